What follows belongs to an exercise in optimizing a design on an open flow for small area and a short achievable clock period; a production flow would make more cautious choices. At most, simulation tests tie the RTL to the original design; equivalence was not proved. The runs stand in the order in which they began. Some may have run side by side, so a run need not build on the results above it, and the first need not be the original design. Not every run is shown, and edits may drop behaviour that the tests do not exercise. Function not checked in runs 2, 4 to 10, 17 to 20, 31, 37, 39, 40, 42, 44 to 49 and 51: the RTL went through the layout flow alone. No activity file was given, so power comes from the tool's default toggle rates.

**flow/config.mk**
```make
export PLATFORM = sky130hd
export DESIGN_NAME = pipecpu
export DESIGN_NICKNAME = pipecpu
export VERILOG_FILES = /design/flow/design.v
export SDC_FILE = /design/flow/constraint.sdc
export NUM_CORES = 8
export LEC_CHECK = 0
export CAP_MARGIN = 20
export CORE_MARGIN = 2
export CORE_UTILIZATION = 40
export SLEW_MARGIN = 20
```
**flow/constraint.sdc**
```tcl
create_clock -name core_clock -period 12.5 [get_ports {clk}]
set_input_delay 2.5000 -clock core_clock [delete_from_list [all_inputs] [get_ports {clk}]]
set_output_delay 2.5000 -clock core_clock [all_outputs]
set_load 0.01 [all_outputs]
```
**flow/design.v**
```verilog
module alu(A, B, ALUOp, C, Zero);
   input  signed [31:0] A, B;
   input         [3:0]  ALUOp;
   output signed [31:0] C;
   output Zero;
   reg signed [31:0] C;
   integer    i;
   always @( * ) begin
      case ( ALUOp )
          4'b0000:  C = A;                           
          4'b0001:  C = A + B;                       
          4'b0010:  C = A - B;                       
          4'b0011:  C = A & B;                       
          4'b0100:   C = A | B;                       
          4'b0101:  C = (A < B) ? 32'd1 : 32'd0;     
          4'b0110: C = ({1'b0, A} < {1'b0, B}) ? 32'd1 : 32'd0;
	      4'b0111:  C = ~(A | B);
	      4'b1000:  C = B << A[4:0];                      
	      4'b1001:  C = B >> A[4:0];                      
	      4'b1010:  C = B >>> A[4:0];                     
	      4'b1011: C = B << A[4:0];                      
	      4'b1100: C = B >> A[4:0];                      
	      4'b1101: C = B << 16;                    
          4'b1110:  C = A ^ B;                       
          default:   C = A;                           
      endcase
   end  
   assign Zero = (C == 32'b0);
endmodule
module dffe32(d, clk, clrn, e, q);
	input [31:0] d;
	input        clk, clrn, e;
	output [31:0] q;
	reg [31:0] q;
	always @(posedge clk or posedge clrn) begin
		if (clrn) begin
				q <= 0;
		end
		else begin
		if(e) 
			q <= d;
		end
	end
endmodule
module mux2x32(a0, a1, s, y);
	input [31:0] a0, a1;
	input        s;
	output [31:0] y;
	assign y = s ? a1:a0;
endmodule
module mux2x5(a0, a1, s, y);
	input [4:0] a0, a1;
	input       s;
	output [4:0] y;
	assign y = s ? a1:a0;
endmodule
module mux4x32(a0, a1, a2, a3, s, y);
	input [31:0] a0, a1, a2, a3;
	input [1:0]  s;
	output [31:0] y;
	function [31:0] select;
		input [31:0] a0,a1,a2,a3;
		input [1:0]  s;
		case(s)
			2'b00:select=a0;
			2'b01:select=a1;
			2'b10:select=a2;
			2'b11:select=a3;
		endcase
	endfunction
	assign y = select(a0, a1, a2, a3, s);
endmodule
module regfile(rna, rnb, d, wn, we, clk, clrn, qa, qb);
	input [4:0] rna, rnb, wn;
	input [31:0] d;
	input        we, clk, clrn;
	output [31:0] qa, qb;
	reg [31:0] register [1:31];
	assign qa = (rna == 0) ? 0:register[rna];
	assign qb = (rnb == 0) ? 0:register[rnb];
	integer i;
	always @(negedge clk or posedge clrn) begin
		if(clrn) begin
			for(i = 1; i <32; i = i + 1)
				register[i] <= 0;
		end else if((wn != 0) && we)
			register[wn] <= d;
	end
endmodule
module pipepc(npc, wpc, clk, clrn, pc);
	input [31:0] npc;
	input        wpc, clrn, clk;
	output [31:0] pc;
	dffe32 program_counter(npc, clk, clrn, wpc, pc);
endmodule
module pipeif(pcsource, ins, pc, bpc, rpc, jpc, npc, pc4, inst);
	input [31:0] pc, bpc, rpc, jpc;   
	input [1:0] pcsource;             
	input [31:0] ins;                 
	output [31:0] npc, pc4, inst;     
	assign pc4 = pc + 4;
	assign inst = ins;               
	mux4x32 next_pc(pc4, bpc, rpc, jpc, pcsource, npc);
endmodule
module pipeir(pc4, inst, wir, clk, clrn, dpc4, dinst);
	input [31:0] pc4,  inst;    
	input        wir, clk, clrn;
	output [31:0] dpc4, dinst;   
	dffe32 pc_plus4(pc4, clk, clrn, wir, dpc4);
	dffe32 instruction (inst, clk, clrn, wir, dinst);
endmodule
module pipeidcu (mwreg, mrn, ern, ewreg, em2reg, mm2reg, rsrtequ, func, op, rs, rt, wreg, m2reg, 
	wmem, aluc, regrt, aluimm, fwda, fwdb, nostall, sext, pcsource, shift, jal);
	input mwreg, ewreg, em2reg, mm2reg, rsrtequ;
	input [4:0] mrn, ern, rs, rt;
	input [5:0] func, op;
	output     wreg, m2reg, wmem, regrt, aluimm, sext, shift, jal;
	output [3:0] aluc;
	output [1:0] pcsource;
	output [1:0] fwda, fwdb;
	output nostall;
	reg [1:0] fwda, fwdb;
   wire r_type  = ~|op;
   wire i_add  = r_type& func[5]&~func[4]&~func[3]&~func[2]&~func[1]&~func[0];  
   wire i_sub  = r_type& func[5]&~func[4]&~func[3]&~func[2]& func[1]&~func[0];  
   wire i_and  = r_type& func[5]&~func[4]&~func[3]& func[2]&~func[1]&~func[0];  
   wire i_or   = r_type& func[5]&~func[4]&~func[3]& func[2]&~func[1]& func[0];  
   wire i_xor  = r_type& func[5]&~func[4]&~func[3]& func[2]& func[1]&~func[0];
   wire i_slt  = r_type& func[5]&~func[4]& func[3]&~func[2]& func[1]&~func[0];  
   wire i_jr   = r_type&~func[5]&~func[4]& func[3]&~func[2]&~func[1]&~func[0];  
   wire i_nor  = r_type& func[5]&~func[4]&~func[3]& func[2]& func[1]& func[0];  
   wire i_sll  = r_type&~func[5]&~func[4]&~func[3]&~func[2]&~func[1]&~func[0];  
   wire i_srl  = r_type&~func[5]&~func[4]&~func[3]&~func[2]& func[1]&~func[0];  
   wire i_sra  = r_type&~func[5]&~func[4]&~func[3]&~func[2]& func[1]& func[0];  
   wire i_sllv = r_type&~func[5]&~func[4]&~func[3]& func[2]&~func[1]&~func[0];  
   wire i_srlv = r_type&~func[5]&~func[4]&~func[3]& func[2]& func[1]&~func[0];  
   wire i_addi = ~op[5]&~op[4]& op[3]&~op[2]&~op[1]&~op[0];  
   wire i_ori  = ~op[5]&~op[4]& op[3]& op[2]&~op[1]& op[0];  
   wire i_xori = ~op[5]&~op[4]& op[3]& op[2]& op[1]&~op[0]; 
   wire i_lw   =  op[5]&~op[4]&~op[3]&~op[2]& op[1]& op[0];  
   wire i_sw   =  op[5]&~op[4]& op[3]&~op[2]& op[1]& op[0];  
   wire i_beq  = ~op[5]&~op[4]&~op[3]& op[2]&~op[1]&~op[0];  
   wire i_bne  = ~op[5]&~op[4]&~op[3]& op[2]&~op[1]& op[0];  
   wire i_lui  = ~op[5]&~op[4]& op[3]& op[2]& op[1]& op[0];  
   wire i_andi = ~op[5]&~op[4]& op[3]& op[2]&~op[1]&~op[0];  
   wire i_j    = ~op[5]&~op[4]&~op[3]&~op[2]& op[1]&~op[0];   
   wire i_jal  = ~op[5]&~op[4]&~op[3]&~op[2]& op[1]& op[0];   
	wire i_rs = i_add | i_sub | i_and | i_or | i_xor | i_jr | i_addi | i_andi | i_ori | i_xori | i_lw | i_sw | i_beq | i_bne | i_nor | i_slt | i_sllv | i_srlv;
	wire i_rt = i_add | i_sub | i_and | i_or | i_xor | i_sll | i_sllv | i_srl | i_srlv | i_sra | i_sw | i_beq | i_bne | i_nor | i_slt;
	assign nostall = ~(ewreg & em2reg & (ern != 0) & (i_rs & (ern == rs) | i_rt & (ern == rt)));
	always @(ewreg or mwreg or ern or mrn or em2reg or mm2reg or mm2reg or rs or rt)
	begin
		fwda = 2'b00;
		if(ewreg & (ern != 0) & (ern == rs) & ~em2reg)
		begin
			fwda = 2'b01;
		end else begin
			if(mwreg & (mrn != 0) & (mrn == rs) & ~mm2reg)
			begin
				fwda = 2'b10;
			end else begin
				if(mwreg & (mrn != 0) & (mrn == rs) & mm2reg) begin
					fwda = 2'b11;
				end
			end
		end
	fwdb = 2'b00;
	if(ewreg & (ern != 0) & (ern == rt) & ~em2reg)begin
		fwdb = 2'b01;
	end else begin
		if(mwreg & (mrn != 0) & (mrn == rt) & ~mm2reg)begin
			fwdb = 2'b10;
		end else begin
			if(mwreg & (mrn != 0) & (mrn == rt) & mm2reg)begin
				fwdb = 2'b11;
			end
		end
	end
end
	assign wreg = (i_add | i_sub | i_and | i_or | i_xor | i_sll | i_sllv | i_srlv | i_nor | i_slt| i_srl | i_sra | i_addi | i_andi | i_ori | i_xori | i_lw | i_lw | i_lui | i_jal) & nostall;
	assign regrt = i_addi | i_andi | i_ori | i_xori | i_lw | i_lui;
	assign jal = i_jal;	
	assign m2reg = i_lw;
	assign shift = i_sll | i_srl | i_sra ;
	assign aluimm = i_addi | i_lw | i_sw | i_beq | i_bne | i_lui | i_ori | i_andi | i_xori;
	assign sext = i_addi | i_lw | i_sw | i_beq | i_bne;
    assign aluc[0] = i_add | i_lw | i_sw | i_addi | i_and   | i_srl  |i_lui | i_andi | i_sllv | i_nor | i_slt;
    assign aluc[1] = i_sub | i_beq | i_and | i_bne | i_sra  | i_andi | i_sllv | i_nor | i_xor | i_xori;
    assign aluc[2] = i_or | i_ori   | i_lui | i_srlv | i_nor | i_slt | i_xor | i_xori;
    assign aluc[3] = i_sll | i_sra | i_srl | i_lui | i_sllv | i_srlv | i_xor | i_xori;
	assign wmem = i_sw & nostall;
	assign pcsource[1] = i_jr | i_j | i_jal;
	assign pcsource[0] = i_beq & rsrtequ | i_bne & ~rsrtequ | i_j | i_jal;
endmodule
module pipeid(mwreg, mrn, ern, ewreg, em2reg, mm2reg, dpc4, dinst, wrn, wdi, ealu, malu, mmo, wwreg, clk, 
clrn, bpc, jpc, pcsource, nostall, wreg, m2reg, wmem, aluc, aluimm, a,b,imm, rn, shift, jal);
	input [31:0] dpc4, dinst, wdi, ealu, malu, mmo;   
	input [4:0]  ern, mrn, wrn;
	input        mwreg, ewreg, em2reg, mm2reg, wwreg;
	input        clk, clrn;
	output [31:0] bpc, jpc, a, b, imm;
	output [4:0]  rn;
	output [3:0]  aluc;
	output [1:0]  pcsource;
	output nostall, wreg, m2reg, wmem, aluimm, shift, jal;
	wire [5:0] op, func;
	wire [4:0] rs, rt, rd;
	wire [31:0] qa, qb, br_offset;
	wire [15:0] ext16;
	wire [1:0]  fwda, fwdb;
	wire        regrt, sext, rsrtequ,e;
	assign func = dinst[5:0];
	assign op = dinst[31:26];
	assign rs = dinst[25:21];
	assign rt = dinst[20:16];
	assign rd = dinst[15:11];
	assign jpc = {dpc4[31:28], dinst[25:0], 2'b00};
	pipeidcu cu(mwreg, mrn, ern, ewreg, em2reg, mm2reg, rsrtequ, func, op, rs, rt, wreg, m2reg, wmem, aluc,
		regrt, aluimm, fwda, fwdb, nostall, sext, pcsource, shift, jal);
	regfile rf(rs,rt, wdi, wrn, wwreg, clk, clrn, qa, qb);
	mux2x5 des_reg_no(rd, rt, regrt, rn);
	mux4x32 alu_a(qa, ealu, malu, mmo, fwda, a);
	mux4x32 alu_b(qb, ealu, malu, mmo, fwdb, b);
	assign rsrtequ = ~|(a^b);                     
	assign e = sext & dinst[15];
	assign ext16 = {16{e}};
	assign imm = {ext16, dinst[15:0]};
	assign br_offset = {imm[29:0], 2'b00};
	assign bpc = dpc4 + br_offset;
endmodule
module pipedereg(dwreg, dm2reg, dwmem, daluc, daluimm, da, db, dimm, drn, dshift, djal, dpc4, clk, clrn, 
                 ewreg,em2reg ,ewmem, ealuc, ealuimm, ea, eb, eimm, ern, eshift, ejal, epc4);
	input [31:0] da, db, dimm, dpc4;
	input [4:0] drn;
	input [3:0]  daluc;
	input        dwreg, dm2reg, dwmem, daluimm, dshift, djal;
	input        clk, clrn;
	output [31:0] ea, eb, eimm, epc4;
	output [4:0]  ern;
	output [3:0]  ealuc;
	output        ewreg, em2reg, ewmem, ealuimm, eshift, ejal;
	reg [31:0]    ea, eb, eimm, epc4;
	reg [4:0]     ern;
	reg [3:0]     ealuc;
	reg	          ewreg, em2reg, ewmem, ealuimm, eshift, ejal;
	always @ (posedge clrn or posedge clk)begin
	if(clrn)
	begin
		ewreg <= 0;
		em2reg <= 0;
		ewmem <= 0;
		ealuc <= 0;
		ealuimm <= 0;
		ea <= 0;
		eb <= 0;
		eimm <= 0;
		ern <= 0;
		eshift <= 0;
		ejal <= 0;
		epc4 <= 0;
	end else begin
		ewreg <= dwreg;
		em2reg <= dm2reg;
		ewmem <= dwmem;
		ealuc <= daluc;
		ealuimm <= daluimm;
		ea <= da;
		eb <= db;
		eimm <= dimm;
		ern <= drn;
		eshift <= dshift;
		ejal <= djal;
		epc4 <= dpc4;
	end
	end
endmodule
module pipeexe(ealuc, ealuimm, ea, eb, eimm, eshift, ern0, epc4, ejal, ern, ealu);
	input [31:0] ea, eb, eimm, epc4;
	input [4:0]  ern0;
	input [3:0]  ealuc;
	input        ealuimm, eshift, ejal;
	output [31:0] ealu;
	output [4:0]  ern;
	wire [31:0] alua, alub, sa, ealu0, epc8;
	wire z;
	assign sa = {eimm[5:0], eimm[10:6]};            
	assign epc8 = epc4 + 4;
	mux2x32 alu_ina(ea, sa, eshift, alua);          
	mux2x32 alu_inb(eb, eimm, ealuimm, alub);       
	mux2x32 save_pc8(ealu0, epc8, ejal, ealu);
	assign ern = ern0 | {5{ejal}};
	alu al_unit(alua, alub, ealuc, ealu0, z);
endmodule
module pipeemreg(ewreg, em2reg, ewmem, ealu, eb, ern, clk, clrn, mwreg, 
	             mm2reg, mwmem, malu, mb, mrn);
	input [31:0] ealu, eb;
	input [4:0]  ern;
	input        ewreg, em2reg, ewmem;
	input        clk, clrn;
	output [31:0] malu, mb;
	output [4:0]  mrn;
	output        mwreg, mm2reg, mwmem;
	reg [31:0]    malu, mb;
	reg [4:0]     mrn;
	reg           mwreg, mm2reg, mwmem;
	always @(posedge clrn or posedge clk) begin
		if (clrn)begin
			mwreg <= 0;
			mm2reg <= 0;
			mwmem <= 0;
			malu <= 0;
			mb <= 0;
			mrn <= 0;
		end
		else  begin
			mwreg <= ewreg;
			mm2reg <= em2reg;
			mwmem <= ewmem;
			malu <= ealu;
			mb <= eb;
			mrn <= ern;
		end
	end
endmodule
module pipemwreg(mwreg, mm2reg, mmo, malu, mrn, clk, clrn,
				  wwreg, wm2reg, wmo, walu, wrn);
	input [31:0] mmo, malu;
	input [4:0] mrn;
	input       mwreg, mm2reg;
	input       clk, clrn;
	output [31:0] wmo, walu;
	output [4:0]  wrn;
	output        wwreg, wm2reg;
	reg [31:0] wmo, walu;
	reg [4:0]  wrn;
	reg        wwreg, wm2reg;
	always @(posedge clrn or posedge clk) begin
		if (clrn) begin
			wwreg <= 0;
			wm2reg <= 0;
			wmo <= 0;
			walu <= 0;
			wrn <= 0;
		end
		else   begin
			wwreg <= mwreg;
			wm2reg <= mm2reg;
			wmo <= mmo;
			walu <= malu;
			wrn <= mrn;
		end
	end
endmodule
module pipecpu(clk, rst, instr, readdata, PC, MemWrite, aluout, writedata);
   input      clk;           
   input      rst;           
   input [31:0]  instr;      
   input [31:0]  readdata;   
   output [31:0] PC;         
   output        MemWrite;   
   output [31:0] aluout;     
   output [31:0] writedata;  
   wire [31:0] dpc4, dinstr, da, db, dimm, ea, eb, eimm;
   wire [31:0] epc4,  wmo, wdi;
   wire       wpcir;         
   wire [1:0] pcsource;      
   wire [31:0] bpc;
   wire [31:0] jpc;
   wire [31:0] npc;
   wire [31:0] pc4;
   wire [31:0] dinst;
   wire [31:0]  walu;
   wire [31:0] ealu;
   wire dwreg, dm2reg, dwmem, daluimm, dshift, djal;
   wire ewreg, em2reg, ewmem, ealuimm, eshift, ejal;
   wire mwreg, mm2reg, mwmem;
   wire wwreg, wm2reg;
   wire [3:0] daluc, ealuc;
   wire [4:0] drn, ern0, ern, mrn, wrn;
   pipepc prog_cnt(  
   				.npc(npc),                
   				.wpc(wpcir),              
   				.clk(clk),              
   				.clrn(rst), 
   				.pc(PC)                  
   				);
   pipeif if_stage(
   		.pcsource(pcsource),          
   		.ins(instr),                  
   		.pc(PC),                      
   		.bpc(bpc),                    
   		.rpc(da),                    
   		.jpc(jpc),                    
   		.npc(npc),                    
   		.pc4(pc4),                    
   		.inst(dinst)                  
   		);
   pipeir inst_reg(
   		.pc4(pc4),                   
   		.inst(dinst),                
   		.wir(wpcir),                 
   		.clk(clk),
   		.clrn(rst),
   		.dpc4(dpc4),                 
   		.dinst(dinstr)                
   	);
   pipeid id_stage(
         .mwreg(mwreg),                 
         .mrn(mrn),                     
         .ern(ern),                    
         .ewreg(ewreg),                 
         .em2reg(em2reg),               
         .mm2reg(mm2reg),               
         .dpc4(dpc4),                   
         .dinst(dinstr),                
         .wrn(wrn),                     
         .wdi(wdi),                     
         .ealu(ealu),                  
         .malu(aluout),                 
         .mmo(readdata),                
         .wwreg(wwreg),
         .clk(clk),
         .clrn(rst),
         .bpc(bpc),
         .jpc(jpc),
         .pcsource(pcsource),
         .nostall(wpcir),
         .wreg(dwreg),
         .m2reg(dm2reg),
         .wmem(dwmem),
         .aluc(daluc),
         .aluimm(daluimm),
         .a(da),
         .b(db),
         .imm(dimm),
         .rn(drn),
         .shift(dshift),
         .jal(djal)
      );
      pipedereg de_reg(
            .dwreg(dwreg),
            .dm2reg(dm2reg),
            .dwmem(dwmem),
            .daluc(daluc),
            .daluimm(daluimm),
            .da(da),
            .db(db),
            .dimm(dimm),
            .drn(drn),
            .dshift(dshift),
            .djal(djal),
            .dpc4(dpc4),
            .clk(clk),
            .clrn(rst),
            .ewreg(ewreg),
            .em2reg(em2reg),
            .ewmem(ewmem),
            .ealuc(ealuc),
            .ealuimm(ealuimm),
            .ea(ea),
            .eb(eb),
            .eimm(eimm),
            .ern(ern0),
            .eshift(eshift),
            .ejal(ejal),
            .epc4(epc4)
         );
      pipeexe exe_stage(
            .ealuc(ealuc),
            .ealuimm(ealuimm),
            .ea(ea),
            .eb(eb),
            .eimm(eimm),
            .eshift(eshift),
            .ern0(ern0),
            .epc4(epc4),
            .ejal(ejal),
            .ern(ern),
            .ealu(ealu)
         );
      pipeemreg em_reg(
            .ewreg(ewreg),
            .em2reg(em2reg),
            .ewmem(ewmem),
            .ealu(ealu),
            .eb(eb),                    
            .ern(ern),
            .clk(clk),
            .clrn(rst),
            .mwreg(mwreg),
            .mm2reg(mm2reg),
            .mwmem(MemWrite),
            .malu(aluout),                 
            .mb(writedata),                
            .mrn(mrn)
         );
      pipemwreg mw_reg(
            .mwreg(mwreg),              
            .mm2reg(mm2reg),            
            .mmo(readdata),             
            .malu(aluout),       
            .mrn(mrn),                
            .clk(clk),
            .clrn(rst),
            .wwreg(wwreg),        
            .wm2reg(wm2reg),     
            .wmo(wmo),            
            .walu(walu),          
            .wrn(wrn)             
         );
      mux2x32 wb_stage(
            .a0(walu),
            .a1(wmo),
            .s(wm2reg),           
            .y(wdi)
         ); 
endmodule
```
**flow/run.sh**
```bash
#!/bin/bash
# synth_recipe.tcl (not shown) runs the flow's synth.tcl, then flattens the netlist and writes it again
# the make line also repeats each setting of config.mk as NAME=value (left out here)
make -C /OpenROAD-flow-scripts/flow DESIGN_CONFIG=/design/flow/config.mk WORK_HOME=/design/flow/orfs CLKGATE_MAP_FILE= SYNTH_SCRIPT=/design/flow/synth_recipe.tcl finish
```
==> impl_metrics.toml, run 1 <==
[run_status]
outcome = "finished clean"

[die]
coreArea_um2 = 188200
fp.dieH_um = 439.7
io-pin-count = 163
rows = 159
initial_core_util = 0.4034
dieWidth_um = 439.7
dieArea_um2 = 193300

[critical_path]
r2r_cells = 19
start_kind = "flip-flop"
critPathBufInv = 4
crit_slowest_cell = "nor4_1"
cp.required_ns = 13.23
slowest_delay_ns = 0.59
crit_fanout = 53
crit_chain = "a22oi_1, nand2_1, or4_1, nor4_1, buf_4, nor2_1, nor3_1, o211ai_1, o21a_1, a2111oi_0, nand4_1, nor4_2, buf_4, and4b_1, or3_2, buf_4, buf_4, nor3_1, nor4_1"
crit_path_end_kind = "flip-flop"
crit_cells = 19
critical_path_class = "flip-flop to flip-flop"
cp_top_family = "simple AND/OR/NAND/NOR gates"
path_common_cell = "buf_4"
arrival_ns = 12.90

[clock_tree]
holdBufCountCts = 0
cts_resized = 0
tritoncts = "yes"
insertion_delay_ns = 0.86
cts.sinks = 1359
cts_setup_buffers = 0
clk_pin_slew_ns = 0.06
h-tree-depth = 4
clockBufferDepth = 3
root_buffer = "clkbuf_16"
cts-buffers-inserted = 152

[routing]
remaining_drc_errors = 0
avgViaCountPerCell = 7.112
ant_nets = 0
wl_per_cell_um = 38.96
drt_iter0_drc = 14470
wirelength_um = 435700
dr.pass1.iters = 10
num_vias = 79520

[run]
drv_cap = 0

[global_route]
antenna_found_initial = 48
grt_pass1_vias = 73540
grt_pass1_wl_um = 595300
grt.total_usage = 0.4385
grt_overflow = 0
grt_max_degree = 159

[yosys]
synth-seq-area-share = 0.4479
synthesis.nets = 8863
synth_edf_count = 0
yosysWarnings = 9
synth.avg_cell_area_um2 = 8.767
async_flop_share = 1.000
ys_ff_latch = 1359
synth_cell_types = 98
syn_inst = 8660
ys.flop_type = "dfrtn_1"
synth_area_um2 = 75920

[power_and_ir_drop]
vdd_drop_max_uv = 160.0
power_frac_seq = 0.401
powerDensity_nw_per_um2 = 165.2
internal_power_mw = 9.046
p_clk_frac = 0.338
pwr-share-comb = 0.261
p_leak_nw = 36.74
p_sw_mw = 5.258
switching_share = 0.3676

[sta]
fin_skew_ns = 0.1312
rsz0062_at_grt = "no"
maxSlewHeadroom = 0.1591
finalHoldViolations = 0
setup_viol = 0
drv_slew = 0
worst_pin_slew_ns = 1.261
timing.setup.tns_ns = 0

[placed_design]
routabilityCongestion = 1.033
place_area_um2 = 81060
port_buffers = 162
dp.cells = 10870
dp_hpwl_um = 287200

[finish]
final_cell_count_no_fill = 11180
nets = 8733
drive_above_1_share = 0.09861
final_area_um2 = 86570
areaGrowthSynthToFinish_pct = 14.02

[min_path]
hold_depth = 0
hold_path_class = "flip-flop to flip-flop"
power by group through the flow:
stage	Combinational [mW]	Sequential, mW	Clock, mW
finish	3.73	5.74	4.83
global route	3.90	5.78	5.02
CTS	3.56	5.71	4.84
detailed placement	3.55	5.77	0
global placement	3.53	5.76	0
floorplan	2.12	5.54	0
Yosys cell counts, types with 19 or more instances:
| cell type | instances | share of area |
|---|---|---|
| nor2_1 | 993 | 0.049 |
| dfrtn_1 | 992 | 0.33 |
| nand2_1 | 968 | 0.048 |
| a21oi_1 | 833 | 0.055 |
| a22oi_1 | 717 | 0.071 |
| o21ai_0 | 704 | 0.046 |
| clkbuf_1 | 610 | 0.030 |
| dfrtp_1 | 367 | 0.12 |
| mux2i_1 | 204 | 0.027 |
| nand3_1 | 142 | 0.0094 |
| nand4_1 | 135 | 0.011 |
| ha_1 | 134 | 0.022 |
| nor3_1 | 123 | 0.0081 |
| inv_1 | 116 | 0.0057 |
| a221oi_1 | 109 | 0.013 |
| a22o_1 | 90 | 0.010 |
| buf_1 | 78 | 0.0039 |
| nand2b_1 | 76 | 0.0063 |
| a211oi_1 | 72 | 0.0071 |
| nor4_1 | 65 | 0.0054 |
| xnor2_1 | 62 | 0.0072 |
| and3_1 | 60 | 0.0049 |
| o211ai_1 | 57 | 0.0056 |
| a222oi_1 | 53 | 0.0070 |
| a31oi_1 | 53 | 0.0044 |
| xor2_1 | 48 | 0.0055 |
| nor2b_1 | 47 | 0.0039 |
| o22ai_1 | 47 | 0.0039 |
| buf_2 | 43 | 0.0028 |
| or3_1 | 42 | 0.0035 |
| mux2_2 | 34 | 0.0050 |
| a21o_1 | 30 | 0.0030 |
| o221ai_1 | 29 | 0.0033 |
| o21a_1 | 27 | 0.0027 |
| o21bai_1 | 24 | 0.0024 |
| o31ai_1 | 21 | 0.0021 |
| or2_2 | 21 | 0.0017 |
| o22a_1 | 20 | 0.0023 |
| a32oi_1 | 19 | 0.0022 |
cells by family (layout without fill, tap and decap cells):
group                    after synthesis  count (layout)  share of synthesized area
AO/OA/AOI/OAI                       3111            3111                     0.2657
AND/OR/NAND/NOR                     2777            2777                     0.1622
flip-flops                          1359            1359                     0.4479
buffers and inverters                887             887                    0.04603
multiplexers                         279             279                    0.04249
adder cells (fa/ha/maj)              137             137                    0.02287
XOR/XNOR                             110             110                    0.01269
other                                  0              27                          0
cell usage in the layout (no fill, tap or decap), types with 34 or more instances in the layout:
| cell | count |
|---|---|
| nand4_1 | 135 |
| clkdlybuf4s50_1 | 162 |
| mux2i_1 | 171 |
| o22ai_1 | 47 |
| nor3_1 | 116 |
| a31oi_1 | 53 |
| a21oi_1 | 833 |
| mux2i_2 | 38 |
| o211ai_1 | 57 |
| nand2_1 | 957 |
| xor2_1 | 48 |
| a221oi_1 | 109 |
| nor2b_1 | 45 |
| nand2b_1 | 73 |
| a222oi_1 | 53 |
| a22oi_1 | 717 |
| nor2_4 | 70 |
| nand3_1 | 142 |
| a211oi_1 | 71 |
| a22o_1 | 90 |
| inv_1 | 115 |
| nor2_1 | 919 |
| clkbuf_16 | 157 |
| mux2_2 | 34 |
| xnor2_1 | 62 |
| o21ai_0 | 702 |
| ha_1 | 134 |
| dfrtn_1 | 992 |
| nor4_1 | 60 |
| clkbuf_8 | 40 |
| or3_1 | 40 |
| dfrtp_1 | 361 |
| and3_1 | 60 |
| buf_4 | 285 |
state kept, by name (all words and copies together), names as in the netlist, 5 cells and up:
name                        count
de_reg.ea                      32
prog_cnt.program_counter.q     32
em_reg.malu                    32
mw_reg.wmo                     32
id_stage.rf.register          992
inst_reg.pc_plus4.q            32
de_reg.epc4                    32
mw_reg.wrn                      5
de_reg.eb                      32
em_reg.mb                      32
mw_reg.walu                    32
em_reg.mrn                      5
de_reg.eimm                    17
de_reg.ern                      5
inst_reg.instruction.q         32
routing by layer:
layer	vias up	share of wire	GRT usage
met1	38990	0.38	0.5797
met5	-	0.0011	0.001737
li1	31530	-	-
met2	7068	0.38	0.5762
met3	1892	0.16	0.1875
met4	46	0.084	0.2888
final cells by class:
cell class,count,area (um2)
antenna,27,67.56
multi-input combinational,6414,39360
clock buffer,223,4556
tap,2495,3122
sequential,1359,34020
timing repair buffer,466,4129
fill,18220,101600
clock inverter,61,795.8
inverter,137,520.5
final timing paths:
path	from	to	slack [ns]
max	id_stage.rf.register[25][9]	prog_cnt.program_counter.q[30]	0.33
min	de_reg.ewmem	em_reg.mwmem	0.39
max reg2reg	id_stage.rf.register[25][9]	prog_cnt.program_counter.q[30]	0.33
min reg2reg	de_reg.ewmem	em_reg.mwmem	0.39
max in group asynchronous	rst	id_stage.rf.register[1][9]	2.79
min in group asynchronous	rst	mw_reg.walu[18]	2.56
through the flow:
step	setup WS (ns)	power (mW)	hold WS (ns)	util
floorplan	-14.56	7.654	0.3312	-
global placement	0.5084	9.291	0.3731	0.4304
detailed placement	0.4474	9.326	0.3582	0.4307
CTS	0.4932	14.11	0.3790	0.4591
global route	0.2422	14.70	0.3812	0.4596
finish	0.3291	14.30	0.3869	0.4600
## Run 2: large edit since run 1, in outline
flow/design.v: 517 -> 302 lines; modules unchanged: 0
  pipecpu: edited, 164 -> 231 lines, shown in part
  rf_read: new, 11 lines, not shown
  alu_add: new, 9 lines, not shown
  alu_ls: new, 27 lines, not shown
  br_eq: new, 24 lines, not shown
  removed: alu, dffe32, mux2x32, mux2x5, mux4x32, regfile, pipepc, pipeif, pipeir and 6 more
==> module pipecpu, changes in run 2, first 4 of 393 lines <==
@@ -1,164 +1,231 @@
 module pipecpu(clk, rst, instr, readdata, PC, MemWrite, aluout, writedata);
-   input      clk;           
-   input      rst;           
removed: flow/run.sh
==> flow/flow/run.sh (new file) <==
#!/bin/bash
# The standard layout, with timing repair aiming well below the clock
# period (the SDC is unchanged).
set -euo pipefail
bash standard.sh SETUP_SLACK_MARGIN=8.5 finish > standard_flow.log 2>&1
==> flow/standard.sh (new file) <==
#!/bin/bash
# synth_recipe.tcl (not shown) runs the flow's synth.tcl, then flattens the netlist and writes it again
# the make line also repeats each setting of config.mk as NAME=value (left out here)
make -C /OpenROAD-flow-scripts/flow DESIGN_CONFIG=/design/flow/config.mk WORK_HOME=/design/flow/orfs CLKGATE_MAP_FILE= SYNTH_SCRIPT=/design/flow/synth_recipe.tcl "${@:-finish}"
--- a/flow/config.mk
+++ b/flow/config.mk
@@ -9,3 +9,4 @@
 export CORE_MARGIN = 2
-export CORE_UTILIZATION = 40
+export CORE_UTILIZATION = 50
 export SLEW_MARGIN = 20
+export SYNTH_HIERARCHICAL = 1
==> run 2 against run 1 <==
  * Critical path depth decreased by 14
  * Die area decreased by 26%
  * Cell count fell by 28%
  * Sequential power is essentially flat
  * Sequential share of layout area is 8.6 points higher
  * Critical endpoint is now PC[0]
==> impl_metrics.toml, run 2 <==
[finish]
mostFrequentLayoutCell = "edfxtp_1"
fillCellCount = 11340
largest_register_ffs = 992
multi_input_area_um2 = 30100
drive_above_1_share = 0.1987
areaGrowthSynthToFinish_pct = 17.56
seqCellArea_um2 = 39610
largest_register = "rf"
most-common-layout-cells = "edfxtp_1, a22oi_1, nand2_1, buf_4, inv_1"
nets = 6342

[yosys]
yosysTopAreaCell = "edfxtp_1"
synth_area_um2 = 70310
async_flop_share = 0.1495
synthTopCellsByCount = "edfxtp_1, a22oi_1, clkbuf_1"
ys.flop_type = "edfxtp_1"
synthTopCellsByArea = "edfxtp_1, a22oi_1, dfrtp_1, dfxtp_1, ha_1"
ys_ff_latch = 1411
synth_edf_count = 1024
synthesis.nets = 6091
synth_top_area_frac = 0.4374
synth_cell_types = 112
synth.avg_cell_area_um2 = 12.12
syn_inst = 5799
yosysMostFrequentCell = "edfxtp_1"
yosysWarnings = 9
synth-seq-area-share = 0.5626

[power_and_ir_drop]
power_mw = 13.02
powerDensity_nw_per_um2 = 157.6
vdd_drop_max_uv = 140.9
p_leak_nw = 30.53

[routing]
wl_per_cell_um = 35.85
num_vias = 56470
ant_nets = 0
avgViaCountPerCell = 7.011
drt_iter0_drc = 8339
dr.pass1.iters = 9
remaining_drc_errors = 0
wirelength_um = 288700

[global_route]
grt_pass1_vias = 52500
grt_max_degree = 123
grt_overflow = 0
antenna_found_initial = 19
grt_pass1_wl_um = 401200
grt.total_usage = 0.3940

[sta]
fin_crit_sh = 0.3706
timing.setup.tns_ns = 0
fin_ws_ns = 7.868
setup_viol = 0
fin_skew_ns = 0.05706
finalHoldViolations = 0
maxSlewHeadroom = 0.08162
worst_pin_slew_ns = 1.378
fmax_mhz = 215.9
fin_crit_ns = 4.632
rsz0062_at_grt = "yes"
hold_ws_ns = 0.3651
drv_slew = 0

[min_path]
hold_path_class = "flip-flop to flip-flop"

[die]
fp.dieH_um = 379.0
initial_core_util = 0.5039
coreArea_um2 = 139500
dieWidth_um = 379.0
dieArea_um2 = 143600
io-pin-count = 163
rows = 137

[placed_design]
pre_cts_ws_ns = 6.772
port_buffers = 162
dp_hpwl_um = 189200
routabilityCongestion = 1.013

[critical_path]
arrival_ns = 2.13
crit_path_end_kind = "primary output"
rrSetupSlack_ns = 8.13
crit_slowest_cell = "dfrtp_2"
cp_top_family = "buffers and inverters"
slowest_delay_ns = 0.41
crit_fanout = 5
crit_chain = "buf_12, buf_8, buf_16, mux2_4, buf_6"
start_kind = "flip-flop"
critPathBufInv = 4
cp.required_ns = 10.00
critical_path_class = "flip-flop to primary output"

[clock_tree]
clk_pin_slew_ns = 0.07
holdBufCountCts = 0
root_buffer = "clkbuf_16"
insertion_delay_ns = 0.82
tritoncts = "yes"
cts.sinks = 1411
cts-buffers-inserted = 154
clockBufferDepth = 3
h-tree-depth = 4

[run]
drv_cap = 0

[run_status]
outcome = "finished clean"
run 2: area by class of cell:
cell class,count,share of cell area
Sequential cell,1411,0.4792
Multi-Input combinational cell,3724,0.3642
Timing Repair Buffer,477,0.05332
Clock buffer,196,0.05064
Tap cell,1876,0.02840
Inverter,282,0.01305
Clock inverter,84,0.01107
Antenna cell,4,0.0001211
run 2: what timing repair did:
item                                    CTS  global route
resized for setup                       647           135
pin swaps                                79            45
buffers inserted                        113            36
gates cloned                             11             2
endpoints found under the setup margin  240           153
run 2: layer usage:
| layer | share of wire | track usage | vias to the layer above |
|---|---|---|---|
| li1 | - | - | 23480 |
| met1 | 0.39 | 0.5391 | 28440 |
| met2 | 0.43 | 0.5820 | 3898 |
| met3 | 0.12 | 0.09460 | 631 |
| met4 | 0.059 | 0.2057 | 18 |
| met5 | 0.00044 | 0 | - |
run 2: worst paths after layout:
path,from,endpoint,cells past startpoint
worst min register to register,ewmem,mwmem,0
max in group asynchronous,rst,dinst[29],3
worst min-delay path,ewmem,mwmem,0
worst max register to register,selb[2],taken,15
min in group asynchronous,rst,sela[19],2
worst max-delay path,taken,PC[0],5
run 2: per-module statistics from Yosys (local to each module, per instance):
module	cell area, um2	cells inside	times used	flip-flops and latches
br_eq	3218	429	1	0
pipecpu	49600	2963	1	1411
alu_add	1837	270	1	0
rf_read	5328	733	2	0
alu_ls	4999	671	1	0
run 2: cell families after synthesis:
family	after synthesis	synth area share
fa+ha+maj	226	0.04054
xor+xnor	240	0.03033
flops	1411	0.5626
compound gates	1830	0.1989
simple gates	1229	0.09532
buf+inv	666	0.04022
mux	197	0.03214
run 2: where the power goes:
part,internal (mW),switching (mW),total [mW]
combinational,1.08,1.63,2.71
sequential,5.45,0.265,5.71
clock,2.60,2.00,4.60
run 2: stage by stage:
step	std cells	instance area [um2]	util
global placement	7607	74020	0.5305
detailed placement	7607	74030	0.5305
finish	8054	82650	0.5924
CTS	8011	81660	0.5852
floorplan	5799	70400	-
global route	8050	82640	0.5923
--- run 3: outline of the changes from run 2 ---
flow/design.v: 302 -> 246 lines; modules unchanged: 0
  pipecpu: edited, 231 -> 246 lines, shown in part
  removed: rf_read, alu_add, alu_ls, br_eq
==> module pipecpu, changes in run 3, first 30 of 75 lines <==
@@ -90,11 +90,12 @@
    end
-   wire [31*32-1:0] rfq;
-   generate
-      for (gi = 1; gi < 32; gi = gi + 1) begin : g_rfq
-         assign rfq[(gi-1)*32 +: 32] = rf[gi];
-      end
-   endgenerate
-   wire [31:0] qa, qb;
-   rf_read rda (.d(rfq), .sel(sela), .q(qa));
-   rf_read rdb (.d(rfq), .sel(selb), .q(qb));
+   reg [31:0] qa, qb;
+   integer k;
+   always @(*) begin
+      qa = 32'd0;
+      qb = 32'd0;
+      for (k = 1; k < 32; k = k + 1) begin
+         qa = qa | (rf[k] & {32{sela[k]}});
+         qb = qb | (rf[k] & {32{selb[k]}});
+      end
+   end
    wire [31:0] ealu;
@@ -141,12 +142,17 @@
    end
-   wire [31:0] sum;
-   wire        slt;
-   alu_add add (.a(ea), .b(eb), .cin(ecin), .sum(sum), .slt(slt));
+   wire [32:0] sum1 = {ea, 1'b1} + {eb, ecin};
+   wire [31:0] sum = sum1[32:1];
+   wire        slt = (ea[31] ^ ~eb[31]) ? ea[31] : sum[31];
--- a/flow/config.mk
+++ b/flow/config.mk
@@ -11,2 +11 @@
 export SLEW_MARGIN = 20
-export SYNTH_HIERARCHICAL = 1
==> run 3 against run 2 <==
  * Highest routed layer unchanged
  * Via count is 12% higher
  * Combinational power is 7% higher
  * Sequential power is 2% higher
  * Fmax is 13% lower
  * Cell count is 2.5% lower
  * Cell area is 0.47% higher
  * Flip-flop and latch count stayed put
  * Still clean on timing, DRC and antenna
  * Clock skew is 0.013 ns higher
==> impl_metrics.toml, run 3 <==
[run_status]
outcome = "finished clean"

[sta]
fin_crit_ns = 5.318
fin_crit_sh = 0.4254
timing.setup.tns_ns = 0
hold_ws_ns = 0.3814
maxSlewHeadroom = 0.1590
worst_pin_slew_ns = 1.262
setup_viol = 0
rsz0062_at_grt = "yes"
fin_ws_ns = 7.182
finalHoldViolations = 0
fmax_mhz = 188.1
drv_slew = 0
fin_skew_ns = 0.06984

[finish]
nets = 6145
most-common-layout-cells = "edfxtp_1, a22oi_1, buf_4, nand2_1, a22o_1"
fillCellCount = 10740
largest_register_ffs = 992
final_util = 0.6055
mostFrequentLayoutCell = "edfxtp_1"
final_cell_count_no_fill = 7855
final_area_um2 = 83040
drive_above_1_share = 0.2464
largest_register = "rf"
areaGrowthSynthToFinish_pct = 20.60

[global_route]
grt_pass1_vias = 58440
grt_max_degree = 78
grt_pass1_wl_um = 496100
grt_overflow = 0
antenna_found_initial = 19
grt.total_usage = 0.5174

[yosys]
synth_edf_count = 1024
ys_ff_latch = 1411
yosysMostFrequentCell = "edfxtp_1"
synth-seq-area-share = 0.5744
async_flop_share = 0.1495
synthesis.nets = 5778
yosysTopAreaCell = "edfxtp_1"
synth_cell_types = 89
synth.avg_cell_area_um2 = 12.40
synth_top_area_frac = 0.4466
synthTopCellsByArea = "edfxtp_1, dfrtp_1, dfxtp_1, a22oi_1, a221oi_1"
syn_inst = 5552
synth_area_um2 = 68860
ys.flop_type = "edfxtp_1"
yosysWarnings = 2
synthTopCellsByCount = "edfxtp_1, a22oi_1, nand2_1"

[critical_path]
rrSetupSlack_ns = 7.23
arrival_ns = 6.00
critical_path_class = "input pin to flip-flop"
start_kind = "input pin"
crit_path_end_kind = "flip-flop"
cp.required_ns = 13.18
crit_end = "taken"
reg2reg_from = "selb[17]"
r2r_cells = 19
crit_fanout = 3
cp-startpoint = "readdata[7]"
r2r-end = "taken"

[die]
io-pin-count = 163
fp.dieH_um = 375.1
coreArea_um2 = 137200
rows = 136
initial_core_util = 0.5021
dieArea_um2 = 140700
dieWidth_um = 375.1

[min_path]
holdPathEnd = "bpcr[0]"
hold_depth = 0
hp-start = "dpc4[0]"
hold_path_class = "flip-flop to flip-flop"

[placed_design]
dp.cells = 7288
routabilityCongestion = 1.066
dp_hpwl_um = 224600
port_buffers = 162
pre_cts_ws_ns = 5.176
place_area_um2 = 73120

[clock_tree]
insertion_delay_ns = 0.85
cts_resized = 814
h-tree-depth = 4
clk_pin_slew_ns = 0.06
cts_setup_buffers = 195
cts.sinks = 1411
tritoncts = "yes"
clockBufferDepth = 3
holdBufCountCts = 0
root_buffer = "clkbuf_16"
cts-buffers-inserted = 151

[routing]
remaining_drc_errors = 0
drt_iter0_drc = 13850
dr.pass1.iters = 12
avgViaCountPerCell = 8.060
wirelength_um = 374400
wl_per_cell_um = 47.67
num_vias = 63310
ant_nets = 0

[power_and_ir_drop]
p_leak_nw = 30.19
powerDensity_nw_per_um2 = 161.4
power_mw = 13.40
vdd_drop_max_uv = 195.0

[run]
drv_cap = 0
==> run 3: changes by cell type in the layout (fill, tap and decap cells not counted), moves of 46 or more <==
cell / before / now
ha_1: 184 / 83
o21ai_0: 158 / 112
dfrtp_2: 31 / 107
buf_4: 263 / 356
nor3_1: 48 / 114
dfrtp_1: 180 / 102
a221o_1: 68 / 8
a22oi_1: 805 / 422
mux4_2: 11 / 76
a22o_1: 68 / 291
a221oi_1: 27 / 270
inv_1: 246 / 134
==> run 3: cell type report <==
| cell class | instances | area [um2] | area share |
|---|---|---|---|
| timing repair buffer | 610 | 5672 | 0.06830 |
| antenna | 13 | 32.53 | 0.0003917 |
| multi-input combinational | 3559 | 29400 | 0.3540 |
| clock buffer | 192 | 4096 | 0.04933 |
| sequential | 1411 | 39800 | 0.4793 |
| clock inverter | 90 | 1052 | 0.01267 |
| timing repair inverter | 3 | 25.02 | 0.0003013 |
| tap | 1794 | 2245 | 0.02703 |
| inverter | 183 | 725.7 | 0.008739 |
==> run 3: layer usage <==
layer	global-route usage	share of wire	up-vias
met4	0.3896	0.10	14
met2	0.7055	0.39	7154
li1	-	-	23140
met5	0	0.00041	-
met3	0.2352	0.17	2257
met1	0.6394	0.33	30750
==> run 3: worst max-delay path: stages <==
cell and delay [ns]:
clkdlybuf4s15_2 0.22, a222oi_1 0.37, nand4_1 0.20, nor3_4 0.27
ha_4 0.22, fa_1 0.41, xor2_1 0.15, nand4_1 0.17
nor4_2 0.29, nand4_1 0.14, o31ai_2 0.24, maj3_2 0.24
nor2_4 0.05, nand3_2 0.07, a31oi_1 0.04, or3_1 0.40
==> run 3: cells by family (layout without fill, tap and decap cells) <==
logic type | after synthesis | count (layout) | synth area share
AO/OA/AOI/OAI | 1714 | 1714 | 0.1933
flip-flops | 1411 | 1411 | 0.5744
AND/OR/NAND/NOR | 1251 | 1251 | 0.09158
buffers and inverters | 582 | 1078 | 0.03252
multiplexers | 249 | 249 | 0.05188
XOR/XNOR | 184 | 184 | 0.02340
adder cells (fa/ha/maj) | 161 | 161 | 0.03292
other | 0 | 13 | 0
==> run 3: power breakdown <==
part           leakage, nW  internal [mW]  switching, mW  total [mW]
combinational         14.2           1.21           1.69        2.90
sequential            13.5           5.45          0.345        5.80
clock                 2.49           2.65           2.06        4.71
--- run 4: outline of the changes from run 3 ---
flow/design.v: 246 -> 300 lines; modules unchanged: 0
  pipecpu: edited, 246 -> 229 lines, shown in part
  rf_read: new, 11 lines, not shown
  alu_add: new, 9 lines
  alu_ls: new, 27 lines, not shown
  br_eq: new, 24 lines, not shown
==> module pipecpu, changes in run 4, first 19 of 92 lines <==
@@ -11,3 +11,3 @@
               OP_SLT = 5, OP_SLL = 6, OP_SRL = 7, OP_SRA = 8;
-   reg  [31:0] dpc4, dinst;
+   reg  [31:0] dinst;
    reg  [31:1] sela, selb;       
@@ -90,12 +90,11 @@
    end
-   reg [31:0] qa, qb;
-   integer k;
-   always @(*) begin
-      qa = 32'd0;
-      qb = 32'd0;
-      for (k = 1; k < 32; k = k + 1) begin
-         qa = qa | (rf[k] & {32{sela[k]}});
-         qb = qb | (rf[k] & {32{selb[k]}});
-      end
-   end
+   wire [31*32-1:0] rfq;
+   generate
==> module alu_add as of run 4 <==
module alu_add(a, b, cin, sum, slt);
   input  [31:0] a, b;
   input         cin;
   output [31:0] sum;
   output        slt;
   wire [32:0] sum1 = {a, 1'b1} + {b, cin};
   assign sum = sum1[32:1];
   assign slt = (a[31] ^ ~b[31]) ? a[31] : sum[31];
endmodule
--- a/flow/config.mk
+++ b/flow/config.mk
@@ -11 +11,2 @@
 export SLEW_MARGIN = 20
+export SYNTH_HIERARCHICAL = 1
==> run 4 against run 3 <==
  * Still clean
  * First-iteration DRC count shrank 36%
  * Fmax up 13%
  * Total power fell by 6.8%
  * Critical path type is now flip-flop to primary output
  * Largest cell class unchanged
==> impl_metrics.toml, run 4 <==
[sta]
fin_skew_ns = 0.06419
maxSlewHeadroom = 0.2175
drv_slew = 0
fin_crit_sh = 0.3771
worst_pin_slew_ns = 1.174
timing.setup.tns_ns = 0
fmax_mhz = 212.1
setup_viol = 0
fin_crit_ns = 4.714
fin_ws_ns = 7.786
rsz0062_at_grt = "yes"
finalHoldViolations = 0

[die]
fp.dieH_um = 375.1
io-pin-count = 163
dieWidth_um = 375.1
initial_core_util = 0.5020
dieArea_um2 = 140700
coreArea_um2 = 137200
rows = 136

[power_and_ir_drop]
power_frac_seq = 0.438
p_leak_nw = 29.79
switching_share = 0.2966
p_sw_mw = 3.706
pwr-share-comb = 0.215
p_clk_frac = 0.347
power_mw = 12.50
powerDensity_nw_per_um2 = 153.6
internal_power_mw = 8.789
vdd_drop_max_uv = 126.8

[yosys]
syn_inst = 5709
async_flop_share = 0.1530
synthTopCellsByArea = "edfxtp_1, a22oi_1, dfrtp_1, dfxtp_1, ha_1"
synth_cell_types = 108
synthTopCellsByCount = "edfxtp_1, a22oi_1, nand2_1"
yosysMostFrequentCell = "edfxtp_1"
yosysTopAreaCell = "edfxtp_1"
synth_area_um2 = 68850
synth.avg_cell_area_um2 = 12.06
yosysWarnings = 9
synth_edf_count = 992
synth-seq-area-share = 0.5605
synth_top_area_frac = 0.4327
ys.flop_type = "edfxtp_1"
ys_ff_latch = 1379
synthesis.nets = 6001

[global_route]
antenna_found_initial = 32
grt.total_usage = 0.3930
grt_max_degree = 155
grt_pass1_vias = 51810
grt_pass1_wl_um = 395300
grt_overflow = 0

[clock_tree]
cts-buffers-inserted = 151
h-tree-depth = 4
root_buffer = "clkbuf_16"
clockBufferDepth = 3
holdBufCountCts = 0
insertion_delay_ns = 0.80
cts.sinks = 1379
clk_pin_slew_ns = 0.06
tritoncts = "yes"

[routing]
remaining_drc_errors = 0
dr.pass1.iters = 10
num_vias = 55700
wirelength_um = 283800
wl_per_cell_um = 35.81
avgViaCountPerCell = 7.027
ant_nets = 0
drt_iter0_drc = 8931

[critical_path]
cp.required_ns = 10.00
start_kind = "flip-flop"
r2r_cells = 13
arrival_ns = 2.21
crit_path_end_kind = "primary output"
crit_fanout = 7
critical_path_class = "flip-flop to primary output"

[run_status]
outcome = "finished clean"

[placed_design]
port_buffers = 162
place_area_um2 = 72420
dp_hpwl_um = 189500
pre_cts_ws_ns = 6.781
routabilityCongestion = 1.045
dp.cells = 7432

[finish]
most-common-layout-cells = "edfxtp_1, a22oi_1, buf_4, nand2_1, inv_1"
final_area_um2 = 81350
areaGrowthSynthToFinish_pct = 18.16
largest_register_ffs = 992
mostFrequentLayoutCell = "edfxtp_1"
drive_above_1_share = 0.2173
final_cell_count_no_fill = 7926
nets = 6294
largest_register = "rf"

[min_path]
hold_depth = 0
hold_path_class = "flip-flop to flip-flop"

[run]
drv_cap = 0
run 4: logic make-up (layout without fill, tap and decap cells):
kind of cell               count (synthesis)  count (layout)  synth area share
AOI/OAI and AO/OA                       1808            1808            0.2007
xor gates and xnor gates                 229             229           0.02924
adders and majority gates                226             226           0.04140
buffers and inverters                    658            1064           0.04071
DFF                                     1379            1379            0.5605
muxes                                    178             178           0.03082
other                                      0              17                 0
and+or+nand+nor                         1231            1231           0.09657
run 4: area by class of cell:
| cell class | instances | area (um2) |
|---|---|---|
| fill | 11100 | 55800 |
| sequential | 1379 | 38720 |
| multi-input combinational | 3672 | 29860 |
| timing repair buffer | 512 | 4663 |
| clock buffer | 200 | 4086 |
| tap | 1794 | 2245 |
| inverter | 286 | 1104 |
| clock inverter | 66 | 628.1 |
| antenna | 17 | 42.54 |
run 4: critical path, cell delays in order (launching register included):
cell	delay, ns
dfrtp_2	0.50
buf_6	0.17
buf_16	0.14
buf_12	0.14
mux2_4	0.34
buf_6	0.13
run 4: final timing paths:
| check | slack [ns] | startpoint | to |
|---|---|---|---|
| max | 7.79 | taken | PC[25] |
| min | 0.36 | ewmem | mwmem |
| max reg2reg | 8.18 | selb[18] | taken |
| min reg2reg | 0.36 | ewmem | mwmem |
| max in group asynchronous | 8.95 | rst | malu[13] |
| min in group asynchronous | 2.25 | rst | dinst[15] |
run 4: power groups by stage:
stage          Combinational, mW  Sequential (mW)  Clock (mW)
4_1_cts                     2.45             5.46        4.37
2_1_floorplan               1.25             5.42           0
3_5_place_dp                2.09             5.51           0
5_1_grt                     2.81             5.48        4.55
6_report                    2.68             5.47        4.34
3_3_place_gp                2.09             5.51           0
run 4: what timing repair did:
item                                    in CTS  in global routing
buffers inserted                           153                 52
gates cloned                                 6                  0
pin swaps                                   96                 68
endpoints found under the setup margin     256                152
resized for setup                          709                154
run 4: routing by layer:
| metal | wire, um | GRT usage |
|---|---|---|
| met5 | 128 | 0 |
| met1 | 111400 | 0.5415 |
| met4 | 15900 | 0.1830 |
| met2 | 125900 | 0.5964 |
| met3 | 30450 | 0.08223 |
run 4: through the flow:
| stage | hold slack (ns) | util |
|---|---|---|
| finish | 0.3550 | 0.5931 |
| global route | 0.3580 | 0.5930 |
| CTS | 0.3563 | 0.5851 |
| detailed placement | 0.3435 | 0.5280 |
| global placement | 0.3421 | 0.5280 |
| floorplan | 0.3290 | - |
==> run 5: changes to the inputs <==
--- a/flow/design.v
+++ b/flow/design.v
@@ -17,3 +17,2 @@
    reg  [31:0] pcn, bpcr;        
-   reg         taken;
    reg  [31:0] ea, eb, es;       
@@ -27,3 +26,2 @@
    reg         mwreg, mm2reg, mwmem;
-   assign PC = taken ? bpcr : pcn;
    assign MemWrite = mwmem;
@@ -152,4 +150,4 @@
    wire [31:0] imm = {{16{sext & dinst[15]}}, dinst[15:0]};
-   wire [31:0] bpc = PC + {imm[29:0], 2'b00};
-   wire [31:0] jpc = {PC[31:28], dinst[25:0], 2'b00};
+   wire [31:0] bpc = pcn + {{14{dinst[15]}}, dinst[15:0], 2'b00};
+   wire [31:0] jpc = {pcn[31:28], dinst[25:0], 2'b00};
    wire [31:0] pc4 = PC + 32'd4;
@@ -157,10 +155,11 @@
    always @(posedge clk or posedge rst) begin
-      if (rst) begin
-         pcn <= 32'd0;
-         taken <= 1'b0;
-      end else begin
-         pcn <= npc;
-         taken <= ntaken;
-      end
+      if (rst) pcn <= 32'd0;
+      else pcn <= npc;
    end
+   generate
+      for (gi = 0; gi < 4; gi = gi + 1) begin : g_pc
+         pc_sel psel (.clk(clk), .rst(rst), .ntaken(ntaken), .bpc(bpcr[gi*8 +: 8]),
+                      .pcn(pcn[gi*8 +: 8]), .pc(PC[gi*8 +: 8]));
+      end
+   endgenerate
    always @(posedge clk) bpcr <= bpc;
@@ -182,3 +181,3 @@
    assign dop[OP_SRA] = i_sra;
-   wire [31:0] da = i_jal ? PC : i_lui ? 32'd0 :
+   wire [31:0] da = i_jal ? pcn : i_lui ? 32'd0 :
                     shift ? {a[31:5], dinst[10:6]} : a;
@@ -300 +299,12 @@
 endmodule
+module pc_sel(clk, rst, ntaken, bpc, pcn, pc);
+   input        clk, rst, ntaken;
+   input  [7:0] bpc, pcn;
+   output [7:0] pc;
+   reg taken;
+   always @(posedge clk or posedge rst) begin
+      if (rst) taken <= 1'b0;
+      else taken <= ntaken;
+   end
+   assign pc = taken ? bpc : pcn;
+endmodule
==> run 5 against run 4 <==
  * First-iteration DRC count shrank 6.6%
  * Global-route usage up 0.28 points
  * Critical path type is now flip-flop to flip-flop
  * Flip-flop and latch count rose by 3
  * Via count barely moved
  * Highest routed layer unchanged
  * Clock power increased by 6.2%
  * Largest power group unchanged
==> impl_metrics.toml, run 5 <==
[routing]
avgViaCountPerCell = 7.112
num_vias = 55700
drt_iter0_drc = 8338
dr.pass1.iters = 7
wirelength_um = 285200
wl_per_cell_um = 36.41
ant_nets = 0
remaining_drc_errors = 0

[yosys]
synthTopCellsByArea = "edfxtp_1, a22oi_1, dfrtp_1, dfxtp_1, ha_1"
synth_cell_types = 106
synth.avg_cell_area_um2 = 12.06
synth_top_area_frac = 0.4330
yosysMostFrequentCell = "edfxtp_1"
synth_edf_count = 992
yosysWarnings = 10
async_flop_share = 0.1548
ys_ff_latch = 1382
yosysTopAreaCell = "edfxtp_1"
syn_inst = 5704
synth-seq-area-share = 0.5620
synthTopCellsByCount = "edfxtp_1, a22oi_1, clkbuf_1"
synthesis.nets = 5996
ys.flop_type = "edfxtp_1"
synth_area_um2 = 68800

[critical_path]
crit_fanout = 16
path_common_cell = "xnor2_1"
cp.required_ns = 13.19
arrival_ns = 5.11
start_kind = "flip-flop"
crit_path_end_kind = "flip-flop"
crit_slowest_cell = "or4_4"
crit_chain = "buf_12, buf_16, a22o_1, a221oi_1, nand3_1, or4_4, a221o_1, inv_1, ha_4, xnor2_1, xnor2_1, nand4_1, nor3_2, a41oi_4, mux2_4"
slowest_delay_ns = 0.65
critical_path_class = "flip-flop to flip-flop"

[global_route]
met1_usage = 0.5292
grtUsageMet2 = 0.5863
grt_pass1_wl_um = 396200
use_met3 = 0.1048
top_usage_layer = "met2"
grt_pass1_vias = 52230
grt_overflow = 0
grt_max_degree = 67
grt.total_usage = 0.3957
antenna_found_initial = 19

[die]
rows = 136
io-pin-count = 163
fp.dieH_um = 375.0
initial_core_util = 0.5023
dieWidth_um = 375.0
coreArea_um2 = 137000
dieArea_um2 = 140600

[clock_tree]
cts-buffers-inserted = 153
holdBufCountCts = 0
clk_pin_slew_ns = 0.06
h-tree-depth = 4
cts.sinks = 1382
tritoncts = "yes"
insertion_delay_ns = 0.83
clockBufferDepth = 3
root_buffer = "clkbuf_16"

[run_status]
outcome = "finished clean"

[power_and_ir_drop]
powerDensity_nw_per_um2 = 157.9
p_leak_nw = 29.53
switching_share = 0.2962
power_frac_seq = 0.432
vdd_drop_max_uv = 129.1
pwr-share-comb = 0.203
p_clk_frac = 0.365
power_mw = 12.64
pg_comb_mw = 2.57
powerClk_mw = 4.61
power_leader = "sequential cells"
internal_power_mw = 8.899
p_seq_mw = 5.46
p_sw_mw = 3.746

[finish]
mostFrequentLayoutCell = "edfxtp_1"
most-common-layout-cells = "edfxtp_1, a22oi_1, nand2_1, buf_4, inv_1"
areaGrowthSynthToFinish_pct = 16.41
final_util = 0.5847
fillCellCount = 11190
final_cell_count_no_fill = 7832
nets = 6202
largest_register_ffs = 992
drive_above_1_share = 0.1905
final_area_um2 = 80090
largest_register = "rf"

[placed_design]
place_area_um2 = 72360
dp_hpwl_um = 188200
dp.cells = 7424
port_buffers = 162
pre_cts_ws_ns = 6.558
routabilityCongestion = 1.024

[sta]
drv_slew = 0
fmax_mhz = 226.6
setup_viol = 0
fin_skew_ns = 0.04274
fin_crit_sh = 0.3530
worst_pin_slew_ns = 1.266
fin_crit_ns = 4.413
finalHoldViolations = 0
hold_ws_ns = 0.3463
fin_ws_ns = 8.087
maxSlewHeadroom = 0.1559
timing.setup.tns_ns = 0
rsz0062_at_grt = "yes"

[run]
drv_cap = 0

[min_path]
hold_path_class = "flip-flop to flip-flop"
## run 5: cell count changes after synthesis, sizes merged, moves of 26 or more
cell	delta
mux2	+32
o22ai	-26
o21ai	+40
nor2	+28
nor2b	-39
mux2i	-30
## run 5: final timing paths
path,start,endpoint,slack (ns),cells after the start
setup / recovery,sela[2],g_pc[3].psel.taken,8.09,15
hold / removal,ewmem,mwmem,0.35,0
setup reg to reg,sela[2],g_pc[3].psel.taken,8.09,15
hold reg to reg,ewmem,mwmem,0.35,0
max in group asynchronous,rst,malu[2],8.89,3
min in group asynchronous,rst,g_pc[2].psel.taken,2.09,2
## run 5: Yosys stat by module, one instance, submodules excluded
module	copies in the design	cells	area (um2)
pipecpu	1	2824	47450
rf_read	2	733	5328
alu_ls	1	671	4999
br_eq	1	429	3218
alu_add	1	270	1837
pc_sel	4	11	160.2
## run 5: logic make-up (layout without fill, tap and decap cells)
group                      count (synthesis)  count (layout)  share of synthesized area
buffers and inverters                    637             966                    0.03934
AOI/OAI and AO/OA                       1845            1845                     0.2047
and+or+nand+nor                         1213            1216                    0.09198
xor gates and xnor gates                 221             221                    0.02813
DFF                                     1382            1382                     0.5620
other                                      0               2                          0
adders and majority gates                226             226                    0.04143
muxes                                    180             180                    0.03242
## run 5: layer usage
| metal | vias up | wire length (um) |
|---|---|---|
| met1 | 27970 | 109200 |
| met3 | 766 | 33680 |
| met4 | 8 | 18200 |
| met5 | - | 49 |
| li1 | 23090 | - |
| met2 | 3867 | 124100 |
## run 5: area by class of cell
class | instances | area, um2 | area share
Sequential cell | 1382 | 38740 | 0.4837
Clock buffer | 211 | 4249 | 0.05305
Multi-Input combinational cell | 3688 | 29280 | 0.3656
Inverter | 261 | 997.2 | 0.01245
Timing Repair Buffer | 423 | 3667 | 0.04579
Tap cell | 1794 | 2245 | 0.02803
Clock inverter | 70 | 897.1 | 0.01120
Timing Repair inverter | 1 | 7.507 | 0.00009373
Antenna cell | 2 | 5.005 | 0.00006249
## run 5: worst max-delay path: cells and delay by family, from the launching register on
kind            cells  cell delay [ns]
buf+inv             3             0.41
flops               1             0.45
mux                 1             0.38
fa+ha+maj           1             0.19
compound gates      4             0.97
xor+xnor            2             0.44
simple gates        4             1.41
## run 5: timing repair
action	4_1_cts	5_1_grt
pin swaps	104	41
gates resized for setup	641	114
gates cloned	4	1
setup endpoints to repair	271	235
buffers inserted	108	12
==> run 6: changes to the inputs <==
--- a/flow/config.mk
+++ b/flow/config.mk
@@ -10,2 +10,3 @@
 export CORE_UTILIZATION = 50
+export CTS_BUF_LIST = sky130_fd_sc_hd__clkbuf_8
 export SLEW_MARGIN = 20
==> run 6 against run 5 <==
  * Area after synthesis stayed put
  * Non-clock buffer count fell by 16
  * Cell count increased by 1.6%
  * Via count grew 0.50%
  * Fmax shrank 3.4%
  * Cell area decreased by 1.1%
  * Total power decreased by 6.0%
  * Synthesized cell count unchanged
  * Clock skew increased by 0.022 ns
  * Critical path type is now flip-flop to primary output
  * Critical endpoint is now PC[0]
==> impl_metrics.toml, run 6 <==
[run_status]
outcome = "finished clean"

[critical_path]
arrival_ns = 2.07
cp_top_family = "flip-flops"
slowest_delay_ns = 0.41
critical_path_class = "flip-flop to primary output"
start_kind = "flip-flop"
crit_chain = "buf_12, mux2_4, buf_6"
crit_slowest_cell = "dfrtp_2"
critPathBufInv = 2
cp.required_ns = 10.00
crit_path_end_kind = "primary output"
crit_fanout = 8

[sta]
setup_viol = 0
hold_ws_ns = 0.3468
fin_crit_sh = 0.3655
rsz0062_at_grt = "yes"
fin_skew_ns = 0.06464
timing.setup.tns_ns = 0
fin_crit_ns = 4.569
finalHoldViolations = 0
worst_pin_slew_ns = 1.268
fmax_mhz = 218.9
drv_slew = 0
maxSlewHeadroom = 0.1545

[power_and_ir_drop]
internal_power_mw = 8.202
p_leak_nw = 29.52
switching_share = 0.3101
pwr-share-comb = 0.214
powerDensity_nw_per_um2 = 150.2
p_sw_mw = 3.688
p_clk_frac = 0.326
power_frac_seq = 0.460
vdd_drop_max_uv = 108.6

[die]
rows = 136
initial_core_util = 0.5023
dieArea_um2 = 140600
dieWidth_um = 375.0
io-pin-count = 163
fp.dieH_um = 375.0
coreArea_um2 = 137000

[yosys]
synthTopCellsByArea = "edfxtp_1, a22oi_1, dfrtp_1, dfxtp_1, ha_1"
yosysWarnings = 10
synth.avg_cell_area_um2 = 12.06
synth-seq-area-share = 0.5620
yosysTopAreaCell = "edfxtp_1"
yosysMostFrequentCell = "edfxtp_1"
ys_ff_latch = 1382
synth_top_area_frac = 0.4330
synth_area_um2 = 68800
synthesis.nets = 5996
ys.flop_type = "edfxtp_1"
async_flop_share = 0.1548
synth_edf_count = 992
synth_cell_types = 106
synthTopCellsByCount = "edfxtp_1, a22oi_1, clkbuf_1"
syn_inst = 5704

[routing]
remaining_drc_errors = 0
wl_per_cell_um = 35.95
ant_nets = 0
num_vias = 55980
avgViaCountPerCell = 7.038
met2_wirelength_um = 124100
drt_iter0_drc = 8132
wl_met1_um = 109900
wirelength_um = 286000
top_layer = "met5"
met3_length_um = 33850
dr.pass1.iters = 6

[clock_tree]
cts.sinks = 1382
h-tree-depth = 4
holdBufCountCts = 0
root_buffer = "clkbuf_8"
cts-buffers-inserted = 226
tritoncts = "yes"
insertion_delay_ns = 1.02
clk_pin_slew_ns = 0.06
clockBufferDepth = 3

[finish]
most-common-layout-cells = "edfxtp_1, a22oi_1, inv_1, nand2_1, clkbuf_8"
areaGrowthSynthToFinish_pct = 15.08
fillCellCount = 11370
largest_register = "rf"
final_area_um2 = 79180
drive_above_1_share = 0.1995
nets = 6259
mostFrequentLayoutCell = "edfxtp_1"
largest_register_ffs = 992

[global_route]
grt_max_degree = 67
grt_overflow = 0
grt_pass1_vias = 52830
top_usage_layer = "met2"
grt_pass1_wl_um = 396700
grtUsageMet2 = 0.5841
antenna_found_initial = 21
grt.total_usage = 0.3959
use_met3 = 0.09731
met1_usage = 0.5346

[placed_design]
dp_hpwl_um = 188200
place_area_um2 = 72360
routabilityCongestion = 1.024
port_buffers = 162

[run]
drv_cap = 0

[min_path]
hold_path_class = "flip-flop to flip-flop"
==> run 6: kinds of logic after synthesis <==
group	after synthesis	share of synthesized area
adders and majority gates	226	0.04143
and+or+nand+nor	1213	0.09198
AOI/OAI and AO/OA	1845	0.2047
buffers and inverters	637	0.03934
muxes	180	0.03242
xor gates and xnor gates	221	0.02813
DFF	1382	0.5620
==> run 6: worst paths after layout <==
path                                          from            endpoint  slack (ns)  cells after the start
worst min register to register               ewmem               mwmem        0.35                      0
worst max register to register             sela[2]  g_pc[1].psel.taken        8.19                     14
worst min-delay path                         ewmem               mwmem        0.35                      0
worst max-delay path            g_pc[0].psel.taken               PC[0]        7.93                      3
max in group asynchronous                      rst            malu[10]        8.78                      3
min in group asynchronous                      rst  g_pc[2].psel.taken        1.86                      2
==> run 6: modules after synthesis (local to each module, per instance) <==
module	cell area (um2)	cells inside	copies in the design	flip-flops and latches
alu_add	1837	270	1	0
alu_ls	4999	671	1	0
br_eq	3218	429	1	0
pc_sel	160.2	11	4	1
pipecpu	47450	2824	1	1378
rf_read	5328	733	2	0
==> run 6: final cells by class <==
class | instances | area [um2] | area share
Timing Repair Buffer | 407 | 3513 | 0.04437
Multi-Input combinational cell | 3688 | 29270 | 0.3697
Tap cell | 1794 | 2245 | 0.02835
Clock inverter | 166 | 952.2 | 0.01203
Clock buffer | 250 | 3441 | 0.04346
Inverter | 261 | 989.7 | 0.01250
Timing Repair inverter | 1 | 7.507 | 0.00009481
Antenna cell | 5 | 12.51 | 0.0001580
Sequential cell | 1382 | 38750 | 0.4893
==> run 6: through the flow <==
stage                     setup slack, ns  cells    util  power [mW]
after global routing                7.899   7951  0.5780       12.25
after global placement              6.608   7424  0.5282       7.751
after floorplan                     7.272   5704       -       6.790
final                               7.931   7954  0.5780       11.89
after CTS                           7.876   7927  0.5738       11.81
after detailed placement            6.558   7424  0.5282       7.765
==> run 6: what timing repair did <==
action | in CTS | in global routing
pin swaps | 86 | 45
setup buffers | 85 | 20
gates resized for setup | 776 | 85
setup endpoints to repair | 269 | 167
gates cloned | 2 | 2
==> run 6: power groups by stage <==
stage | logic, mW | clock network, mW | registers [mW]
final | 2.55 | 3.88 | 5.47
after global routing | 2.67 | 4.09 | 5.48
after CTS | 2.44 | 3.90 | 5.46
after detailed placement | 2.21 | 0 | 5.55
after global placement | 2.20 | 0 | 5.55
after floorplan | 1.33 | 0 | 5.46
==> run 7: changes to the inputs <==
--- a/flow/design.v
+++ b/flow/design.v
@@ -29,2 +29,28 @@
    assign writedata = mb;
+   function uses_rs;
+      input [31:0] w;
+      reg r;
+      begin
+         r = (w[31:26] == 6'b000000);
+         uses_rs = r & (w[5:0] == 6'b100000 || w[5:0] == 6'b100010 || w[5:0] == 6'b100100 ||
+                        w[5:0] == 6'b100101 || w[5:0] == 6'b100110 || w[5:0] == 6'b100111 ||
+                        w[5:0] == 6'b101010 || w[5:0] == 6'b000100 || w[5:0] == 6'b000110 ||
+                        w[5:0] == 6'b001000) |
+                   (w[31:26] == 6'b001000) | (w[31:26] == 6'b001100) | (w[31:26] == 6'b001101) |
+                   (w[31:26] == 6'b001110) | (w[31:26] == 6'b100011) | (w[31:26] == 6'b101011) |
+                   (w[31:26] == 6'b000100) | (w[31:26] == 6'b000101);
+      end
+   endfunction
+   function uses_rt;
+      input [31:0] w;
+      reg r;
+      begin
+         r = (w[31:26] == 6'b000000);
+         uses_rt = r & (w[5:0] == 6'b100000 || w[5:0] == 6'b100010 || w[5:0] == 6'b100100 ||
+                        w[5:0] == 6'b100101 || w[5:0] == 6'b100110 || w[5:0] == 6'b100111 ||
+                        w[5:0] == 6'b101010 || w[5:0] == 6'b000000 || w[5:0] == 6'b000010 ||
+                        w[5:0] == 6'b000011 || w[5:0] == 6'b000100 || w[5:0] == 6'b000110) |
+                   (w[31:26] == 6'b101011) | (w[31:26] == 6'b000100) | (w[31:26] == 6'b000101);
+      end
+   endfunction
    wire [5:0] op = dinst[31:26];
@@ -59,6 +85,2 @@
    wire i_jal  = (op == 6'b000011);
-   wire i_rs = i_add | i_sub | i_and | i_or | i_xor | i_jr | i_addi | i_andi | i_ori | i_xori |
-               i_lw | i_sw | i_beq | i_bne | i_nor | i_slt | i_sllv | i_srlv;
-   wire i_rt = i_add | i_sub | i_and | i_or | i_xor | i_sll | i_sllv | i_srl | i_srlv | i_sra |
-               i_sw | i_beq | i_bne | i_nor | i_slt;
    wire wreg = i_add | i_sub | i_and | i_or | i_xor | i_sll | i_sllv | i_srlv | i_nor | i_slt |
@@ -71,3 +93,3 @@
    wire dwreg = wreg & (rn != 5'd0);    
-   wire stall = ewreg & em2reg & (i_rs & (ern == rs) | i_rt & (ern == rt));
+   reg stall;
    reg  [31:0] rf [1:31];
@@ -107,2 +129,4 @@
    wire efwd = ~stall & dwreg & ~i_lw;
+   wire nstall = ~stall & dwreg & i_lw &
+                 (uses_rs(instr) & (rn == instr[25:21]) | uses_rt(instr) & (rn == instr[20:16]));
    wire nfea = efwd & (rn == nrs);
@@ -120,2 +144,3 @@
       if (rst) begin
+         stall <= 1'b0;
          sela <= 31'd0;
@@ -129,2 +154,3 @@
       end else begin
+         stall <= nstall;
          sela <= nsela;
--- a/flow/config.mk
+++ b/flow/config.mk
@@ -10,3 +10,2 @@
 export CORE_UTILIZATION = 50
-export CTS_BUF_LIST = sky130_fd_sc_hd__clkbuf_8
 export SLEW_MARGIN = 20
==> run 7 against run 6 <==
  * Largest cell class unchanged
  * Cell count down 1.4%
  * Clock skew is 0.027 ns lower
  * Critical endpoint is now g_pc[0].psel.taken
  * Critical path depth is 8 higher
  * Area after synthesis up 0.27%
  * Count of clock-buffer cells in the layout shrank 55
  * Via count decreased by 1.8%
  * Highest routed layer unchanged
  * Sequential share of layout area is 0.86 points lower
  * Non-clock buffer count increased by 64
  * Worst setup slack improved by 0.19 ns
  * Utilization grew 1.0 points
==> impl_metrics.toml, run 7 <==
[run_status]
outcome = "finished clean"

[yosys]
syn_inst = 5649
synth_area_um2 = 68990
yosysMostFrequentCell = "edfxtp_1"
synth.avg_cell_area_um2 = 12.21
ys.flop_type = "edfxtp_1"
synthesis.nets = 5941
synthTopCellsByArea = "edfxtp_1, a22oi_1, dfrtp_1, dfxtp_1, ha_1"
async_flop_share = 0.1555
yosysTopAreaCell = "edfxtp_1"
ys_ff_latch = 1383
synth-seq-area-share = 0.5609
synth_edf_count = 992
synthTopCellsByCount = "edfxtp_1, a22oi_1, inv_1"
synth_cell_types = 117
yosysWarnings = 10
synth_top_area_frac = 0.4318

[global_route]
grt_pass1_wl_um = 398300
grt_overflow = 0
use_met3 = 0.08610
grt.total_usage = 0.3986
met1_usage = 0.5461
grt_pass1_vias = 51070
top_usage_layer = "met2"
grtUsageMet2 = 0.5898
antenna_found_initial = 32
grt_max_degree = 78

[critical_path]
critPathBufInv = 3
cp.required_ns = 13.17
crit_slowest_cell = "nor4_2"
cp_top_family = "simple AND/OR/NAND/NOR gates"
start_kind = "input pin"
crit_path_end_kind = "flip-flop"
critical_path_class = "input pin to flip-flop"
slowest_delay_ns = 0.39
crit_fanout = 4
arrival_ns = 5.05
crit_chain = "dlygate4sd2_1, a221o_1, inv_2, ha_4, buf_4, xnor2_1, xnor2_2, nor4_2, and3_1, a41oi_4, mux2_4"

[placed_design]
place_area_um2 = 72640
dp_hpwl_um = 197400
routabilityCongestion = 0.9943
pre_cts_ws_ns = 6.756
dp.cells = 7391
port_buffers = 162

[sta]
fin_crit_sh = 0.3502
rsz0062_at_grt = "yes"
fmax_mhz = 228.4
timing.setup.tns_ns = 0
setup_viol = 0
maxSlewHeadroom = 0.2297
worst_pin_slew_ns = 1.155
drv_slew = 0
fin_ws_ns = 8.122
fin_skew_ns = 0.03723
finalHoldViolations = 0
fin_crit_ns = 4.378
hold_ws_ns = 0.3603

[clock_tree]
tritoncts = "yes"
clk_pin_slew_ns = 0.06
root_buffer = "clkbuf_16"
cts.sinks = 1383
cts-buffers-inserted = 147
insertion_delay_ns = 0.81
h-tree-depth = 4
clockBufferDepth = 3
holdBufCountCts = 0

[routing]
dr.pass1.iters = 9
wirelength_um = 287100
top_layer = "met5"
avgViaCountPerCell = 7.014
drt_iter0_drc = 8140
ant_nets = 0
met2_wirelength_um = 125500
wl_met1_um = 112500
num_vias = 55000
wl_per_cell_um = 36.61
met3_length_um = 30310
remaining_drc_errors = 0

[finish]
nets = 6200
final_util = 0.5882
largest_register_ffs = 992
final_area_um2 = 80670
multi_input_area_um2 = 29520
drive_above_1_share = 0.2104
most-common-layout-cells = "edfxtp_1, a22oi_1, buf_4, nand2_1, inv_1"
seqCellArea_um2 = 38780
largest_register = "rf"
areaGrowthSynthToFinish_pct = 16.93
mostFrequentLayoutCell = "edfxtp_1"
fillCellCount = 11190
final_cell_count_no_fill = 7841

[die]
dieArea_um2 = 141000
io-pin-count = 163
initial_core_util = 0.5030
rows = 136
fp.dieH_um = 375.5
coreArea_um2 = 137200
dieWidth_um = 375.5

[power_and_ir_drop]
power_mw = 12.69
vdd_drop_max_uv = 143.7
powerDensity_nw_per_um2 = 157.3
p_leak_nw = 29.42

[run]
drv_cap = 0

[min_path]
hold_path_class = "flip-flop to flip-flop"
==> run 7: changes by cell type after synthesis, moves of 20 or more <==
cell / previous run / this run
nor3_1: 67 / 36
nand3_1: 210 / 179
mux2_2: 71 / 96
nand2_1: 270 / 248
and4_1: 3 / 28
nor2_1: 210 / 182
and2_1: 32 / 12
==> run 7: cell type report <==
cell class                      count  share of cell area
Tap cell                         1794             0.02783
Clock inverter                     73             0.01018
Multi-Input combinational cell   3628              0.3660
Clock buffer                      195             0.05004
Sequential cell                  1383              0.4808
Timing Repair Buffer              471             0.05156
Antenna cell                       20           0.0006204
Inverter                          276             0.01300
Timing Repair inverter              1          0.00006204
==> run 7: worst register-to-register path, stage by stage, from the launching register on <==
cell,delay (ns)
dfrtp_1,0.36
buf_4,0.25
buf_4,0.29
a22oi_1,0.23
nand4_1,0.32
or4_4,0.62
a221o_1,0.32
inv_2,0.08
ha_4,0.23
o21ai_2,0.12
xnor2_2,0.30
nand4_1,0.21
nor4_4,0.33
a41oi_4,0.22
mux2_4,0.36
==> run 7: worst paths after layout <==
path,startpoint,to,slack [ns],cells past startpoint
worst max register to register,sela[15],g_pc[0].psel.taken,8.15,14
max in group asynchronous,rst,selb[8],8.79,4
worst min-delay path,ewmem,mwmem,0.36,0
worst min register to register,ewmem,mwmem,0.36,0
worst max-delay path,readdata[4],g_pc[0].psel.taken,8.12,11
min in group asynchronous,rst,g_pc[1].psel.taken,2.08,2
==> run 7: cell families (layout without fill, tap and decap cells) <==
family / count (synthesis) / in the layout / share of synthesized area
compound gates: 1795 / 1795 / 0.1987
flops: 1383 / 1383 / 0.5609
simple gates: 1156 / 1156 / 0.09188
buf+inv: 638 / 1016 / 0.03941
xor+xnor: 238 / 238 / 0.03032
fa+ha+maj: 226 / 226 / 0.04132
mux: 213 / 213 / 0.03756
other cells: 0 / 20 / 0
==> run 7: power by group <==
part           switching (mW)  total, mW  leakage [nW]  internal [mW]
Sequential              0.230       5.49          13.3           5.26
Combinational            1.66       2.78          13.8           1.13
Clock                    1.93       4.42          2.35           2.49
Total                    3.82       12.7          29.4           8.87
==> run 7: repair_timing <==
item / 4_1_cts / 5_1_grt
cloned: 2 / 3
endpoints found under the hold margin: 0 / 0
resized for setup: 644 / 150
buffers inserted: 118 / 39
setup endpoints to repair: 296 / 202
pin swaps: 128 / 70
==> run 8: changes to the inputs <==
==> flow/flow/run.sh (replaced) <==
#!/bin/bash
# The standard layout, with timing repair aiming well below the clock
# period (the SDC is unchanged).
set -euo pipefail
bash standard.sh SETUP_SLACK_MARGIN=8.0 finish > standard_flow.log 2>&1
==> run 8 against run 7 <==
  * Global-route usage decreased by 0.35 points
  * Area after synthesis unchanged
  * Synthesized cell count unchanged
  * Utilization decreased by 1.5 points
  * Worst setup slack got worse by 0.24 ns
  * Fmax decreased by 5.1%
  * Critical path depth unchanged
  * Total power decreased by 2.2%
  * Critical path type is now flip-flop to flip-flop
==> impl_metrics.toml, run 8 <==
[yosys]
async_flop_share = 0.1555
ys_ff_latch = 1383
synth_top_area_frac = 0.4318
synthTopCellsByArea = "edfxtp_1, a22oi_1, dfrtp_1, dfxtp_1, ha_1"
synth_cell_types = 117
yosys.area_share.simple = 0.09188
synth_top_family_by_area = "compound AO/OA/AOI/OAI gates"
syn_inst = 5649
synth_area_um2 = 68990
ys.flop_type = "edfxtp_1"
synth-adder-area-share = 0.04132
synth-compound-area-share = 0.1987
synthesis.nets = 5941
yosysTopAreaCell = "edfxtp_1"
yosysWarnings = 10
synth_edf_count = 992
synth-seq-area-share = 0.5609
synth_xor_area_frac = 0.03032
yosysMostFrequentCell = "edfxtp_1"
synth.avg_cell_area_um2 = 12.21
synthTopCellsByCount = "edfxtp_1, a22oi_1, inv_1"
synthMuxAreaShare = 0.03756

[die]
io-pin-count = 163
coreArea_um2 = 137200
initial_core_util = 0.5030
rows = 136
dieArea_um2 = 141000
dieWidth_um = 375.5
fp.dieH_um = 375.5

[clock_tree]
clk_pin_slew_ns = 0.06
cts.sinks = 1383
cts-buffers-inserted = 150
clockBufferDepth = 3
root_buffer = "clkbuf_16"
cts_setup_buffers = 10
tritoncts = "yes"
holdBufCountCts = 0
h-tree-depth = 4
insertion_delay_ns = 0.81
cts_resized = 207

[power_and_ir_drop]
power_frac_seq = 0.443
p_clk_frac = 0.355
switching_share = 0.2997
internal_power_mw = 8.695
pwr-share-comb = 0.202
vdd_drop_max_uv = 136.5
powerDensity_nw_per_um2 = 157.9
p_leak_nw = 28.38
p_sw_mw = 3.722

[critical_path]
crit_slowest_cell = "a221oi_1"
cp_top_family = "compound AO/OA/AOI/OAI gates"
start_kind = "flip-flop"
crit_fanout = 29
crit_chain = "buf_4, nand2b_1, o22ai_1, a221oi_1, o221ai_1, o31ai_2, a21o_1, a21oi_1, nor2_1, a21oi_1, o21ai_0"
cp.required_ns = 13.08
arrival_ns = 5.19
crit_path_end_kind = "flip-flop"
critPathBufInv = 1
critical_path_class = "flip-flop to flip-flop"
path_common_cell = "a21oi_1"
slowest_delay_ns = 0.71

[placed_design]
dp_hpwl_um = 191500
place_area_um2 = 72520
routabilityCongestion = 1.039
port_buffers = 162

[routing]
drt_iter0_drc = 8570
remaining_drc_errors = 0
wl_per_cell_um = 37.05
dr.pass1.iters = 6
ant_nets = 0
wirelength_um = 285000
avgViaCountPerCell = 7.154
num_vias = 55050

[sta]
finalHoldViolations = 0
fmax_mhz = 216.7
timing.setup.tns_ns = 0
fin_crit_ns = 4.615
setup_viol = 0
rsz0062_at_grt = "yes"
fin_crit_sh = 0.3692
maxSlewHeadroom = 0.1363
fin_skew_ns = 0.04637
worst_pin_slew_ns = 1.296
drv_slew = 0
hold_ws_ns = 0.3503

[finish]
mostFrequentLayoutCell = "edfxtp_1"
seqCellArea_um2 = 38730
areaGrowthSynthToFinish_pct = 13.96
fillCellCount = 11230
final_area_um2 = 78620
drive_above_1_share = 0.1522
nets = 6055
largest_register = "rf"
most-common-layout-cells = "edfxtp_1, a22oi_1, inv_1, nand2_1, dfrtp_1"
largest_register_ffs = 992
multi_input_area_um2 = 28710

[global_route]
grt_pass1_vias = 50900
grt_pass1_wl_um = 394300
grtUsageMet2 = 0.5778
grt_overflow = 0
top_usage_layer = "met2"
met1_usage = 0.5267
use_met3 = 0.1162
antenna_found_initial = 46
grt.total_usage = 0.3951
grt_max_degree = 78

[run]
drv_cap = 0

[run_status]
outcome = "finished clean"

[min_path]
hold_path_class = "flip-flop to flip-flop"
## run 8: per-module statistics from Yosys, one instance, submodules excluded
module,cells inside,flops+latches,cell area [um2],copies in the design
alu_ls,671,0,4999,1
pipecpu,2769,1379,47640,1
rf_read,733,0,5328,2
alu_add,270,0,1837,1
pc_sel,11,1,160.2,4
br_eq,429,0,3218,1
## run 8: stage by stage
stage,worst slack [ns],utilization,std cells,power (mW)
after floorplan,7.258,-,5649,6.869
after global placement,6.388,0.5287,7379,7.884
after detailed placement,6.306,0.5288,7380,7.895
after CTS,8.000,0.5699,7659,12.33
after global routing,7.936,0.5730,7681,12.76
final,7.885,0.5732,7694,12.42
## run 8: metal layers
| layer | wire [um] | part of all wire | up-vias |
|---|---|---|---|
| met4 | 18400 | 0.065 | 24 |
| li1 | - | - | 22670 |
| met2 | 122800 | 0.43 | 3887 |
| met3 | 35180 | 0.12 | 765 |
| met5 | 153 | 0.00054 | - |
| met1 | 108500 | 0.38 | 27700 |
## run 8: worst paths after layout
check | to | start | slack [ns] | cells past startpoint
setup / recovery | ea[2] | esa[0] | 7.88 | 11
hold / removal | mb[4] | es[4] | 0.35 | 0
setup reg to reg | ea[2] | esa[0] | 7.88 | 11
hold reg to reg | mb[4] | es[4] | 0.35 | 0
max in group asynchronous | sela[3] | rst | 8.34 | 4
min in group asynchronous | g_pc[0].psel.taken | rst | 2.11 | 2
## run 8: final cells by class
class	count	share of cell area
flip-flops and latches	1383	0.4926
multi-input cells	3628	0.3651
clock buffers	195	0.05198
repair buffers	323	0.03789
well taps	1794	0.02855
inverters	276	0.01323
clock inverters	74	0.009883
diodes	20	0.0006366
repair inverters	1	0.00006366
## run 8: power groups by stage
| stage | Sequential [mW] | Combinational (mW) | Clock [mW] |
|---|---|---|---|
| global placement | 5.58 | 2.31 | 0 |
| CTS | 5.49 | 2.40 | 4.44 |
| global route | 5.50 | 2.64 | 4.62 |
| detailed placement | 5.58 | 2.31 | 0 |
| floorplan | 5.47 | 1.40 | 0 |
| finish | 5.50 | 2.51 | 4.41 |
## run 8: worst reg2reg max path, stage by stage (launching register included)
cell and delay (ns):
dfxtp_1 0.30, buf_4 0.36, nand2b_1 0.49, o22ai_1 0.18, a221oi_1 0.71, o221ai_1 0.28, o31ai_2 0.54, a21o_1 0.19
a21oi_1 0.38, nor2_1 0.24, a21oi_1 0.05, o21ai_0 0.71
==> run 9: changes to the inputs <==
==> flow/design.v: back to that of run 5 <==
==> flow/flow/run.sh (replaced) <==
#!/bin/bash
# The standard layout, with timing repair aiming well below the clock
# period (the SDC is unchanged).
set -euo pipefail
bash standard.sh SETUP_SLACK_MARGIN=8.5 finish > standard_flow.log 2>&1
--- a/flow/config.mk
+++ b/flow/config.mk
@@ -10,2 +10,3 @@
 export CORE_UTILIZATION = 50
+export PLACE_DENSITY = 0.75
 export SLEW_MARGIN = 20
==> run 9 against run 8 <==
  * Sequential share of layout area shrank 1.0 points
  * Clock power is essentially flat
  * Synthesized cell count grew 0.97%
  * Worst hold slack gained 0.019 ns
  * Clock skew grew 0.014 ns
  * Total power grew 0.74%
  * Die area shrank 0.27%
  * Sequential power is essentially flat
  * First-iteration DRC count grew 36%
  * Worst setup slack gained 0.25 ns
  * Fmax grew 5.6%
  * Area after synthesis shrank 0.27%
==> impl_metrics.toml, run 9 <==
[run_status]
outcome = "finished clean"

[yosys]
synth.avg_cell_area_um2 = 12.06
yosysTopAreaCell = "edfxtp_1"
ys.flop_type = "edfxtp_1"
synth_area_um2 = 68800
syn_inst = 5704
synth_edf_count = 992
async_flop_share = 0.1548
synthesis.nets = 5996
yosysWarnings = 10
synth_top_area_frac = 0.4330
synth-seq-area-share = 0.5620
synthTopCellsByCount = "edfxtp_1, a22oi_1, clkbuf_1"
ys_ff_latch = 1382
synth_cell_types = 106
synthTopCellsByArea = "edfxtp_1, a22oi_1, dfrtp_1, dfxtp_1, ha_1"
yosysMostFrequentCell = "edfxtp_1"

[finish]
largest_register = "rf"
areaGrowthSynthToFinish_pct = 16.76
drive_above_1_share = 0.2030
fillCellCount = 10620
final_cell_count_no_fill = 7873
nets = 6227
seqCellArea_um2 = 38750
mostFrequentLayoutCell = "edfxtp_1"
final_util = 0.5865
multi_input_area_um2 = 29440
final_area_um2 = 80330
most-common-layout-cells = "edfxtp_1, a22oi_1, nand2_1, buf_4, inv_1"
largest_register_ffs = 992

[placed_design]
port_buffers = 162
routabilityCongestion = 1.049
pre_cts_ws_ns = 6.930
place_area_um2 = 72440
dp.cells = 7432
dp_hpwl_um = 195900

[power_and_ir_drop]
powerDensity_nw_per_um2 = 155.7
p_leak_nw = 29.70
pwr-share-comb = 0.209
p_sw_mw = 3.750
power_frac_seq = 0.439
switching_share = 0.2998
p_clk_frac = 0.352
vdd_drop_max_uv = 101.0
power_mw = 12.51
internal_power_mw = 8.757

[routing]
dr.pass1.iters = 13
avgViaCountPerCell = 7.335
remaining_drc_errors = 0
wl_per_cell_um = 37.33
drt_iter0_drc = 11690
num_vias = 57750
wirelength_um = 293900
ant_nets = 0

[critical_path]
critPathBufInv = 2
start_kind = "flip-flop"
cp.required_ns = 10.00
arrival_ns = 1.87
r2r_cells = 15
crit_fanout = 8
crit_path_end_kind = "primary output"
crit_cells = 3
crit_slowest_cell = "dfrtp_2"
cp_top_family = "flip-flops"
critical_path_class = "flip-flop to primary output"
crit_chain = "buf_12, mux2_4, buf_6"
slowest_delay_ns = 0.41

[die]
coreArea_um2 = 137000
dieArea_um2 = 140600
io-pin-count = 163
dieWidth_um = 375.0
fp.dieH_um = 375.0
rows = 136
initial_core_util = 0.5023

[clock_tree]
root_buffer = "clkbuf_16"
clk_pin_slew_ns = 0.06
cts-buffers-inserted = 145
cts.sinks = 1382
insertion_delay_ns = 0.84
h-tree-depth = 4
tritoncts = "yes"
clockBufferDepth = 3

[sta]
fmax_mhz = 228.8
worst_pin_slew_ns = 1.319
rsz0062_at_grt = "yes"
fin_ws_ns = 8.130
timing.setup.tns_ns = 0
fin_crit_sh = 0.3496
hold_ws_ns = 0.3694
drv_slew = 0
setup_viol = 0
finalHoldViolations = 0
fin_crit_ns = 4.370
maxSlewHeadroom = 0.1206
fin_skew_ns = 0.06036

[global_route]
grt_overflow = 0
antenna_found_initial = 42
grt.total_usage = 0.4055
grt_max_degree = 73
grt_pass1_vias = 53680
grt_pass1_wl_um = 405800

[min_path]
hold_depth = 0
hold_path_class = "flip-flop to flip-flop"

[run]
drv_cap = 0
## run 9: cell types whose count changed after synthesis, moves of 16 or more
cell      change
o211ai_1     -17
mux2_2       -25
nand2b_1     -18
nand3_1      +31
nand2_1      +22
inv_1        -16
nor3_1       +31
nor2_1       +28
and2_1       +20
and4_1       -25
## run 9: kinds of logic (layout without fill, tap and decap cells)
group                    Yosys count  in the layout  synth area share
multiplexers                     180            180           0.03242
adder cells (fa/ha/maj)          226            226           0.04143
AND/OR/NAND/NOR                 1213           1218           0.09198
XOR/XNOR                         221            221           0.02813
other                              0             24                 0
AO/OA/AOI/OAI                   1845           1845            0.2047
flip-flops                      1382           1382            0.5620
buffers and inverters            637            983           0.03934
## run 9: final timing paths
path                                            to  slack [ns]               start
worst min-delay path                         mwmem        0.37               ewmem
worst min register to register               mwmem        0.37               ewmem
worst max register to register  g_pc[3].psel.taken        8.20             selb[2]
min in group asynchronous       g_pc[2].psel.taken        2.08                 rst
worst max-delay path                         PC[3]        8.13  g_pc[0].psel.taken
max in group asynchronous                 sela[20]        8.73                 rst
## run 9: routing by layer
layer / part of all wire / track usage
met5: 0.00036 / 0
met4: 0.076 / 0.2458
met3: 0.15 / 0.1413
met2: 0.43 / 0.6070
met1: 0.34 / 0.5053
## run 9: modules after synthesis, one instance, submodules excluded
| module | times used | area [um2] |
|---|---|---|
| pc_sel | 4 | 160.2 |
| alu_add | 1 | 1837 |
| br_eq | 1 | 3218 |
| rf_read | 2 | 5328 |
| alu_ls | 1 | 4999 |
| pipecpu | 1 | 47450 |
## run 9: layout make-up
class,instances,share of cell area
multi-input combinational,3690,0.3665
antenna,24,0.0007476
clock inverter,83,0.01123
timing repair buffer,454,0.05043
timing repair inverter,1,0.00009345
sequential,1382,0.4823
inverter,261,0.01238
tap,1794,0.02794
clock buffer,184,0.04838
## run 9: power groups by stage
stage                     logic, mW  registers (mW)  clock network (mW)
after floorplan                1.33            5.46                   0
after global placement         2.19            5.57                   0
after detailed placement       2.21            5.57                   0
after CTS                      2.46            5.47                4.41
after global routing           2.71            5.49                4.58
final                          2.61            5.49                4.41
## run 9: repair_timing
| action | CTS | global route |
|---|---|---|
| hold buffers | 0 | 0 |
| pin swaps | 130 | 38 |
| setup buffers | 122 | 15 |
| cloned | 10 | 2 |
| hold endpoints to repair | 0 | 0 |
| resized for setup | 696 | 110 |
| endpoints found under the setup margin | 344 | 213 |
==> run 10: changes to the inputs <==
==> flow/flow/run.sh (replaced) <==
#!/bin/bash
# The standard layout, with timing repair aiming well below the clock
# period (the SDC is unchanged).
set -euo pipefail
bash standard.sh SETUP_SLACK_MARGIN=9.0 finish > standard_flow.log 2>&1
--- a/flow/config.mk
+++ b/flow/config.mk
@@ -10,3 +10,2 @@
 export CORE_UTILIZATION = 50
-export PLACE_DENSITY = 0.75
 export SLEW_MARGIN = 20
==> run 10 against run 9 <==
  * Sequential share of layout area decreased by 2.0 points
  * Critical path depth is 12 higher
  * Combinational power grew 4%
  * Total power up 0.46%
  * Still clean
  * Register-to-register slack got worse by 0.04 ns
  * Clock skew is 0.0092 ns lower
  * Utilization up 2.8 points
  * Via count fell by 0.29%
  * Count of clock-buffer cells in the layout rose by 27
  * Routed wire length increased by 3.0%
  * Global-route usage increased by 1.3 points
  * Largest power group unchanged
==> impl_metrics.toml, run 10 <==
[run_status]
outcome = "finished clean"

[yosys]
synth-seq-area-share = 0.5620
async_flop_share = 0.1548
synth_top_area_frac = 0.4330
yosysMostFrequentCell = "edfxtp_1"
ys_ff_latch = 1382
synthTopCellsByCount = "edfxtp_1, a22oi_1, clkbuf_1"
synthTopCellsByArea = "edfxtp_1, a22oi_1, dfrtp_1, dfxtp_1, ha_1"
syn_inst = 5704
synthesis.nets = 5996
yosysTopAreaCell = "edfxtp_1"
synth_edf_count = 992
ys.flop_type = "edfxtp_1"
synth_area_um2 = 68800
synth.avg_cell_area_um2 = 12.06
yosysWarnings = 10
synth_cell_types = 106

[critical_path]
start_kind = "flip-flop"
crit_cells = 15
crit_chain = "buf_12, buf_4, a22oi_1, nand4_1, or4_1, a221o_1, inv_1, ha_4, buf_4, o21ai_0, xnor2_1, nand4_1, nor3_2, a41oi_4, mux2_4"
r2r_cells = 15
critical_path_class = "flip-flop to flip-flop"
cp.required_ns = 13.16
crit_slowest_cell = "or4_1"
cp_top_family = "simple AND/OR/NAND/NOR gates"
crit_fanout = 6
critPathBufInv = 4
arrival_ns = 5.00
slowest_delay_ns = 0.69
crit_path_end_kind = "flip-flop"

[routing]
num_vias = 57580
met3_length_um = 36560
met2_wirelength_um = 130600
wl_met1_um = 112500
dr.pass1.iters = 10
ant_nets = 0
avgViaCountPerCell = 7.166
drt_iter0_drc = 10230
wl_per_cell_um = 37.69
remaining_drc_errors = 0
wirelength_um = 302800
top_layer = "met5"

[global_route]
grt_max_degree = 82
grt.total_usage = 0.4185
grt_pass1_vias = 53470
antenna_found_initial = 21
grt_pass1_wl_um = 416300
grt_overflow = 0

[power_and_ir_drop]
power_frac_seq = 0.436
internal_power_mw = 8.808
vdd_drop_max_uv = 118.8
p_clk_frac = 0.348
power_mw = 12.56
p_leak_nw = 30.56
powerDensity_nw_per_um2 = 149.3
p_sw_mw = 3.757
pwr-share-comb = 0.216
switching_share = 0.2990

[clock_tree]
clockBufferDepth = 3
clk_pin_slew_ns = 0.06
insertion_delay_ns = 0.81
cts.sinks = 1382
cts_resized = 1144
h-tree-depth = 4
holdBufCountCts = 0
cts-buffers-inserted = 153
tritoncts = "yes"
cts_setup_buffers = 225
root_buffer = "clkbuf_16"

[finish]
largest_register = "rf"
areaGrowthSynthToFinish_pct = 22.30
fillCellCount = 10720
most-common-layout-cells = "edfxtp_1, a22oi_1, buf_4, nand2_1, inv_1"
final_util = 0.6143
final_cell_count_no_fill = 8035
mostFrequentLayoutCell = "edfxtp_1"
seqCellArea_um2 = 38870
largest_register_ffs = 992
drive_above_1_share = 0.2681
nets = 6397
multi_input_area_um2 = 30790

[sta]
fmax_mhz = 230.5
fin_crit_sh = 0.3471
maxSlewHeadroom = 0.2183
worst_pin_slew_ns = 1.173
rsz0062_at_grt = "yes"
finalHoldViolations = 0
drv_slew = 0
fin_crit_ns = 4.338
fin_skew_ns = 0.05117
timing.setup.tns_ns = 0
setup_viol = 0
hold_ws_ns = 0.3553

[min_path]
hold_depth = 0
hold_path_class = "flip-flop to flip-flop"

[die]
fp.dieH_um = 375.0
coreArea_um2 = 137000
initial_core_util = 0.5023
io-pin-count = 163
dieWidth_um = 375.0
dieArea_um2 = 140600
rows = 136

[run]
drv_cap = 0

[placed_design]
dp.cells = 7421
routabilityCongestion = 0.9892
dp_hpwl_um = 188200
port_buffers = 162
==> run 10: cell types whose count changed in the layout (fill, tap and decap cells not counted), moves of 39 or more <==
cell,delta
buf_4,+82
buf_6,+73
dfxtp_1,-48
nor3_1,-43
nor3_2,+43
nand3_1,+39
==> run 10: worst register-to-register path: cells and delay by family, from the launching register on <==
family,cells,cell delay [ns]
and+or+nand+nor,4,1.38
muxes,1,0.37
buffers and inverters,4,0.60
adders and majority gates,1,0.19
xor gates and xnor gates,1,0.33
AOI/OAI and AO/OA,4,0.91
DFF,1,0.45
==> run 10: metrics by stage <==
step	area, um2	setup WS (ns)
floorplan	69370	7.272
global placement	72790	6.526
detailed placement	72790	6.500
CTS	82660	8.152
global route	84130	8.152
finish	84140	8.162
==> run 10: cell families after synthesis <==
group           synth area share
compound gates            0.2047
flops                     0.5620
simple gates             0.09198
buf+inv                  0.03934
fa+ha+maj                0.04143
xor+xnor                 0.02813
mux                      0.03242
==> run 10: final timing paths <==
path / startpoint / endpoint / slack (ns)
setup / recovery: selb[1] / g_pc[0].psel.taken / 8.16
min in group asynchronous: rst / g_pc[2].psel.taken / 2.09
max in group asynchronous: rst / selb[30] / 9.09
setup reg to reg: selb[1] / g_pc[0].psel.taken / 8.16
hold / removal: ewmem / mwmem / 0.36
hold reg to reg: ewmem / mwmem / 0.36
==> run 10: final cells by class <==
class	instances	share of cell area
well taps	1794	0.02668
clock buffers	211	0.05016
diodes	9	0.0002677
flip-flops and latches	1382	0.4620
repair buffers	616	0.07542
multi-input cells	3690	0.3660
repair inverters	1	0.0001041
clock inverters	71	0.007316
inverters	261	0.01213
==> run 10: layer usage <==
layer  global-route usage  vias up
li1                     -    23510
met1               0.5548    28680
met2               0.6205     4475
met3               0.1019      909
met4               0.2575        8
met5                    0        -
==> run 10: power groups by stage <==
stage          clock network (mW)  registers [mW]  logic [mW]
2_1_floorplan                   0            5.46        1.34
3_3_place_gp                    0            5.56        2.19
3_5_place_dp                    0            5.56        2.19
4_1_cts                      4.39            5.47        2.54
5_1_grt                      4.57            5.49        2.84
6_report                     4.37            5.48        2.71
==> run 10: per-module statistics from Yosys, one instance, submodules excluded <==
module,times used,cells,flops+latches,area [um2]
pipecpu,1,2824,1378,47450
alu_add,1,270,0,1837
alu_ls,1,671,0,4999
rf_read,2,733,0,5328
br_eq,1,429,0,3218
pc_sel,4,11,1,160.2
==> run 11: changes to the inputs <==
--- a/flow/design.v
+++ b/flow/design.v
@@ -139,2 +139,4 @@
    end
+   wire [31:0] ep = ea ^ eb;
+   wire [31:0] eg = ea & eb;
    wire [31:0] sum;
@@ -143,7 +145,8 @@
    wire [31:0] ealu_ls;
+   wire [31:0] ealu_lss = ealu_ls | {31'd0, eop[OP_SLT] & slt};
    wire ntaken;
    wire fe1 = fea ^ feb;
-   br_eq beq_unit (.ao(ao), .bo(bo), .ea(ea), .eb(eb), .ecin(ecin), .slt(slt), .els(ealu_ls),
+   br_eq beq_unit (.ao(ao), .bo(bo), .p(ep), .g(eg), .ecin(ecin), .els(ealu_lss),
                    .m_same(fea & feb), .m_n(~fea & ~feb), .m_add(fe1 & eop[OP_ADD]),
-                   .m_slt(fe1 & eop[OP_SLT]), .m_ls(fe1 & ~eop[OP_ADD] & ~eop[OP_SLT]),
+                   .m_ls(fe1 & ~eop[OP_ADD]),
                    .beq(i_beq & ~stall), .bne(i_bne & ~stall), .taken(ntaken));
@@ -191,4 +194,4 @@
       ecin <= dsub;
-      esa <= (i_sll ? -dinst[10:6] : 5'd0) | ((i_srl | i_sra) ? dinst[10:6] : 5'd0) |
-             (i_sllv ? -a[4:0] : 5'd0) | (i_srlv ? a[4:0] : 5'd0);
+      esa <= (i_sll ? ~dinst[10:6] : 5'd0) | ((i_srl | i_sra) ? dinst[10:6] : 5'd0) |
+             (i_sllv ? ~a[4:0] : 5'd0) | (i_srlv ? a[4:0] : 5'd0);
       ern <= rn;
@@ -208,4 +211,4 @@
    end
-   alu_ls ls (.a(ea), .b(eb), .s(es), .sa(esa), .op(eop[8:1]), .y(ealu_ls));
-   assign ealu = ({32{eop[OP_ADD]}} & sum) | ({32{eop[OP_SLT]}} & {31'd0, slt}) | ealu_ls;
+   alu_ls ls (.p(ep), .g(eg), .s(es), .sa(esa), .op(eop[8:1]), .y(ealu_ls));
+   assign ealu = ({32{eop[OP_ADD]}} & sum) | ealu_lss;
    always @(posedge clk or posedge rst) begin
@@ -248,4 +251,4 @@
 endmodule
-module alu_ls(a, b, s, sa, op, y);
-   input  [31:0] a, b, s;
+module alu_ls(p, g, s, sa, op, y);
+   input  [31:0] p, g, s;       
    input  [4:0]  sa;
@@ -253,3 +256,5 @@
    output [31:0] y;
-   wire [31:0] r1 = sa[0] ? {s[0],     s[31:1]}  : s;
+   wire left = op[5];
+   wire [31:0] r0 = left  ? {s[0],     s[31:1]}  : s;
+   wire [31:0] r1 = sa[0] ? {r0[0],    r0[31:1]} : r0;
    wire [31:0] r2 = sa[1] ? {r1[1:0],  r1[31:2]} : r1;
@@ -267,17 +272,15 @@
    wire fill = op[7] & s[31];
-   wire [31:0] m = op[5] ? (~t & {32{|sa}}) : t;
+   wire [31:0] m = left ? ~{1'b1, t[31:1]} : t;
    wire [31:0] sh = (r5 & ~m) | ({32{fill}} & m);
-   assign y = ({32{op[0]}} & (a & b)) |
-              ({32{op[1]}} & (a | b)) |
-              ({32{op[2]}} & (a ^ b)) |
-              ({32{op[3]}} & ~(a | b)) |
+   assign y = ({32{op[0]}} & g) |
+              ({32{op[1]}} & (p | g)) |
+              ({32{op[2]}} & p) |
+              ({32{op[3]}} & ~(p | g)) |
               ({32{op[5] | op[6] | op[7]}} & sh);
 endmodule
-module br_eq(ao, bo, ea, eb, ecin, slt, els, m_same, m_n, m_add, m_slt, m_ls, beq, bne, taken);
-   input  [31:0] ao, bo, ea, eb, els;
-   input         ecin, slt, m_same, m_n, m_add, m_slt, m_ls, beq, bne;
+module br_eq(ao, bo, p, g, ecin, els, m_same, m_n, m_add, m_ls, beq, bne, taken);
+   input  [31:0] ao, bo, p, g, els;
+   input         ecin, m_same, m_n, m_add, m_ls, beq, bne;
    output        taken;
    wire [31:0] x = ao | bo;
-   wire [31:0] p = ea ^ eb;
-   wire [31:0] g = ea & eb;
    wire [31:0] c0 = {g[30:0] | p[30:0], ecin};
@@ -293,6 +296,5 @@
    wire eq_add = &(~(x ^ p ^ cin_i));
-   wire eq_slt = ~|x[31:1] & ~(x[0] ^ slt);
    wire eq_ls = &(~(els ^ x));
    wire eq_n = &(~(ao ^ bo));
-   wire eq = m_same | (m_n & eq_n) | (m_add & eq_add) | (m_slt & eq_slt) | (m_ls & eq_ls);
+   wire eq = m_same | (m_n & eq_n) | (m_add & eq_add) | (m_ls & eq_ls);
    assign taken = beq & eq | bne & ~eq;
==> flow/flow/run.sh (replaced) <==
#!/bin/bash
# The standard layout, with timing repair aiming well below the clock
# period (the SDC is unchanged).
set -euo pipefail
bash standard.sh SETUP_SLACK_MARGIN=8.5 finish > standard_flow.log 2>&1
==> run 11 against run 10 <==
  * Sequential power fell by 0.9%
  * Non-clock buffer count fell by 222
  * Total power fell by 3.3%
  * Sequential share of layout area rose by 3.4 points
  * Critical path depth did not move
  * Area after synthesis fell by 2.3%
  * Via count fell by 6.8%
  * Flip-flop and latch count did not move
  * Fmax fell by 2.9%
  * Clock skew rose by 0.0013 ns
  * Critical path type unchanged
  * Still clean on timing, DRC and antenna
==> impl_metrics.toml, run 11 <==
[run_status]
outcome = "finished clean"

[power_and_ir_drop]
internal_power_mw = 8.606
power_mw = 12.15
pwr-share-comb = 0.189
p_clk_frac = 0.364
p_leak_nw = 28.43
p_sw_mw = 3.540
powerDensity_nw_per_um2 = 155.6
switching_share = 0.2915
vdd_drop_max_uv = 132.2
power_frac_seq = 0.447

[min_path]
hold_path_class = "flip-flop to flip-flop"

[global_route]
grt_pass1_vias = 49740
grt_overflow = 0
grt_pass1_wl_um = 373600
grt_max_degree = 147
grt.total_usage = 0.3808
antenna_found_initial = 27

[sta]
drv_slew = 0
fin_skew_ns = 0.05249
fin_crit_sh = 0.3574
timing.setup.tns_ns = 0
fin_crit_ns = 4.467
finalHoldViolations = 0
worst_pin_slew_ns = 1.148
rsz0062_at_grt = "yes"
maxSlewHeadroom = 0.2323
fin_ws_ns = 8.033
fmax_mhz = 223.8
hold_ws_ns = 0.3519
setup_viol = 0

[placed_design]
place_area_um2 = 70710
dp_hpwl_um = 181500
dp.cells = 7128
port_buffers = 162
routabilityCongestion = 1.017
pre_cts_ws_ns = 6.827

[routing]
drt_iter0_drc = 8647
remaining_drc_errors = 0
wl_per_cell_um = 35.79
avgViaCountPerCell = 7.135
wirelength_um = 269300
num_vias = 53680
ant_nets = 0
dr.pass1.iters = 7

[critical_path]
critical_path_class = "flip-flop to flip-flop"
start_kind = "flip-flop"
crit_slowest_cell = "or4_1"
critPathBufInv = 2
cp.required_ns = 13.16
cp_top_family = "simple AND/OR/NAND/NOR gates"
crit_fanout = 32
crit_path_end_kind = "flip-flop"
slowest_delay_ns = 0.81
arrival_ns = 5.13
crit_chain = "buf_4, a22o_1, a221oi_2, nand3_1, or4_1, a221o_1, inv_1, ha_2, nor4_4, nand4_1, nor4_2, a21oi_1, o21ai_2, a31oi_4, mux2_4"

[finish]
final_area_um2 = 78050
most-common-layout-cells = "edfxtp_1, a22oi_1, a21oi_1, nand2_1, buf_4"
final_util = 0.5848
fillCellCount = 10940
areaGrowthSynthToFinish_pct = 16.08
largest_register_ffs = 992
seqCellArea_um2 = 38730
largest_register = "rf"
final_cell_count_no_fill = 7523
drive_above_1_share = 0.1948
multi_input_area_um2 = 27880
mostFrequentLayoutCell = "edfxtp_1"
nets = 5814

[die]
rows = 134
dieWidth_um = 370.7
dieArea_um2 = 137400
coreArea_um2 = 133500
initial_core_util = 0.5038
io-pin-count = 163
fp.dieH_um = 370.7

[yosys]
synth-seq-area-share = 0.5751
yosysTopAreaCell = "edfxtp_1"
synth_edf_count = 992
syn_inst = 5444
yosysWarnings = 10
synthTopCellsByCount = "edfxtp_1, a22oi_1, clkbuf_1"
ys.flop_type = "edfxtp_1"
yosysMostFrequentCell = "edfxtp_1"
synth_top_area_frac = 0.4430
synthesis.nets = 5640
synth.avg_cell_area_um2 = 12.35
async_flop_share = 0.1548
synthTopCellsByArea = "edfxtp_1, a22oi_1, dfrtp_1, dfxtp_1, ha_1"
synth_area_um2 = 67240
ys_ff_latch = 1382
synth_cell_types = 114

[clock_tree]
insertion_delay_ns = 0.80
root_buffer = "clkbuf_16"
clockBufferDepth = 3
cts-buffers-inserted = 151
cts.sinks = 1382
h-tree-depth = 4
holdBufCountCts = 0
cts_setup_buffers = 76
tritoncts = "yes"
clk_pin_slew_ns = 0.06
cts_resized = 531

[run]
drv_cap = 0
## run 11: changes by cell type in the layout (fill, tap and decap cells not counted), moves of 52 or more
| cell | previous run | this run |
|---|---|---|
| buf_4 | 339 | 204 |
| inv_1 | 224 | 140 |
| buf_6 | 112 | 33 |
| ha_1 | 172 | 99 |
| a21oi_1 | 151 | 211 |
| dfxtp_1 | 117 | 174 |
| nand3_1 | 205 | 150 |
| nor3_1 | 22 | 74 |
## run 11: kinds of logic (layout without fill, tap and decap cells)
| group | Yosys count | after routing | share of synthesized area |
|---|---|---|---|
| multiplexers | 190 | 190 | 0.04250 |
| XOR/XNOR | 177 | 177 | 0.02306 |
| adder cells (fa/ha/maj) | 130 | 130 | 0.02453 |
| AO/OA/AOI/OAI | 1877 | 1877 | 0.2096 |
| buffers and inverters | 545 | 843 | 0.03435 |
| AND/OR/NAND/NOR | 1143 | 1144 | 0.09095 |
| other | 0 | 12 | 0 |
| flip-flops | 1382 | 1382 | 0.5751 |
## run 11: final timing paths
| check | startpoint | to | slack (ns) | depth (start not counted) |
|---|---|---|---|---|
| min in group asynchronous | rst | g_pc[3].psel.taken | 2.12 | 2 |
| worst max-delay path | sela[5] | g_pc[2].psel.taken | 8.03 | 15 |
| worst max register to register | sela[5] | g_pc[2].psel.taken | 8.03 | 15 |
| max in group asynchronous | rst | sela[7] | 8.67 | 3 |
| worst min-delay path | ewmem | mwmem | 0.35 | 0 |
| worst min register to register | ewmem | mwmem | 0.35 | 0 |
## run 11: power groups by stage
stage / logic, mW / clock network (mW) / registers [mW]
2_1_floorplan: 1.23 / 0 / 5.42
3_3_place_gp: 1.98 / 0 / 5.52
3_5_place_dp: 1.99 / 0 / 5.52
4_1_cts: 2.18 / 4.45 / 5.42
5_1_grt: 2.42 / 4.63 / 5.44
6_report: 2.29 / 4.42 / 5.43
## run 11: final cells by class
type / instances / area share
clock buffer: 199 / 0.05218
inverter: 171 / 0.008432
timing repair buffer: 394 / 0.04670
tap: 1768 / 0.02834
antenna: 12 / 0.0003847
multi-input combinational: 3518 / 0.3571
sequential: 1382 / 0.4962
clock inverter: 79 / 0.01068
## run 11: per-layer routing
layer,GRT usage,vias to the layer above,wire (um)
li1,-,22440,-
met2,0.5746,3549,121000
met3,0.08795,547,30970
met5,0,-,85
met1,0.5143,27130,102200
met4,0.1974,12,15000
==> run 12: changes to the inputs <==
--- a/flow/config.mk
+++ b/flow/config.mk
@@ -10,2 +10,3 @@
 export CORE_UTILIZATION = 50
+export PLACE_DENSITY = 0.85
 export SLEW_MARGIN = 20
==> run 12 against run 11 <==
  * Critical path type unchanged
  * First-iteration DRC count up 47%
  * Die area unchanged
  * Critical endpoint is now g_pc[0].psel.taken
  * Sequential share of layout area increased by 0.31 points
  * Total power shrank 0.34%
  * Largest power group unchanged
  * Via count up 8.6%
  * Count of clock-buffer cells in the layout increased by 2
  * Highest routed layer unchanged
==> impl_metrics.toml, run 12 <==
[power_and_ir_drop]
power_mw = 12.10
pg_comb_mw = 2.37
switching_share = 0.2916
power_frac_seq = 0.450
p_sw_mw = 3.530
internal_power_mw = 8.574
power_leader = "sequential cells"
p_leak_nw = 28.11
p_clk_frac = 0.354
pwr-share-comb = 0.196
powerClk_mw = 4.28
powerDensity_nw_per_um2 = 155.8
vdd_drop_max_uv = 161.9
p_seq_mw = 5.45

[sta]
finalHoldViolations = 0
rsz0062_at_grt = "yes"
timing.setup.tns_ns = 0
worst_pin_slew_ns = 1.171
fin_crit_ns = 4.586
fin_skew_ns = 0.04450
fmax_mhz = 218.0
drv_slew = 0
setup_viol = 0
fin_ws_ns = 7.914
maxSlewHeadroom = 0.2171
fin_crit_sh = 0.3669
hold_ws_ns = 0.3585

[yosys]
yosysTopAreaCell = "edfxtp_1"
synthTopCellsByArea = "edfxtp_1, a22oi_1, dfrtp_1, dfxtp_1, ha_1"
synth_edf_count = 992
yosysWarnings = 10
async_flop_share = 0.1548
ys_ff_latch = 1382
yosysMostFrequentCell = "edfxtp_1"
synth_top_area_frac = 0.4430
synth_area_um2 = 67240
synthTopCellsByCount = "edfxtp_1, a22oi_1, clkbuf_1"
synth.avg_cell_area_um2 = 12.35
ys.flop_type = "edfxtp_1"
synthesis.nets = 5640
synth-seq-area-share = 0.5751
synth_cell_types = 114
syn_inst = 5444

[routing]
num_vias = 58270
avgViaCountPerCell = 7.752
dr.pass1.iters = 13
remaining_drc_errors = 0
drt_iter0_drc = 12680
wirelength_um = 275400
wl_per_cell_um = 36.63
ant_nets = 0

[finish]
final_cell_count_no_fill = 7517
most-common-layout-cells = "edfxtp_1, a22oi_1, nand2_1, a21oi_1, buf_4"
drive_above_1_share = 0.1949
final_area_um2 = 77700
largest_register_ffs = 992
largest_register = "rf"
mostFrequentLayoutCell = "edfxtp_1"
fillCellCount = 10020
final_util = 0.5822
areaGrowthSynthToFinish_pct = 15.55
nets = 5799

[min_path]
hold_path_class = "flip-flop to flip-flop"
hp-start = "ewmem"

[clock_tree]
cts-buffers-inserted = 136
clockBufferDepth = 3
root_buffer = "clkbuf_16"
cts.sinks = 1382
clk_pin_slew_ns = 0.06
tritoncts = "yes"
insertion_delay_ns = 0.81
h-tree-depth = 4

[placed_design]
pre_cts_ws_ns = 6.684
dp.cells = 7112
routabilityCongestion = 1.166
port_buffers = 162
dp_hpwl_um = 177000
place_area_um2 = 70600

[run]
drv_cap = 0

[die]
dieWidth_um = 370.7
fp.dieH_um = 370.7
rows = 134
dieArea_um2 = 137400
initial_core_util = 0.5038
io-pin-count = 163
coreArea_um2 = 133500

[run_status]
outcome = "finished clean"

[critical_path]
slowest_delay_ns = 0.61
crit_path_end_kind = "flip-flop"
arrival_ns = 5.26
critical_path_class = "flip-flop to flip-flop"
reg2reg_from = "esa[0]"
crit_chain = "buf_16, mux4_2, mux4_2, a222oi_1, o22a_1, o21ai_1, xnor2_1, nor4_2, nand3_1, o21ai_2, a31oi_4, mux2_4"
crit_fanout = 12
cp-startpoint = "esa[0]"
rrSetupSlack_ns = 7.91
path_common_cell = "mux4_2"
start_kind = "flip-flop"
cp.required_ns = 13.17
crit_slowest_cell = "mux4_2"

[global_route]
grt_pass1_vias = 53820
grt_max_degree = 69
grt_pass1_wl_um = 383600
grt_overflow = 0
grt.total_usage = 0.3839
antenna_found_initial = 42
[run 12: what timing repair did]
item / in CTS / in global routing
gates cloned: 1 / 5
hold buffers: 0 / 0
setup endpoints to repair: 352 / 270
pin swaps: 89 / 51
buffers inserted: 89 / 26
resized for setup: 566 / 142
[run 12: final cells by class]
| class | count | area, um2 | area share |
|---|---|---|---|
| antenna | 32 | 80.08 | 0.001031 |
| clock buffer | 201 | 4030 | 0.05187 |
| clock inverter | 51 | 601.8 | 0.007746 |
| inverter | 171 | 655.6 | 0.008438 |
| multi-input combinational | 3517 | 27790 | 0.3576 |
| sequential | 1382 | 38790 | 0.4992 |
| tap | 1768 | 2212 | 0.02847 |
| timing repair buffer | 394 | 3536 | 0.04551 |
| timing repair inverter | 1 | 5.005 | 0.00006442 |
[run 12: final timing paths]
kind                                      end  cells past startpoint
setup / recovery           g_pc[0].psel.taken                     12
hold / removal                          mwmem                      0
setup reg to reg           g_pc[0].psel.taken                     12
hold reg to reg                         mwmem                      0
max in group asynchronous            dinst[2]                      4
min in group asynchronous  g_pc[2].psel.taken                      2
[run 12: modules after synthesis (local to each module, per instance)]
module,cells inside,area [um2]
br_eq,283,1981
rf_read,733,5328
alu_add,273,1879
pc_sel,11,160.2
alu_ls,519,4325
pipecpu,2859,47760
[run 12: logic make-up (layout without fill, tap and decap cells)]
| group | Yosys count | after routing | share of synthesized area |
|---|---|---|---|
| AOI/OAI and AO/OA | 1877 | 1877 | 0.2096 |
| DFF | 1382 | 1382 | 0.5751 |
| and+or+nand+nor | 1143 | 1143 | 0.09095 |
| buffers and inverters | 545 | 818 | 0.03435 |
| muxes | 190 | 190 | 0.04250 |
| xor gates and xnor gates | 177 | 177 | 0.02306 |
| adders and majority gates | 130 | 130 | 0.02453 |
| other | 0 | 32 | 0 |
[run 12: layer usage]
metal | share of wire | GRT usage | wire, um
met3 | 0.18 | 0.1675 | 49470
met2 | 0.41 | 0.5581 | 113700
met4 | 0.095 | 0.2525 | 26290
met5 | 0.0013 | 0 | 356
met1 | 0.31 | 0.4631 | 85590
[run 12: critical path: cells and delay by family, from the launching register on]
kind,cells,cell delay (ns)
multiplexers,3,1.57
AO/OA/AOI/OAI,5,1.30
AND/OR/NAND/NOR,2,0.59
flip-flops,1,0.50
XOR/XNOR,1,0.26
buffers and inverters,1,0.22
==> run 13: changes to the inputs <==
==> flow/flow/run.sh (replaced) <==
#!/bin/bash
# The standard layout, with timing repair aiming well below the clock
# period (the SDC is unchanged), plain buffers on the ports, and without the
# slow two-stage OR / AND cells (the platform's don't-use cells stay
# don't-use).
set -euo pipefail
DONT_USE="sky130_fd_sc_hd__probe_p_8 sky130_fd_sc_hd__probec_p_8 sky130_fd_sc_hd__lpflow_bleeder_1 sky130_fd_sc_hd__lpflow_clkbufkapwr_1 sky130_fd_sc_hd__lpflow_clkbufkapwr_16 sky130_fd_sc_hd__lpflow_clkbufkapwr_2 sky130_fd_sc_hd__lpflow_clkbufkapwr_4 sky130_fd_sc_hd__lpflow_clkbufkapwr_8 sky130_fd_sc_hd__lpflow_clkinvkapwr_1 sky130_fd_sc_hd__lpflow_clkinvkapwr_16 sky130_fd_sc_hd__lpflow_clkinvkapwr_2 sky130_fd_sc_hd__lpflow_clkinvkapwr_4 sky130_fd_sc_hd__lpflow_clkinvkapwr_8 sky130_fd_sc_hd__lpflow_decapkapwr_12 sky130_fd_sc_hd__lpflow_decapkapwr_3 sky130_fd_sc_hd__lpflow_decapkapwr_4 sky130_fd_sc_hd__lpflow_decapkapwr_6 sky130_fd_sc_hd__lpflow_decapkapwr_8 sky130_fd_sc_hd__lpflow_inputiso0n_1 sky130_fd_sc_hd__lpflow_inputiso0p_1 sky130_fd_sc_hd__lpflow_inputiso1n_1 sky130_fd_sc_hd__lpflow_inputiso1p_1 sky130_fd_sc_hd__lpflow_inputisolatch_1 sky130_fd_sc_hd__lpflow_isobufsrc_1 sky130_fd_sc_hd__lpflow_isobufsrc_16 sky130_fd_sc_hd__lpflow_isobufsrc_2 sky130_fd_sc_hd__lpflow_isobufsrc_4 sky130_fd_sc_hd__lpflow_isobufsrc_8 sky130_fd_sc_hd__lpflow_isobufsrckapwr_16 sky130_fd_sc_hd__lpflow_lsbuf_lh_hl_isowell_tap_1 sky130_fd_sc_hd__lpflow_lsbuf_lh_hl_isowell_tap_2 sky130_fd_sc_hd__lpflow_lsbuf_lh_hl_isowell_tap_4 sky130_fd_sc_hd__lpflow_lsbuf_lh_isowell_4 sky130_fd_sc_hd__lpflow_lsbuf_lh_isowell_tap_1 sky130_fd_sc_hd__lpflow_lsbuf_lh_isowell_tap_2 sky130_fd_sc_hd__lpflow_lsbuf_lh_isowell_tap_4 sky130_fd_sc_hd__a2111o_1 sky130_fd_sc_hd__a2111o_2 sky130_fd_sc_hd__a2111o_4 sky130_fd_sc_hd__and4_1 sky130_fd_sc_hd__and4_2 sky130_fd_sc_hd__and4_4 sky130_fd_sc_hd__and4b_1 sky130_fd_sc_hd__and4b_2 sky130_fd_sc_hd__and4b_4 sky130_fd_sc_hd__and4bb_1 sky130_fd_sc_hd__and4bb_2 sky130_fd_sc_hd__and4bb_4 sky130_fd_sc_hd__o2111a_1 sky130_fd_sc_hd__o2111a_2 sky130_fd_sc_hd__o2111a_4 sky130_fd_sc_hd__or3_1 sky130_fd_sc_hd__or3_2 sky130_fd_sc_hd__or3_4 sky130_fd_sc_hd__or3b_1 sky130_fd_sc_hd__or3b_2 sky130_fd_sc_hd__or3b_4 sky130_fd_sc_hd__or4_1 sky130_fd_sc_hd__or4_2 sky130_fd_sc_hd__or4_4 sky130_fd_sc_hd__or4b_1 sky130_fd_sc_hd__or4b_2 sky130_fd_sc_hd__or4b_4 sky130_fd_sc_hd__or4bb_1 sky130_fd_sc_hd__or4bb_2 sky130_fd_sc_hd__or4bb_4 "
bash standard.sh SETUP_SLACK_MARGIN=8.5 "BUFFER_PORTS_ARGS=-buffer_cell sky130_fd_sc_hd__buf_4" "DONT_USE_CELLS=$DONT_USE" finish > standard_flow.log 2>&1
--- a/flow/config.mk
+++ b/flow/config.mk
@@ -10,3 +10,3 @@
 export CORE_UTILIZATION = 50
-export PLACE_DENSITY = 0.85
+export PLACE_DENSITY = 0.75
 export SLEW_MARGIN = 20
==> run 13 against run 12 <==
  * Worst hold slack worse by 0.0057 ns
  * Cell count about the same
  * Cell area is essentially flat
  * Fmax is 5.1% higher
  * Critical path type is now flip-flop to primary output
  * Largest power group unchanged
  * Total power shrank 0.30%
  * Non-clock buffer count down 21
  * Sequential power about the same
  * Routed wire length shrank 1.7%
  * Via count down 4.1%
  * Highest routed layer unchanged
  * Synthesized cell count is essentially flat
  * First-iteration DRC count fell by 13%
==> impl_metrics.toml, run 13 <==
[run_status]
outcome = "finished clean"

[routing]
avgViaCountPerCell = 7.440
remaining_drc_errors = 0
drt_iter0_drc = 10970
dr.pass1.iters = 12
wirelength_um = 270700
wl_per_cell_um = 36.03
num_vias = 55890
ant_nets = 0

[critical_path]
cp-startpoint = "g_pc[3].psel.taken"
critPathBufInv = 2
cp_top_family = "flip-flops"
crit_cells = 3
crit_fanout = 8
r2r_cells = 15
cp.required_ns = 10.00
arrival_ns = 1.87
reg2reg_from = "selb[22]"
crit_slowest_cell = "dfrtp_2"
crit_end = "PC[26]"
crit_chain = "buf_12, mux2_4, buf_6"
crit_path_end_kind = "primary output"
start_kind = "flip-flop"
slowest_delay_ns = 0.41
critical_path_class = "flip-flop to primary output"
r2r-end = "g_pc[1].psel.taken"
rrSetupSlack_ns = 8.14

[placed_design]
dp.cells = 7157
dp_hpwl_um = 172700
port_buffers = 162
routabilityCongestion = 1.126
pre_cts_ws_ns = 7.271
place_area_um2 = 70850

[sta]
maxSlewHeadroom = 0.2153
fmax_mhz = 229.1
drv_slew = 0
hold_ws_ns = 0.3528
fin_crit_ns = 4.365
fin_crit_sh = 0.3492
finalHoldViolations = 0
setup_viol = 0
fin_skew_ns = 0.05652
fin_ws_ns = 8.135
timing.setup.tns_ns = 0
worst_pin_slew_ns = 1.166
rsz0062_at_grt = "yes"

[clock_tree]
clk_pin_slew_ns = 0.06
cts.sinks = 1382
clockBufferDepth = 3
h-tree-depth = 4
root_buffer = "clkbuf_16"
tritoncts = "yes"
insertion_delay_ns = 0.81
cts-buffers-inserted = 145

[finish]
fillCellCount = 10500
areaGrowthSynthToFinish_pct = 15.35
final_util = 0.5818
final_area_um2 = 77750
most-common-layout-cells = "edfxtp_1, a22oi_1, buf_4, nand4_1, a21oi_1"
drive_above_1_share = 0.1968
nets = 5807
largest_register_ffs = 992
mostFrequentLayoutCell = "edfxtp_1"
final_cell_count_no_fill = 7513
largest_register = "rf"

[yosys]
ys_ff_latch = 1382
yosysTopAreaCell = "edfxtp_1"
ys.flop_type = "edfxtp_1"
yosysMostFrequentCell = "edfxtp_1"
synth-seq-area-share = 0.5737
synth_top_family_by_area = "compound AO/OA/AOI/OAI gates"
synth.avg_cell_area_um2 = 12.37
synth_xor_area_frac = 0.02311
synth_top_area_frac = 0.4420
async_flop_share = 0.1548
syn_inst = 5447
synthTopCellsByCount = "edfxtp_1, a22oi_1, clkbuf_1"
synthMuxAreaShare = 0.04218
synth-adder-area-share = 0.02447
synth_cell_types = 114
synthTopCellsByArea = "edfxtp_1, dfrtp_1, a22oi_1, dfxtp_1, ha_1"
yosysWarnings = 10
yosys.area_share.simple = 0.09046
synthesis.nets = 5643
synth_area_um2 = 67400
synth_edf_count = 992
synth-compound-area-share = 0.2128

[power_and_ir_drop]
internal_power_mw = 8.512
power_mw = 12.07
pwr-share-comb = 0.191
p_clk_frac = 0.357
powerDensity_nw_per_um2 = 155.2
power_frac_seq = 0.451
switching_share = 0.2946
p_sw_mw = 3.556
vdd_drop_max_uv = 125.0
p_leak_nw = 27.50

[global_route]
grt_pass1_wl_um = 371700
grt_overflow = 0
grt.total_usage = 0.3766
grt_max_degree = 153
antenna_found_initial = 34
grt_pass1_vias = 51490

[die]
coreArea_um2 = 133600
dieWidth_um = 371.1
io-pin-count = 163
rows = 134
initial_core_util = 0.5044
dieArea_um2 = 137700
fp.dieH_um = 371.1

[run]
drv_cap = 0

[min_path]
hold_path_class = "flip-flop to flip-flop"
==> run 13: repair_timing <==
| item | in CTS | in global routing |
|---|---|---|
| cloned | 3 | 9 |
| hold buffers | 0 | 0 |
| setup endpoints to repair | 225 | 137 |
| pin swaps | 54 | 64 |
| resized for setup | 179 | 182 |
| setup buffers | 40 | 23 |
==> run 13: cell type report <==
type	count	area (um2)	area share
repair buffers	373	3550	0.04566
well taps	1768	2212	0.02845
inverters	171	650.6	0.008369
flip-flops and latches	1382	38710	0.4980
clock inverters	71	823.3	0.01059
clock buffers	193	3879	0.04989
multi-input cells	3538	27870	0.3585
diodes	17	42.54	0.0005472
==> run 13: Yosys stat by module, one instance, submodules excluded <==
module / times used / flip-flops and latches
alu_ls: 1 / 0
pipecpu: 1 / 1378
pc_sel: 4 / 1
br_eq: 1 / 0
alu_add: 1 / 0
rf_read: 2 / 0
==> run 13: worst min-delay path by stage <==
stage               startpoint      to  cells past startpoint
finish                   ewmem   mwmem                      0
global route             ewmem   mwmem                      0
CTS                      ewmem   mwmem                      0
detailed placement       ewmem   mwmem                      0
global placement         ewmem   mwmem                      0
floorplan               ern[2]  mrn[2]                      0
==> run 13: worst reg2reg max path, delay by kind of cell (launching register included) <==
kind	cells	cell delay, ns
AO/OA/AOI/OAI	4	1.08
buffers and inverters	2	0.32
flip-flops	1	0.37
XOR/XNOR	1	0.15
AND/OR/NAND/NOR	6	1.76
multiplexers	1	0.38
adder cells (fa/ha/maj)	1	0.19
==> run 13: logic make-up after synthesis <==
logic type,count (synthesis)
adder cells (fa/ha/maj),130
AO/OA/AOI/OAI,1887
AND/OR/NAND/NOR,1162
multiplexers,180
buffers and inverters,529
flip-flops,1382
XOR/XNOR,177
==> run 13: per-layer routing <==
| layer | vias up | global-route usage | part of all wire |
|---|---|---|---|
| met5 | - | 0 | 0.00036 |
| met4 | 14 | 0.2305 | 0.077 |
| met3 | 1018 | 0.1202 | 0.15 |
| met2 | 5000 | 0.5591 | 0.43 |
| met1 | 27430 | 0.4807 | 0.34 |
| li1 | 22430 | - | - |
==> run 13: power by group through the flow <==
stage	logic, mW	registers [mW]	clock network [mW]
4_1_cts	2.16	5.43	4.31
5_1_grt	2.39	5.45	4.50
2_1_floorplan	1.25	5.43	0
3_5_place_dp	2.01	5.52	0
3_3_place_gp	1.99	5.52	0
6_report	2.31	5.45	4.31
==> run 14: changes to the inputs <==
==> flow/flow/run.sh (replaced) <==
#!/bin/bash
# The standard layout, with timing repair aiming well below the clock
# period (the SDC is unchanged) and plain buffers on the ports.
set -euo pipefail
bash standard.sh SETUP_SLACK_MARGIN=8.5 "BUFFER_PORTS_ARGS=-buffer_cell sky130_fd_sc_hd__buf_4" finish > standard_flow.log 2>&1
--- a/flow/config.mk
+++ b/flow/config.mk
@@ -10,2 +10,4 @@
 export CORE_UTILIZATION = 50
+export CTS_CLUSTER_DIAMETER = 100
+export CTS_CLUSTER_SIZE = 30
 export PLACE_DENSITY = 0.75
==> run 14 against run 13 <==
  * Still clean
  * First-iteration DRC count decreased by 1.8%
  * Clock power decreased by 42%
  * Synthesized cell count about the same
  * Count of clock-buffer cells in the layout decreased by 117
  * Non-clock buffer count decreased by 14
  * Combinational power about the same
  * Sequential power about the same
  * Worst hold slack improved by 0.045 ns
  * Area after synthesis decreased by 0.23%
  * Die area decreased by 0.23%
==> impl_metrics.toml, run 14 <==
[clock_tree]
cts.sinks = 1382
clockBufferDepth = 3
holdBufCountCts = 0
tritoncts = "yes"
root_buffer = "clkbuf_16"
h-tree-depth = 2
clk_pin_slew_ns = 0.11
insertion_delay_ns = 0.80
cts-buffers-inserted = 59

[global_route]
grtUsageMet2 = 0.5986
top_usage_layer = "met2"
grt_overflow = 0
grt.total_usage = 0.3906
grt_pass1_vias = 50730
grt_pass1_wl_um = 384200
grt_max_degree = 69
met1_usage = 0.5081
use_met3 = 0.1127
antenna_found_initial = 36

[yosys]
synthTopCellsByCount = "edfxtp_1, a22oi_1, clkbuf_1"
synth_cell_types = 114
synth_top_area_frac = 0.4430
synth_area_um2 = 67240
synth-seq-area-share = 0.5751
synth_edf_count = 992
synthesis.nets = 5640
yosysWarnings = 10
synthTopCellsByArea = "edfxtp_1, a22oi_1, dfrtp_1, dfxtp_1, ha_1"
yosysTopAreaCell = "edfxtp_1"
synth.avg_cell_area_um2 = 12.35
ys_ff_latch = 1382
async_flop_share = 0.1548
yosysMostFrequentCell = "edfxtp_1"
syn_inst = 5444
ys.flop_type = "edfxtp_1"

[placed_design]
routabilityCongestion = 1.078
dp_hpwl_um = 186700
dp.cells = 7129
port_buffers = 162

[routing]
wirelength_um = 276700
dr.pass1.iters = 10
avgViaCountPerCell = 7.498
remaining_drc_errors = 0
drt_iter0_drc = 10780
wl_met1_um = 97250
met2_wirelength_um = 123200
ant_nets = 0
wl_per_cell_um = 37.81
met3_length_um = 38540
top_layer = "met5"
num_vias = 54870

[sta]
maxSlewHeadroom = 0.1859
rsz0062_at_grt = "yes"
setup_viol = 0
fin_skew_ns = 0.07137
drv_slew = 0
fin_crit_ns = 4.588
fin_crit_sh = 0.3671
timing.setup.tns_ns = 0
worst_pin_slew_ns = 1.217
finalHoldViolations = 0
fmax_mhz = 218.0

[finish]
areaGrowthSynthToFinish_pct = 10.87
fillCellCount = 10890
mostFrequentLayoutCell = "edfxtp_1"
multi_input_area_um2 = 27870
nets = 5686
most-common-layout-cells = "edfxtp_1, a22oi_1, buf_4, nand2_1, a21oi_1"
seqCellArea_um2 = 38740
final_cell_count_no_fill = 7317
drive_above_1_share = 0.1902
largest_register = "rf"
largest_register_ffs = 992

[power_and_ir_drop]
p_sw_mw = 3.230
vdd_drop_max_uv = 125.3
p_clk_frac = 0.243
p_seq_mw = 5.46
pg_comb_mw = 2.32
switching_share = 0.3138
power_leader = "sequential cells"
power_frac_seq = 0.531
pwr-share-comb = 0.226
powerClk_mw = 2.50
powerDensity_nw_per_um2 = 138.0
p_leak_nw = 26.66
internal_power_mw = 7.061

[critical_path]
crit_chain = "buf_12, a22o_1, a221oi_2, nand3_1, or4_4, a221o_1, inv_1, ha_2, a21oi_1, xor2_1, o21ai_0, a32oi_1, nor4_2, a31oi_4, mux2_4"
crit_path_end_kind = "flip-flop"
crit_slowest_cell = "or4_4"
slowest_delay_ns = 0.64
start_kind = "flip-flop"
crit_fanout = 32
critical_path_class = "flip-flop to flip-flop"
arrival_ns = 5.22
cp.required_ns = 13.13

[die]
fp.dieH_um = 370.7
dieWidth_um = 370.7
initial_core_util = 0.5038
coreArea_um2 = 133500
rows = 134
io-pin-count = 163
dieArea_um2 = 137400

[run_status]
outcome = "finished clean"

[min_path]
hold_path_class = "flip-flop to flip-flop"

[run]
drv_cap = 0
[run 14: changes by cell type in the layout (fill, tap and decap cells not counted), moves of 33 or more]
cell,previous run,this run
nand4_1,239,189
nor2_1,195,138
or4_4,0,37
nand3_2,2,41
a22o_1,126,71
or4_1,0,33
a22oi_1,662,805
and3_1,86,27
nand3_1,87,150
clkbuf_16,151,61
a221oi_1,73,7
[run 14: kinds of logic after synthesis]
logic type                 synth area share
and+or+nand+nor                     0.09095
AOI/OAI and AO/OA                    0.2096
xor gates and xnor gates            0.02306
buffers and inverters               0.03435
adders and majority gates           0.02453
muxes                               0.04250
DFF                                  0.5751
[run 14: worst paths after layout]
check                        start            endpoint  slack, ns  cells after the start
min in group asynchronous      rst  g_pc[0].psel.taken       1.63                      2
setup reg to reg           sela[7]  g_pc[1].psel.taken       7.91                     15
max in group asynchronous      rst            malu[22]       8.83                      4
hold / removal               ewmem               mwmem       0.40                      0
hold reg to reg              ewmem               mwmem       0.40                      0
setup / recovery           sela[7]  g_pc[1].psel.taken       7.91                     15
[run 14: final cells by class]
| class | count | area share |
|---|---|---|
| repair buffers | 359 | 0.04161 |
| well taps | 1768 | 0.02967 |
| clock inverters | 21 | 0.005018 |
| clock buffers | 76 | 0.02066 |
| diodes | 23 | 0.0007720 |
| inverters | 171 | 0.008761 |
| multi-input cells | 3517 | 0.3738 |
| flip-flops and latches | 1382 | 0.5197 |
[run 14: stage by stage]
step                      instance area [um2]  setup slack [ns]    util  hold slack (ns)  power, mW
after detailed placement                70320             6.785  0.5269           0.3355      7.531
after floorplan                         67260             7.272       -           0.3290      6.646
after CTS                               73880             8.165  0.5536           0.4032      10.14
after global placement                  70320             6.782  0.5269           0.3364      7.505
final                                   74550             7.912  0.5586           0.3981      10.29
after global routing                    74520             7.901  0.5584           0.4057      10.53
[run 14: critical path: cells and delay by family (launching register included)]
kind / cells / cell delay, ns
buffers and inverters: 2 / 0.25
AOI/OAI and AO/OA: 7 / 1.54
and+or+nand+nor: 3 / 1.26
adders and majority gates: 1 / 0.31
muxes: 1 / 0.36
xor gates and xnor gates: 1 / 0.21
DFF: 1 / 0.45
[run 14: timing repair]
item | in CTS | in global routing
gates cloned | 1 | 2
resized for setup | 280 | 89
setup buffers | 48 | 17
endpoints found under the setup margin | 333 | 217
pin swaps | 29 | 31
==> run 15: changes to the inputs <==
--- a/flow/config.mk
+++ b/flow/config.mk
@@ -10,4 +10,2 @@
 export CORE_UTILIZATION = 50
-export CTS_CLUSTER_DIAMETER = 100
-export CTS_CLUSTER_SIZE = 30
 export PLACE_DENSITY = 0.75
==> run 15 against run 14 <==
  * Routed wire length rose by 1.4%
  * Register-to-register slack improved by 0.21 ns
  * Total power rose by 20%
  * Synthesized cell count did not move
  * Utilization rose by 2.5 points
  * Cell area rose by 4.5%
  * Critical path depth fell by 2
  * Cell count rose by 2.5%
  * Fmax rose by 4.8%
  * Count of clock-buffer cells in the layout rose by 105
  * Largest cell class unchanged
  * Largest power group unchanged
  * Highest routed layer unchanged
==> impl_metrics.toml, run 15 <==
[run_status]
outcome = "finished clean"

[power_and_ir_drop]
p_sw_mw = 3.601
p_clk_frac = 0.363
internal_power_mw = 8.699
power_frac_seq = 0.445
p_leak_nw = 28.23
vdd_drop_max_uv = 125.1
power_mw = 12.30
powerDensity_nw_per_um2 = 157.8
pwr-share-comb = 0.192
switching_share = 0.2927

[routing]
avgViaCountPerCell = 7.448
wl_per_cell_um = 37.41
wirelength_um = 280600
dr.pass1.iters = 15
drt_iter0_drc = 10660
remaining_drc_errors = 0
ant_nets = 0
num_vias = 55870

[finish]
largest_register = "rf"
final_util = 0.5840
nets = 5780
mostFrequentLayoutCell = "edfxtp_1"
most-common-layout-cells = "edfxtp_1, a22oi_1, buf_4, nand2_1, a21oi_1"
final_area_um2 = 77930
largest_register_ffs = 992
final_cell_count_no_fill = 7501
drive_above_1_share = 0.2188
fillCellCount = 10500
areaGrowthSynthToFinish_pct = 15.90

[clock_tree]
cts-buffers-inserted = 149
holdBufCountCts = 0
clk_pin_slew_ns = 0.06
clockBufferDepth = 3
cts_resized = 337
h-tree-depth = 4
cts_setup_buffers = 53
cts.sinks = 1382
root_buffer = "clkbuf_16"
tritoncts = "yes"
insertion_delay_ns = 0.81

[critical_path]
crit_chain = "a22oi_1, nand4_1, or4_4, a221o_1, inv_2, ha_4, xnor2_1, xnor2_1, nor4_2, nand4_1, nor4_4, a31oi_4, mux2_4"
start_kind = "flip-flop"
critical_path_class = "flip-flop to flip-flop"
crit_path_end_kind = "flip-flop"
crit_fanout = 32
crit_slowest_cell = "dfrtp_2"
critPathBufInv = 1
slowest_delay_ns = 0.78
arrival_ns = 5.07
cp.required_ns = 13.19
cp_top_family = "simple AND/OR/NAND/NOR gates"

[yosys]
synth-compound-area-share = 0.2096
synthMuxAreaShare = 0.04250
synth_top_area_frac = 0.4430
ys.flop_type = "edfxtp_1"
synth_area_um2 = 67240
yosysTopAreaCell = "edfxtp_1"
synth.avg_cell_area_um2 = 12.35
yosys.area_share.simple = 0.09095
synthTopCellsByCount = "edfxtp_1, a22oi_1, clkbuf_1"
yosysWarnings = 10
synth_cell_types = 114
yosysMostFrequentCell = "edfxtp_1"
async_flop_share = 0.1548
synth-seq-area-share = 0.5751
ys_ff_latch = 1382
syn_inst = 5444
synth_top_family_by_area = "compound AO/OA/AOI/OAI gates"
synth_xor_area_frac = 0.02306
synth_edf_count = 992
synthesis.nets = 5640
synthTopCellsByArea = "edfxtp_1, a22oi_1, dfrtp_1, dfxtp_1, ha_1"
synth-adder-area-share = 0.02453

[min_path]
hold_path_class = "flip-flop to flip-flop"

[global_route]
grt_pass1_wl_um = 391100
antenna_found_initial = 36
grt_overflow = 0
grt.total_usage = 0.3985
grt_pass1_vias = 51990
grt_max_degree = 69

[placed_design]
dp_hpwl_um = 186700
place_area_um2 = 70320
pre_cts_ws_ns = 6.785
port_buffers = 162
dp.cells = 7129
routabilityCongestion = 1.078

[die]
rows = 134
initial_core_util = 0.5038
dieArea_um2 = 137400
io-pin-count = 163
coreArea_um2 = 133500
dieWidth_um = 370.7
fp.dieH_um = 370.7

[sta]
setup_viol = 0
finalHoldViolations = 0
timing.setup.tns_ns = 0
fin_skew_ns = 0.03132
fin_ws_ns = 8.122
drv_slew = 0
fin_crit_ns = 4.378
fmax_mhz = 228.4
maxSlewHeadroom = 0.2167
rsz0062_at_grt = "yes"
worst_pin_slew_ns = 1.171
fin_crit_sh = 0.3502
hold_ws_ns = 0.3537

[run]
drv_cap = 0
-- run 15: cell types whose count changed in the layout (fill, tap and decap cells not counted), sizes merged, moves of 2 or more --
cell / before / now
clkbuf: 79 / 182
bufinv: 0 / 13
clkinvlp: 1 / 8
diode: 23 / 30
buf: 356 / 361
clkinv: 15 / 65
inv: 176 / 174
-- run 15: kinds of logic (layout without fill, tap and decap cells) --
logic type | after synthesis | count (layout)
other | 0 | 30
AO/OA/AOI/OAI | 1877 | 1877
buffers and inverters | 545 | 804
flip-flops | 1382 | 1382
AND/OR/NAND/NOR | 1143 | 1143
multiplexers | 190 | 190
XOR/XNOR | 177 | 177
adder cells (fa/ha/maj) | 130 | 130
-- run 15: per-module statistics from Yosys, one instance, submodules excluded --
module   area, um2  times used  flip-flops and latches
alu_add       1879           1                       0
alu_ls        4325           1                       0
br_eq         1981           1                       0
pc_sel       160.2           4                       1
pipecpu      47760           1                    1378
rf_read       5328           2                       0
-- run 15: path summary, 6_finish.rpt --
path / startpoint / end / slack (ns) / cells after the start
setup reg to reg: selb[1] / g_pc[1].psel.taken / 8.12 / 13
setup / recovery: selb[1] / g_pc[1].psel.taken / 8.12 / 13
hold reg to reg: ewmem / mwmem / 0.35 / 0
max in group asynchronous: rst / malu[21] / 8.88 / 4
min in group asynchronous: rst / g_pc[0].psel.taken / 1.58 / 2
hold / removal: ewmem / mwmem / 0.35 / 0
-- run 15: power groups by stage --
stage               sequential, mW  combinational [mW]  clock (mW)
floorplan                     5.42                1.23           0
global placement              5.54                1.96           0
detailed placement            5.55                1.98           0
CTS                           5.46                2.22        4.47
global route                  5.47                2.45        4.66
finish                        5.47                2.36        4.47
-- run 15: area by class of cell --
| cell class | count | area, um2 | share of cell area |
|---|---|---|---|
| clock buffer | 181 | 3963 | 0.05084 |
| inverter | 171 | 653.1 | 0.008380 |
| sequential | 1382 | 38750 | 0.4972 |
| clock inverter | 89 | 915.9 | 0.01175 |
| tap | 1768 | 2212 | 0.02838 |
| timing repair buffer | 363 | 3174 | 0.04073 |
| multi-input combinational | 3517 | 28190 | 0.3617 |
| antenna | 30 | 75.07 | 0.0009633 |
-- run 15: per-layer routing --
layer  global-route usage  part of all wire
met5             0.003846           0.00093
met4               0.2046             0.063
met3               0.1204              0.14
met2               0.6086              0.45
met1               0.5135              0.35
==> run 16: changes to the inputs <==
==> flow/flow/run.sh: back to that of run 13 <==
--- a/flow/config.mk
+++ b/flow/config.mk
@@ -10,2 +10,4 @@
 export CORE_UTILIZATION = 50
+export CTS_CLUSTER_DIAMETER = 70
+export CTS_CLUSTER_SIZE = 20
 export PLACE_DENSITY = 0.75
==> run 16 against run 15 <==
  * Still clean on timing, DRC and antenna
  * Cell area fell by 2.4%
  * Global-route usage is 2.6 points lower
  * Largest power group unchanged
  * Routed wire length shrank 3.9%
  * Count of clock-buffer cells in the layout decreased by 67
  * Critical path type unchanged
  * Largest cell class unchanged
  * Critical path depth up 3
  * Critical endpoint unchanged
  * Clock power shrank 29%
  * Sequential power about the same
  * Worst hold slack better by 0.0036 ns
  * Highest routed layer unchanged
  * Worst setup slack worse by 0.091 ns
  * Clock skew is 0.064 ns higher
  * Total power shrank 11%
  * Via count fell by 1.1%
==> impl_metrics.toml, run 16 <==
[run_status]
outcome = "finished clean"

[sta]
finalHoldViolations = 0
maxSlewHeadroom = 0.3071
fin_crit_sh = 0.3575
rsz0062_at_grt = "yes"
fmax_mhz = 223.8
timing.setup.tns_ns = 0
setup_viol = 0
fin_ws_ns = 8.032
worst_pin_slew_ns = 1.030
fin_skew_ns = 0.09540
fin_crit_ns = 4.468
drv_slew = 0
hold_ws_ns = 0.3573

[min_path]
hold_path_class = "flip-flop to flip-flop"

[power_and_ir_drop]
switching_share = 0.3054
powerDensity_nw_per_um2 = 143.7
power_mw = 10.93
internal_power_mw = 7.591
power_frac_seq = 0.498
vdd_drop_max_uv = 120.6
p_clk_frac = 0.292
p_sw_mw = 3.338
pwr-share-comb = 0.211
p_leak_nw = 26.75

[die]
dieWidth_um = 371.1
rows = 134
io-pin-count = 163
fp.dieH_um = 371.1
coreArea_um2 = 133600
dieArea_um2 = 137700
initial_core_util = 0.5044

[yosys]
synth-seq-area-share = 0.5737
ys_ff_latch = 1382
synth_top_area_frac = 0.4420
synthesis.nets = 5643
synth_area_um2 = 67400
ys.flop_type = "edfxtp_1"
yosysMostFrequentCell = "edfxtp_1"
synth.avg_cell_area_um2 = 12.37
synth_cell_types = 114
synthTopCellsByArea = "edfxtp_1, dfrtp_1, a22oi_1, dfxtp_1, ha_1"
yosysTopAreaCell = "edfxtp_1"
synthTopCellsByCount = "edfxtp_1, a22oi_1, clkbuf_1"
synth_edf_count = 992
async_flop_share = 0.1548
syn_inst = 5447
yosysWarnings = 10

[global_route]
grt_pass1_wl_um = 367700
grt_pass1_vias = 50830
grt_overflow = 0
grt_max_degree = 153
use_met3 = 0.1079
top_usage_layer = "met2"
grt.total_usage = 0.3722
grtUsageMet2 = 0.5553
met1_usage = 0.4777
antenna_found_initial = 32

[critical_path]
cp.required_ns = 13.13
start_kind = "flip-flop"
crit_path_end_kind = "flip-flop"
arrival_ns = 5.10
crit_fanout = 16
critical_path_class = "flip-flop to flip-flop"
rrSetupSlack_ns = 8.03

[clock_tree]
h-tree-depth = 3
cts.sinks = 1382
clk_pin_slew_ns = 0.09
cts-buffers-inserted = 93
clockBufferDepth = 3
tritoncts = "yes"
holdBufCountCts = 0
insertion_delay_ns = 0.78
root_buffer = "clkbuf_16"

[finish]
mostFrequentLayoutCell = "edfxtp_1"
largest_register_ffs = 992
nets = 5762
final_area_um2 = 76080
most-common-layout-cells = "edfxtp_1, a22oi_1, buf_4, nand4_1, a21oi_1"
fillCellCount = 10640
final_cell_count_no_fill = 7410
final_util = 0.5694
largest_register = "rf"
areaGrowthSynthToFinish_pct = 12.88
drive_above_1_share = 0.1874

[routing]
met2_wirelength_um = 117500
wl_per_cell_um = 36.37
remaining_drc_errors = 0
num_vias = 55270
top_layer = "met5"
wirelength_um = 269500
drt_iter0_drc = 10620
dr.pass1.iters = 10
met3_length_um = 39880
wl_met1_um = 91120
ant_nets = 0
avgViaCountPerCell = 7.459

[placed_design]
routabilityCongestion = 1.126
dp_hpwl_um = 172700
dp.cells = 7157
pre_cts_ws_ns = 7.271
port_buffers = 162
place_area_um2 = 70850

[run]
drv_cap = 0
-- run 16: cell count changes after synthesis, moves of 55 or more --
cell / change
a22oi_1: -125
nand3_1: -102
nor2_1: +93
or4_1: -69
a221oi_1: +68
and3_1: +60
a22o_1: +55
-- run 16: what timing repair did --
action / in CTS / in global routing
pin swaps: 50 / 60
resized for setup: 152 / 194
cloned: 0 / 12
endpoints found under the setup margin: 210 / 209
buffers inserted: 37 / 33
-- run 16: layout make-up --
class | count | area, um2 | area share
diodes | 13 | 32.53 | 0.0004276
clock buffers | 114 | 2426 | 0.03189
clock inverters | 44 | 573.1 | 0.007532
inverters | 171 | 650.6 | 0.008552
multi-input cells | 3538 | 27850 | 0.3660
flip-flops and latches | 1382 | 38710 | 0.5088
well taps | 1768 | 2212 | 0.02908
repair buffers | 380 | 3631 | 0.04772
-- run 16: worst paths after layout --
| check | from | end | cells after the start |
|---|---|---|---|
| worst max-delay path | sela[15] | g_pc[1].psel.taken | 16 |
| worst min-delay path | ewmem | mwmem | 0 |
| worst max register to register | sela[15] | g_pc[1].psel.taken | 16 |
| worst min register to register | ewmem | mwmem | 0 |
| max in group asynchronous | rst | sela[8] | 4 |
| min in group asynchronous | rst | g_pc[0].psel.taken | 2 |
-- run 16: power by group through the flow --
| stage | clock, mW | combinational, mW | sequential (mW) |
|---|---|---|---|
| 2_1_floorplan | 0 | 1.25 | 5.43 |
| 3_3_place_gp | 0 | 1.99 | 5.52 |
| 3_5_place_dp | 0 | 2.01 | 5.52 |
| 4_1_cts | 3.19 | 2.16 | 5.42 |
| 5_1_grt | 3.35 | 2.39 | 5.44 |
| 6_report | 3.19 | 2.31 | 5.44 |
-- run 16: worst max-delay path, stage by stage (launching register included) --
cell       delay, ns
dfrtp_2         0.43
buf_4           0.18
clkbuf_16       0.21
a22oi_1         0.18
nand4_1         0.14
nor2_2          0.33
nand4_1         0.54
a221o_1         0.48
inv_2           0.07
ha_4            0.15
xnor2_2         0.13
xnor2_1         0.13
nor4_2          0.29
nand2_1         0.14
nor4_4          0.29
a31oi_4         0.23
mux2_4          0.37
-- run 16: cell families (layout without fill, tap and decap cells) --
group           Yosys count  after routing  synth area share
mux                     180            180           0.04218
other cells               0             13                 0
simple gates           1162           1163           0.09046
compound gates         1887           1888            0.2128
fa+ha+maj               130            130           0.02447
flops                  1382           1382            0.5737
xor+xnor                177            177           0.02311
buf+inv                 529            709           0.03327
==> run 17: changes to the inputs <==
--- a/flow/design.v
+++ b/flow/design.v
@@ -95,7 +95,7 @@
    wire [31:0] qa, qb;
-   rf_read rda (.d(rfq), .sel(sela), .q(qa));
-   rf_read rdb (.d(rfq), .sel(selb), .q(qb));
+   rf_read rda (.d({malu, rfq}), .sel({fxa, sela}), .q(qa));
+   rf_read rdb (.d({malu, rfq}), .sel({fxb, selb}), .q(qb));
+   wire [31:0] ao = ({32{fla}} & readdata) | qa;
+   wire [31:0] bo = ({32{flb}} & readdata) | qb;
    wire [31:0] ealu;
-   wire [31:0] ao = ({32{fla}} & readdata) | ({32{fxa}} & malu) | qa;    
-   wire [31:0] bo = ({32{flb}} & readdata) | ({32{fxb}} & malu) | qb;    
    wire [31:0] a = ({32{fea}} & ealu) | ao;
@@ -232,4 +232,4 @@
 module rf_read(d, sel, q);
-   input  [31*32-1:0] d;
-   input  [31:1]      sel;
+   input  [32*32-1:0] d;
+   input  [32:1]      sel;
    output reg [31:0]  q;
@@ -238,3 +238,3 @@
       q = 32'd0;
-      for (k = 1; k < 32; k = k + 1)
+      for (k = 1; k < 33; k = k + 1)
          q = q | (d[(k-1)*32 +: 32] & {32{sel[k]}});
--- a/flow/config.mk
+++ b/flow/config.mk
@@ -10,4 +10,2 @@
 export CORE_UTILIZATION = 50
-export CTS_CLUSTER_DIAMETER = 70
-export CTS_CLUSTER_SIZE = 20
 export PLACE_DENSITY = 0.75
==> run 17 against run 16 <==
  * Still clean
  * Clock power up 33%
  * Non-clock buffer count up 40
  * Cell area rose by 3.6%
  * Count of clock-buffer cells in the layout increased by 89
  * Largest cell class unchanged
  * Largest power group unchanged
  * Highest routed layer unchanged
==> impl_metrics.toml, run 17 <==
[run_status]
outcome = "finished clean"

[yosys]
synthesis.nets = 5718
yosysMostFrequentCell = "edfxtp_1"
synthMuxAreaShare = 0.04150
synth_edf_count = 992
ys.flop_type = "edfxtp_1"
synth_cell_types = 107
synthTopCellsByArea = "edfxtp_1, dfrtp_1, a22o_1, a22oi_1, dfxtp_1"
synth_top_area_frac = 0.4364
synth-seq-area-share = 0.5665
ys_ff_latch = 1382
synth-compound-area-share = 0.2105
synth.avg_cell_area_um2 = 12.36
synthTopCellsByCount = "edfxtp_1, a22oi_1, a22o_1"
yosys.area_share.simple = 0.09998
synth-adder-area-share = 0.02416
yosysWarnings = 10
synth_top_family_by_area = "compound AO/OA/AOI/OAI gates"
synth_area_um2 = 68260
syn_inst = 5522
synth_xor_area_frac = 0.02359
yosysTopAreaCell = "edfxtp_1"
async_flop_share = 0.1548

[placed_design]
routabilityCongestion = 1.052
dp_hpwl_um = 197500
port_buffers = 162

[die]
coreArea_um2 = 135500
dieArea_um2 = 139500
dieWidth_um = 373.5
initial_core_util = 0.5039
rows = 135
fp.dieH_um = 373.5
io-pin-count = 163

[routing]
dr.pass1.iters = 9
num_vias = 57310
ant_nets = 0
avgViaCountPerCell = 7.512
remaining_drc_errors = 0
wirelength_um = 295500
drt_iter0_drc = 11010
wl_per_cell_um = 38.74

[global_route]
antenna_found_initial = 26
grt_pass1_vias = 54260
grt_pass1_wl_um = 406100
grt_overflow = 0
grt.total_usage = 0.4108
grt_max_degree = 85

[clock_tree]
insertion_delay_ns = 0.83
cts-buffers-inserted = 145
cts.sinks = 1382
root_buffer = "clkbuf_16"
tritoncts = "yes"
h-tree-depth = 4
clk_pin_slew_ns = 0.06
clockBufferDepth = 3

[power_and_ir_drop]
vdd_drop_max_uv = 122.3
p_clk_frac = 0.352
p_sw_mw = 3.548
powerDensity_nw_per_um2 = 152.8
internal_power_mw = 8.498
power_frac_seq = 0.453
p_leak_nw = 29.02
switching_share = 0.2945
pwr-share-comb = 0.195
power_mw = 12.05

[critical_path]
crit_slowest_cell = "dfrtp_4"
slowest_delay_ns = 0.58
crit_fanout = 8
cp.required_ns = 10.00
crit_chain = "mux2_4, buf_6"
arrival_ns = 1.93
critPathBufInv = 1
critical_path_class = "flip-flop to primary output"
crit_path_end_kind = "primary output"
start_kind = "flip-flop"
cp_top_family = "flip-flops"

[sta]
fmax_mhz = 225.7
worst_pin_slew_ns = 1.088
setup_viol = 0
rsz0062_at_grt = "yes"
fin_crit_ns = 4.431
fin_crit_sh = 0.3545
maxSlewHeadroom = 0.2750
finalHoldViolations = 0
timing.setup.tns_ns = 0
drv_slew = 0
fin_skew_ns = 0.03670
hold_ws_ns = 0.3514

[finish]
largest_register = "rf"
mostFrequentLayoutCell = "edfxtp_1"
drive_above_1_share = 0.1998
nets = 5917
largest_register_ffs = 992
most-common-layout-cells = "edfxtp_1, a22oi_1, a22o_1, buf_4, nand2_1"
areaGrowthSynthToFinish_pct = 15.53

[min_path]
hold_path_class = "flip-flop to flip-flop"

[run]
drv_cap = 0
==> run 17: cell count changes after synthesis, sizes merged, moves of 62 or more <==
cell,change
nand4,-84
nor2,-96
nand4bb,+62
a22o,+384
nand2,+76
a222oi,-65
a221o,-68
and3,-62
a221oi,-126
nor4,+167
a22oi,-131
==> run 17: routing by layer <==
layer,vias up,share of wire,track usage
met1,27860,0.35,0.5175
li1,22600,-,-
met3,1313,0.16,0.1605
met2,5519,0.42,0.5890
met4,18,0.076,0.2649
met5,-,0.00049,0
==> run 17: final timing paths <==
| kind | slack [ns] | start | depth (start not counted) | to |
|---|---|---|---|---|
| worst min-delay path | 0.35 | ewmem | 0 | mwmem |
| worst min register to register | 0.35 | ewmem | 0 | mwmem |
| worst max-delay path | 8.07 | g_pc[1].psel.taken | 2 | PC[11] |
| worst max register to register | 8.20 | selb[6] | 14 | g_pc[3].psel.taken |
| min in group asynchronous | 1.58 | rst | 2 | g_pc[0].psel.taken |
| max in group asynchronous | 8.84 | rst | 4 | malu[17] |
==> run 17: what timing repair did <==
action	4_1_cts	5_1_grt
pin swaps	23	55
buffers inserted	56	25
endpoints found under the setup margin	248	143
gates resized for setup	229	170
cloned	3	3
hold buffers	0	0
==> run 17: power groups by stage <==
stage                     clock [mW]  sequential (mW)  combinational, mW
after floorplan                    0             5.43               1.23
after detailed placement           0             5.54               1.99
after global placement             0             5.54               1.97
after CTS                       4.22             5.44               2.19
after global routing            4.41             5.46               2.45
final                           4.24             5.46               2.35
==> run 17: modules after synthesis, one instance, submodules excluded <==
module,cell area (um2),cells,flops+latches,copies in the design
br_eq,2016,283,0,1
alu_ls,4362,526,0,1
pipecpu,47520,2864,1378,1
rf_read,5937,768,0,2
alu_add,1844,269,0,1
pc_sel,160.2,11,1,4
==> run 17: metrics by stage <==
step | instances | worst slack [ns] | util | cell area (um2)
6_report | 7629 | 8.069 | 0.5821 | 78860
5_1_grt | 7621 | 8.035 | 0.5820 | 78840
4_1_cts | 7590 | 8.047 | 0.5731 | 77630
3_5_place_dp | 7268 | 7.324 | 0.5287 | 71630
3_3_place_gp | 7267 | 7.346 | 0.5287 | 71620
2_1_floorplan | 5522 | 7.272 | - | 68310
==> run 17: cell type report <==
class                      count  area, um2
fill                       10660      56610
timing repair buffer         420       3628
sequential                  1382      38740
tap                         1781       2228
multi-input combinational   3602      29060
clock inverter                60      551.8
antenna                       11      27.53
inverter                     170      646.9
clock buffer                 203       3970
==> run 18: changes to the inputs <==
--- a/flow/config.mk
+++ b/flow/config.mk
@@ -12,2 +12 @@
 export SLEW_MARGIN = 20
-export SYNTH_HIERARCHICAL = 1
==> run 18 against run 17 <==
  * Count of clock-buffer cells in the layout is 14 lower
  * Synthesized cell count is 5.6% higher
  * Critical endpoint is now g_pc[3].psel.taken
  * Global-route usage grew 8.8 points
  * Still clean on timing, DRC and antenna
  * Critical path depth grew 16
  * Routed wire length rose by 23%
  * Register-to-register slack worse by 1.2 ns
  * Critical path type is now input pin to flip-flop
  * Via count is 14% higher
  * Area after synthesis rose by 0.71%
  * Clock power grew 4%
  * Total power is 14% higher
  * Largest cell class unchanged
  * Non-clock buffer count rose by 164
==> impl_metrics.toml, run 18 <==
[yosys]
synthesis.nets = 6028
synth_cell_types = 91
synth.avg_cell_area_um2 = 11.79
synthTopCellsByCount = "edfxtp_1, a22oi_1, nand2_1"
synth_area_um2 = 68740
yosysWarnings = 4
synthTopCellsByArea = "edfxtp_1, dfrtp_1, dfxtp_1, a22oi_1, a221oi_1"
ys_ff_latch = 1379
yosysMostFrequentCell = "edfxtp_1"
ys.flop_type = "edfxtp_1"
syn_inst = 5831
synth_top_area_frac = 0.4333
yosysTopAreaCell = "edfxtp_1"
synth-seq-area-share = 0.5614
synth_edf_count = 992
async_flop_share = 0.1530

[sta]
timing.setup.tns_ns = 0
finalHoldViolations = 0
setup_viol = 0
fin_crit_ns = 5.595
rsz0062_at_grt = "yes"
fin_crit_sh = 0.4476
worst_pin_slew_ns = 1.247
drv_slew = 0
maxSlewHeadroom = 0.1683
fin_skew_ns = 0.06802
fmax_mhz = 178.7

[die]
coreArea_um2 = 137000
fp.dieH_um = 374.8
dieWidth_um = 374.8
rows = 136
dieArea_um2 = 140500
io-pin-count = 163
initial_core_util = 0.5018

[routing]
wirelength_um = 364200
remaining_drc_errors = 0
wl_per_cell_um = 45.11
dr.pass1.iters = 15
ant_nets = 0
avgViaCountPerCell = 8.103
drt_iter0_drc = 16090
num_vias = 65430

[finish]
most-common-layout-cells = "edfxtp_1, buf_4, a22oi_1, nand2_1"
areaGrowthSynthToFinish_pct = 19.56
multi_input_area_um2 = 30090
mostFrequentLayoutCell = "edfxtp_1"
seqCellArea_um2 = 38790
final_cell_count_no_fill = 8074
nets = 6318
largest_register = "rf"
drive_above_1_share = 0.2411
largest_register_ffs = 992
final_util = 0.6000
final_area_um2 = 82190
fillCellCount = 10530

[min_path]
holdPathEnd = "mwmem"
hp-start = "ewmem"
hold_depth = 0
hold_path_class = "flip-flop to flip-flop"

[global_route]
grt_pass1_wl_um = 485200
grt_max_degree = 114
antenna_found_initial = 30
grt.total_usage = 0.4984
grt_overflow = 0
grt_pass1_vias = 60610

[clock_tree]
root_buffer = "clkbuf_16"
tritoncts = "yes"
cts.sinks = 1379
cts-buffers-inserted = 147
h-tree-depth = 4
clk_pin_slew_ns = 0.06
holdBufCountCts = 0
insertion_delay_ns = 0.84
clockBufferDepth = 3

[power_and_ir_drop]
pwr-share-comb = 0.259
vdd_drop_max_uv = 149.6
internal_power_mw = 9.134
p_leak_nw = 29.72
switching_share = 0.3349
powerClk_mw = 4.43
power_mw = 13.73
powerDensity_nw_per_um2 = 167.1
p_clk_frac = 0.323
pg_comb_mw = 3.55
p_sw_mw = 4.599
power_frac_seq = 0.419
p_seq_mw = 5.75
power_leader = "sequential cells"

[critical_path]
cp.required_ns = 13.24
rrSetupSlack_ns = 7.01
crit_path_end_kind = "flip-flop"
crit_fanout = 7
r2r-end = "g_pc[3].psel.taken"
reg2reg_from = "sela[12]"
start_kind = "input pin"
r2r_cells = 19
critical_path_class = "input pin to flip-flop"
cp-startpoint = "readdata[3]"
arrival_ns = 6.33

[placed_design]
place_area_um2 = 72120
dp.cells = 7528
routabilityCongestion = 1.066
port_buffers = 162
dp_hpwl_um = 224800

[run_status]
outcome = "finished clean"

[run]
drv_cap = 0
run 18: per-layer routing:
layer,track usage,vias to the layer above,share of wire
li1,-,23870,-
met1,0.5643,30820,0.31
met2,0.6858,7911,0.39
met3,0.2550,2792,0.18
met4,0.4251,28,0.12
met5,0.07238,-,0.0031
run 18: how the worst max path moves through the flow:
stage | to | slack (ns) | cells after the start
6_report | g_pc[3].psel.taken | 6.90 | 18
5_1_grt | g_pc[3].psel.taken | 6.82 | 18
4_1_cts | g_pc[3].psel.taken | 7.01 | 23
3_5_place_dp | g_pc[3].psel.taken | 5.27 | 15
3_3_place_gp | g_pc[3].psel.taken | 5.30 | 15
2_1_floorplan | dinst[0] | 7.26 | 1
run 18: critical path, cell delays in order:
cell       delay, ns
buf_4           0.13
a22oi_1         0.19
nand3_1         0.10
nor3_1          0.32
nand2_2         0.24
inv_1           0.11
ha_1            0.16
buf_6           0.23
xor2_1          0.42
xnor2_2         0.24
nand4_1         0.32
nor2_1          0.18
o2111ai_1       0.17
nor4_2          0.41
a211oi_1        0.15
o41ai_4         0.14
xnor2_1         0.14
nor4_2          0.16
run 18: cells by family (layout without fill, tap and decap cells):
| kind of cell | count (synthesis) | count (layout) | share of synthesized area |
|---|---|---|---|
| compound gates | 1865 | 1865 | 0.2067 |
| xor+xnor | 187 | 187 | 0.02383 |
| fa+ha+maj | 131 | 131 | 0.02417 |
| buf+inv | 656 | 1063 | 0.03928 |
| flops | 1379 | 1379 | 0.5614 |
| mux | 270 | 270 | 0.04900 |
| other cells | 0 | 42 | 0 |
| simple gates | 1343 | 1343 | 0.09566 |
run 18: repair_timing:
| item | in CTS | in global routing |
|---|---|---|
| setup endpoints to repair | 344 | 178 |
| gates resized for setup | 525 | 199 |
| buffers inserted | 141 | 81 |
| cloned | 7 | 5 |
| pin swaps | 86 | 83 |
run 18: metrics by stage:
stage / hold WS, ns / setup slack, ns
CTS: 0.3639 / 7.014
global placement: 0.3337 / 5.302
global route: 0.3777 / 6.824
floorplan: 0.3290 / 7.258
finish: 0.3567 / 6.905
detailed placement: 0.3509 / 5.267
run 18: area by class of cell:
| type | instances | area share |
|---|---|---|
| diodes | 42 | 0.001279 |
| clock buffers | 189 | 0.04804 |
| clock inverters | 77 | 0.01011 |
| inverters | 213 | 0.009941 |
| multi-input cells | 3796 | 0.3661 |
| flip-flops and latches | 1379 | 0.4720 |
| well taps | 1794 | 0.02731 |
| repair buffers | 584 | 0.06526 |
--- run 19: outline of the changes from run 18 ---
flow/design.v: 312 -> 330 lines; modules unchanged: 3
  pipecpu: edited, 231 -> 241 lines, shown in part
  alu_ls: edited, 29 -> 30 lines, not shown
  br_eq: edited, 21 -> 28 lines, not shown
==> module pipecpu, changes in run 19, first 16 of 55 lines <==
@@ -20,2 +20,3 @@
    reg  [4:0]  esa;              
+   reg  [3:0]  esb, esc;         
    reg  [8:0]  eop;
@@ -97,5 +98,5 @@
    rf_read rdb (.d({malu, rfq}), .sel({fxb, selb}), .q(qb));
-   wire [31:0] ao = ({32{fla}} & readdata) | qa;
-   wire [31:0] bo = ({32{flb}} & readdata) | qb;
    wire [31:0] ealu;
+   wire [31:0] ao = ({32{fla}} & readdata) | qa;    
+   wire [31:0] bo = ({32{flb}} & readdata) | qb;    
    wire [31:0] a = ({32{fea}} & ealu) | ao;
@@ -148,5 +149,8 @@
    wire fe1 = fea ^ feb;
-   br_eq beq_unit (.ao(ao), .bo(bo), .p(ep), .g(eg), .ecin(ecin), .els(ealu_lss),
-                   .m_same(fea & feb), .m_n(~fea & ~feb), .m_add(fe1 & eop[OP_ADD]),
--- a/flow/config.mk
+++ b/flow/config.mk
@@ -10,3 +10,6 @@
 export CORE_UTILIZATION = 50
+export CTS_CLUSTER_DIAMETER = 70
+export CTS_CLUSTER_SIZE = 20
 export PLACE_DENSITY = 0.75
 export SLEW_MARGIN = 20
+export SYNTH_HIERARCHICAL = 1
==> run 19 against run 18 <==
  * Non-clock buffer count down 183
  * Total power decreased by 17%
  * Count of clock-buffer cells in the layout down 60
  * First-iteration DRC count down 30%
  * Combinational power down 32%
  * Via count fell by 11%
  * Die area rose by 2.3%
  * Critical path depth shrank 10
==> impl_metrics.toml, run 19 <==
[yosys]
synthTopCellsByArea = "edfxtp_1, dfrtp_1, a22o_1, a22oi_1, dfxtp_1"
synth-seq-area-share = 0.5533
synthesis.nets = 6021
async_flop_share = 0.1564
ys_ff_latch = 1394
synth_cell_types = 111
synth.avg_cell_area_um2 = 12.08
yosysWarnings = 10
syn_inst = 5823
ys.flop_type = "edfxtp_1"
synth_edf_count = 992
synth_top_area_frac = 0.4234
yosysTopAreaCell = "edfxtp_1"
yosysMostFrequentCell = "edfxtp_1"
synth_area_um2 = 70350
synthTopCellsByCount = "edfxtp_1, a22oi_1, a22o_1"

[placed_design]
port_buffers = 162
pre_cts_ws_ns = 6.867
dp_hpwl_um = 191600
dp.cells = 7611
place_area_um2 = 73500
routabilityCongestion = 1.121

[global_route]
antenna_found_initial = 17
grt_max_degree = 164
grt.total_usage = 0.3774
grt_pass1_vias = 53780
grt_overflow = 0
grt_pass1_wl_um = 390700

[power_and_ir_drop]
power_mw = 11.44
internal_power_mw = 7.920
p_sw_mw = 3.521
powerDensity_nw_per_um2 = 141.9
pwr-share-comb = 0.210
p_leak_nw = 28.79
vdd_drop_max_uv = 111.6
switching_share = 0.3077
power_frac_seq = 0.478
p_clk_frac = 0.312

[critical_path]
crit_path_end_kind = "flip-flop"
start_kind = "input pin"
cp.required_ns = 13.14
cp_top_family = "compound AO/OA/AOI/OAI gates"
crit_chain = "buf_4, xor2_4, o32ai_4, nor3_2, nand4_1, a2111oi_4, a311oi_4, mux2_4"
slowest_delay_ns = 0.44
critical_path_class = "input pin to flip-flop"
arrival_ns = 5.03
crit_fanout = 8
crit_slowest_cell = "xor2_4"
critPathBufInv = 1

[finish]
largest_register = "rf"
multi_input_area_um2 = 31510
areaGrowthSynthToFinish_pct = 14.57
nets = 6140
most-common-layout-cells = "edfxtp_1, a22oi_1, a22o_1, buf_4, nor2_1"
largest_register_ffs = 992
mostFrequentLayoutCell = "edfxtp_1"
final_util = 0.5777
fillCellCount = 11100
final_cell_count_no_fill = 7902
seqCellArea_um2 = 39030
drive_above_1_share = 0.1916
final_area_um2 = 80600

[die]
coreArea_um2 = 139500
io-pin-count = 163
dieWidth_um = 379.1
fp.dieH_um = 379.1
dieArea_um2 = 143700
rows = 137
initial_core_util = 0.5042

[sta]
hold_ws_ns = 0.3552
rsz0062_at_grt = "yes"
setup_viol = 0
fin_crit_sh = 0.3516
fin_skew_ns = 0.08574
worst_pin_slew_ns = 1.367
maxSlewHeadroom = 0.07899
fin_ws_ns = 8.105
timing.setup.tns_ns = 0
fmax_mhz = 227.5
finalHoldViolations = 0
drv_slew = 0
fin_crit_ns = 4.395

[routing]
remaining_drc_errors = 0
drt_iter0_drc = 11190
num_vias = 57940
wirelength_um = 280700
dr.pass1.iters = 12
ant_nets = 0
wl_per_cell_um = 35.53
avgViaCountPerCell = 7.332

[clock_tree]
insertion_delay_ns = 0.78
h-tree-depth = 3
clk_pin_slew_ns = 0.07
cts.sinks = 1394
tritoncts = "yes"
clockBufferDepth = 3
root_buffer = "clkbuf_16"
cts-buffers-inserted = 100

[run_status]
outcome = "finished clean"

[min_path]
hold_path_class = "flip-flop to flip-flop"

[run]
drv_cap = 0
run 19: timing repair:
action,4_1_cts,5_1_grt
setup endpoints to repair,246,147
hold buffers,0,0
pin swaps,21,55
gates resized for setup,225,214
gates cloned,1,1
setup buffers,39,64
run 19: path summary, 6_finish.rpt:
kind	cells after the start	slack, ns	from	end
setup / recovery	8	8.11	readdata[14]	g_pc[1].psel.taken
setup reg to reg	15	8.19	es[27]	g_pc[1].psel.taken
hold reg to reg	0	0.36	ewmem	mwmem
max in group asynchronous	3	9.54	rst	sela[13]
hold / removal	0	0.36	ewmem	mwmem
min in group asynchronous	2	1.63	rst	g_pc[2].isel.taken
run 19: logic make-up (layout without fill, tap and decap cells):
family          Yosys count  after routing  share of synthesized area
compound gates         2021           2022                     0.2174
fa+ha+maj               133            133                    0.02394
simple gates           1238           1239                     0.1034
xor+xnor                302            302                    0.03781
flops                  1394           1394                     0.5533
buf+inv                 577            775                    0.03537
mux                     158            158                    0.02878
other cells               0              3                          0
run 19: power by group through the flow:
| stage | clock network [mW] | registers (mW) | logic, mW |
|---|---|---|---|
| floorplan | 0 | 5.42 | 1.35 |
| global placement | 0 | 5.53 | 2.08 |
| detailed placement | 0 | 5.54 | 2.10 |
| CTS | 3.57 | 5.44 | 2.21 |
| global route | 3.74 | 5.47 | 2.51 |
| finish | 3.57 | 5.46 | 2.41 |
run 19: final cells by class:
type,instances,area share
Multi-Input combinational cell,3854,0.3909
Antenna cell,3,0.00009314
Inverter,191,0.009081
Timing Repair Buffer,401,0.04284
Sequential cell,1394,0.4843
Clock buffer,129,0.03502
Clock inverter,54,0.008647
Tap cell,1876,0.02912
run 19: per-module statistics from Yosys (local to each module, per instance):
module / cells inside / cell area, um2 / flip-flops and latches
alu_add: 268 / 1854 / 0
alu_ls: 650 / 4334 / 0
br_eq: 542 / 3795 / 0
pc_sel: 11 / 160.2 / 1
pipecpu: 2739 / 47210 / 1386
rf_read: 768 / 5937 / 0
run 19: per-layer routing:
layer / share of wire / track usage / vias to the layer above
met2: 0.45 / 0.5885 / 4661
met5: 0.00039 / 0 / -
met4: 0.066 / 0.1956 / 16
met1: 0.35 / 0.4807 / 28780
met3: 0.14 / 0.1039 / 912
li1: - / - / 23570
==> run 20: changes to the inputs <==
--- a/flow/design.v
+++ b/flow/design.v
@@ -12,6 +12,5 @@
    reg  [31:0] dinst;
-   reg  [31:1] sela, selb;       
+   reg  [31:0] qa, qb;           
    reg         fea, feb;
    reg         fla, flb;
-   reg         fxa, fxb;
    reg  [31:0] pcn, bpcr;        
@@ -25,2 +24,3 @@
    reg  [31:0] malu, mb;
+   wire [31:0] ealu;
    reg  [4:0]  mrn;
@@ -30,2 +30,28 @@
    assign writedata = mb;
+   function uses_rs;
+      input [31:0] w;
+      reg r;
+      begin
+         r = (w[31:26] == 6'b000000);
+         uses_rs = r & (w[5:0] == 6'b100000 || w[5:0] == 6'b100010 || w[5:0] == 6'b100100 ||
+                        w[5:0] == 6'b100101 || w[5:0] == 6'b100110 || w[5:0] == 6'b100111 ||
+                        w[5:0] == 6'b101010 || w[5:0] == 6'b000100 || w[5:0] == 6'b000110 ||
+                        w[5:0] == 6'b001000) |
+                   (w[31:26] == 6'b001000) | (w[31:26] == 6'b001100) | (w[31:26] == 6'b001101) |
+                   (w[31:26] == 6'b001110) | (w[31:26] == 6'b100011) | (w[31:26] == 6'b101011) |
+                   (w[31:26] == 6'b000100) | (w[31:26] == 6'b000101);
+      end
+   endfunction
+   function uses_rt;
+      input [31:0] w;
+      reg r;
+      begin
+         r = (w[31:26] == 6'b000000);
+         uses_rt = r & (w[5:0] == 6'b100000 || w[5:0] == 6'b100010 || w[5:0] == 6'b100100 ||
+                        w[5:0] == 6'b100101 || w[5:0] == 6'b100110 || w[5:0] == 6'b100111 ||
+                        w[5:0] == 6'b101010 || w[5:0] == 6'b000000 || w[5:0] == 6'b000010 ||
+                        w[5:0] == 6'b000011 || w[5:0] == 6'b000100 || w[5:0] == 6'b000110) |
+                   (w[31:26] == 6'b101011) | (w[31:26] == 6'b000100) | (w[31:26] == 6'b000101);
+      end
+   endfunction
    wire [5:0] op = dinst[31:26];
@@ -60,6 +86,2 @@
    wire i_jal  = (op == 6'b000011);
-   wire i_rs = i_add | i_sub | i_and | i_or | i_xor | i_jr | i_addi | i_andi | i_ori | i_xori |
-               i_lw | i_sw | i_beq | i_bne | i_nor | i_slt | i_sllv | i_srlv;
-   wire i_rt = i_add | i_sub | i_and | i_or | i_xor | i_sll | i_sllv | i_srl | i_srlv | i_sra |
-               i_sw | i_beq | i_bne | i_nor | i_slt;
    wire wreg = i_add | i_sub | i_and | i_or | i_xor | i_sll | i_sllv | i_srlv | i_nor | i_slt |
@@ -72,3 +94,3 @@
    wire dwreg = wreg & (rn != 5'd0);    
-   wire stall = ewreg & em2reg & (i_rs & (ern == rs) | i_rt & (ern == rt));
+   reg stall;
    reg  [31:0] rf [1:31];
@@ -95,6 +117,2 @@
    endgenerate
-   wire [31:0] qa, qb;
-   rf_read rda (.d({malu, rfq}), .sel({fxa, sela}), .q(qa));
-   rf_read rdb (.d({malu, rfq}), .sel({fxb, selb}), .q(qb));
-   wire [31:0] ealu;
    wire [31:0] ao = ({32{fla}} & readdata) | qa;    
@@ -106,3 +124,3 @@
    wire [4:0]  nrt = ninst[20:16];
-   wire [31:1] nvalid = rfv | wsel;
+   wire [31:1] rfok = rfv & ~wsel;     
    wire efwd = ~stall & dwreg & ~i_lw;
@@ -112,2 +130,4 @@
    wire nfmb = ewreg & (ern == nrt) & ~nfeb;
+   wire nfwa = mwreg & (mrn == nrs) & ~nfea & ~nfma;
+   wire nfwb = mwreg & (mrn == nrt) & ~nfeb & ~nfmb;
    wire [31:1] nsela, nselb;
@@ -115,10 +135,18 @@
       for (gi = 1; gi < 32; gi = gi + 1) begin : g_sel
-         assign nsela[gi] = (nrs == gi) & nvalid[gi] & ~nfea & ~nfma;
-         assign nselb[gi] = (nrt == gi) & nvalid[gi] & ~nfeb & ~nfmb;
+         assign nsela[gi] = (nrs == gi) & rfok[gi];
+         assign nselb[gi] = (nrt == gi) & rfok[gi];
       end
    endgenerate
+   wire [31:0] rqa, rqb;
+   rf_read rda (.d(rfq), .sel(nsela), .q(rqa));
+   rf_read rdb (.d(rfq), .sel(nselb), .q(rqb));
+   wire [31:0] nqa = ({32{~nfea & ~nfma}} & rqa) | ({32{nfma & ~em2reg}} & ealu) | ({32{nfwa}} & wdi);
+   wire [31:0] nqb = ({32{~nfeb & ~nfmb}} & rqb) | ({32{nfmb & ~em2reg}} & ealu) | ({32{nfwb}} & wdi);
+   wire nstall = ~stall & dwreg & i_lw &
+                 (uses_rs(instr) & (rn == instr[25:21]) | uses_rt(instr) & (rn == instr[20:16]));
    always @(posedge clk or posedge rst) begin
       if (rst) begin
-         sela <= 31'd0;
-         selb <= 31'd0;
+         stall <= 1'b0;
+         qa <= 32'd0;
+         qb <= 32'd0;
          fea <= 1'b0;
@@ -127,7 +155,6 @@
          flb <= 1'b0;
-         fxa <= 1'b0;
-         fxb <= 1'b0;
       end else begin
-         sela <= nsela;
-         selb <= nselb;
+         stall <= nstall;
+         qa <= nqa;
+         qb <= nqb;
          fea <= nfea;
@@ -136,4 +163,2 @@
          flb <= nfmb & em2reg;
-         fxa <= nfma & ~em2reg;
-         fxb <= nfmb & ~em2reg;
       end
@@ -242,4 +267,4 @@
 module rf_read(d, sel, q);
-   input  [32*32-1:0] d;
-   input  [32:1]      sel;
+   input  [31*32-1:0] d;
+   input  [31:1]      sel;
    output reg [31:0]  q;
@@ -248,3 +273,3 @@
       q = 32'd0;
-      for (k = 1; k < 33; k = k + 1)
+      for (k = 1; k < 32; k = k + 1)
          q = q | (d[(k-1)*32 +: 32] & {32{sel[k]}});
==> run 20 against run 19 <==
  * Cell count up 3.5%
  * Die area is 0.15% lower
  * Fmax shrank 0.20%
  * Combinational power rose by 17%
  * Total power rose by 2.4%
  * Sequential power increased by 2%
  * Still clean
  * Worst hold slack worse by 0.0026 ns
  * Worst setup slack worse by 0.0089 ns
  * Utilization increased by 3.1 points
  * Clock skew decreased by 0.0016 ns
==> impl_metrics.toml, run 20 <==
[run_status]
outcome = "finished clean"

[run]
drv_cap = 0

[die]
initial_core_util = 0.5034
io-pin-count = 163
dieWidth_um = 378.8
fp.dieH_um = 378.8
rows = 137
dieArea_um2 = 143500
coreArea_um2 = 139500

[sta]
fin_ws_ns = 8.096
finalHoldViolations = 0
fin_crit_ns = 4.404
worst_pin_slew_ns = 1.218
hold_ws_ns = 0.3525
maxSlewHeadroom = 0.1796
fin_crit_sh = 0.3523
drv_slew = 0
fin_skew_ns = 0.08418
timing.setup.tns_ns = 0
setup_viol = 0
rsz0062_at_grt = "yes"
fmax_mhz = 227.1

[placed_design]
place_area_um2 = 74300
routabilityCongestion = 1.158
pre_cts_ws_ns = 6.986
port_buffers = 162
dp_hpwl_um = 195300
dp.cells = 7754

[clock_tree]
h-tree-depth = 3
clk_pin_slew_ns = 0.09
clockBufferDepth = 3
insertion_delay_ns = 0.78
tritoncts = "yes"
holdBufCountCts = 0
cts.sinks = 1395
cts-buffers-inserted = 95
root_buffer = "clkbuf_16"

[power_and_ir_drop]
power_mw = 11.72
switching_share = 0.3265
vdd_drop_max_uv = 127.3
p_sw_mw = 3.826
pwr-share-comb = 0.241
p_clk_frac = 0.284
internal_power_mw = 7.892
power_frac_seq = 0.475
powerDensity_nw_per_um2 = 138.0
p_leak_nw = 29.46

[yosys]
synthesis.nets = 6154
synth_top_family_by_area = "compound AO/OA/AOI/OAI gates"
synthMuxAreaShare = 0.02925
synth.avg_cell_area_um2 = 11.79
ys_ff_latch = 1395
synth_xor_area_frac = 0.03913
synth_area_um2 = 70240
synthTopCellsByCount = "edfxtp_1, a22oi_1, a21oi_1"
yosys.area_share.simple = 0.09086
yosysWarnings = 10
syn_inst = 5956
async_flop_share = 0.1570
yosysMostFrequentCell = "edfxtp_1"
synth_edf_count = 992
synth_top_area_frac = 0.4241
synth-compound-area-share = 0.2262
synth_cell_types = 103
synth-adder-area-share = 0.02397
synth-seq-area-share = 0.5545
ys.flop_type = "edfxtp_1"
synthTopCellsByArea = "edfxtp_1, dfrtp_1, a22oi_1, dfxtp_1, a21oi_1"
yosysTopAreaCell = "edfxtp_1"

[critical_path]
crit_fanout = 32
slowest_delay_ns = 0.40
critPathBufInv = 4
critical_path_class = "input pin to flip-flop"
crit_path_end_kind = "flip-flop"
cp_top_family = "simple AND/OR/NAND/NOR gates"
start_kind = "input pin"
crit_chain = "buf_12, mux2i_4, clkinv_4, buf_12, nand3_4, nor3_2, buf_12, a22oi_2, nand4_1, nor2_2, nand4_1, a21oi_2, o22ai_1"
crit_slowest_cell = "nand4_1"
arrival_ns = 5.03
path_common_cell = "buf_12"
cp.required_ns = 13.13

[finish]
final_util = 0.6084
largest_register_ffs = 992
final_cell_count_no_fill = 8176
nets = 6438
mostFrequentLayoutCell = "edfxtp_1"
final_area_um2 = 84890
most-common-layout-cells = "edfxtp_1, a22oi_1, buf_4, a21oi_1, nand4_1"
largest_register = "rf"
areaGrowthSynthToFinish_pct = 20.85
drive_above_1_share = 0.2582
fillCellCount = 10670

[routing]
avgViaCountPerCell = 7.577
wirelength_um = 314000
ant_nets = 0
dr.pass1.iters = 17
wl_per_cell_um = 38.40
remaining_drc_errors = 0
num_vias = 61950
drt_iter0_drc = 11750

[global_route]
grt_overflow = 0
grt_pass1_wl_um = 432500
grt_max_degree = 89
antenna_found_initial = 15
grt_pass1_vias = 57840
grt.total_usage = 0.4229

[min_path]
hold_path_class = "flip-flop to flip-flop"
[run 20: changes by cell type after synthesis, moves of 48 or more]
cell and change:
a21oi_1 +126, a221oi_1 +66, a221oi_2 +60, a222oi_1 +63
a22o_1 -386, a22oi_1 +127, and3_1 +61, nand4_1 +61
nand4bb_1 -64, nor3_1 +66, nor4_1 -121, nor4_2 -60
o21ai_0 +48, o22ai_1 +69
[run 20: final cells by class]
| cell class | count | area [um2] | area share |
|---|---|---|---|
| Sequential cell | 1395 | 39010 | 0.4595 |
| Timing Repair Buffer | 576 | 6794 | 0.08003 |
| Clock buffer | 110 | 2486 | 0.02929 |
| Multi-Input combinational cell | 3968 | 32840 | 0.3868 |
| Clock inverter | 41 | 586.8 | 0.006913 |
| Tap cell | 1876 | 2347 | 0.02765 |
| Antenna cell | 6 | 15.01 | 0.0001769 |
| Inverter | 204 | 810.8 | 0.009551 |
[run 20: what timing repair did]
item | CTS | global route
hold endpoints to repair | 0 | 0
setup endpoints to repair | 301 | 237
gates resized for setup | 703 | 249
cloned | 35 | 6
buffers inserted | 172 | 52
pin swaps | 239 | 233
[run 20: path summary, 6_finish.rpt]
path / start / depth (start not counted) / slack, ns / end
max: instr[20] / 13 / 8.10 / qb[2]
min reg2reg: ewmem / 0 / 0.35 / mwmem
min: ewmem / 0 / 0.35 / mwmem
min in group asynchronous: rst / 2 / 1.63 / g_pc[3].isel.taken
max reg2reg: mrn[1] / 12 / 8.33 / qb[17]
max in group asynchronous: rst / 5 / 8.77 / malu[19]
[run 20: kinds of logic (layout without fill, tap and decap cells)]
logic type | after synthesis | after routing
XOR/XNOR | 313 | 313
buffers and inverters | 593 | 931
AO/OA/AOI/OAI | 2149 | 2149
other | 0 | 6
multiplexers | 164 | 164
flip-flops | 1395 | 1395
adder cells (fa/ha/maj) | 133 | 133
AND/OR/NAND/NOR | 1209 | 1209
[run 20: per-layer routing]
metal / up-vias / GRT usage / part of all wire
met5: - / 0 / 0.00022
li1: 24390 / - / -
met1: 30090 / 0.5084 / 0.33
met2: 5875 / 0.6343 / 0.43
met3: 1590 / 0.1274 / 0.14
met4: 10 / 0.3321 / 0.10
[run 20: power groups by stage]
stage,Clock [mW],Sequential [mW],Combinational [mW]
after floorplan,0,5.51,1.50
after global placement,0,5.63,2.37
after detailed placement,0,5.64,2.39
after CTS,3.30,5.55,2.61
after global routing,3.47,5.58,2.90
final,3.33,5.57,2.82
## Run 21: large edit since run 20, in outline
flow/design.v: 355 -> 315 lines; modules unchanged: 3
  pipecpu: edited, 266 -> 234 lines, shown in part
  alu_ls: edited, 30 -> 29 lines, not shown
  br_eq: edited, 28 -> 21 lines, not shown
==> module pipecpu as of run 21, first 29 of 234 lines <==
module pipecpu(clk, rst, instr, readdata, PC, MemWrite, aluout, writedata);
   input         clk;
   input         rst;
   input  [31:0] instr;
   input  [31:0] readdata;
   output [31:0] PC;
   output        MemWrite;
   output [31:0] aluout;
   output [31:0] writedata;
   localparam OP_ADD = 0, OP_AND = 1, OP_OR = 2, OP_XOR = 3, OP_NOR = 4,
              OP_SLT = 5, OP_SLL = 6, OP_SRL = 7, OP_SRA = 8;
   reg  [31:0] dinst;
   reg  [31:1] sela, selb;       
   reg         fea, feb;
   reg         fla, flb;
   reg         fxa, fxb;
   reg  [31:0] pcn, bpcr;        
   reg  [31:0] ea, eb, es;       
   reg         ecin;             
   reg  [4:0]  esa;              
   reg  [8:0]  eop;
   reg  [4:0]  ern;
   reg         ewreg, em2reg, ewmem;
   reg  [31:0] malu, mb;
   reg  [4:0]  mrn;
   reg         mwreg, mm2reg, mwmem;
   assign MemWrite = mwmem;
   assign aluout = malu;
   assign writedata = mb;
==> run 21 against run 20 <==
  * Critical path type is now flip-flop to flip-flop
  * Largest cell class unchanged
  * Routed wire length is 13% lower
  * Clock power is 4% lower
  * Synthesized cell count is 7.8% lower
  * First-iteration DRC count is 13% lower
  * Fmax is 0.15% lower
  * Non-clock buffer count is 234 lower
  * Flip-flop and latch count is 9 lower
  * Sequential power is 1% lower
  * Sequential share of layout area is 5.0 points higher
  * Combinational power is about 20% lower
  * Still clean
==> impl_metrics.toml, run 21 <==
[run_status]
outcome = "finished clean"

[clock_tree]
h-tree-depth = 3
cts.sinks = 1386
cts-buffers-inserted = 93
tritoncts = "yes"
holdBufCountCts = 0
insertion_delay_ns = 0.77
clk_pin_slew_ns = 0.09
clockBufferDepth = 3
root_buffer = "clkbuf_16"

[global_route]
grt_pass1_wl_um = 381500
grt.total_usage = 0.3795
grt_max_degree = 79
grt_pass1_vias = 51210
grt_overflow = 0
antenna_found_initial = 22

[power_and_ir_drop]
p_seq_mw = 5.49
pg_comb_mw = 2.27
power_mw = 10.97
p_leak_nw = 26.81
vdd_drop_max_uv = 149.9
powerClk_mw = 3.21
switching_share = 0.3055
internal_power_mw = 7.618
p_sw_mw = 3.351
pwr-share-comb = 0.207
powerDensity_nw_per_um2 = 144.1
power_frac_seq = 0.500
p_clk_frac = 0.293
power_leader = "sequential cells"

[placed_design]
routabilityCongestion = 1.082
dp_hpwl_um = 179900
port_buffers = 162

[sta]
rsz0062_at_grt = "yes"
timing.setup.tns_ns = 0
drv_slew = 0
setup_viol = 0
fin_skew_ns = 0.07398
fmax_mhz = 226.7
fin_crit_sh = 0.3528
finalHoldViolations = 0
worst_pin_slew_ns = 1.133
maxSlewHeadroom = 0.2422
fin_crit_ns = 4.410

[critical_path]
slowest_delay_ns = 0.47
critical_path_class = "flip-flop to flip-flop"
crit_chain = "buf_4, a22oi_1, nand4_1, nor2_2, nand4_1, a221o_1, inv_2, ha_4, xnor2_2, xnor2_2, nor4_2, nand2_1, nor4_4, a31oi_4, mux2_4"
reg2reg_from = "selb[21]"
crit_slowest_cell = "a221o_1"
cp.required_ns = 13.14
crit_end = "g_pc[1].psel.taken"
arrival_ns = 5.05
rrSetupSlack_ns = 8.09
cp-startpoint = "selb[21]"
start_kind = "flip-flop"
crit_fanout = 32
r2r_cells = 15
crit_path_end_kind = "flip-flop"
r2r-end = "g_pc[1].psel.taken"

[die]
initial_core_util = 0.5029
io-pin-count = 163
coreArea_um2 = 135300
dieWidth_um = 372.9
dieArea_um2 = 139000
rows = 135
fp.dieH_um = 372.9

[yosys]
yosysWarnings = 10
synth-compound-area-share = 0.2108
synth_area_um2 = 68040
synth_top_family_by_area = "compound AO/OA/AOI/OAI gates"
synth-seq-area-share = 0.5698
synth_top_area_frac = 0.4378
yosysMostFrequentCell = "edfxtp_1"
synthTopCellsByCount = "edfxtp_1, a22oi_1, clkbuf_1"
synthTopCellsByArea = "edfxtp_1, dfrtp_1, a22oi_1, dfxtp_1, ha_1"
ys.flop_type = "edfxtp_1"
yosysTopAreaCell = "edfxtp_1"
yosys.area_share.simple = 0.08961
synthMuxAreaShare = 0.04884
synth_xor_area_frac = 0.02289
synth.avg_cell_area_um2 = 12.39
synth_edf_count = 992
ys_ff_latch = 1386
synthesis.nets = 5687
syn_inst = 5491
synth-adder-area-share = 0.02424
synth_cell_types = 114
async_flop_share = 0.1573

[routing]
wl_met1_um = 95840
top_layer = "met5"
wirelength_um = 273600
drt_iter0_drc = 10270
dr.pass1.iters = 9
wl_per_cell_um = 36.85
remaining_drc_errors = 0
met2_wirelength_um = 121400
num_vias = 55230
met3_length_um = 36360
ant_nets = 0
avgViaCountPerCell = 7.439

[finish]
largest_register_ffs = 992
drive_above_1_share = 0.1867
nets = 5763
areaGrowthSynthToFinish_pct = 11.89
most-common-layout-cells = "edfxtp_1, a22oi_1, buf_4, nand4_1, nor2_1"
largest_register = "rf"
mostFrequentLayoutCell = "edfxtp_1"

[min_path]
hold_path_class = "flip-flop to flip-flop"

[run]
drv_cap = 0
[run 21: cell types whose count changed in the layout (fill, tap and decap cells not counted), sizes merged, moves of 33 or more]
| cell | before | now |
|---|---|---|
| a21oi | 355 | 244 |
| nor4 | 75 | 34 |
| xnor2 | 192 | 91 |
| o22ai | 199 | 36 |
| o21ai | 246 | 197 |
| a21o | 15 | 77 |
| xor2 | 121 | 86 |
| a221o | 10 | 69 |
| inv | 223 | 190 |
| buf | 567 | 339 |
| mux4 | 0 | 60 |
| a221oi | 191 | 136 |
[run 21: worst min path at each step]
stage,depth (start not counted),start,end
after global routing,0,ewmem,mwmem
after floorplan,0,ern[2],mrn[2]
after global placement,0,ewmem,mwmem
final,0,ewmem,mwmem
after CTS,0,ewmem,mwmem
after detailed placement,0,ewmem,mwmem
[run 21: metal layers]
| metal | up-vias | global-route usage |
|---|---|---|
| met5 | - | 0 |
| met4 | 14 | 0.2181 |
| met3 | 887 | 0.09253 |
| met2 | 4728 | 0.5831 |
| met1 | 27250 | 0.4916 |
| li1 | 22350 | - |
[run 21: stage by stage]
step                area, um2  setup WS (ns)    util  instances  hold WS, ns
detailed placement      71420          7.257  0.5279       7207       0.3425
floorplan               68340          7.272       -       5491       0.3258
global route            76100          8.066  0.5625       7413       0.3733
finish                  76130          8.090  0.5627       7424       0.3659
global placement        71420          7.262  0.5279       7207       0.3449
CTS                     75390          8.198  0.5572       7386       0.3686
[run 21: layout make-up]
cell class	instances	area, um2
antenna	18	45.04
clock buffer	114	2441
clock inverter	39	548.0
fill	10860	59170
inverter	175	666.9
multi-input combinational	3569	28390
sequential	1386	38820
tap	1781	2228
timing repair buffer	342	2990
[run 21: modules after synthesis, one instance, submodules excluded]
module	times used	cells	flops+latches	area (um2)
pc_sel	8	11	1	160.2
alu_add	1	269	0	1844
rf_read	2	733	0	5358
pipecpu	1	2859	1378	47820
alu_ls	1	526	0	4362
br_eq	1	283	0	2016
[run 21: critical path, delay by kind of cell (launching register included)]
kind / cells / cell delay, ns
fa+ha+maj: 1 / 0.18
flops: 1 / 0.36
simple gates: 6 / 1.77
buf+inv: 2 / 0.39
compound gates: 3 / 0.92
xor+xnor: 2 / 0.25
mux: 1 / 0.38
[run 21: repair_timing]
item,4_1_cts,5_1_grt
setup endpoints to repair,269,215
gates resized for setup,178,129
gates cloned,2,2
pin swaps,45,44
setup buffers,24,18
==> run 22: changes to the inputs <==
--- a/flow/config.mk
+++ b/flow/config.mk
@@ -15 +15,2 @@
 export SYNTH_HIERARCHICAL = 1
+export TNS_END_PERCENT = 20
==> run 22 against run 21 <==
  * Still clean
  * First-iteration DRC count rose by 9.9%
  * Register-to-register slack barely moved
  * Routed wire length rose by 2.9%
  * Combinational power barely moved
==> impl_metrics.toml, run 22 <==
[yosys]
synth_cell_types = 114
synthTopCellsByCount = "edfxtp_1, a22oi_1, clkbuf_1"
synth-seq-area-share = 0.5698
synthesis.nets = 5687
yosysWarnings = 10
yosysMostFrequentCell = "edfxtp_1"
synth.avg_cell_area_um2 = 12.39
yosysTopAreaCell = "edfxtp_1"
async_flop_share = 0.1573
ys.flop_type = "edfxtp_1"
ys_ff_latch = 1386
synth_area_um2 = 68040
synth_top_area_frac = 0.4378
synthTopCellsByArea = "edfxtp_1, dfrtp_1, a22oi_1, dfxtp_1, ha_1"
synth_edf_count = 992
syn_inst = 5491

[die]
io-pin-count = 163
coreArea_um2 = 135300
initial_core_util = 0.5029
rows = 135
fp.dieH_um = 372.9
dieWidth_um = 372.9
dieArea_um2 = 139000

[critical_path]
slowest_delay_ns = 0.69
path_common_cell = "mux4_2"
r2r_cells = 9
crit_fanout = 12
crit_chain = "buf_12, mux4_2, mux4_2, a222oi_1, mux2i_1, a31o_1, a21o_1, a21oi_1, o21ai_0"
rrSetupSlack_ns = 8.07
reg2reg_from = "esa[0]"
r2r-end = "ea[29]"
start_kind = "flip-flop"
cp.required_ns = 13.00
arrival_ns = 4.93
crit_path_end_kind = "flip-flop"
crit_slowest_cell = "a21oi_1"
critical_path_class = "flip-flop to flip-flop"

[global_route]
grt_max_degree = 165
antenna_found_initial = 22
met1_usage = 0.5001
grt.total_usage = 0.3835
grt_pass1_wl_um = 385000
grtUsageMet2 = 0.5701
grt_overflow = 0
grt_pass1_vias = 51950
top_usage_layer = "met2"
use_met3 = 0.1021

[routing]
ant_nets = 0
wl_per_cell_um = 37.70
wirelength_um = 281400
avgViaCountPerCell = 7.498
dr.pass1.iters = 10
drt_iter0_drc = 11290
remaining_drc_errors = 0
num_vias = 55970

[clock_tree]
clk_pin_slew_ns = 0.08
clockBufferDepth = 3
cts.sinks = 1386
cts-buffers-inserted = 96
root_buffer = "clkbuf_16"
tritoncts = "yes"
insertion_delay_ns = 0.77
h-tree-depth = 3

[sta]
worst_pin_slew_ns = 1.123
rsz0062_at_grt = "yes"
setup_viol = 0
finalHoldViolations = 0
fin_crit_ns = 4.425
maxSlewHeadroom = 0.2432
fin_crit_sh = 0.3540
fin_ws_ns = 8.075
drv_slew = 0
fmax_mhz = 226.0
timing.setup.tns_ns = 0
fin_skew_ns = 0.03966

[finish]
final_cell_count_no_fill = 7464
largest_register_ffs = 992
final_util = 0.5675
mostFrequentLayoutCell = "edfxtp_1"
nets = 5798
most-common-layout-cells = "edfxtp_1, a22oi_1, buf_4, nand4_1, a21oi_1"
areaGrowthSynthToFinish_pct = 12.84
drive_above_1_share = 0.1922
largest_register = "rf"

[min_path]
holdPathEnd = "mwmem"
hold_path_class = "flip-flop to flip-flop"
hp-start = "ewmem"
hold_depth = 0

[placed_design]
dp_hpwl_um = 179000
port_buffers = 162
routabilityCongestion = 1.088
pre_cts_ws_ns = 7.047
dp.cells = 7206

[run]
drv_cap = 0

[power_and_ir_drop]
power_mw = 11.04
powerDensity_nw_per_um2 = 143.8
vdd_drop_max_uv = 167.6
p_leak_nw = 27.04

[run_status]
outcome = "finished clean"
## run 22: cell families (layout without fill, tap and decap cells)
| kind of cell | after synthesis | in the layout | share of synthesized area |
|---|---|---|---|
| flip-flops | 1386 | 1386 | 0.5698 |
| XOR/XNOR | 177 | 177 | 0.02289 |
| adder cells (fa/ha/maj) | 130 | 130 | 0.02424 |
| buffers and inverters | 537 | 710 | 0.03384 |
| AO/OA/AOI/OAI | 1887 | 1888 | 0.2108 |
| other | 0 | 16 | 0 |
| multiplexers | 212 | 212 | 0.04884 |
| AND/OR/NAND/NOR | 1162 | 1164 | 0.08961 |
## run 22: worst max-delay path by stage
stage / from / cells after the start / end
global route: esa[0] / 13 / g_pc[0].psel.taken
detailed placement: readdata[12] / 11 / g_pc[1].isel.taken
finish: esa[0] / 9 / ea[29]
floorplan: rst / 1 / dinst[0]
CTS: g_pc[2].psel.taken / 3 / PC[21]
global placement: readdata[12] / 11 / g_pc[0].isel.taken
## run 22: layout make-up
class	count	area [um2]
fill	10860	58520
sequential	1386	38840
multi-input combinational	3571	28250
timing repair buffer	372	3691
clock buffer	121	2527
tap	1781	2228
inverter	175	663.1
clock inverter	42	538.0
antenna	16	40.04
## run 22: worst max-delay path, delay by kind of cell, from the launching register on
family                 cells  cell delay (ns)
flip-flops                 1             0.48
AO/OA/AOI/OAI              5             2.16
multiplexers               3             1.30
buffers and inverters      1             0.21
## run 22: through the flow
stage / hold slack, ns / area, um2
6_report: 0.3626 / 76780
2_1_floorplan: 0.3258 / 68040
3_3_place_gp: 0.3404 / 71170
4_1_cts: 0.3636 / 75440
3_5_place_dp: 0.3443 / 71170
5_1_grt: 0.3679 / 76760
## run 22: where the power goes
group	switching (mW)	total (mW)	leakage, nW	internal [mW]
combinational	1.39	2.28	12.2	0.890
sequential	0.254	5.49	13.4	5.24
clock	1.76	3.26	1.47	1.50
total	3.41	11.0	27.0	7.63
## run 22: metal layers
layer  vias up  share of wire
met5         -        0.00016
met3      1043           0.14
met2      5020           0.43
met1     27480           0.35
met4         8          0.080
li1      22420              -
## run 22: what timing repair did
item	in CTS	in global routing
hold buffers	0	0
cloned	6	11
endpoints found under the setup margin	217	152
setup buffers	24	38
pin swaps	51	66
resized for setup	210	212
endpoints found under the hold margin	0	0
## run 22: modules after synthesis, one instance, submodules excluded
module,flops+latches,times used
br_eq,0,1
alu_add,0,1
alu_ls,0,1
pipecpu,1378,1
rf_read,0,2
pc_sel,1,8
==> run 23: changes to the inputs <==
--- a/flow/design.v
+++ b/flow/design.v
@@ -12,3 +12,2 @@
    reg  [31:0] dinst;
-   reg  [31:1] sela, selb;       
    reg         fea, feb;
@@ -88,6 +87,7 @@
    end
-   wire [31*32-1:0] rfq;
+   wire [31*16-1:0] rfh [0:1];    
    generate
       for (gi = 1; gi < 32; gi = gi + 1) begin : g_rfq
-         assign rfq[(gi-1)*32 +: 32] = rf[gi];
+         assign rfh[0][(gi-1)*16 +: 16] = rf[gi][15:0];
+         assign rfh[1][(gi-1)*16 +: 16] = rf[gi][31:16];
       end
@@ -95,4 +95,9 @@
    wire [31:0] qa, qb;
-   rf_read rda (.d(rfq), .sel(sela), .q(qa));
-   rf_read rdb (.d(rfq), .sel(selb), .q(qb));
+   wire [31:1] nsela, nselb;    
+   generate
+      for (gi = 0; gi < 2; gi = gi + 1) begin : g_rd
+         rf_read rda (.clk(clk), .rst(rst), .nsel(nsela), .d(rfh[gi]), .q(qa[gi*16 +: 16]));
+         rf_read rdb (.clk(clk), .rst(rst), .nsel(nselb), .d(rfh[gi]), .q(qb[gi*16 +: 16]));
+      end
+   endgenerate
    wire [31:0] ealu;
@@ -111,3 +116,2 @@
    wire nfmb = ewreg & (ern == nrt) & ~nfeb;
-   wire [31:1] nsela, nselb;
    generate
@@ -120,4 +124,2 @@
       if (rst) begin
-         sela <= 31'd0;
-         selb <= 31'd0;
          fea <= 1'b0;
@@ -129,4 +131,2 @@
       end else begin
-         sela <= nsela;
-         selb <= nselb;
          fea <= nfea;
@@ -234,11 +234,17 @@
 endmodule
-module rf_read(d, sel, q);
-   input  [31*32-1:0] d;
-   input  [31:1]      sel;
-   output reg [31:0]  q;
+module rf_read(clk, rst, nsel, d, q);
+   input              clk, rst;
+   input  [31:1]      nsel;
+   input  [31*16-1:0] d;
+   output reg [15:0]  q;
+   reg [31:1] sel;
+   always @(posedge clk or posedge rst) begin
+      if (rst) sel <= 31'd0;
+      else sel <= nsel;
+   end
    integer k;
    always @(*) begin
-      q = 32'd0;
+      q = 16'd0;
       for (k = 1; k < 32; k = k + 1)
-         q = q | (d[(k-1)*32 +: 32] & {32{sel[k]}});
+         q = q | (d[(k-1)*16 +: 16] & {16{sel[k]}});
    end
--- a/flow/config.mk
+++ b/flow/config.mk
@@ -9,3 +9,3 @@
 export CORE_MARGIN = 2
-export CORE_UTILIZATION = 50
+export CORE_UTILIZATION = 65
 export CTS_CLUSTER_DIAMETER = 70
@@ -15,2 +15 @@
 export SYNTH_HIERARCHICAL = 1
-export TNS_END_PERCENT = 20
==> run 23 against run 22 <==
  * Utilization increased by 15 points
  * First-iteration DRC count grew 1.1%
  * Sequential share of layout area is 2.1 points higher
  * Worst hold slack got worse by 0.0013 ns
  * Count of clock-buffer cells in the layout up 25
  * Largest cell class unchanged
  * Cell area barely moved
  * Critical path depth up 5
  * Combinational power shrank 11%
  * Synthesized cell count rose by 2.7%
==> impl_metrics.toml, run 23 <==
[run_status]
outcome = "finished clean"

[sta]
fin_crit_sh = 0.3557
maxSlewHeadroom = 0.1958
fin_crit_ns = 4.446
drv_slew = 0
worst_pin_slew_ns = 1.198
timing.setup.tns_ns = 0
fmax_mhz = 224.9
finalHoldViolations = 0
rsz0062_at_grt = "yes"
setup_viol = 0
fin_skew_ns = 0.07726
fin_ws_ns = 8.054
hold_ws_ns = 0.3612

[die]
dieArea_um2 = 110300
rows = 120
coreArea_um2 = 106900
dieWidth_um = 332.1
fp.dieH_um = 332.1
initial_core_util = 0.6544
io-pin-count = 163

[clock_tree]
h-tree-depth = 3
root_buffer = "clkbuf_16"
tritoncts = "yes"
cts_resized = 261
clk_pin_slew_ns = 0.08
cts.sinks = 1448
cts_setup_buffers = 20
cts-buffers-inserted = 93
clockBufferDepth = 3
holdBufCountCts = 0
insertion_delay_ns = 0.76

[critical_path]
crit_fanout = 16
arrival_ns = 5.05
critical_path_class = "flip-flop to flip-flop"
crit_chain = "a22oi_1, nand4_1, nor2_1, nand4_1, a221o_1, inv_1, ha_2, a21oi_2, xnor2_1, nor4_2, nand2_1, nor4_4, a31oi_4, mux2_4"
slowest_delay_ns = 0.63
r2r-end = "g_pc[2].psel.taken"
crit_end = "g_pc[2].psel.taken"
r2r_cells = 14
start_kind = "flip-flop"
reg2reg_from = "g_rd[1].rda.sel[12]"
cp-startpoint = "g_rd[1].rda.sel[12]"
path_common_cell = "nand4_1"
crit_path_end_kind = "flip-flop"
crit_slowest_cell = "dfrtp_2"
rrSetupSlack_ns = 8.05
cp.required_ns = 13.11

[yosys]
synthTopCellsByArea = "edfxtp_1, dfrtp_1, a22oi_1, dfxtp_1, ha_1"
yosysMostFrequentCell = "edfxtp_1"
synthesis.nets = 5836
synth_area_um2 = 69950
ys.flop_type = "edfxtp_1"
syn_inst = 5640
async_flop_share = 0.1934
synth_cell_types = 106
synth_edf_count = 992
yosysWarnings = 11
synth-seq-area-share = 0.5764
ys_ff_latch = 1448
synth_top_area_frac = 0.4258
yosysTopAreaCell = "edfxtp_1"
synthTopCellsByCount = "edfxtp_1, a22oi_1, nand2_1"
synth.avg_cell_area_um2 = 12.40

[routing]
dr.pass1.iters = 10
drt_iter0_drc = 11410
top_layer = "met5"
avgViaCountPerCell = 7.870
met3_length_um = 38870
num_vias = 55920
wl_met1_um = 88570
remaining_drc_errors = 0
wirelength_um = 266700
met2_wirelength_um = 116200
wl_per_cell_um = 37.53
ant_nets = 0

[power_and_ir_drop]
pwr-share-comb = 0.187
p_sw_mw = 3.154
powerDensity_nw_per_um2 = 141.7
vdd_drop_max_uv = 135.5
internal_power_mw = 7.727
power_mw = 10.88
switching_share = 0.2899
p_leak_nw = 27.20
p_clk_frac = 0.297
power_frac_seq = 0.516

[finish]
final_util = 0.7184
most-common-layout-cells = "edfxtp_1, a22oi_1, nand2_1, buf_4, nand4_1"
largest_register = "rf"
areaGrowthSynthToFinish_pct = 9.782
mostFrequentLayoutCell = "edfxtp_1"
largest_register_ffs = 992
top_regs = "rf x992, g_rd.rda.sel x62, g_rd.rdb.sel x62"
nets = 5812
final_cell_count_no_fill = 7106
drive_above_1_share = 0.1889
final_area_um2 = 76800

[global_route]
grt_pass1_wl_um = 372900
grt.total_usage = 0.4712
grt_max_degree = 76
grt_overflow = 0
grt_pass1_vias = 52280
antenna_found_initial = 20

[min_path]
hold_depth = 0
hold_path_class = "flip-flop to flip-flop"

[placed_design]
pre_cts_ws_ns = 7.289
dp_hpwl_um = 177300
routabilityCongestion = 1.064
dp.cells = 6864
place_area_um2 = 71940
port_buffers = 162

[run]
drv_cap = 0
## run 23: area by class of cell
type | instances | area [um2]
Antenna cell | 6 | 15.01
Timing Repair Buffer | 299 | 2560
Sequential cell | 1448 | 40490
Multi-Input combinational cell | 3628 | 28410
Inverter | 145 | 553.0
Tap cell | 1403 | 1755
Clock inverter | 30 | 362.8
Fill cell | 7183 | 30110
Clock buffer | 146 | 2636
Timing Repair inverter | 1 | 7.507
## run 23: cells by family (layout without fill, tap and decap cells)
group                    count (synthesis)  count (layout)  share of synthesized area
flip-flops                            1448            1448                     0.5764
XOR/XNOR                               201             201                    0.02527
multiplexers                           218             218                    0.04860
other                                    0               6                          0
AND/OR/NAND/NOR                       1242            1242                    0.09081
buffers and inverters                  565             621                    0.03693
adder cells (fa/ha/maj)                130             130                    0.02357
AO/OA/AOI/OAI                         1836            1837                     0.1985
## run 23: worst min path at each step
| stage | from | to | slack [ns] |
|---|---|---|---|
| after floorplan | ern[1] | mrn[1] | 0.33 |
| after global placement | ewmem | mwmem | 0.34 |
| after detailed placement | ewmem | mwmem | 0.35 |
| after CTS | ewmem | mwmem | 0.36 |
| after global routing | ewmem | mwmem | 0.36 |
| final | ewmem | mwmem | 0.36 |
## run 23: critical path: cells and delay by family, from the launching register on
family	cells	cell delay, ns
flip-flops	1	0.63
AND/OR/NAND/NOR	6	1.85
adder cells (fa/ha/maj)	1	0.21
buffers and inverters	1	0.07
XOR/XNOR	1	0.16
multiplexers	1	0.38
AO/OA/AOI/OAI	4	0.98
## run 23: per-layer routing
layer,GRT usage,up-vias
met5,0.002171,-
met4,0.3094,18
met3,0.1331,1147
met2,0.7036,5322
met1,0.6063,27000
li1,-,22430
## run 23: modules after synthesis (local to each module, per instance)
module / flops+latches / times used
pc_sel: 1 / 8
pipecpu: 1316 / 1
rf_read: 31 / 4
alu_add: 0 / 1
alu_ls: 0 / 1
br_eq: 0 / 1
## run 23: power groups by stage
stage | clock, mW | sequential (mW) | combinational [mW]
2_1_floorplan | 0 | 5.60 | 1.21
3_3_place_gp | 0 | 5.70 | 1.80
3_5_place_dp | 0 | 5.71 | 1.83
4_1_cts | 3.21 | 5.60 | 1.93
5_1_grt | 3.39 | 5.62 | 2.13
6_report | 3.23 | 5.61 | 2.03
==> run 24: changes to the inputs <==
--- a/flow/flow/run.sh
+++ b/flow/flow/run.sh
@@ -7,2 +7,2 @@
 DONT_USE="sky130_fd_sc_hd__probe_p_8 sky130_fd_sc_hd__probec_p_8 sky130_fd_sc_hd__lpflow_bleeder_1 sky130_fd_sc_hd__lpflow_clkbufkapwr_1 sky130_fd_sc_hd__lpflow_clkbufkapwr_16 sky130_fd_sc_hd__lpflow_clkbufkapwr_2 sky130_fd_sc_hd__lpflow_clkbufkapwr_4 sky130_fd_sc_hd__lpflow_clkbufkapwr_8 sky130_fd_sc_hd__lpflow_clkinvkapwr_1 sky130_fd_sc_hd__lpflow_clkinvkapwr_16 sky130_fd_sc_hd__lpflow_clkinvkapwr_2 sky130_fd_sc_hd__lpflow_clkinvkapwr_4 sky130_fd_sc_hd__lpflow_clkinvkapwr_8 sky130_fd_sc_hd__lpflow_decapkapwr_12 sky130_fd_sc_hd__lpflow_decapkapwr_3 sky130_fd_sc_hd__lpflow_decapkapwr_4 sky130_fd_sc_hd__lpflow_decapkapwr_6 sky130_fd_sc_hd__lpflow_decapkapwr_8 sky130_fd_sc_hd__lpflow_inputiso0n_1 sky130_fd_sc_hd__lpflow_inputiso0p_1 sky130_fd_sc_hd__lpflow_inputiso1n_1 sky130_fd_sc_hd__lpflow_inputiso1p_1 sky130_fd_sc_hd__lpflow_inputisolatch_1 sky130_fd_sc_hd__lpflow_isobufsrc_1 sky130_fd_sc_hd__lpflow_isobufsrc_16 sky130_fd_sc_hd__lpflow_isobufsrc_2 sky130_fd_sc_hd__lpflow_isobufsrc_4 sky130_fd_sc_hd__lpflow_isobufsrc_8 sky130_fd_sc_hd__lpflow_isobufsrckapwr_16 sky130_fd_sc_hd__lpflow_lsbuf_lh_hl_isowell_tap_1 sky130_fd_sc_hd__lpflow_lsbuf_lh_hl_isowell_tap_2 sky130_fd_sc_hd__lpflow_lsbuf_lh_hl_isowell_tap_4 sky130_fd_sc_hd__lpflow_lsbuf_lh_isowell_4 sky130_fd_sc_hd__lpflow_lsbuf_lh_isowell_tap_1 sky130_fd_sc_hd__lpflow_lsbuf_lh_isowell_tap_2 sky130_fd_sc_hd__lpflow_lsbuf_lh_isowell_tap_4 sky130_fd_sc_hd__a2111o_1 sky130_fd_sc_hd__a2111o_2 sky130_fd_sc_hd__a2111o_4 sky130_fd_sc_hd__and4_1 sky130_fd_sc_hd__and4_2 sky130_fd_sc_hd__and4_4 sky130_fd_sc_hd__and4b_1 sky130_fd_sc_hd__and4b_2 sky130_fd_sc_hd__and4b_4 sky130_fd_sc_hd__and4bb_1 sky130_fd_sc_hd__and4bb_2 sky130_fd_sc_hd__and4bb_4 sky130_fd_sc_hd__o2111a_1 sky130_fd_sc_hd__o2111a_2 sky130_fd_sc_hd__o2111a_4 sky130_fd_sc_hd__or3_1 sky130_fd_sc_hd__or3_2 sky130_fd_sc_hd__or3_4 sky130_fd_sc_hd__or3b_1 sky130_fd_sc_hd__or3b_2 sky130_fd_sc_hd__or3b_4 sky130_fd_sc_hd__or4_1 sky130_fd_sc_hd__or4_2 sky130_fd_sc_hd__or4_4 sky130_fd_sc_hd__or4b_1 sky130_fd_sc_hd__or4b_2 sky130_fd_sc_hd__or4b_4 sky130_fd_sc_hd__or4bb_1 sky130_fd_sc_hd__or4bb_2 sky130_fd_sc_hd__or4bb_4 "
-bash standard.sh SETUP_SLACK_MARGIN=8.5 "BUFFER_PORTS_ARGS=-buffer_cell sky130_fd_sc_hd__buf_4" "DONT_USE_CELLS=$DONT_USE" finish > standard_flow.log 2>&1
+bash standard.sh SETUP_SLACK_MARGIN=8.8 "BUFFER_PORTS_ARGS=-buffer_cell sky130_fd_sc_hd__buf_4" "DONT_USE_CELLS=$DONT_USE" finish > standard_flow.log 2>&1
--- a/flow/config.mk
+++ b/flow/config.mk
@@ -9,3 +9,3 @@
 export CORE_MARGIN = 2
-export CORE_UTILIZATION = 65
+export CORE_UTILIZATION = 50
 export CTS_CLUSTER_DIAMETER = 70
==> run 24 against run 23 <==
  * Area after synthesis unchanged
  * Utilization fell by 14 points
  * Sequential power is essentially flat
  * Still clean
  * Fmax up 0.35%
  * Count of clock-buffer cells in the layout is 9 lower
==> impl_metrics.toml, run 24 <==
[sta]
fin_ws_ns = 8.069
finalHoldViolations = 0
timing.setup.tns_ns = 0
rsz0062_at_grt = "yes"
fmax_mhz = 225.7
fin_skew_ns = 0.04568
drv_slew = 0
setup_viol = 0
maxSlewHeadroom = 0.2430
fin_crit_ns = 4.431
fin_crit_sh = 0.3545
worst_pin_slew_ns = 1.136

[yosys]
yosysWarnings = 11
ys_ff_latch = 1448
async_flop_share = 0.1934
yosysMostFrequentCell = "edfxtp_1"
synthTopCellsByCount = "edfxtp_1, a22oi_1, nand2_1"
synth_area_um2 = 69950
synth.avg_cell_area_um2 = 12.40
synth_cell_types = 106
synth-seq-area-share = 0.5764
synthTopCellsByArea = "edfxtp_1, dfrtp_1, a22oi_1, dfxtp_1, ha_1"
synthesis.nets = 5836
synth_top_area_frac = 0.4258
ys.flop_type = "edfxtp_1"
yosysTopAreaCell = "edfxtp_1"
synth_edf_count = 992
syn_inst = 5640

[power_and_ir_drop]
pwr-share-comb = 0.194
p_leak_nw = 28.25
power_frac_seq = 0.505
p_sw_mw = 3.263
switching_share = 0.2932
internal_power_mw = 7.867
powerDensity_nw_per_um2 = 137.9
p_clk_frac = 0.301
vdd_drop_max_uv = 109.9

[critical_path]
crit_fanout = 16
critical_path_class = "flip-flop to flip-flop"
crit_path_end_kind = "flip-flop"
cp-startpoint = "g_rd[1].rdb.sel[19]"
start_kind = "flip-flop"
crit_slowest_cell = "dfrtp_2"
cp.required_ns = 13.13
slowest_delay_ns = 0.65
arrival_ns = 5.06
crit_chain = "a22oi_1, nand4_1, nor2_1, nand4_1, a221o_1, inv_1, ha_1, nor4_1, nand4_1, nor2_1, a21oi_1, o21ai_2, a31oi_4, mux2_4"
path_common_cell = "nand4_1"
reg2reg_from = "g_rd[1].rdb.sel[19]"

[global_route]
grt_pass1_vias = 53370
grt_pass1_wl_um = 384000
met1_usage = 0.4621
grt.total_usage = 0.3760
grtUsageMet2 = 0.5665
use_met3 = 0.1155
grt_overflow = 0
grt_max_degree = 64
antenna_found_initial = 12
top_usage_layer = "met2"

[routing]
wl_met1_um = 92880
drt_iter0_drc = 10190
remaining_drc_errors = 0
top_layer = "met5"
wirelength_um = 277800
ant_nets = 0
wl_per_cell_um = 35.96
dr.pass1.iters = 13
num_vias = 56670
met3_length_um = 38880
met2_wirelength_um = 122000
avgViaCountPerCell = 7.336

[clock_tree]
root_buffer = "clkbuf_16"
cts_resized = 423
cts.sinks = 1448
tritoncts = "yes"
insertion_delay_ns = 0.76
cts_setup_buffers = 86
h-tree-depth = 3
holdBufCountCts = 0
clk_pin_slew_ns = 0.09
cts-buffers-inserted = 96
clockBufferDepth = 3

[placed_design]
routabilityCongestion = 1.037
port_buffers = 162
dp_hpwl_um = 180800
pre_cts_ws_ns = 7.193

[die]
rows = 137
fp.dieH_um = 378.0
io-pin-count = 163
initial_core_util = 0.5026
dieWidth_um = 378.0
dieArea_um2 = 142900
coreArea_um2 = 139200

[min_path]
hold_path_class = "flip-flop to flip-flop"
hp-start = "ewmem"

[finish]
areaGrowthSynthToFinish_pct = 15.37
top_regs = "rf x992, g_rd.rda.sel x62, g_rd.rdb.sel x62"
mostFrequentLayoutCell = "edfxtp_1"
nets = 5960
largest_register_ffs = 992
drive_above_1_share = 0.2381
largest_register = "rf"
most-common-layout-cells = "edfxtp_1, a22oi_1, nand2_1, buf_4, nand4_1"

[run]
drv_cap = 0

[run_status]
outcome = "finished clean"
run 24: critical path, delay by kind of cell (launching register included):
family	cells	cell delay (ns)
DFF	1	0.65
and+or+nand+nor	6	1.95
AOI/OAI and AO/OA	5	1.05
buffers and inverters	1	0.07
adders and majority gates	1	0.22
muxes	1	0.38
run 24: path summary, 6_finish.rpt:
check | to | slack [ns] | cells after the start
min in group asynchronous | g_pc[2].psel.taken | 1.71 | 2
max in group asynchronous | malu[23] | 9.03 | 4
hold / removal | mwmem | 0.38 | 0
hold reg to reg | mwmem | 0.38 | 0
setup / recovery | g_pc[2].psel.taken | 8.07 | 14
setup reg to reg | g_pc[2].psel.taken | 8.07 | 14
run 24: stage by stage:
stage	cells	area, um2	hold slack, ns	total power [mW]	utilization
2_1_floorplan	5640	70960	0.3258	6.822	-
3_3_place_gp	7374	73550	0.3358	7.531	0.5284
3_5_place_dp	7375	73560	0.3404	7.565	0.5285
4_1_cts	7646	79220	0.3724	10.98	0.5692
5_1_grt	7717	80690	0.3786	11.42	0.5797
6_report	7725	80710	0.3800	11.13	0.5799
run 24: logic make-up after synthesis:
group / Yosys count / synth area share
AOI/OAI and AO/OA: 1836 / 0.1985
xor gates and xnor gates: 201 / 0.02527
adders and majority gates: 130 / 0.02357
buffers and inverters: 565 / 0.03693
DFF: 1448 / 0.5764
muxes: 218 / 0.04860
and+or+nand+nor: 1242 / 0.09081
run 24: per-module statistics from Yosys (local to each module, per instance):
| module | cells | flops+latches | times used |
|---|---|---|---|
| rf_read | 411 | 31 | 4 |
| pc_sel | 11 | 1 | 8 |
| br_eq | 283 | 0 | 1 |
| alu_ls | 526 | 0 | 1 |
| alu_add | 268 | 0 | 1 |
| pipecpu | 2831 | 1316 | 1 |
run 24: cell type report:
type	instances	area, um2
sequential	1448	40500
clock inverter	38	521.8
fill	10950	58480
timing repair inverter	1	7.507
inverter	145	561.8
tap	1876	2347
timing repair buffer	444	4364
antenna	8	20.02
clock buffer	137	2640
multi-input combinational	3628	29750
run 24: power groups by stage:
stage | clock network [mW] | logic [mW] | registers, mW
floorplan | 0 | 1.23 | 5.60
global placement | 0 | 1.83 | 5.70
detailed placement | 0 | 1.86 | 5.71
CTS | 3.35 | 2.03 | 5.60
global route | 3.52 | 2.26 | 5.63
finish | 3.35 | 2.16 | 5.62
==> run 25: changes to the inputs <==
==> flow/flow/run.sh: back to that of run 13 <==
==> run 25 against run 24 <==
  * Die area unchanged
  * Largest power group unchanged
  * Synthesized cell count unchanged
  * Via count decreased by 1.5%
  * Critical path depth fell by 2
  * Critical endpoint is now g_pc[0].psel.taken
  * Cell count down 1.9%
==> impl_metrics.toml, run 25 <==
[sta]
fin_crit_ns = 4.291
drv_slew = 0
fin_crit_sh = 0.3433
fin_skew_ns = 0.05203
maxSlewHeadroom = 0.1334
fmax_mhz = 233.1
finalHoldViolations = 0
hold_ws_ns = 0.3542
rsz0062_at_grt = "yes"
worst_pin_slew_ns = 1.291
setup_viol = 0
fin_ws_ns = 8.209
timing.setup.tns_ns = 0

[power_and_ir_drop]
power_frac_seq = 0.511
pwr-share-comb = 0.186
power_mw = 11.02
internal_power_mw = 7.824
vdd_drop_max_uv = 124.0
powerDensity_nw_per_um2 = 141.8
switching_share = 0.2899
p_sw_mw = 3.194
p_clk_frac = 0.303
p_leak_nw = 27.30

[critical_path]
rrSetupSlack_ns = 8.21
arrival_ns = 4.89
start_kind = "flip-flop"
cp-startpoint = "g_rd[0].rda.sel[22]"
cp.required_ns = 13.09
crit_path_end_kind = "flip-flop"
crit_fanout = 16
reg2reg_from = "g_rd[0].rda.sel[22]"
r2r_cells = 12
r2r-end = "g_pc[0].psel.taken"
crit_end = "g_pc[0].psel.taken"
critical_path_class = "flip-flop to flip-flop"

[global_route]
grt.total_usage = 0.3704
grtUsageMet2 = 0.5563
use_met3 = 0.1162
grt_overflow = 0
grt_max_degree = 133
met1_usage = 0.4559
top_usage_layer = "met2"
grt_pass1_vias = 52640
antenna_found_initial = 15
grt_pass1_wl_um = 379300

[clock_tree]
cts.sinks = 1448
cts-buffers-inserted = 96
h-tree-depth = 3
clockBufferDepth = 3
tritoncts = "yes"
clk_pin_slew_ns = 0.08
insertion_delay_ns = 0.77
holdBufCountCts = 0
root_buffer = "clkbuf_16"

[finish]
nets = 5814
mostFrequentLayoutCell = "edfxtp_1"
final_cell_count_no_fill = 7577
top_regs = "rf x992, g_rd.rda.sel x62, g_rd.rdb.sel x62"
largest_register_ffs = 992
final_area_um2 = 77730
largest_register = "rf"
drive_above_1_share = 0.1919
final_util = 0.5584
fillCellCount = 11170
areaGrowthSynthToFinish_pct = 11.11
most-common-layout-cells = "edfxtp_1, a22oi_1, nand2_1, buf_4, nand4_1"

[yosys]
ys.flop_type = "edfxtp_1"
synthTopCellsByCount = "edfxtp_1, a22oi_1, nand2_1"
yosysMostFrequentCell = "edfxtp_1"
synthesis.nets = 5836
synthTopCellsByArea = "edfxtp_1, dfrtp_1, a22oi_1, dfxtp_1, ha_1"
synth_cell_types = 106
yosysTopAreaCell = "edfxtp_1"
synth-seq-area-share = 0.5764
synth.avg_cell_area_um2 = 12.40
ys_ff_latch = 1448
synth_edf_count = 992
syn_inst = 5640
async_flop_share = 0.1934
synth_area_um2 = 69950
synth_top_area_frac = 0.4258
yosysWarnings = 11

[routing]
avgViaCountPerCell = 7.370
wirelength_um = 271800
dr.pass1.iters = 9
met3_length_um = 38590
drt_iter0_drc = 10600
met2_wirelength_um = 119100
wl_met1_um = 91220
remaining_drc_errors = 0
ant_nets = 0
wl_per_cell_um = 35.88
top_layer = "met5"
num_vias = 55850

[run]
drv_cap = 0

[min_path]
hold_path_class = "flip-flop to flip-flop"
hp-start = "ewmem"

[die]
dieArea_um2 = 142900
io-pin-count = 163
initial_core_util = 0.5026
dieWidth_um = 378.0
fp.dieH_um = 378.0
rows = 137
coreArea_um2 = 139200

[placed_design]
place_area_um2 = 72670
dp.cells = 7354
pre_cts_ws_ns = 7.301
routabilityCongestion = 1.035
port_buffers = 162
dp_hpwl_um = 179500

[run_status]
outcome = "finished clean"
-- run 25: cell type report --
| type | instances | area [um2] | share of cell area |
|---|---|---|---|
| flip-flops and latches | 1448 | 40470 | 0.5207 |
| diodes | 5 | 12.51 | 0.0001610 |
| clock buffers | 138 | 2675 | 0.03442 |
| clock inverters | 38 | 440.4 | 0.005666 |
| well taps | 1876 | 2347 | 0.03020 |
| inverters | 145 | 551.8 | 0.007099 |
| multi-input cells | 3628 | 28580 | 0.3678 |
| repair buffers | 299 | 2645 | 0.03403 |
-- run 25: kinds of logic after synthesis --
logic type      after synthesis  synth area share
compound gates             1836            0.1985
xor+xnor                    201           0.02527
fa+ha+maj                   130           0.02357
buf+inv                     565           0.03693
flops                      1448            0.5764
mux                         218           0.04860
simple gates               1242           0.09081
-- run 25: modules after synthesis (local to each module, per instance) --
| module | cells | flip-flops and latches | area, um2 |
|---|---|---|---|
| pipecpu | 2831 | 1316 | 46340 |
| pc_sel | 11 | 1 | 160.2 |
| br_eq | 283 | 0 | 2016 |
| rf_read | 411 | 31 | 3525 |
| alu_ls | 526 | 0 | 4362 |
| alu_add | 268 | 0 | 1854 |
-- run 25: power groups by stage --
| stage | registers (mW) | clock network [mW] | logic, mW |
|---|---|---|---|
| 2_1_floorplan | 5.60 | 0 | 1.21 |
| 3_3_place_gp | 5.72 | 0 | 1.82 |
| 3_5_place_dp | 5.72 | 0 | 1.84 |
| 4_1_cts | 5.62 | 3.34 | 1.95 |
| 5_1_grt | 5.64 | 3.51 | 2.16 |
| 6_report | 5.63 | 3.34 | 2.05 |
-- run 25: worst min-delay path by stage --
| stage | slack (ns) | to | cells past startpoint |
|---|---|---|---|
| final | 0.35 | mwmem | 0 |
| after global routing | 0.37 | mwmem | 0 |
| after CTS | 0.35 | mwmem | 0 |
| after detailed placement | 0.34 | mwmem | 0 |
| after global placement | 0.34 | mwmem | 0 |
| after floorplan | 0.33 | mrn[1] | 0 |
-- run 25: critical path, stage by stage (launching register included) --
cell and delay (ns):
dfrtp_2 0.61, a22oi_1 0.28, nand4_1 0.16, nor2_1 0.53, nand4_1 0.51, a221o_1 0.43, inv_1 0.06, ha_1 0.30
o21ai_0 0.20, a32oi_4 0.33, nor4_4 0.08, a31oi_4 0.25, mux2_4 0.37
-- run 25: repair_timing --
action,CTS,global route
cloned,5,0
pin swaps,30,33
endpoints found under the setup margin,242,194
buffers inserted,21,16
resized for setup,241,137
==> run 26: changes to the inputs <==
==> flow/flow/run.sh (replaced) <==
#!/bin/bash
# The standard layout, with timing repair aiming well below the clock
# period (the SDC is unchanged), plain buffers on the ports, and without the
# slow two-stage OR / AND / MUX cells (the platform's don't-use cells stay
# don't-use).
set -euo pipefail
DONT_USE="sky130_fd_sc_hd__probe_p_8 sky130_fd_sc_hd__probec_p_8 sky130_fd_sc_hd__lpflow_bleeder_1 sky130_fd_sc_hd__lpflow_clkbufkapwr_1 sky130_fd_sc_hd__lpflow_clkbufkapwr_16 sky130_fd_sc_hd__lpflow_clkbufkapwr_2 sky130_fd_sc_hd__lpflow_clkbufkapwr_4 sky130_fd_sc_hd__lpflow_clkbufkapwr_8 sky130_fd_sc_hd__lpflow_clkinvkapwr_1 sky130_fd_sc_hd__lpflow_clkinvkapwr_16 sky130_fd_sc_hd__lpflow_clkinvkapwr_2 sky130_fd_sc_hd__lpflow_clkinvkapwr_4 sky130_fd_sc_hd__lpflow_clkinvkapwr_8 sky130_fd_sc_hd__lpflow_decapkapwr_12 sky130_fd_sc_hd__lpflow_decapkapwr_3 sky130_fd_sc_hd__lpflow_decapkapwr_4 sky130_fd_sc_hd__lpflow_decapkapwr_6 sky130_fd_sc_hd__lpflow_decapkapwr_8 sky130_fd_sc_hd__lpflow_inputiso0n_1 sky130_fd_sc_hd__lpflow_inputiso0p_1 sky130_fd_sc_hd__lpflow_inputiso1n_1 sky130_fd_sc_hd__lpflow_inputiso1p_1 sky130_fd_sc_hd__lpflow_inputisolatch_1 sky130_fd_sc_hd__lpflow_isobufsrc_1 sky130_fd_sc_hd__lpflow_isobufsrc_16 sky130_fd_sc_hd__lpflow_isobufsrc_2 sky130_fd_sc_hd__lpflow_isobufsrc_4 sky130_fd_sc_hd__lpflow_isobufsrc_8 sky130_fd_sc_hd__lpflow_isobufsrckapwr_16 sky130_fd_sc_hd__lpflow_lsbuf_lh_hl_isowell_tap_1 sky130_fd_sc_hd__lpflow_lsbuf_lh_hl_isowell_tap_2 sky130_fd_sc_hd__lpflow_lsbuf_lh_hl_isowell_tap_4 sky130_fd_sc_hd__lpflow_lsbuf_lh_isowell_4 sky130_fd_sc_hd__lpflow_lsbuf_lh_isowell_tap_1 sky130_fd_sc_hd__lpflow_lsbuf_lh_isowell_tap_2 sky130_fd_sc_hd__lpflow_lsbuf_lh_isowell_tap_4 sky130_fd_sc_hd__a2111o_1 sky130_fd_sc_hd__a2111o_2 sky130_fd_sc_hd__a2111o_4 sky130_fd_sc_hd__and4_1 sky130_fd_sc_hd__and4_2 sky130_fd_sc_hd__and4_4 sky130_fd_sc_hd__and4b_1 sky130_fd_sc_hd__and4b_2 sky130_fd_sc_hd__and4b_4 sky130_fd_sc_hd__and4bb_1 sky130_fd_sc_hd__and4bb_2 sky130_fd_sc_hd__and4bb_4 sky130_fd_sc_hd__o2111a_1 sky130_fd_sc_hd__o2111a_2 sky130_fd_sc_hd__o2111a_4 sky130_fd_sc_hd__or3_1 sky130_fd_sc_hd__or3_2 sky130_fd_sc_hd__or3_4 sky130_fd_sc_hd__or3b_1 sky130_fd_sc_hd__or3b_2 sky130_fd_sc_hd__or3b_4 sky130_fd_sc_hd__or4_1 sky130_fd_sc_hd__or4_2 sky130_fd_sc_hd__or4_4 sky130_fd_sc_hd__or4b_1 sky130_fd_sc_hd__or4b_2 sky130_fd_sc_hd__or4b_4 sky130_fd_sc_hd__or4bb_1 sky130_fd_sc_hd__or4bb_2 sky130_fd_sc_hd__or4bb_4  sky130_fd_sc_hd__mux2_1 sky130_fd_sc_hd__mux2_2 sky130_fd_sc_hd__mux2_4 sky130_fd_sc_hd__mux2_8"
bash standard.sh SETUP_SLACK_MARGIN=8.5 "BUFFER_PORTS_ARGS=-buffer_cell sky130_fd_sc_hd__buf_4" "DONT_USE_CELLS=$DONT_USE" finish > standard_flow.log 2>&1
==> run 26 against run 25 <==
  * Highest routed layer unchanged
  * First-iteration DRC count grew 1.8%
  * Critical path depth grew 3
  * Worst setup slack lost 0.036 ns
  * Utilization grew 1.4 points
  * Largest cell class unchanged
  * Clock power is essentially flat
==> impl_metrics.toml, run 26 <==
[critical_path]
crit_fanout = 8
arrival_ns = 4.97
cp_top_family = "simple AND/OR/NAND/NOR gates"
crit_chain = "buf_4, a22oi_1, nand4_1, nor2_1, nand4_1, a221o_1, inv_1, ha_4, a21oi_1, xnor2_1, nor4_2, nand2_1, nor4_4, a31oi_4, mux2i_4"
crit_slowest_cell = "dfrtp_4"
path_common_cell = "nand4_1"
critical_path_class = "flip-flop to flip-flop"
start_kind = "flip-flop"
crit_path_end_kind = "flip-flop"
cp.required_ns = 13.15
critPathBufInv = 2
slowest_delay_ns = 0.57

[finish]
fillCellCount = 11100
largest_register = "rf"
areaGrowthSynthToFinish_pct = 14.13
multi_input_area_um2 = 28900
top_regs = "rf x992, g_rd.rda.sel x62, g_rd.rdb.sel x62"
final_cell_count_no_fill = 7905
drive_above_1_share = 0.2022
seqCellArea_um2 = 40520
most-common-layout-cells = "edfxtp_1, a22oi_1, nand2_1, buf_4, inv_1"
final_area_um2 = 79570
final_util = 0.5723
mostFrequentLayoutCell = "edfxtp_1"
nets = 6141
largest_register_ffs = 992

[die]
io-pin-count = 163
dieArea_um2 = 142400
coreArea_um2 = 139000
fp.dieH_um = 377.4
initial_core_util = 0.5015
dieWidth_um = 377.4
rows = 137

[yosys]
synthTopCellsByCount = "edfxtp_1, a22oi_1, nand2_1"
synth-seq-area-share = 0.5783
synthTopCellsByArea = "edfxtp_1, dfrtp_1, a22oi_1, dfxtp_1, ha_1"
async_flop_share = 0.1934
synthesis.nets = 6067
syn_inst = 5871
synth_cell_types = 105
synth_top_area_frac = 0.4273
ys.flop_type = "edfxtp_1"
yosysTopAreaCell = "edfxtp_1"
ys_ff_latch = 1448
synth_area_um2 = 69710
yosysWarnings = 11
yosysMostFrequentCell = "edfxtp_1"
synth_edf_count = 992
synth.avg_cell_area_um2 = 11.87

[routing]
dr.pass1.iters = 9
wl_per_cell_um = 36.14
remaining_drc_errors = 0
drt_iter0_drc = 10790
wirelength_um = 285700
ant_nets = 0
avgViaCountPerCell = 7.206
num_vias = 56960

[power_and_ir_drop]
vdd_drop_max_uv = 139.1
p_leak_nw = 28.11
power_mw = 11.63
powerDensity_nw_per_um2 = 146.2

[clock_tree]
tritoncts = "yes"
cts.sinks = 1448
cts-buffers-inserted = 97
clk_pin_slew_ns = 0.09
holdBufCountCts = 0
h-tree-depth = 3
clockBufferDepth = 3
insertion_delay_ns = 0.79
root_buffer = "clkbuf_16"

[sta]
rsz0062_at_grt = "yes"
drv_slew = 0
finalHoldViolations = 0
timing.setup.tns_ns = 0
setup_viol = 0
maxSlewHeadroom = 0.2619
fmax_mhz = 231.1
fin_skew_ns = 0.07120
worst_pin_slew_ns = 1.107
fin_crit_ns = 4.327
fin_crit_sh = 0.3462

[placed_design]
place_area_um2 = 73060
dp.cells = 7603
port_buffers = 162
dp_hpwl_um = 194200
routabilityCongestion = 1.050

[global_route]
grt.total_usage = 0.3870
antenna_found_initial = 30
grt_overflow = 0
grt_max_degree = 71
grt_pass1_wl_um = 391600
grt_pass1_vias = 52660

[min_path]
hold_path_class = "flip-flop to flip-flop"

[run]
drv_cap = 0

[run_status]
outcome = "finished clean"
==> run 26: logic make-up after synthesis <==
family                     count (synthesis)  synth area share
xor gates and xnor gates                 200           0.02523
and+or+nand+nor                         1315           0.09469
adders and majority gates                130           0.02365
muxes                                    116           0.02527
buffers and inverters                    700           0.04433
DFF                                     1448            0.5783
AOI/OAI and AO/OA                       1962            0.2085
==> run 26: layer usage <==
metal | track usage | share of wire | vias up
met5 | 0 | 0.00067 | -
met4 | 0.2524 | 0.079 | 30
met3 | 0.1289 | 0.15 | 1000
met2 | 0.5679 | 0.43 | 4831
met1 | 0.4895 | 0.35 | 27890
li1 | - | - | 23210
==> run 26: power by group <==
part | leakage [nW] | total [mW] | switching, mW | internal (mW)
Clock | 1.52 | 3.33 | 1.78 | 1.55
Combinational | 12.5 | 2.56 | 1.62 | 0.935
Sequential | 14.1 | 5.75 | 0.283 | 5.46
==> run 26: cell type report <==
cell class,count,area share
clock inverter,43,0.006526
tap,1876,0.02950
antenna,14,0.0004403
clock buffer,126,0.03280
sequential,1448,0.5093
timing repair buffer,401,0.04497
inverter,272,0.01313
timing repair inverter,1,0.00006290
multi-input combinational,3724,0.3633
==> run 26: worst paths after layout <==
check	startpoint	to	slack (ns)	cells after the start
max	g_rd[0].rdb.sel[23]	g_pc[3].psel.taken	8.17	15
min	ewmem	mwmem	0.36	0
min in group asynchronous	rst	g_pc[0].psel.taken	1.67	2
max in group asynchronous	rst	malu[30]	9.21	3
min reg2reg	ewmem	mwmem	0.36	0
max reg2reg	g_rd[0].rdb.sel[23]	g_pc[3].psel.taken	8.17	15
==> run 26: modules after synthesis (local to each module, per instance) <==
module	copies in the design	flip-flops and latches	cell area, um2
pipecpu	1	1316	46460
alu_ls	1	0	4160
rf_read	4	31	3525
br_eq	1	0	2024
alu_add	1	0	1852
pc_sel	8	1	140.1
==> run 26: stage by stage <==
step / setup slack, ns / hold slack (ns)
4_1_cts: 8.218 / 0.3582
3_5_place_dp: 7.089 / 0.3441
6_report: 8.173 / 0.3601
2_1_floorplan: 8.139 / 0.3258
3_3_place_gp: 7.133 / 0.3381
5_1_grt: 8.198 / 0.3631
==> run 26: repair_timing <==
item                       in CTS  in global routing
buffers inserted               35                 78
pin swaps                      52                 74
setup endpoints to repair     277                203
gates resized for setup       389                206
cloned                          3                  2
==> run 27: changes to the inputs <==
==> flow/flow/run.sh (replaced) <==
#!/bin/bash
# The standard layout, with timing repair aiming well below the clock
# period (the SDC is unchanged), plain buffers on the ports, and without the
# slow two-stage OR / AND cells (the platform's don't-use cells stay
# don't-use), and resizing free to change a cell's footprint.
set -euo pipefail
DONT_USE="sky130_fd_sc_hd__probe_p_8 sky130_fd_sc_hd__probec_p_8 sky130_fd_sc_hd__lpflow_bleeder_1 sky130_fd_sc_hd__lpflow_clkbufkapwr_1 sky130_fd_sc_hd__lpflow_clkbufkapwr_16 sky130_fd_sc_hd__lpflow_clkbufkapwr_2 sky130_fd_sc_hd__lpflow_clkbufkapwr_4 sky130_fd_sc_hd__lpflow_clkbufkapwr_8 sky130_fd_sc_hd__lpflow_clkinvkapwr_1 sky130_fd_sc_hd__lpflow_clkinvkapwr_16 sky130_fd_sc_hd__lpflow_clkinvkapwr_2 sky130_fd_sc_hd__lpflow_clkinvkapwr_4 sky130_fd_sc_hd__lpflow_clkinvkapwr_8 sky130_fd_sc_hd__lpflow_decapkapwr_12 sky130_fd_sc_hd__lpflow_decapkapwr_3 sky130_fd_sc_hd__lpflow_decapkapwr_4 sky130_fd_sc_hd__lpflow_decapkapwr_6 sky130_fd_sc_hd__lpflow_decapkapwr_8 sky130_fd_sc_hd__lpflow_inputiso0n_1 sky130_fd_sc_hd__lpflow_inputiso0p_1 sky130_fd_sc_hd__lpflow_inputiso1n_1 sky130_fd_sc_hd__lpflow_inputiso1p_1 sky130_fd_sc_hd__lpflow_inputisolatch_1 sky130_fd_sc_hd__lpflow_isobufsrc_1 sky130_fd_sc_hd__lpflow_isobufsrc_16 sky130_fd_sc_hd__lpflow_isobufsrc_2 sky130_fd_sc_hd__lpflow_isobufsrc_4 sky130_fd_sc_hd__lpflow_isobufsrc_8 sky130_fd_sc_hd__lpflow_isobufsrckapwr_16 sky130_fd_sc_hd__lpflow_lsbuf_lh_hl_isowell_tap_1 sky130_fd_sc_hd__lpflow_lsbuf_lh_hl_isowell_tap_2 sky130_fd_sc_hd__lpflow_lsbuf_lh_hl_isowell_tap_4 sky130_fd_sc_hd__lpflow_lsbuf_lh_isowell_4 sky130_fd_sc_hd__lpflow_lsbuf_lh_isowell_tap_1 sky130_fd_sc_hd__lpflow_lsbuf_lh_isowell_tap_2 sky130_fd_sc_hd__lpflow_lsbuf_lh_isowell_tap_4 sky130_fd_sc_hd__a2111o_1 sky130_fd_sc_hd__a2111o_2 sky130_fd_sc_hd__a2111o_4 sky130_fd_sc_hd__and4_1 sky130_fd_sc_hd__and4_2 sky130_fd_sc_hd__and4_4 sky130_fd_sc_hd__and4b_1 sky130_fd_sc_hd__and4b_2 sky130_fd_sc_hd__and4b_4 sky130_fd_sc_hd__and4bb_1 sky130_fd_sc_hd__and4bb_2 sky130_fd_sc_hd__and4bb_4 sky130_fd_sc_hd__o2111a_1 sky130_fd_sc_hd__o2111a_2 sky130_fd_sc_hd__o2111a_4 sky130_fd_sc_hd__or3_1 sky130_fd_sc_hd__or3_2 sky130_fd_sc_hd__or3_4 sky130_fd_sc_hd__or3b_1 sky130_fd_sc_hd__or3b_2 sky130_fd_sc_hd__or3b_4 sky130_fd_sc_hd__or4_1 sky130_fd_sc_hd__or4_2 sky130_fd_sc_hd__or4_4 sky130_fd_sc_hd__or4b_1 sky130_fd_sc_hd__or4b_2 sky130_fd_sc_hd__or4b_4 sky130_fd_sc_hd__or4bb_1 sky130_fd_sc_hd__or4bb_2 sky130_fd_sc_hd__or4bb_4 "
bash standard.sh SETUP_SLACK_MARGIN=8.5 "BUFFER_PORTS_ARGS=-buffer_cell sky130_fd_sc_hd__buf_4" "DONT_USE_CELLS=$DONT_USE" MATCH_CELL_FOOTPRINT=0 finish > standard_flow.log 2>&1
==> run 27 against run 26 <==
  * Register-to-register slack improved by 0.02 ns
  * Total power shrank 4.9%
  * Routed wire length decreased by 3.7%
  * Still clean
  * Cell area fell by 2.6%
  * Critical path type is now flip-flop to primary output
  * Global-route usage is 1.2 points lower
  * Largest cell class unchanged
  * Critical path depth down 12
  * Worst setup slack gained 0.0099 ns
  * Clock skew shrank 0.025 ns
==> impl_metrics.toml, run 27 <==
[critical_path]
crit_chain = "buf_12, mux2_4, buf_6"
slowest_delay_ns = 0.42
cp.required_ns = 10.00
crit_fanout = 8
crit_slowest_cell = "dfrtp_2"
crit_path_end_kind = "primary output"
start_kind = "flip-flop"
arrival_ns = 1.82
critical_path_class = "flip-flop to primary output"

[sta]
timing.setup.tns_ns = 0
fmax_mhz = 231.6
drv_slew = 0
rsz0062_at_grt = "yes"
maxSlewHeadroom = 0.1797
fin_skew_ns = 0.04640
finalHoldViolations = 0
fin_crit_sh = 0.3454
setup_viol = 0
fin_crit_ns = 4.317
worst_pin_slew_ns = 1.227

[yosys]
synthTopCellsByArea = "edfxtp_1, dfrtp_1, a22oi_1, dfxtp_1, ha_1"
synth_top_area_frac = 0.4258
synth.avg_cell_area_um2 = 12.40
yosysMostFrequentCell = "edfxtp_1"
synthMuxAreaShare = 0.04860
synth-seq-area-share = 0.5764
synth_edf_count = 992
synth-adder-area-share = 0.02357
synthesis.nets = 5836
synthTopCellsByCount = "edfxtp_1, a22oi_1, nand2_1"
synth_xor_area_frac = 0.02527
synth_cell_types = 106
async_flop_share = 0.1934
yosys.area_share.simple = 0.09081
synth_top_family_by_area = "compound AO/OA/AOI/OAI gates"
synth_area_um2 = 69950
yosysWarnings = 11
synth-compound-area-share = 0.1985
yosysTopAreaCell = "edfxtp_1"
ys_ff_latch = 1448
ys.flop_type = "edfxtp_1"
syn_inst = 5640

[finish]
largest_register = "rf"
areaGrowthSynthToFinish_pct = 10.84
most-common-layout-cells = "edfxtp_1, a22oi_1, nand2_1, buf_4, nand4_1"
top_regs = "rf x992, g_rd.rda.sel x62, g_rd.rdb.sel x62"
final_cell_count_no_fill = 7582
mostFrequentLayoutCell = "edfxtp_1"
drive_above_1_share = 0.1854
largest_register_ffs = 992
nets = 5820

[global_route]
grt_max_degree = 68
grt_overflow = 0
met1_usage = 0.4676
grt.total_usage = 0.3747
grt_pass1_vias = 52530
antenna_found_initial = 15
grtUsageMet2 = 0.5713
top_usage_layer = "met2"
use_met3 = 0.1012
grt_pass1_wl_um = 381200

[power_and_ir_drop]
vdd_drop_max_uv = 123.6
p_leak_nw = 27.33
powerDensity_nw_per_um2 = 142.6

[clock_tree]
cts.sinks = 1448
insertion_delay_ns = 0.76
tritoncts = "yes"
h-tree-depth = 3
clk_pin_slew_ns = 0.09
cts-buffers-inserted = 96
holdBufCountCts = 0
root_buffer = "clkbuf_16"
clockBufferDepth = 3

[routing]
remaining_drc_errors = 0
num_vias = 55320
avgViaCountPerCell = 7.296
wl_per_cell_um = 36.29
top_layer = "met5"
met3_length_um = 35530
wirelength_um = 275200
drt_iter0_drc = 10150
met2_wirelength_um = 122400
wl_met1_um = 94890
dr.pass1.iters = 9
ant_nets = 0

[placed_design]
port_buffers = 162
dp_hpwl_um = 183600
dp.cells = 7368
routabilityCongestion = 1.012

[die]
coreArea_um2 = 139200
dieArea_um2 = 142900
fp.dieH_um = 378.0
rows = 137
initial_core_util = 0.5026
io-pin-count = 163
dieWidth_um = 378.0

[run]
drv_cap = 0

[run_status]
outcome = "finished clean"

[min_path]
hold_path_class = "flip-flop to flip-flop"
==> run 27: changes by cell type in the layout (fill, tap and decap cells not counted), sizes merged, moves of 18 or more <==
cell and delta:
mux2 +123, inv -116, o21ai -111, buf -99, nand2 -94, mux2i -37, a21oi -27, a21o +21
clkinv -18
==> run 27: worst paths after layout <==
kind                       slack, ns                  to           startpoint  cells past startpoint
max                             8.18               PC[7]   g_pc[0].psel.taken                      3
min                             0.36               mwmem                ewmem                      0
max reg2reg                     8.19  g_pc[2].psel.taken  g_rd[1].rdb.sel[19]                     13
min reg2reg                     0.36               mwmem                ewmem                      0
max in group asynchronous       8.79                 feb                  rst                      4
min in group asynchronous       1.70  g_pc[3].psel.taken                  rst                      2
==> run 27: timing repair <==
| action | in CTS | in global routing |
|---|---|---|
| setup buffers | 15 | 15 |
| endpoints found under the setup margin | 324 | 257 |
| pin swaps | 32 | 39 |
| endpoints found under the hold margin | 0 | 0 |
| gates resized for setup | 229 | 103 |
| cloned | 4 | 0 |
==> run 27: stage by stage <==
step / utilization / setup slack [ns] / total power [mW] / area (um2) / hold WS [ns]
after floorplan: - / 8.111 / 6.809 / 70130 / 0.3258
after global placement: 0.5229 / 7.307 / 7.562 / 72780 / 0.3397
after detailed placement: 0.5229 / 7.228 / 7.591 / 72780 / 0.3385
after CTS: 0.5530 / 8.177 / 10.96 / 76970 / 0.3562
after global routing: 0.5570 / 8.159 / 11.35 / 77530 / 0.3683
final: 0.5571 / 8.183 / 11.06 / 77540 / 0.3571
==> run 27: layout make-up <==
class | instances | area [um2]
inverters | 145 | 554.3
fillers | 11280 | 61650
clock inverters | 35 | 505.5
diodes | 6 | 15.01
well taps | 1876 | 2347
repair inverters | 1 | 7.507
flip-flops and latches | 1448 | 40430
repair buffers | 305 | 2650
multi-input cells | 3627 | 28400
clock buffers | 139 | 2626
==> run 27: cell families (layout without fill, tap and decap cells) <==
family          Yosys count  count (layout)
compound gates         1836            1836
xor+xnor                201             201
fa+ha+maj               130             130
buf+inv                 565             625
flops                  1448            1448
mux                     218             218
other cells               0               6
simple gates           1242            1242
==> run 27: critical path: cells and delay by family (launching register included) <==
family,cells,cell delay [ns]
flip-flops,1,0.42
multiplexers,1,0.35
buffers and inverters,2,0.29
==> run 27: where the power goes <==
group	internal (mW)	switching [mW]
clock	1.60	1.77
sequential	5.38	0.243
combinational	0.847	1.22
total	7.82	3.23
==> run 28: changes to the inputs <==
==> flow/flow/run.sh: back to that of run 13 <==
--- a/flow/config.mk
+++ b/flow/config.mk
@@ -10,4 +10,4 @@
 export CORE_UTILIZATION = 50
-export CTS_CLUSTER_DIAMETER = 70
-export CTS_CLUSTER_SIZE = 20
+export CTS_CLUSTER_DIAMETER = 85
+export CTS_CLUSTER_SIZE = 25
 export PLACE_DENSITY = 0.75
==> run 28 against run 27 <==
  * Non-clock buffer count decreased by 11
  * Synthesized cell count did not move
  * Count of clock-buffer cells in the layout down 32
  * Critical path type unchanged
  * Total power is 4.8% lower
  * Critical path depth is the same
  * Combinational power shrank 2%
  * Worst setup slack better by 0.015 ns
  * Clock skew grew 0.0088 ns
  * First-iteration DRC count up 0.71%
  * Fmax increased by 0.35%
  * Utilization decreased by 0.59 points
  * Die area is the same
==> impl_metrics.toml, run 28 <==
[global_route]
grt_max_degree = 133
grt_pass1_vias = 52250
grt_overflow = 0
grt.total_usage = 0.3686
grt_pass1_wl_um = 377200
antenna_found_initial = 15

[yosys]
yosysTopAreaCell = "edfxtp_1"
synth_cell_types = 106
synthTopCellsByArea = "edfxtp_1, dfrtp_1, a22oi_1, dfxtp_1, ha_1"
synthTopCellsByCount = "edfxtp_1, a22oi_1, nand2_1"
async_flop_share = 0.1934
synth-seq-area-share = 0.5764
synth_top_area_frac = 0.4258
synth_edf_count = 992
synth_area_um2 = 69950
yosysMostFrequentCell = "edfxtp_1"
synthesis.nets = 5836
ys.flop_type = "edfxtp_1"
ys_ff_latch = 1448
yosysWarnings = 11
syn_inst = 5640
synth.avg_cell_area_um2 = 12.40

[die]
n_tap_cell = 1876
rows = 137
fp.dieH_um = 378.0
dieWidth_um = 378.0
io-pin-count = 163
coreArea_um2 = 139200
dieArea_um2 = 142900
initial_core_util = 0.5026

[clock_tree]
cts_resized = 228
root_buffer = "clkbuf_16"
tritoncts = "yes"
cts.sinks = 1448
cts-buffers-inserted = 74
cts_setup_buffers = 17
holdBufCountCts = 0
insertion_delay_ns = 0.75
h-tree-depth = 3
clockBufferDepth = 3
clk_pin_slew_ns = 0.10

[finish]
most-common-layout-cells = "edfxtp_1, a22oi_1, nand2_1, buf_4, nand4_1"
num-nonclk-buffers = 294
seq-cell-share = 0.5274
drive_above_1_share = 0.1815
areaGrowthSynthToFinish_pct = 9.669
multi_input_area_um2 = 28360
clock_area_frac = 0.03086
seq_cells = 1448
largest_register_ffs = 992
fillCellCount = 11310
largest_register = "rf"
seqCellArea_um2 = 40460
n_all_inverters = 145
largest_cell_class = "registers"
diodes = 9
clock_buffers = 107
multi_input_area_share = 0.3697
multi_input_cells = 3628
mostFrequentLayoutCell = "edfxtp_1"
top_regs = "rf x992, g_rd.rda.sel x62, g_rd.rdb.sel x62"
nets = 5787
buffer_area_frac = 0.03400

[critical_path]
arrival_ns = 1.80
start_kind = "flip-flop"
cp.required_ns = 10.00
crit_path_end_kind = "primary output"
critical_path_class = "flip-flop to primary output"
crit_fanout = 5

[power_and_ir_drop]
powerDensity_nw_per_um2 = 137.3
power_mw = 10.53
p_leak_nw = 26.86
vdd_drop_max_uv = 125.2

[routing]
wl_met1_um = 91090
met3_length_um = 38150
ant_nets = 0
avgViaCountPerCell = 7.384
drt_iter0_drc = 10220
wl_per_cell_um = 35.92
dr.pass1.iters = 9
met2_wirelength_um = 118300
num_vias = 55630
top_layer = "met5"
wirelength_um = 270600
remaining_drc_errors = 0

[sta]
rsz0062_at_grt = "yes"
fin_skew_ns = 0.05522
timing.setup.tns_ns = 0
drv_slew = 0
worst_pin_slew_ns = 1.270
maxSlewHeadroom = 0.1484
fmax_mhz = 232.4
finalHoldViolations = 0
setup_viol = 0
fin_crit_sh = 0.3442
fin_crit_ns = 4.302

[placed_design]
routabilityCongestion = 1.035
dp_hpwl_um = 179500
port_buffers = 162

[run_status]
outcome = "finished clean"

[min_path]
hold_path_class = "flip-flop to flip-flop"

[run]
drv_cap = 0
-- run 28: cell counts after synthesis --
Identical to the previous run, type by type.
-- run 28: where the power goes --
part / total [mW] / internal [mW] / leakage, nW / switching, mW
sequential: 5.63 / 5.38 / 14.2 / 0.250
combinational: 2.03 / 0.836 / 11.6 / 1.19
clock: 2.87 / 1.23 / 1.14 / 1.65
total: 10.5 / 7.44 / 26.9 / 3.09
-- run 28: path summary, 6_finish.rpt --
check | slack, ns | cells past startpoint | endpoint | startpoint
setup / recovery | 8.20 | 3 | PC[5] | g_pc[0].psel.taken
hold / removal | 0.36 | 0 | mwmem | ewmem
setup reg to reg | 8.20 | 15 | g_pc[2].psel.taken | g_rd[1].rda.sel[20]
hold reg to reg | 0.36 | 0 | mwmem | ewmem
max in group asynchronous | 9.22 | 3 | feb | rst
min in group asynchronous | 1.72 | 2 | g_pc[0].psel.taken | rst
-- run 28: logic make-up (layout without fill, tap and decap cells) --
group	Yosys count	after routing	share of synthesized area
other	0	9	0
flip-flops	1448	1448	0.5764
XOR/XNOR	201	201	0.02527
AND/OR/NAND/NOR	1242	1242	0.09081
buffers and inverters	565	572	0.03693
multiplexers	218	218	0.04860
adder cells (fa/ha/maj)	130	130	0.02357
AO/OA/AOI/OAI	1836	1837	0.1985
-- run 28: modules after synthesis, one instance, submodules excluded --
| module | flip-flops and latches | cells inside | copies in the design |
|---|---|---|---|
| pc_sel | 1 | 11 | 8 |
| br_eq | 0 | 283 | 1 |
| rf_read | 31 | 411 | 4 |
| alu_ls | 0 | 526 | 1 |
| alu_add | 0 | 268 | 1 |
| pipecpu | 1316 | 2831 | 1 |
-- run 28: metrics by stage --
step	std cells	instance area [um2]	worst slack (ns)	util	hold WS [ns]
after global routing	7524	76700	8.165	0.5510	0.3753
after floorplan	5640	70130	8.111	-	0.3258
final	7533	76720	8.198	0.5512	0.3562
after global placement	7354	72670	7.312	0.5221	0.3354
after CTS	7508	76150	8.184	0.5471	0.3572
after detailed placement	7354	72670	7.301	0.5221	0.3356
-- run 28: metal layers --
| metal | vias to the layer above | track usage |
|---|---|---|
| li1 | 22350 | - |
| met1 | 27250 | 0.4532 |
| met2 | 4955 | 0.5542 |
| met3 | 1061 | 0.1160 |
| met4 | 10 | 0.2550 |
| met5 | - | 0 |
-- run 28: critical path, cell delays in order, from the launching register on --
cell	delay [ns]
dfrtp_2	0.45
buf_12	0.15
mux2_4	0.32
buf_6	0.14
==> run 29: changes to the inputs <==
--- a/flow/config.mk
+++ b/flow/config.mk
@@ -12,3 +12,3 @@
 export CTS_CLUSTER_SIZE = 25
-export PLACE_DENSITY = 0.75
+export PLACE_DENSITY = 0.8
 export SLEW_MARGIN = 20
==> run 29 against run 28 <==
  * Largest cell class unchanged
  * Critical endpoint is now PC[28]
  * Still clean on timing, DRC and antenna
  * Register-to-register slack gained 0.02 ns
  * Utilization increased by 0.13 points
  * Worst setup slack got worse by 0.034 ns
==> impl_metrics.toml, run 29 <==
[critical_path]
critPathBufInv = 1
crit_slowest_cell = "dfrtp_4"
cp-startpoint = "g_pc[3].psel.taken"
crit_fanout = 8
start_kind = "flip-flop"
slowest_delay_ns = 0.59
critical_path_class = "flip-flop to primary output"
arrival_ns = 1.84
cp.required_ns = 10.00
crit_chain = "mux2_4, buf_6"
crit_path_end_kind = "primary output"
cp_top_family = "flip-flops"
reg2reg_from = "g_rd[0].rda.sel[3]"

[placed_design]
dp_hpwl_um = 180300
port_buffers = 162
routabilityCongestion = 1.036

[power_and_ir_drop]
p_clk_frac = 0.276
switching_share = 0.2964
p_sw_mw = 3.146
internal_power_mw = 7.469
powerDensity_nw_per_um2 = 138.0
p_leak_nw = 26.95
power_mw = 10.62
power_frac_seq = 0.529
pwr-share-comb = 0.195
vdd_drop_max_uv = 112.1

[routing]
drt_iter0_drc = 10630
num_vias = 55680
wl_per_cell_um = 35.78
remaining_drc_errors = 0
ant_nets = 0
wirelength_um = 269700
avgViaCountPerCell = 7.387
dr.pass1.iters = 11

[clock_tree]
clockBufferDepth = 3
tritoncts = "yes"
h-tree-depth = 3
holdBufCountCts = 0
root_buffer = "clkbuf_16"
insertion_delay_ns = 0.76
cts_resized = 191
cts-buffers-inserted = 76
cts_setup_buffers = 11
clk_pin_slew_ns = 0.11
cts.sinks = 1448

[sta]
fmax_mhz = 230.6
timing.setup.tns_ns = 0
drv_slew = 0
fin_crit_sh = 0.3469
setup_viol = 0
fin_skew_ns = 0.04472
worst_pin_slew_ns = 1.136
finalHoldViolations = 0
hold_ws_ns = 0.3603
fin_crit_ns = 4.336
rsz0062_at_grt = "yes"
maxSlewHeadroom = 0.2382

[yosys]
ys_ff_latch = 1448
synth_edf_count = 992
yosysMostFrequentCell = "edfxtp_1"
synthTopCellsByArea = "edfxtp_1, dfrtp_1, a22oi_1, dfxtp_1, ha_1"
synth.avg_cell_area_um2 = 12.40
ys.flop_type = "edfxtp_1"
synth_area_um2 = 69950
syn_inst = 5640
yosysWarnings = 11
synth_cell_types = 106
synth-seq-area-share = 0.5764
synthesis.nets = 5836
synthTopCellsByCount = "edfxtp_1, a22oi_1, nand2_1"
async_flop_share = 0.1934
synth_top_area_frac = 0.4258
yosysTopAreaCell = "edfxtp_1"

[min_path]
hp-start = "ewmem"
hold_path_class = "flip-flop to flip-flop"

[run_status]
outcome = "finished clean"

[finish]
fillCellCount = 11210
largest_register = "rf"
most-common-layout-cells = "edfxtp_1, a22oi_1, nand2_1, buf_4, nand4_1"
drive_above_1_share = 0.1812
mostFrequentLayoutCell = "edfxtp_1"
multi_input_area_um2 = 28420
top_regs = "rf x992, g_rd.rda.sel x62, g_rd.rdb.sel x62"
seqCellArea_um2 = 40470
largest_register_ffs = 992
areaGrowthSynthToFinish_pct = 9.925
nets = 5793
final_util = 0.5525

[die]
dieWidth_um = 378.0
io-pin-count = 163
rows = 137
fp.dieH_um = 378.0
initial_core_util = 0.5026
coreArea_um2 = 139200
dieArea_um2 = 142900

[global_route]
antenna_found_initial = 13
grt_max_degree = 65
grt_pass1_vias = 52100
grt.total_usage = 0.3663
grt_overflow = 0
grt_pass1_wl_um = 375500

[run]
drv_cap = 0
-- run 29: cell counts after synthesis --
No cell type changed its count.
-- run 29: logic make-up after synthesis --
logic type / Yosys count / share of synthesized area
and+or+nand+nor: 1242 / 0.09081
AOI/OAI and AO/OA: 1836 / 0.1985
buffers and inverters: 565 / 0.03693
xor gates and xnor gates: 201 / 0.02527
DFF: 1448 / 0.5764
muxes: 218 / 0.04860
adders and majority gates: 130 / 0.02357
-- run 29: Yosys stat by module (local to each module, per instance) --
| module | copies in the design | cells inside | flip-flops and latches | cell area (um2) |
|---|---|---|---|---|
| rf_read | 4 | 411 | 31 | 3525 |
| br_eq | 1 | 283 | 0 | 2016 |
| alu_add | 1 | 268 | 0 | 1854 |
| pc_sel | 8 | 11 | 1 | 160.2 |
| pipecpu | 1 | 2831 | 1316 | 46340 |
| alu_ls | 1 | 526 | 0 | 4362 |
-- run 29: worst paths after layout --
| kind | endpoint | slack, ns | cells after the start |
|---|---|---|---|
| worst min-delay path | mwmem | 0.36 | 0 |
| worst max register to register | g_pc[1].psel.taken | 8.22 | 13 |
| worst min register to register | mwmem | 0.36 | 0 |
| min in group asynchronous | g_pc[3].isel.taken | 1.70 | 2 |
| max in group asynchronous | feb | 9.09 | 3 |
| worst max-delay path | PC[28] | 8.16 | 2 |
-- run 29: power groups by stage --
stage          combinational, mW  sequential [mW]  clock, mW
3_5_place_dp                1.86             5.71          0
4_1_cts                     1.96             5.60       2.91
5_1_grt                     2.18             5.62       3.08
2_1_floorplan               1.21             5.60          0
6_report                    2.07             5.62       2.93
3_3_place_gp                1.83             5.70          0
-- run 29: layout make-up --
type | count | share of cell area
Antenna cell | 6 | 0.0001953
Tap cell | 1876 | 0.03052
Clock buffer | 109 | 0.02662
Multi-Input combinational cell | 3629 | 0.3696
Clock inverter | 28 | 0.005321
Timing Repair Buffer | 297 | 0.03427
Sequential cell | 1448 | 0.5263
Inverter | 145 | 0.007176
-- run 29: metrics by stage --
stage	setup slack [ns]	std cells	area, um2
global route	8.115	7533	76890
floorplan	8.111	5640	70130
finish	8.164	7538	76900
detailed placement	7.244	7353	72660
CTS	8.140	7505	75970
global placement	7.237	7353	72660
-- run 29: layer usage --
metal	wire, um	track usage	vias to the layer above	part of all wire
li1	-	-	22380	-
met1	89260	0.4541	27100	0.33
met2	118500	0.5534	5094	0.44
met3	39090	0.1112	1099	0.14
met4	22770	0.2449	12	0.084
met5	80	0	-	0.00030
==> run 30: changes to the inputs <==
--- a/flow/design.v
+++ b/flow/design.v
@@ -163,7 +163,9 @@
    generate
-      for (gi = 0; gi < 4; gi = gi + 1) begin : g_pc
-         pc_sel psel (.clk(clk), .rst(rst), .ntaken(ntaken), .bpc(bpcr[gi*8 +: 8]),
-                      .pcn(pcn[gi*8 +: 8]), .pc(PC[gi*8 +: 8]));
-         pc_sel isel (.clk(clk), .rst(rst), .ntaken(ntaken), .bpc(bpcr[gi*8 +: 8]),
-                      .pcn(pcn[gi*8 +: 8]), .pc(pci[gi*8 +: 8]));
+      for (gi = 0; gi < 8; gi = gi + 1) begin : g_pc
+         pc_sel psel (.clk(clk), .rst(rst), .ntaken(ntaken), .bpc(bpcr[gi*4 +: 4]),
+                      .pcn(pcn[gi*4 +: 4]), .pc(PC[gi*4 +: 4]));
+      end
+      for (gi = 0; gi < 2; gi = gi + 1) begin : g_pci
+         pci_sel isel (.clk(clk), .rst(rst), .ntaken(ntaken), .bpc(bpcr[gi*16 +: 16]),
+                       .pcn(pcn[gi*16 +: 16]), .pc(pci[gi*16 +: 16]));
       end
@@ -312,4 +314,15 @@
    input        clk, rst, ntaken;
-   input  [7:0] bpc, pcn;
-   output [7:0] pc;
+   input  [3:0] bpc, pcn;
+   output [3:0] pc;
+   reg taken;
+   always @(posedge clk or posedge rst) begin
+      if (rst) taken <= 1'b0;
+      else taken <= ntaken;
+   end
+   assign pc = taken ? bpc : pcn;
+endmodule
+module pci_sel(clk, rst, ntaken, bpc, pcn, pc);
+   input         clk, rst, ntaken;
+   input  [15:0] bpc, pcn;
+   output [15:0] pc;
    reg taken;
--- a/flow/config.mk
+++ b/flow/config.mk
@@ -12,3 +12,3 @@
 export CTS_CLUSTER_SIZE = 25
-export PLACE_DENSITY = 0.8
+export PLACE_DENSITY = 0.75
 export SLEW_MARGIN = 20
==> run 30 against run 29 <==
  * Sequential power about the same
  * Synthesized cell count about the same
  * Clock power about the same
  * Combinational power about the same
  * Count of clock-buffer cells in the layout decreased by 5
  * Still clean on timing, DRC and antenna
==> impl_metrics.toml, run 30 <==
[yosys]
ys.flop_type = "edfxtp_1"
synthTopCellsByCount = "edfxtp_1, a22oi_1, nand2_1"
synthesis.nets = 5837
synth_top_area_frac = 0.4267
async_flop_share = 0.1945
synth-seq-area-share = 0.5783
synth_edf_count = 992
ys_ff_latch = 1450
yosysMostFrequentCell = "edfxtp_1"
syn_inst = 5641
synth.avg_cell_area_um2 = 12.38
yosysTopAreaCell = "edfxtp_1"
synth_cell_types = 105
synthTopCellsByArea = "edfxtp_1, dfrtp_1, a22oi_1, dfxtp_1, ha_1"
yosysWarnings = 12
synth_area_um2 = 69810

[sta]
fmax_mhz = 234.5
finalHoldViolations = 0
drv_slew = 0
fin_crit_ns = 4.265
fin_crit_sh = 0.3412
fin_skew_ns = 0.04853
setup_viol = 0
timing.setup.tns_ns = 0
worst_pin_slew_ns = 1.193
rsz0062_at_grt = "yes"
maxSlewHeadroom = 0.2048

[min_path]
holdPathEnd = "mwmem"
hp-start = "ewmem"
hold_path_class = "flip-flop to flip-flop"
hold_depth = 0

[routing]
wirelength_um = 269400
ant_nets = 0
wl_per_cell_um = 35.70
avgViaCountPerCell = 7.321
drt_iter0_drc = 9557
remaining_drc_errors = 0
dr.pass1.iters = 10
num_vias = 55260

[die]
rows = 137
initial_core_util = 0.5022
dieWidth_um = 377.7
io-pin-count = 163
dieArea_um2 = 142600
coreArea_um2 = 139000
fp.dieH_um = 377.7

[critical_path]
arrival_ns = 4.88
r2r-end = "g_pc[2].psel.taken"
start_kind = "flip-flop"
cp.required_ns = 13.11
critical_path_class = "flip-flop to flip-flop"
crit_fanout = 16
rrSetupSlack_ns = 8.24
r2r_cells = 14
crit_path_end_kind = "flip-flop"
reg2reg_from = "g_rd[1].rda.sel[16]"

[clock_tree]
clk_pin_slew_ns = 0.10
cts-buffers-inserted = 75
h-tree-depth = 3
holdBufCountCts = 0
insertion_delay_ns = 0.74
cts_setup_buffers = 14
tritoncts = "yes"
root_buffer = "clkbuf_16"
cts.sinks = 1450
clockBufferDepth = 3
cts_resized = 248

[finish]
largest_register_ffs = 992
top_regs = "rf x992, g_rd.rda.sel x62, g_rd.rdb.sel x62"
nets = 5810
final_cell_count_no_fill = 7548
drive_above_1_share = 0.1849
largest_register = "rf"
areaGrowthSynthToFinish_pct = 10.08
most-common-layout-cells = "edfxtp_1, a22oi_1, nand2_1, buf_4, nand4_1"
mostFrequentLayoutCell = "edfxtp_1"
final_util = 0.5528

[placed_design]
port_buffers = 162
routabilityCongestion = 1.042
dp_hpwl_um = 181400
dp.cells = 7380

[global_route]
grt.total_usage = 0.3678
grt_pass1_vias = 51800
grt_overflow = 0
grt_pass1_wl_um = 375900
grt_max_degree = 147
antenna_found_initial = 16

[power_and_ir_drop]
p_leak_nw = 27.00
vdd_drop_max_uv = 110.3
powerDensity_nw_per_um2 = 137.7

[run]
drv_cap = 0

[run_status]
outcome = "finished clean"
## run 30: area by class of cell
cell class                 count  area, um2
fill                       11270      62170
sequential                  1450      40480
multi-input combinational   3632      28430
timing repair buffer         309       2621
tap                         1876       2347
clock buffer                 104       2092
inverter                     146      555.5
clock inverter                23      311.5
antenna                        8      20.02
## run 30: where the power goes
group	internal (mW)	switching, mW
sequential	5.39	0.231
combinational	0.841	1.23
clock	1.25	1.65
## run 30: stage by stage
step	instance area, um2	power (mW)	setup WS [ns]	hold WS [ns]
5_1_grt	76830	10.85	8.181	0.3691
2_1_floorplan	69990	6.771	8.102	0.3258
3_5_place_dp	72700	7.533	7.136	0.3402
3_3_place_gp	72700	7.504	7.073	0.3355
6_report	76850	10.59	8.235	0.3633
4_1_cts	76170	10.46	8.254	0.3626
## run 30: worst max-delay path, stage by stage, from the launching register on
cell and delay, ns:
dfrtp_1 0.70, a22oi_1 0.35, nand4_1 0.12, nor2_1 0.43
nand4_1 0.36, a221o_1 0.41, inv_2 0.09, ha_4 0.16
xor2_1 0.25, nand4_1 0.19, nor4_4 0.33, nand4_1 0.14
o21ai_2 0.18, a31oi_4 0.08, mux2_4 0.37
## run 30: modules after synthesis, one instance, submodules excluded
module,cell area (um2),flops+latches
pipecpu,46340,1316
alu_ls,4362,0
rf_read,3525,31
br_eq,2016,0
alu_add,1844,0
pci_sel,277.8,1
pc_sel,73.82,1
## run 30: layer usage
metal,up-vias,GRT usage,share of wire
met4,12,0.2412,0.079
li1,22410,-,-
met1,27150,0.4536,0.34
met2,4711,0.5681,0.45
met3,973,0.1013,0.13
met5,-,0,0.00030
## run 30: kinds of logic after synthesis
kind of cell	after synthesis	synth area share
flip-flops	1450	0.5783
AO/OA/AOI/OAI	1836	0.1986
AND/OR/NAND/NOR	1244	0.09107
buffers and inverters	562	0.03676
multiplexers	218	0.04633
adder cells (fa/ha/maj)	130	0.02362
XOR/XNOR	201	0.02533
## run 30: worst max path at each step
stage          depth (start not counted)                 end                 from
2_1_floorplan                         10  g_pc[0].psel.taken         readdata[25]
5_1_grt                               11  g_pc[4].psel.taken          readdata[4]
4_1_cts                                2               PC[1]   g_pc[0].psel.taken
3_5_place_dp                          11  g_pc[4].psel.taken          readdata[3]
6_report                              14  g_pc[2].psel.taken  g_rd[1].rda.sel[16]
3_3_place_gp                          11  g_pc[4].psel.taken          readdata[3]
==> run 31: changes to the inputs <==
--- a/flow/design.v
+++ b/flow/design.v
@@ -147,6 +147,6 @@
    wire ntaken;
-   wire fe1 = fea ^ feb;
    br_eq beq_unit (.ao(ao), .bo(bo), .p(ep), .g(eg), .ecin(ecin), .els(ealu_lss),
-                   .m_same(fea & feb), .m_n(~fea & ~feb), .m_add(fe1 & eop[OP_ADD]),
-                   .m_ls(fe1 & ~eop[OP_ADD]),
+                   .m_same(fea & feb), .m_n(~fea & ~feb),
+                   .m_adda(feb & ~fea & eop[OP_ADD]), .m_addb(fea & ~feb & eop[OP_ADD]),
+                   .m_lsa(feb & ~fea & ~eop[OP_ADD]), .m_lsb(fea & ~feb & ~eop[OP_ADD]),
                    .beq(i_beq & ~stall), .bne(i_bne & ~stall), .taken(ntaken));
@@ -164,8 +164,8 @@
       for (gi = 0; gi < 8; gi = gi + 1) begin : g_pc
-         pc_sel psel (.clk(clk), .rst(rst), .ntaken(ntaken), .bpc(bpcr[gi*4 +: 4]),
-                      .pcn(pcn[gi*4 +: 4]), .pc(PC[gi*4 +: 4]));
+         pc_sel #(4) psel (.clk(clk), .rst(rst), .ntaken(ntaken), .bpc(bpcr[gi*4 +: 4]),
+                           .pcn(pcn[gi*4 +: 4]), .pc(PC[gi*4 +: 4]));
       end
       for (gi = 0; gi < 2; gi = gi + 1) begin : g_pci
-         pci_sel isel (.clk(clk), .rst(rst), .ntaken(ntaken), .bpc(bpcr[gi*16 +: 16]),
-                       .pcn(pcn[gi*16 +: 16]), .pc(pci[gi*16 +: 16]));
+         pc_sel #(16) isel (.clk(clk), .rst(rst), .ntaken(ntaken), .bpc(bpcr[gi*16 +: 16]),
+                            .pcn(pcn[gi*16 +: 16]), .pc(pci[gi*16 +: 16]));
       end
@@ -291,11 +291,11 @@
 endmodule
-module br_eq(ao, bo, p, g, ecin, els, m_same, m_n, m_add, m_ls, beq, bne, taken);
+module br_eq(ao, bo, p, g, ecin, els, m_same, m_n, m_adda, m_addb, m_lsa, m_lsb, beq, bne, taken);
    input  [31:0] ao, bo, p, g, els;
-   input         ecin, m_same, m_n, m_add, m_ls, beq, bne;
+   input         ecin, m_same, m_n, m_adda, m_addb, m_lsa, m_lsb, beq, bne;
    output        taken;
-   wire [31:0] x = ao | bo;
    wire [31:0] c0 = {g[30:0] | p[30:0], ecin};
    wire [31:0] c1 = {g[30:0], ecin};
-   wire [31:0] xm1 = {x[30:0], 1'b0};
-   wire [31:0] cin_i;
+   wire [31:0] am1 = {ao[30:0], 1'b0};
+   wire [31:0] bm1 = {bo[30:0], 1'b0};
+   wire [31:0] cin_a, cin_b;
    genvar i;
@@ -303,9 +303,13 @@
       for (i = 0; i < 32; i = i + 1) begin : g_c
-         assign cin_i[i] = xm1[i] ? c1[i] : c0[i];
+         assign cin_a[i] = am1[i] ? c1[i] : c0[i];
+         assign cin_b[i] = bm1[i] ? c1[i] : c0[i];
       end
    endgenerate
-   wire eq_add = &(~(x ^ p ^ cin_i));
-   wire eq_ls = &(~(els ^ x));
+   wire eq_adda = &(~(ao ^ p ^ cin_a));
+   wire eq_addb = &(~(bo ^ p ^ cin_b));
+   wire eq_lsa = &(~(els ^ ao));
+   wire eq_lsb = &(~(els ^ bo));
    wire eq_n = &(~(ao ^ bo));
-   wire eq = m_same | (m_n & eq_n) | (m_add & eq_add) | (m_ls & eq_ls);
+   wire eq = m_same | (m_n & eq_n) | (m_adda & eq_adda) | (m_addb & eq_addb) |
+             (m_lsa & eq_lsa) | (m_lsb & eq_lsb);
    assign taken = beq & eq | bne & ~eq;
@@ -313,16 +317,6 @@
 module pc_sel(clk, rst, ntaken, bpc, pcn, pc);
-   input        clk, rst, ntaken;
-   input  [3:0] bpc, pcn;
-   output [3:0] pc;
-   reg taken;
-   always @(posedge clk or posedge rst) begin
-      if (rst) taken <= 1'b0;
-      else taken <= ntaken;
-   end
-   assign pc = taken ? bpc : pcn;
-endmodule
-module pci_sel(clk, rst, ntaken, bpc, pcn, pc);
-   input         clk, rst, ntaken;
-   input  [15:0] bpc, pcn;
-   output [15:0] pc;
+   parameter W = 8;
+   input          clk, rst, ntaken;
+   input  [W-1:0] bpc, pcn;
+   output [W-1:0] pc;
    reg taken;
==> run 31 against run 30 <==
  * Highest routed layer unchanged
  * Routed wire length grew 4.0%
  * Sequential power is 2% higher
  * First-iteration DRC count grew 16%
  * Clock power decreased by 3%
  * Synthesized cell count grew 3.6%
  * Register-to-register slack got worse by 0.38 ns
  * Combinational power grew 23%
  * Clock skew up 0.0011 ns
  * Critical endpoint is now g_pc[0].psel.taken
  * Critical path depth decreased by 2
==> impl_metrics.toml, run 31 <==
[sta]
hold_ws_ns = 0.3745
fmax_mhz = 215.1
fin_skew_ns = 0.04965
drv_slew = 0
maxSlewHeadroom = 0.1909
rsz0062_at_grt = "yes"
fin_crit_sh = 0.3719
fin_crit_ns = 4.648
fin_ws_ns = 7.852
setup_viol = 0
worst_pin_slew_ns = 1.208
timing.setup.tns_ns = 0
finalHoldViolations = 0

[yosys]
yosysMostFrequentCell = "edfxtp_1"
yosysTopAreaCell = "edfxtp_1"
synth_area_um2 = 70880
async_flop_share = 0.1945
synth_cell_types = 110
synth-seq-area-share = 0.5695
synth_top_area_frac = 0.4202
yosysWarnings = 12
synth_edf_count = 992
ys.flop_type = "edfxtp_1"
synthTopCellsByCount = "edfxtp_1, a22oi_1, nor2_1"
ys_ff_latch = 1450
syn_inst = 5842
synth.avg_cell_area_um2 = 12.13
synthTopCellsByArea = "edfxtp_1, dfrtp_1, a22oi_1, dfxtp_1, xnor2_1"
synthesis.nets = 6004

[global_route]
grt_max_degree = 67
grt.total_usage = 0.3737
met1_usage = 0.4724
grt_pass1_vias = 53340
top_usage_layer = "met2"
antenna_found_initial = 7
grt_overflow = 0
use_met3 = 0.09779
grt_pass1_wl_um = 391200
grtUsageMet2 = 0.5635

[critical_path]
crit_fanout = 16
crit_chain = "a22oi_1, nand4_1, nor2_1, nand4_1, a221o_1, xnor2_1, nand4_1, nor4_2, nor4_2, o311ai_4, buf_6, mux2_4"
crit_slowest_cell = "dfrtp_2"
crit_path_end_kind = "flip-flop"
slowest_delay_ns = 0.64
critPathBufInv = 1
cp.required_ns = 13.12
critical_path_class = "flip-flop to flip-flop"
cp_top_family = "simple AND/OR/NAND/NOR gates"
path_common_cell = "nand4_1"
start_kind = "flip-flop"
arrival_ns = 5.27

[clock_tree]
clk_pin_slew_ns = 0.10
tritoncts = "yes"
clockBufferDepth = 3
cts_resized = 263
holdBufCountCts = 0
insertion_delay_ns = 0.75
cts_setup_buffers = 32
h-tree-depth = 3
root_buffer = "clkbuf_16"
cts.sinks = 1450
cts-buffers-inserted = 73

[run]
drv_cap = 0

[routing]
wirelength_um = 280300
drt_iter0_drc = 11070
num_vias = 57380
ant_nets = 0
avgViaCountPerCell = 7.400
dr.pass1.iters = 9
wl_per_cell_um = 36.14
remaining_drc_errors = 0

[finish]
largest_register_ffs = 992
mostFrequentLayoutCell = "edfxtp_1"
most-common-layout-cells = "edfxtp_1, a22oi_1, nand2_1, buf_4, nand4_1"
nets = 5965
largest_register = "rf"
final_area_um2 = 77870
top_regs = "rf x992, g_rd.rda.sel x62, g_rd.rdb.sel x62"
final_util = 0.5520
drive_above_1_share = 0.1738
final_cell_count_no_fill = 7754
areaGrowthSynthToFinish_pct = 9.862

[power_and_ir_drop]
power_frac_seq = 0.517
pwr-share-comb = 0.230
pg_comb_mw = 2.55
switching_share = 0.3147
internal_power_mw = 7.616
powerClk_mw = 2.81
p_leak_nw = 27.05
power_mw = 11.11
p_clk_frac = 0.253
power_leader = "sequential cells"
powerDensity_nw_per_um2 = 142.7
vdd_drop_max_uv = 132.5
p_seq_mw = 5.75
p_sw_mw = 3.497

[placed_design]
pre_cts_ws_ns = 6.681
port_buffers = 162
place_area_um2 = 73460
routabilityCongestion = 1.112
dp_hpwl_um = 189500
dp.cells = 7563

[run_status]
outcome = "finished clean"

[die]
dieWidth_um = 380.5
fp.dieH_um = 380.5
rows = 138
dieArea_um2 = 144800
io-pin-count = 163
coreArea_um2 = 141100
initial_core_util = 0.5025

[min_path]
hold_path_class = "flip-flop to flip-flop"
[run 31: cell count changes after synthesis, sizes merged, moves of 27 or more]
cell | before | now
xor2 | 93 | 63
nor2 | 266 | 297
or2 | 43 | 11
xnor2 | 108 | 224
nor3 | 50 | 88
a21oi | 222 | 262
ha | 127 | 93
inv | 144 | 171
[run 31: final timing paths]
check | start | endpoint | slack [ns] | depth (start not counted)
min reg2reg | ewmem | mwmem | 0.37 | 0
min | ewmem | mwmem | 0.37 | 0
max in group asynchronous | rst | rfv[27] | 8.94 | 4
max | g_rd[0].rdb.sel[12] | g_pc[0].psel.taken | 7.85 | 12
min in group asynchronous | rst | g_pc[3].psel.taken | 1.75 | 2
max reg2reg | g_rd[0].rdb.sel[12] | g_pc[0].psel.taken | 7.85 | 12
[run 31: area by class of cell]
| type | count | area [um2] |
|---|---|---|
| Antenna cell | 1 | 2.502 |
| Fill cell | 11500 | 63190 |
| Inverter | 172 | 655.6 |
| Clock buffer | 118 | 2058 |
| Timing Repair inverter | 1 | 5.005 |
| Tap cell | 1890 | 2365 |
| Multi-Input combinational cell | 3801 | 29420 |
| Timing Repair Buffer | 304 | 2658 |
| Clock inverter | 17 | 241.5 |
| Sequential cell | 1450 | 40470 |
[run 31: logic make-up (layout without fill, tap and decap cells)]
family,Yosys count,count (layout),synth area share
AO/OA/AOI/OAI,1906,1906,0.2026
flip-flops,1450,1450,0.5695
AND/OR/NAND/NOR,1303,1305,0.09384
buffers and inverters,594,612,0.03746
XOR/XNOR,287,287,0.03557
multiplexers,206,207,0.04381
adder cells (fa/ha/maj),96,96,0.01726
other,0,1,0
[run 31: layer usage]
layer  routed length [um]  vias to the layer above  part of all wire
met2               122200                     5078              0.44
met4                24790                       10             0.088
met3                37770                     1095              0.13
met5                   61                        -           0.00022
li1                     -                    23140                 -
met1                95390                    28050              0.34
[run 31: Yosys stat by module (local to each module, per instance), a selection]
module,flip-flops and latches,times used
pipecpu,1316,1
alu_ls,0,1
rf_read,31,4
br_eq,0,1
alu_add,0,1
[run 31: worst register-to-register path, stage by stage, from the launching register on]
cell and delay, ns:
dfrtp_2 0.64, a22oi_1 0.27, nand4_1 0.17, nor2_1 0.41, nand4_1 0.48, a221o_1 0.61, xnor2_1 0.56, nand4_1 0.39
nor4_2 0.32, nor4_2 0.10, o311ai_4 0.07, buf_6 0.17, mux2_4 0.34
==> run 32: changes to the inputs <==
==> flow/design.v: back to that of run 23 <==
==> flow/flow/run.sh (replaced) <==
#!/bin/bash
# The standard layout, with:
# - synthesis: the standard flow's own synthesis script, with a delay-driven ABC script
#   (strash; dch; map -D; buffer; upsize; dnsize) for the final technology
#   mapping in place of ORFS's abc_speed.script; registers are untouched;
# - timing repair aiming well below the clock period (the SDC is unchanged);
# - plain buffers on the ports;
# - without the slow two-stage OR / AND cells (the platform's don't-use cells
#   stay don't-use).
set -euo pipefail
W=$(pwd)
cat > "$W/synth_abc.tcl" <<EOT
proc abc {args} {
   set rest {}
   set skip 0
   foreach a \$args {
      if {\$skip} { set skip 0; continue }
      if {\$a eq "-script"} { set skip 1; continue }
      lappend rest \$a
   }
   yosys abc -script "+strash;dch;map,-D,1100;buffer;upsize,-D,1100;dnsize,-D,1100" {*}\$rest
}
source $W/synth_recipe.tcl
EOT
DONT_USE="sky130_fd_sc_hd__probe_p_8 sky130_fd_sc_hd__probec_p_8 sky130_fd_sc_hd__lpflow_bleeder_1 sky130_fd_sc_hd__lpflow_clkbufkapwr_1 sky130_fd_sc_hd__lpflow_clkbufkapwr_16 sky130_fd_sc_hd__lpflow_clkbufkapwr_2 sky130_fd_sc_hd__lpflow_clkbufkapwr_4 sky130_fd_sc_hd__lpflow_clkbufkapwr_8 sky130_fd_sc_hd__lpflow_clkinvkapwr_1 sky130_fd_sc_hd__lpflow_clkinvkapwr_16 sky130_fd_sc_hd__lpflow_clkinvkapwr_2 sky130_fd_sc_hd__lpflow_clkinvkapwr_4 sky130_fd_sc_hd__lpflow_clkinvkapwr_8 sky130_fd_sc_hd__lpflow_decapkapwr_12 sky130_fd_sc_hd__lpflow_decapkapwr_3 sky130_fd_sc_hd__lpflow_decapkapwr_4 sky130_fd_sc_hd__lpflow_decapkapwr_6 sky130_fd_sc_hd__lpflow_decapkapwr_8 sky130_fd_sc_hd__lpflow_inputiso0n_1 sky130_fd_sc_hd__lpflow_inputiso0p_1 sky130_fd_sc_hd__lpflow_inputiso1n_1 sky130_fd_sc_hd__lpflow_inputiso1p_1 sky130_fd_sc_hd__lpflow_inputisolatch_1 sky130_fd_sc_hd__lpflow_isobufsrc_1 sky130_fd_sc_hd__lpflow_isobufsrc_16 sky130_fd_sc_hd__lpflow_isobufsrc_2 sky130_fd_sc_hd__lpflow_isobufsrc_4 sky130_fd_sc_hd__lpflow_isobufsrc_8 sky130_fd_sc_hd__lpflow_isobufsrckapwr_16 sky130_fd_sc_hd__lpflow_lsbuf_lh_hl_isowell_tap_1 sky130_fd_sc_hd__lpflow_lsbuf_lh_hl_isowell_tap_2 sky130_fd_sc_hd__lpflow_lsbuf_lh_hl_isowell_tap_4 sky130_fd_sc_hd__lpflow_lsbuf_lh_isowell_4 sky130_fd_sc_hd__lpflow_lsbuf_lh_isowell_tap_1 sky130_fd_sc_hd__lpflow_lsbuf_lh_isowell_tap_2 sky130_fd_sc_hd__lpflow_lsbuf_lh_isowell_tap_4 sky130_fd_sc_hd__a2111o_1 sky130_fd_sc_hd__a2111o_2 sky130_fd_sc_hd__a2111o_4 sky130_fd_sc_hd__and4_1 sky130_fd_sc_hd__and4_2 sky130_fd_sc_hd__and4_4 sky130_fd_sc_hd__and4b_1 sky130_fd_sc_hd__and4b_2 sky130_fd_sc_hd__and4b_4 sky130_fd_sc_hd__and4bb_1 sky130_fd_sc_hd__and4bb_2 sky130_fd_sc_hd__and4bb_4 sky130_fd_sc_hd__o2111a_1 sky130_fd_sc_hd__o2111a_2 sky130_fd_sc_hd__o2111a_4 sky130_fd_sc_hd__or3_1 sky130_fd_sc_hd__or3_2 sky130_fd_sc_hd__or3_4 sky130_fd_sc_hd__or3b_1 sky130_fd_sc_hd__or3b_2 sky130_fd_sc_hd__or3b_4 sky130_fd_sc_hd__or4_1 sky130_fd_sc_hd__or4_2 sky130_fd_sc_hd__or4_4 sky130_fd_sc_hd__or4b_1 sky130_fd_sc_hd__or4b_2 sky130_fd_sc_hd__or4b_4 sky130_fd_sc_hd__or4bb_1 sky130_fd_sc_hd__or4bb_2 sky130_fd_sc_hd__or4bb_4 "
bash standard.sh "SYNTH_SCRIPT=$W/synth_abc.tcl" SETUP_SLACK_MARGIN=8.5 "BUFFER_PORTS_ARGS=-buffer_cell sky130_fd_sc_hd__buf_4" "DONT_USE_CELLS=$DONT_USE" finish > standard_flow.log 2>&1
==> run 32 against run 31 <==
  * Still clean on timing, DRC and antenna
  * Die area is 1.3% lower
  * Cell count rose by 7.7%
  * Global-route usage up 0.95 points
  * Non-clock buffer count increased by 20
  * First-iteration DRC count decreased by 4.4%
  * Routed wire length increased by 0.58%
  * Clock skew grew 0.0061 ns
  * Sequential power up 1%
  * Critical path type is now flip-flop to primary output
  * Largest power group unchanged
  * Highest routed layer unchanged
==> impl_metrics.toml, run 32 <==
[run_status]
outcome = "finished clean"

[routing]
wl_per_cell_um = 33.75
ant_nets = 0
num_vias = 59490
avgViaCountPerCell = 7.123
wirelength_um = 281900
remaining_drc_errors = 0
drt_iter0_drc = 10580
dr.pass1.iters = 8

[power_and_ir_drop]
powerDensity_nw_per_um2 = 145.9
power_mw = 11.37
pwr-share-comb = 0.228
internal_power_mw = 7.705
vdd_drop_max_uv = 122.4
power_frac_seq = 0.512
switching_share = 0.3226
p_sw_mw = 3.669
p_clk_frac = 0.260
p_leak_nw = 28.84

[global_route]
grt_pass1_vias = 55440
grt.total_usage = 0.3832
grt_pass1_wl_um = 394600
antenna_found_initial = 12
grt_overflow = 0
grt_max_degree = 72

[sta]
timing.setup.tns_ns = 0
setup_viol = 0
maxSlewHeadroom = 0.1863
fin_crit_sh = 0.3423
rsz0062_at_grt = "yes"
fin_ws_ns = 8.222
fin_skew_ns = 0.05574
drv_slew = 0
finalHoldViolations = 0
fmax_mhz = 233.7
fin_crit_ns = 4.278
worst_pin_slew_ns = 1.221
hold_ws_ns = 0.3752

[yosys]
ys.flop_type = "edfxtp_1"
synth.avg_cell_area_um2 = 11.09
syn_inst = 6307
yosysTopAreaCell = "edfxtp_1"
synth_cell_types = 89
synth_edf_count = 992
synth_top_area_frac = 0.4259
yosysMostFrequentCell = "edfxtp_1"
ys_ff_latch = 1448
synthTopCellsByArea = "edfxtp_1, dfrtp_1, a22oi_1, dfxtp_1, nand2_1"
synthesis.nets = 6503
async_flop_share = 0.1934
synth_area_um2 = 69940
synth-seq-area-share = 0.5765
yosysWarnings = 11
synthTopCellsByCount = "edfxtp_1, a22oi_1, nand2_1"

[critical_path]
r2r-end = "g_pc[0].isel.taken"
crit_slowest_cell = "dfrtp_2"
reg2reg_from = "g_rd[1].rdb.sel[6]"
critPathBufInv = 2
start_kind = "flip-flop"
critical_path_class = "flip-flop to primary output"
crit_fanout = 8
crit_chain = "buf_12, mux2_2, buf_4"
rrSetupSlack_ns = 8.40
slowest_delay_ns = 0.39
cp_top_family = "flip-flops"
r2r_cells = 15
cp-startpoint = "g_pc[1].psel.taken"
cp.required_ns = 10.00
crit_path_end_kind = "primary output"
arrival_ns = 1.78

[min_path]
hp-start = "es[8]"
hold_path_class = "flip-flop to flip-flop"
hold_depth = 0
holdPathEnd = "mb[8]"

[finish]
areaGrowthSynthToFinish_pct = 11.44
drive_above_1_share = 0.1418
largest_register_ffs = 992
top_regs = "rf x992, g_rd.rda.sel x62, g_rd.rdb.sel x62"
largest_register = "rf"
nets = 6599
most-common-layout-cells = "edfxtp_1, a22oi_1, nand2_1, nand3_1, nor2_1"
mostFrequentLayoutCell = "edfxtp_1"
final_cell_count_no_fill = 8352

[die]
initial_core_util = 0.5025
rows = 137
io-pin-count = 163
fp.dieH_um = 378.0
dieArea_um2 = 142900
coreArea_um2 = 139200
dieWidth_um = 378.0

[clock_tree]
root_buffer = "clkbuf_16"
insertion_delay_ns = 0.76
cts.sinks = 1448
cts-buffers-inserted = 77
tritoncts = "yes"
clockBufferDepth = 3
h-tree-depth = 3
clk_pin_slew_ns = 0.10

[run]
drv_cap = 0

[placed_design]
pre_cts_ws_ns = 7.295
dp_hpwl_um = 193800
routabilityCongestion = 1.064
dp.cells = 8136
port_buffers = 162
==> run 32: per-stage QoR <==
step | instance area, um2 | utilization
after global routing | 77920 | 0.5598
after global placement | 73280 | 0.5265
after CTS | 77030 | 0.5534
final | 77940 | 0.5599
after detailed placement | 73280 | 0.5265
after floorplan | 70000 | -
==> run 32: timing repair <==
action,4_1_cts,5_1_grt
pin swaps,55,54
gates cloned,4,2
gates resized for setup,217,212
hold buffers,0,0
setup buffers,36,22
endpoints found under the setup margin,250,221
==> run 32: cells by family after synthesis <==
| family | Yosys count | share of synthesized area |
|---|---|---|
| adders and majority gates | 130 | 0.02358 |
| and+or+nand+nor | 1839 | 0.1212 |
| xor gates and xnor gates | 137 | 0.01716 |
| buffers and inverters | 652 | 0.03703 |
| muxes | 101 | 0.01617 |
| DFF | 1448 | 0.5765 |
| AOI/OAI and AO/OA | 2000 | 0.2083 |
==> run 32: worst max path at each step <==
stage	to	slack, ns	cells after the start
after global placement	g_pc[0].isel.taken	7.33	11
after global routing	PC[13]	8.19	3
after CTS	PC[31]	8.22	3
after floorplan	dinst[0]	8.14	1
after detailed placement	g_pc[0].isel.taken	7.30	11
final	PC[12]	8.22	3
==> run 32: layout make-up <==
cell class / instances / area, um2
sequential: 1448 / 40450
timing repair buffer: 324 / 2791
clock inverter: 25 / 390.4
fill: 11630 / 61250
multi-input combinational: 4211 / 28500
inverter: 341 / 1299
clock buffer: 119 / 2137
tap: 1876 / 2347
antenna: 8 / 20.02
==> run 32: layer usage <==
metal | GRT usage | wire length (um) | vias up
met4 | 0.2240 | 21200 | 10
met5 | 0 | 61 | -
met1 | 0.4872 | 98860 | 28920
li1 | - | - | 24590
met3 | 0.1147 | 38850 | 1002
met2 | 0.5809 | 122900 | 4977
==> run 32: modules after synthesis, one instance, submodules excluded <==
| module | cell area, um2 | flops+latches |
|---|---|---|
| pc_sel | 122.6 | 1 |
| br_eq | 1982 | 0 |
| alu_ls | 4190 | 0 |
| rf_read | 3378 | 31 |
| pipecpu | 47510 | 1316 |
| alu_add | 1759 | 0 |
==> run 32: power by group through the flow <==
stage	logic, mW	clock network (mW)	registers [mW]
2_1_floorplan	1.42	0	5.76
3_3_place_gp	2.24	0	5.90
3_5_place_dp	2.27	0	5.90
4_1_cts	2.41	2.96	5.80
5_1_grt	2.74	3.12	5.83
6_report	2.59	2.96	5.82
==> run 33: changes to the inputs <==
--- a/flow/flow/run.sh
+++ b/flow/flow/run.sh
@@ -20,3 +20,3 @@
    }
-   yosys abc -script "+strash;dch;map,-D,1100;buffer;upsize,-D,1100;dnsize,-D,1100" {*}\$rest
+   yosys abc -script "+strash;dch;map,-D,700;buffer;upsize,-D,700;dnsize,-D,700" {*}\$rest
 }
==> run 33 against run 32 <==
  * Still clean on timing, DRC and antenna
  * Non-clock buffer count is 13 lower
  * Synthesized cell count is 6.5% higher
  * Clock power is 6% higher
  * Count of clock-buffer cells in the layout is 1 higher
  * Via count is 5.3% higher
  * Cell count is 4.8% higher
  * Cell area is 2.2% higher
  * Total power is 1.6% higher
  * Critical endpoint is now PC[30]
  * Largest cell class unchanged
  * Highest routed layer unchanged
==> impl_metrics.toml, run 33 <==
[run_status]
outcome = "finished clean"

[yosys]
syn_inst = 6718
synth-seq-area-share = 0.5573
synthesis.nets = 6914
synth_cell_types = 93
synth_edf_count = 992
yosysTopAreaCell = "edfxtp_1"
yosysMostFrequentCell = "edfxtp_1"
ys_ff_latch = 1448
ys.flop_type = "edfxtp_1"
synthTopCellsByArea = "edfxtp_1, dfrtp_1, a22oi_1, dfxtp_1, nand3_1"
yosysWarnings = 11
synth.avg_cell_area_um2 = 10.77
synthTopCellsByCount = "edfxtp_1, a22oi_1, nand2_1"
synth_area_um2 = 72340
synth_top_area_frac = 0.4118
async_flop_share = 0.1934

[sta]
finalHoldViolations = 0
worst_pin_slew_ns = 1.238
hold_ws_ns = 0.3794
setup_viol = 0
fin_ws_ns = 8.188
fin_skew_ns = 0.04786
fin_crit_ns = 4.312
timing.setup.tns_ns = 0
fmax_mhz = 231.9
rsz0062_at_grt = "yes"
fin_crit_sh = 0.3450
drv_slew = 0
maxSlewHeadroom = 0.1746

[global_route]
grt_pass1_wl_um = 409800
grt.total_usage = 0.3828
grt_pass1_vias = 57580
antenna_found_initial = 18
grt_max_degree = 95
grt_overflow = 0

[clock_tree]
clk_pin_slew_ns = 0.10
root_buffer = "clkbuf_16"
cts.sinks = 1448
clockBufferDepth = 3
insertion_delay_ns = 0.77
tritoncts = "yes"
h-tree-depth = 3
holdBufCountCts = 0
cts-buffers-inserted = 80

[routing]
wirelength_um = 290900
met3_length_um = 42240
top_layer = "met5"
met2_wirelength_um = 121400
ant_nets = 0
dr.pass1.iters = 27
wl_per_cell_um = 33.24
num_vias = 62640
remaining_drc_errors = 0
wl_met1_um = 106800
avgViaCountPerCell = 7.158
drt_iter0_drc = 11350

[power_and_ir_drop]
powerDensity_nw_per_um2 = 145.0
vdd_drop_max_uv = 137.3
p_leak_nw = 29.74
power_mw = 11.55

[finish]
most-common-layout-cells = "edfxtp_1, a22oi_1, nand2_1, nand3_1, inv_1"
final_area_um2 = 79680
top_regs = "rf x992, g_rd.rda.sel x62, g_rd.rdb.sel x62"
largest_register = "rf"
mostFrequentLayoutCell = "edfxtp_1"
final_cell_count_no_fill = 8752
nets = 6970
drive_above_1_share = 0.1285
areaGrowthSynthToFinish_pct = 10.14
largest_register_ffs = 992
final_util = 0.5546

[die]
dieArea_um2 = 147700
initial_core_util = 0.5036
coreArea_um2 = 143700
fp.dieH_um = 384.4
rows = 139
io-pin-count = 163
dieWidth_um = 384.4

[critical_path]
crit_path_end_kind = "primary output"
critical_path_class = "flip-flop to primary output"
critPathBufInv = 2
rrSetupSlack_ns = 8.39
slowest_delay_ns = 0.43
cp_top_family = "flip-flops"
crit_slowest_cell = "dfrtp_2"
arrival_ns = 1.81
crit_chain = "buf_12, mux2_4, buf_6"
crit_fanout = 8
cp.required_ns = 10.00
start_kind = "flip-flop"

[placed_design]
dp_hpwl_um = 200000
port_buffers = 162
routabilityCongestion = 1.053
place_area_um2 = 75250
pre_cts_ws_ns = 7.256
dp.cells = 8536

[min_path]
hold_path_class = "flip-flop to flip-flop"

[run]
drv_cap = 0
## run 33: kinds of logic after synthesis
group	Yosys count	share of synthesized area
AOI/OAI and AO/OA	1988	0.2032
xor gates and xnor gates	78	0.009824
adders and majority gates	130	0.02280
buffers and inverters	748	0.04590
DFF	1448	0.5573
muxes	96	0.01494
and+or+nand+nor	2230	0.1460
## run 33: area by class of cell
cell class / instances / area (um2)
Sequential cell: 1448 / 40360
Tap cell: 1903 / 2381
Clock inverter: 30 / 584.3
Inverter: 408 / 1551
Clock buffer: 120 / 2226
Antenna cell: 7 / 17.52
Timing Repair Buffer: 311 / 2678
Multi-Input combinational cell: 4525 / 29880
Fill cell: 12140 / 63980
## run 33: worst reg2reg max path, cell delays in order, from the launching register on
cell      delay (ns)
dfrtp_1         0.76
a22oi_1         0.38
nand4_1         0.15
nor2_1          0.45
nand2_1         0.20
a221o_1         0.39
inv_1           0.10
ha_2            0.27
nor2_2          0.12
nand4_1         0.20
nor2_2          0.26
nand4_1         0.11
nand2_1         0.11
o21bai_4        0.14
a41oi_2         0.07
o21ai_4         0.30
## run 33: where the power goes
part | switching, mW | internal [mW] | leakage [nW]
combinational | 1.69 | 0.898 | 14.2
clock | 1.79 | 1.36 | 1.33
sequential | 0.288 | 5.52 | 14.2
total | 3.77 | 7.78 | 29.7
## run 33: metal layers
| layer | vias to the layer above | global-route usage |
|---|---|---|
| li1 | 26040 | - |
| met5 | - | 0 |
| met3 | 959 | 0.1127 |
| met1 | 30250 | 0.5198 |
| met2 | 5372 | 0.5494 |
| met4 | 20 | 0.2114 |
## run 33: final timing paths
kind                                          from                 end  cells past startpoint
worst min register to register               ewmem               mwmem                      0
worst max register to register  g_rd[1].rdb.sel[9]  g_pc[0].psel.taken                     15
worst min-delay path                         ewmem               mwmem                      0
worst max-delay path            g_pc[3].psel.taken              PC[30]                      3
max in group asynchronous                      rst              mm2reg                      4
min in group asynchronous                      rst  g_pc[0].isel.taken                      2
## run 33: repair_timing
action,in CTS,in global routing
cloned,3,1
setup buffers,38,15
setup endpoints to repair,282,211
pin swaps,39,20
resized for setup,159,122
## run 33: per-module statistics from Yosys, one instance, submodules excluded
module	cell area [um2]	cells inside
br_eq	2387	425
alu_add	2253	385
pipecpu	47510	3084
alu_ls	5225	1012
pc_sel	123.9	11
rf_read	3493	431
==> run 34: changes to the inputs <==
--- a/flow/design.v
+++ b/flow/design.v
@@ -163,7 +163,9 @@
    generate
-      for (gi = 0; gi < 4; gi = gi + 1) begin : g_pc
-         pc_sel psel (.clk(clk), .rst(rst), .ntaken(ntaken), .bpc(bpcr[gi*8 +: 8]),
-                      .pcn(pcn[gi*8 +: 8]), .pc(PC[gi*8 +: 8]));
-         pc_sel isel (.clk(clk), .rst(rst), .ntaken(ntaken), .bpc(bpcr[gi*8 +: 8]),
-                      .pcn(pcn[gi*8 +: 8]), .pc(pci[gi*8 +: 8]));
+      for (gi = 0; gi < 8; gi = gi + 1) begin : g_pc
+         pc_sel psel (.clk(clk), .rst(rst), .ntaken(ntaken), .bpc(bpcr[gi*4 +: 4]),
+                      .pcn(pcn[gi*4 +: 4]), .pc(PC[gi*4 +: 4]));
+      end
+      for (gi = 0; gi < 2; gi = gi + 1) begin : g_pci
+         pci_sel isel (.clk(clk), .rst(rst), .ntaken(ntaken), .bpc(bpcr[gi*16 +: 16]),
+                       .pcn(pcn[gi*16 +: 16]), .pc(pci[gi*16 +: 16]));
       end
@@ -312,4 +314,15 @@
    input        clk, rst, ntaken;
-   input  [7:0] bpc, pcn;
-   output [7:0] pc;
+   input  [3:0] bpc, pcn;
+   output [3:0] pc;
+   reg taken;
+   always @(posedge clk or posedge rst) begin
+      if (rst) taken <= 1'b0;
+      else taken <= ntaken;
+   end
+   assign pc = taken ? bpc : pcn;
+endmodule
+module pci_sel(clk, rst, ntaken, bpc, pcn, pc);
+   input         clk, rst, ntaken;
+   input  [15:0] bpc, pcn;
+   output [15:0] pc;
    reg taken;
--- a/flow/flow/run.sh
+++ b/flow/flow/run.sh
@@ -20,3 +20,3 @@
    }
-   yosys abc -script "+strash;dch;map,-D,700;buffer;upsize,-D,700;dnsize,-D,700" {*}\$rest
+   yosys abc -script "+strash;dch;map,-D,1100;buffer;upsize,-D,1100;dnsize,-D,1100" {*}\$rest
 }
==> run 34 against run 33 <==
  * Combinational power about the same
  * Largest power group unchanged
  * Via count decreased by 5.0%
  * First-iteration DRC count decreased by 6.8%
  * Die area decreased by 3.2%
  * Global-route usage decreased by 0.15 points
  * Cell count decreased by 4.6%
==> impl_metrics.toml, run 34 <==
[routing]
wl_per_cell_um = 33.56
num_vias = 59490
wirelength_um = 280200
dr.pass1.iters = 22
drt_iter0_drc = 10580
ant_nets = 0
remaining_drc_errors = 0
avgViaCountPerCell = 7.123

[power_and_ir_drop]
vdd_drop_max_uv = 126.7
p_leak_nw = 28.85
powerDensity_nw_per_um2 = 146.1

[die]
fp.dieH_um = 378.1
dieWidth_um = 378.1
coreArea_um2 = 139200
dieArea_um2 = 143000
io-pin-count = 163
rows = 137
initial_core_util = 0.5028

[yosys]
yosysTopAreaCell = "edfxtp_1"
synth_edf_count = 992
synth.avg_cell_area_um2 = 11.10
yosysMostFrequentCell = "edfxtp_1"
synth_cell_types = 89
syn_inst = 6307
synthesis.nets = 6503
synthTopCellsByArea = "edfxtp_1, dfrtp_1, a22oi_1, dfxtp_1, nand2_1"
synthTopCellsByCount = "edfxtp_1, a22oi_1, nand2_1"
synth_area_um2 = 69980
ys.flop_type = "edfxtp_1"
async_flop_share = 0.1945
synth-seq-area-share = 0.5768
synth_top_area_frac = 0.4257
yosysWarnings = 12
ys_ff_latch = 1450

[clock_tree]
tritoncts = "yes"
clk_pin_slew_ns = 0.10
clockBufferDepth = 3
cts.sinks = 1450
root_buffer = "clkbuf_16"
cts-buffers-inserted = 78
insertion_delay_ns = 0.77
h-tree-depth = 3
holdBufCountCts = 0

[sta]
fin_ws_ns = 8.277
fin_skew_ns = 0.05537
drv_slew = 0
hold_ws_ns = 0.3704
fmax_mhz = 236.8
fin_crit_sh = 0.3378
maxSlewHeadroom = 0.1855
setup_viol = 0
rsz0062_at_grt = "yes"
finalHoldViolations = 0
timing.setup.tns_ns = 0
worst_pin_slew_ns = 1.222
fin_crit_ns = 4.223

[finish]
drive_above_1_share = 0.1388
nets = 6594
largest_register_ffs = 992
mostFrequentLayoutCell = "edfxtp_1"
top_regs = "rf x992, g_rd.rda.sel x62, g_rd.rdb.sel x62"
final_util = 0.5595
areaGrowthSynthToFinish_pct = 11.28
most-common-layout-cells = "edfxtp_1, a22oi_1, nand2_1, nand3_1, nor2_1"
final_area_um2 = 77880
fillCellCount = 11600
largest_register = "rf"

[run]
drv_cap = 0

[critical_path]
start_kind = "flip-flop"
crit_path_end_kind = "primary output"
crit_fanout = 4
crit_slowest_cell = "dfrtp_2"
crit_chain = "mux2_4, buf_6"
cp.required_ns = 10.00
rrSetupSlack_ns = 8.37
arrival_ns = 1.72
slowest_delay_ns = 0.52
critical_path_class = "flip-flop to primary output"

[global_route]
grt_overflow = 0
antenna_found_initial = 9
grt_pass1_vias = 55800
grt_max_degree = 72
grt_pass1_wl_um = 392800
grt.total_usage = 0.3813

[placed_design]
dp_hpwl_um = 192500
port_buffers = 162
routabilityCongestion = 1.050
pre_cts_ws_ns = 7.239
place_area_um2 = 73320

[run_status]
outcome = "finished clean"

[min_path]
hold_path_class = "flip-flop to flip-flop"
run 34: final timing paths:
check | start | to | cells past startpoint
setup / recovery | g_pc[0].psel.taken | PC[1] | 2
hold / removal | ewmem | mwmem | 0
setup reg to reg | g_rd[1].rdb.sel[27] | g_pc[7].psel.taken | 15
hold reg to reg | ewmem | mwmem | 0
max in group asynchronous | rst | mm2reg | 4
min in group asynchronous | rst | g_pc[1].psel.taken | 2
run 34: cells by family after synthesis:
logic type,count (synthesis),synth area share
simple gates,1839,0.1212
buf+inv,650,0.03694
compound gates,2000,0.2082
mux,101,0.01616
xor+xnor,137,0.01715
flops,1450,0.5768
fa+ha+maj,130,0.02356
run 34: layout make-up:
type | count | area, um2 | area share
antenna | 12 | 30.03 | 0.0003856
clock buffer | 119 | 2137 | 0.02744
clock inverter | 26 | 404.1 | 0.005190
inverter | 343 | 1320 | 0.01695
multi-input combinational | 4211 | 28530 | 0.3663
sequential | 1450 | 40500 | 0.5200
tap | 1876 | 2347 | 0.03014
timing repair buffer | 314 | 2613 | 0.03355
run 34: metrics by stage:
step | instances | power [mW]
finish | 8351 | 11.38
global route | 8340 | 11.69
CTS | 8314 | 11.22
global placement | 8137 | 8.119
floorplan | 6307 | 7.182
detailed placement | 8137 | 8.152
run 34: modules after synthesis (local to each module, per instance):
module	area, um2	cells inside
pipecpu	47510	3084
alu_ls	4190	835
rf_read	3378	431
br_eq	1982	296
alu_add	1759	280
pci_sel	217.7	20
pc_sel	73.82	6
run 34: where the power goes:
part / leakage, nW / internal (mW) / switching [mW]
Combinational: 13.5 / 0.921 / 1.65
Clock: 1.22 / 1.28 / 1.71
Sequential: 14.2 / 5.53 / 0.289
run 34: critical path, delay by kind of cell, from the launching register on:
kind / cells / cell delay, ns
multiplexers: 1 / 0.33
flip-flops: 1 / 0.52
buffers and inverters: 1 / 0.12
run 34: per-layer routing:
metal / vias up / GRT usage / part of all wire
met1: 28830 / 0.4753 / 0.35
met5: - / 0.002401 / 0.00023
met2: 5008 / 0.5799 / 0.44
li1: 24610 / - / -
met3: 1035 / 0.1256 / 0.14
met4: 6 / 0.2225 / 0.072
run 34: repair_timing:
| item | in CTS | in global routing |
|---|---|---|
| pin swaps | 67 | 34 |
| setup buffers | 28 | 23 |
| gates cloned | 4 | 1 |
| endpoints found under the setup margin | 264 | 215 |
| gates resized for setup | 269 | 147 |
==> run 35: changes to the inputs <==
--- a/flow/config.mk
+++ b/flow/config.mk
@@ -14,2 +14 @@
 export SLEW_MARGIN = 20
-export SYNTH_HIERARCHICAL = 1
==> run 35 against run 34 <==
  * Die area grew 0.55%
  * Cell count grew 14%
  * First-iteration DRC count grew 27%
  * Sequential power shrank 5.0%
  * Count of clock-buffer cells in the layout shrank 37
  * Synthesized cell count grew 14%
  * Area after synthesis grew 0.55%
  * Sequential share of layout area shrank 5.5 points
  * Non-clock buffer count grew 382
  * Critical path type is now input pin to flip-flop
  * Flip-flop and latch count shrank 71
  * Routed wire length grew 32%
  * Fmax shrank 16%
==> impl_metrics.toml, run 35 <==
[critical_path]
arrival_ns = 5.69
r2r-end = "g_pci[1].isel.taken"
crit_end = "g_pci[1].isel.taken"
cp.required_ns = 13.15
rrSetupSlack_ns = 7.50
r2r_cells = 19
crit_path_end_kind = "flip-flop"
cp-startpoint = "readdata[20]"
critical_path_class = "input pin to flip-flop"
crit_fanout = 4
start_kind = "input pin"
reg2reg_from = "g_rd[1].rdb.sel[21]"

[yosys]
synth_edf_count = 992
synth_cell_types = 80
synth-compound-area-share = 0.1993
ys.flop_type = "edfxtp_1"
synthTopCellsByArea = "edfxtp_1, dfrtp_1, nand2_1, dfxtp_1, inv_1"
async_flop_share = 0.1530
ys_ff_latch = 1379
synth_top_area_frac = 0.4233
synth_top_family_by_area = "compound AO/OA/AOI/OAI gates"
synthMuxAreaShare = 0.001600
yosys.area_share.simple = 0.1450
yosysTopAreaCell = "edfxtp_1"
synth_xor_area_frac = 0.01469
synth_area_um2 = 70370
synthTopCellsByCount = "nand2_1, edfxtp_1, inv_1"
syn_inst = 7199
yosysWarnings = 6
yosysMostFrequentCell = "nand2_1"
synth-seq-area-share = 0.5484
synth.avg_cell_area_um2 = 9.775
synth-adder-area-share = 0.02361
synthesis.nets = 7396

[die]
rows = 137
io-pin-count = 163
initial_core_util = 0.5043
coreArea_um2 = 139500
dieWidth_um = 379.2
dieArea_um2 = 143800
fp.dieH_um = 379.2

[sta]
hold_ws_ns = 0.3997
fin_crit_ns = 5.041
fin_crit_sh = 0.4033
fin_ws_ns = 7.459
worst_pin_slew_ns = 1.400
fmax_mhz = 198.4
setup_viol = 0
rsz0062_at_grt = "yes"
timing.setup.tns_ns = 0
drv_slew = 0
fin_skew_ns = 0.06566
finalHoldViolations = 0
maxSlewHeadroom = 0.05811

[global_route]
grt_overflow = 0
grt_pass1_vias = 62130
grt_max_degree = 73
antenna_found_initial = 25
grt.total_usage = 0.4938
grt_pass1_wl_um = 488300

[min_path]
hold_path_class = "flip-flop to flip-flop"
hold_depth = 0

[finish]
final_util = 0.5961
most-common-layout-cells = "nand2_1, edfxtp_1, inv_1, buf_4, nand3_1"
drive_above_1_share = 0.1807
largest_register = "rf"
mostFrequentLayoutCell = "nand2_1"
fillCellCount = 11390
largest_register_ffs = 992
areaGrowthSynthToFinish_pct = 18.20
final_area_um2 = 83180
final_cell_count_no_fill = 9518
nets = 7771

[routing]
wl_per_cell_um = 38.96
num_vias = 68850
drt_iter0_drc = 13470
avgViaCountPerCell = 7.233
wirelength_um = 370800
dr.pass1.iters = 15
remaining_drc_errors = 0
ant_nets = 0

[placed_design]
pre_cts_ws_ns = 5.390
dp_hpwl_um = 243300
routabilityCongestion = 1.147
place_area_um2 = 74420
dp.cells = 9051
port_buffers = 162

[clock_tree]
tritoncts = "yes"
cts-buffers-inserted = 73
clk_pin_slew_ns = 0.11
insertion_delay_ns = 0.77
clockBufferDepth = 3
h-tree-depth = 3
root_buffer = "clkbuf_16"
cts.sinks = 1379

[power_and_ir_drop]
powerDensity_nw_per_um2 = 141.6
vdd_drop_max_uv = 169.3
power_mw = 11.78
p_leak_nw = 32.89

[run_status]
outcome = "finished clean"

[run]
drv_cap = 0
## run 35: cell types whose count changed in the layout (fill, tap and decap cells not counted), moves of 91 or more
cell | previous run | this run
nand2_1 | 712 | 1011
a221oi_1 | 146 | 242
o211ai_1 | 75 | 191
nand3_1 | 335 | 449
inv_1 | 305 | 785
buf_4 | 263 | 486
a22o_1 | 128 | 37
buf_6 | 41 | 158
o22ai_1 | 15 | 193
a22oi_1 | 748 | 290
## run 35: what timing repair did
action / CTS / global route
resized for setup: 539 / 364
hold endpoints to repair: 0 / 0
buffers inserted: 196 / 112
setup endpoints to repair: 280 / 191
cloned: 7 / 3
pin swaps: 89 / 131
hold buffers: 0 / 0
## run 35: layout make-up
| class | count | area [um2] | area share |
|---|---|---|---|
| clock buffers | 82 | 1892 | 0.02274 |
| diodes | 34 | 85.08 | 0.001023 |
| flip-flops and latches | 1379 | 38650 | 0.4647 |
| multi-input cells | 4579 | 30100 | 0.3619 |
| clock inverters | 27 | 417.9 | 0.005024 |
| repair buffers | 696 | 6460 | 0.07767 |
| inverters | 845 | 3222 | 0.03874 |
| well taps | 1876 | 2347 | 0.02822 |
## run 35: critical path, cell delays in order
cell	delay, ns
buf_4	0.14
a22o_1	0.24
a211oi_1	0.34
nand4_1	0.34
nor4_2	0.26
buf_4	0.24
ha_2	0.29
nor2_1	0.06
a21oi_1	0.25
o22ai_1	0.18
nor4_4	0.37
nand4_1	0.17
nand2_2	0.14
inv_1	0.05
nand4_1	0.06
o21ai_1	0.06
## run 35: report_power, final
group          internal, mW  switching [mW]
logic                  1.28            2.14
registers              5.25           0.278
clock network          1.17            1.67
total                  7.70            4.08
## run 35: cell families (layout without fill, tap and decap cells)
logic type | Yosys count | count (layout)
fa+ha+maj | 131 | 131
xor+xnor | 118 | 118
compound gates | 2009 | 2010
flops | 1379 | 1379
mux | 10 | 10
simple gates | 2309 | 2310
buf+inv | 1243 | 1650
other cells | 0 | 34
## run 35: how the worst min path moves through the flow
stage	start	endpoint
2_1_floorplan	ewmem	mwmem
3_3_place_gp	ewmem	mwmem
3_5_place_dp	ewmem	mwmem
4_1_cts	ewmem	mwmem
5_1_grt	ewmem	mwmem
6_report	ewmem	mwmem
## run 35: layer usage
layer  global-route usage  share of wire  vias up
li1                     -              -    27150
met1               0.5809           0.32    32660
met2               0.6994           0.40     7008
met3               0.2047           0.16     2019
met4               0.4155           0.11       18
met5            0.0003431         0.0011        -
==> run 36: changes to the inputs <==
--- a/flow/flow/run.sh
+++ b/flow/flow/run.sh
@@ -20,3 +20,3 @@
    }
-   yosys abc -script "+strash;dch;map,-D,1100;buffer;upsize,-D,1100;dnsize,-D,1100" {*}\$rest
+   yosys abc -script "+strash;dch;map,-D,1300;buffer;upsize,-D,1300;dnsize,-D,1300" {*}\$rest
 }
--- a/flow/config.mk
+++ b/flow/config.mk
@@ -14 +14,2 @@
 export SLEW_MARGIN = 20
+export SYNTH_HIERARCHICAL = 1
==> run 36 against run 35 <==
  * First-iteration DRC count decreased by 22%
  * Non-clock buffer count shrank 335
  * Clock skew shrank 0.025 ns
  * Worst hold slack got worse by 0.031 ns
==> impl_metrics.toml, run 36 <==
[clock_tree]
cts-buffers-inserted = 77
cts.sinks = 1450
root_buffer = "clkbuf_16"
tritoncts = "yes"
h-tree-depth = 3
insertion_delay_ns = 0.74
clockBufferDepth = 3
clk_pin_slew_ns = 0.10

[die]
dieWidth_um = 377.9
io-pin-count = 163
rows = 137
coreArea_um2 = 139200
fp.dieH_um = 377.9
initial_core_util = 0.5023
dieArea_um2 = 142800

[critical_path]
r2r_cells = 22
critical_path_class = "flip-flop to flip-flop"
crit_slowest_cell = "dfrtp_4"
crit_path_end_kind = "flip-flop"
path_common_cell = "nand2_1"
cp.required_ns = 13.17
arrival_ns = 4.93
reg2reg_from = "eop[6]"
start_kind = "flip-flop"
crit_fanout = 13
crit_chain = "buf_8, clkbuf_16, o21a_1, o21ai_2, nand2_1, o21a_1, nand2_1, o21ai_1, nand2_1, o21ai_2, nand2_1, nand3_1, o211ai_1, o311ai_2, xor2_1, nand3b_1, nor4_1, a221o_1, a41oi_4, nand2_1, o21ai_2, buf_6"
r2r-end = "g_pc[7].psel.taken"
slowest_delay_ns = 0.52
rrSetupSlack_ns = 8.24

[yosys]
syn_inst = 6325
synthTopCellsByCount = "edfxtp_1, a22oi_1, nand2_1"
synth_cell_types = 85
yosysMostFrequentCell = "edfxtp_1"
synth.avg_cell_area_um2 = 11.05
ys.flop_type = "edfxtp_1"
async_flop_share = 0.1945
synth_edf_count = 992
synthTopCellsByArea = "edfxtp_1, dfrtp_1, a22oi_1, dfxtp_1, nand2_1"
synth_top_area_frac = 0.4261
ys_ff_latch = 1450
synth-seq-area-share = 0.5774
yosysTopAreaCell = "edfxtp_1"
synthesis.nets = 6521
synth_area_um2 = 69910
yosysWarnings = 12

[global_route]
grt_overflow = 0
grt_pass1_wl_um = 396000
use_met3 = 0.09474
grt.total_usage = 0.3862
grt_max_degree = 64
top_usage_layer = "met2"
grtUsageMet2 = 0.5975
grt_pass1_vias = 54440
antenna_found_initial = 23
met1_usage = 0.5010

[finish]
most-common-layout-cells = "edfxtp_1, a22oi_1, nand2_1, inv_1, nor2_1"
drive_above_1_share = 0.1641
largest_register_ffs = 992
fillCellCount = 11560
final_area_um2 = 79380
top_regs = "rf x992, g_rd.rda.sel x62, g_rd.rdb.sel x62"
final_cell_count_no_fill = 8419
final_util = 0.5703
areaGrowthSynthToFinish_pct = 13.54
mostFrequentLayoutCell = "edfxtp_1"
largest_register = "rf"
nets = 6663

[min_path]
hp-start = "es[8]"
holdPathEnd = "mb[8]"
hold_path_class = "flip-flop to flip-flop"
hold_depth = 0

[sta]
fin_crit_sh = 0.3411
maxSlewHeadroom = 0.2367
drv_slew = 0
setup_viol = 0
timing.setup.tns_ns = 0
fin_ws_ns = 8.236
hold_ws_ns = 0.3687
worst_pin_slew_ns = 1.140
fin_skew_ns = 0.04074
finalHoldViolations = 0
fin_crit_ns = 4.264
fmax_mhz = 234.5
rsz0062_at_grt = "yes"

[placed_design]
dp_hpwl_um = 197400
place_area_um2 = 73300
dp.cells = 8170
pre_cts_ws_ns = 6.788
routabilityCongestion = 1.054
port_buffers = 162

[power_and_ir_drop]
powerDensity_nw_per_um2 = 144.4
p_leak_nw = 29.47
vdd_drop_max_uv = 146.3
power_mw = 11.46

[routing]
num_vias = 59130
ant_nets = 0
avgViaCountPerCell = 7.023
wl_per_cell_um = 33.80
dr.pass1.iters = 7
remaining_drc_errors = 0
wirelength_um = 284600
drt_iter0_drc = 10470

[run_status]
outcome = "finished clean"

[run]
drv_cap = 0
-- run 36: layout make-up --
type / count / area, um2 / share of cell area
inverters: 394 / 1540 / 0.01940
multi-input cells: 4183 / 29210 / 0.3680
flip-flops and latches: 1450 / 40500 / 0.5102
repair buffers: 361 / 3191 / 0.04020
well taps: 1876 / 2347 / 0.02957
clock buffers: 117 / 2150 / 0.02708
diodes: 12 / 30.03 / 0.0003783
clock inverters: 26 / 406.6 / 0.005123
-- run 36: where the power goes --
part           total [mW]  switching [mW]  internal, mW
combinational        2.65            1.70         0.955
clock                2.97            1.70          1.27
sequential           5.84           0.302          5.54
total                11.5            3.70          7.76
-- run 36: what timing repair did --
action                                 in CTS  in global routing
endpoints found under the hold margin       0                  0
gates cloned                                4                  9
setup buffers                              40                 41
pin swaps                                  50                 82
hold buffers                                0                  0
resized for setup                         332                349
setup endpoints to repair                 299                231
-- run 36: modules after synthesis, one instance, submodules excluded --
module | flops+latches | cells
pipecpu | 1316 | 3084
alu_ls | 0 | 836
rf_read | 31 | 431
br_eq | 0 | 297
alu_add | 0 | 296
pci_sel | 1 | 20
pc_sel | 1 | 6
-- run 36: worst max-delay path, delay by kind of cell (launching register included) --
kind                   cells  cell delay, ns
buffers and inverters      3            0.46
flip-flops                 1            0.52
AO/OA/AOI/OAI             10            2.20
AND/OR/NAND/NOR            8            0.80
XOR/XNOR                   1            0.22
-- run 36: layer usage --
metal	wire length [um]	share of wire	up-vias
li1	-	-	24670
met3	35690	0.13	867
met1	101700	0.36	28930
met5	156	0.00055	-
met2	126900	0.45	4633
met4	20110	0.071	20
-- run 36: worst max path at each step --
stage / start / endpoint / cells after the start
after floorplan: readdata[13] / g_pc[0].psel.taken / 11
after global placement: readdata[1] / g_pc[6].psel.taken / 11
after detailed placement: readdata[1] / g_pc[6].psel.taken / 11
after CTS: g_pc[1].psel.taken / PC[6] / 2
after global routing: eop[6] / g_pc[7].psel.taken / 23
final: eop[6] / g_pc[7].psel.taken / 22
-- run 36: cell families (layout without fill, tap and decap cells) --
kind of cell / after synthesis / in the layout / synth area share
XOR/XNOR: 141 / 141 / 0.01766
AND/OR/NAND/NOR: 1791 / 1793 / 0.1163
flip-flops: 1450 / 1450 / 0.5774
adder cells (fa/ha/maj): 130 / 130 / 0.02359
AO/OA/AOI/OAI: 2016 / 2016 / 0.2091
buffers and inverters: 694 / 898 / 0.03950
multiplexers: 103 / 103 / 0.01647
other: 0 / 12 / 0
==> run 37: changes to the inputs <==
--- a/flow/design.v
+++ b/flow/design.v
@@ -19,2 +19,3 @@
    reg  [4:0]  esa;              
+   reg  [4:0]  esan;             
    reg  [8:0]  eop;
@@ -194,2 +195,4 @@
    wire [31:0] db = dsub ? ~db0 : db0;
+   wire [4:0] dsa = (i_sll ? ~dinst[10:6] : 5'd0) | ((i_srl | i_sra) ? dinst[10:6] : 5'd0) |
+             (i_sllv ? ~a[4:0] : 5'd0) | (i_srlv ? a[4:0] : 5'd0);
    always @(posedge clk) begin
@@ -199,4 +202,4 @@
       ecin <= dsub;
-      esa <= (i_sll ? ~dinst[10:6] : 5'd0) | ((i_srl | i_sra) ? dinst[10:6] : 5'd0) |
-             (i_sllv ? ~a[4:0] : 5'd0) | (i_srlv ? a[4:0] : 5'd0);
+      esa <= dsa;
+      esan <= ~dsa;
       ern <= rn;
@@ -216,3 +219,3 @@
    end
-   alu_ls ls (.p(ep), .g(eg), .s(es), .sa(esa), .op(eop[8:1]), .y(ealu_ls));
+   alu_ls ls (.p(ep), .g(eg), .s(es), .sa(esa), .sm(~esan), .op(eop[8:1]), .y(ealu_ls));
    assign ealu = ({32{eop[OP_ADD]}} & sum) | ealu_lss;
@@ -262,5 +265,5 @@
 endmodule
-module alu_ls(p, g, s, sa, op, y);
+module alu_ls(p, g, s, sa, sm, op, y);
    input  [31:0] p, g, s;       
-   input  [4:0]  sa;
+   input  [4:0]  sa, sm;        
    input  [7:0]  op;
@@ -279,3 +282,3 @@
          if (i == 0) assign t[i] = 1'b0;
-         else assign t[i] = (sa >= 32 - i);
+         else assign t[i] = (sm >= 32 - i);
       end
--- a/flow/flow/run.sh
+++ b/flow/flow/run.sh
@@ -20,3 +20,3 @@
    }
-   yosys abc -script "+strash;dch;map,-D,1300;buffer;upsize,-D,1300;dnsize,-D,1300" {*}\$rest
+   yosys abc -script "+strash;dch;map,-D,1100;buffer;upsize,-D,1100;dnsize,-D,1100" {*}\$rest
 }
==> run 37 against run 36 <==
  * Combinational power about the same
  * Total power grew 0.23%
  * Critical path depth is 10 lower
  * Die area about the same
  * Fmax up 1.0%
  * Register-to-register slack gained 0.04 ns
  * Non-clock buffer count is 61 lower
  * Synthesized cell count shrank 0.19%
  * Worst hold slack got worse by 0.011 ns
  * Largest power group unchanged
==> impl_metrics.toml, run 37 <==
[finish]
mostFrequentLayoutCell = "edfxtp_1"
fillCellCount = 11830
final_area_um2 = 77770
largest_register_ffs = 992
largest_register = "rf"
areaGrowthSynthToFinish_pct = 11.21
drive_above_1_share = 0.1316
top_regs = "rf x992, g_rd.rda.sel x62, g_rd.rdb.sel x62"
final_cell_count_no_fill = 8343
final_util = 0.5588
nets = 6593
most-common-layout-cells = "edfxtp_1, a22oi_1, nand2_1, nor2_1, inv_1"

[routing]
wirelength_um = 285400
num_vias = 59000
remaining_drc_errors = 0
avgViaCountPerCell = 7.072
drt_iter0_drc = 10130
wl_per_cell_um = 34.20
dr.pass1.iters = 6
ant_nets = 0

[run_status]
outcome = "finished clean"

[power_and_ir_drop]
vdd_drop_max_uv = 167.6
power_leader = "sequential cells"
switching_share = 0.3244
p_sw_mw = 3.726
power_mw = 11.49
pg_comb_mw = 2.67
internal_power_mw = 7.760
power_frac_seq = 0.507
p_seq_mw = 5.83
p_clk_frac = 0.260
powerDensity_nw_per_um2 = 147.7
powerClk_mw = 2.98
p_leak_nw = 28.80
pwr-share-comb = 0.233

[sta]
maxSlewHeadroom = 0.1601
setup_viol = 0
fin_skew_ns = 0.05665
rsz0062_at_grt = "yes"
fmax_mhz = 236.9
fin_crit_ns = 4.221
worst_pin_slew_ns = 1.260
drv_slew = 0
hold_ws_ns = 0.3580
fin_crit_sh = 0.3377
fin_ws_ns = 8.279
finalHoldViolations = 0
timing.setup.tns_ns = 0

[die]
dieArea_um2 = 142900
dieWidth_um = 378.0
coreArea_um2 = 139200
io-pin-count = 163
initial_core_util = 0.5025
rows = 137
fp.dieH_um = 378.0

[critical_path]
crit_chain = "buf_4, a221o_1, inv_1, ha_4, buf_4, xnor2_2, xor2_1, o211ai_1, nor4_4, a41oi_4, nand2_4, o21ai_4"
crit_slowest_cell = "a221o_1"
crit_fanout = 5
critPathBufInv = 3
crit_path_end_kind = "flip-flop"
arrival_ns = 4.80
cp.required_ns = 13.08
start_kind = "input pin"
slowest_delay_ns = 0.37
critical_path_class = "input pin to flip-flop"
path_common_cell = "buf_4"
cp_top_family = "compound AO/OA/AOI/OAI gates"

[clock_tree]
tritoncts = "yes"
h-tree-depth = 3
cts-buffers-inserted = 78
cts.sinks = 1455
holdBufCountCts = 0
clockBufferDepth = 3
insertion_delay_ns = 0.76
root_buffer = "clkbuf_16"
clk_pin_slew_ns = 0.10

[placed_design]
pre_cts_ws_ns = 6.956
port_buffers = 162
dp_hpwl_um = 197900
dp.cells = 8136
routabilityCongestion = 1.033
place_area_um2 = 73190

[min_path]
hold_path_class = "flip-flop to flip-flop"

[yosys]
synth.avg_cell_area_um2 = 11.08
synthTopCellsByArea = "edfxtp_1, dfrtp_1, a22oi_1, dfxtp_1, nand2_1"
synthesis.nets = 6509
ys_ff_latch = 1455
ys.flop_type = "edfxtp_1"
async_flop_share = 0.1938
synthTopCellsByCount = "edfxtp_1, a22oi_1, nand2_1"
synth_cell_types = 86
yosysWarnings = 12
yosysTopAreaCell = "edfxtp_1"
synth_top_area_frac = 0.4259
yosysMostFrequentCell = "edfxtp_1"
synth_area_um2 = 69940
synth_edf_count = 992
synth-seq-area-share = 0.5787
syn_inst = 6313

[global_route]
grt_max_degree = 149
grt_pass1_wl_um = 398400
antenna_found_initial = 21
grt_overflow = 0
grt.total_usage = 0.3897
grt_pass1_vias = 54530

[run]
drv_cap = 0
-- run 37: cell types whose count changed after synthesis, moves of 20 or more --
| cell | delta |
|---|---|
| o21ai_0 | -51 |
| a21oi_1 | +42 |
| o311a_1 | +40 |
| o211a_1 | -33 |
| nor3_1 | +32 |
| o21ai_1 | +31 |
| inv_1 | -28 |
| nor4_1 | -28 |
| o21a_1 | -25 |
| o211ai_1 | +24 |
| nand4_1 | -20 |
| o21bai_1 | -20 |
-- run 37: what timing repair did --
item                                    4_1_cts  5_1_grt
pin swaps                                    56       32
gates cloned                                  6        0
gates resized for setup                     239      129
endpoints found under the setup margin      309      230
setup buffers                                28       23
-- run 37: cell type report --
class / count / area, um2 / share of cell area
flip-flops and latches: 1455 / 40530 / 0.5211
multi-input cells: 4194 / 28360 / 0.3647
repair buffers: 300 / 2545 / 0.03272
well taps: 1876 / 2347 / 0.03018
clock buffers: 108 / 2107 / 0.02709
inverters: 367 / 1405 / 0.01807
clock inverters: 34 / 451.7 / 0.005808
diodes: 8 / 20.02 / 0.0002574
repair inverters: 1 / 7.507 / 0.00009653
-- run 37: worst paths after layout --
kind                                     start            endpoint  cells past startpoint  slack, ns
setup reg to reg           g_rd[1].rdb.sel[31]  g_pc[4].psel.taken                     16       8.28
hold reg to reg                          ewmem               mwmem                      0       0.36
max in group asynchronous                  rst              eop[6]                      3       9.44
setup / recovery                  readdata[20]  g_pc[4].psel.taken                     12       8.28
min in group asynchronous                  rst  g_pc[2].psel.taken                      2       1.75
hold / removal                           ewmem               mwmem                      0       0.36
-- run 37: modules after synthesis (local to each module, per instance) --
module	times used	cell area [um2]
br_eq	1	1982
rf_read	4	3378
pci_sel	2	217.7
pc_sel	8	73.82
alu_add	1	1759
alu_ls	1	4214
pipecpu	1	47440
-- run 37: routing by layer --
layer / track usage / part of all wire / up-vias
li1: - / - / 24480
met1: 0.5153 / 0.37 / 28860
met2: 0.5854 / 0.43 / 4742
met3: 0.09460 / 0.12 / 903
met4: 0.2263 / 0.073 / 14
met5: 0 / 0.00029 / -
-- run 37: logic make-up (layout without fill, tap and decap cells) --
kind of cell,count (synthesis),in the layout,synth area share
mux,99,99,0.01589
fa+ha+maj,130,130,0.02358
simple gates,1787,1790,0.1158
flops,1455,1455,0.5787
other cells,0,8,0
xor+xnor,157,157,0.01966
buf+inv,668,810,0.03811
compound gates,2017,2018,0.2083
==> run 38: changes to the inputs <==
--- a/flow/design.v
+++ b/flow/design.v
@@ -19,3 +19,2 @@
    reg  [4:0]  esa;              
-   reg  [4:0]  esan;             
    reg  [8:0]  eop;
@@ -195,4 +194,2 @@
    wire [31:0] db = dsub ? ~db0 : db0;
-   wire [4:0] dsa = (i_sll ? ~dinst[10:6] : 5'd0) | ((i_srl | i_sra) ? dinst[10:6] : 5'd0) |
-             (i_sllv ? ~a[4:0] : 5'd0) | (i_srlv ? a[4:0] : 5'd0);
    always @(posedge clk) begin
@@ -202,4 +199,4 @@
       ecin <= dsub;
-      esa <= dsa;
-      esan <= ~dsa;
+      esa <= (i_sll ? ~dinst[10:6] : 5'd0) | ((i_srl | i_sra) ? dinst[10:6] : 5'd0) |
+             (i_sllv ? ~a[4:0] : 5'd0) | (i_srlv ? a[4:0] : 5'd0);
       ern <= rn;
@@ -219,3 +216,3 @@
    end
-   alu_ls ls (.p(ep), .g(eg), .s(es), .sa(esa), .sm(~esan), .op(eop[8:1]), .y(ealu_ls));
+   alu_ls ls (.p(ep), .g(eg), .s(es), .sa(esa), .op(eop[8:1]), .y(ealu_ls));
    assign ealu = ({32{eop[OP_ADD]}} & sum) | ealu_lss;
@@ -265,5 +262,5 @@
 endmodule
-module alu_ls(p, g, s, sa, sm, op, y);
+module alu_ls(p, g, s, sa, op, y);
    input  [31:0] p, g, s;       
-   input  [4:0]  sa, sm;        
+   input  [4:0]  sa;
    input  [7:0]  op;
@@ -282,3 +279,3 @@
          if (i == 0) assign t[i] = 1'b0;
-         else assign t[i] = (sm >= 32 - i);
+         else assign t[i] = (sa >= 32 - i);
       end
--- a/flow/flow/run.sh
+++ b/flow/flow/run.sh
@@ -25,2 +25,2 @@
 DONT_USE="sky130_fd_sc_hd__probe_p_8 sky130_fd_sc_hd__probec_p_8 sky130_fd_sc_hd__lpflow_bleeder_1 sky130_fd_sc_hd__lpflow_clkbufkapwr_1 sky130_fd_sc_hd__lpflow_clkbufkapwr_16 sky130_fd_sc_hd__lpflow_clkbufkapwr_2 sky130_fd_sc_hd__lpflow_clkbufkapwr_4 sky130_fd_sc_hd__lpflow_clkbufkapwr_8 sky130_fd_sc_hd__lpflow_clkinvkapwr_1 sky130_fd_sc_hd__lpflow_clkinvkapwr_16 sky130_fd_sc_hd__lpflow_clkinvkapwr_2 sky130_fd_sc_hd__lpflow_clkinvkapwr_4 sky130_fd_sc_hd__lpflow_clkinvkapwr_8 sky130_fd_sc_hd__lpflow_decapkapwr_12 sky130_fd_sc_hd__lpflow_decapkapwr_3 sky130_fd_sc_hd__lpflow_decapkapwr_4 sky130_fd_sc_hd__lpflow_decapkapwr_6 sky130_fd_sc_hd__lpflow_decapkapwr_8 sky130_fd_sc_hd__lpflow_inputiso0n_1 sky130_fd_sc_hd__lpflow_inputiso0p_1 sky130_fd_sc_hd__lpflow_inputiso1n_1 sky130_fd_sc_hd__lpflow_inputiso1p_1 sky130_fd_sc_hd__lpflow_inputisolatch_1 sky130_fd_sc_hd__lpflow_isobufsrc_1 sky130_fd_sc_hd__lpflow_isobufsrc_16 sky130_fd_sc_hd__lpflow_isobufsrc_2 sky130_fd_sc_hd__lpflow_isobufsrc_4 sky130_fd_sc_hd__lpflow_isobufsrc_8 sky130_fd_sc_hd__lpflow_isobufsrckapwr_16 sky130_fd_sc_hd__lpflow_lsbuf_lh_hl_isowell_tap_1 sky130_fd_sc_hd__lpflow_lsbuf_lh_hl_isowell_tap_2 sky130_fd_sc_hd__lpflow_lsbuf_lh_hl_isowell_tap_4 sky130_fd_sc_hd__lpflow_lsbuf_lh_isowell_4 sky130_fd_sc_hd__lpflow_lsbuf_lh_isowell_tap_1 sky130_fd_sc_hd__lpflow_lsbuf_lh_isowell_tap_2 sky130_fd_sc_hd__lpflow_lsbuf_lh_isowell_tap_4 sky130_fd_sc_hd__a2111o_1 sky130_fd_sc_hd__a2111o_2 sky130_fd_sc_hd__a2111o_4 sky130_fd_sc_hd__and4_1 sky130_fd_sc_hd__and4_2 sky130_fd_sc_hd__and4_4 sky130_fd_sc_hd__and4b_1 sky130_fd_sc_hd__and4b_2 sky130_fd_sc_hd__and4b_4 sky130_fd_sc_hd__and4bb_1 sky130_fd_sc_hd__and4bb_2 sky130_fd_sc_hd__and4bb_4 sky130_fd_sc_hd__o2111a_1 sky130_fd_sc_hd__o2111a_2 sky130_fd_sc_hd__o2111a_4 sky130_fd_sc_hd__or3_1 sky130_fd_sc_hd__or3_2 sky130_fd_sc_hd__or3_4 sky130_fd_sc_hd__or3b_1 sky130_fd_sc_hd__or3b_2 sky130_fd_sc_hd__or3b_4 sky130_fd_sc_hd__or4_1 sky130_fd_sc_hd__or4_2 sky130_fd_sc_hd__or4_4 sky130_fd_sc_hd__or4b_1 sky130_fd_sc_hd__or4b_2 sky130_fd_sc_hd__or4b_4 sky130_fd_sc_hd__or4bb_1 sky130_fd_sc_hd__or4bb_2 sky130_fd_sc_hd__or4bb_4 "
-bash standard.sh "SYNTH_SCRIPT=$W/synth_abc.tcl" SETUP_SLACK_MARGIN=8.5 "BUFFER_PORTS_ARGS=-buffer_cell sky130_fd_sc_hd__buf_4" "DONT_USE_CELLS=$DONT_USE" finish > standard_flow.log 2>&1
+bash standard.sh "SYNTH_SCRIPT=$W/synth_abc.tcl" SETUP_SLACK_MARGIN=8.5 "BUFFER_PORTS_ARGS=-buffer_cell sky130_fd_sc_hd__buf_4" "DONT_USE_CELLS=$DONT_USE" MATCH_CELL_FOOTPRINT=0 finish > standard_flow.log 2>&1
==> run 38 against run 37 <==
  * Sequential share of layout area decreased by 0.10 points
  * Combinational power decreased by 4%
  * Routed wire length is 1.7% lower
  * Fmax about the same
  * First-iteration DRC count is 2.7% higher
  * Worst setup slack hardly changed
  * Cell area is 0.12% higher
==> impl_metrics.toml, run 38 <==
[finish]
n_all_inverters = 343
num-nonclk-buffers = 314
multi_input_cells = 4211
fillCellCount = 11600
seq_cells = 1450
top_regs = "rf x992, g_rd.rda.sel x62, g_rd.rdb.sel x62"
clock_area_frac = 0.03263
areaGrowthSynthToFinish_pct = 11.27
largest_register = "rf"
seq-cell-share = 0.5201
seqCellArea_um2 = 40500
multi_input_area_share = 0.3664
clock_buffers = 119
final_cell_count_no_fill = 8345
multi_input_area_um2 = 28530
largest_cell_class = "registers"
buffer_area_frac = 0.03361
nets = 6594
diodes = 6
mostFrequentLayoutCell = "edfxtp_1"
largest_register_ffs = 992
drive_above_1_share = 0.1388
most-common-layout-cells = "edfxtp_1, a22oi_1, nand2_1, nand3_1, nor2_1"

[clock_tree]
insertion_delay_ns = 0.76
cts-buffers-inserted = 78
root_buffer = "clkbuf_16"
clk_pin_slew_ns = 0.10
cts.sinks = 1450
h-tree-depth = 3
tritoncts = "yes"
clockBufferDepth = 3
holdBufCountCts = 0

[routing]
dr.pass1.iters = 12
remaining_drc_errors = 0
wl_per_cell_um = 33.62
avgViaCountPerCell = 7.134
drt_iter0_drc = 10410
num_vias = 59530
wirelength_um = 280500
ant_nets = 0

[yosys]
synth-compound-area-share = 0.2082
ys.flop_type = "edfxtp_1"
synth_area_um2 = 69980
synth-seq-area-share = 0.5768
synth_top_area_frac = 0.4257
yosysMostFrequentCell = "edfxtp_1"
syn_inst = 6307
synthTopCellsByArea = "edfxtp_1, dfrtp_1, a22oi_1, dfxtp_1, nand2_1"
yosysWarnings = 12
synth-adder-area-share = 0.02356
synth_edf_count = 992
synthTopCellsByCount = "edfxtp_1, a22oi_1, nand2_1"
yosysTopAreaCell = "edfxtp_1"
synth.avg_cell_area_um2 = 11.10
synthesis.nets = 6503
ys_ff_latch = 1450
yosys.area_share.simple = 0.1212
synth_cell_types = 89
synth_top_family_by_area = "compound AO/OA/AOI/OAI gates"
synthMuxAreaShare = 0.01616
synth_xor_area_frac = 0.01715
async_flop_share = 0.1945

[sta]
drv_slew = 0
setup_viol = 0
maxSlewHeadroom = 0.1807
fmax_mhz = 236.9
rsz0062_at_grt = "yes"
fin_ws_ns = 8.279
worst_pin_slew_ns = 1.229
fin_skew_ns = 0.05768
finalHoldViolations = 0
timing.setup.tns_ns = 0
fin_crit_ns = 4.221
fin_crit_sh = 0.3377

[critical_path]
crit_path_end_kind = "primary output"
reg2reg_from = "g_rd[0].rda.sel[27]"
critical_path_class = "flip-flop to primary output"
crit_chain = "mux2_4, buf_6"
slowest_delay_ns = 0.52
crit_slowest_cell = "dfrtp_2"
cp_top_family = "flip-flops"
critPathBufInv = 1
cp.required_ns = 10.00
crit_fanout = 4
r2r-end = "g_pc[7].psel.taken"
r2r_cells = 14
rrSetupSlack_ns = 8.30
start_kind = "flip-flop"
arrival_ns = 1.72

[placed_design]
dp_hpwl_um = 192500
dp.cells = 8137
port_buffers = 162
pre_cts_ws_ns = 7.239
routabilityCongestion = 1.050

[die]
fp.dieH_um = 378.1
dieWidth_um = 378.1
dieArea_um2 = 143000
io-pin-count = 163
initial_core_util = 0.5028
coreArea_um2 = 139200
rows = 137
n_tap_cell = 1876

[global_route]
grt_max_degree = 72
grt_pass1_wl_um = 392800
grt_pass1_vias = 55800
grt.total_usage = 0.3813
grt_overflow = 0
antenna_found_initial = 9

[power_and_ir_drop]
p_leak_nw = 28.85
powerDensity_nw_per_um2 = 146.1
vdd_drop_max_uv = 127.4

[min_path]
hold_depth = 0
hp-start = "ewmem"
hold_path_class = "flip-flop to flip-flop"
holdPathEnd = "mwmem"

[run]
drv_cap = 0

[run_status]
outcome = "finished clean"
==> run 38: changes by cell type after synthesis, sizes merged, moves of 28 or more <==
| cell | delta |
|---|---|
| nand4 | +28 |
| nor4 | +28 |
| nand3 | +45 |
| nor2 | -34 |
| a21oi | -42 |
| o211a | +33 |
==> run 38: logic make-up after synthesis <==
| group | count (synthesis) |
|---|---|
| muxes | 101 |
| DFF | 1450 |
| and+or+nand+nor | 1839 |
| buffers and inverters | 650 |
| xor gates and xnor gates | 137 |
| adders and majority gates | 130 |
| AOI/OAI and AO/OA | 2000 |
==> run 38: modules after synthesis (local to each module, per instance) <==
module	flip-flops and latches	times used
br_eq	0	1
alu_add	0	1
pipecpu	1316	1
rf_read	31	4
pci_sel	1	2
pc_sel	1	8
alu_ls	0	1
==> run 38: how the worst max path moves through the flow <==
stage | end | cells past startpoint | slack (ns) | startpoint
floorplan | dinst[0] | 1 | 8.14 | rst
global placement | g_pc[2].psel.taken | 10 | 7.25 | readdata[4]
detailed placement | g_pc[4].psel.taken | 10 | 7.24 | readdata[4]
CTS | PC[1] | 2 | 8.26 | g_pc[0].psel.taken
global route | PC[2] | 2 | 8.24 | g_pc[0].psel.taken
finish | PC[1] | 2 | 8.28 | g_pc[0].psel.taken
==> run 38: repair_timing <==
| action | CTS | global route |
|---|---|---|
| pin swaps | 67 | 33 |
| setup endpoints to repair | 264 | 216 |
| gates resized for setup | 275 | 148 |
| buffers inserted | 28 | 23 |
| gates cloned | 4 | 1 |
==> run 38: routing by layer <==
layer,up-vias,share of wire,track usage
li1,24590,-,-
met1,28870,0.35,0.4753
met2,5065,0.44,0.5799
met3,1004,0.15,0.1256
met4,8,0.072,0.2225
met5,-,0.00029,0.002401
==> run 38: power by group <==
group	internal, mW	total [mW]	leakage (nW)	switching (mW)
Combinational	0.921	2.57	13.5	1.65
Clock	1.28	2.98	1.22	1.71
Sequential	5.53	5.82	14.2	0.288
Total	7.73	11.4	28.8	3.64
==> run 38: metrics by stage <==
step | utilization | hold WS (ns) | total power [mW] | cell area [um2]
floorplan | - | 0.3312 | 7.182 | 70040
global placement | 0.5267 | 0.3320 | 8.119 | 73320
detailed placement | 0.5267 | 0.3634 | 8.152 | 73320
CTS | 0.5543 | 0.3760 | 11.22 | 77150
global route | 0.5594 | 0.3724 | 11.69 | 77860
finish | 0.5594 | 0.3709 | 11.38 | 77870
--- run 39: outline of the changes from run 38 ---
flow/design.v: 334 -> 345 lines; modules unchanged: 3
  pipecpu: edited, 236 -> 240 lines, shown in part
  rf_read: edited, 17 -> 17 lines, not shown
  alu_ls: edited, 29 -> 29 lines
  br_eq: edited, 21 -> 28 lines, not shown
==> module pipecpu, changes in run 39, first 14 of 73 lines <==
@@ -14,3 +14,2 @@
    reg         fla, flb;
-   reg         fxa, fxb;
    reg  [31:0] pcn, bpcr;        
@@ -19,2 +18,3 @@
    reg  [4:0]  esa;              
+   reg  [4:0]  esan;             
    reg  [8:0]  eop;
@@ -96,6 +96,9 @@
    wire [31:1] nsela, nselb;    
+   wire        nfma, nfmb;      
    generate
       for (gi = 0; gi < 2; gi = gi + 1) begin : g_rd
-         rf_read rda (.clk(clk), .rst(rst), .nsel(nsela), .d(rfh[gi]), .q(qa[gi*16 +: 16]));
==> module alu_ls, changes in run 39 <==
@@ -1,4 +1,4 @@
-module alu_ls(p, g, s, sa, op, y);
+module alu_ls(p, g, s, sa, sm, op, y);
    input  [31:0] p, g, s;       
-   input  [4:0]  sa;
+   input  [4:0]  sa, sm;        
    input  [7:0]  op;
@@ -17,3 +17,3 @@
          if (i == 0) assign t[i] = 1'b0;
-         else assign t[i] = (sa >= 32 - i);
+         else assign t[i] = (sm >= 32 - i);
       end
==> flow/flow/run.sh: back to that of run 32 <==
==> run 39 against run 38 <==
  * Still clean
  * Flip-flop and latch count up 7
  * Die area rose by 3.7%
  * Register-to-register slack improved by 0.04 ns
  * First-iteration DRC count rose by 3.8%
  * Area after synthesis is 3.7% higher
  * Cell area up 7.0%
  * Fmax fell by 1.7%
  * Global-route usage up 3.1 points
  * Clock power barely moved
  * Largest power group unchanged
  * Highest routed layer unchanged
==> impl_metrics.toml, run 39 <==
[global_route]
grt_pass1_wl_um = 436700
grt.total_usage = 0.4127
grt_max_degree = 63
grt_pass1_vias = 58720
antenna_found_initial = 12
grt_overflow = 0

[finish]
most-common-layout-cells = "a22o_1, edfxtp_1, nand2_1, buf_4, inv_1"
mostFrequentLayoutCell = "a22o_1"
final_cell_count_no_fill = 8781
drive_above_1_share = 0.1788
top_regs = "rf x992, g_rd.rda.sel x64, g_rd.rdb.sel x64"
largest_register = "rf"
final_area_um2 = 83340
areaGrowthSynthToFinish_pct = 14.83
largest_register_ffs = 992
nets = 7010

[routing]
avgViaCountPerCell = 7.232
wl_per_cell_um = 36.22
wirelength_um = 318100
drt_iter0_drc = 10810
num_vias = 63500
remaining_drc_errors = 0
dr.pass1.iters = 14
ant_nets = 0

[clock_tree]
insertion_delay_ns = 0.79
cts-buffers-inserted = 76
h-tree-depth = 3
clk_pin_slew_ns = 0.10
clockBufferDepth = 3
root_buffer = "clkbuf_16"
tritoncts = "yes"
cts.sinks = 1457

[yosys]
synthTopCellsByCount = "a22o_1, edfxtp_1, nand2_1"
async_flop_share = 0.1949
synthesis.nets = 6749
synth-seq-area-share = 0.5583
synth_area_um2 = 72580
yosysWarnings = 11
ys_ff_latch = 1457
yosysTopAreaCell = "edfxtp_1"
synth.avg_cell_area_um2 = 11.08
synthTopCellsByArea = "edfxtp_1, a22o_1, dfrtp_1, dfxtp_1, nand2_1"
synth_edf_count = 992
synth_top_area_frac = 0.4104
ys.flop_type = "edfxtp_1"
syn_inst = 6551
yosysMostFrequentCell = "a22o_1"
synth_cell_types = 87

[run_status]
outcome = "finished clean"

[sta]
drv_slew = 0
fin_crit_sh = 0.3435
timing.setup.tns_ns = 0
finalHoldViolations = 0
rsz0062_at_grt = "yes"
fin_skew_ns = 0.08185
maxSlewHeadroom = 0.2468
setup_viol = 0
fin_ws_ns = 8.206
fmax_mhz = 232.9
fin_crit_ns = 4.294
worst_pin_slew_ns = 1.129
hold_ws_ns = 0.3864

[critical_path]
crit_path_end_kind = "primary output"
r2r_cells = 16
crit_slowest_cell = "dfrtp_2"
arrival_ns = 1.79
rrSetupSlack_ns = 8.34
cp.required_ns = 10.00
slowest_delay_ns = 0.45
critical_path_class = "flip-flop to primary output"
crit_chain = "mux2_2, buf_4"
reg2reg_from = "g_rd[1].rda.sel[14]"
crit_fanout = 4
start_kind = "flip-flop"
r2r-end = "g_pc[2].psel.taken"

[die]
dieArea_um2 = 148200
fp.dieH_um = 385.0
initial_core_util = 0.5046
coreArea_um2 = 143800
io-pin-count = 163
dieWidth_um = 385.0
rows = 139

[placed_design]
pre_cts_ws_ns = 6.895
port_buffers = 162
place_area_um2 = 76450
routabilityCongestion = 1.096
dp_hpwl_um = 226000
dp.cells = 8484

[min_path]
hold_path_class = "flip-flop to flip-flop"
holdPathEnd = "mb[17]"
hp-start = "es[17]"
hold_depth = 0

[power_and_ir_drop]
p_leak_nw = 31.79
powerDensity_nw_per_um2 = 139.7
vdd_drop_max_uv = 104.4

[run]
drv_cap = 0
run 39: through the flow:
step | power (mW) | util
after floorplan | 7.215 | -
after global placement | 8.343 | 0.5312
after detailed placement | 8.362 | 0.5316
after CTS | 11.43 | 0.5671
after global routing | 11.93 | 0.5792
final | 11.64 | 0.5794
run 39: logic make-up (layout without fill, tap and decap cells):
group	after synthesis	count (layout)	synth area share
compound gates	2152	2153	0.2240
simple gates	1780	1787	0.1163
flops	1457	1457	0.5583
buf+inv	749	1057	0.04112
xor+xnor	182	182	0.02196
fa+ha+maj	132	132	0.02307
mux	99	99	0.01531
other cells	0	11	0
run 39: final cells by class:
type	count	area, um2
Antenna cell	11	27.53
Clock buffer	105	2011
Clock inverter	28	534.3
Fill cell	11830	60490
Inverter	444	1709
Multi-Input combinational cell	4353	32010
Sequential cell	1457	40630
Tap cell	1903	2381
Timing Repair Buffer	478	4014
Timing Repair inverter	2	12.51
run 39: worst max-delay path by stage:
stage | startpoint | endpoint
floorplan | rst | dinst[0]
detailed placement | eop[6] | g_pc[5].psel.taken
finish | g_pc[3].psel.taken | PC[15]
CTS | g_pc[1].psel.taken | PC[7]
global route | g_pc[3].psel.taken | PC[12]
global placement | eop[6] | ea[6]
run 39: worst max-delay path, delay by kind of cell (launching register included):
family   cells  cell delay (ns)
flops        1             0.45
mux          1             0.41
buf+inv      1             0.17
run 39: Yosys stat by module, one instance, submodules excluded:
module	cells	copies in the design
pipecpu	3110	1
alu_ls	851	1
br_eq	618	1
rf_read	401	4
alu_add	280	1
pci_sel	20	2
pc_sel	6	8
run 39: layer usage:
metal	vias up	track usage	part of all wire
met1	30950	0.5289	0.35
met4	12	0.2307	0.071
li1	25920	-	-
met3	1102	0.1017	0.13
met5	-	0.0006498	0.00034
met2	5515	0.6418	0.44
run 39: timing repair:
| item | in CTS | in global routing |
|---|---|---|
| endpoints found under the setup margin | 319 | 239 |
| buffers inserted | 87 | 49 |
| pin swaps | 63 | 56 |
| gates cloned | 9 | 8 |
| hold buffers | 0 | 0 |
| resized for setup | 385 | 255 |
run 39: power by group:
part | total (mW) | switching [mW] | internal (mW)
logic | 2.80 | 1.85 | 0.954
clock network | 3.01 | 1.72 | 1.29
registers | 5.83 | 0.285 | 5.55
==> run 40: changes to the inputs <==
--- a/flow/design.v
+++ b/flow/design.v
@@ -14,3 +14,5 @@
    reg         fla, flb;
-   reg  [31:0] pcn, bpcr;        
+   reg  [31:0] pcnn, bpcrn;
+   wire [31:0] pcn = ~pcnn;
+   wire [31:0] bpcr = ~bpcrn;
    reg  [31:0] ea, eb, es;       
@@ -161,4 +163,4 @@
    always @(posedge clk or posedge rst) begin
-      if (rst) pcn <= 32'd0;
-      else pcn <= npc;
+      if (rst) pcnn <= 32'hffffffff;
+      else pcnn <= ~npc;
    end
@@ -166,11 +168,14 @@
       for (gi = 0; gi < 8; gi = gi + 1) begin : g_pc
-         pc_sel psel (.clk(clk), .rst(rst), .ntaken(ntaken), .bpc(bpcr[gi*4 +: 4]),
-                      .pcn(pcn[gi*4 +: 4]), .pc(PC[gi*4 +: 4]));
+         pc_sel psel (.clk(clk), .ntaken(ntaken), .bpcn(bpcrn[gi*4 +: 4]),
+                      .pcnn(pcnn[gi*4 +: 4]), .pc(PC[gi*4 +: 4]));
       end
       for (gi = 0; gi < 2; gi = gi + 1) begin : g_pci
-         pci_sel isel (.clk(clk), .rst(rst), .ntaken(ntaken), .bpc(bpcr[gi*16 +: 16]),
-                       .pcn(pcn[gi*16 +: 16]), .pc(pci[gi*16 +: 16]));
+         pci_sel isel (.clk(clk), .ntaken(ntaken), .bpcn(bpcrn[gi*16 +: 16]),
+                       .pcnn(pcnn[gi*16 +: 16]), .pc(pci[gi*16 +: 16]));
       end
    endgenerate
-   always @(posedge clk) bpcr <= bpc;
+   always @(posedge clk or posedge rst) begin
+      if (rst) bpcrn <= 32'hffffffff;
+      else bpcrn <= ~bpc;
+   end
    always @(posedge clk or posedge rst) begin
@@ -323,23 +328,17 @@
 endmodule
-module pc_sel(clk, rst, ntaken, bpc, pcn, pc);
-   input        clk, rst, ntaken;
-   input  [3:0] bpc, pcn;
+module pc_sel(clk, ntaken, bpcn, pcnn, pc);
+   input        clk, ntaken;
+   input  [3:0] bpcn, pcnn;
    output [3:0] pc;
    reg taken;
-   always @(posedge clk or posedge rst) begin
-      if (rst) taken <= 1'b0;
-      else taken <= ntaken;
-   end
-   assign pc = taken ? bpc : pcn;
+   always @(posedge clk) taken <= ntaken;
+   assign pc = ~(taken ? bpcn : pcnn);
 endmodule
-module pci_sel(clk, rst, ntaken, bpc, pcn, pc);
-   input         clk, rst, ntaken;
-   input  [15:0] bpc, pcn;
+module pci_sel(clk, ntaken, bpcn, pcnn, pc);
+   input         clk, ntaken;
+   input  [15:0] bpcn, pcnn;
    output [15:0] pc;
    reg taken;
-   always @(posedge clk or posedge rst) begin
-      if (rst) taken <= 1'b0;
-      else taken <= ntaken;
-   end
-   assign pc = taken ? bpc : pcn;
+   always @(posedge clk) taken <= ntaken;
+   assign pc = ~(taken ? bpcn : pcnn);
 endmodule
==> run 40 against run 39 <==
  * Highest routed layer unchanged
  * Global-route usage rose by 0.34 points
  * Area after synthesis rose by 0.15%
  * Count of clock-buffer cells in the layout grew 8
  * Synthesized cell count is 0.14% lower
  * Still clean
  * Largest cell class unchanged
  * Via count is essentially flat
  * Die area grew 0.15%
==> impl_metrics.toml, run 40 <==
[global_route]
antenna_found_initial = 26
grt.total_usage = 0.4161
grt_overflow = 0
grt_pass1_wl_um = 437600
grt_pass1_vias = 58240
grt_max_degree = 76

[critical_path]
crit_end = "g_pc[1].psel.taken"
slowest_delay_ns = 0.65
path_common_cell = "nand4_1"
cp-startpoint = "g_rd[1].rda.sel[13]"
r2r-end = "g_pc[1].psel.taken"
start_kind = "flip-flop"
r2r_cells = 14
reg2reg_from = "g_rd[1].rda.sel[13]"
crit_chain = "a22o_1, nor4_1, nand4_1, inv_1, ha_1, nor4_1, nand4_1, nor2_1, a21o_1, a41oi_1, nand4_1, buf_6, buf_12, o21ai_4"
crit_path_end_kind = "flip-flop"
crit_fanout = 16
rrSetupSlack_ns = 8.23
crit_slowest_cell = "nor4_1"
critical_path_class = "flip-flop to flip-flop"
arrival_ns = 4.88
cp.required_ns = 13.11

[routing]
drt_iter0_drc = 11360
avgViaCountPerCell = 7.285
wirelength_um = 320000
remaining_drc_errors = 0
dr.pass1.iters = 7
num_vias = 63560
wl_per_cell_um = 36.68
ant_nets = 0

[run_status]
outcome = "finished clean"

[finish]
largest_register = "rf"
nets = 6948
drive_above_1_share = 0.1812
most-common-layout-cells = "a22o_1, edfxtp_1, nand2_1, inv_1, buf_4"
top_regs = "rf x992, g_rd.rda.sel x64, g_rd.rdb.sel x64"
fillCellCount = 11800
largest_register_ffs = 992
mostFrequentLayoutCell = "a22o_1"
areaGrowthSynthToFinish_pct = 14.74

[power_and_ir_drop]
power_mw = 11.88
switching_share = 0.3381
p_sw_mw = 4.018
powerDensity_nw_per_um2 = 142.5
p_clk_frac = 0.257
pg_comb_mw = 2.97
p_seq_mw = 5.86
power_leader = "sequential cells"
vdd_drop_max_uv = 127.0
powerClk_mw = 3.05
internal_power_mw = 7.863
power_frac_seq = 0.493
p_leak_nw = 31.59
pwr-share-comb = 0.250

[yosys]
synth_cell_types = 81
syn_inst = 6542
yosysMostFrequentCell = "a22o_1"
yosysTopAreaCell = "edfxtp_1"
ys_ff_latch = 1457
synth-seq-area-share = 0.5601
yosysWarnings = 11
synth.avg_cell_area_um2 = 11.11
ys.flop_type = "edfxtp_1"
synthTopCellsByArea = "edfxtp_1, a22o_1, dfrtp_1, dfxtp_1, nand2_1"
async_flop_share = 0.2100
synthTopCellsByCount = "a22o_1, edfxtp_1, nand2_1"
synth_area_um2 = 72680
synth_edf_count = 992
synth_top_area_frac = 0.4098
synthesis.nets = 6740

[min_path]
holdPathEnd = "mwmem"
hold_path_class = "flip-flop to flip-flop"
hp-start = "ewmem"
hold_depth = 0

[clock_tree]
clk_pin_slew_ns = 0.11
clockBufferDepth = 3
root_buffer = "clkbuf_16"
cts-buffers-inserted = 78
tritoncts = "yes"
h-tree-depth = 3
insertion_delay_ns = 0.79
cts.sinks = 1457

[die]
dieArea_um2 = 148400
coreArea_um2 = 144000
fp.dieH_um = 385.3
io-pin-count = 163
initial_core_util = 0.5047
rows = 139
dieWidth_um = 385.3

[sta]
timing.setup.tns_ns = 0
fin_crit_ns = 4.265
worst_pin_slew_ns = 1.132
finalHoldViolations = 0
fin_ws_ns = 8.235
rsz0062_at_grt = "yes"
drv_slew = 0
fin_crit_sh = 0.3412
fin_skew_ns = 0.07630
setup_viol = 0
maxSlewHeadroom = 0.2377
fmax_mhz = 234.5

[placed_design]
routabilityCongestion = 1.106
pre_cts_ws_ns = 6.695
dp_hpwl_um = 225200
port_buffers = 162

[run]
drv_cap = 0
==> run 40: modules after synthesis, one instance, submodules excluded <==
module | copies in the design | cells
pci_sel | 2 | 19
pipecpu | 1 | 3111
rf_read | 4 | 401
br_eq | 1 | 618
alu_add | 1 | 280
pc_sel | 8 | 5
alu_ls | 1 | 851
==> run 40: timing repair <==
| action | CTS | global route |
|---|---|---|
| setup endpoints to repair | 388 | 298 |
| gates resized for setup | 476 | 222 |
| pin swaps | 38 | 47 |
| hold buffers | 0 | 0 |
| cloned | 7 | 6 |
| buffers inserted | 63 | 43 |
| endpoints found under the hold margin | 0 | 0 |
==> run 40: area by class of cell <==
class	instances	area, um2	area share
Inverter	489	1882	0.02256
Clock inverter	31	544.3	0.006526
Timing Repair Buffer	430	3588	0.04303
Clock buffer	113	2115	0.02535
Sequential cell	1457	40890	0.4903
Antenna cell	7	17.52	0.0002100
Multi-Input combinational cell	4293	31970	0.3834
Tap cell	1903	2381	0.02855
Timing Repair inverter	1	7.507	0.00009002
==> run 40: cell families (layout without fill, tap and decap cells) <==
family                     Yosys count  after routing  synth area share
AOI/OAI and AO/OA                 2123           2124            0.2215
and+or+nand+nor                   1736           1738            0.1138
DFF                               1457           1457            0.5601
buffers and inverters              795           1064           0.04310
xor gates and xnor gates           192            192           0.02314
adders and majority gates          132            132           0.02303
muxes                              107            107           0.01529
other                                0              7                 0
==> run 40: through the flow <==
step	std cells	util	hold slack (ns)	cell area (um2)
after global routing	8718	0.5790	0.3811	83380
after CTS	8665	0.5678	0.3641	81770
after global placement	8449	0.5302	0.3345	76350
after detailed placement	8451	0.5304	0.3347	76390
after floorplan	6542	-	0.3308	72690
final	8724	0.5791	0.3683	83400
==> run 40: critical path: cells and delay by family, from the launching register on <==
| kind | cells | cell delay (ns) |
|---|---|---|
| AOI/OAI and AO/OA | 4 | 0.55 |
| adders and majority gates | 1 | 0.27 |
| buffers and inverters | 3 | 0.42 |
| DFF | 1 | 0.58 |
| and+or+nand+nor | 6 | 2.26 |
==> run 40: per-layer routing <==
layer	track usage	up-vias	part of all wire	wire length, um
li1	-	25710	-	-
met1	0.5534	31220	0.37	117700
met2	0.5947	5524	0.41	132400
met3	0.1353	1074	0.14	45980
met4	0.2435	26	0.074	23800
met5	0	-	0.00052	167
==> run 41: changes to the inputs <==
==> flow/design.v: back to that of run 30 <==
--- a/flow/flow/run.sh
+++ b/flow/flow/run.sh
@@ -25,2 +25,2 @@
 DONT_USE="sky130_fd_sc_hd__probe_p_8 sky130_fd_sc_hd__probec_p_8 sky130_fd_sc_hd__lpflow_bleeder_1 sky130_fd_sc_hd__lpflow_clkbufkapwr_1 sky130_fd_sc_hd__lpflow_clkbufkapwr_16 sky130_fd_sc_hd__lpflow_clkbufkapwr_2 sky130_fd_sc_hd__lpflow_clkbufkapwr_4 sky130_fd_sc_hd__lpflow_clkbufkapwr_8 sky130_fd_sc_hd__lpflow_clkinvkapwr_1 sky130_fd_sc_hd__lpflow_clkinvkapwr_16 sky130_fd_sc_hd__lpflow_clkinvkapwr_2 sky130_fd_sc_hd__lpflow_clkinvkapwr_4 sky130_fd_sc_hd__lpflow_clkinvkapwr_8 sky130_fd_sc_hd__lpflow_decapkapwr_12 sky130_fd_sc_hd__lpflow_decapkapwr_3 sky130_fd_sc_hd__lpflow_decapkapwr_4 sky130_fd_sc_hd__lpflow_decapkapwr_6 sky130_fd_sc_hd__lpflow_decapkapwr_8 sky130_fd_sc_hd__lpflow_inputiso0n_1 sky130_fd_sc_hd__lpflow_inputiso0p_1 sky130_fd_sc_hd__lpflow_inputiso1n_1 sky130_fd_sc_hd__lpflow_inputiso1p_1 sky130_fd_sc_hd__lpflow_inputisolatch_1 sky130_fd_sc_hd__lpflow_isobufsrc_1 sky130_fd_sc_hd__lpflow_isobufsrc_16 sky130_fd_sc_hd__lpflow_isobufsrc_2 sky130_fd_sc_hd__lpflow_isobufsrc_4 sky130_fd_sc_hd__lpflow_isobufsrc_8 sky130_fd_sc_hd__lpflow_isobufsrckapwr_16 sky130_fd_sc_hd__lpflow_lsbuf_lh_hl_isowell_tap_1 sky130_fd_sc_hd__lpflow_lsbuf_lh_hl_isowell_tap_2 sky130_fd_sc_hd__lpflow_lsbuf_lh_hl_isowell_tap_4 sky130_fd_sc_hd__lpflow_lsbuf_lh_isowell_4 sky130_fd_sc_hd__lpflow_lsbuf_lh_isowell_tap_1 sky130_fd_sc_hd__lpflow_lsbuf_lh_isowell_tap_2 sky130_fd_sc_hd__lpflow_lsbuf_lh_isowell_tap_4 sky130_fd_sc_hd__a2111o_1 sky130_fd_sc_hd__a2111o_2 sky130_fd_sc_hd__a2111o_4 sky130_fd_sc_hd__and4_1 sky130_fd_sc_hd__and4_2 sky130_fd_sc_hd__and4_4 sky130_fd_sc_hd__and4b_1 sky130_fd_sc_hd__and4b_2 sky130_fd_sc_hd__and4b_4 sky130_fd_sc_hd__and4bb_1 sky130_fd_sc_hd__and4bb_2 sky130_fd_sc_hd__and4bb_4 sky130_fd_sc_hd__o2111a_1 sky130_fd_sc_hd__o2111a_2 sky130_fd_sc_hd__o2111a_4 sky130_fd_sc_hd__or3_1 sky130_fd_sc_hd__or3_2 sky130_fd_sc_hd__or3_4 sky130_fd_sc_hd__or3b_1 sky130_fd_sc_hd__or3b_2 sky130_fd_sc_hd__or3b_4 sky130_fd_sc_hd__or4_1 sky130_fd_sc_hd__or4_2 sky130_fd_sc_hd__or4_4 sky130_fd_sc_hd__or4b_1 sky130_fd_sc_hd__or4b_2 sky130_fd_sc_hd__or4b_4 sky130_fd_sc_hd__or4bb_1 sky130_fd_sc_hd__or4bb_2 sky130_fd_sc_hd__or4bb_4 "
-bash standard.sh "SYNTH_SCRIPT=$W/synth_abc.tcl" SETUP_SLACK_MARGIN=8.5 "BUFFER_PORTS_ARGS=-buffer_cell sky130_fd_sc_hd__buf_4" "DONT_USE_CELLS=$DONT_USE" finish > standard_flow.log 2>&1
+bash standard.sh "SYNTH_SCRIPT=$W/synth_abc.tcl" SETUP_SLACK_MARGIN=8.3 "BUFFER_PORTS_ARGS=-buffer_cell sky130_fd_sc_hd__buf_4" "DONT_USE_CELLS=$DONT_USE" finish > standard_flow.log 2>&1
==> run 41 against run 40 <==
  * Critical endpoint is now PC[1]
  * Global-route usage decreased by 3.8 points
  * Still clean on timing, DRC and antenna
  * Utilization decreased by 2.5 points
  * Fmax increased by 0.45%
  * Largest cell class unchanged
==> impl_metrics.toml, run 41 <==
[critical_path]
cp.required_ns = 10.00
critPathBufInv = 1
r2r-end = "g_pc[7].psel.taken"
r2r_cells = 16
arrival_ns = 1.75
crit_end = "PC[1]"
slowest_delay_ns = 0.54
crit_fanout = 4
critical_path_class = "flip-flop to primary output"
crit_path_end_kind = "primary output"
reg2reg_from = "g_rd[0].rda.sel[30]"
crit_slowest_cell = "dfrtp_2"
rrSetupSlack_ns = 8.29
start_kind = "flip-flop"
crit_chain = "mux2_4, buf_6"
cp-startpoint = "g_pc[0].psel.taken"
crit_cells = 2
cp_top_family = "flip-flops"

[yosys]
synthTopCellsByCount = "edfxtp_1, a22oi_1, nand2_1"
synthTopCellsByArea = "edfxtp_1, dfrtp_1, a22oi_1, dfxtp_1, nand2_1"
synthesis.nets = 6503
synth_edf_count = 992
ys.flop_type = "edfxtp_1"
synth_area_um2 = 69980
yosysTopAreaCell = "edfxtp_1"
synth.avg_cell_area_um2 = 11.10
synth_cell_types = 89
yosysWarnings = 12
synth_top_area_frac = 0.4257
ys_ff_latch = 1450
yosysMostFrequentCell = "edfxtp_1"
synth-seq-area-share = 0.5768
syn_inst = 6307
async_flop_share = 0.1945

[global_route]
grt_pass1_vias = 55370
grt_max_degree = 74
grt_pass1_wl_um = 389500
grt_overflow = 0
grt.total_usage = 0.3781
antenna_found_initial = 9

[finish]
multi_input_area_um2 = 27990
final_cell_count_no_fill = 8330
mostFrequentLayoutCell = "edfxtp_1"
areaGrowthSynthToFinish_pct = 10.25
drive_above_1_share = 0.1215
largest_register_ffs = 992
fillCellCount = 11660
top_regs = "rf x992, g_rd.rda.sel x62, g_rd.rdb.sel x62"
seqCellArea_um2 = 40480
most-common-layout-cells = "edfxtp_1, a22oi_1, nand2_1, nand3_1, nor2_1"
largest_register = "rf"
nets = 6576

[placed_design]
routabilityCongestion = 1.050
port_buffers = 162
dp_hpwl_um = 192500
pre_cts_ws_ns = 7.239
dp.cells = 8137

[power_and_ir_drop]
vdd_drop_max_uv = 126.5
powerDensity_nw_per_um2 = 146.3
p_leak_nw = 28.63
power_mw = 11.29

[routing]
ant_nets = 0
wl_per_cell_um = 33.57
drt_iter0_drc = 10260
dr.pass1.iters = 10
avgViaCountPerCell = 7.130
wirelength_um = 279600
remaining_drc_errors = 0
num_vias = 59390

[die]
coreArea_um2 = 139200
dieWidth_um = 378.1
initial_core_util = 0.5028
io-pin-count = 163
dieArea_um2 = 143000
rows = 137
fp.dieH_um = 378.1

[min_path]
hold_depth = 0
hp-start = "ewmem"
holdPathEnd = "mwmem"
hold_path_class = "flip-flop to flip-flop"

[run]
drv_cap = 0

[clock_tree]
holdBufCountCts = 0
clk_pin_slew_ns = 0.11
root_buffer = "clkbuf_16"
clockBufferDepth = 3
cts-buffers-inserted = 78
cts.sinks = 1450
tritoncts = "yes"
insertion_delay_ns = 0.76
h-tree-depth = 3

[sta]
fin_crit_ns = 4.246
rsz0062_at_grt = "yes"
fin_ws_ns = 8.254
drv_slew = 0
fin_skew_ns = 0.06250
finalHoldViolations = 0
fin_crit_sh = 0.3397
worst_pin_slew_ns = 1.253
maxSlewHeadroom = 0.1648
fmax_mhz = 235.5
setup_viol = 0
timing.setup.tns_ns = 0

[run_status]
outcome = "finished clean"
-- run 41: cell families after synthesis --
| kind of cell | count (synthesis) | synth area share |
|---|---|---|
| AO/OA/AOI/OAI | 2000 | 0.2082 |
| AND/OR/NAND/NOR | 1839 | 0.1212 |
| flip-flops | 1450 | 0.5768 |
| buffers and inverters | 650 | 0.03694 |
| XOR/XNOR | 137 | 0.01715 |
| adder cells (fa/ha/maj) | 130 | 0.02356 |
| multiplexers | 101 | 0.01616 |
-- run 41: metal layers --
| layer | wire length, um | share of wire | vias up | GRT usage |
|---|---|---|---|---|
| met5 | 104 | 0.00037 | - | 0.002744 |
| met4 | 20790 | 0.074 | 8 | 0.2195 |
| met3 | 39940 | 0.14 | 1041 | 0.1267 |
| met2 | 121500 | 0.43 | 4978 | 0.5726 |
| met1 | 97250 | 0.35 | 28810 | 0.4726 |
| li1 | - | - | 24560 | - |
-- run 41: cell type report --
| type | instances | area share |
|---|---|---|
| diodes | 9 | 0.0002919 |
| repair buffers | 296 | 0.03198 |
| multi-input cells | 4211 | 0.3627 |
| well taps | 1876 | 0.03042 |
| clock inverters | 26 | 0.005238 |
| flip-flops and latches | 1450 | 0.5246 |
| inverters | 343 | 0.01700 |
| clock buffers | 119 | 0.02770 |
-- run 41: power by group --
group | internal, mW | switching (mW) | leakage [nW] | total (mW)
combinational | 0.862 | 1.62 | 13.2 | 2.48
clock | 1.28 | 1.71 | 1.22 | 2.99
sequential | 5.53 | 0.288 | 14.2 | 5.82
total | 7.67 | 3.61 | 28.6 | 11.3
-- run 41: stage by stage --
step	cell area, um2	hold WS [ns]	utilization
6_report	77150	0.3732	0.5543
5_1_grt	77130	0.3723	0.5542
4_1_cts	76340	0.3760	0.5485
3_3_place_gp	73320	0.3320	0.5267
3_5_place_dp	73320	0.3634	0.5267
2_1_floorplan	70040	0.3312	-
-- run 41: per-module statistics from Yosys, one instance, submodules excluded --
module | cells inside | area (um2) | times used | flops+latches
pci_sel | 20 | 217.7 | 2 | 1
rf_read | 431 | 3378 | 4 | 31
br_eq | 296 | 1982 | 1 | 0
pipecpu | 3084 | 47510 | 1 | 1316
alu_ls | 835 | 4190 | 1 | 0
pc_sel | 6 | 73.82 | 8 | 1
alu_add | 280 | 1759 | 1 | 0
-- run 41: what timing repair did --
item	4_1_cts	5_1_grt
cloned	1	5
pin swaps	7	17
endpoints found under the hold margin	0	0
buffers inserted	11	21
endpoints found under the setup margin	218	203
resized for setup	120	155
--- run 42: outline of the changes from run 41 ---
changed, not shown: flow/flow/run.sh
--- a/flow/design.v
+++ b/flow/design.v
@@ -19,2 +19,3 @@
    reg  [4:0]  esa;              
+   reg  [4:0]  esan;             
    reg  [8:0]  eop;
@@ -194,2 +195,4 @@
    wire [31:0] db = dsub ? ~db0 : db0;
+   wire [4:0] dsa = (i_sll ? ~dinst[10:6] : 5'd0) | ((i_srl | i_sra) ? dinst[10:6] : 5'd0) |
+             (i_sllv ? ~a[4:0] : 5'd0) | (i_srlv ? a[4:0] : 5'd0);
    always @(posedge clk) begin
@@ -199,4 +202,4 @@
       ecin <= dsub;
-      esa <= (i_sll ? ~dinst[10:6] : 5'd0) | ((i_srl | i_sra) ? dinst[10:6] : 5'd0) |
-             (i_sllv ? ~a[4:0] : 5'd0) | (i_srlv ? a[4:0] : 5'd0);
+      esa <= dsa;
+      esan <= ~dsa;
       ern <= rn;
@@ -216,3 +219,3 @@
    end
-   alu_ls ls (.p(ep), .g(eg), .s(es), .sa(esa), .op(eop[8:1]), .y(ealu_ls));
+   alu_ls ls (.p(ep), .g(eg), .s(es), .sa(esa), .sm(~esan), .op(eop[8:1]), .y(ealu_ls));
    assign ealu = ({32{eop[OP_ADD]}} & sum) | ealu_lss;
@@ -262,5 +265,5 @@
 endmodule
-module alu_ls(p, g, s, sa, op, y);
+module alu_ls(p, g, s, sa, sm, op, y);
    input  [31:0] p, g, s;       
-   input  [4:0]  sa;
+   input  [4:0]  sa, sm;        
    input  [7:0]  op;
@@ -279,3 +282,3 @@
          if (i == 0) assign t[i] = 1'b0;
-         else assign t[i] = (sa >= 32 - i);
+         else assign t[i] = (sm >= 32 - i);
       end
==> run 42 against run 41 <==
  * Highest routed layer unchanged
  * Utilization decreased by 0.11 points
  * Non-clock buffer count is 2 lower
  * Critical path type is now flip-flop to flip-flop
  * Still clean on timing, DRC and antenna
  * Largest power group unchanged
  * Critical endpoint is now g_pc[5].psel.taken
  * Count of clock-buffer cells in the layout shrank 19
  * Combinational power barely moved
  * Worst hold slack worse by 0.012 ns
==> impl_metrics.toml, run 42 <==
[finish]
most-common-layout-cells = "edfxtp_1, nand2_1, a22oi_1, nor2_1, inv_1"
largest_register = "rf"
seqCellArea_um2 = 40550
mostFrequentLayoutCell = "edfxtp_1"
top_regs = "rf x992, g_rd.rda.sel x62, g_rd.rdb.sel x62"
largest_register_ffs = 992
multi_input_area_um2 = 27860
drive_above_1_share = 0.1259
nets = 6602
areaGrowthSynthToFinish_pct = 10.12
fillCellCount = 11670

[critical_path]
rrSetupSlack_ns = 8.04
crit_slowest_cell = "dfrtp_1"
crit_cells = 14
crit_chain = "a221oi_1, nand3_1, nor2_1, nand2_1, a221o_1, inv_1, ha_1, a21oi_1, xor2_1, nand4_1, a211oi_2, a41oi_2, o21ai_2, buf_6"
crit_fanout = 16
cp-startpoint = "g_rd[1].rda.sel[1]"
r2r-end = "g_pc[5].psel.taken"
crit_end = "g_pc[5].psel.taken"
r2r_cells = 14
reg2reg_from = "g_rd[1].rda.sel[1]"
critical_path_class = "flip-flop to flip-flop"
cp.required_ns = 13.16
slowest_delay_ns = 0.78
critPathBufInv = 2
arrival_ns = 5.12
cp_top_family = "compound AO/OA/AOI/OAI gates"
crit_path_end_kind = "flip-flop"
start_kind = "flip-flop"

[yosys]
yosys.area_share.simple = 0.1191
synth_edf_count = 992
synth_xor_area_frac = 0.01929
synth-seq-area-share = 0.5788
synth-compound-area-share = 0.2068
synthesis.nets = 6518
synthMuxAreaShare = 0.01589
synthTopCellsByArea = "edfxtp_1, dfrtp_1, a22oi_1, dfxtp_1, nand2_1"
synth.avg_cell_area_um2 = 11.06
async_flop_share = 0.1938
yosysTopAreaCell = "edfxtp_1"
synth_top_area_frac = 0.4260
ys_ff_latch = 1455
yosysMostFrequentCell = "edfxtp_1"
syn_inst = 6322
synth_cell_types = 88
synth-adder-area-share = 0.02359
yosysWarnings = 12
synth_top_family_by_area = "compound AO/OA/AOI/OAI gates"
synth_area_um2 = 69920
synthTopCellsByCount = "edfxtp_1, nand2_1, a22oi_1"
ys.flop_type = "edfxtp_1"

[min_path]
hp-start = "ewmem"
hold_path_class = "flip-flop to flip-flop"

[die]
dieArea_um2 = 142800
io-pin-count = 163
initial_core_util = 0.5023
dieWidth_um = 378.0
rows = 137
coreArea_um2 = 139200
fp.dieH_um = 378.0

[global_route]
use_met3 = 0.1058
met1_usage = 0.4850
grt_max_degree = 82
grt_overflow = 0
grt_pass1_vias = 55170
grtUsageMet2 = 0.5694
grt_pass1_wl_um = 389000
antenna_found_initial = 12
grt.total_usage = 0.3789
top_usage_layer = "met2"

[sta]
maxSlewHeadroom = 0.1951
worst_pin_slew_ns = 1.207
fmax_mhz = 224.3
finalHoldViolations = 0
fin_crit_ns = 4.459
timing.setup.tns_ns = 0
setup_viol = 0
rsz0062_at_grt = "yes"
fin_skew_ns = 0.06864
drv_slew = 0
fin_crit_sh = 0.3567

[routing]
num_vias = 59060
drt_iter0_drc = 10480
remaining_drc_errors = 0
wl_per_cell_um = 33.39
dr.pass1.iters = 6
wirelength_um = 278500
ant_nets = 0
avgViaCountPerCell = 7.079

[power_and_ir_drop]
vdd_drop_max_uv = 126.8
powerDensity_nw_per_um2 = 146.4
power_mw = 11.27
p_leak_nw = 28.59

[clock_tree]
h-tree-depth = 3
clockBufferDepth = 3
root_buffer = "clkbuf_16"
insertion_delay_ns = 0.77
holdBufCountCts = 0
clk_pin_slew_ns = 0.10
cts-buffers-inserted = 75
tritoncts = "yes"
cts.sinks = 1455

[run_status]
outcome = "finished clean"

[placed_design]
dp_hpwl_um = 191700
routabilityCongestion = 1.076
port_buffers = 162

[run]
drv_cap = 0
-- run 42: cell count changes after synthesis, sizes merged, moves of 34 or more --
cell / change
nand3: -45
nor4: -81
a21oi: +37
nor3: +52
nor2: +52
o211a: -34
nand2: +55
-- run 42: modules after synthesis (local to each module, per instance) --
module / times used / flip-flops and latches / cell area [um2]
pipecpu: 1 / 1321 / 47450
rf_read: 4 / 31 / 3378
pci_sel: 2 / 1 / 217.7
pc_sel: 8 / 1 / 73.82
alu_ls: 1 / 0 / 4235
alu_add: 1 / 0 / 1772
br_eq: 1 / 0 / 1926
-- run 42: power breakdown --
part           total, mW  switching [mW]  internal (mW)
combinational       2.48            1.62          0.857
sequential          5.83           0.277           5.55
clock               2.97            1.67           1.29
total               11.3            3.57           7.70
-- run 42: what timing repair did --
item | in CTS | in global routing
resized for setup | 117 | 128
pin swaps | 17 | 14
setup buffers | 8 | 22
gates cloned | 4 | 4
endpoints found under the setup margin | 294 | 251
-- run 42: cell families after synthesis --
family / Yosys count
adders and majority gates: 130
and+or+nand+nor: 1864
AOI/OAI and AO/OA: 1989
buffers and inverters: 631
muxes: 99
DFF: 1455
xor gates and xnor gates: 154
-- run 42: per-stage QoR --
step	cells	cell area, um2	utilization	hold WS (ns)	setup WS (ns)
CTS	8305	76290	0.5481	0.3636	8.035
detailed placement	8167	73210	0.5260	0.3418	7.190
floorplan	6322	69930	-	0.3308	8.139
finish	8342	77000	0.5532	0.3615	8.041
global route	8332	76970	0.5530	0.3710	8.057
global placement	8167	73210	0.5260	0.3400	7.190
-- run 42: routing by layer --
metal,vias up,wire (um),share of wire
li1,24420,-,-
met1,28820,99070,0.36
met5,-,59,0.00021
met3,941,36480,0.13
met2,4874,120900,0.43
met4,10,22020,0.079
-- run 42: final cells by class --
class	count	share of cell area
timing repair buffer	294	0.03112
multi-input combinational	4240	0.3618
antenna	11	0.0003575
inverter	338	0.01680
clock buffer	100	0.02654
timing repair inverter	2	0.0001625
clock inverter	26	0.006061
sequential	1455	0.5267
tap	1876	0.03049
-- run 42: worst min-delay path by stage --
| stage | endpoint | slack, ns | cells past startpoint |
|---|---|---|---|
| after global placement | mwmem | 0.34 | 0 |
| after global routing | mwmem | 0.37 | 0 |
| after CTS | mwmem | 0.36 | 0 |
| after detailed placement | mwmem | 0.34 | 0 |
| after floorplan | mb[29] | 0.33 | 0 |
| final | mwmem | 0.36 | 0 |
--- run 43: outline of the changes from run 42 ---
changed, not shown: flow/flow/run.sh
--- a/flow/design.v
+++ b/flow/design.v
@@ -19,3 +19,2 @@
    reg  [4:0]  esa;              
-   reg  [4:0]  esan;             
    reg  [8:0]  eop;
@@ -195,4 +194,2 @@
    wire [31:0] db = dsub ? ~db0 : db0;
-   wire [4:0] dsa = (i_sll ? ~dinst[10:6] : 5'd0) | ((i_srl | i_sra) ? dinst[10:6] : 5'd0) |
-             (i_sllv ? ~a[4:0] : 5'd0) | (i_srlv ? a[4:0] : 5'd0);
    always @(posedge clk) begin
@@ -202,4 +199,4 @@
       ecin <= dsub;
-      esa <= dsa;
-      esan <= ~dsa;
+      esa <= (i_sll ? ~dinst[10:6] : 5'd0) | ((i_srl | i_sra) ? dinst[10:6] : 5'd0) |
+             (i_sllv ? ~a[4:0] : 5'd0) | (i_srlv ? a[4:0] : 5'd0);
       ern <= rn;
@@ -219,3 +216,3 @@
    end
-   alu_ls ls (.p(ep), .g(eg), .s(es), .sa(esa), .sm(~esan), .op(eop[8:1]), .y(ealu_ls));
+   alu_ls ls (.p(ep), .g(eg), .s(es), .sa(esa), .op(eop[8:1]), .y(ealu_ls));
    assign ealu = ({32{eop[OP_ADD]}} & sum) | ealu_lss;
@@ -265,5 +262,5 @@
 endmodule
-module alu_ls(p, g, s, sa, sm, op, y);
+module alu_ls(p, g, s, sa, op, y);
    input  [31:0] p, g, s;       
-   input  [4:0]  sa, sm;        
+   input  [4:0]  sa;
    input  [7:0]  op;
@@ -282,3 +279,3 @@
          if (i == 0) assign t[i] = 1'b0;
-         else assign t[i] = (sm >= 32 - i);
+         else assign t[i] = (sa >= 32 - i);
       end
==> run 43 against run 42 <==
  * Still clean on timing, DRC and antenna
  * Flip-flop and latch count decreased by 5
  * Clock power rose by 1%
  * Critical path depth rose by 1
  * Worst hold slack worse by 0.0057 ns
  * Largest cell class unchanged
==> impl_metrics.toml, run 43 <==
[yosys]
synth_edf_count = 992
yosysTopAreaCell = "edfxtp_1"
ys.flop_type = "edfxtp_1"
async_flop_share = 0.1945
synth-seq-area-share = 0.5842
synth_top_area_frac = 0.4311
synth_area_um2 = 69110
synthTopCellsByCount = "edfxtp_1, a22oi_1, nand2_1"
synthesis.nets = 6384
synth_cell_types = 80
synth.avg_cell_area_um2 = 11.17
syn_inst = 6188
yosysWarnings = 12
yosysMostFrequentCell = "edfxtp_1"
synthTopCellsByArea = "edfxtp_1, dfrtp_1, a22oi_1, dfxtp_1, nand2_1"
ys_ff_latch = 1450

[sta]
rsz0062_at_grt = "yes"
timing.setup.tns_ns = 0
fin_ws_ns = 8.286
fmax_mhz = 237.3
maxSlewHeadroom = 0.2512
fin_crit_ns = 4.214
fin_skew_ns = 0.04452
worst_pin_slew_ns = 1.123
finalHoldViolations = 0
fin_crit_sh = 0.3371
setup_viol = 0
hold_ws_ns = 0.3558
drv_slew = 0

[routing]
wl_per_cell_um = 33.20
remaining_drc_errors = 0
wirelength_um = 270700
drt_iter0_drc = 8702
avgViaCountPerCell = 7.046
ant_nets = 0
dr.pass1.iters = 9
num_vias = 57450

[finish]
nets = 6484
largest_register = "rf"
mostFrequentLayoutCell = "edfxtp_1"
final_util = 0.5599
drive_above_1_share = 0.1297
fillCellCount = 11300
areaGrowthSynthToFinish_pct = 11.25
top_regs = "rf x992, g_rd.rda.sel x62, g_rd.rdb.sel x62"
most-common-layout-cells = "edfxtp_1, a22oi_1, nand2_1, nor2_1, inv_1"
largest_register_ffs = 992
final_cell_count_no_fill = 8153
final_area_um2 = 76880

[critical_path]
arrival_ns = 4.85
crit_path_end_kind = "flip-flop"
start_kind = "flip-flop"
cp.required_ns = 13.13
critical_path_class = "flip-flop to flip-flop"
crit_fanout = 16

[die]
dieArea_um2 = 141200
dieWidth_um = 375.8
io-pin-count = 163
fp.dieH_um = 375.8
rows = 136
initial_core_util = 0.5032
coreArea_um2 = 137300

[global_route]
antenna_found_initial = 18
grt_pass1_wl_um = 383000
grt.total_usage = 0.3725
grt_overflow = 0
grt_pass1_vias = 54470
grt_max_degree = 60

[power_and_ir_drop]
switching_share = 0.3138
pwr-share-comb = 0.217
powerDensity_nw_per_um2 = 146.8
p_sw_mw = 3.542
power_leader = "sequential cells"
power_mw = 11.29
p_leak_nw = 28.56
powerClk_mw = 3.01
power_frac_seq = 0.516
pg_comb_mw = 2.45
p_clk_frac = 0.267
internal_power_mw = 7.744
p_seq_mw = 5.83
vdd_drop_max_uv = 111.1

[placed_design]
port_buffers = 162
dp_hpwl_um = 189300
place_area_um2 = 72360
dp.cells = 7940
routabilityCongestion = 1.040
pre_cts_ws_ns = 6.825

[clock_tree]
clockBufferDepth = 3
clk_pin_slew_ns = 0.11
tritoncts = "yes"
root_buffer = "clkbuf_16"
cts.sinks = 1450
holdBufCountCts = 0
h-tree-depth = 3
insertion_delay_ns = 0.75
cts-buffers-inserted = 77

[run_status]
outcome = "finished clean"

[min_path]
hold_path_class = "flip-flop to flip-flop"

[run]
drv_cap = 0
==> run 43: per-layer routing <==
layer / GRT usage / wire, um
met1: 0.4608 / 94750
met2: 0.5944 / 123800
met3: 0.09699 / 32310
met4: 0.2091 / 19680
met5: 0 / 118
==> run 43: worst max-delay path: stages, from the launching register on <==
cell and delay [ns]:
dfrtp_1 0.73, a22oi_1 0.32, nand4_1 0.14, nor2_1 0.54, nand2_1 0.24, a221o_1 0.37
inv_2 0.09, ha_4 0.22, nor4_4 0.36, nand4_1 0.24, nor2_2 0.21, nand2_4 0.05
nand3b_1 0.10, a41oi_2 0.05, buf_6 0.18, o21ai_4 0.24
==> run 43: final timing paths <==
path                                    start            endpoint  slack (ns)  cells after the start
hold reg to reg                         ewmem               mwmem        0.36                      0
hold / removal                          ewmem               mwmem        0.36                      0
setup / recovery           g_rd[1].rdb.sel[8]  g_pc[1].psel.taken        8.29                     15
max in group asynchronous                 rst            malu[12]        8.91                      3
setup reg to reg           g_rd[1].rdb.sel[8]  g_pc[1].psel.taken        8.29                     15
min in group asynchronous                 rst  g_pc[7].psel.taken        1.74                      2
==> run 43: timing repair <==
item / CTS / global route
gates resized for setup: 231 / 121
pin swaps: 53 / 38
setup buffers: 38 / 15
cloned: 9 / 1
endpoints found under the setup margin: 289 / 201
==> run 43: logic make-up after synthesis <==
kind of cell | count (synthesis) | synth area share
AOI/OAI and AO/OA | 1971 | 0.2051
adders and majority gates | 130 | 0.02386
xor gates and xnor gates | 161 | 0.02041
and+or+nand+nor | 1707 | 0.1120
DFF | 1450 | 0.5842
buffers and inverters | 668 | 0.03804
muxes | 101 | 0.01637
==> run 43: area by class of cell <==
class,instances,area [um2],share of cell area
inverters,367,1393,0.01811
clock inverters,25,431.7,0.005615
repair buffers,315,2701,0.03514
multi-input cells,4077,27500,0.3577
well taps,1794,2245,0.02920
clock buffers,119,2148,0.02794
flip-flops and latches,1450,40450,0.5261
diodes,6,15.01,0.0001953
==> run 43: Yosys stat by module (local to each module, per instance) <==
module | area [um2] | cells
alu_add | 1759 | 280
br_eq | 1982 | 296
pc_sel | 73.82 | 6
rf_read | 3378 | 431
pci_sel | 217.7 | 20
pipecpu | 46630 | 2965
alu_ls | 4190 | 835
==> run 44: changes to the inputs <==
--- a/flow/design.v
+++ b/flow/design.v
@@ -15,3 +15,5 @@
    reg         fxa, fxb;
-   reg  [31:0] pcn, bpcr;        
+   reg  [31:0] pcnn, bpcrn;
+   wire [31:0] pcn = ~pcnn;
+   wire [31:0] bpcr = ~bpcrn;
    reg  [31:0] ea, eb, es;       
@@ -159,4 +161,4 @@
    always @(posedge clk or posedge rst) begin
-      if (rst) pcn <= 32'd0;
-      else pcn <= npc;
+      if (rst) pcnn <= 32'hffffffff;
+      else pcnn <= ~npc;
    end
@@ -164,11 +166,14 @@
       for (gi = 0; gi < 8; gi = gi + 1) begin : g_pc
-         pc_sel psel (.clk(clk), .rst(rst), .ntaken(ntaken), .bpc(bpcr[gi*4 +: 4]),
-                      .pcn(pcn[gi*4 +: 4]), .pc(PC[gi*4 +: 4]));
+         pc_sel psel (.clk(clk), .ntaken(ntaken), .bpcn(bpcrn[gi*4 +: 4]),
+                      .pcnn(pcnn[gi*4 +: 4]), .pc(PC[gi*4 +: 4]));
       end
       for (gi = 0; gi < 2; gi = gi + 1) begin : g_pci
-         pci_sel isel (.clk(clk), .rst(rst), .ntaken(ntaken), .bpc(bpcr[gi*16 +: 16]),
-                       .pcn(pcn[gi*16 +: 16]), .pc(pci[gi*16 +: 16]));
+         pci_sel isel (.clk(clk), .ntaken(ntaken), .bpcn(bpcrn[gi*16 +: 16]),
+                       .pcnn(pcnn[gi*16 +: 16]), .pc(pci[gi*16 +: 16]));
       end
    endgenerate
-   always @(posedge clk) bpcr <= bpc;
+   always @(posedge clk or posedge rst) begin
+      if (rst) bpcrn <= 32'hffffffff;
+      else bpcrn <= ~bpc;
+   end
    always @(posedge clk or posedge rst) begin
@@ -312,23 +317,17 @@
 endmodule
-module pc_sel(clk, rst, ntaken, bpc, pcn, pc);
-   input        clk, rst, ntaken;
-   input  [3:0] bpc, pcn;
+module pc_sel(clk, ntaken, bpcn, pcnn, pc);
+   input        clk, ntaken;
+   input  [3:0] bpcn, pcnn;
    output [3:0] pc;
    reg taken;
-   always @(posedge clk or posedge rst) begin
-      if (rst) taken <= 1'b0;
-      else taken <= ntaken;
-   end
-   assign pc = taken ? bpc : pcn;
+   always @(posedge clk) taken <= ntaken;
+   assign pc = ~(taken ? bpcn : pcnn);
 endmodule
-module pci_sel(clk, rst, ntaken, bpc, pcn, pc);
-   input         clk, rst, ntaken;
-   input  [15:0] bpc, pcn;
+module pci_sel(clk, ntaken, bpcn, pcnn, pc);
+   input         clk, ntaken;
+   input  [15:0] bpcn, pcnn;
    output [15:0] pc;
    reg taken;
-   always @(posedge clk or posedge rst) begin
-      if (rst) taken <= 1'b0;
-      else taken <= ntaken;
-   end
-   assign pc = taken ? bpc : pcn;
+   always @(posedge clk) taken <= ntaken;
+   assign pc = ~(taken ? bpcn : pcnn);
 endmodule
--- a/flow/flow/run.sh
+++ b/flow/flow/run.sh
@@ -4,4 +4,3 @@
 #   (strash; dch; map -D; buffer; upsize; dnsize) for the final technology
-#   mapping in place of ORFS's abc_speed.script (a looser delay target for
-#   the top module than for the others); registers are untouched;
+#   mapping in place of ORFS's abc_speed.script; registers are untouched;
 # - timing repair aiming well below the clock period (the SDC is unchanged);
@@ -21,4 +20,3 @@
    }
-   yosys abc -script "+strash;dch;map,-D,1100;buffer;upsize,-D,1100;dnsize,-D,1100" {*}\$rest rf_read br_eq alu_add alu_ls pc_sel pci_sel
-   yosys abc -script "+strash;dch;map,-D,1600;buffer;upsize,-D,1600;dnsize,-D,1600" {*}\$rest pipecpu
+   yosys abc -script "+strash;dch;map,-D,1100;buffer;upsize,-D,1100;dnsize,-D,1100" {*}\$rest
 }
==> run 44 against run 43 <==
  * Still clean
  * Die area increased by 1.3%
  * Global-route usage decreased by 0.053 points
  * Critical path depth unchanged
  * Via count increased by 2.8%
  * Clock skew increased by 0.014 ns
  * Synthesized cell count increased by 2.9%
  * Register-to-register slack got worse by 0.04 ns
  * Routed wire length increased by 1.5%
  * Critical path type unchanged
  * Largest cell class unchanged
  * Highest routed layer unchanged
==> impl_metrics.toml, run 44 <==
[global_route]
grt_pass1_wl_um = 385200
grt_max_degree = 79
grt_pass1_vias = 54650
antenna_found_initial = 21
grtUsageMet2 = 0.5450
met1_usage = 0.4910
top_usage_layer = "met2"
grt_overflow = 0
grt.total_usage = 0.3719
use_met3 = 0.1101

[sta]
fin_ws_ns = 8.246
timing.setup.tns_ns = 0
rsz0062_at_grt = "yes"
maxSlewHeadroom = 0.1086
fin_skew_ns = 0.05846
fin_crit_ns = 4.254
hold_ws_ns = 0.3839
setup_viol = 0
finalHoldViolations = 0
worst_pin_slew_ns = 1.325
fmax_mhz = 235.1
drv_slew = 0
fin_crit_sh = 0.3403

[critical_path]
cp.required_ns = 13.09
crit_fanout = 16
critical_path_class = "flip-flop to flip-flop"
arrival_ns = 4.84
crit_path_end_kind = "flip-flop"
start_kind = "flip-flop"
r2r_cells = 15

[yosys]
synthTopCellsByCount = "edfxtp_1, nand2_1, a22oi_1"
synth_area_um2 = 69990
syn_inst = 6365
yosysMostFrequentCell = "edfxtp_1"
yosysWarnings = 12
yosysTopAreaCell = "edfxtp_1"
synthTopCellsByArea = "edfxtp_1, dfrtp_1, a22oi_1, dfxtp_1, nand2_1"
ys.flop_type = "edfxtp_1"
synthesis.nets = 6561
synth.avg_cell_area_um2 = 11.00
synth-seq-area-share = 0.5795
synth_top_area_frac = 0.4256
async_flop_share = 0.2097
synth_edf_count = 992
ys_ff_latch = 1450
synth_cell_types = 84

[die]
rows = 137
initial_core_util = 0.5028
fp.dieH_um = 378.1
dieWidth_um = 378.1
coreArea_um2 = 139200
io-pin-count = 163
dieArea_um2 = 143000

[routing]
avgViaCountPerCell = 7.044
dr.pass1.iters = 8
wirelength_um = 274600
drt_iter0_drc = 10080
num_vias = 59060
wl_per_cell_um = 32.75
ant_nets = 0
remaining_drc_errors = 0

[power_and_ir_drop]
vdd_drop_max_uv = 147.9
powerDensity_nw_per_um2 = 148.2
p_leak_nw = 28.74

[finish]
areaGrowthSynthToFinish_pct = 11.12
nets = 6639
seqCellArea_um2 = 40670
top_regs = "rf x992, g_rd.rda.sel x62, g_rd.rdb.sel x62"
most-common-layout-cells = "edfxtp_1, nand2_1, a22oi_1, nor2_1, inv_1"
mostFrequentLayoutCell = "edfxtp_1"
largest_register = "rf"
final_util = 0.5588
multi_input_area_um2 = 28380
drive_above_1_share = 0.1373
fillCellCount = 11770
largest_register_ffs = 992

[run_status]
outcome = "finished clean"

[placed_design]
port_buffers = 162
pre_cts_ws_ns = 7.290
dp_hpwl_um = 190300
routabilityCongestion = 1.050

[clock_tree]
clockBufferDepth = 3
cts.sinks = 1450
cts-buffers-inserted = 76
insertion_delay_ns = 0.74
root_buffer = "clkbuf_16"
holdBufCountCts = 0
tritoncts = "yes"
clk_pin_slew_ns = 0.10
h-tree-depth = 3

[run]
drv_cap = 0

[min_path]
hold_depth = 0
hold_path_class = "flip-flop to flip-flop"
==> run 44: through the flow <==
stage               power (mW)  cells  cell area (um2)
finish                   11.53   8385            77770
CTS                      11.31   8357            76830
global placement         8.295   8174            73190
detailed placement       8.322   8175            73210
global route             11.86   8376            77750
floorplan                7.282   6365            70050
==> run 44: modules after synthesis, one instance, submodules excluded <==
module | cells inside | flops+latches | copies in the design
alu_add | 280 | 0 | 1
rf_read | 431 | 31 | 4
alu_ls | 835 | 0 | 1
pci_sel | 19 | 1 | 2
pc_sel | 5 | 1 | 8
br_eq | 296 | 0 | 1
pipecpu | 3152 | 1316 | 1
==> run 44: cell type report <==
type	instances	area share
flip-flops and latches	1450	0.5229
multi-input cells	4244	0.3649
repair buffers	305	0.03248
well taps	1876	0.03018
clock buffers	114	0.02696
inverters	366	0.01799
clock inverters	19	0.004247
diodes	11	0.0003539
==> run 44: kinds of logic after synthesis <==
| family | Yosys count | share of synthesized area |
|---|---|---|
| compound gates | 2050 | 0.2106 |
| xor+xnor | 130 | 0.01627 |
| fa+ha+maj | 130 | 0.02356 |
| buf+inv | 675 | 0.03783 |
| flops | 1450 | 0.5795 |
| mux | 105 | 0.01559 |
| simple gates | 1825 | 0.1166 |
==> run 44: worst paths after layout <==
check	start	end	slack [ns]
max in group asynchronous	rst	eop[6]	8.78
min	es[22]	mb[22]	0.38
max	g_rd[1].rda.sel[28]	g_pc[1].psel.taken	8.25
min in group asynchronous	rst	g_rd[0].rdb.sel[17]	1.67
max reg2reg	g_rd[1].rda.sel[28]	g_pc[1].psel.taken	8.25
min reg2reg	es[22]	mb[22]	0.38
==> run 44: where the power goes <==
group          switching [mW]  internal [mW]
logic                    1.78          0.935
clock network            1.65           1.25
registers               0.289           5.62
==> run 44: routing by layer <==
layer  up-vias  share of wire
li1      24680              -
met1     28950           0.36
met2      4578           0.43
met3       839           0.14
met4        18          0.072
met5         -        0.00046
==> run 44: critical path: stages (launching register included) <==
cell      delay (ns)
dfrtp_1         0.71
a22oi_1         0.31
nand4_1         0.30
nor2_1          0.48
nand2_1         0.25
a221o_1         0.34
inv_1           0.07
ha_2            0.29
nor4_4          0.27
nand4_1         0.26
nor2_2          0.23
nand2_4         0.05
nand3b_1        0.15
a41oi_4         0.11
nand2_4         0.19
o21ai_4         0.10
==> run 44: timing repair <==
item,in CTS,in global routing
buffers inserted,46,13
cloned,3,4
pin swaps,50,64
resized for setup,194,216
endpoints found under the setup margin,276,226
==> run 45: changes to the inputs <==
--- a/flow/flow/run.sh
+++ b/flow/flow/run.sh
@@ -4,3 +4,4 @@
 #   (strash; dch; map -D; buffer; upsize; dnsize) for the final technology
-#   mapping in place of ORFS's abc_speed.script; registers are untouched;
+#   mapping in place of ORFS's abc_speed.script (a looser delay target for
+#   the top module than for the others); registers are untouched;
 # - timing repair aiming well below the clock period (the SDC is unchanged);
@@ -20,3 +21,4 @@
    }
-   yosys abc -script "+strash;dch;map,-D,1100;buffer;upsize,-D,1100;dnsize,-D,1100" {*}\$rest
+   yosys abc -script "+strash;dch;map,-D,1100;buffer;upsize,-D,1100;dnsize,-D,1100" {*}\$rest rf_read br_eq alu_add alu_ls pc_sel pci_sel
+   yosys abc -script "+strash;dch;map,-D,1600;buffer;upsize,-D,1600;dnsize,-D,1600" {*}\$rest pipecpu
 }
==> run 45 against run 44 <==
  * Die area shrank 0.70%
  * Cell count shrank 3.0%
  * Flip-flop and latch count is the same
  * Cell area shrank 1.0%
  * Largest cell class unchanged
  * Clock power grew 3%
  * Area after synthesis shrank 0.71%
  * Combinational power shrank 3%
  * Register-to-register slack gained 0.06 ns
  * Routed wire length shrank 0.45%
  * Non-clock buffer count grew 1
  * Still clean
==> impl_metrics.toml, run 45 <==
[critical_path]
reg2reg_from = "g_rd[0].rda.sel[22]"
critical_path_class = "flip-flop to flip-flop"
r2r_cells = 14
crit_slowest_cell = "dfrtp_1"
cp-startpoint = "g_rd[0].rda.sel[22]"
arrival_ns = 4.80
crit_chain = "a22oi_1, nand4_1, nor2_1, nand2_1, a221o_1, inv_2, ha_4, xnor2_1, or2_1, o2111ai_2, nor4_4, a41oi_4, nand2_4, o21ai_4"
cp_top_family = "simple AND/OR/NAND/NOR gates"
cp.required_ns = 13.11
rrSetupSlack_ns = 8.31
critPathBufInv = 1
slowest_delay_ns = 0.69
r2r-end = "g_pc[0].psel.taken"
start_kind = "flip-flop"
crit_path_end_kind = "flip-flop"
crit_fanout = 16

[routing]
ant_nets = 0
remaining_drc_errors = 0
wl_per_cell_um = 33.60
drt_iter0_drc = 11360
num_vias = 58400
avgViaCountPerCell = 7.178
wirelength_um = 273400
dr.pass1.iters = 10

[finish]
drive_above_1_share = 0.1362
largest_register_ffs = 992
nets = 6472
top_regs = "rf x992, g_rd.rda.sel x62, g_rd.rdb.sel x62"
mostFrequentLayoutCell = "edfxtp_1"
most-common-layout-cells = "edfxtp_1, a22oi_1, nand2_1, nor2_1, inv_1"
areaGrowthSynthToFinish_pct = 10.76
final_cell_count_no_fill = 8136
fillCellCount = 11300
largest_register = "rf"

[clock_tree]
h-tree-depth = 3
holdBufCountCts = 0
clockBufferDepth = 3
root_buffer = "clkbuf_16"
insertion_delay_ns = 0.76
cts-buffers-inserted = 78
tritoncts = "yes"
cts.sinks = 1450
clk_pin_slew_ns = 0.10

[yosys]
synthTopCellsByArea = "edfxtp_1, dfrtp_1, a22oi_1, dfxtp_1, nand2_1"
synth_edf_count = 992
synth-seq-area-share = 0.5837
synth_top_area_frac = 0.4287
ys_ff_latch = 1450
yosysTopAreaCell = "edfxtp_1"
syn_inst = 6185
synth_area_um2 = 69490
synthTopCellsByCount = "edfxtp_1, a22oi_1, nand2_1"
yosysMostFrequentCell = "edfxtp_1"
synthesis.nets = 6381
synth.avg_cell_area_um2 = 11.24
yosysWarnings = 12
synth_cell_types = 87
ys.flop_type = "edfxtp_1"
async_flop_share = 0.2097

[power_and_ir_drop]
p_leak_nw = 28.33
power_leader = "sequential cells"
switching_share = 0.3231
pwr-share-comb = 0.230
vdd_drop_max_uv = 146.2
power_mw = 11.49
p_clk_frac = 0.259
p_sw_mw = 3.711
pg_comb_mw = 2.64
p_seq_mw = 5.87
powerDensity_nw_per_um2 = 149.2
internal_power_mw = 7.776
power_frac_seq = 0.511
powerClk_mw = 2.98

[placed_design]
port_buffers = 162
dp_hpwl_um = 187800
dp.cells = 7921
routabilityCongestion = 1.092

[sta]
worst_pin_slew_ns = 1.150
fin_skew_ns = 0.03836
hold_ws_ns = 0.3609
fmax_mhz = 238.6
drv_slew = 0
finalHoldViolations = 0
maxSlewHeadroom = 0.2335
rsz0062_at_grt = "yes"
fin_crit_sh = 0.3353
timing.setup.tns_ns = 0
setup_viol = 0
fin_crit_ns = 4.191

[die]
dieArea_um2 = 142000
io-pin-count = 163
coreArea_um2 = 137700
fp.dieH_um = 376.8
initial_core_util = 0.5048
rows = 136
dieWidth_um = 376.8

[run_status]
outcome = "finished clean"

[global_route]
grt_max_degree = 160
antenna_found_initial = 17
grt_pass1_vias = 54110
grt_overflow = 0
grt_pass1_wl_um = 382200
grt.total_usage = 0.3720

[min_path]
hold_path_class = "flip-flop to flip-flop"
holdPathEnd = "mwmem"
hp-start = "ewmem"
hold_depth = 0

[run]
drv_cap = 0
run 45: cell types whose count changed after synthesis, moves of 33 or more:
cell / before / now
o21ai_0: 249 / 211
nor4_1: 18 / 90
a21oi_1: 278 / 243
o211a_1: 70 / 33
o311a_1: 19 / 52
nand3_1: 295 / 257
nand2_1: 758 / 639
nor3_1: 104 / 33
run 45: layout make-up:
| cell class | count | area [um2] | area share |
|---|---|---|---|
| flip-flops and latches | 1450 | 40670 | 0.5283 |
| multi-input cells | 4043 | 27550 | 0.3580 |
| repair buffers | 306 | 2430 | 0.03157 |
| well taps | 1794 | 2245 | 0.02916 |
| clock buffers | 104 | 2071 | 0.02690 |
| inverters | 396 | 1501 | 0.01951 |
| clock inverters | 35 | 479.2 | 0.006226 |
| diodes | 7 | 17.52 | 0.0002276 |
| repair inverters | 1 | 7.507 | 0.00009753 |
run 45: layer usage:
layer  routed length [um]  global-route usage
met1                98230              0.4980
met2               116400              0.5446
met3                39960              0.1067
met4                18500              0.2057
met5                  218                   0
run 45: through the flow:
step / worst slack [ns] / utilization / instance area [um2]
after floorplan: 7.744 / - / 69550
after CTS: 8.362 / 0.5547 / 76360
final: 8.309 / 0.5591 / 76970
after global routing: 8.323 / 0.5590 / 76950
after global placement: 7.176 / 0.5274 / 72600
after detailed placement: 7.123 / 0.5274 / 72600
run 45: worst max path at each step:
stage / endpoint / depth (start not counted) / slack [ns]
5_1_grt: g_pc[0].psel.taken / 19 / 8.32
3_3_place_gp: g_rd[0].rda.sel[4] / 14 / 7.18
4_1_cts: PC[7] / 2 / 8.36
6_report: g_pc[0].psel.taken / 14 / 8.31
3_5_place_dp: g_rd[1].rda.sel[5] / 14 / 7.12
2_1_floorplan: dinst[0] / 1 / 7.74
run 45: kinds of logic (layout without fill, tap and decap cells):
group | count (synthesis) | count (layout) | synth area share
and+or+nand+nor | 1641 | 1642 | 0.1069
adders and majority gates | 130 | 130 | 0.02373
AOI/OAI and AO/OA | 1999 | 2004 | 0.2096
other | 0 | 7 | 0
buffers and inverters | 698 | 842 | 0.03997
DFF | 1450 | 1450 | 0.5837
xor gates and xnor gates | 163 | 163 | 0.02054
muxes | 104 | 104 | 0.01556
run 45: repair_timing:
action | in CTS | in global routing
setup buffers | 46 | 14
pin swaps | 54 | 31
resized for setup | 201 | 123
endpoints found under the setup margin | 290 | 238
gates cloned | 4 | 4
==> run 46: changes to the inputs <==
--- a/flow/design.v
+++ b/flow/design.v
@@ -105,4 +105,6 @@
    wire [31:0] ealu;
-   wire [31:0] ao = ({32{fla}} & readdata) | ({32{fxa}} & malu) | qa;    
-   wire [31:0] bo = ({32{flb}} & readdata) | ({32{fxb}} & malu) | qb;    
+   wire [31:0] qma = ({32{fxa}} & malu) | qa;      
+   wire [31:0] qmb = ({32{fxb}} & malu) | qb;
+   wire [31:0] ao = ({32{fla}} & readdata) | qma;    
+   wire [31:0] bo = ({32{flb}} & readdata) | qmb;    
    wire [31:0] a = ({32{fea}} & ealu) | ao;
@@ -150,3 +152,4 @@
    wire fe1 = fea ^ feb;
-   br_eq beq_unit (.ao(ao), .bo(bo), .p(ep), .g(eg), .ecin(ecin), .els(ealu_lss),
+   br_eq beq_unit (.ao(ao), .bo(bo), .qm(qma | qmb), .rd(readdata), .fl(fla | flb),
+                   .p(ep), .g(eg), .ecin(ecin), .els(ealu_lss),
                    .m_same(fea & feb), .m_n(~fea & ~feb), .m_add(fe1 & eop[OP_ADD]),
@@ -296,7 +299,7 @@
 endmodule
-module br_eq(ao, bo, p, g, ecin, els, m_same, m_n, m_add, m_ls, beq, bne, taken);
-   input  [31:0] ao, bo, p, g, els;
-   input         ecin, m_same, m_n, m_add, m_ls, beq, bne;
+module br_eq(ao, bo, qm, rd, fl, p, g, ecin, els, m_same, m_n, m_add, m_ls, beq, bne, taken);
+   input  [31:0] ao, bo, qm, rd, p, g, els;
+   input         fl, ecin, m_same, m_n, m_add, m_ls, beq, bne;
    output        taken;
-   wire [31:0] x = ao | bo;
+   wire [31:0] x = qm | ({32{fl}} & rd);
    wire [31:0] c0 = {g[30:0] | p[30:0], ecin};
==> run 46 against run 45 <==
  * Still clean on timing, DRC and antenna
  * Critical path depth shrank 4
  * Fmax grew 1.6%
  * Synthesized cell count grew 2.8%
  * Non-clock buffer count increased by 105
  * Die area is essentially flat
  * First-iteration DRC count down 2.2%
  * Clock power down about 10%
==> impl_metrics.toml, run 46 <==
[run_status]
outcome = "finished clean"

[global_route]
grt_pass1_wl_um = 389100
grt_overflow = 0
antenna_found_initial = 10
grt_max_degree = 150
grt.total_usage = 0.3815
grt_pass1_vias = 54800

[yosys]
ys.flop_type = "edfxtp_1"
synth_area_um2 = 69550
syn_inst = 6358
synth-seq-area-share = 0.5832
synth_top_area_frac = 0.4283
synth.avg_cell_area_um2 = 10.94
synth_edf_count = 992
synthTopCellsByCount = "edfxtp_1, a22oi_1, nand2_1"
yosysWarnings = 12
async_flop_share = 0.2097
synthTopCellsByArea = "edfxtp_1, dfrtp_1, a22oi_1, dfxtp_1, nand2_1"
yosysTopAreaCell = "edfxtp_1"
synthesis.nets = 6522
synth_cell_types = 84
ys_ff_latch = 1450
yosysMostFrequentCell = "edfxtp_1"

[finish]
fillCellCount = 11340
most-common-layout-cells = "edfxtp_1, a22oi_1, nand2_1, inv_1, nor2_1"
mostFrequentLayoutCell = "edfxtp_1"
areaGrowthSynthToFinish_pct = 13.01
seqCellArea_um2 = 40690
multi_input_area_um2 = 28500
largest_register = "rf"
largest_register_ffs = 992
top_regs = "rf x992, g_rd.rda.sel x62, g_rd.rdb.sel x62"
drive_above_1_share = 0.1641
nets = 6702

[placed_design]
port_buffers = 162
routabilityCongestion = 1.087
pre_cts_ws_ns = 7.081
dp_hpwl_um = 189300

[clock_tree]
clockBufferDepth = 3
h-tree-depth = 3
insertion_delay_ns = 0.73
cts.sinks = 1450
clk_pin_slew_ns = 0.10
holdBufCountCts = 0
tritoncts = "yes"
cts-buffers-inserted = 70
root_buffer = "clkbuf_16"

[die]
fp.dieH_um = 377.0
dieWidth_um = 377.0
coreArea_um2 = 137800
initial_core_util = 0.5046
io-pin-count = 163
dieArea_um2 = 142100
rows = 136

[sta]
finalHoldViolations = 0
drv_slew = 0
fin_crit_ns = 4.124
fin_ws_ns = 8.376
worst_pin_slew_ns = 1.252
maxSlewHeadroom = 0.1652
setup_viol = 0
fmax_mhz = 242.5
fin_crit_sh = 0.3299
hold_ws_ns = 0.3835
timing.setup.tns_ns = 0
rsz0062_at_grt = "yes"
fin_skew_ns = 0.05148

[critical_path]
cp.required_ns = 13.14
arrival_ns = 4.76
crit_slowest_cell = "o21ai_0"
crit_cells = 10
critical_path_class = "input pin to flip-flop"
cp_top_family = "compound AO/OA/AOI/OAI gates"
crit_path_end_kind = "flip-flop"
r2r_cells = 17
critPathBufInv = 3
crit_chain = "buf_4, inv_1, o21ai_0, o221ai_1, nor4_2, a41oi_2, nand2_1, a31oi_2, o21ai_4, buf_12"
start_kind = "input pin"
slowest_delay_ns = 0.53
crit_fanout = 10

[min_path]
hold_depth = 0
hold_path_class = "flip-flop to flip-flop"

[routing]
avgViaCountPerCell = 7.156
remaining_drc_errors = 0
drt_iter0_drc = 11110
wirelength_um = 282700
num_vias = 60040
wl_per_cell_um = 33.70
ant_nets = 0
dr.pass1.iters = 7

[power_and_ir_drop]
p_leak_nw = 29.68
vdd_drop_max_uv = 139.0
power_mw = 11.24
powerDensity_nw_per_um2 = 143.0

[run]
drv_cap = 0
[run 46: per-stage QoR]
step | area, um2 | std cells | utilization
floorplan | 69550 | 6358 | -
global placement | 73040 | 8134 | 0.5299
detailed placement | 73060 | 8135 | 0.5300
CTS | 76230 | 8310 | 0.5531
global route | 78580 | 8385 | 0.5701
finish | 78590 | 8390 | 0.5702
[run 46: logic make-up (layout without fill, tap and decap cells)]
group,after synthesis,count (layout),synth area share
other,0,7,0
flip-flops,1450,1450,0.5832
adder cells (fa/ha/maj),98,98,0.01796
AND/OR/NAND/NOR,1726,1730,0.1094
XOR/XNOR,162,162,0.02080
multiplexers,72,72,0.01036
AO/OA/AOI/OAI,2137,2141,0.2173
buffers and inverters,713,936,0.04102
[run 46: final timing paths]
check / end / from / slack (ns)
setup / recovery: g_pci[1].isel.taken / readdata[12] / 8.38
hold / removal: mwmem / ewmem / 0.38
setup reg to reg: g_pci[1].isel.taken / g_rd[0].rdb.sel[6] / 8.42
hold reg to reg: mwmem / ewmem / 0.38
max in group asynchronous: dinst[1] / rst / 9.09
min in group asynchronous: g_rd[0].rdb.sel[9] / rst / 1.90
[run 46: cell type report]
type	count	area share
Sequential cell	1450	0.5177
Antenna cell	7	0.0002229
Clock buffer	108	0.02437
Clock inverter	15	0.002786
Inverter	402	0.01980
Timing Repair Buffer	411	0.04391
Tap cell	1794	0.02856
Multi-Input combinational cell	4203	0.3627
[run 46: repair_timing]
item / 4_1_cts / 5_1_grt
pin swaps: 11 / 77
gates resized for setup: 149 / 446
buffers inserted: 45 / 68
setup endpoints to repair: 301 / 266
gates cloned: 7 / 4
[run 46: metal layers]
layer | track usage | up-vias | part of all wire | wire length (um)
met4 | 0.2110 | 6 | 0.065 | 18500
met2 | 0.5414 | 5182 | 0.42 | 118200
met3 | 0.1218 | 897 | 0.15 | 42820
met1 | 0.5177 | 29280 | 0.36 | 103000
met5 | 0 | - | 0.00075 | 212
li1 | - | 24680 | - | -
[run 46: Yosys stat by module, one instance, submodules excluded]
module   cells  cell area, um2  copies in the design
pci_sel     19           188.9                     2
alu_ls     835            4190                     1
br_eq      329            2142                     1
alu_add    280            1759                     1
pipecpu   3112           47080                     1
pc_sel       5           60.06                     8
rf_read    431            3378                     4
[run 46: power by group]
part | switching, mW | internal [mW] | total [mW]
combinational | 1.78 | 0.918 | 2.69
clock | 1.56 | 1.12 | 2.68
sequential | 0.263 | 5.60 | 5.86
total | 3.60 | 7.63 | 11.2
==> run 47: changes to the inputs <==
--- a/flow/flow/run.sh
+++ b/flow/flow/run.sh
@@ -4,4 +4,3 @@
 #   (strash; dch; map -D; buffer; upsize; dnsize) for the final technology
-#   mapping in place of ORFS's abc_speed.script (a looser delay target for
-#   the top module than for the others); registers are untouched;
+#   mapping in place of ORFS's abc_speed.script; registers are untouched;
 # - timing repair aiming well below the clock period (the SDC is unchanged);
@@ -21,4 +20,3 @@
    }
-   yosys abc -script "+strash;dch;map,-D,1100;buffer;upsize,-D,1100;dnsize,-D,1100" {*}\$rest rf_read br_eq alu_add alu_ls pc_sel pci_sel
-   yosys abc -script "+strash;dch;map,-D,1600;buffer;upsize,-D,1600;dnsize,-D,1600" {*}\$rest pipecpu
+   yosys abc -script "+strash;dch;map,-D,1100;buffer;upsize,-D,1100;dnsize,-D,1100" {*}\$rest
 }
==> run 47 against run 46 <==
  * Critical path depth is 8 lower
  * Total power is 1.6% higher
  * Cell area is 0.12% higher
  * Count of clock-buffer cells in the layout is 8 higher
  * Largest cell class unchanged
==> impl_metrics.toml, run 47 <==
[sta]
finalHoldViolations = 0
setup_viol = 0
hold_ws_ns = 0.3698
timing.setup.tns_ns = 0
worst_pin_slew_ns = 1.186
fin_skew_ns = 0.04420
rsz0062_at_grt = "yes"
maxSlewHeadroom = 0.2092
fin_crit_sh = 0.3286
fmax_mhz = 243.5
drv_slew = 0
fin_crit_ns = 4.107

[clock_tree]
holdBufCountCts = 0
cts-buffers-inserted = 73
tritoncts = "yes"
cts_resized = 178
clk_pin_slew_ns = 0.10
clockBufferDepth = 3
h-tree-depth = 3
cts.sinks = 1450
root_buffer = "clkbuf_16"
cts_setup_buffers = 50
insertion_delay_ns = 0.75

[power_and_ir_drop]
powerClk_mw = 2.84
pwr-share-comb = 0.237
switching_share = 0.3286
powerDensity_nw_per_um2 = 145.1
internal_power_mw = 7.666
p_sw_mw = 3.751
pg_comb_mw = 2.71
power_leader = "sequential cells"
power_frac_seq = 0.514
p_seq_mw = 5.87
p_leak_nw = 29.54
vdd_drop_max_uv = 112.4
p_clk_frac = 0.249

[yosys]
yosysTopAreaCell = "edfxtp_1"
synth.avg_cell_area_um2 = 10.69
ys.flop_type = "edfxtp_1"
async_flop_share = 0.2097
yosysMostFrequentCell = "edfxtp_1"
synth_cell_types = 80
synthTopCellsByArea = "edfxtp_1, dfrtp_1, a22oi_1, dfxtp_1, nand2_1"
synth_edf_count = 992
synth_area_um2 = 70300
synth_top_area_frac = 0.4237
synth-seq-area-share = 0.5769
syn_inst = 6574
synthTopCellsByCount = "edfxtp_1, a22oi_1, nand2_1"
synthesis.nets = 6738
ys_ff_latch = 1450
yosysWarnings = 12

[placed_design]
dp_hpwl_um = 198300
port_buffers = 162
routabilityCongestion = 1.091

[critical_path]
r2r_cells = 18
slowest_delay_ns = 0.43
reg2reg_from = "eop[6]"
crit_chain = "mux2i_4, buf_6"
crit_slowest_cell = "dfxtp_4"
cp.required_ns = 10.00
rrSetupSlack_ns = 8.48
start_kind = "flip-flop"
r2r-end = "ea[1]"
crit_path_end_kind = "primary output"
critPathBufInv = 1
critical_path_class = "flip-flop to primary output"
arrival_ns = 1.61
cp_top_family = "flip-flops"
crit_fanout = 4

[die]
dieWidth_um = 379.0
io-pin-count = 163
fp.dieH_um = 379.0
rows = 137
dieArea_um2 = 143600
initial_core_util = 0.5038
coreArea_um2 = 139500

[finish]
top_regs = "rf x992, g_rd.rda.sel x62, g_rd.rdb.sel x62"
largest_register = "rf"
largest_register_ffs = 992
mostFrequentLayoutCell = "edfxtp_1"
most-common-layout-cells = "edfxtp_1, a22oi_1, nand2_1, inv_1, nor2_1"
nets = 6890
areaGrowthSynthToFinish_pct = 11.94
drive_above_1_share = 0.1420

[min_path]
hold_depth = 0
hp-start = "ewmem"
hold_path_class = "flip-flop to flip-flop"
holdPathEnd = "mwmem"

[routing]
wl_per_cell_um = 33.29
wirelength_um = 288600
remaining_drc_errors = 0
ant_nets = 0
dr.pass1.iters = 8
drt_iter0_drc = 12310
num_vias = 61430
avgViaCountPerCell = 7.085

[run]
drv_cap = 0

[global_route]
grt_pass1_vias = 56290
grt.total_usage = 0.3892
grt_pass1_wl_um = 400400
grt_max_degree = 152
grt_overflow = 0
antenna_found_initial = 15

[run_status]
outcome = "finished clean"
-- run 47: metal layers --
metal	GRT usage	part of all wire	wire length, um
met1	0.5450	0.38	108900
met2	0.5447	0.41	118800
met4	0.2081	0.062	17760
met3	0.1124	0.15	43080
met5	0	0.00017	50
-- run 47: Yosys stat by module, one instance, submodules excluded --
module   flops+latches  cells  area [um2]  copies in the design
pipecpu           1316   3328       47840                     1
alu_ls               0    835        4190                     1
alu_add              0    280        1759                     1
pc_sel               1      5       60.06                     8
rf_read             31    431        3378                     4
br_eq                0    329        2142                     1
pci_sel              1     19       188.9                     2
-- run 47: worst max path at each step --
stage                  startpoint                  end  depth (start not counted)
2_1_floorplan                 rst             dinst[0]                          1
4_1_cts        g_pc[4].psel.taken               PC[16]                          2
3_3_place_gp            dinst[29]  g_rd[0].rdb.sel[24]                         14
6_report       g_pc[5].psel.taken               PC[20]                          2
3_5_place_dp            dinst[29]   g_rd[1].rda.sel[2]                         13
5_1_grt        g_pc[4].psel.taken               PC[16]                          2
-- run 47: metrics by stage --
stage                     instances  cell area, um2  power [mW]  worst slack (ns)  utilization
after floorplan                6574           70310       7.246             7.744            -
after global placement         8429           73930       8.291             6.984       0.5299
after detailed placement       8430           73940       8.311             6.988       0.5299
after CTS                      8618           77270       11.21             8.374       0.5538
after global routing           8666           78680       11.72             8.384       0.5639
final                          8671           78690       11.42             8.393       0.5640
-- run 47: worst register-to-register path, stage by stage (launching register included) --
cell,delay [ns]
dfrtp_2,0.47
buf_16,0.24
inv_8,0.14
a21boi_1,0.24
nand2_1,0.08
nand2_1,0.10
o21ai_0,0.13
nand2_1,0.11
nand3_1,0.14
nand3_1,0.12
nand2_1,0.09
o21ai_1,0.24
nand2_1,0.22
a21oi_1,0.25
inv_1,0.13
a21oi_2,0.55
inv_1,0.15
nor2_1,0.13
o22ai_1,0.26
-- run 47: cells by family after synthesis --
kind of cell | count (synthesis) | synth area share
and+or+nand+nor | 1874 | 0.1178
DFF | 1450 | 0.5769
adders and majority gates | 98 | 0.01776
AOI/OAI and AO/OA | 2210 | 0.2198
xor gates and xnor gates | 121 | 0.01547
buffers and inverters | 749 | 0.04195
muxes | 72 | 0.01025
-- run 47: final cells by class --
cell class                 instances  area [um2]
fill                           11720       60840
sequential                      1450       40680
multi-input combinational       4377       28470
timing repair buffer             392        3171
tap                             1876        2347
clock buffer                     116        2031
inverter                         432        1653
clock inverter                    20       312.8
antenna                            8       20.02
==> run 48: changes to the inputs <==
--- a/flow/design.v
+++ b/flow/design.v
@@ -159,4 +159,4 @@
    wire [31:0] bpc = pcn + {{14{dinst[15]}}, dinst[15:0], 2'b00};
-   wire [31:0] jpc = {pcn[31:28], dinst[25:0], 2'b00};
    wire [31:0] pci;       
+   wire [31:0] jpc = {pci[31:28], dinst[25:0], 2'b00};
    wire [31:0] pc4 = pci + 32'd4;
==> run 48 against run 47 <==
  * Synthesized cell count is 0.78% lower
  * Global-route usage hardly changed
  * Count of clock-buffer cells in the layout is 3 higher
  * Via count is 0.35% higher
  * Die area is 0.28% higher
  * Clock power is 3% higher
  * Clock skew is 0.0071 ns higher
  * Critical path depth stayed put
  * Worst hold slack worse by 0.0015 ns
  * Flip-flop and latch count stayed put
  * Sequential share of layout area is 0.65 points lower
  * Area after synthesis is 0.28% higher
  * Largest cell class unchanged
  * Highest routed layer unchanged
==> impl_metrics.toml, run 48 <==
[sta]
finalHoldViolations = 0
hold_ws_ns = 0.3683
fin_skew_ns = 0.05135
fin_crit_sh = 0.3328
worst_pin_slew_ns = 1.222
drv_slew = 0
timing.setup.tns_ns = 0
fmax_mhz = 240.4
maxSlewHeadroom = 0.1854
setup_viol = 0
rsz0062_at_grt = "yes"
fin_crit_ns = 4.160

[clock_tree]
cts-buffers-inserted = 75
cts_resized = 211
clockBufferDepth = 3
h-tree-depth = 3
cts_setup_buffers = 40
holdBufCountCts = 0
insertion_delay_ns = 0.75
root_buffer = "clkbuf_16"
clk_pin_slew_ns = 0.10
cts.sinks = 1450
tritoncts = "yes"

[yosys]
synth.avg_cell_area_um2 = 10.81
synthTopCellsByCount = "edfxtp_1, a22oi_1, nand2_1"
synthMuxAreaShare = 0.01065
yosys.area_share.simple = 0.1156
synth-seq-area-share = 0.5753
yosysMostFrequentCell = "edfxtp_1"
synth_xor_area_frac = 0.01878
yosysTopAreaCell = "edfxtp_1"
synth_cell_types = 86
synth-adder-area-share = 0.01771
synthesis.nets = 6687
synth-compound-area-share = 0.2226
syn_inst = 6523
synth_area_um2 = 70500
synth_top_family_by_area = "compound AO/OA/AOI/OAI gates"
synth_top_area_frac = 0.4226
yosysWarnings = 12
synth_edf_count = 992
async_flop_share = 0.2097
ys_ff_latch = 1450
ys.flop_type = "edfxtp_1"
synthTopCellsByArea = "edfxtp_1, dfrtp_1, a22oi_1, dfxtp_1, nand2_1"

[power_and_ir_drop]
vdd_drop_max_uv = 139.3
power_mw = 11.71
p_clk_frac = 0.250
p_sw_mw = 3.897
pwr-share-comb = 0.242
power_frac_seq = 0.508
powerDensity_nw_per_um2 = 146.9
internal_power_mw = 7.808
p_leak_nw = 29.74
switching_share = 0.3329

[routing]
num_vias = 61650
dr.pass1.iters = 9
wirelength_um = 290700
drt_iter0_drc = 11700
remaining_drc_errors = 0
wl_per_cell_um = 33.57
ant_nets = 0
avgViaCountPerCell = 7.119

[die]
dieArea_um2 = 144000
rows = 137
fp.dieH_um = 379.5
dieWidth_um = 379.5
coreArea_um2 = 139700
initial_core_util = 0.5046
io-pin-count = 163

[global_route]
grt.total_usage = 0.3894
antenna_found_initial = 12
grt_overflow = 0
grt_pass1_wl_um = 401500
grt_max_degree = 97
grt_pass1_vias = 56080

[critical_path]
crit_path_end_kind = "primary output"
crit_chain = "mux2i_4, buf_6"
start_kind = "flip-flop"
critPathBufInv = 1
crit_fanout = 4
crit_slowest_cell = "dfxtp_4"
cp_top_family = "flip-flops"
cp.required_ns = 10.00
arrival_ns = 1.66
slowest_delay_ns = 0.44
critical_path_class = "flip-flop to primary output"

[run]
drv_cap = 0

[finish]
areaGrowthSynthToFinish_pct = 13.04
final_area_um2 = 79690
largest_register_ffs = 992
most-common-layout-cells = "edfxtp_1, a22oi_1, nand2_1, buf_4, nor2_1"
mostFrequentLayoutCell = "edfxtp_1"
nets = 6883
drive_above_1_share = 0.1550
top_regs = "rf x992, g_rd.rda.sel x62, g_rd.rdb.sel x62"
largest_register = "rf"
final_util = 0.5704

[min_path]
hold_path_class = "flip-flop to flip-flop"

[placed_design]
dp_hpwl_um = 200700
routabilityCongestion = 1.026
port_buffers = 162
place_area_um2 = 74480

[run_status]
outcome = "finished clean"
## run 48: changes by cell type after synthesis, sizes merged, moves of 15 or more
cell    previous run  this run
nor2             479       453
a221oi           159       139
nand2            727       681
o311a             52        19
inv              429       368
nand3            290       307
o22ai             42        57
o211a             36        72
o21bai            23        39
nor3             106        77
xor2              81       104
## run 48: modules after synthesis (local to each module, per instance)
module	times used	cells inside	flip-flops and latches
pipecpu	1	3277	1316
pci_sel	2	19	1
alu_ls	1	835	0
alu_add	1	280	0
br_eq	1	329	0
rf_read	4	431	31
pc_sel	8	5	1
## run 48: metrics by stage
stage | setup slack (ns) | cells
detailed placement | 7.106 | 8428
finish | 8.340 | 8660
floorplan | 7.744 | 6523
CTS | 8.331 | 8611
global route | 8.335 | 8658
global placement | 6.943 | 8427
## run 48: path summary, 6_finish.rpt
path	from	to	slack, ns	cells after the start
min reg2reg	es[0]	mb[0]	0.37	0
min in group asynchronous	rst	g_rd[1].rdb.sel[7]	1.71	2
max in group asynchronous	rst	eop[6]	8.75	4
min	es[0]	mb[0]	0.37	0
max	g_pc[7].psel.taken	PC[31]	8.34	2
max reg2reg	dinst[31]	fla	8.45	13
## run 48: power groups by stage
stage / clock network (mW) / logic (mW) / registers, mW
detailed placement: 0 / 2.43 / 6.04
global placement: 0 / 2.42 / 6.03
finish: 2.93 / 2.83 / 5.95
floorplan: 0 / 1.45 / 5.88
CTS: 2.92 / 2.63 / 5.92
global route: 3.09 / 2.99 / 5.95
## run 48: area by class of cell
cell class / count / area (um2)
fillers: 11510 / 60020
flip-flops and latches: 1450 / 40680
multi-input cells: 4385 / 29070
repair buffers: 437 / 3695
well taps: 1876 / 2347
clock buffers: 119 / 2126
inverters: 370 / 1431
clock inverters: 21 / 332.8
diodes: 2 / 5.005
## run 48: kinds of logic (layout without fill, tap and decap cells)
logic type	Yosys count	after routing
buffers and inverters	691	947
AOI/OAI and AO/OA	2245	2246
DFF	1450	1450
and+or+nand+nor	1816	1818
adders and majority gates	98	98
other	0	2
xor gates and xnor gates	148	148
muxes	75	75
## run 48: layer usage
metal  share of wire  global-route usage  wire, um  vias up
met2            0.41              0.5466    119300     5434
met5         0.00051                   0       148        -
met3            0.15              0.1213     44530      843
li1                -                   -         -    25430
met1            0.38              0.5468    110000    29920
met4           0.057              0.1867     16690       22
==> run 49: changes to the inputs <==
--- a/flow/flow/run.sh
+++ b/flow/flow/run.sh
@@ -4,3 +4,4 @@
 #   (strash; dch; map -D; buffer; upsize; dnsize) for the final technology
-#   mapping in place of ORFS's abc_speed.script; registers are untouched;
+#   mapping in place of ORFS's abc_speed.script (a looser delay target for
+#   the top module than for the others); registers are untouched;
 # - timing repair aiming well below the clock period (the SDC is unchanged);
@@ -20,3 +21,4 @@
    }
-   yosys abc -script "+strash;dch;map,-D,1100;buffer;upsize,-D,1100;dnsize,-D,1100" {*}\$rest
+   yosys abc -script "+strash;dch;map,-D,1100;buffer;upsize,-D,1100;dnsize,-D,1100" {*}\$rest rf_read br_eq alu_add alu_ls pc_sel pci_sel
+   yosys abc -script "+strash;dch;map,-D,1600;buffer;upsize,-D,1600;dnsize,-D,1600" {*}\$rest pipecpu
 }
==> run 49 against run 48 <==
  * The layout now fails its checks (max-slew violations)
  * Critical path depth grew 9
  * Total power fell by 3.1%
  * Count of clock-buffer cells in the layout fell by 5
  * First-iteration DRC count is 3.3% lower
  * Worst setup slack better by 0.082 ns
  * Fmax increased by 2.0%
  * Via count decreased by 3.1%
  * Flip-flop and latch count unchanged
  * Worst hold slack worse by 0.012 ns
  * Sequential share of layout area up 0.84 points
  * Largest power group unchanged
==> impl_metrics.toml, run 49 <==
[yosys]
ys.flop_type = "edfxtp_1"
synth_area_um2 = 69670
synthTopCellsByCount = "edfxtp_1, a22oi_1, nand2_1"
synth_cell_types = 85
syn_inst = 6404
yosysTopAreaCell = "edfxtp_1"
synthTopCellsByArea = "edfxtp_1, dfrtp_1, a22oi_1, dfxtp_1, nand2_1"
synthesis.nets = 6568
yosysMostFrequentCell = "edfxtp_1"
ys_ff_latch = 1450
async_flop_share = 0.2097
synth-seq-area-share = 0.5821
synth_edf_count = 992
synth.avg_cell_area_um2 = 10.88
synth_top_area_frac = 0.4276
yosysWarnings = 12

[routing]
num_vias = 59730
ant_nets = 0
remaining_drc_errors = 0
avgViaCountPerCell = 7.088
drt_iter0_drc = 11320
wirelength_um = 280500
dr.pass1.iters = 10
wl_per_cell_um = 33.29

[finish]
final_util = 0.5691
largest_register_ffs = 992
drive_above_1_share = 0.1652
largest_register = "rf"
mostFrequentLayoutCell = "edfxtp_1"
nets = 6735
fillCellCount = 11400
final_cell_count_no_fill = 8426
areaGrowthSynthToFinish_pct = 12.59
final_area_um2 = 78440
most-common-layout-cells = "edfxtp_1, a22oi_1, nand2_1, nor2_1, buf_4"
top_regs = "rf x992, g_rd.rda.sel x62, g_rd.rdb.sel x62"

[die]
dieArea_um2 = 142300
dieWidth_um = 377.3
io-pin-count = 163
coreArea_um2 = 137800
rows = 136
fp.dieH_um = 377.3
initial_core_util = 0.5055

[sta]
setup_viol = 0
fin_crit_sh = 0.3262
timing.setup.tns_ns = 0
fin_crit_ns = 4.078
fin_ws_ns = 8.422
fin_skew_ns = 0.04551
finalHoldViolations = 0
rsz0062_at_grt = "yes"
hold_ws_ns = 0.3567
drv_slew = 13
fmax_mhz = 245.2
maxSlewHeadroom = -0.006792
worst_pin_slew_ns = 1.510

[critical_path]
arrival_ns = 4.71
critical_path_class = "input pin to flip-flop"
crit_slowest_cell = "o21ai_1"
reg2reg_from = "g_rd[1].rda.sel[6]"
r2r-end = "g_pc[6].psel.taken"
crit_path_end_kind = "flip-flop"
critPathBufInv = 3
crit_fanout = 10
cp.required_ns = 13.13
r2r_cells = 16
start_kind = "input pin"
slowest_delay_ns = 0.49
crit_chain = "buf_4, inv_1, o21ai_1, o21ai_0, a211o_1, nor4_1, a41oi_2, nand2_1, a31oi_2, o21ai_4, buf_12"
cp_top_family = "compound AO/OA/AOI/OAI gates"
rrSetupSlack_ns = 8.45

[placed_design]
place_area_um2 = 73240
dp.cells = 8184
routabilityCongestion = 1.084
pre_cts_ws_ns = 7.150
dp_hpwl_um = 190800
port_buffers = 162

[run]
drv_cap = 0

[global_route]
antenna_found_initial = 21
grt_pass1_wl_um = 385200
grt_pass1_vias = 54490
grt.total_usage = 0.3754
grt_max_degree = 159
grt_overflow = 0

[clock_tree]
clk_pin_slew_ns = 0.09
root_buffer = "clkbuf_16"
holdBufCountCts = 0
cts_setup_buffers = 43
tritoncts = "yes"
h-tree-depth = 3
cts_resized = 194
insertion_delay_ns = 0.74
cts.sinks = 1450
cts-buffers-inserted = 71
clockBufferDepth = 3

[power_and_ir_drop]
power_mw = 11.34
vdd_drop_max_uv = 158.0
powerDensity_nw_per_um2 = 144.6
p_leak_nw = 29.36

[min_path]
hold_depth = 0
hp-start = "ewmem"
hold_path_class = "flip-flop to flip-flop"
holdPathEnd = "mwmem"

[run_status]
outcome = "finished with violations"
so_faults = "max-slew violations"
==> run 49: cell types whose count changed in the layout (fill, tap and decap cells not counted), sizes merged, moves of 24 or more <==
cell	change
nand4	-53
nand3	-55
o211ai	-24
o21ai	-28
nor3	-40
buf	-32
inv	-39
nor2	+58
nand2	+59
==> run 49: how the worst max path moves through the flow <==
stage | from | cells after the start | slack [ns] | endpoint
2_1_floorplan | rst | 1 | 7.74 | dinst[0]
3_3_place_gp | dinst[30] | 13 | 6.78 | g_rd[0].rda.sel[1]
3_5_place_dp | dinst[30] | 13 | 7.15 | g_rd[0].rda.sel[22]
4_1_cts | g_pc[6].psel.taken | 2 | 8.41 | PC[27]
5_1_grt | g_pc[6].psel.taken | 2 | 8.40 | PC[27]
6_report | readdata[4] | 11 | 8.42 | g_pc[6].psel.taken
==> run 49: cell type report <==
type	instances	area [um2]	area share
sequential	1450	40700	0.5188
multi-input combinational	4312	28770	0.3667
timing repair buffer	401	3252	0.04146
tap	1794	2245	0.02862
clock buffer	114	1961	0.02499
inverter	335	1275	0.01625
clock inverter	16	235.2	0.002999
antenna	4	10.01	0.0001276
==> run 49: report_power, final <==
part / internal [mW] / switching (mW)
combinational: 0.922 / 1.78
sequential: 5.62 / 0.264
clock: 1.15 / 1.61
total: 7.69 / 3.65
==> run 49: per-module statistics from Yosys (local to each module, per instance) <==
module,cells,times used,flip-flops and latches,area (um2)
alu_add,280,1,0,1759
br_eq,329,1,0,2142
pc_sel,5,8,1,60.06
pipecpu,3158,1,1316,47210
alu_ls,835,1,0,4190
pci_sel,19,2,1,188.9
rf_read,431,4,31,3378
==> run 49: routing by layer <==
layer  track usage  vias up  wire length (um)  part of all wire
li1              -    24730                 -                 -
met1        0.5250    29010            104600              0.37
met2        0.5404     5143            118600              0.42
met3        0.1018      816             41420              0.15
met4        0.1812       24             15540             0.055
met5      0.004460        -               230           0.00082
==> run 49: logic make-up (layout without fill, tap and decap cells) <==
family                   Yosys count  in the layout  synth area share
AO/OA/AOI/OAI                   2193           2195            0.2209
AND/OR/NAND/NOR                 1791           1792            0.1116
flip-flops                      1450           1450            0.5821
buffers and inverters            645            866           0.03698
XOR/XNOR                         150            150           0.01936
adder cells (fa/ha/maj)           98             98           0.01792
multiplexers                      77             77           0.01106
other                              0              4                 0
==> run 50: changes to the inputs <==
==> flow/design.v: back to that of run 30 <==
==> flow/flow/run.sh (replaced) <==
#!/bin/bash
# The standard layout, with:
# - synthesis: the standard flow's own synthesis script, with a delay-driven ABC script
#   (strash; dch; map -D; buffer; upsize; dnsize) for the final technology
#   mapping in place of ORFS's abc_speed.script; registers are untouched;
# - timing repair aiming well below the clock period (the SDC is unchanged);
# - plain buffers on the ports;
# - without the slow two-stage OR / AND cells (the platform's don't-use cells
#   stay don't-use).
set -euo pipefail
W=$(pwd)
cat > "$W/synth_abc.tcl" <<EOT
proc abc {args} {
   set rest {}
   set skip 0
   foreach a \$args {
      if {\$skip} { set skip 0; continue }
      if {\$a eq "-script"} { set skip 1; continue }
      lappend rest \$a
   }
   yosys abc -script "+strash;dch;map,-D,1100;buffer;upsize,-D,1100;dnsize,-D,1100" {*}\$rest
}
source $W/synth_recipe.tcl
EOT
DONT_USE="sky130_fd_sc_hd__probe_p_8 sky130_fd_sc_hd__probec_p_8 sky130_fd_sc_hd__lpflow_bleeder_1 sky130_fd_sc_hd__lpflow_clkbufkapwr_1 sky130_fd_sc_hd__lpflow_clkbufkapwr_16 sky130_fd_sc_hd__lpflow_clkbufkapwr_2 sky130_fd_sc_hd__lpflow_clkbufkapwr_4 sky130_fd_sc_hd__lpflow_clkbufkapwr_8 sky130_fd_sc_hd__lpflow_clkinvkapwr_1 sky130_fd_sc_hd__lpflow_clkinvkapwr_16 sky130_fd_sc_hd__lpflow_clkinvkapwr_2 sky130_fd_sc_hd__lpflow_clkinvkapwr_4 sky130_fd_sc_hd__lpflow_clkinvkapwr_8 sky130_fd_sc_hd__lpflow_decapkapwr_12 sky130_fd_sc_hd__lpflow_decapkapwr_3 sky130_fd_sc_hd__lpflow_decapkapwr_4 sky130_fd_sc_hd__lpflow_decapkapwr_6 sky130_fd_sc_hd__lpflow_decapkapwr_8 sky130_fd_sc_hd__lpflow_inputiso0n_1 sky130_fd_sc_hd__lpflow_inputiso0p_1 sky130_fd_sc_hd__lpflow_inputiso1n_1 sky130_fd_sc_hd__lpflow_inputiso1p_1 sky130_fd_sc_hd__lpflow_inputisolatch_1 sky130_fd_sc_hd__lpflow_isobufsrc_1 sky130_fd_sc_hd__lpflow_isobufsrc_16 sky130_fd_sc_hd__lpflow_isobufsrc_2 sky130_fd_sc_hd__lpflow_isobufsrc_4 sky130_fd_sc_hd__lpflow_isobufsrc_8 sky130_fd_sc_hd__lpflow_isobufsrckapwr_16 sky130_fd_sc_hd__lpflow_lsbuf_lh_hl_isowell_tap_1 sky130_fd_sc_hd__lpflow_lsbuf_lh_hl_isowell_tap_2 sky130_fd_sc_hd__lpflow_lsbuf_lh_hl_isowell_tap_4 sky130_fd_sc_hd__lpflow_lsbuf_lh_isowell_4 sky130_fd_sc_hd__lpflow_lsbuf_lh_isowell_tap_1 sky130_fd_sc_hd__lpflow_lsbuf_lh_isowell_tap_2 sky130_fd_sc_hd__lpflow_lsbuf_lh_isowell_tap_4 sky130_fd_sc_hd__a2111o_1 sky130_fd_sc_hd__a2111o_2 sky130_fd_sc_hd__a2111o_4 sky130_fd_sc_hd__and4_1 sky130_fd_sc_hd__and4_2 sky130_fd_sc_hd__and4_4 sky130_fd_sc_hd__and4b_1 sky130_fd_sc_hd__and4b_2 sky130_fd_sc_hd__and4b_4 sky130_fd_sc_hd__and4bb_1 sky130_fd_sc_hd__and4bb_2 sky130_fd_sc_hd__and4bb_4 sky130_fd_sc_hd__o2111a_1 sky130_fd_sc_hd__o2111a_2 sky130_fd_sc_hd__o2111a_4 sky130_fd_sc_hd__or3_1 sky130_fd_sc_hd__or3_2 sky130_fd_sc_hd__or3_4 sky130_fd_sc_hd__or3b_1 sky130_fd_sc_hd__or3b_2 sky130_fd_sc_hd__or3b_4 sky130_fd_sc_hd__or4_1 sky130_fd_sc_hd__or4_2 sky130_fd_sc_hd__or4_4 sky130_fd_sc_hd__or4b_1 sky130_fd_sc_hd__or4b_2 sky130_fd_sc_hd__or4b_4 sky130_fd_sc_hd__or4bb_1 sky130_fd_sc_hd__or4bb_2 sky130_fd_sc_hd__or4bb_4 "
bash standard.sh "SYNTH_SCRIPT=$W/synth_abc.tcl" SETUP_SLACK_MARGIN=8.5 "BUFFER_PORTS_ARGS=-buffer_cell sky130_fd_sc_hd__buf_4" "DONT_USE_CELLS=$DONT_USE" SKIP_CTS_REPAIR_TIMING=1 finish > standard_flow.log 2>&1
==> run 50 against run 49 <==
  * Now clean on timing, DRC and antenna
  * Cell count decreased by 0.94%
  * Flip-flop and latch count unchanged
  * Sequential power decreased by 1%
  * Count of clock-buffer cells in the layout increased by 5
  * Fmax decreased by 3.1%
  * Critical path type is now flip-flop to primary output
  * Critical endpoint is now PC[1]
==> impl_metrics.toml, run 50 <==
[run_status]
outcome = "finished clean"

[placed_design]
port_buffers = 162
dp.cells = 8137
pre_cts_ws_ns = 7.239
routabilityCongestion = 1.050
dp_hpwl_um = 192500

[finish]
final_cell_count_no_fill = 8347
top_regs = "rf x992, g_rd.rda.sel x62, g_rd.rdb.sel x62"
most-common-layout-cells = "edfxtp_1, a22oi_1, nand2_1, nand3_1, nor2_1"
areaGrowthSynthToFinish_pct = 11.17
largest_register_ffs = 992
fillCellCount = 11630
drive_above_1_share = 0.1393
seqCellArea_um2 = 40490
multi_input_area_um2 = 28470
final_util = 0.5590
nets = 6592
mostFrequentLayoutCell = "edfxtp_1"
largest_register = "rf"

[sta]
fin_skew_ns = 0.06396
fin_crit_sh = 0.3367
fmax_mhz = 237.6
worst_pin_slew_ns = 1.242
finalHoldViolations = 0
setup_viol = 0
maxSlewHeadroom = 0.1719
fin_crit_ns = 4.209
fin_ws_ns = 8.291
timing.setup.tns_ns = 0
drv_slew = 0
rsz0062_at_grt = "yes"

[yosys]
syn_inst = 6307
synth_top_area_frac = 0.4257
yosysWarnings = 12
synthTopCellsByArea = "edfxtp_1, dfrtp_1, a22oi_1, dfxtp_1, nand2_1"
ys.flop_type = "edfxtp_1"
ys_ff_latch = 1450
synth_edf_count = 992
synthTopCellsByCount = "edfxtp_1, a22oi_1, nand2_1"
synth-seq-area-share = 0.5768
synthesis.nets = 6503
synth_area_um2 = 69980
async_flop_share = 0.1945
synth_cell_types = 89
synth.avg_cell_area_um2 = 11.10
yosysTopAreaCell = "edfxtp_1"
yosysMostFrequentCell = "edfxtp_1"

[die]
dieArea_um2 = 143000
initial_core_util = 0.5028
dieWidth_um = 378.1
rows = 137
io-pin-count = 163
fp.dieH_um = 378.1
coreArea_um2 = 139200

[routing]
num_vias = 59510
wl_per_cell_um = 33.48
wirelength_um = 279400
ant_nets = 0
remaining_drc_errors = 0
dr.pass1.iters = 9
avgViaCountPerCell = 7.130
drt_iter0_drc = 10100

[min_path]
hold_path_class = "flip-flop to flip-flop"

[run]
drv_cap = 0

[critical_path]
rrSetupSlack_ns = 8.37
start_kind = "flip-flop"
crit_path_end_kind = "primary output"
crit_fanout = 4
critical_path_class = "flip-flop to primary output"
arrival_ns = 1.71
cp.required_ns = 10.00

[clock_tree]
root_buffer = "clkbuf_16"
clockBufferDepth = 3
cts.sinks = 1450
h-tree-depth = 3
cts-buffers-inserted = 78
tritoncts = "yes"
clk_pin_slew_ns = 0.11
insertion_delay_ns = 0.77

[global_route]
grt_overflow = 0
grt_max_degree = 74
grt_pass1_wl_um = 388200
grt.total_usage = 0.3768
grt_pass1_vias = 55160
antenna_found_initial = 8

[power_and_ir_drop]
p_leak_nw = 28.84
vdd_drop_max_uv = 127.0
powerDensity_nw_per_um2 = 146.1
power_mw = 11.37
[run 50: changes by cell type after synthesis, sizes merged, moves of 38 or more]
cell   delta
a21oi   -163
a221o    +65
dfrtp    +42
dfstp    -64
mux2     +96
mux2i    -72
nand3    +93
nor2    -134
nor4     +67
o21ai    -51
o22ai    -38
[run 50: layer usage]
layer | track usage | up-vias | part of all wire
met5 | 0.002744 | - | 0.00029
met4 | 0.2185 | 8 | 0.071
met3 | 0.1251 | 1020 | 0.14
met2 | 0.5713 | 5033 | 0.44
met1 | 0.4711 | 28860 | 0.35
li1 | - | 24590 | -
[run 50: cell families after synthesis]
group	synth area share
AOI/OAI and AO/OA	0.2082
xor gates and xnor gates	0.01715
adders and majority gates	0.02356
buffers and inverters	0.03694
DFF	0.5768
muxes	0.01616
and+or+nand+nor	0.1212
[run 50: Yosys stat by module (local to each module, per instance)]
module	flip-flops and latches	cells inside
pipecpu	1316	3084
alu_ls	0	835
rf_read	31	431
br_eq	0	296
alu_add	0	280
pci_sel	1	20
pc_sel	1	6
[run 50: worst paths after layout]
check	startpoint	end	depth (start not counted)
worst max-delay path	g_pc[0].psel.taken	PC[1]	2
worst min-delay path	ewmem	mwmem	0
worst max register to register	esa[2]	g_pc[7].psel.taken	17
worst min register to register	ewmem	mwmem	0
max in group asynchronous	rst	mm2reg	4
min in group asynchronous	rst	g_pc[3].psel.taken	2
[run 50: metrics by stage]
stage / hold WS (ns) / instance area, um2
floorplan: 0.3312 / 70040
global placement: 0.3320 / 73320
detailed placement: 0.3634 / 73320
CTS: 0.3760 / 75860
global route: 0.3723 / 77780
finish: 0.3744 / 77800
[run 50: critical path, cell delays in order (launching register included)]
cell and delay (ns):
dfrtp_2 0.50, mux2_4 0.33, buf_6 0.13
[run 50: area by class of cell]
class	count	area share
clock buffers	119	0.02747
clock inverters	26	0.005195
multi-input cells	4210	0.3659
well taps	1876	0.03017
diodes	10	0.0003216
flip-flops and latches	1450	0.5205
repair buffers	313	0.03347
inverters	343	0.01700
[run 50: where the power goes]
group	internal [mW]	leakage, nW	total, mW	switching [mW]
registers	5.53	14.2	5.82	0.287
logic	0.918	13.4	2.56	1.64
clock network	1.28	1.22	2.98	1.71
total	7.73	28.8	11.4	3.64
==> run 51: too many edits to list; what changed since run 50 <==
flow/design.v: 334 -> 369 lines; modules unchanged: 2
  pipecpu: edited, 236 -> 276 lines, shown in part
  alu_ls: edited, 29 -> 30 lines, not shown
  br_eq: edited, 21 -> 21 lines, not shown
  pc_sel: edited, 11 -> 8 lines
  pci_sel: edited, 11 -> 8 lines, not shown
==> module pipecpu, changes in run 51, first 20 of 135 lines <==
@@ -15,3 +15,5 @@
    reg         fxa, fxb;
-   reg  [31:0] pcn, bpcr;        
+   reg  [31:0] pcnn, bpcrn;
+   wire [31:0] pcn = ~pcnn;
+   wire [31:0] bpcr = ~bpcrn;
    reg  [31:0] ea, eb, es;       
@@ -19,2 +21,4 @@
    reg  [4:0]  esa;              
+   reg  [4:0]  esan;             
+   reg         esln;             
    reg  [8:0]  eop;
@@ -28,2 +32,28 @@
    assign writedata = mb;
+   function uses_rs;
+      input [31:0] w;
+      reg r;
+      begin
+         r = (w[31:26] == 6'b000000);
+         uses_rs = r & (w[5:0] == 6'b100000 || w[5:0] == 6'b100010 || w[5:0] == 6'b100100 ||
==> module pc_sel as of run 51 <==
module pc_sel(clk, ntaken, bpcn, pcnn, pc);
   input        clk, ntaken;
   input  [3:0] bpcn, pcnn;
   output [3:0] pc;
   reg taken;
   always @(posedge clk) taken <= ntaken;
   assign pc = ~(taken ? bpcn : pcnn);
endmodule
==> flow/flow/run.sh: back to that of run 32 <==
==> run 51 against run 50 <==
  * Total power down 0.39%
  * Utilization up 0.33 points
  * Combinational power about the same
  * Die area up 0.15%
  * Worst setup slack better by 0.12 ns
  * Critical path type is now flip-flop to flip-flop
==> impl_metrics.toml, run 51 <==
[critical_path]
cp_top_family = "compound AO/OA/AOI/OAI gates"
crit_chain = "bufinv_16, o21ai_1, o21ai_1, o21ai_0, nand2_1, nand3_1, a31oi_1, o21ai_1, nand2_1, nand2_1, a21oi_1, inv_1, a21oi_1, o21ai_0, o22ai_1"
reg2reg_from = "esln"
cp-startpoint = "esln"
critical_path_class = "flip-flop to flip-flop"
start_kind = "flip-flop"
slowest_delay_ns = 0.83
cp.required_ns = 13.15
crit_path_end_kind = "flip-flop"
crit_slowest_cell = "a21oi_1"
r2r-end = "pcnn[9]"
rrSetupSlack_ns = 8.41
critPathBufInv = 2
r2r_cells = 15
crit_fanout = 77
arrival_ns = 4.74

[power_and_ir_drop]
p_leak_nw = 29.05
vdd_drop_max_uv = 160.5
power_mw = 11.32
powerDensity_nw_per_um2 = 144.5

[die]
fp.dieH_um = 378.4
rows = 137
coreArea_um2 = 139400
io-pin-count = 163
initial_core_util = 0.5029
dieArea_um2 = 143200
dieWidth_um = 378.4

[sta]
fin_crit_ns = 4.093
fin_ws_ns = 8.407
fin_crit_sh = 0.3275
finalHoldViolations = 0
maxSlewHeadroom = 0.1960
fmax_mhz = 244.3
rsz0062_at_grt = "yes"
setup_viol = 0
drv_slew = 0
worst_pin_slew_ns = 1.206
timing.setup.tns_ns = 0
fin_skew_ns = 0.04863
hold_ws_ns = 0.3590

[yosys]
synthesis.nets = 6767
yosysTopAreaCell = "edfxtp_1"
ys.flop_type = "edfxtp_1"
synth_cell_types = 77
ys_ff_latch = 1457
async_flop_share = 0.2093
synthTopCellsByCount = "edfxtp_1, a22oi_1, nand2_1"
synth_area_um2 = 70080
synth_top_area_frac = 0.4250
synthTopCellsByArea = "edfxtp_1, dfrtp_1, a22oi_1, dfxtp_1, nand2_1"
synth.avg_cell_area_um2 = 10.61
syn_inst = 6603
yosysWarnings = 12
synth-seq-area-share = 0.5808
yosysMostFrequentCell = "edfxtp_1"
synth_edf_count = 992

[global_route]
grt_overflow = 0
grt_pass1_wl_um = 390600
antenna_found_initial = 19
grt.total_usage = 0.3796
grt_max_degree = 78
grt_pass1_vias = 55240

[routing]
met2_wirelength_um = 118700
drt_iter0_drc = 10350
wl_per_cell_um = 32.30
remaining_drc_errors = 0
met3_length_um = 41770
wl_met1_um = 104200
wirelength_um = 280900
ant_nets = 0
top_layer = "met5"
dr.pass1.iters = 10
avgViaCountPerCell = 7.011
num_vias = 60970

[clock_tree]
root_buffer = "clkbuf_16"
clk_pin_slew_ns = 0.10
tritoncts = "yes"
cts-buffers-inserted = 74
h-tree-depth = 3
cts.sinks = 1457
insertion_delay_ns = 0.75
clockBufferDepth = 3

[finish]
final_area_um2 = 78350
fillCellCount = 11610
final_util = 0.5622
top_regs = "rf x992, g_rd.rda.sel x62, g_rd.rdb.sel x62"
nets = 6914
largest_register_ffs = 992
final_cell_count_no_fill = 8696
most-common-layout-cells = "edfxtp_1, a22oi_1, nand2_1, nor2_1, inv_1"
largest_register = "rf"
areaGrowthSynthToFinish_pct = 11.80
mostFrequentLayoutCell = "edfxtp_1"
drive_above_1_share = 0.1405

[placed_design]
dp_hpwl_um = 193800
dp.cells = 8464
routabilityCongestion = 1.078
place_area_um2 = 73730
pre_cts_ws_ns = 7.371
port_buffers = 162

[min_path]
hp-start = "ewmem"
holdPathEnd = "mwmem"
hold_path_class = "flip-flop to flip-flop"
hold_depth = 0

[run_status]
outcome = "finished clean"

[run]
drv_cap = 0
==> run 51: layout make-up <==
type	count	area [um2]	share of cell area
Sequential cell	1457	40850	0.5213
Timing Repair inverter	5	37.54	0.0004791
Clock inverter	16	325.3	0.004152
Timing Repair Buffer	370	2918	0.03724
Clock buffer	121	2102	0.02683
Tap cell	1876	2347	0.02996
Antenna cell	9	22.52	0.0002874
Multi-Input combinational cell	4406	28070	0.3582
Inverter	436	1688	0.02154
==> run 51: cells by family after synthesis <==
kind of cell | after synthesis | synth area share
compound gates | 2193 | 0.2116
xor+xnor | 124 | 0.01589
fa+ha+maj | 98 | 0.01782
buf+inv | 742 | 0.04174
flops | 1457 | 0.5808
mux | 69 | 0.009855
simple gates | 1920 | 0.1223
==> run 51: per-layer routing <==
metal  vias up  GRT usage
met2      5191     0.5481
li1      25340          -
met4        12     0.1831
met5         -          0
met3       793     0.1118
met1     29640     0.5233
==> run 51: what timing repair did <==
item,4_1_cts,5_1_grt
pin swaps,5,60
setup endpoints to repair,225,214
gates cloned,5,2
hold buffers,0,0
resized for setup,110,303
buffers inserted,34,44
==> run 51: power by group <==
part,total [mW],switching (mW),leakage (nW),internal [mW]
combinational,2.57,1.72,13.6,0.846
sequential,5.88,0.287,14.3,5.60
clock,2.87,1.65,1.14,1.22
==> run 51: worst max path at each step <==
stage | endpoint | slack, ns | depth (start not counted)
6_report | pcnn[9] | 8.41 | 15
3_3_place_gp | g_pc[0].psel.taken | 7.34 | 11
3_5_place_dp | g_pc[0].psel.taken | 7.37 | 11
2_1_floorplan | dinst[0] | 7.73 | 1
5_1_grt | PC[18] | 8.38 | 2
4_1_cts | PC[22] | 8.37 | 2
==> run 51: modules after synthesis (local to each module, per instance), a selection <==
module	times used	cell area, um2	flops+latches	cells
pc_sel	8	60.06	1	5
br_eq	1	2142	0	329
alu_ls	1	4330	0	877
rf_read	4	3378	31	431
alu_add	1	1759	0	280
pci_sel	2	188.9	1	19
==> run 52: changes to the inputs <==
==> flow/design.v: back to that of run 30 <==
==> flow/flow/run.sh (replaced) <==
#!/bin/bash
# The standard layout, with:
# - synthesis: the standard flow's own synthesis script, with a delay-driven ABC script
#   (strash; dch; map -D; buffer; upsize; dnsize) for the final technology
#   mapping in place of ORFS's abc_speed.script; registers are untouched;
# - timing repair aiming well below the clock period (the SDC is unchanged);
# - plain buffers on the ports.
set -euo pipefail
W=$(pwd)
cat > "$W/synth_abc.tcl" <<EOT
proc abc {args} {
   set rest {}
   set skip 0
   foreach a \$args {
      if {\$skip} { set skip 0; continue }
      if {\$a eq "-script"} { set skip 1; continue }
      lappend rest \$a
   }
   yosys abc -script "+strash;dch;map,-D,1100;buffer;upsize,-D,1100;dnsize,-D,1100" {*}\$rest
}
source $W/synth_recipe.tcl
EOT
bash standard.sh "SYNTH_SCRIPT=$W/synth_abc.tcl" SETUP_SLACK_MARGIN=8.5 "BUFFER_PORTS_ARGS=-buffer_cell sky130_fd_sc_hd__buf_4" finish > standard_flow.log 2>&1
==> run 52 against run 51 <==
  * Die area fell by 0.89%
  * First-iteration DRC count rose by 1.4%
  * Largest power group unchanged
  * Worst setup slack got worse by 0.11 ns
  * Flip-flop and latch count fell by 7
  * Critical endpoint is now PC[29]
  * Total power rose by 0.87%
  * Cell area fell by 0.85%
  * Clock skew rose by 0.016 ns
  * Sequential power fell by 0.7%
  * Critical path depth fell by 13
  * Worst hold slack improved by 0.013 ns
  * Fmax fell by 2.6%
  * Clock power barely moved
==> impl_metrics.toml, run 52 <==
[yosys]
yosysWarnings = 12
yosysTopAreaCell = "edfxtp_1"
yosysMostFrequentCell = "edfxtp_1"
synth.avg_cell_area_um2 = 11.24
synthMuxAreaShare = 0.01629
synthTopCellsByArea = "edfxtp_1, a22oi_1, dfrtp_1, dfxtp_1, nand2_1"
synthTopCellsByCount = "edfxtp_1, a22oi_1, nand2_1"
synth-compound-area-share = 0.2065
synth_edf_count = 992
synthesis.nets = 6375
ys.flop_type = "edfxtp_1"
ys_ff_latch = 1450
synth_top_family_by_area = "compound AO/OA/AOI/OAI gates"
synth_top_area_frac = 0.4289
async_flop_share = 0.1945
syn_inst = 6179
synth-seq-area-share = 0.5813
synth-adder-area-share = 0.02374
synth_xor_area_frac = 0.01942
yosys.area_share.simple = 0.1160
synth_cell_types = 85
synth_area_um2 = 69450

[finish]
final_area_um2 = 77690
drive_above_1_share = 0.1546
fillCellCount = 11250
final_util = 0.5644
largest_register = "rf"
final_cell_count_no_fill = 8139
largest_register_ffs = 992
top_regs = "rf x992, g_rd.rda.sel x62, g_rd.rdb.sel x62"
areaGrowthSynthToFinish_pct = 11.86
mostFrequentLayoutCell = "edfxtp_1"
most-common-layout-cells = "edfxtp_1, a22oi_1, nand2_1, nand4_1, inv_1"
nets = 6459

[placed_design]
dp.cells = 7916
pre_cts_ws_ns = 7.040
dp_hpwl_um = 193300
routabilityCongestion = 1.088
port_buffers = 162
place_area_um2 = 72650

[power_and_ir_drop]
vdd_drop_max_uv = 158.9
powerDensity_nw_per_um2 = 147.0
p_leak_nw = 28.17
power_mw = 11.42

[global_route]
grt_pass1_vias = 54220
grt.total_usage = 0.3777
grt_overflow = 0
grt_max_degree = 73
antenna_found_initial = 18
grt_pass1_wl_um = 387900

[sta]
timing.setup.tns_ns = 0
fin_ws_ns = 8.296
hold_ws_ns = 0.3721
worst_pin_slew_ns = 1.051
setup_viol = 0
fin_skew_ns = 0.06484
fin_crit_sh = 0.3364
fin_crit_ns = 4.204
drv_slew = 0
fmax_mhz = 237.8
maxSlewHeadroom = 0.2988
rsz0062_at_grt = "yes"
finalHoldViolations = 0

[clock_tree]
cts-buffers-inserted = 76
cts.sinks = 1450
root_buffer = "clkbuf_16"
clockBufferDepth = 3
insertion_delay_ns = 0.75
holdBufCountCts = 0
clk_pin_slew_ns = 0.10
h-tree-depth = 3
tritoncts = "yes"

[routing]
drt_iter0_drc = 10500
wl_per_cell_um = 34.14
remaining_drc_errors = 0
dr.pass1.iters = 9
ant_nets = 0
avgViaCountPerCell = 7.223
num_vias = 58790
wirelength_um = 277800

[die]
initial_core_util = 0.5045
fp.dieH_um = 376.7
rows = 136
io-pin-count = 163
dieArea_um2 = 141900
coreArea_um2 = 137700
dieWidth_um = 376.7

[critical_path]
crit_fanout = 4
start_kind = "flip-flop"
cp-startpoint = "g_pc[7].psel.taken"
crit_end = "PC[29]"
crit_path_end_kind = "primary output"
reg2reg_from = "g_rd[1].rdb.sel[5]"
arrival_ns = 1.70
r2r_cells = 14
cp.required_ns = 10.00
r2r-end = "g_pc[0].psel.taken"
rrSetupSlack_ns = 8.38
critical_path_class = "flip-flop to primary output"

[min_path]
hold_depth = 0
hold_path_class = "flip-flop to flip-flop"

[run]
drv_cap = 0

[run_status]
outcome = "finished clean"
==> run 52: changes by cell type in the layout (fill, tap and decap cells not counted), sizes merged, moves of 65 or more <==
cell,change
o21ai,-118
inv,-82
a22o,-112
o211a,+66
nand2,-94
a21oi,-159
a221oi,-103
a221o,+65
nand4,+78
a22oi,+216
nor2,-283
mux2,+96
==> run 52: worst max-delay path, stage by stage, from the launching register on <==
cell	delay [ns]
dfrtp_2	0.49
mux2_4	0.34
buf_6	0.13
==> run 52: how the worst min path moves through the flow <==
stage	to	slack, ns	startpoint
CTS	mb[16]	0.36	es[16]
global placement	mwmem	0.34	ewmem
floorplan	mwmem	0.33	ewmem
finish	mwmem	0.37	ewmem
global route	mwmem	0.38	ewmem
detailed placement	mwmem	0.35	ewmem
==> run 52: cell type report <==
type / instances / area, um2 / share of cell area
flip-flops and latches: 1450 / 40570 / 0.5222
clock inverters: 17 / 286.5 / 0.003688
repair buffers: 310 / 2634 / 0.03390
well taps: 1794 / 2245 / 0.02889
clock buffers: 124 / 2145 / 0.02760
multi-input cells: 4075 / 28420 / 0.3658
inverters: 350 / 1345 / 0.01731
diodes: 19 / 47.55 / 0.0006120
==> run 52: timing repair <==
action,in CTS,in global routing
pin swaps,89,41
setup buffers,40,18
resized for setup,386,164
gates cloned,2,3
setup endpoints to repair,277,217
==> run 52: Yosys stat by module (local to each module, per instance), a selection <==
module | area [um2] | cells | flip-flops and latches
pipecpu | 47330 | 3078 | 1316
alu_ls | 4190 | 835 | 0
rf_read | 3304 | 402 | 31
br_eq | 1904 | 289 | 0
alu_add | 1780 | 281 | 0
pci_sel | 217.7 | 20 | 1
==> run 52: layer usage <==
metal / track usage / wire length, um / share of wire
met4: 0.2020 / 18960 / 0.068
met5: 0 / 83 / 0.00030
met1: 0.4936 / 98550 / 0.35
met2: 0.5718 / 121700 / 0.44
met3: 0.1057 / 38560 / 0.14
==> run 52: power by group <==
part	internal, mW	switching, mW
clock	1.25	1.65
combinational	0.976	1.70
sequential	5.55	0.293
==> run 52: cell families (layout without fill, tap and decap cells) <==
family,after synthesis,in the layout
AOI/OAI and AO/OA,2027,2028
DFF,1450,1450
muxes,101,101
other,0,19
and+or+nand+nor,1661,1662
xor gates and xnor gates,154,154
buffers and inverters,656,801
adders and majority gates,130,130

-- what the ideal ports hide --
Ports are ideal in the flow. The routed layouts listed here were re-timed in OpenROAD.
Step 1 assumes that a clkbuf_16 drives the clock port and a buf_2 every other input.
Step 2 adds t to the input delays and takes it off the output delays; t is the mean of the earliest and latest rising clock arrival at the registers after step 1. Input paths then give back, and output paths get back, about the clock's delay inside the block.
Slacks: no drivers / after step 1 / after step 2; pairs: no drivers / after step 1.
run | shift t [ns] | slack for setup (ns) | hold slack, ns
run 2 | 0.881 | 7.868 / 7.780 / 7.363 | 0.365 / 0.365 / 0.365
run 3 | 0.897 | 7.182 / 7.203 / 6.306 | 0.381 / 0.381 / 0.381
run 4 | 0.843 | 7.786 / 7.711 / 7.328 | 0.355 / 0.355 / 0.355
run 5 | 0.900 | 8.087 / 8.041 / 7.268 | 0.346 / 0.346 / 0.346
run 6 | 1.068 | 7.931 / 7.855 / 7.183 | 0.347 / 0.347 / 0.347
run 7 | 0.881 | 8.122 / 8.054 / 7.269 | 0.360 / 0.360 / 0.360
run 8 | 0.865 | 7.885 / 7.885 / 7.073 | 0.350 / 0.350 / 0.350
run 9 | 0.887 | 8.130 / 8.050 / 7.290 | 0.369 / 0.369 / 0.369
run 10 | 0.863 | 8.162 / 8.104 / 7.348 | 0.355 / 0.355 / 0.355
run 11 | 0.866 | 8.033 / 8.033 / 7.200 | 0.352 / 0.352 / 0.352
run 12 | 0.865 | 7.914 / 7.914 / 7.159 | 0.358 / 0.358 / 0.358
run 13 | 0.856 | 8.135 / 8.058 / 7.373 | 0.353 / 0.353 / 0.353
run 14 | 0.836 | 7.912 / 7.912 / 7.107 | 0.398 / 0.398 / 0.398
run 15 | 0.877 | 8.122 / 8.055 / 7.267 | 0.354 / 0.354 / 0.354
run 16 | 0.808 | 8.032 / 8.032 / 7.359 | 0.357 / 0.357 / 0.357
run 17 | 0.892 | 8.069 / 7.985 / 7.458 | 0.351 / 0.351 / 0.351
run 18 | 0.897 | 6.905 / 6.945 / 6.048 | 0.357 / 0.357 / 0.357
run 19 | 0.823 | 8.105 / 8.110 / 7.336 | 0.355 / 0.355 / 0.355
run 20 | 0.817 | 8.096 / 8.086 / 7.269 | 0.353 / 0.353 / 0.353
run 21 | 0.813 | 8.090 / 8.090 / 7.322 | 0.366 / 0.366 / 0.366
run 22 | 0.827 | 8.075 / 8.075 / 7.372 | 0.363 / 0.363 / 0.363
run 23 | 0.804 | 8.054 / 8.054 / 7.409 | 0.361 / 0.361 / 0.361
run 24 | 0.809 | 8.069 / 8.069 / 7.469 | 0.380 / 0.380 / 0.380
run 25 | 0.814 | 8.209 / 8.150 / 7.520 | 0.354 / 0.354 / 0.354
run 26 | 0.837 | 8.173 / 8.158 / 7.514 | 0.360 / 0.360 / 0.360
run 27 | 0.815 | 8.183 / 8.101 / 7.442 | 0.357 / 0.357 / 0.357
run 28 | 0.794 | 8.198 / 8.124 / 7.563 | 0.356 / 0.356 / 0.356
run 29 | 0.826 | 8.164 / 8.081 / 7.543 | 0.360 / 0.360 / 0.360
run 30 | 0.804 | 8.235 / 8.207 / 7.478 | 0.363 / 0.363 / 0.363
run 31 | 0.798 | 7.852 / 7.852 / 7.148 | 0.375 / 0.375 / 0.375
run 32 | 0.810 | 8.222 / 8.146 / 7.608 | 0.375 / 0.375 / 0.375
run 33 | 0.835 | 8.188 / 8.104 / 7.610 | 0.379 / 0.379 / 0.379
run 34 | 0.819 | 8.277 / 8.199 / 7.567 | 0.370 / 0.370 / 0.370
run 35 | 0.826 | 7.459 / 7.494 / 6.669 | 0.400 / 0.400 / 0.400
run 36 | 0.802 | 8.236 / 8.178 / 7.445 | 0.369 / 0.369 / 0.369
run 37 | 0.812 | 8.279 / 8.223 / 7.506 | 0.358 / 0.358 / 0.358
run 38 | 0.816 | 8.279 / 8.202 / 7.576 | 0.371 / 0.371 / 0.371
run 39 | 0.827 | 8.206 / 8.126 / 7.683 | 0.386 / 0.386 / 0.386
run 40 | 0.836 | 8.235 / 8.235 / 7.697 | 0.368 / 0.368 / 0.368
run 41 | 0.812 | 8.254 / 8.174 / 7.472 | 0.373 / 0.373 / 0.373
run 42 | 0.813 | 8.041 / 8.041 / 7.254 | 0.361 / 0.361 / 0.361
run 43 | 0.814 | 8.286 / 8.221 / 7.516 | 0.356 / 0.356 / 0.356
run 44 | 0.797 | 8.246 / 8.246 / 7.518 | 0.384 / 0.384 / 0.384
run 45 | 0.817 | 8.309 / 8.309 / 7.521 | 0.361 / 0.361 / 0.361
run 46 | 0.789 | 8.376 / 8.307 / 7.612 | 0.384 / 0.384 / 0.384
run 47 | 0.812 | 8.393 / 8.306 / 7.648 | 0.370 / 0.370 / 0.370
run 48 | 0.801 | 8.340 / 8.263 / 7.689 | 0.368 / 0.368 / 0.368
run 49 | 0.786 | 8.422 / 8.362 / 7.686 | 0.357 / 0.357 / 0.357
run 50 | 0.821 | 8.291 / 8.212 / 7.546 | 0.374 / 0.374 / 0.374
run 51 | 0.801 | 8.407 / 8.334 / 7.561 | 0.359 / 0.359 / 0.359
run 52 | 0.799 | 8.296 / 8.214 / 7.601 | 0.372 / 0.372 / 0.372
The setup slack of run 3, which loses most, moves by +0.021 ns with the drivers and by -0.876 ns with both steps.
